From an optimization exercise on the open Yosys and OpenROAD flow, aimed at small area, a short achievable clock period and few clock cycles; shortcuts taken in it are not production practice. At most, simulation tests tie the RTL to the original design; equivalence was not proved. Order is by start time. A run may have started before the one above it ended, and the first run may already hold edits. Not every run is shown, and edits may drop behaviour that the tests do not exercise. No functional check of the RTL was part of runs 1, 6 and 7. Power and IR drop assume default switching activity.

==> design/flow/design.v <==
`timescale 1ns / 1ps
module sub_4set #
(
    parameter DW      = 24,     
    parameter NUM_SET = 4       
)(
    input  wire clk,
    input  wire rst_n,
    input  wire [(NUM_SET*DW)-1:0] a_vec,  
    input  wire [(NUM_SET*DW)-1:0] b_vec,  
    output reg  [(NUM_SET*DW)-1:0] res_vec  
);
    wire signed [DW-1:0] a [0:NUM_SET-1];
    wire signed [DW-1:0] b [0:NUM_SET-1];
    genvar i;
    generate
        for (i = 0; i < NUM_SET; i = i + 1) begin : unpack_vecs
            assign a[i] = a_vec[i*DW +: DW];
            assign b[i] = b_vec[i*DW +: DW];
        end
    endgenerate
    integer j;
    always @(posedge clk or negedge rst_n) begin
        if (!rst_n) begin
            res_vec <= 0;
        end else begin
            for (j = 0; j < NUM_SET; j = j + 1) begin
                res_vec[j*DW +: DW] <= a[j] - b[j];
            end
        end
    end
endmodule
`timescale 1ns / 1ps
module mul_scalar_4set #
(
    parameter DW      = 24,     
    parameter SW      = 24,     
    parameter NUM_SET = 4       
)(
    input  wire clk,
    input  wire rst_n,
    input  wire [(NUM_SET*DW)-1:0] v_in,      
    input  wire signed [SW-1:0]    scalar,
    input  wire [5:0]              shift, 
    output reg  [(NUM_SET*DW)-1:0] v_out      
);
    wire signed [DW-1:0] v [0:NUM_SET-1];
    genvar i;
    generate
        for (i = 0; i < NUM_SET; i = i + 1) begin : unpack_v
            assign v[i] = v_in[i*DW +: DW];
        end
    endgenerate
    reg signed [DW+SW-1:0] m [0:NUM_SET-1];
    localparam signed [DW-1:0] MAX_POS = {1'b0, {(DW-1){1'b1}}};  
    localparam signed [DW-1:0] MAX_NEG = {1'b1, {(DW-1){1'b0}}};  
    integer j;
    always @(posedge clk) begin
        for (j = 0; j < NUM_SET; j = j + 1) begin
            m[j] <= v[j] * scalar;
        end
        for (j = 0; j < NUM_SET; j = j + 1) begin
            v_out[j*DW +: DW] <= saturate(m[j] >>> shift);
        end
    end
    function [DW-1:0] saturate(input signed [DW+SW-1:0] val);
        if (val > $signed({ {(SW){1'b0}}, MAX_POS })) 
            saturate = MAX_POS;
        else if (val < $signed({ {(SW){1'b1}}, MAX_NEG })) 
            saturate = MAX_NEG;
        else 
            saturate = val[DW-1:0];
    endfunction
endmodule
`timescale 1ns / 1ps
module fast_isr #
(
    parameter IN_W   = 56,     
    parameter OUT_W  = 24,     
    parameter FW_IN  = 26,     
    parameter FW_OUT = 22,     
    parameter LUT_ADDR_W = 8   
)
(
    input  wire clk,
    input  wire rst_n,
    input  wire start,
    input  wire [IN_W-1:0] u_in,
    output reg [OUT_W-1:0] y_out,
    output reg             done
);
    localparam SHIFT_U_Y2 = (FW_IN + 2*FW_OUT) - FW_OUT;  
    localparam SHIFT_FINAL = (2*FW_OUT) - FW_OUT + 1;     
    localparam IDLE    = 3'd0,
               CALC_1  = 3'd1,  
               CALC_2  = 3'd2,  
               CALC_3  = 3'd3,  
               CALC_4  = 3'd4,  
               FINISH  = 3'd5;
    reg [2:0] state;
    reg [IN_W-1:0] u_reg;
    reg [OUT_W-1:0] y_initial;  
    reg signed [(2*OUT_W)-1:0]      y0_sq_q44;       
    reg signed [(IN_W+2*OUT_W)-1:0] u_y2_q70;       
    reg signed [OUT_W+7:0]          diff_q22;        
    reg signed [(OUT_W + 40) - 1 : 0] prod_final_q44;
    localparam signed [OUT_W+7:0] CONST_3_Q = (3 << FW_OUT); 
    wire [LUT_ADDR_W-1:0] lut_addr = (u_in[IN_W-1 : FW_IN+4] != 0) ? {LUT_ADDR_W{1'b1}} : 
                                      u_in[FW_IN+4-1 : FW_IN+4-LUT_ADDR_W];
    always @(*) begin
        case(lut_addr)
            8'h00: y_initial = 24'hFFFFFF;
            8'h01: y_initial = 24'hFFFFFF;
            8'h02: y_initial = 24'hB504F3;
            8'h03: y_initial = 24'h93CD3A;
            8'h04: y_initial = 24'h800000;
            8'h05: y_initial = 24'h727C97;
            8'h06: y_initial = 24'h6882F6;
            8'h07: y_initial = 24'h60C248;
            8'h08: y_initial = 24'h5A827A;
            8'h09: y_initial = 24'h555555;
            8'h0A: y_initial = 24'h50F44E;
            8'h0B: y_initial = 24'h4D2FD9;
            8'h0C: y_initial = 24'h49E69D;
            8'h0D: y_initial = 24'h47006B;
            8'h0E: y_initial = 24'h446B3C;
            8'h0F: y_initial = 24'h421953;
            8'h10: y_initial = 24'h400000;
            8'h11: y_initial = 24'h3E16D1;
            8'h12: y_initial = 24'h3C56FC;
            8'h13: y_initial = 24'h3ABAFD;
            8'h14: y_initial = 24'h393E4C;
            8'h15: y_initial = 24'h37DD21;
            8'h16: y_initial = 24'h369452;
            8'h17: y_initial = 24'h356133;
            8'h18: y_initial = 24'h34417B;
            8'h19: y_initial = 24'h333333;
            8'h1A: y_initial = 24'h3234AB;
            8'h1B: y_initial = 24'h314469;
            8'h1C: y_initial = 24'h306124;
            8'h1D: y_initial = 24'h2F89BB;
            8'h1E: y_initial = 24'h2EBD2F;
            8'h1F: y_initial = 24'h2DFA9D;
            8'h20: y_initial = 24'h2D413D;
            8'h21: y_initial = 24'h2C905A;
            8'h22: y_initial = 24'h2BE755;
            8'h23: y_initial = 24'h2B459B;
            8'h24: y_initial = 24'h2AAAAB;
            8'h25: y_initial = 24'h2A160D;
            8'h26: y_initial = 24'h298758;
            8'h27: y_initial = 24'h28FE29;
            8'h28: y_initial = 24'h287A27;
            8'h29: y_initial = 24'h27FB01;
            8'h2A: y_initial = 24'h27806D;
            8'h2B: y_initial = 24'h270A25;
            8'h2C: y_initial = 24'h2697EC;
            8'h2D: y_initial = 24'h262988;
            8'h2E: y_initial = 24'h25BEC2;
            8'h2F: y_initial = 24'h255768;
            8'h30: y_initial = 24'h24F34F;
            8'h31: y_initial = 24'h249249;
            8'h32: y_initial = 24'h243431;
            8'h33: y_initial = 24'h23D8E0;
            8'h34: y_initial = 24'h238035;
            8'h35: y_initial = 24'h232A10;
            8'h36: y_initial = 24'h22D652;
            8'h37: y_initial = 24'h2284DF;
            8'h38: y_initial = 24'h22359E;
            8'h39: y_initial = 24'h21E875;
            8'h3A: y_initial = 24'h219D4C;
            8'h3B: y_initial = 24'h21540F;
            8'h3C: y_initial = 24'h210CA9;
            8'h3D: y_initial = 24'h20C706;
            8'h3E: y_initial = 24'h208315;
            8'h3F: y_initial = 24'h2040C3;
            8'h40: y_initial = 24'h200000;
            8'h41: y_initial = 24'h1FC0BE;
            8'h42: y_initial = 24'h1F82ED;
            8'h43: y_initial = 24'h1F467F;
            8'h44: y_initial = 24'h1F0B68;
            8'h45: y_initial = 24'h1ED19B;
            8'h46: y_initial = 24'h1E990D;
            8'h47: y_initial = 24'h1E61B1;
            8'h48: y_initial = 24'h1E2B7E;
            8'h49: y_initial = 24'h1DF669;
            8'h4A: y_initial = 24'h1DC268;
            8'h4B: y_initial = 24'h1D8F72;
            8'h4C: y_initial = 24'h1D5D7F;
            8'h4D: y_initial = 24'h1D2C85;
            8'h4E: y_initial = 24'h1CFC7E;
            8'h4F: y_initial = 24'h1CCD60;
            8'h50: y_initial = 24'h1C9F26;
            8'h51: y_initial = 24'h1C71C7;
            8'h52: y_initial = 24'h1C453E;
            8'h53: y_initial = 24'h1C1983;
            8'h54: y_initial = 24'h1BEE90;
            8'h55: y_initial = 24'h1BC461;
            8'h56: y_initial = 24'h1B9AEE;
            8'h57: y_initial = 24'h1B7232;
            8'h58: y_initial = 24'h1B4A29;
            8'h59: y_initial = 24'h1B22CD;
            8'h5A: y_initial = 24'h1AFC1A;
            8'h5B: y_initial = 24'h1AD60A;
            8'h5C: y_initial = 24'h1AB09A;
            8'h5D: y_initial = 24'h1A8BC4;
            8'h5E: y_initial = 24'h1A6786;
            8'h5F: y_initial = 24'h1A43DA;
            8'h60: y_initial = 24'h1A20BD;
            8'h61: y_initial = 24'h19FE2C;
            8'h62: y_initial = 24'h19DC23;
            8'h63: y_initial = 24'h19BA9E;
            8'h64: y_initial = 24'h19999A;
            8'h65: y_initial = 24'h197913;
            8'h66: y_initial = 24'h195908;
            8'h67: y_initial = 24'h193974;
            8'h68: y_initial = 24'h191A55;
            8'h69: y_initial = 24'h18FBA9;
            8'h6A: y_initial = 24'h18DD6B;
            8'h6B: y_initial = 24'h18BF9B;
            8'h6C: y_initial = 24'h18A234;
            8'h6D: y_initial = 24'h188536;
            8'h6E: y_initial = 24'h18689D;
            8'h6F: y_initial = 24'h184C67;
            8'h70: y_initial = 24'h183092;
            8'h71: y_initial = 24'h18151C;
            8'h72: y_initial = 24'h17FA02;
            8'h73: y_initial = 24'h17DF43;
            8'h74: y_initial = 24'h17C4DD;
            8'h75: y_initial = 24'h17AACE;
            8'h76: y_initial = 24'h179114;
            8'h77: y_initial = 24'h1777AD;
            8'h78: y_initial = 24'h175E97;
            8'h79: y_initial = 24'h1745D1;
            8'h7A: y_initial = 24'h172D5A;
            8'h7B: y_initial = 24'h17152F;
            8'h7C: y_initial = 24'h16FD4E;
            8'h7D: y_initial = 24'h16E5B8;
            8'h7E: y_initial = 24'h16CE69;
            8'h7F: y_initial = 24'h16B761;
            8'h80: y_initial = 24'h16A09E;
            8'h81: y_initial = 24'h168A20;
            8'h82: y_initial = 24'h1673E3;
            8'h83: y_initial = 24'h165DE8;
            8'h84: y_initial = 24'h16482D;
            8'h85: y_initial = 24'h1632B1;
            8'h86: y_initial = 24'h161D73;
            8'h87: y_initial = 24'h160871;
            8'h88: y_initial = 24'h15F3AA;
            8'h89: y_initial = 24'h15DF1E;
            8'h8A: y_initial = 24'h15CACB;
            8'h8B: y_initial = 24'h15B6B1;
            8'h8C: y_initial = 24'h15A2CE;
            8'h8D: y_initial = 24'h158F20;
            8'h8E: y_initial = 24'h157BA9;
            8'h8F: y_initial = 24'h156865;
            8'h90: y_initial = 24'h155555;
            8'h91: y_initial = 24'h154278;
            8'h92: y_initial = 24'h152FCC;
            8'h93: y_initial = 24'h151D51;
            8'h94: y_initial = 24'h150B07;
            8'h95: y_initial = 24'h14F8EB;
            8'h96: y_initial = 24'h14E6FE;
            8'h97: y_initial = 24'h14D53E;
            8'h98: y_initial = 24'h14C3AC;
            8'h99: y_initial = 24'h14B246;
            8'h9A: y_initial = 24'h14A10B;
            8'h9B: y_initial = 24'h148FFA;
            8'h9C: y_initial = 24'h147F14;
            8'h9D: y_initial = 24'h146E58;
            8'h9E: y_initial = 24'h145DC4;
            8'h9F: y_initial = 24'h144D58;
            8'hA0: y_initial = 24'h143D13;
            8'hA1: y_initial = 24'h142CF6;
            8'hA2: y_initial = 24'h141CFF;
            8'hA3: y_initial = 24'h140D2D;
            8'hA4: y_initial = 24'h13FD80;
            8'hA5: y_initial = 24'h13EDF8;
            8'hA6: y_initial = 24'h13DE95;
            8'hA7: y_initial = 24'h13CF54;
            8'hA8: y_initial = 24'h13C036;
            8'hA9: y_initial = 24'h13B13B;
            8'hAA: y_initial = 24'h13A262;
            8'hAB: y_initial = 24'h1393AA;
            8'hAC: y_initial = 24'h138513;
            8'hAD: y_initial = 24'h13769C;
            8'hAE: y_initial = 24'h136845;
            8'hAF: y_initial = 24'h135A0E;
            8'hB0: y_initial = 24'h134BF6;
            8'hB1: y_initial = 24'h133DFD;
            8'hB2: y_initial = 24'h133022;
            8'hB3: y_initial = 24'h132264;
            8'hB4: y_initial = 24'h1314C4;
            8'hB5: y_initial = 24'h130741;
            8'hB6: y_initial = 24'h12F9DA;
            8'hB7: y_initial = 24'h12EC8F;
            8'hB8: y_initial = 24'h12DF61;
            8'hB9: y_initial = 24'h12D24D;
            8'hBA: y_initial = 24'h12C555;
            8'hBB: y_initial = 24'h12B878;
            8'hBC: y_initial = 24'h12ABB4;
            8'hBD: y_initial = 24'h129F0B;
            8'hBE: y_initial = 24'h12927B;
            8'hBF: y_initial = 24'h128605;
            8'hC0: y_initial = 24'h1279A7;
            8'hC1: y_initial = 24'h126D62;
            8'hC2: y_initial = 24'h126136;
            8'hC3: y_initial = 24'h125521;
            8'hC4: y_initial = 24'h124925;
            8'hC5: y_initial = 24'h123D3F;
            8'hC6: y_initial = 24'h123171;
            8'hC7: y_initial = 24'h1225B9;
            8'hC8: y_initial = 24'h121A18;
            8'hC9: y_initial = 24'h120E8E;
            8'hCA: y_initial = 24'h120319;
            8'hCB: y_initial = 24'h11F7BA;
            8'hCC: y_initial = 24'h11EC70;
            8'hCD: y_initial = 24'h11E13C;
            8'hCE: y_initial = 24'h11D61C;
            8'hCF: y_initial = 24'h11CB11;
            8'hD0: y_initial = 24'h11C01B;
            8'hD1: y_initial = 24'h11B538;
            8'hD2: y_initial = 24'h11AA6A;
            8'hD3: y_initial = 24'h119FAF;
            8'hD4: y_initial = 24'h119508;
            8'hD5: y_initial = 24'h118A74;
            8'hD6: y_initial = 24'h117FF3;
            8'hD7: y_initial = 24'h117585;
            8'hD8: y_initial = 24'h116B29;
            8'hD9: y_initial = 24'h1160E0;
            8'hDA: y_initial = 24'h1156A8;
            8'hDB: y_initial = 24'h114C83;
            8'hDC: y_initial = 24'h114270;
            8'hDD: y_initial = 24'h11386E;
            8'hDE: y_initial = 24'h112E7D;
            8'hDF: y_initial = 24'h11249D;
            8'hE0: y_initial = 24'h111ACF;
            8'hE1: y_initial = 24'h111111;
            8'hE2: y_initial = 24'h110764;
            8'hE3: y_initial = 24'h10FDC7;
            8'hE4: y_initial = 24'h10F43A;
            8'hE5: y_initial = 24'h10EABE;
            8'hE6: y_initial = 24'h10E151;
            8'hE7: y_initial = 24'h10D7F4;
            8'hE8: y_initial = 24'h10CEA6;
            8'hE9: y_initial = 24'h10C568;
            8'hEA: y_initial = 24'h10BC39;
            8'hEB: y_initial = 24'h10B319;
            8'hEC: y_initial = 24'h10AA08;
            8'hED: y_initial = 24'h10A105;
            8'hEE: y_initial = 24'h109811;
            8'hEF: y_initial = 24'h108F2C;
            8'hF0: y_initial = 24'h108655;
            8'hF1: y_initial = 24'h107D8B;
            8'hF2: y_initial = 24'h1074D0;
            8'hF3: y_initial = 24'h106C23;
            8'hF4: y_initial = 24'h106383;
            8'hF5: y_initial = 24'h105AF1;
            8'hF6: y_initial = 24'h10526C;
            8'hF7: y_initial = 24'h1049F5;
            8'hF8: y_initial = 24'h10418A;
            8'hF9: y_initial = 24'h10392D;
            8'hFA: y_initial = 24'h1030DC;
            8'hFB: y_initial = 24'h102898;
            8'hFC: y_initial = 24'h102061;
            8'hFD: y_initial = 24'h101837;
            8'hFE: y_initial = 24'h101018;
            8'hFF: y_initial = 24'h100806;
            default: y_initial = 24'h400000;
        endcase
    end
    always @(posedge clk or negedge rst_n) begin
        if (!rst_n) begin
            state <= IDLE; done <= 0; y_out <= 0;
            u_reg <= 0; y0_sq_q44 <= 0; u_y2_q70 <= 0; diff_q22 <= 0; prod_final_q44 <= 0;
        end else begin
            case (state)
                IDLE: begin
                    done <= 0;
                    if (start) begin
                        u_reg <= u_in;
                        state <= CALC_1;
                    end
                end
                CALC_1: begin
                    y0_sq_q44 <= $signed({1'b0, y_initial}) * $signed({1'b0, y_initial});
                    state <= CALC_2;
                end
                CALC_2: begin
                    u_y2_q70 <= $signed({1'b0, u_reg}) * y0_sq_q44;
                    state <= CALC_3;
                end
                CALC_3: begin
                    diff_q22 <= CONST_3_Q - $signed(u_y2_q70[(IN_W+2*OUT_W)-1 : SHIFT_U_Y2]);
                    state <= CALC_4;
                end
                CALC_4: begin
                    if (diff_q22[OUT_W+7])  
                        prod_final_q44 <= {1'b0, y_initial, {(FW_OUT+1){1'b0}}};
                    else
                        prod_final_q44 <= $signed({1'b0, y_initial}) * diff_q22;
                    state <= FINISH;
                end
                FINISH: begin
                    if (prod_final_q44[(OUT_W + 40) - 1 : FW_OUT+FW_IN-1] != 0) 
                        y_out <= {OUT_W{1'b1}};
                    else
                        y_out <= prod_final_q44[SHIFT_FINAL + OUT_W - 1 : SHIFT_FINAL]; 
                    done  <= 1'b1;
                    state <= IDLE;
                end
                default: state <= IDLE;
            endcase
        end
    end
endmodule
`timescale 1ns / 1ps
module dot_product_4mac #
(
    parameter NUM_MAC = 4,     
    parameter ADDR_W = 12,     
    parameter COL_W  = 8,      
    parameter ROW_W  = 6,      
    parameter ROW_N  = 4,      
    parameter DW     = 24,     
    parameter ACC_W  = 56,     
    parameter OUT_W  = 56      
)
(
    input  wire clk,
    input  wire rst_n,
    input  wire start_a,      
    input  wire [COL_W-1:0] N_cols,  
    input  wire [ROW_W-1:0] M_rows,  
    output reg  [ADDR_W-1:0] phi_addr, 
    input  wire [(NUM_MAC*DW)-1:0]   phi_data,  
    output reg  [ROW_W-1:0]  r_addr, 
    input  wire [(NUM_MAC*DW)-1:0]   r_data,    
    output reg  [OUT_W-1:0]  dot_result, 
    output reg  [COL_W-1:0]  current_col_idx,
    output wire [ROW_W-1:0]  row_cnt_out,
    output reg               col_done, 
    output reg               all_done  
);
    localparam IDLE      = 2'd0,
               RUN_COL   = 2'd1,  
               HOLD_RES  = 2'd2,  
               FINISH    = 2'd3;
    reg [1:0] state;
    reg [ROW_W-1:0] row_ptr;     
    reg [COL_W-1:0] col_ptr;     
    reg signed [ACC_W-1:0] acc;  
    reg pipe_vld;                
    wire signed [DW-1:0] p[0:NUM_MAC-1];  
    wire signed [DW-1:0] r[0:NUM_MAC-1];  
    genvar g;  
    generate
        for (g = 0; g < NUM_MAC; g = g + 1) begin : unpack_loop
            assign p[g] = phi_data[g*DW +: DW];
            assign r[g] = r_data[g*DW +: DW];
        end
    endgenerate
    assign row_cnt_out = row_ptr;
    always @(posedge clk or negedge rst_n) begin
        if (!rst_n) begin
            state <= IDLE;
            phi_addr <= 0; r_addr <= 0;
            acc <= 0; pipe_vld <= 0;
            col_done <= 0; all_done <= 0;
            row_ptr <= 0; col_ptr <= 0;
            current_col_idx <= 0; dot_result <= 0;
        end else begin
            col_done <= 0;  
            case (state)
                IDLE: begin
                    all_done <= 0;
                    if (start_a) begin
                        state    <= RUN_COL;
                        col_ptr  <= 0;
                        row_ptr  <= 0;
                        acc      <= 0;
                        pipe_vld <= 0;
                        phi_addr <= (0 << ROW_N); 
                        r_addr   <= 0;
                    end
                end
                RUN_COL: begin
                    if (row_ptr < M_rows) begin
                        row_ptr  <= row_ptr + 1'b1;
                        phi_addr <= (col_ptr << ROW_N) + (row_ptr + 1'b1);
                        r_addr   <= row_ptr + 1'b1;
                        pipe_vld <= 1'b1;
                    end else begin
                        pipe_vld <= 1'b0;  
                    end
                    if (pipe_vld || (row_ptr > 0 && row_ptr <= M_rows)) begin
                        acc <= acc + 
                               ($signed(p[0]) * $signed(r[0])) +
                               ($signed(p[1]) * $signed(r[1])) +
                               ($signed(p[2]) * $signed(r[2])) +
                               ($signed(p[3]) * $signed(r[3]));
                    end
                    if (!pipe_vld && row_ptr == M_rows) begin
                        state <= HOLD_RES;
                    end
                end
                HOLD_RES: begin
                    dot_result      <= acc;
                    current_col_idx <= col_ptr;
                    col_done        <= 1'b1;  
                    if (col_ptr == N_cols) begin
                        state <= FINISH;
                    end else begin
                        col_ptr  <= col_ptr + 1'b1;
                        row_ptr  <= 0;
                        acc      <= 0;
                        pipe_vld <= 0;
                        phi_addr <= ((col_ptr + 1'b1) << ROW_N);
                        r_addr   <= 0;
                        state    <= RUN_COL;
                    end
                end
                FINISH: begin
                    all_done <= 1'b1;
                    state    <= IDLE;
                end
                default: state <= IDLE;
            endcase
        end
    end
endmodule
`timescale 1ns / 1ps
module qr_mgs_core #
(
    parameter NUM_MAC    = 4,      
    parameter DW         = 24,     
    parameter DOT_W      = 56,     
    parameter COL_W      = 8,      
    parameter I_W        = 4,      
    parameter M_W        = 6,      
    parameter ROW_N      = 4,      
    parameter ADDR_W_PHI = 12,     
    parameter ADDR_W_Q   = 12,     
    parameter ADDR_W_R   = 12,    
    parameter FW_DATA    = 13,     
    parameter FW_ISR     = 22      
)
(
    input  wire                  clk, 
    input  wire                  rst_n, 
    input  wire                  start_core,      
    input  wire [COL_W-1:0]      lambda_i,    
    input  wire [I_W-1:0]        current_i,   
    input  wire [M_W-1:0]        M_rows_in,   
    output wire [ADDR_W_PHI-1:0] phi_addr,
    input  wire [(NUM_MAC*DW)-1:0] phi_data,  
    output reg  [ADDR_W_R-1:0]   r_addr_a,    
    output reg                   r_we_a,
    output reg  [DW-1:0]         r_din_a,
    output wire [ADDR_W_Q-1:0]   q_addr_a,    
    output wire                  q_we_a,
    output wire [(NUM_MAC*DW)-1:0] q_din_a,
    output wire [ADDR_W_Q-1:0]   q_addr_b,
    input  wire [(NUM_MAC*DW)-1:0] q_dout_b,
    output wire [M_W-1:0]        res_addr_a,  
    output wire                  res_we_a,
    output wire [(NUM_MAC*DW)-1:0] res_din_a,
    output wire [M_W-1:0]        res_addr_b, 
    input  wire [(NUM_MAC*DW)-1:0] res_dout_b,
    output reg                   core_done
);
    localparam W_DEPTH = 1 << ROW_N; 
    localparam IDLE       = 4'd0, LOAD_W = 4'd1, J_INIT = 4'd2, TRG_MAC = 4'd3, 
               WAIT_MAC   = 4'd4, RJI_SUB = 4'd5, TRG_U = 4'd6, WAIT_U = 4'd7, 
               TRG_ISR    = 4'd8, WAIT_ISR = 4'd9, NORM_Q = 4'd10, TRG_ALPHA = 4'd11, 
               WAIT_ALPHA = 4'd12, UPD_RESID = 4'd13;
    reg [3:0] state;
    reg [I_W-1:0] j_cnt;       
    reg [M_W-1:0] r_ptr;       
    reg signed [DW-1:0] r_ji_reg, isr_reg, alpha_reg;
    reg mac_start, isr_start, mac_done_latch;
    wire        w_we_a; 
    wire [M_W-1:0]  w_addr_a; 
    wire [(NUM_MAC*DW)-1:0] w_din_a; 
    wire [M_W-1:0]  w_addr_b;
    wire [(NUM_MAC*DW)-1:0] w_dout_b;
    reg [(NUM_MAC*DW)-1:0] w_ram [0:W_DEPTH-1];
    reg [(NUM_MAC*DW)-1:0] w_dout_reg;
    always @(posedge clk) begin
        if(w_we_a) w_ram[w_addr_a] <= w_din_a;
        w_dout_reg <= w_ram[w_addr_b]; 
    end
    assign w_dout_b = w_dout_reg;
    wire [DOT_W-1:0] mac_res; 
    wire mac_done_p; 
    wire [M_W-1:0] mac_r_addr; 
    wire [ADDR_W_PHI-1:0] mac_phi_addr_p;
    wire is_mac_j = (state == TRG_MAC   || state == WAIT_MAC);
    wire is_mac_u = (state == TRG_U     || state == WAIT_U);
    wire is_mac_i = (state == TRG_ALPHA || state == WAIT_ALPHA);
    wire [(NUM_MAC*DW)-1:0] mac_in_phi = is_mac_u ? w_dout_b   : q_dout_b; 
    wire [(NUM_MAC*DW)-1:0] mac_in_r   = is_mac_i ? res_dout_b : w_dout_b; 
    assign phi_addr = (state == LOAD_W) ? (lambda_i << ROW_N) + r_ptr : mac_phi_addr_p;
    assign q_addr_b = is_mac_j ? ((j_cnt << ROW_N) + mac_phi_addr_p) : 
                      is_mac_i ? ((current_i << ROW_N) + mac_phi_addr_p) : 
                      (state == RJI_SUB) ? ((j_cnt << ROW_N) + r_ptr) :          
                      (state == UPD_RESID) ? ((current_i << ROW_N) + r_ptr) : {ADDR_W_Q{1'b0}};
    assign w_addr_b = (is_mac_j || is_mac_u) ? mac_r_addr :
                      (state == RJI_SUB || state == NORM_Q)  ? r_ptr : {M_W{1'b0}};
    assign res_addr_b = is_mac_i ? mac_r_addr :
                        (state == UPD_RESID)  ? r_ptr : {M_W{1'b0}};
    dot_product_4mac #(.NUM_MAC(NUM_MAC), .ROW_W(M_W), .ROW_N(ROW_N), .DW(DW), .ACC_W(DOT_W), .OUT_W(DOT_W)) u_mac (
        .clk(clk), .rst_n(rst_n), .start_a(mac_start), 
        .N_cols({COL_W{1'b0}}), .M_rows(M_rows_in),
        .phi_addr(mac_phi_addr_p), .phi_data(mac_in_phi), 
        .r_data(mac_in_r), .dot_result(mac_res), 
        .all_done(mac_done_p), .r_addr(mac_r_addr)
    );
    wire isr_done_p; wire [DW-1:0] isr_val;
    fast_isr #(.IN_W(DOT_W), .OUT_W(DW), .FW_IN(26), .FW_OUT(FW_ISR)) u_isr (
        .clk(clk), .rst_n(rst_n), .start(isr_start),
        .u_in(mac_res), .y_out(isr_val), .done(isr_done_p)
    );
    reg [DW-1:0] mul_scalar; reg [5:0] mul_shift; wire [(NUM_MAC*DW)-1:0] mul_res, sub_res;
    wire [(NUM_MAC*DW)-1:0] mul_vector_in = (state == NORM_Q) ? w_dout_b : q_dout_b; 
    reg [(NUM_MAC*DW)-1:0] vec_from_ram, vec_delay_1;
    mul_scalar_4set #(.DW(DW), .SW(DW), .NUM_SET(NUM_MAC)) u_mul (
        .clk(clk), .rst_n(rst_n), 
        .v_in(mul_vector_in), .scalar(mul_scalar), .shift(mul_shift), .v_out(mul_res)
    );
    sub_4set #(.DW(DW), .NUM_SET(NUM_MAC)) u_sub (
        .clk(clk), .rst_n(rst_n), 
        .a_vec(vec_delay_1), 
        .b_vec(mul_res), .res_vec(sub_res)
    );
    reg [M_W-1:0] addr_p1, addr_p2, addr_p3, addr_p4;
    reg we_load_p1, we_nrm_p1, we_nrm_p2, we_nrm_p3;
    reg we_sub_p1, we_sub_p2, we_sub_p3, we_sub_p4, is_rji_p1, is_rji_p2, is_rji_p3, is_rji_p4;
    always @(posedge clk or negedge rst_n) begin
        if(!rst_n) begin
            addr_p1 <= 0; addr_p2 <= 0; addr_p3 <= 0; addr_p4 <= 0;
            we_load_p1 <= 0; we_nrm_p1 <= 0; we_nrm_p2 <= 0; we_nrm_p3 <= 0; 
            we_sub_p1 <= 0; we_sub_p2 <= 0; we_sub_p3 <= 0; we_sub_p4 <= 0; 
            is_rji_p1 <= 0; is_rji_p2 <= 0; is_rji_p3 <= 0; is_rji_p4 <= 0; 
            vec_from_ram <= 0; vec_delay_1 <= 0;
        end else begin
            addr_p1   <= r_ptr;
            we_load_p1<= (state == LOAD_W)    && (r_ptr <= M_rows_in);
            we_nrm_p1 <= (state == NORM_Q)    && (r_ptr <= M_rows_in);
            we_sub_p1 <= (state == RJI_SUB || state == UPD_RESID) && (r_ptr <= M_rows_in);
            is_rji_p1 <= (state == RJI_SUB);
            addr_p2   <= addr_p1; we_nrm_p2 <= we_nrm_p1; we_sub_p2 <= we_sub_p1; is_rji_p2 <= is_rji_p1;
            vec_from_ram <= (we_sub_p1) ? (is_rji_p1 ? w_dout_b : res_dout_b) : {(NUM_MAC*DW){1'b0}};
            addr_p3   <= addr_p2; we_nrm_p3 <= we_nrm_p2; we_sub_p3 <= we_sub_p2; is_rji_p3 <= is_rji_p2;
            vec_delay_1 <= vec_from_ram; 
            addr_p4   <= addr_p3; we_sub_p4 <= we_sub_p3; is_rji_p4 <= is_rji_p3;
        end
    end
    assign w_we_a   = we_load_p1 | (we_sub_p4 & is_rji_p4);
    assign w_addr_a = we_load_p1 ? addr_p1 : addr_p4;
    assign w_din_a  = we_load_p1 ? phi_data : sub_res;
    assign q_we_a   = we_nrm_p3;
    assign q_addr_a = (current_i << ROW_N) + addr_p3;  
    assign q_din_a  = mul_res;
    assign res_we_a   = (we_sub_p4 & ~is_rji_p4);
    assign res_addr_a = addr_p4;
    assign res_din_a  = sub_res;
    always @(posedge clk or negedge rst_n) begin
        if(!rst_n) begin 
            state <= IDLE; core_done <= 0; mac_start <= 0; isr_start <= 0; mac_done_latch <= 0; 
            r_ptr <= 0; j_cnt <= 0; r_we_a <= 0; r_addr_a <= 0; r_din_a <= 0;
        end else begin
            core_done <= 0; mac_start <= 0; isr_start <= 0; r_we_a <= 0;
            if (mac_done_p) mac_done_latch <= 1;
            case(state)
                IDLE: begin r_ptr <= 0; if(start_core) state <= LOAD_W; end
                LOAD_W: begin
                    if(r_ptr >= M_rows_in + 1) begin state <= J_INIT; r_ptr <= 0; end 
                    else r_ptr <= r_ptr + 1'b1;
                end
                J_INIT: begin 
                    j_cnt <= 0; mac_done_latch <= 0; 
                    if(current_i == 0) state <= TRG_U; 
                    else state <= TRG_MAC; 
                end
                TRG_MAC: begin mac_start <= 1; state <= WAIT_MAC; end
                WAIT_MAC: begin
                    if(mac_done_latch) begin 
                        r_ji_reg <= mac_res[FW_DATA +: DW];  
                        state <= RJI_SUB; r_ptr <= 0; mac_done_latch <= 0; 
                    end
                end
                RJI_SUB: begin
                    mul_scalar <= r_ji_reg; mul_shift <= FW_DATA;  
                    if (r_ptr == 0) begin
                        r_we_a   <= 1'b1; 
                        r_addr_a <= (j_cnt << ROW_N) + current_i;  
                        r_din_a  <= r_ji_reg;
                    end
                    if(r_ptr >= M_rows_in + 4) begin 
                        r_ptr <= 0; 
                        if(j_cnt >= current_i - 1'b1) state <= TRG_U; 
                        else begin j_cnt <= j_cnt + 1'b1; state <= TRG_MAC; end
                    end else r_ptr <= r_ptr + 1'b1;
                end
                TRG_U: begin mac_start <= 1; state <= WAIT_U; end
                WAIT_U: begin
                    if(mac_done_latch) begin state <= TRG_ISR; mac_done_latch <= 0; end
                end
                TRG_ISR: begin isr_start <= 1; state <= WAIT_ISR; end
                WAIT_ISR: begin
                    if(isr_done_p) begin isr_reg <= isr_val; state <= NORM_Q; r_ptr <= 0; end
                end
                NORM_Q: begin
                    mul_scalar <= isr_reg; mul_shift <= FW_ISR;  
                    if (r_ptr == 0) begin
                        r_we_a   <= 1'b1; 
                        r_addr_a <= (current_i << ROW_N) + current_i;  
                        r_din_a  <= isr_reg;
                    end
                    if(r_ptr >= M_rows_in + 3) begin state <= TRG_ALPHA; r_ptr <= 0; end 
                    else r_ptr <= r_ptr + 1'b1;
                end
                TRG_ALPHA: begin mac_start <= 1; state <= WAIT_ALPHA; end
                WAIT_ALPHA: begin
                    if(mac_done_latch) begin 
                        alpha_reg <= mac_res[FW_DATA +: DW];  
                        state <= UPD_RESID; r_ptr <= 0; mac_done_latch <= 0; 
                    end
                end
                UPD_RESID: begin
                    mul_scalar <= alpha_reg; mul_shift <= FW_DATA;  
                    if(r_ptr >= M_rows_in + 4) begin core_done <= 1; state <= IDLE; end 
                    else r_ptr <= r_ptr + 1'b1;
                end
                default: state <= IDLE;
            endcase
        end
    end
endmodule
==> design/flow/run.sh <==
#!/bin/bash
# synth_recipe.tcl (not shown) runs the flow's synth.tcl, then flattens the netlist and writes it again
# the make line also repeats each setting of config.mk as NAME=value (left out here)
make -C /OpenROAD-flow-scripts/flow DESIGN_CONFIG=/design/flow/config.mk WORK_HOME=/design/flow/orfs CLKGATE_MAP_FILE= SYNTH_SCRIPT=/design/flow/synth_recipe.tcl finish
==> design/flow/config.mk <==
export PLATFORM = sky130hd
export DESIGN_NAME = qr_mgs_core
export DESIGN_NICKNAME = qr_mgs_core
export VERILOG_FILES = /design/flow/design.v
export SDC_FILE = /design/flow/constraint.sdc
export NUM_CORES = 8
export LEC_CHECK = 0
export CAP_MARGIN = 20
export CORE_MARGIN = 2
export CORE_UTILIZATION = 40
export PLACE_DENSITY = 0.6
export SLEW_MARGIN = 20
export SYNTH_MEMORY_MAX_BITS = 8192
==> design/flow/constraint.sdc <==
create_clock -name core_clock -period 25.0 [get_ports {clk}]
set_input_delay 5.0000 -clock core_clock [delete_from_list [all_inputs] [get_ports {clk}]]
set_output_delay 5.0000 -clock core_clock [all_outputs]
set_load 0.01 [all_outputs]
==> summary.md, run 1 <==
| Metric | Value |
|---|---|
| Status | finished clean |
| Sequential-to-total area share from yosys stat | 0.187 |
| Drt total wl | 1460000 microns |
| Critical path peak fanout | 24 |
| Initial antenna violation count | 227 |
| DRT iter0 DRCs | 27600 |
| Worst clock skew | 0.172 ns |
| Cell taking the most area after synthesis | fa_1 |
| Cts repair resizes | 0 |
| CTS H-tree lvls | 5 |
| DR pass1 iterations | 8 |
| Clock sink count | 2748 |
| Via-to-Cell Ratio | 5.43 |
| Hold buffers post-CTS | 0 |
| Pre-CTS setup slack | 5.57 ns |
| Vias in the first global route | 317000 |
| Main synth FF type | edfxtp_1 |
| Syn Inst Count | 41200 |
| Buffers on Ports | 581 |
| Post-synth ARST share | 0.271 |
| I/O Pins | 589 |
| Max reg flops | 1536 |
| DIE WIDTH | 1010 microns |
| Placer Congestion | 0.973 |
| Worst Hold Class | reg2reg |
| Core ar. | 999000 sq um |
| Post-route ant nets | 0 |
| Slew @ Worst Pin | 1.42 ns |
| Largest net degree at the start of global routing | 154 |
| MaxCap Viol Count | 0 |
| Yosys top cell area share | 0.419 |
| Slowest cell delay on critical path | 0.98 ns |
| Area of the mapped netlist | 401000 sq um |
| Num CTS Buffers | 311 |
| Setup bufs post-CTS | 0 |
| Setup repair after global routing missed its margin | no |
| Latest clock arrival within the worst-skew pair | 1.07 ns |
| Initial Util | 0.401 |
| Final WS setup | 6.45 ns |
| Required time of the critical path | 25.80 ns |
| Die H | 1010 microns |
| Final Setup Violations | 0 |
| CP max-delay cell | mux2i_4 |
| Fin crit share | 0.742 |
| Die ar. | 1010000 sq um |
| Biggest regs | w_ram (1536), u_mul.m (176) |
| DP Wirelength | 1120000 microns |
| CTS root buffer | clkbuf_16 |
| GRT Total Usage | 0.291 |
| F_max | 53.9 MHz |
| Final hold violations | 0 |
| Via Count | 296000 |
| Register bit count reported by yosys | 2748 |
| YS warnings | 6 |
| Post-synth EDFFs | 1634 |
| Total Negative Setup Slacks | 0 ns |
| Post-Syn Area per Cell | 9.73 sq um |
| Final Net Count | 51500 |
| Max-slew headroom | 0.0556 |
| Global-route wire length before repair | 2160000 microns |
| Crit Path Class | in2reg |
| CTS tree | done |
| Layout cell share with drive strength beyond 1 | 0.0559 |
| Gr ovfl total | 0 |
| DRC errors left | 0 |
| Max clock buf depth | 4 |
| R2R setup slack | 7.31 ns |
| Reg clk slew, reported paths | 0.06 ns |
| DR WL/cell | 26.8 microns |
| Synth cell types | 106 |
| Area growth syn-to-layout | 8.33% |
| Worst Setup End Kind | register |
| Final Util | 0.435 |
| Crit path launch type | input pin |
| Largest reg by FF count | w_ram |
| Fin crit period | 18.55 ns |
| Top area cells in the synthesized netlist | fa_1 42%, edfxtp_1 12%, inv_1 8.1%, nand2_1 7.2%, ha_1 6.3% |
| FP Rows | 367 |
| Pins Over Slew Limit | 0 |
| Crit-path most repeated cell | fa_1 |
| CP arrival | 19.35 ns |
-- worst paths after layout --
path,end,from,cells after the start
min in group asynchronous,u_isr.prod_final_q44[49],rst_n,1
hold reg to reg,vec_delay_1[21],vec_from_ram[21],0
hold / removal,vec_delay_1[21],vec_from_ram[21],0
max in group asynchronous,u_isr.u_reg[33],rst_n,5
setup reg to reg,u_mac.acc[54],state[0],46
setup / recovery,u_mac.acc[54],res_dout_b[1],39
-- worst max-delay path: cells and delay by family --
kind | cells | cell delay, ns
buffers and inverters | 6 | 1.21
AO/OA/AOI/OAI | 16 | 5.97
multiplexers | 1 | 0.98
AND/OR/NAND/NOR | 3 | 0.57
XOR/XNOR | 2 | 0.33
adder cells (fa/ha/maj) | 11 | 5.23
-- synth_stat cells, types with 58 or more instances --
cell type	number
mux4_2	101
nand3_1	563
and3_1	279
clkbuf_1	2034
a211oi_1	71
nand2b_1	149
dfrtp_1	746
and2_1	1716
a21boi_0	58
a21oi_1	699
nor2b_1	192
o21a_1	125
or2_2	160
buf_1	108
edfxtp_1	1634
mux2i_1	324
o211ai_1	81
inv_1	8604
a21o_1	269
nor3_1	208
nor2_1	1554
fa_1	8382
a22o_1	73
a31oi_1	168
nand2_1	7690
xor2_1	187
o21bai_1	71
nand4_1	58
ha_1	2020
o21ai_0	596
mux2_2	397
a311oi_1	311
dfxtp_1	368
xnor2_1	565
-- logic make-up (layout without fill, tap and decap cells) --
family | after synthesis | count (layout) | share of synthesized area
xor+xnor | 752 | 752 | 0.0164
other cells | 2 | 311 | 0.0000187
simple gates | 12700 | 12700 | 0.139
buf+inv | 10800 | 10600 | 0.101
flops | 2748 | 2748 | 0.187
fa+ha+maj | 10400 | 10400 | 0.482
mux | 822 | 822 | 0.0249
compound gates | 2968 | 2968 | 0.0496
-- final cells by class --
type                            count  area (sq um)
Antenna cell                      303           758
Clock inverter                    169          2070
Tap cell                        13300         16600
Multi-Input combinational cell  27700        287000
Inverter                         8611         32300
Sequential cell                  2748         75300
Fill cell                       95800        564000
Clock buffer                      406          8550
Timing Repair Buffer             1382         12100
-- placed cells by master (no fill, tap or decap), types with 123 or more instances in the layout --
| cell type | Yosys | layout |
|---|---|---|
| inv_1 | 8604 | 8602 |
| fa_1 | 8382 | 8382 |
| nand2_1 | 7690 | 7679 |
| ha_1 | 2020 | 2016 |
| and2_1 | 1716 | 1715 |
| edfxtp_1 | 1634 | 1634 |
| nor2_1 | 1554 | 1526 |
| buf_4 | 15 | 777 |
| a21oi_1 | 699 | 690 |
| dfrtp_1 | 746 | 659 |
| o21ai_0 | 596 | 589 |
| clkdlybuf4s50_1 | 0 | 580 |
| nand3_1 | 563 | 562 |
| xnor2_1 | 565 | 534 |
| mux2_2 | 397 | 397 |
| dfxtp_1 | 368 | 368 |
| clkbuf_16 | 0 | 316 |
| a311oi_1 | 311 | 311 |
| diode_2 | 0 | 303 |
| and3_1 | 279 | 276 |
| a21o_1 | 269 | 269 |
| mux2i_1 | 324 | 267 |
| nor3_1 | 208 | 207 |
| nor2b_1 | 192 | 191 |
| xor2_1 | 187 | 176 |
| a31oi_1 | 168 | 163 |
| or2_2 | 160 | 159 |
| nand2b_1 | 149 | 148 |
| o21a_1 | 125 | 123 |
-- metal layers --
layer  global-route usage  up-vias  routed length [microns]  share of wire
met3               0.0641     3255                   138000          0.094
met4                0.173       78                   105000          0.072
met2                0.447    14000                   648000           0.44
met1                0.380   155000                   573000           0.39
met5                    0        -                      504        0.00034
li1                     -   124000                        -              -
-- stage by stage --
stage | area (sq um) | hold slack [ns] | instances
final | 434000 | 0.286 | 54600
after global routing | 434000 | 0.296 | 54500
after CTS | 433000 | 0.297 | 54300
after detailed placement | 423000 | 0.335 | 53700
after global placement | 423000 | 0.333 | 53700
after floorplan | 401000 | 0.331 | 41200
Power of run 1 is left out: the tool's default activity adds up to more than one toggle a clock period on the data nets, which glitch-free logic cannot reach.
--- run 2: outline of the changes from run 1 ---
design/flow/design.v: 739 -> 1969 lines; modules unchanged: 0
  qr_scale_lane: new, 15 lines
  qr_mul_cs: new, 594 lines, not shown
  qr_isr_lut: new, 263 lines
  qr_add9: new, 785 lines, shown in part
  qr_mgs_core: edited, 208 -> 311 lines
  removed: sub_4set, mul_scalar_4set, fast_isr, dot_product_4mac
  code outside the modules changed too, not shown
==> module qr_scale_lane as of run 2 <==
module qr_scale_lane (
    input  wire [47:0] ps,
    input  wire [47:0] pc,
    input  wire        sh22,
    input  wire        sub,
    input  wire [23:0] base,
    output wire [23:0] o
);
    wire [47:0] p = ps + pc;
    wire fit13 = (&p[47:36]) | ~(|p[47:36]);
    wire fit22 = (&p[47:45]) | ~(|p[47:45]);
    wire [23:0] sat = p[47] ? 24'h800000 : 24'h7FFFFF;
    wire [23:0] y = sh22 ? (fit22 ? p[45:22] : sat) : (fit13 ? p[36:13] : sat);
    assign o = sub ? base - y : y;
endmodule
==> module qr_isr_lut as of run 2 <==
module qr_isr_lut(input [7:0] a, output reg [23:0] y);
  always @(*) begin
    case (a)
      8'h00: y = 24'hFFFFFF;
      8'h01: y = 24'hFFFFFF;
      8'h02: y = 24'hB504F3;
      8'h03: y = 24'h93CD3A;
      8'h04: y = 24'h800000;
      8'h05: y = 24'h727C97;
      8'h06: y = 24'h6882F6;
      8'h07: y = 24'h60C248;
      8'h08: y = 24'h5A827A;
      8'h09: y = 24'h555555;
      8'h0A: y = 24'h50F44E;
      8'h0B: y = 24'h4D2FD9;
      8'h0C: y = 24'h49E69D;
      8'h0D: y = 24'h47006B;
      8'h0E: y = 24'h446B3C;
      8'h0F: y = 24'h421953;
      8'h10: y = 24'h400000;
      8'h11: y = 24'h3E16D1;
      8'h12: y = 24'h3C56FC;
      8'h13: y = 24'h3ABAFD;
      8'h14: y = 24'h393E4C;
      8'h15: y = 24'h37DD21;
      8'h16: y = 24'h369452;
      8'h17: y = 24'h356133;
      8'h18: y = 24'h34417B;
      8'h19: y = 24'h333333;
      8'h1A: y = 24'h3234AB;
      8'h1B: y = 24'h314469;
      8'h1C: y = 24'h306124;
      8'h1D: y = 24'h2F89BB;
      8'h1E: y = 24'h2EBD2F;
      8'h1F: y = 24'h2DFA9D;
      8'h20: y = 24'h2D413D;
      8'h21: y = 24'h2C905A;
      8'h22: y = 24'h2BE755;
      8'h23: y = 24'h2B459B;
      8'h24: y = 24'h2AAAAB;
      8'h25: y = 24'h2A160D;
      8'h26: y = 24'h298758;
      8'h27: y = 24'h28FE29;
      8'h28: y = 24'h287A27;
      8'h29: y = 24'h27FB01;
      8'h2A: y = 24'h27806D;
      8'h2B: y = 24'h270A25;
      8'h2C: y = 24'h2697EC;
      8'h2D: y = 24'h262988;
      8'h2E: y = 24'h25BEC2;
      8'h2F: y = 24'h255768;
      8'h30: y = 24'h24F34F;
      8'h31: y = 24'h249249;
      8'h32: y = 24'h243431;
      8'h33: y = 24'h23D8E0;
      8'h34: y = 24'h238035;
      8'h35: y = 24'h232A10;
      8'h36: y = 24'h22D652;
      8'h37: y = 24'h2284DF;
      8'h38: y = 24'h22359E;
      8'h39: y = 24'h21E875;
      8'h3A: y = 24'h219D4C;
      8'h3B: y = 24'h21540F;
      8'h3C: y = 24'h210CA9;
      8'h3D: y = 24'h20C706;
      8'h3E: y = 24'h208315;
      8'h3F: y = 24'h2040C3;
      8'h40: y = 24'h200000;
      8'h41: y = 24'h1FC0BE;
      8'h42: y = 24'h1F82ED;
      8'h43: y = 24'h1F467F;
      8'h44: y = 24'h1F0B68;
      8'h45: y = 24'h1ED19B;
      8'h46: y = 24'h1E990D;
      8'h47: y = 24'h1E61B1;
      8'h48: y = 24'h1E2B7E;
      8'h49: y = 24'h1DF669;
      8'h4A: y = 24'h1DC268;
      8'h4B: y = 24'h1D8F72;
      8'h4C: y = 24'h1D5D7F;
      8'h4D: y = 24'h1D2C85;
      8'h4E: y = 24'h1CFC7E;
      8'h4F: y = 24'h1CCD60;
      8'h50: y = 24'h1C9F26;
      8'h51: y = 24'h1C71C7;
      8'h52: y = 24'h1C453E;
      8'h53: y = 24'h1C1983;
      8'h54: y = 24'h1BEE90;
      8'h55: y = 24'h1BC461;
      8'h56: y = 24'h1B9AEE;
      8'h57: y = 24'h1B7232;
      8'h58: y = 24'h1B4A29;
      8'h59: y = 24'h1B22CD;
      8'h5A: y = 24'h1AFC1A;
      8'h5B: y = 24'h1AD60A;
      8'h5C: y = 24'h1AB09A;
      8'h5D: y = 24'h1A8BC4;
      8'h5E: y = 24'h1A6786;
      8'h5F: y = 24'h1A43DA;
      8'h60: y = 24'h1A20BD;
      8'h61: y = 24'h19FE2C;
      8'h62: y = 24'h19DC23;
      8'h63: y = 24'h19BA9E;
      8'h64: y = 24'h19999A;
      8'h65: y = 24'h197913;
      8'h66: y = 24'h195908;
      8'h67: y = 24'h193974;
      8'h68: y = 24'h191A55;
      8'h69: y = 24'h18FBA9;
      8'h6A: y = 24'h18DD6B;
      8'h6B: y = 24'h18BF9B;
      8'h6C: y = 24'h18A234;
      8'h6D: y = 24'h188536;
      8'h6E: y = 24'h18689D;
      8'h6F: y = 24'h184C67;
      8'h70: y = 24'h183092;
      8'h71: y = 24'h18151C;
      8'h72: y = 24'h17FA02;
      8'h73: y = 24'h17DF43;
      8'h74: y = 24'h17C4DD;
      8'h75: y = 24'h17AACE;
      8'h76: y = 24'h179114;
      8'h77: y = 24'h1777AD;
      8'h78: y = 24'h175E97;
      8'h79: y = 24'h1745D1;
      8'h7A: y = 24'h172D5A;
      8'h7B: y = 24'h17152F;
      8'h7C: y = 24'h16FD4E;
      8'h7D: y = 24'h16E5B8;
      8'h7E: y = 24'h16CE69;
      8'h7F: y = 24'h16B761;
      8'h80: y = 24'h16A09E;
      8'h81: y = 24'h168A20;
      8'h82: y = 24'h1673E3;
      8'h83: y = 24'h165DE8;
      8'h84: y = 24'h16482D;
      8'h85: y = 24'h1632B1;
      8'h86: y = 24'h161D73;
      8'h87: y = 24'h160871;
      8'h88: y = 24'h15F3AA;
      8'h89: y = 24'h15DF1E;
      8'h8A: y = 24'h15CACB;
      8'h8B: y = 24'h15B6B1;
      8'h8C: y = 24'h15A2CE;
      8'h8D: y = 24'h158F20;
      8'h8E: y = 24'h157BA9;
      8'h8F: y = 24'h156865;
      8'h90: y = 24'h155555;
      8'h91: y = 24'h154278;
      8'h92: y = 24'h152FCC;
      8'h93: y = 24'h151D51;
      8'h94: y = 24'h150B07;
      8'h95: y = 24'h14F8EB;
      8'h96: y = 24'h14E6FE;
      8'h97: y = 24'h14D53E;
      8'h98: y = 24'h14C3AC;
      8'h99: y = 24'h14B246;
      8'h9A: y = 24'h14A10B;
      8'h9B: y = 24'h148FFA;
      8'h9C: y = 24'h147F14;
      8'h9D: y = 24'h146E58;
      8'h9E: y = 24'h145DC4;
      8'h9F: y = 24'h144D58;
      8'hA0: y = 24'h143D13;
      8'hA1: y = 24'h142CF6;
      8'hA2: y = 24'h141CFF;
      8'hA3: y = 24'h140D2D;
      8'hA4: y = 24'h13FD80;
      8'hA5: y = 24'h13EDF8;
      8'hA6: y = 24'h13DE95;
      8'hA7: y = 24'h13CF54;
      8'hA8: y = 24'h13C036;
      8'hA9: y = 24'h13B13B;
      8'hAA: y = 24'h13A262;
      8'hAB: y = 24'h1393AA;
      8'hAC: y = 24'h138513;
      8'hAD: y = 24'h13769C;
      8'hAE: y = 24'h136845;
      8'hAF: y = 24'h135A0E;
      8'hB0: y = 24'h134BF6;
      8'hB1: y = 24'h133DFD;
      8'hB2: y = 24'h133022;
      8'hB3: y = 24'h132264;
      8'hB4: y = 24'h1314C4;
      8'hB5: y = 24'h130741;
      8'hB6: y = 24'h12F9DA;
      8'hB7: y = 24'h12EC8F;
      8'hB8: y = 24'h12DF61;
      8'hB9: y = 24'h12D24D;
      8'hBA: y = 24'h12C555;
      8'hBB: y = 24'h12B878;
      8'hBC: y = 24'h12ABB4;
      8'hBD: y = 24'h129F0B;
      8'hBE: y = 24'h12927B;
      8'hBF: y = 24'h128605;
      8'hC0: y = 24'h1279A7;
      8'hC1: y = 24'h126D62;
      8'hC2: y = 24'h126136;
      8'hC3: y = 24'h125521;
      8'hC4: y = 24'h124925;
      8'hC5: y = 24'h123D3F;
      8'hC6: y = 24'h123171;
      8'hC7: y = 24'h1225B9;
      8'hC8: y = 24'h121A18;
      8'hC9: y = 24'h120E8E;
      8'hCA: y = 24'h120319;
      8'hCB: y = 24'h11F7BA;
      8'hCC: y = 24'h11EC70;
      8'hCD: y = 24'h11E13C;
      8'hCE: y = 24'h11D61C;
      8'hCF: y = 24'h11CB11;
      8'hD0: y = 24'h11C01B;
      8'hD1: y = 24'h11B538;
      8'hD2: y = 24'h11AA6A;
      8'hD3: y = 24'h119FAF;
      8'hD4: y = 24'h119508;
      8'hD5: y = 24'h118A74;
      8'hD6: y = 24'h117FF3;
      8'hD7: y = 24'h117585;
      8'hD8: y = 24'h116B29;
      8'hD9: y = 24'h1160E0;
      8'hDA: y = 24'h1156A8;
      8'hDB: y = 24'h114C83;
      8'hDC: y = 24'h114270;
      8'hDD: y = 24'h11386E;
      8'hDE: y = 24'h112E7D;
      8'hDF: y = 24'h11249D;
      8'hE0: y = 24'h111ACF;
      8'hE1: y = 24'h111111;
      8'hE2: y = 24'h110764;
      8'hE3: y = 24'h10FDC7;
      8'hE4: y = 24'h10F43A;
      8'hE5: y = 24'h10EABE;
      8'hE6: y = 24'h10E151;
      8'hE7: y = 24'h10D7F4;
      8'hE8: y = 24'h10CEA6;
      8'hE9: y = 24'h10C568;
      8'hEA: y = 24'h10BC39;
      8'hEB: y = 24'h10B319;
      8'hEC: y = 24'h10AA08;
      8'hED: y = 24'h10A105;
      8'hEE: y = 24'h109811;
      8'hEF: y = 24'h108F2C;
      8'hF0: y = 24'h108655;
      8'hF1: y = 24'h107D8B;
      8'hF2: y = 24'h1074D0;
      8'hF3: y = 24'h106C23;
      8'hF4: y = 24'h106383;
      8'hF5: y = 24'h105AF1;
      8'hF6: y = 24'h10526C;
      8'hF7: y = 24'h1049F5;
      8'hF8: y = 24'h10418A;
      8'hF9: y = 24'h10392D;
      8'hFA: y = 24'h1030DC;
      8'hFB: y = 24'h102898;
      8'hFC: y = 24'h102061;
      8'hFD: y = 24'h101837;
      8'hFE: y = 24'h101018;
      8'hFF: y = 24'h100806;
      default: y = 24'h400000;
    endcase
  end
endmodule
==> module qr_add9 as of run 2, first 34 of 785 lines <==
module qr_add9(input [55:0] i0, input [55:0] i1, input [55:0] i2, input [55:0] i3, input [55:0] i4, input [55:0] i5, input [55:0] i6, input [55:0] i7, input [55:0] i8, output [55:0] o);
  wire t_1 = i0[0] ^ i1[0] ^ i2[0];
  wire t_2 = (i0[0] & i1[0]) | (i0[0] & i2[0]) | (i1[0] & i2[0]);
  wire t_3 = i3[0] ^ i4[0];
  wire t_4 = i3[0] & i4[0];
  wire t_5 = i0[1] ^ i1[1] ^ i2[1];
  wire t_6 = (i0[1] & i1[1]) | (i0[1] & i2[1]) | (i1[1] & i2[1]);
  wire t_7 = i3[1] ^ i4[1] ^ i5[1];
  wire t_8 = (i3[1] & i4[1]) | (i3[1] & i5[1]) | (i4[1] & i5[1]);
  wire t_9 = i6[1] ^ i7[1];
  wire t_10 = i6[1] & i7[1];
  wire t_11 = i0[2] ^ i1[2] ^ i2[2];
  wire t_12 = (i0[2] & i1[2]) | (i0[2] & i2[2]) | (i1[2] & i2[2]);
  wire t_13 = i3[2] ^ i4[2] ^ i5[2];
  wire t_14 = (i3[2] & i4[2]) | (i3[2] & i5[2]) | (i4[2] & i5[2]);
  wire t_15 = i6[2] ^ i7[2] ^ i8[2];
  wire t_16 = (i6[2] & i7[2]) | (i6[2] & i8[2]) | (i7[2] & i8[2]);
  wire t_17 = i0[3] ^ i1[3] ^ i2[3];
  wire t_18 = (i0[3] & i1[3]) | (i0[3] & i2[3]) | (i1[3] & i2[3]);
  wire t_19 = i3[3] ^ i4[3] ^ i5[3];
  wire t_20 = (i3[3] & i4[3]) | (i3[3] & i5[3]) | (i4[3] & i5[3]);
  wire t_21 = i6[3] ^ i7[3] ^ i8[3];
  wire t_22 = (i6[3] & i7[3]) | (i6[3] & i8[3]) | (i7[3] & i8[3]);
  wire t_23 = i0[4] ^ i1[4] ^ i2[4];
  wire t_24 = (i0[4] & i1[4]) | (i0[4] & i2[4]) | (i1[4] & i2[4]);
  wire t_25 = i3[4] ^ i4[4] ^ i5[4];
  wire t_26 = (i3[4] & i4[4]) | (i3[4] & i5[4]) | (i4[4] & i5[4]);
  wire t_27 = i6[4] ^ i7[4] ^ i8[4];
  wire t_28 = (i6[4] & i7[4]) | (i6[4] & i8[4]) | (i7[4] & i8[4]);
  wire t_29 = i0[5] ^ i1[5] ^ i2[5];
  wire t_30 = (i0[5] & i1[5]) | (i0[5] & i2[5]) | (i1[5] & i2[5]);
  wire t_31 = i3[5] ^ i4[5] ^ i5[5];
  wire t_32 = (i3[5] & i4[5]) | (i3[5] & i5[5]) | (i4[5] & i5[5]);
  wire t_33 = i6[5] ^ i7[5] ^ i8[5];
==> module qr_mgs_core as of run 2 <==
module qr_mgs_core #
(
    parameter NUM_MAC    = 4,
    parameter DW         = 24,
    parameter DOT_W      = 56,
    parameter COL_W      = 8,
    parameter I_W        = 4,
    parameter M_W        = 6,
    parameter ROW_N      = 4,
    parameter ADDR_W_PHI = 12,
    parameter ADDR_W_Q   = 12,
    parameter ADDR_W_R   = 12,
    parameter FW_DATA    = 13,
    parameter FW_ISR     = 22
)
(
    input  wire                    clk,
    input  wire                    rst_n,
    input  wire                    start_core,
    input  wire [COL_W-1:0]        lambda_i,
    input  wire [I_W-1:0]          current_i,
    input  wire [M_W-1:0]          M_rows_in,
    output reg  [ADDR_W_PHI-1:0]   phi_addr,
    input  wire [(NUM_MAC*DW)-1:0] phi_data,
    output reg  [ADDR_W_R-1:0]     r_addr_a,
    output reg                     r_we_a,
    output reg  [DW-1:0]           r_din_a,
    output reg  [ADDR_W_Q-1:0]     q_addr_a,
    output reg                     q_we_a,
    output wire [(NUM_MAC*DW)-1:0] q_din_a,
    output reg  [ADDR_W_Q-1:0]     q_addr_b,
    input  wire [(NUM_MAC*DW)-1:0] q_dout_b,
    output reg  [M_W-1:0]          res_addr_a,
    output reg                     res_we_a,
    output wire [(NUM_MAC*DW)-1:0] res_din_a,
    output reg  [M_W-1:0]          res_addr_b,
    input  wire [(NUM_MAC*DW)-1:0] res_dout_b,
    output reg                     core_done
);
    localparam P_LD0 = 3'd0,   
               P_LU  = 3'd1,   
               P_D   = 3'd2,   
               P_U   = 3'd3,   
               P_UQ  = 3'd4,   
               P_N1  = 3'd5,   
               P_N2  = 3'd6,   
               P_RR  = 3'd7;   
    localparam S_IDLE = 2'd0, S_PASS = 2'd1, S_GAP = 2'd2, S_WISR = 2'd3;
    reg [1:0] st;
    reg [2:0] ptype;
    reg [3:0] pcnt;           
    reg [3:0] jc;
    reg       gcnt;
    reg [3:0] cur_i;
    reg [5:0] mrow;
    reg [7:0] lam;
    wire isr_go;
    wire       start_now = (st == S_IDLE) && start_core;
    wire       issue     = (st == S_PASS) || start_now;
    wire [2:0] iss_type  = start_now ? ((current_i == 4'd0) ? P_LU : P_LD0) : ptype;
    wire [3:0] rr        = start_now ? 4'd0 : pcnt;
    wire [5:0] mm        = start_now ? M_rows_in : mrow;
    wire       iss_val   = ({2'b00, rr} <= mm);
    wire       iss_first = start_now || (pcnt == 4'd0);
    wire       iss_last  = (st == S_PASS) && (pcnt == 4'd15);
    wire [3:0] jq        = start_now ? 4'd0 : (ptype == P_N2 || ptype == P_RR) ? cur_i : jc;
    always @(posedge clk or negedge rst_n) begin
        if (!rst_n) begin
            st <= S_IDLE; ptype <= P_LD0; pcnt <= 4'd0; jc <= 4'd0; gcnt <= 1'b0;
            cur_i <= 4'd0; mrow <= 6'd0; lam <= 8'd0;
        end else begin
            case (st)
                S_IDLE: if (start_core) begin
                    cur_i <= current_i; mrow <= M_rows_in; lam <= lambda_i;
                    ptype <= (current_i == 4'd0) ? P_LU : P_LD0;
                    jc <= 4'd0; pcnt <= 4'd1; st <= S_PASS;
                end
                S_PASS: begin
                    pcnt <= pcnt + 4'd1;
                    if (pcnt == 4'd15) begin
                        case (ptype)
                            P_LD0, P_D: begin ptype <= P_U; st <= S_GAP; gcnt <= 1'b1; end
                            P_U: begin
                                if (jc == cur_i - 4'd1) ptype <= P_UQ;
                                else begin jc <= jc + 4'd1; ptype <= P_D; end
                            end
                            P_LU, P_UQ: begin ptype <= P_N1; st <= S_WISR; end
                            P_N1: ptype <= P_N2;
                            P_N2: begin ptype <= P_RR; st <= S_GAP; gcnt <= 1'b1; end
                            default: st <= S_IDLE;    
                        endcase
                    end
                end
                S_GAP: begin
                    if (!gcnt) st <= S_PASS;
                    gcnt <= 1'b0;
                end
                default: if (isr_go) st <= S_PASS;    
            endcase
        end
    end
    always @(posedge clk) begin
        phi_addr   <= {start_now ? lambda_i : lam, rr};
        q_addr_b   <= {4'd0, jq, rr};
        res_addr_b <= {2'b00, rr};
    end
    reg       a_v, a_val, a_first, a_last;
    reg [2:0] a_type;
    reg [3:0] a_row;
    always @(posedge clk or negedge rst_n) begin
        if (!rst_n) begin
            a_v <= 1'b0; a_val <= 1'b0; a_first <= 1'b0; a_last <= 1'b0; a_type <= 3'd0; a_row <= 4'd0;
        end else begin
            a_v <= issue; a_val <= issue && iss_val; a_first <= iss_first; a_last <= iss_last;
            a_type <= iss_type; a_row <= rr;
        end
    end
    reg d_v, d_val, d_first, d_last, d_load;
    reg [2:0] d_type;
    reg [3:0] d_row;
    reg d_xphi, d_xres, d_xscal, d_yq, d_yphi, d_yres, d_bq;
    always @(posedge clk or negedge rst_n) begin
        if (!rst_n) begin
            d_v <= 1'b0; d_val <= 1'b0; d_first <= 1'b0; d_last <= 1'b0; d_load <= 1'b0;
            d_type <= 3'd0; d_row <= 4'd0;
            d_xphi <= 1'b0; d_xres <= 1'b0; d_xscal <= 1'b0;
            d_yq <= 1'b0; d_yphi <= 1'b0; d_yres <= 1'b0; d_bq <= 1'b0;
        end else begin
            d_v <= a_v; d_val <= a_val; d_first <= a_first; d_last <= a_last; d_type <= a_type; d_row <= a_row;
            d_load  <= a_val && (a_type == P_LD0 || a_type == P_LU);
            d_xphi  <= a_val && (a_type == P_LD0 || a_type == P_LU);
            d_xres  <= a_val && (a_type == P_D || a_type == P_UQ || a_type == P_N2);
            d_xscal <= a_v && (a_type == P_U || a_type == P_RR || a_type == P_N1);
            d_yq    <= a_type == P_LD0 || a_type == P_D || a_type == P_U || a_type == P_N2;
            d_yphi  <= a_type == P_LU;
            d_yres  <= a_type == P_UQ || a_type == P_N1 || a_type == P_RR;
            d_bq    <= a_type == P_RR;
        end
    end
    reg        isr_act;
    reg [3:0]  ic;
    reg [23:0] y0reg;
    reg [52:0] ureg;          
    reg [22:0] sreg0, sreg1;  
    reg [1:0]  sreg2;
    reg [55:0] acc;
    wire       s2_lastu;
    wire [7:0]  lut_a = (|acc[55:30]) ? 8'hFF : acc[29:22];
    wire [23:0] lut_y;
    qr_isr_lut u_lut (.a(lut_a), .y(lut_y));
    wire [22:0] yc0 = y0reg[22:0];
    wire        yc1 = y0reg[23];
    wire [22:0] u0 = ureg[22:0];
    wire [22:0] u1 = ureg[45:23];
    wire [6:0]  u2 = ureg[52:46];
    wire [31:0] dreg = ureg[31:0];
    wire [31:0] diff = 32'h00C00000 - {acc[10:0], sreg0[22:2]} + (sreg2[1] ? ureg[31:0] : 32'd0);
    always @(posedge clk or negedge rst_n) begin
        if (!rst_n) begin
            isr_act <= 1'b0; ic <= 4'd0;
        end else if (s2_lastu) begin
            isr_act <= 1'b1; ic <= 4'd0;
        end else if (isr_act) begin
            ic <= ic + 4'd1;
            if (ic == 4'd14) isr_act <= 1'b0;
        end
    end
    assign isr_go = isr_act && (ic == 4'd11);
    always @(posedge clk) begin
        if (isr_act) begin
            if (ic == 4'd0) begin y0reg <= lut_y; ureg <= acc[52:0]; end
            if (ic == 4'd4) sreg0 <= acc[22:0];
            if (ic == 4'd5) begin sreg1 <= acc[22:0]; sreg2 <= acc[24:23]; end
            if (ic == 4'd9) sreg0 <= acc[22:0];
            if (ic == 4'd10) ureg[31:0] <= diff;
        end
    end
    wire [23:0] isr_y = dreg[31] ? y0reg : ((|acc[40:24]) ? 24'hFFFFFF : acc[23:0]);
    reg [23:0] ix0, iy0, ix1, iy1, ix2, iy2;
    reg        i_ld, i_clr;
    always @(*) begin
        ix0 = 24'd0; iy0 = 24'd0; ix1 = 24'd0; iy1 = 24'd0; ix2 = 24'd0; iy2 = 24'd0;
        i_ld = 1'b0; i_clr = 1'b0;
        if (isr_act) begin
            case (ic)
                4'd1: begin i_ld = 1'b1; i_clr = 1'b1; ix0 = {1'b0, yc0}; iy0 = {1'b0, yc0}; end
                4'd2: begin i_ld = 1'b1; ix0 = {1'b0, yc0}; iy0 = {22'd0, yc1, 1'b0};
                            ix1 = {1'b0, yc1, 22'd0}; iy1 = 24'd2; end
                4'd4: begin i_ld = 1'b1; i_clr = 1'b1; ix0 = {1'b0, u0}; iy0 = {1'b0, acc[22:0]}; end
                4'd5: begin i_ld = 1'b1; ix0 = {1'b0, u0}; iy0 = {1'b0, acc[22:0]};
                            ix1 = {1'b0, u1}; iy1 = {1'b0, sreg0}; end
                4'd6: begin i_ld = 1'b1; ix0 = {1'b0, u0}; iy0 = {22'd0, sreg2};
                            ix1 = {1'b0, u1}; iy1 = {1'b0, sreg1};
                            ix2 = {17'd0, u2}; iy2 = {1'b0, sreg0}; end
                4'd7: begin i_ld = 1'b1; ix0 = {1'b0, u1}; iy0 = {22'd0, sreg2};
                            ix1 = {17'd0, u2}; iy1 = {1'b0, sreg1}; end
                4'd10: begin i_ld = 1'b1; i_clr = 1'b1; ix0 = {1'b0, yc0}; iy0 = {1'b0, diff[22:0]}; end
                4'd11: begin i_ld = 1'b1; ix0 = {1'b0, yc0}; iy0 = {16'd0, dreg[30:23]};
                             ix1 = {23'd0, yc1}; iy1 = {1'b0, dreg[22:0]};
                             ix2 = {1'b0, (yc1 ? dreg[30:23] : 8'd0), 15'd0}; iy2 = 24'd256; end
                default: ;
            endcase
        end
    end
    wire [23:0] scal = (d_type == P_N1) ? isr_y : acc[36:13];
    reg [95:0] xr, yr;        
    reg [95:0] br1, br2;      
    reg [95:0] qd;            
    reg [95:0] rd;            
    wire [95:0] sc_out;
    integer l;
    always @(posedge clk) begin
        for (l = 0; l < 4; l = l + 1) begin
            xr[l*24 +: 24] <= ({24{d_xphi}}  & phi_data[l*24 +: 24]) |
                              ({24{d_xres}}  & res_dout_b[l*24 +: 24]) |
                              ({24{d_xscal}} & scal);
            yr[l*24 +: 24] <= ({24{d_yq}}    & q_dout_b[l*24 +: 24]) |
                              ({24{d_yphi}}  & phi_data[l*24 +: 24]) |
                              ({24{d_yres}}  & res_dout_b[l*24 +: 24]);
        end
        if (i_ld) begin
            xr[23:0]  <= ix0; yr[23:0]  <= iy0;
            xr[47:24] <= ix1; yr[47:24] <= iy1;
            xr[71:48] <= ix2; yr[71:48] <= iy2;
            xr[95:72] <= 24'd0; yr[95:72] <= 24'd0;
        end
        br1 <= d_bq ? q_dout_b : res_dout_b;
        br2 <= br1;
        qd  <= res_dout_b;
        rd  <= d_load ? phi_data : sc_out;
    end
    assign q_din_a   = qd;
    assign res_din_a = rd;
    reg s1_acc, s1_clr, s1_shift, s1_wres, s1_sh22, s1_sub, s1_lastu, s1_done;
    reg [3:0] s1_row;
    always @(posedge clk or negedge rst_n) begin
        if (!rst_n) begin
            s1_acc <= 1'b0; s1_clr <= 1'b0; s1_shift <= 1'b0; s1_wres <= 1'b0;
            s1_sh22 <= 1'b0; s1_sub <= 1'b0; s1_lastu <= 1'b0; s1_done <= 1'b0; s1_row <= 4'd0;
        end else begin
            s1_acc   <= (d_v && (d_type == P_LD0 || d_type == P_LU || d_type == P_D ||
                                 d_type == P_UQ || d_type == P_N2)) || i_ld;
            s1_clr   <= (d_v && d_first) || i_clr;
            s1_shift <= i_ld && !i_clr;
            s1_wres  <= d_val && (d_type == P_U || d_type == P_N1 || d_type == P_RR);
            s1_sh22  <= d_type == P_N1;
            s1_sub   <= d_type != P_N1;
            s1_lastu <= d_v && d_last && (d_type == P_LU || d_type == P_UQ);
            s1_done  <= d_v && d_last && (d_type == P_RR);
            s1_row   <= d_row;
        end
    end
    reg  [223:0] cs_s, cs_c;                   
    wire [223:0] ms, mc;
    genvar g;
    generate
        for (g = 0; g < 4; g = g + 1) begin : lane
            qr_mul_cs u_mul (.a(xr[g*24 +: 24]), .b(yr[g*24 +: 24]), .s(ms[g*56 +: 56]), .c(mc[g*56 +: 56]));
        end
    endgenerate
    always @(posedge clk) begin
        cs_s <= ms;
        cs_c <= mc;
    end
    reg s2_acc, s2_clr, s2_shift, s2_wres, s2_sh22, s2_sub, s2_lastu_r, s2_done;
    reg [3:0] s2_row;
    always @(posedge clk or negedge rst_n) begin
        if (!rst_n) begin
            s2_acc <= 1'b0; s2_clr <= 1'b0; s2_shift <= 1'b0; s2_wres <= 1'b0; s2_sh22 <= 1'b0;
            s2_sub <= 1'b0; s2_lastu_r <= 1'b0; s2_done <= 1'b0; s2_row <= 4'd0;
        end else begin
            s2_acc <= s1_acc; s2_clr <= s1_clr; s2_shift <= s1_shift; s2_wres <= s1_wres;
            s2_sh22 <= s1_sh22; s2_sub <= s1_sub; s2_lastu_r <= s1_lastu; s2_done <= s1_done;
            s2_row <= s1_row;
        end
    end
    assign s2_lastu = s2_lastu_r;
    wire [55:0] acc_src = s2_clr ? 56'd0 : (s2_shift ? {23'd0, acc[55:23]} : acc);
    wire [55:0] acc_next;
    qr_add9 u_add (.i0(cs_s[0 +: 56]), .i1(cs_c[0 +: 56]), .i2(cs_s[56 +: 56]), .i3(cs_c[56 +: 56]),
                   .i4(cs_s[112 +: 56]), .i5(cs_c[112 +: 56]), .i6(cs_s[168 +: 56]), .i7(cs_c[168 +: 56]),
                   .i8(acc_src), .o(acc_next));
    always @(posedge clk) begin
        if (s2_acc) acc <= acc_next;
    end
    generate
        for (g = 0; g < 4; g = g + 1) begin : slane
            qr_scale_lane u_sc (.ps(cs_s[g*56 +: 48]), .pc(cs_c[g*56 +: 48]), .sh22(s2_sh22), .sub(s2_sub),
                                .base(br2[g*24 +: 24]), .o(sc_out[g*24 +: 24]));
        end
    endgenerate
    always @(posedge clk or negedge rst_n) begin
        if (!rst_n) begin
            q_we_a <= 1'b0; q_addr_a <= 12'd0; res_we_a <= 1'b0; res_addr_a <= 6'd0;
            r_we_a <= 1'b0; r_addr_a <= 12'd0; r_din_a <= 24'd0; core_done <= 1'b0;
        end else begin
            q_we_a     <= d_val && (d_type == P_LD0 || d_type == P_LU || d_type == P_RR);
            q_addr_a   <= {4'd0, cur_i, d_row};
            res_we_a   <= d_load || s2_wres;
            res_addr_a <= {2'b00, d_load ? d_row : s2_row};
            core_done  <= s2_done;
            r_we_a     <= 1'b0;
            if (d_v && d_first && d_type == P_U) begin
                r_we_a <= 1'b1; r_addr_a <= {4'd0, jc, cur_i}; r_din_a <= acc[36:13];
            end
            if (isr_act && ic == 4'd14) begin
                r_we_a <= 1'b1; r_addr_a <= {4'd0, cur_i, cur_i}; r_din_a <= isr_y;
            end
        end
    end
endmodule
--- a/design/flow/config.mk
+++ b/design/flow/config.mk
@@ -8,5 +8,6 @@
 export CAP_MARGIN = 20
+export CELL_PAD_IN_SITES_DETAIL_PLACEMENT = 1
 export CORE_MARGIN = 2
 export CORE_UTILIZATION = 40
-export PLACE_DENSITY = 0.6
+export PLACE_DENSITY = 0.45
 export SLEW_MARGIN = 20
==> run 2 against run 1 <==
  * Still clean on timing, DRC and antenna
  * Wire length shrank 53%
  * Hold slack gained 0.033 ns
  * Flip-flop and latch count shrank 1469
  * Global-route usage grew 15 points
  * Area after synthesis shrank 70%
  * Critical path type is now reg2reg
==> summary.md, run 2 <==
| Metric | Value |
|---|---|
| Status | finished clean |
| F_max | 104 MHz |
| GRT Total Usage | 0.436 |
| CP arrival | 10.35 ns |
| DIE WIDTH | 553 microns |
| Main synth FF type | dfxtp_1 |
| Max clock buf depth | 4 |
| Cell taking the most area after synthesis | fa_1 |
| Final Util | 0.455 |
| Area of the mapped netlist | 121000 sq um |
| Worst Hold Class | reg2reg |
| FP Rows | 201 |
| Slowest cell delay on critical path | 0.85 ns |
| Buffers on Ports | 572 |
| Worst clock skew | 0.0647 ns |
| Slew @ Worst Pin | 1.37 ns |
| Via Count | 114000 |
| Vias in the first global route | 116000 |
| Latest clock arrival within the worst-skew pair | 0.90 ns |
| Top area cells in the synthesized netlist | fa_1 20%, dfxtp_1 16%, xnor2_1 8.7%, ha_1 7.0%, a22oi_1 6.7% |
| DR WL/cell | 39.2 microns |
| Core ar. | 300000 sq um |
| Crit path launch type | register |
| CTS H-tree lvls | 4 |
| Sequential-to-total area share from yosys stat | 0.233 |
| Setup bufs post-CTS | 0 |
| Num CTS Buffers | 167 |
| DR pass1 iterations | 11 |
| MaxCap Viol Count | 0 |
| Pre-CTS setup slack | 15.71 ns |
| Max-slew headroom | 0.0835 |
| Pins Over Slew Limit | 0 |
| Final WS setup | 15.37 ns |
| CTS root buffer | clkbuf_16 |
| Largest net degree at the start of global routing | 94 |
| Register bit count reported by yosys | 1279 |
| Post-Syn Area per Cell | 9.11 sq um |
| Largest reg by FF count | cs_s |
| Initial Util | 0.402 |
| DRT iter0 DRCs | 16500 |
| Gr ovfl total | 0 |
| Post-route ant nets | 0 |
| Fin crit period | 9.63 ns |
| Most common cell in the netlist | inv_1 |
| I/O Pins | 589 |
| Final Net Count | 15500 |
| Die H | 553 microns |
| Most frequent cells after synthesis | 1545 x inv_1, 1204 x xnor2_1, 1188 x fa_1 |
| Setup repair after global routing missed its margin | no |
| DP Wirelength | 531000 microns |
| Critical path peak fanout | 28 |
| Required time of the critical path | 25.72 ns |
| Via-to-Cell Ratio | 6.51 |
| Clock sink count | 1279 |
| Area growth syn-to-layout | 13.0% |
| Cts repair resizes | 0 |
| Yosys top cell area share | 0.197 |
| Syn Inst Count | 13200 |
| Final Setup Violations | 0 |
| Synth cell types | 106 |
| Final hold violations | 0 |
| Post-synth EDFFs | 181 |
| CP max-delay cell | a2111oi_0 |
| Worst Setup End Kind | register |
| Crit Path Class | reg2reg |
| Placer Congestion | 1.08 |
| Max reg flops | 188 |
| Final Hold Slack | 0.319 ns |
| Crit-path most repeated cell | o21ai_0 |
| Initial antenna violation count | 119 |
| Layout cell share with drive strength beyond 1 | 0.0765 |
| Biggest regs | cs_s (188), cs_c (184) |
| Reg clk slew, reported paths | 0.06 ns |
| CTS tree | done |
| Post-synth ARST share | 0.105 |
| DRC errors left | 0 |
| Most frequent cells in the layout | 1545 x inv_1, 1204 x xnor2_1, 1188 x fa_1, 1076 x a22oi_1, 958 x dfxtp_1 |
| Total Negative Setup Slacks | 0 ns |
| Global-route wire length before repair | 946000 microns |
| Hold buffers post-CTS | 0 |
| Drt total wl | 686000 microns |
| Fin crit share | 0.385 |
| Most common cell after layout, fill and taps aside | inv_1 |
| YS warnings | 2 |
| Die ar. | 306000 sq um |
run 2: cell type report:
class / count / area [sq um]
antenna: 64 / 160
inverter: 1589 / 5960
sequential: 1279 / 28100
tap: 3958 / 4950
clock inverter: 83 / 937
clock buffer: 217 / 4680
fill: 33900 / 164000
multi-input combinational: 9340 / 82800
timing repair buffer: 976 / 8790
run 2: logic make-up after synthesis:
group,count (synthesis),share of synthesized area
AO/OA/AOI/OAI,3664,0.208
XOR/XNOR,1463,0.106
adder cells (fa/ha/maj),1866,0.267
buffers and inverters,2638,0.0831
flip-flops,1279,0.233
multiplexers,248,0.0226
other,1,0.0000311
AND/OR/NAND/NOR,2083,0.0801
run 2: per-layer routing:
layer	wire length (microns)	up-vias	GRT usage
met5	514	-	0
met4	55200	74	0.290
met3	74800	1907	0.119
met2	292000	7524	0.646
met1	263000	58500	0.555
li1	-	45900	-
run 2: final timing paths:
kind                            cells after the start             to  slack, ns  startpoint
worst max-delay path                               30         rd[46]      15.37    cs_c[84]
worst min-delay path                                0        br2[21]       0.32     br1[21]
worst max register to register                     30         rd[46]      15.37    cs_c[84]
worst min register to register                      0        br2[21]       0.32     br1[21]
max in group asynchronous                           2         s2_sub      19.47       rst_n
min in group asynchronous                           1  res_addr_a[0]       4.17       rst_n
run 2: worst max-delay path: cells and delay by family (launching register included):
family,cells,cell delay (ns)
xor gates and xnor gates,2,0.28
adders and majority gates,3,1.03
AOI/OAI and AO/OA,15,4.92
DFF,1,0.33
and+or+nand+nor,9,2.85
buffers and inverters,1,0.06
run 2: through the flow:
| step | instance area (sq um) | instances |
|---|---|---|
| after floorplan | 121000 | 13300 |
| after global placement | 131000 | 17100 |
| after detailed placement | 131000 | 17100 |
| after CTS | 136000 | 17400 |
| after global routing | 136000 | 17500 |
| final | 136000 | 17500 |
Testbench counts for the RTL of run 2, summed over its fixed seeds: cycles 98,226.
Power of run 2 is left out for the same reason.
==> run 3: too many edits to list; what changed since run 2 <==
design/flow/design.v: 1969 -> 2213 lines; modules unchanged: 1
  qr_scale_lane: edited, 15 -> 22 lines
  qr_mul_cs: edited, 594 -> 825 lines, shown in part
  qr_csa6: new, 782 lines, not shown
  qr_mgs_core: edited, 311 -> 320 lines
  removed: qr_add9
==> module qr_scale_lane as of run 3 <==
module qr_scale_lane (
    input  wire [47:0] ps,
    input  wire [47:0] pc,
    input  wire        sh22,
    input  wire [23:0] base,
    output wire [47:0] p,
    output wire [23:0] o
);
    assign p = ps + pc;
    wire fit13 = (&p[47:36]) | ~(|p[47:36]);
    wire fit22 = (&p[47:45]) | ~(|p[47:45]);
    wire [23:0] sat = p[47] ? 24'h800000 : 24'h7FFFFF;
    wire [13:0] lo = {1'b0, ps[12:0]} + {1'b0, pc[12:0]};
    wire c13 = lo[13];
    wire [23:0] na = ~ps[36:13];
    wire [23:0] nb = ~pc[36:13];
    wire [23:0] t_s = base ^ na ^ nb;
    wire [23:0] t_c = (base & na) | (base & nb) | (na & nb);
    wire [23:0] dif = t_s + {t_c[22:0], 1'b1} + {23'd0, ~c13};
    wire [23:0] bsat = p[47] ? (base ^ 24'h800000) : ((base + 24'd1) ^ 24'h800000);
    assign o = sh22 ? (fit22 ? p[45:22] : sat) : (fit13 ? dif : bsat);
endmodule
==> module qr_mul_cs as of run 3, first 42 of 825 lines <==
module qr_mul_cs(input [23:0] a, input [23:0] b, output [47:0] s, output [47:0] c);
  wire [24:0] ae = {a[23], a};
  wire [25:0] bb = {b, 1'b0};
  wire [2:0] g0 = bb[2:0];
  wire one0 = g0[0] ^ g0[1];
  wire two0 = (g0==3'b011) | (g0==3'b100);
  wire neg0 = g0[2];
  wire [24:0] y0 = (({25{one0}} & ae) | ({25{two0}} & {ae[23:0],1'b0})) ^ {25{neg0}};
  wire [2:0] g1 = bb[4:2];
  wire one1 = g1[0] ^ g1[1];
  wire two1 = (g1==3'b011) | (g1==3'b100);
  wire neg1 = g1[2];
  wire [24:0] y1 = (({25{one1}} & ae) | ({25{two1}} & {ae[23:0],1'b0})) ^ {25{neg1}};
  wire [2:0] g2 = bb[6:4];
  wire one2 = g2[0] ^ g2[1];
  wire two2 = (g2==3'b011) | (g2==3'b100);
  wire neg2 = g2[2];
  wire [24:0] y2 = (({25{one2}} & ae) | ({25{two2}} & {ae[23:0],1'b0})) ^ {25{neg2}};
  wire [2:0] g3 = bb[8:6];
  wire one3 = g3[0] ^ g3[1];
  wire two3 = (g3==3'b011) | (g3==3'b100);
  wire neg3 = g3[2];
  wire [24:0] y3 = (({25{one3}} & ae) | ({25{two3}} & {ae[23:0],1'b0})) ^ {25{neg3}};
  wire [2:0] g4 = bb[10:8];
  wire one4 = g4[0] ^ g4[1];
  wire two4 = (g4==3'b011) | (g4==3'b100);
  wire neg4 = g4[2];
  wire [24:0] y4 = (({25{one4}} & ae) | ({25{two4}} & {ae[23:0],1'b0})) ^ {25{neg4}};
  wire [2:0] g5 = bb[12:10];
  wire one5 = g5[0] ^ g5[1];
  wire two5 = (g5==3'b011) | (g5==3'b100);
  wire neg5 = g5[2];
  wire [24:0] y5 = (({25{one5}} & ae) | ({25{two5}} & {ae[23:0],1'b0})) ^ {25{neg5}};
  wire [2:0] g6 = bb[14:12];
  wire one6 = g6[0] ^ g6[1];
  wire two6 = (g6==3'b011) | (g6==3'b100);
  wire neg6 = g6[2];
  wire [24:0] y6 = (({25{one6}} & ae) | ({25{two6}} & {ae[23:0],1'b0})) ^ {25{neg6}};
  wire [2:0] g7 = bb[16:14];
  wire one7 = g7[0] ^ g7[1];
  wire two7 = (g7==3'b011) | (g7==3'b100);
  wire neg7 = g7[2];
==> module qr_mgs_core, changes in run 3 <==
@@ -145,5 +145,5 @@
     reg [1:0]  sreg2;
-    reg [55:0] acc;
+    wire [55:0] accv;         
     wire       s2_lastu;
-    wire [7:0]  lut_a = (|acc[55:30]) ? 8'hFF : acc[29:22];
+    wire [7:0]  lut_a = (|ureg[52:30]) ? 8'hFF : ureg[29:22];
     wire [23:0] lut_y;
@@ -156,3 +156,3 @@
     wire [31:0] dreg = ureg[31:0];
-    wire [31:0] diff = 32'h00C00000 - {acc[10:0], sreg0[22:2]} + (sreg2[1] ? ureg[31:0] : 32'd0);
+    wire [31:0] diff = 32'h00C00000 - {accv[10:0], sreg0[22:2]} + (sreg2[1] ? ureg[31:0] : 32'd0);
     always @(posedge clk or negedge rst_n) begin
@@ -164,16 +164,17 @@
             ic <= ic + 4'd1;
-            if (ic == 4'd14) isr_act <= 1'b0;
+            if (ic == 4'd15) isr_act <= 1'b0;
         end
     end
-    assign isr_go = isr_act && (ic == 4'd11);
+    assign isr_go = isr_act && (ic == 4'd12);
     always @(posedge clk) begin
         if (isr_act) begin
-            if (ic == 4'd0) begin y0reg <= lut_y; ureg <= acc[52:0]; end
-            if (ic == 4'd4) sreg0 <= acc[22:0];
-            if (ic == 4'd5) begin sreg1 <= acc[22:0]; sreg2 <= acc[24:23]; end
-            if (ic == 4'd9) sreg0 <= acc[22:0];
-            if (ic == 4'd10) ureg[31:0] <= diff;
+            if (ic == 4'd0) ureg <= accv[52:0];
+            if (ic == 4'd1) y0reg <= lut_y;
+            if (ic == 4'd5) sreg0 <= accv[22:0];
+            if (ic == 4'd6) begin sreg1 <= accv[22:0]; sreg2 <= accv[24:23]; end
+            if (ic == 4'd10) sreg0 <= accv[22:0];
+            if (ic == 4'd11) ureg[31:0] <= diff;
         end
     end
-    wire [23:0] isr_y = dreg[31] ? y0reg : ((|acc[40:24]) ? 24'hFFFFFF : acc[23:0]);
+    wire [23:0] isr_y = dreg[31] ? y0reg : ((|accv[40:24]) ? 24'hFFFFFF : accv[23:0]);
     reg [23:0] ix0, iy0, ix1, iy1, ix2, iy2;
@@ -185,15 +186,15 @@
             case (ic)
-                4'd1: begin i_ld = 1'b1; i_clr = 1'b1; ix0 = {1'b0, yc0}; iy0 = {1'b0, yc0}; end
-                4'd2: begin i_ld = 1'b1; ix0 = {1'b0, yc0}; iy0 = {22'd0, yc1, 1'b0};
+                4'd2: begin i_ld = 1'b1; i_clr = 1'b1; ix0 = {1'b0, yc0}; iy0 = {1'b0, yc0}; end
+                4'd3: begin i_ld = 1'b1; ix0 = {1'b0, yc0}; iy0 = {22'd0, yc1, 1'b0};
                             ix1 = {1'b0, yc1, 22'd0}; iy1 = 24'd2; end
-                4'd4: begin i_ld = 1'b1; i_clr = 1'b1; ix0 = {1'b0, u0}; iy0 = {1'b0, acc[22:0]}; end
-                4'd5: begin i_ld = 1'b1; ix0 = {1'b0, u0}; iy0 = {1'b0, acc[22:0]};
+                4'd5: begin i_ld = 1'b1; i_clr = 1'b1; ix0 = {1'b0, u0}; iy0 = {1'b0, accv[22:0]}; end
+                4'd6: begin i_ld = 1'b1; ix0 = {1'b0, u0}; iy0 = {1'b0, accv[22:0]};
                             ix1 = {1'b0, u1}; iy1 = {1'b0, sreg0}; end
-                4'd6: begin i_ld = 1'b1; ix0 = {1'b0, u0}; iy0 = {22'd0, sreg2};
+                4'd7: begin i_ld = 1'b1; ix0 = {1'b0, u0}; iy0 = {22'd0, sreg2};
                             ix1 = {1'b0, u1}; iy1 = {1'b0, sreg1};
                             ix2 = {17'd0, u2}; iy2 = {1'b0, sreg0}; end
-                4'd7: begin i_ld = 1'b1; ix0 = {1'b0, u1}; iy0 = {22'd0, sreg2};
+                4'd8: begin i_ld = 1'b1; ix0 = {1'b0, u1}; iy0 = {22'd0, sreg2};
                             ix1 = {17'd0, u2}; iy1 = {1'b0, sreg1}; end
-                4'd10: begin i_ld = 1'b1; i_clr = 1'b1; ix0 = {1'b0, yc0}; iy0 = {1'b0, diff[22:0]}; end
-                4'd11: begin i_ld = 1'b1; ix0 = {1'b0, yc0}; iy0 = {16'd0, dreg[30:23]};
+                4'd11: begin i_ld = 1'b1; i_clr = 1'b1; ix0 = {1'b0, yc0}; iy0 = {1'b0, diff[22:0]}; end
+                4'd12: begin i_ld = 1'b1; ix0 = {1'b0, yc0}; iy0 = {16'd0, dreg[30:23]};
                              ix1 = {23'd0, yc1}; iy1 = {1'b0, dreg[22:0]};
@@ -204,3 +205,3 @@
     end
-    wire [23:0] scal = (d_type == P_N1) ? isr_y : acc[36:13];
+    wire [23:0] scal = (d_type == P_N1) ? isr_y : accv[36:13];
     reg [95:0] xr, yr;        
@@ -233,3 +234,3 @@
     assign res_din_a = rd;
-    reg s1_acc, s1_clr, s1_shift, s1_wres, s1_sh22, s1_sub, s1_lastu, s1_done;
+    reg s1_acc, s1_clr, s1_shift, s1_wres, s1_sh22, s1_lastu, s1_done;
     reg [3:0] s1_row;
@@ -238,3 +239,3 @@
             s1_acc <= 1'b0; s1_clr <= 1'b0; s1_shift <= 1'b0; s1_wres <= 1'b0;
-            s1_sh22 <= 1'b0; s1_sub <= 1'b0; s1_lastu <= 1'b0; s1_done <= 1'b0; s1_row <= 4'd0;
+            s1_sh22 <= 1'b0; s1_lastu <= 1'b0; s1_done <= 1'b0; s1_row <= 4'd0;
         end else begin
@@ -246,3 +247,2 @@
             s1_sh22  <= d_type == P_N1;
-            s1_sub   <= d_type != P_N1;
             s1_lastu <= d_v && d_last && (d_type == P_LU || d_type == P_UQ);
@@ -252,4 +252,4 @@
     end
-    reg  [223:0] cs_s, cs_c;                   
-    wire [223:0] ms, mc;
+    reg  [191:0] cs_s, cs_c;                   
+    wire [191:0] ms, mc;
     genvar g;
@@ -257,3 +257,3 @@
         for (g = 0; g < 4; g = g + 1) begin : lane
-            qr_mul_cs u_mul (.a(xr[g*24 +: 24]), .b(yr[g*24 +: 24]), .s(ms[g*56 +: 56]), .c(mc[g*56 +: 56]));
+            qr_mul_cs u_mul (.a(xr[g*24 +: 24]), .b(yr[g*24 +: 24]), .s(ms[g*48 +: 48]), .c(mc[g*48 +: 48]));
         end
@@ -264,3 +264,3 @@
     end
-    reg s2_acc, s2_clr, s2_shift, s2_wres, s2_sh22, s2_sub, s2_lastu_r, s2_done;
+    reg s2_acc, s2_clr, s2_shift, s2_wres, s2_sh22, s2_lastu_r, s2_done;
     reg [3:0] s2_row;
@@ -269,6 +269,6 @@
             s2_acc <= 1'b0; s2_clr <= 1'b0; s2_shift <= 1'b0; s2_wres <= 1'b0; s2_sh22 <= 1'b0;
-            s2_sub <= 1'b0; s2_lastu_r <= 1'b0; s2_done <= 1'b0; s2_row <= 4'd0;
+            s2_lastu_r <= 1'b0; s2_done <= 1'b0; s2_row <= 4'd0;
         end else begin
             s2_acc <= s1_acc; s2_clr <= s1_clr; s2_shift <= s1_shift; s2_wres <= s1_wres;
-            s2_sh22 <= s1_sh22; s2_sub <= s1_sub; s2_lastu_r <= s1_lastu; s2_done <= s1_done;
+            s2_sh22 <= s1_sh22; s2_lastu_r <= s1_lastu; s2_done <= s1_done;
             s2_row <= s1_row;
@@ -277,16 +277,25 @@
     assign s2_lastu = s2_lastu_r;
-    wire [55:0] acc_src = s2_clr ? 56'd0 : (s2_shift ? {23'd0, acc[55:23]} : acc);
-    wire [55:0] acc_next;
-    qr_add9 u_add (.i0(cs_s[0 +: 56]), .i1(cs_c[0 +: 56]), .i2(cs_s[56 +: 56]), .i3(cs_c[56 +: 56]),
-                   .i4(cs_s[112 +: 56]), .i5(cs_c[112 +: 56]), .i6(cs_s[168 +: 56]), .i7(cs_c[168 +: 56]),
-                   .i8(acc_src), .o(acc_next));
-    always @(posedge clk) begin
-        if (s2_acc) acc <= acc_next;
-    end
+    wire [191:0] pl;          
     generate
         for (g = 0; g < 4; g = g + 1) begin : slane
-            qr_scale_lane u_sc (.ps(cs_s[g*56 +: 48]), .pc(cs_c[g*56 +: 48]), .sh22(s2_sh22), .sub(s2_sub),
-                                .base(br2[g*24 +: 24]), .o(sc_out[g*24 +: 24]));
+            qr_scale_lane u_sc (.ps(cs_s[g*48 +: 48]), .pc(cs_c[g*48 +: 48]), .sh22(s2_sh22),
+                                .base(br2[g*24 +: 24]), .p(pl[g*48 +: 48]), .o(sc_out[g*24 +: 24]));
         end
     endgenerate
+    reg  [55:0] acc_s, acc_c;
+    wire [23:0] lo23 = {1'b0, acc_s[22:0]} + {1'b0, acc_c[22:0]};
+    wire [55:0] src_s = s2_clr ? 56'd0 : (s2_shift ? {23'd0, acc_s[55:23]} : acc_s);
+    wire [55:0] src_c = s2_clr ? 56'd0 : (s2_shift ? {23'd0, acc_c[55:23]} : acc_c);
+    wire        src_i = s2_shift && !s2_clr && lo23[23];
+    wire [55:0] nx_s, nx_c;
+    qr_csa6 u_csa (.i0({{8{pl[47]}}, pl[47:0]}), .i1({{8{pl[95]}}, pl[95:48]}),
+                   .i2({{8{pl[143]}}, pl[143:96]}), .i3({{8{pl[191]}}, pl[191:144]}),
+                   .i4(src_s), .i5(src_c), .ci(src_i), .s(nx_s), .c(nx_c));
+    always @(posedge clk) begin
+        if (s2_acc) begin
+            acc_s <= nx_s;
+            acc_c <= nx_c;
+        end
+    end
+    assign accv = acc_s + acc_c;
     always @(posedge clk or negedge rst_n) begin
@@ -303,5 +312,5 @@
             if (d_v && d_first && d_type == P_U) begin
-                r_we_a <= 1'b1; r_addr_a <= {4'd0, jc, cur_i}; r_din_a <= acc[36:13];
+                r_we_a <= 1'b1; r_addr_a <= {4'd0, jc, cur_i}; r_din_a <= accv[36:13];
             end
-            if (isr_act && ic == 4'd14) begin
+            if (isr_act && ic == 4'd15) begin
                 r_we_a <= 1'b1; r_addr_a <= {4'd0, cur_i, cur_i}; r_din_a <= isr_y;
==> run 3 against run 2 <==
  * Still clean
  * Synthesized cell count grew 4.8%
  * Non-clock buffer count up 23
  * Utilization increased by 0.074 points
  * Global-route usage fell by 0.30 points
  * Final area is 5.3% higher
  * Highest routed layer unchanged
==> summary.md, run 3 <==
| Metric | Value |
|---|---|
| Critical path endpoint | q_din_a[9] |
| Num CTS Buffers | 174 |
| Fin crit share | 0.296 |
| Critical path peak fanout | 1 |
| Most frequent cells after synthesis | 1570 x inv_1, 1304 x xnor2_1, 1174 x fa_1 |
| CP cell instances | clkdlybuf4s50_1 |
| Die ar. | 322000 sq um |
| Setup repair after global routing missed its margin | no |
| Setup bufs post-CTS | 0 |
| Syn Inst Count | 13900 |
| Hold buffers post-CTS | 0 |
| Layout fillers | 35700 |
| Post-Syn Area per Cell | 9.15 sq um |
| Largest reg by FF count | cs_s |
| CP delay by family, top | flip-flops |
| Largest net degree at the start of global routing | 80 |
| DR WL/cell | 39.1 microns |
| Reg2reg path depth | 14 |
| MaxCap Viol Count | 0 |
| Final Util | 0.455 |
| Final Setup Violations | 0 |
| Sequential-to-total area share from yosys stat | 0.234 |
| Post-route ant nets | 0 |
| Crit Path Class | reg2out |
| Final WS setup | 17.60 ns |
| Setup crit start | qd[9] |
| F_max | 135 MHz |
| Fin crit period | 7.40 ns |
| Worst Hold Class | reg2reg |
| Die H | 567 microns |
| Pre-CTS setup slack | 17.36 ns |
| Register bit count reported by yosys | 1333 |
| Core ar. | 315000 sq um |
| Worst R2R End | y0reg[15] |
| Dpl cells | 18000 |
| Fin cells | 18300 |
| R2R setup slack | 17.94 ns |
| Slowest cell delay on critical path | 0.79 ns |
| Area growth syn-to-layout | 13.2% |
| Worst Setup End Kind | output port |
| Worst path depth | 1 |
| Gr ovfl total | 0 |
| Max-slew headroom | 0.129 |
| Main synth FF type | dfxtp_1 |
| Slew @ Worst Pin | 1.30 ns |
| GRT Total Usage | 0.433 |
| DR pass1 iterations | 13 |
| Hold Path Depth | 0 |
| Buffers on Ports | 572 |
| Initial Util | 0.402 |
| CP arrival | 2.40 ns |
| Top area cells in the synthesized netlist | fa_1 19%, dfxtp_1 15%, xnor2_1 9.0%, ha_1 8.1%, a22oi_1 6.4% |
| Clock sink count | 1333 |
| Most common cell after layout, fill and taps aside | inv_1 |
| CTS root buffer | clkbuf_16 |
| Worst clock skew | 0.0770 ns |
| Area of the mapped netlist | 127000 sq um |
| Via-to-Cell Ratio | 6.50 |
| Biggest regs | cs_s (188), cs_c (184) |
| Worst R2R Start | ureg[34] |
| Synth cell types | 102 |
| Final hold violations | 0 |
| Post-synth EDFFs | 237 |
| Max reg flops | 188 |
| Reg clk slew, reported paths | 0.06 ns |
| Drt total wl | 717000 microns |
| Placer Congestion | 1.06 |
| Cell taking the most area after synthesis | fa_1 |
| Layout cell share with drive strength beyond 1 | 0.0785 |
| CTS H-tree lvls | 4 |
| Via Count | 119000 |
| Crit path launch type | register |
| DP Wirelength | 550000 microns |
| Latest clock arrival within the worst-skew pair | 0.95 ns |
| Required time of the critical path | 20.00 ns |
| Most common cell in the netlist | inv_1 |
| Initial antenna violation count | 96 |
| Total Negative Setup Slacks | 0 ns |
| FP Rows | 206 |
| I/O Pins | 589 |
| Pins Over Slew Limit | 0 |
| Vias in the first global route | 122000 |
| Status | finished clean |
| Most frequent cells in the layout | 1568 x inv_1, 1281 x xnor2_1, 1174 x fa_1, 1083 x a22oi_1, 940 x dfxtp_1 |
| Buf+Inv Stages, Crit Path | 1 |
| Post-synth ARST share | 0.0990 |
| Yosys top cell area share | 0.185 |
| DIE WIDTH | 567 microns |
| Max clock buf depth | 4 |
| CP max-delay cell | dfxtp_1 |
| DRC errors left | 0 |
| YS warnings | 2 |
| DRT iter0 DRCs | 15900 |
| CTS tree | done |
| Cts repair resizes | 0 |
| Global-route wire length before repair | 985000 microns |
| Final Net Count | 16300 |
-- run 3: changes by cell type in the layout (fill, tap and decap cells not counted), moves of 68 or more --
cell | before | now
ha_1 | 675 | 816
mux2i_1 | 61 | 168
nand3_1 | 139 | 243
nor2_1 | 428 | 518
xnor2_1 | 1204 | 1281
a21oi_1 | 684 | 609
o22ai_1 | 101 | 33
-- run 3: how the worst min path moves through the flow --
| stage | from | endpoint |
|---|---|---|
| 5_1_grt | br1[9] | br2[9] |
| 4_1_cts | br1[9] | br2[9] |
| 3_5_place_dp | br1[8] | br2[8] |
| 2_1_floorplan | br1[0] | br2[0] |
| 3_3_place_gp | br1[56] | br2[56] |
| 6_report | br1[9] | br2[9] |
-- run 3: per-stage QoR --
step	hold WS [ns]	instance area [sq um]
after floorplan	0.310	127000
after global placement	0.313	138000
after detailed placement	0.313	138000
after CTS	0.320	143000
after global routing	0.328	144000
final	0.317	144000
-- run 3: cells by family after synthesis --
kind of cell	count (synthesis)	synth area share
adders and majority gates	1995	0.266
and+or+nand+nor	2402	0.0904
DFF	1333	0.234
muxes	339	0.0284
other	1	0.0000295
AOI/OAI and AO/OA	3596	0.195
xor gates and xnor gates	1534	0.106
buffers and inverters	2681	0.0804
-- run 3: final cells by class --
| cell class | instances | area [sq um] | share of cell area |
|---|---|---|---|
| antenna | 55 | 138 | 0.000958 |
| tap | 4160 | 5200 | 0.0362 |
| timing repair buffer | 999 | 8980 | 0.0625 |
| clock inverter | 95 | 921 | 0.00641 |
| multi-input combinational | 9882 | 87700 | 0.611 |
| sequential | 1333 | 29800 | 0.207 |
| inverter | 1601 | 6010 | 0.0418 |
| clock buffer | 223 | 4910 | 0.0342 |
-- run 3: worst register-to-register path, stage by stage (launching register included) --
cell and delay (ns):
edfxtp_1 0.54, nor3_1 0.79, nand4_1 0.57, or2_2 0.59, nor2_1 0.13, buf_4 0.37, inv_1 0.44, ha_2 0.55
nand2_1 0.48, o21ai_0 0.48, nor3_1 0.46, a21oi_1 0.07, o21ai_0 0.21, o31ai_1 0.20, o21ai_0 0.78
-- run 3: per-layer routing --
layer / up-vias / global-route usage / part of all wire
met3: 1884 / 0.120 / 0.11
met1: 61900 / 0.548 / 0.39
met5: - / 0 / 0.00048
li1: 47900 / - / -
met2: 7510 / 0.642 / 0.43
met4: 50 / 0.294 / 0.080
Testbench counts for the RTL of run 3, summed over its fixed seeds: cycles 98,514.
Power of run 3 is not shown: the default activity estimate is doubtful for this run.
==> run 4: changes to the inputs <==
==> design/flow/flow/run.sh (new file) <==
#!/bin/bash
# Standard layout, except that the port buffers are sky130_fd_sc_hd__buf_2 instead of the
# weakest buffer the resizer would pick. Each step's output goes to a log file of its own.
set -euo pipefail
bash standard.sh synth > synth.log 2>&1
BUFFER_PORTS_ARGS="-buffer_cell sky130_fd_sc_hd__buf_2" bash standard.sh > layout.log 2>&1
==> design/flow/standard.sh (new file) <==
#!/bin/bash
# synth_recipe.tcl (not shown) runs the flow's synth.tcl, then flattens the netlist and writes it again
# the make line also repeats each setting of config.mk as NAME=value (left out here)
make -C /OpenROAD-flow-scripts/flow DESIGN_CONFIG=/design/flow/config.mk WORK_HOME=/design/flow/orfs CLKGATE_MAP_FILE= SYNTH_SCRIPT=/design/flow/synth_recipe.tcl "${@:-finish}"
removed: design/flow/run.sh
==> run 4 against run 3 <==
  * Synthesized cell count stayed put
  * Final area is 1.8% lower
  * Global-route usage is 1.1 points lower
  * Utilization is 0.83 points lower
  * Fmax is 8.1% higher
  * Non-clock buffer count is 5 lower
  * Wire length is 2.6% lower
  * Critical path type unchanged
  * Highest routed layer unchanged
==> summary.md, run 4 <==
| Metric | Value |
|---|---|
| Hold Path Depth | 0 |
| R2R setup slack | 18.20 ns |
| Vias in the first global route | 122000 |
| Most frequent cells after synthesis | 1570 x inv_1, 1304 x xnor2_1, 1174 x fa_1 |
| CP max-delay cell | dfxtp_1 |
| Fin crit share | 0.274 |
| CP delay by family, top | flip-flops |
| Setup repair after global routing missed its margin | no |
| CTS H-tree lvls | 4 |
| CTS root buffer | clkbuf_16 |
| Clock sink count | 1333 |
| Initial Util | 0.402 |
| WHS Endpoint | br2[66] |
| Layout cell share with drive strength beyond 1 | 0.118 |
| Die ar. | 322000 sq um |
| Setup bufs post-CTS | 0 |
| Area growth syn-to-layout | 11.1% |
| Most frequent cells in the layout | 1568 x inv_1, 1283 x xnor2_1, 1174 x fa_1, 1083 x a22oi_1, 933 x dfxtp_1 |
| Crit path launch type | register |
| Most common cell after layout, fill and taps aside | inv_1 |
| DR WL/cell | 38.0 microns |
| Final Setup Violations | 0 |
| Met2 global-route usage | 0.629 |
| GRT Total Usage | 0.422 |
| DRT iter0 DRCs | 14700 |
| Max-slew headroom | 0.0659 |
| Compound-cell area share of the yosys netlist | 0.195 |
| Die H | 567 microns |
| Cts repair resizes | 0 |
| Post-synth EDFFs | 237 |
| Layout fillers | 35900 |
| Slowest cell delay on critical path | 0.71 ns |
| Drt total wl | 698000 microns |
| Main synth FF type | dfxtp_1 |
| Num CTS Buffers | 177 |
| CP cell instances | buf_2 |
| Met1 usage | 0.530 |
| Hold Startpoint | br1[66] |
| Slew @ Worst Pin | 1.40 ns |
| Top area cells in the synthesized netlist | fa_1 19%, dfxtp_1 15%, xnor2_1 9.0%, ha_1 8.1%, a22oi_1 6.4% |
| Total Negative Setup Slacks | 0 ns |
| Cell taking the most area after synthesis | fa_1 |
| F_max | 146 MHz |
| Mux cell area share after synthesis | 0.0284 |
| YS warnings | 2 |
| Main combinational cell family by area after synthesis | adder cells |
| Core ar. | 315000 sq um |
| Most common cell in the netlist | inv_1 |
| CTS tree | done |
| Max reg flops | 188 |
| Biggest regs | cs_s (188), cs_c (184) |
| Gr busiest metal | met2 |
| Buf+Inv Stages, Crit Path | 1 |
| Required time of the critical path | 20.00 ns |
| Fin crit period | 6.84 ns |
| Final Net Count | 16300 |
| DP Wirelength | 535000 microns |
| Synth Area in Simple Gates | 0.0904 |
| Post-synth ARST share | 0.0990 |
| Synth Area in XOR/XNOR | 0.106 |
| Area of the mapped netlist | 127000 sq um |
| Buffers on Ports | 572 |
| Latest clock arrival within the worst-skew pair | 0.94 ns |
| Placed inst area | 135000 sq um |
| Global-route wire length before repair | 965000 microns |
| Hold buffers post-CTS | 0 |
| Final hold violations | 0 |
| Reg clk slew, reported paths | 0.06 ns |
| Initial antenna violation count | 117 |
| Worst R2R Start | cs_s[0] |
| MaxCap Viol Count | 0 |
| Via Count | 118000 |
| Sequential-to-total area share from yosys stat | 0.234 |
| Post-Syn Area per Cell | 9.15 sq um |
| DR pass1 iterations | 10 |
| Placer Congestion | 1.04 |
| CP arrival | 1.84 ns |
| Syn Inst Count | 13900 |
| I/O Pins | 589 |
| Worst R2R End | acc_s[47] |
| Via-to-Cell Ratio | 6.43 |
| FP Rows | 206 |
| Worst Hold Class | reg2reg |
| Reg2reg path depth | 17 |
| Post-route ant nets | 0 |
| Largest reg by FF count | cs_s |
| Gr ovfl total | 0 |
| Final Util | 0.447 |
| Register bit count reported by yosys | 1333 |
| Crit Path Class | reg2out |
| Met3 Use GR | 0.103 |
| Post-synthesis adder-cell area fraction | 0.266 |
| DRC errors left | 0 |
| Largest net degree at the start of global routing | 119 |
| DIE WIDTH | 567 microns |
| Synth cell types | 102 |
| Max clock buf depth | 4 |
| Worst clock skew | 0.0767 ns |
| Critical path peak fanout | 1 |
| Pins Over Slew Limit | 0 |
| Worst Setup End Kind | output port |
| Status | finished clean |
| Post-route cell area | 141000 sq um |
| Yosys top cell area share | 0.185 |
| Final Hold Slack | 0.302 ns |
[run 4: cell count changes in the layout (fill, tap and decap cells not counted), sizes merged]
cell / before / now
buf: 427 / 994
bufinv: 10 / 20
clkbuf: 224 / 236
clkdlybuf4s50: 571 / 0
clkinv: 65 / 44
clkinvlp: 12 / 10
diode: 55 / 82
inv: 1609 / 1615
[run 4: metal layers]
layer  part of all wire  vias to the layer above
met5            0.00041                        -
met4              0.088                       46
met3               0.10                     1905
met2               0.43                     7267
met1               0.38                    60900
li1                   -                    48000
[run 4: how the worst max path moves through the flow]
stage | slack, ns | to | depth (start not counted) | from
after detailed placement | 17.63 | a_val | 9 | start_core
after global routing | 18.15 | acc_s[46] | 17 | cs_s[0]
final | 18.16 | q_din_a[9] | 1 | qd[9]
after floorplan | 18.22 | a_val | 10 | start_core
after global placement | 17.51 | a_val | 9 | start_core
after CTS | 18.10 | q_din_a[9] | 1 | qd[9]
[run 4: area by class of cell]
type / instances / area [sq um] / share of cell area
multi-input combinational: 9882 / 87600 / 0.621
sequential: 1333 / 29800 / 0.211
timing repair buffer: 994 / 6050 / 0.0429
inverter: 1601 / 6010 / 0.0426
tap: 4160 / 5200 / 0.0369
clock buffer: 236 / 5050 / 0.0358
clock inverter: 88 / 1170 / 0.00829
antenna: 82 / 205 / 0.00145
[run 4: logic make-up (layout without fill, tap and decap cells)]
| family | Yosys count | count (layout) |
|---|---|---|
| AND/OR/NAND/NOR | 2402 | 2402 |
| AO/OA/AOI/OAI | 3596 | 3596 |
| multiplexers | 339 | 339 |
| XOR/XNOR | 1534 | 1534 |
| other | 1 | 98 |
| adder cells (fa/ha/maj) | 1995 | 1995 |
| buffers and inverters | 2681 | 2919 |
| flip-flops | 1333 | 1333 |
[run 4: through the flow]
| step | setup WS, ns | instances |
|---|---|---|
| floorplan | 18.22 | 13900 |
| global placement | 17.51 | 18000 |
| detailed placement | 17.63 | 18000 |
| CTS | 18.10 | 18300 |
| global route | 18.15 | 18300 |
| finish | 18.16 | 18400 |
Power of run 4 is not shown: the default activity estimate is doubtful for this run.
==> run 5: changes to the inputs <==
--- a/design/flow/design.v
+++ b/design/flow/design.v
@@ -18,3 +18,4 @@
     wire [23:0] t_c = (base & na) | (base & nb) | (na & nb);
-    wire [23:0] dif = t_s + {t_c[22:0], 1'b1} + {23'd0, ~c13};
+    wire [24:0] sum25 = {t_s, 1'b1} + {t_c[22:0], 1'b1, ~c13};
+    wire [23:0] dif = sum25[24:1];
     wire [23:0] bsat = p[47] ? (base ^ 24'h800000) : ((base + 24'd1) ^ 24'h800000);
@@ -22,65 +23,17 @@
 endmodule
-module qr_mul_cs(input [23:0] a, input [23:0] b, output [47:0] s, output [47:0] c);
+module qr_mul_cs(input [23:0] a, input [11:0] one, input [11:0] two, input [11:0] neg,
+                 output [47:0] s, output [47:0] c);
   wire [24:0] ae = {a[23], a};
-  wire [25:0] bb = {b, 1'b0};
-  wire [2:0] g0 = bb[2:0];
-  wire one0 = g0[0] ^ g0[1];
-  wire two0 = (g0==3'b011) | (g0==3'b100);
-  wire neg0 = g0[2];
-  wire [24:0] y0 = (({25{one0}} & ae) | ({25{two0}} & {ae[23:0],1'b0})) ^ {25{neg0}};
-  wire [2:0] g1 = bb[4:2];
-  wire one1 = g1[0] ^ g1[1];
-  wire two1 = (g1==3'b011) | (g1==3'b100);
-  wire neg1 = g1[2];
-  wire [24:0] y1 = (({25{one1}} & ae) | ({25{two1}} & {ae[23:0],1'b0})) ^ {25{neg1}};
-  wire [2:0] g2 = bb[6:4];
-  wire one2 = g2[0] ^ g2[1];
-  wire two2 = (g2==3'b011) | (g2==3'b100);
-  wire neg2 = g2[2];
-  wire [24:0] y2 = (({25{one2}} & ae) | ({25{two2}} & {ae[23:0],1'b0})) ^ {25{neg2}};
-  wire [2:0] g3 = bb[8:6];
-  wire one3 = g3[0] ^ g3[1];
-  wire two3 = (g3==3'b011) | (g3==3'b100);
-  wire neg3 = g3[2];
-  wire [24:0] y3 = (({25{one3}} & ae) | ({25{two3}} & {ae[23:0],1'b0})) ^ {25{neg3}};
-  wire [2:0] g4 = bb[10:8];
-  wire one4 = g4[0] ^ g4[1];
-  wire two4 = (g4==3'b011) | (g4==3'b100);
-  wire neg4 = g4[2];
-  wire [24:0] y4 = (({25{one4}} & ae) | ({25{two4}} & {ae[23:0],1'b0})) ^ {25{neg4}};
-  wire [2:0] g5 = bb[12:10];
-  wire one5 = g5[0] ^ g5[1];
-  wire two5 = (g5==3'b011) | (g5==3'b100);
-  wire neg5 = g5[2];
-  wire [24:0] y5 = (({25{one5}} & ae) | ({25{two5}} & {ae[23:0],1'b0})) ^ {25{neg5}};
-  wire [2:0] g6 = bb[14:12];
-  wire one6 = g6[0] ^ g6[1];
-  wire two6 = (g6==3'b011) | (g6==3'b100);
-  wire neg6 = g6[2];
-  wire [24:0] y6 = (({25{one6}} & ae) | ({25{two6}} & {ae[23:0],1'b0})) ^ {25{neg6}};
-  wire [2:0] g7 = bb[16:14];
-  wire one7 = g7[0] ^ g7[1];
-  wire two7 = (g7==3'b011) | (g7==3'b100);
-  wire neg7 = g7[2];
-  wire [24:0] y7 = (({25{one7}} & ae) | ({25{two7}} & {ae[23:0],1'b0})) ^ {25{neg7}};
-  wire [2:0] g8 = bb[18:16];
-  wire one8 = g8[0] ^ g8[1];
-  wire two8 = (g8==3'b011) | (g8==3'b100);
-  wire neg8 = g8[2];
-  wire [24:0] y8 = (({25{one8}} & ae) | ({25{two8}} & {ae[23:0],1'b0})) ^ {25{neg8}};
-  wire [2:0] g9 = bb[20:18];
-  wire one9 = g9[0] ^ g9[1];
-  wire two9 = (g9==3'b011) | (g9==3'b100);
-  wire neg9 = g9[2];
-  wire [24:0] y9 = (({25{one9}} & ae) | ({25{two9}} & {ae[23:0],1'b0})) ^ {25{neg9}};
-  wire [2:0] g10 = bb[22:20];
-  wire one10 = g10[0] ^ g10[1];
-  wire two10 = (g10==3'b011) | (g10==3'b100);
-  wire neg10 = g10[2];
-  wire [24:0] y10 = (({25{one10}} & ae) | ({25{two10}} & {ae[23:0],1'b0})) ^ {25{neg10}};
-  wire [2:0] g11 = bb[24:22];
-  wire one11 = g11[0] ^ g11[1];
-  wire two11 = (g11==3'b011) | (g11==3'b100);
-  wire neg11 = g11[2];
-  wire [24:0] y11 = (({25{one11}} & ae) | ({25{two11}} & {ae[23:0],1'b0})) ^ {25{neg11}};
+  wire [24:0] y0 = (({25{one[0]}} & ae) | ({25{two[0]}} & {ae[23:0],1'b0})) ^ {25{neg[0]}};
+  wire [24:0] y1 = (({25{one[1]}} & ae) | ({25{two[1]}} & {ae[23:0],1'b0})) ^ {25{neg[1]}};
+  wire [24:0] y2 = (({25{one[2]}} & ae) | ({25{two[2]}} & {ae[23:0],1'b0})) ^ {25{neg[2]}};
+  wire [24:0] y3 = (({25{one[3]}} & ae) | ({25{two[3]}} & {ae[23:0],1'b0})) ^ {25{neg[3]}};
+  wire [24:0] y4 = (({25{one[4]}} & ae) | ({25{two[4]}} & {ae[23:0],1'b0})) ^ {25{neg[4]}};
+  wire [24:0] y5 = (({25{one[5]}} & ae) | ({25{two[5]}} & {ae[23:0],1'b0})) ^ {25{neg[5]}};
+  wire [24:0] y6 = (({25{one[6]}} & ae) | ({25{two[6]}} & {ae[23:0],1'b0})) ^ {25{neg[6]}};
+  wire [24:0] y7 = (({25{one[7]}} & ae) | ({25{two[7]}} & {ae[23:0],1'b0})) ^ {25{neg[7]}};
+  wire [24:0] y8 = (({25{one[8]}} & ae) | ({25{two[8]}} & {ae[23:0],1'b0})) ^ {25{neg[8]}};
+  wire [24:0] y9 = (({25{one[9]}} & ae) | ({25{two[9]}} & {ae[23:0],1'b0})) ^ {25{neg[9]}};
+  wire [24:0] y10 = (({25{one[10]}} & ae) | ({25{two[10]}} & {ae[23:0],1'b0})) ^ {25{neg[10]}};
+  wire [24:0] y11 = (({25{one[11]}} & ae) | ({25{two[11]}} & {ae[23:0],1'b0})) ^ {25{neg[11]}};
   wire t_1 = y0[16] ^ y1[14];
@@ -229,5 +182,5 @@
   wire t_143 = (y5[6] & y6[4]) | (t_144 & y7[2]);
-  wire t_147 = y8[0] ^ neg8;
+  wire t_147 = y8[0] ^ neg[8];
   wire t_145 = t_147 ^ t_1;
-  wire t_146 = (y8[0] & neg8) | (t_147 & t_1);
+  wire t_146 = (y8[0] & neg[8]) | (t_147 & t_1);
   wire t_150 = y2[13] ^ y3[11];
@@ -245,4 +198,4 @@
   wire t_162 = y8[2] ^ y9[0];
-  wire t_160 = t_162 ^ neg9;
-  wire t_161 = (y8[2] & y9[0]) | (t_162 & neg9);
+  wire t_160 = t_162 ^ neg[9];
+  wire t_161 = (y8[2] & y9[0]) | (t_162 & neg[9]);
   wire t_165 = t_5 ^ t_8;
@@ -262,5 +215,5 @@
   wire t_176 = (y8[4] & y9[2]) | (t_177 & y10[0]);
-  wire t_180 = neg10 ^ t_15;
+  wire t_180 = neg[10] ^ t_15;
   wire t_178 = t_180 ^ t_18;
-  wire t_179 = (neg10 & t_15) | (t_180 & t_18);
+  wire t_179 = (neg[10] & t_15) | (t_180 & t_18);
   wire t_183 = t_21 ^ t_11;
@@ -277,5 +230,5 @@
   wire t_191 = (t_16 & t_19) | (t_192 & t_22);
-  wire t_195 = y11[0] ^ neg11;
+  wire t_195 = y11[0] ^ neg[11];
   wire t_193 = t_195 ^ t_31;
-  wire t_194 = (y11[0] & neg11) | (t_195 & t_31);
+  wire t_194 = (y11[0] & neg[11]) | (t_195 & t_31);
   wire t_198 = t_34 ^ t_37;
@@ -417,5 +370,5 @@
   wire t_331 = (y2[6] & y3[4]) | (t_332 & y4[2]);
-  wire t_335 = y5[0] ^ neg5;
+  wire t_335 = y5[0] ^ neg[5];
   wire t_333 = t_335 ^ t_109;
-  wire t_334 = (y5[0] & neg5) | (t_335 & t_109);
+  wire t_334 = (y5[0] & neg[5]) | (t_335 & t_109);
   wire t_338 = y2[7] ^ y3[5];
@@ -427,4 +380,4 @@
   wire t_344 = y5[2] ^ y6[0];
-  wire t_342 = t_344 ^ neg6;
-  wire t_343 = (y5[2] & y6[0]) | (t_344 & neg6);
+  wire t_342 = t_344 ^ neg[6];
+  wire t_343 = (y5[2] & y6[0]) | (t_344 & neg[6]);
   wire t_347 = t_113 ^ t_116;
@@ -438,5 +391,5 @@
   wire t_352 = (t_121 & t_114) | (t_353 & t_117);
-  wire t_356 = neg7 ^ t_123;
+  wire t_356 = neg[7] ^ t_123;
   wire t_354 = t_356 ^ t_126;
-  wire t_355 = (neg7 & t_123) | (t_356 & t_126);
+  wire t_355 = (neg[7] & t_123) | (t_356 & t_126);
   wire t_359 = t_129 ^ t_119;
@@ -603,4 +556,4 @@
   wire t_520 = y2[2] ^ y3[0];
-  wire t_518 = t_520 ^ neg3;
-  wire t_519 = (y2[2] & y3[0]) | (t_520 & neg3);
+  wire t_518 = t_520 ^ neg[3];
+  wire t_519 = (y2[2] & y3[0]) | (t_520 & neg[3]);
   wire t_523 = y2[3] ^ y3[1];
@@ -608,5 +561,5 @@
   wire t_522 = (y2[3] & y3[1]) | (t_523 & t_318);
-  wire t_526 = neg4 ^ t_320;
+  wire t_526 = neg[4] ^ t_320;
   wire t_524 = t_526 ^ t_323;
-  wire t_525 = (neg4 & t_320) | (t_526 & t_323);
+  wire t_525 = (neg[4] & t_320) | (t_526 & t_323);
   wire t_529 = t_325 ^ t_328;
@@ -719,5 +672,5 @@
   wire t_634 = y0[3] & y1[1];
-  wire t_637 = y2[0] ^ neg2;
+  wire t_637 = y2[0] ^ neg[2];
   wire t_635 = t_637 ^ t_514;
-  wire t_636 = (y2[0] & neg2) | (t_637 & t_514);
+  wire t_636 = (y2[0] & neg[2]) | (t_637 & t_514);
   wire t_640 = y2[1] ^ t_516;
@@ -844,4 +797,16 @@
   wire t_759 = y11[23] & 1'b1;
-  assign s = {1'b1, ~y11[24], t_758, t_755, t_752, t_749, t_746, t_743, t_740, t_737, t_734, t_731, t_728, t_725, t_722, t_719, t_716, t_713, t_710, t_707, t_704, t_701, t_698, t_695, t_692, t_689, t_686, t_683, t_680, t_677, t_674, t_671, t_668, t_665, t_662, t_659, t_656, t_653, t_650, t_647, t_644, t_641, t_638, t_635, t_633, neg1, y0[1], y0[0]};
-  assign c = {1'b0, t_759, t_756, t_753, t_750, t_747, t_744, t_741, t_738, t_735, t_732, t_729, t_726, t_723, t_720, t_717, t_714, t_711, t_708, t_705, t_702, t_699, t_696, t_693, t_690, t_687, t_684, t_681, t_678, t_675, t_672, t_669, t_666, t_663, t_660, t_657, t_654, t_651, t_648, t_645, t_642, t_639, t_636, t_634, t_632, t_631, 1'b0, neg0};
+  assign s = {1'b1, ~y11[24], t_758, t_755, t_752, t_749, t_746, t_743, t_740, t_737, t_734, t_731, t_728, t_725, t_722, t_719, t_716, t_713, t_710, t_707, t_704, t_701, t_698, t_695, t_692, t_689, t_686, t_683, t_680, t_677, t_674, t_671, t_668, t_665, t_662, t_659, t_656, t_653, t_650, t_647, t_644, t_641, t_638, t_635, t_633, neg[1], y0[1], y0[0]};
+  assign c = {1'b0, t_759, t_756, t_753, t_750, t_747, t_744, t_741, t_738, t_735, t_732, t_729, t_726, t_723, t_720, t_717, t_714, t_711, t_708, t_705, t_702, t_699, t_696, t_693, t_690, t_687, t_684, t_681, t_678, t_675, t_672, t_669, t_666, t_663, t_660, t_657, t_654, t_651, t_648, t_645, t_642, t_639, t_636, t_634, t_632, t_631, 1'b0, neg[0]};
+endmodule
+module qr_booth_enc(input [23:0] b, output [11:0] one, output [11:0] two, output [11:0] neg);
+  wire [24:0] bb = {b, 1'b0};
+  genvar k;
+  generate
+    for (k = 0; k < 12; k = k + 1) begin : dg
+      wire [2:0] g3 = bb[2*k+2 : 2*k];
+      assign one[k] = g3[0] ^ g3[1];
+      assign two[k] = (g3 == 3'b011) | (g3 == 3'b100);
+      assign neg[k] = g3[2];
+    end
+  endgenerate
 endmodule
@@ -1110,783 +1075,707 @@
 endmodule
-module qr_csa6(input [55:0] i0, input [55:0] i1, input [55:0] i2, input [55:0] i3, input [55:0] i4, input [55:0] i5, input ci, output [55:0] s, output [55:0] c);
-  wire t_1 = i0[0] ^ i1[0];
-  wire t_2 = i0[0] & i1[0];
-  wire t_3 = i0[1] ^ i1[1];
-  wire t_4 = i0[1] & i1[1];
-  wire t_5 = i0[2] ^ i1[2];
-  wire t_6 = i0[2] & i1[2];
-  wire t_7 = i0[3] ^ i1[3];
-  wire t_8 = i0[3] & i1[3];
-  wire t_9 = i0[4] ^ i1[4];
-  wire t_10 = i0[4] & i1[4];
-  wire t_11 = i0[5] ^ i1[5];
-  wire t_12 = i0[5] & i1[5];
-  wire t_13 = i0[6] ^ i1[6];
-  wire t_14 = i0[6] & i1[6];
-  wire t_15 = i0[7] ^ i1[7];
-  wire t_16 = i0[7] & i1[7];
-  wire t_17 = i0[8] ^ i1[8];
-  wire t_18 = i0[8] & i1[8];
-  wire t_19 = i0[9] ^ i1[9];
-  wire t_20 = i0[9] & i1[9];
-  wire t_21 = i0[10] ^ i1[10];
-  wire t_22 = i0[10] & i1[10];
-  wire t_23 = i0[11] ^ i1[11];
-  wire t_24 = i0[11] & i1[11];
-  wire t_25 = i0[12] ^ i1[12];
-  wire t_26 = i0[12] & i1[12];
-  wire t_27 = i0[13] ^ i1[13];
-  wire t_28 = i0[13] & i1[13];
-  wire t_29 = i0[14] ^ i1[14];
-  wire t_30 = i0[14] & i1[14];
-  wire t_31 = i0[15] ^ i1[15];
-  wire t_32 = i0[15] & i1[15];
-  wire t_33 = i0[16] ^ i1[16];
-  wire t_34 = i0[16] & i1[16];
-  wire t_35 = i0[17] ^ i1[17];
-  wire t_36 = i0[17] & i1[17];
-  wire t_37 = i0[18] ^ i1[18];
-  wire t_38 = i0[18] & i1[18];
-  wire t_39 = i0[19] ^ i1[19];
-  wire t_40 = i0[19] & i1[19];
-  wire t_41 = i0[20] ^ i1[20];
-  wire t_42 = i0[20] & i1[20];
-  wire t_43 = i0[21] ^ i1[21];
-  wire t_44 = i0[21] & i1[21];
-  wire t_45 = i0[22] ^ i1[22];
-  wire t_46 = i0[22] & i1[22];
-  wire t_47 = i0[23] ^ i1[23];
-  wire t_48 = i0[23] & i1[23];
-  wire t_49 = i0[24] ^ i1[24];
-  wire t_50 = i0[24] & i1[24];
-  wire t_51 = i0[25] ^ i1[25];
-  wire t_52 = i0[25] & i1[25];
-  wire t_53 = i0[26] ^ i1[26];
-  wire t_54 = i0[26] & i1[26];
-  wire t_55 = i0[27] ^ i1[27];
-  wire t_56 = i0[27] & i1[27];
-  wire t_57 = i0[28] ^ i1[28];
-  wire t_58 = i0[28] & i1[28];
-  wire t_59 = i0[29] ^ i1[29];
-  wire t_60 = i0[29] & i1[29];
-  wire t_61 = i0[30] ^ i1[30];
-  wire t_62 = i0[30] & i1[30];
-  wire t_63 = i0[31] ^ i1[31];
-  wire t_64 = i0[31] & i1[31];
-  wire t_65 = i0[32] ^ i1[32];
-  wire t_66 = i0[32] & i1[32];
-  wire t_67 = i0[33] ^ i1[33];
-  wire t_68 = i0[33] & i1[33];
-  wire t_69 = i0[34] ^ i1[34];
-  wire t_70 = i0[34] & i1[34];
-  wire t_71 = i0[35] ^ i1[35];
-  wire t_72 = i0[35] & i1[35];
-  wire t_73 = i0[36] ^ i1[36];
-  wire t_74 = i0[36] & i1[36];
-  wire t_75 = i0[37] ^ i1[37];
-  wire t_76 = i0[37] & i1[37];
-  wire t_77 = i0[38] ^ i1[38];
-  wire t_78 = i0[38] & i1[38];
-  wire t_79 = i0[39] ^ i1[39];
-  wire t_80 = i0[39] & i1[39];
-  wire t_81 = i0[40] ^ i1[40];
-  wire t_82 = i0[40] & i1[40];
-  wire t_83 = i0[41] ^ i1[41];
-  wire t_84 = i0[41] & i1[41];
-  wire t_85 = i0[42] ^ i1[42];
-  wire t_86 = i0[42] & i1[42];
-  wire t_87 = i0[43] ^ i1[43];
-  wire t_88 = i0[43] & i1[43];
-  wire t_89 = i0[44] ^ i1[44];
-  wire t_90 = i0[44] & i1[44];
-  wire t_91 = i0[45] ^ i1[45];
-  wire t_92 = i0[45] & i1[45];
-  wire t_93 = i0[46] ^ i1[46];
-  wire t_94 = i0[46] & i1[46];
-  wire t_95 = i0[47] ^ i1[47];
-  wire t_96 = i0[47] & i1[47];
-  wire t_97 = i0[48] ^ i1[48];
-  wire t_98 = i0[48] & i1[48];
-  wire t_99 = i0[49] ^ i1[49];
-  wire t_100 = i0[49] & i1[49];
-  wire t_101 = i0[50] ^ i1[50];
-  wire t_102 = i0[50] & i1[50];
-  wire t_103 = i0[51] ^ i1[51];
-  wire t_104 = i0[51] & i1[51];
-  wire t_105 = i0[52] ^ i1[52];
-  wire t_106 = i0[52] & i1[52];
-  wire t_107 = i0[53] ^ i1[53];
-  wire t_108 = i0[53] & i1[53];
-  wire t_109 = i0[54] ^ i1[54];
-  wire t_110 = i0[54] & i1[54];
-  wire t_111 = i0[55] ^ i1[55];
-  wire t_112 = i0[55] & i1[55];
-  wire t_115 = i2[0] ^ i3[0];
-  wire t_113 = t_115 ^ i4[0];
-  wire t_114 = (i2[0] & i3[0]) | (t_115 & i4[0]);
-  wire t_118 = i2[1] ^ i3[1];
-  wire t_116 = t_118 ^ i4[1];
-  wire t_117 = (i2[1] & i3[1]) | (t_118 & i4[1]);
-  wire t_119 = i5[1] ^ t_3;
-  wire t_120 = i5[1] & t_3;
-  wire t_123 = i2[2] ^ i3[2];
-  wire t_121 = t_123 ^ i4[2];
-  wire t_122 = (i2[2] & i3[2]) | (t_123 & i4[2]);
-  wire t_126 = i5[2] ^ t_5;
-  wire t_124 = t_126 ^ t_4;
-  wire t_125 = (i5[2] & t_5) | (t_126 & t_4);
-  wire t_129 = i2[3] ^ i3[3];
-  wire t_127 = t_129 ^ i4[3];
-  wire t_128 = (i2[3] & i3[3]) | (t_129 & i4[3]);
-  wire t_132 = i5[3] ^ t_7;
-  wire t_130 = t_132 ^ t_6;
-  wire t_131 = (i5[3] & t_7) | (t_132 & t_6);
-  wire t_135 = i2[4] ^ i3[4];
-  wire t_133 = t_135 ^ i4[4];
-  wire t_134 = (i2[4] & i3[4]) | (t_135 & i4[4]);
-  wire t_138 = i5[4] ^ t_9;
-  wire t_136 = t_138 ^ t_8;
-  wire t_137 = (i5[4] & t_9) | (t_138 & t_8);
-  wire t_141 = i2[5] ^ i3[5];
-  wire t_139 = t_141 ^ i4[5];
-  wire t_140 = (i2[5] & i3[5]) | (t_141 & i4[5]);
-  wire t_144 = i5[5] ^ t_11;
-  wire t_142 = t_144 ^ t_10;
-  wire t_143 = (i5[5] & t_11) | (t_144 & t_10);
-  wire t_147 = i2[6] ^ i3[6];
-  wire t_145 = t_147 ^ i4[6];
-  wire t_146 = (i2[6] & i3[6]) | (t_147 & i4[6]);
-  wire t_150 = i5[6] ^ t_13;
-  wire t_148 = t_150 ^ t_12;
-  wire t_149 = (i5[6] & t_13) | (t_150 & t_12);
-  wire t_153 = i2[7] ^ i3[7];
-  wire t_151 = t_153 ^ i4[7];
-  wire t_152 = (i2[7] & i3[7]) | (t_153 & i4[7]);
-  wire t_156 = i5[7] ^ t_15;
-  wire t_154 = t_156 ^ t_14;
-  wire t_155 = (i5[7] & t_15) | (t_156 & t_14);
-  wire t_159 = i2[8] ^ i3[8];
-  wire t_157 = t_159 ^ i4[8];
-  wire t_158 = (i2[8] & i3[8]) | (t_159 & i4[8]);
-  wire t_162 = i5[8] ^ t_17;
-  wire t_160 = t_162 ^ t_16;
-  wire t_161 = (i5[8] & t_17) | (t_162 & t_16);
-  wire t_165 = i2[9] ^ i3[9];
-  wire t_163 = t_165 ^ i4[9];
-  wire t_164 = (i2[9] & i3[9]) | (t_165 & i4[9]);
-  wire t_168 = i5[9] ^ t_19;
-  wire t_166 = t_168 ^ t_18;
-  wire t_167 = (i5[9] & t_19) | (t_168 & t_18);
-  wire t_171 = i2[10] ^ i3[10];
-  wire t_169 = t_171 ^ i4[10];
-  wire t_170 = (i2[10] & i3[10]) | (t_171 & i4[10]);
-  wire t_174 = i5[10] ^ t_21;
-  wire t_172 = t_174 ^ t_20;
-  wire t_173 = (i5[10] & t_21) | (t_174 & t_20);
-  wire t_177 = i2[11] ^ i3[11];
-  wire t_175 = t_177 ^ i4[11];
-  wire t_176 = (i2[11] & i3[11]) | (t_177 & i4[11]);
-  wire t_180 = i5[11] ^ t_23;
-  wire t_178 = t_180 ^ t_22;
-  wire t_179 = (i5[11] & t_23) | (t_180 & t_22);
-  wire t_183 = i2[12] ^ i3[12];
-  wire t_181 = t_183 ^ i4[12];
-  wire t_182 = (i2[12] & i3[12]) | (t_183 & i4[12]);
-  wire t_186 = i5[12] ^ t_25;
-  wire t_184 = t_186 ^ t_24;
-  wire t_185 = (i5[12] & t_25) | (t_186 & t_24);
-  wire t_189 = i2[13] ^ i3[13];
-  wire t_187 = t_189 ^ i4[13];
-  wire t_188 = (i2[13] & i3[13]) | (t_189 & i4[13]);
-  wire t_192 = i5[13] ^ t_27;
-  wire t_190 = t_192 ^ t_26;
-  wire t_191 = (i5[13] & t_27) | (t_192 & t_26);
-  wire t_195 = i2[14] ^ i3[14];
-  wire t_193 = t_195 ^ i4[14];
-  wire t_194 = (i2[14] & i3[14]) | (t_195 & i4[14]);
-  wire t_198 = i5[14] ^ t_29;
-  wire t_196 = t_198 ^ t_28;
-  wire t_197 = (i5[14] & t_29) | (t_198 & t_28);
-  wire t_201 = i2[15] ^ i3[15];
-  wire t_199 = t_201 ^ i4[15];
-  wire t_200 = (i2[15] & i3[15]) | (t_201 & i4[15]);
-  wire t_204 = i5[15] ^ t_31;
-  wire t_202 = t_204 ^ t_30;
-  wire t_203 = (i5[15] & t_31) | (t_204 & t_30);
-  wire t_207 = i2[16] ^ i3[16];
-  wire t_205 = t_207 ^ i4[16];
-  wire t_206 = (i2[16] & i3[16]) | (t_207 & i4[16]);
-  wire t_210 = i5[16] ^ t_33;
-  wire t_208 = t_210 ^ t_32;
-  wire t_209 = (i5[16] & t_33) | (t_210 & t_32);
-  wire t_213 = i2[17] ^ i3[17];
-  wire t_211 = t_213 ^ i4[17];
-  wire t_212 = (i2[17] & i3[17]) | (t_213 & i4[17]);
-  wire t_216 = i5[17] ^ t_35;
-  wire t_214 = t_216 ^ t_34;
-  wire t_215 = (i5[17] & t_35) | (t_216 & t_34);
-  wire t_219 = i2[18] ^ i3[18];
-  wire t_217 = t_219 ^ i4[18];
-  wire t_218 = (i2[18] & i3[18]) | (t_219 & i4[18]);
-  wire t_222 = i5[18] ^ t_37;
-  wire t_220 = t_222 ^ t_36;
-  wire t_221 = (i5[18] & t_37) | (t_222 & t_36);
-  wire t_225 = i2[19] ^ i3[19];
-  wire t_223 = t_225 ^ i4[19];
-  wire t_224 = (i2[19] & i3[19]) | (t_225 & i4[19]);
-  wire t_228 = i5[19] ^ t_39;
-  wire t_226 = t_228 ^ t_38;
-  wire t_227 = (i5[19] & t_39) | (t_228 & t_38);
-  wire t_231 = i2[20] ^ i3[20];
-  wire t_229 = t_231 ^ i4[20];
-  wire t_230 = (i2[20] & i3[20]) | (t_231 & i4[20]);
-  wire t_234 = i5[20] ^ t_41;
-  wire t_232 = t_234 ^ t_40;
-  wire t_233 = (i5[20] & t_41) | (t_234 & t_40);
-  wire t_237 = i2[21] ^ i3[21];
-  wire t_235 = t_237 ^ i4[21];
-  wire t_236 = (i2[21] & i3[21]) | (t_237 & i4[21]);
-  wire t_240 = i5[21] ^ t_43;
-  wire t_238 = t_240 ^ t_42;
-  wire t_239 = (i5[21] & t_43) | (t_240 & t_42);
-  wire t_243 = i2[22] ^ i3[22];
-  wire t_241 = t_243 ^ i4[22];
-  wire t_242 = (i2[22] & i3[22]) | (t_243 & i4[22]);
-  wire t_246 = i5[22] ^ t_45;
-  wire t_244 = t_246 ^ t_44;
-  wire t_245 = (i5[22] & t_45) | (t_246 & t_44);
-  wire t_249 = i2[23] ^ i3[23];
-  wire t_247 = t_249 ^ i4[23];
-  wire t_248 = (i2[23] & i3[23]) | (t_249 & i4[23]);
-  wire t_252 = i5[23] ^ t_47;
-  wire t_250 = t_252 ^ t_46;
-  wire t_251 = (i5[23] & t_47) | (t_252 & t_46);
-  wire t_255 = i2[24] ^ i3[24];
-  wire t_253 = t_255 ^ i4[24];
-  wire t_254 = (i2[24] & i3[24]) | (t_255 & i4[24]);
-  wire t_258 = i5[24] ^ t_49;
-  wire t_256 = t_258 ^ t_48;
-  wire t_257 = (i5[24] & t_49) | (t_258 & t_48);
-  wire t_261 = i2[25] ^ i3[25];
-  wire t_259 = t_261 ^ i4[25];
-  wire t_260 = (i2[25] & i3[25]) | (t_261 & i4[25]);
-  wire t_264 = i5[25] ^ t_51;
-  wire t_262 = t_264 ^ t_50;
-  wire t_263 = (i5[25] & t_51) | (t_264 & t_50);
-  wire t_267 = i2[26] ^ i3[26];
-  wire t_265 = t_267 ^ i4[26];
-  wire t_266 = (i2[26] & i3[26]) | (t_267 & i4[26]);
-  wire t_270 = i5[26] ^ t_53;
-  wire t_268 = t_270 ^ t_52;
-  wire t_269 = (i5[26] & t_53) | (t_270 & t_52);
-  wire t_273 = i2[27] ^ i3[27];
-  wire t_271 = t_273 ^ i4[27];
-  wire t_272 = (i2[27] & i3[27]) | (t_273 & i4[27]);
-  wire t_276 = i5[27] ^ t_55;
-  wire t_274 = t_276 ^ t_54;
-  wire t_275 = (i5[27] & t_55) | (t_276 & t_54);
-  wire t_279 = i2[28] ^ i3[28];
-  wire t_277 = t_279 ^ i4[28];
-  wire t_278 = (i2[28] & i3[28]) | (t_279 & i4[28]);
-  wire t_282 = i5[28] ^ t_57;
-  wire t_280 = t_282 ^ t_56;
-  wire t_281 = (i5[28] & t_57) | (t_282 & t_56);
-  wire t_285 = i2[29] ^ i3[29];
-  wire t_283 = t_285 ^ i4[29];
-  wire t_284 = (i2[29] & i3[29]) | (t_285 & i4[29]);
-  wire t_288 = i5[29] ^ t_59;
-  wire t_286 = t_288 ^ t_58;
-  wire t_287 = (i5[29] & t_59) | (t_288 & t_58);
-  wire t_291 = i2[30] ^ i3[30];
-  wire t_289 = t_291 ^ i4[30];
-  wire t_290 = (i2[30] & i3[30]) | (t_291 & i4[30]);
-  wire t_294 = i5[30] ^ t_61;
-  wire t_292 = t_294 ^ t_60;
-  wire t_293 = (i5[30] & t_61) | (t_294 & t_60);
-  wire t_297 = i2[31] ^ i3[31];
-  wire t_295 = t_297 ^ i4[31];
-  wire t_296 = (i2[31] & i3[31]) | (t_297 & i4[31]);
-  wire t_300 = i5[31] ^ t_63;
-  wire t_298 = t_300 ^ t_62;
-  wire t_299 = (i5[31] & t_63) | (t_300 & t_62);
-  wire t_303 = i2[32] ^ i3[32];
-  wire t_301 = t_303 ^ i4[32];
-  wire t_302 = (i2[32] & i3[32]) | (t_303 & i4[32]);
-  wire t_306 = i5[32] ^ t_65;
-  wire t_304 = t_306 ^ t_64;
-  wire t_305 = (i5[32] & t_65) | (t_306 & t_64);
-  wire t_309 = i2[33] ^ i3[33];
-  wire t_307 = t_309 ^ i4[33];
-  wire t_308 = (i2[33] & i3[33]) | (t_309 & i4[33]);
-  wire t_312 = i5[33] ^ t_67;
-  wire t_310 = t_312 ^ t_66;
-  wire t_311 = (i5[33] & t_67) | (t_312 & t_66);
-  wire t_315 = i2[34] ^ i3[34];
-  wire t_313 = t_315 ^ i4[34];
-  wire t_314 = (i2[34] & i3[34]) | (t_315 & i4[34]);
-  wire t_318 = i5[34] ^ t_69;
-  wire t_316 = t_318 ^ t_68;
-  wire t_317 = (i5[34] & t_69) | (t_318 & t_68);
-  wire t_321 = i2[35] ^ i3[35];
-  wire t_319 = t_321 ^ i4[35];
-  wire t_320 = (i2[35] & i3[35]) | (t_321 & i4[35]);
-  wire t_324 = i5[35] ^ t_71;
-  wire t_322 = t_324 ^ t_70;
-  wire t_323 = (i5[35] & t_71) | (t_324 & t_70);
-  wire t_327 = i2[36] ^ i3[36];
-  wire t_325 = t_327 ^ i4[36];
-  wire t_326 = (i2[36] & i3[36]) | (t_327 & i4[36]);
-  wire t_330 = i5[36] ^ t_73;
-  wire t_328 = t_330 ^ t_72;
-  wire t_329 = (i5[36] & t_73) | (t_330 & t_72);
-  wire t_333 = i2[37] ^ i3[37];
-  wire t_331 = t_333 ^ i4[37];
-  wire t_332 = (i2[37] & i3[37]) | (t_333 & i4[37]);
-  wire t_336 = i5[37] ^ t_75;
-  wire t_334 = t_336 ^ t_74;
-  wire t_335 = (i5[37] & t_75) | (t_336 & t_74);
-  wire t_339 = i2[38] ^ i3[38];
-  wire t_337 = t_339 ^ i4[38];
-  wire t_338 = (i2[38] & i3[38]) | (t_339 & i4[38]);
-  wire t_342 = i5[38] ^ t_77;
-  wire t_340 = t_342 ^ t_76;
-  wire t_341 = (i5[38] & t_77) | (t_342 & t_76);
-  wire t_345 = i2[39] ^ i3[39];
-  wire t_343 = t_345 ^ i4[39];
-  wire t_344 = (i2[39] & i3[39]) | (t_345 & i4[39]);
-  wire t_348 = i5[39] ^ t_79;
-  wire t_346 = t_348 ^ t_78;
-  wire t_347 = (i5[39] & t_79) | (t_348 & t_78);
-  wire t_351 = i2[40] ^ i3[40];
-  wire t_349 = t_351 ^ i4[40];
-  wire t_350 = (i2[40] & i3[40]) | (t_351 & i4[40]);
-  wire t_354 = i5[40] ^ t_81;
-  wire t_352 = t_354 ^ t_80;
-  wire t_353 = (i5[40] & t_81) | (t_354 & t_80);
-  wire t_357 = i2[41] ^ i3[41];
-  wire t_355 = t_357 ^ i4[41];
-  wire t_356 = (i2[41] & i3[41]) | (t_357 & i4[41]);
-  wire t_360 = i5[41] ^ t_83;
-  wire t_358 = t_360 ^ t_82;
-  wire t_359 = (i5[41] & t_83) | (t_360 & t_82);
-  wire t_363 = i2[42] ^ i3[42];
-  wire t_361 = t_363 ^ i4[42];
-  wire t_362 = (i2[42] & i3[42]) | (t_363 & i4[42]);
-  wire t_366 = i5[42] ^ t_85;
-  wire t_364 = t_366 ^ t_84;
-  wire t_365 = (i5[42] & t_85) | (t_366 & t_84);
-  wire t_369 = i2[43] ^ i3[43];
-  wire t_367 = t_369 ^ i4[43];
-  wire t_368 = (i2[43] & i3[43]) | (t_369 & i4[43]);
-  wire t_372 = i5[43] ^ t_87;
-  wire t_370 = t_372 ^ t_86;
-  wire t_371 = (i5[43] & t_87) | (t_372 & t_86);
-  wire t_375 = i2[44] ^ i3[44];
-  wire t_373 = t_375 ^ i4[44];
-  wire t_374 = (i2[44] & i3[44]) | (t_375 & i4[44]);
-  wire t_378 = i5[44] ^ t_89;
-  wire t_376 = t_378 ^ t_88;
-  wire t_377 = (i5[44] & t_89) | (t_378 & t_88);
-  wire t_381 = i2[45] ^ i3[45];
-  wire t_379 = t_381 ^ i4[45];
-  wire t_380 = (i2[45] & i3[45]) | (t_381 & i4[45]);
-  wire t_384 = i5[45] ^ t_91;
-  wire t_382 = t_384 ^ t_90;
-  wire t_383 = (i5[45] & t_91) | (t_384 & t_90);
-  wire t_387 = i2[46] ^ i3[46];
-  wire t_385 = t_387 ^ i4[46];
-  wire t_386 = (i2[46] & i3[46]) | (t_387 & i4[46]);
-  wire t_390 = i5[46] ^ t_93;
-  wire t_388 = t_390 ^ t_92;
-  wire t_389 = (i5[46] & t_93) | (t_390 & t_92);
-  wire t_393 = i2[47] ^ i3[47];
-  wire t_391 = t_393 ^ i4[47];
-  wire t_392 = (i2[47] & i3[47]) | (t_393 & i4[47]);
-  wire t_396 = i5[47] ^ t_95;
-  wire t_394 = t_396 ^ t_94;
-  wire t_395 = (i5[47] & t_95) | (t_396 & t_94);
-  wire t_399 = i2[48] ^ i3[48];
-  wire t_397 = t_399 ^ i4[48];
-  wire t_398 = (i2[48] & i3[48]) | (t_399 & i4[48]);
-  wire t_402 = i5[48] ^ t_97;
-  wire t_400 = t_402 ^ t_96;
-  wire t_401 = (i5[48] & t_97) | (t_402 & t_96);
-  wire t_405 = i2[49] ^ i3[49];
-  wire t_403 = t_405 ^ i4[49];
-  wire t_404 = (i2[49] & i3[49]) | (t_405 & i4[49]);
-  wire t_408 = i5[49] ^ t_99;
-  wire t_406 = t_408 ^ t_98;
-  wire t_407 = (i5[49] & t_99) | (t_408 & t_98);
-  wire t_411 = i2[50] ^ i3[50];
-  wire t_409 = t_411 ^ i4[50];
-  wire t_410 = (i2[50] & i3[50]) | (t_411 & i4[50]);
-  wire t_414 = i5[50] ^ t_101;
-  wire t_412 = t_414 ^ t_100;
-  wire t_413 = (i5[50] & t_101) | (t_414 & t_100);
-  wire t_417 = i2[51] ^ i3[51];
-  wire t_415 = t_417 ^ i4[51];
-  wire t_416 = (i2[51] & i3[51]) | (t_417 & i4[51]);
-  wire t_420 = i5[51] ^ t_103;
-  wire t_418 = t_420 ^ t_102;
-  wire t_419 = (i5[51] & t_103) | (t_420 & t_102);
-  wire t_423 = i2[52] ^ i3[52];
-  wire t_421 = t_423 ^ i4[52];
-  wire t_422 = (i2[52] & i3[52]) | (t_423 & i4[52]);
-  wire t_426 = i5[52] ^ t_105;
-  wire t_424 = t_426 ^ t_104;
-  wire t_425 = (i5[52] & t_105) | (t_426 & t_104);
-  wire t_429 = i2[53] ^ i3[53];
-  wire t_427 = t_429 ^ i4[53];
-  wire t_428 = (i2[53] & i3[53]) | (t_429 & i4[53]);
-  wire t_432 = i5[53] ^ t_107;
-  wire t_430 = t_432 ^ t_106;
-  wire t_431 = (i5[53] & t_107) | (t_432 & t_106);
-  wire t_435 = i2[54] ^ i3[54];
-  wire t_433 = t_435 ^ i4[54];
-  wire t_434 = (i2[54] & i3[54]) | (t_435 & i4[54]);
-  wire t_438 = i5[54] ^ t_109;
-  wire t_436 = t_438 ^ t_108;
-  wire t_437 = (i5[54] & t_109) | (t_438 & t_108);
-  wire t_441 = i2[55] ^ i3[55];
-  wire t_439 = t_441 ^ i4[55];
-  wire t_440 = (i2[55] & i3[55]) | (t_441 & i4[55]);
-  wire t_444 = i5[55] ^ t_111;
-  wire t_442 = t_444 ^ t_110;
-  wire t_443 = (i5[55] & t_111) | (t_444 & t_110);
-  wire t_445 = i5[0] ^ ci;
-  wire t_446 = i5[0] & ci;
-  wire t_449 = t_2 ^ t_116;
-  wire t_447 = t_449 ^ t_119;
-  wire t_448 = (t_2 & t_116) | (t_449 & t_119);
-  wire t_452 = t_121 ^ t_124;
-  wire t_450 = t_452 ^ t_117;
-  wire t_451 = (t_121 & t_124) | (t_452 & t_117);
-  wire t_455 = t_127 ^ t_130;
-  wire t_453 = t_455 ^ t_122;
-  wire t_454 = (t_127 & t_130) | (t_455 & t_122);
-  wire t_458 = t_133 ^ t_136;
-  wire t_456 = t_458 ^ t_128;
-  wire t_457 = (t_133 & t_136) | (t_458 & t_128);
-  wire t_461 = t_139 ^ t_142;
-  wire t_459 = t_461 ^ t_134;
-  wire t_460 = (t_139 & t_142) | (t_461 & t_134);
-  wire t_464 = t_145 ^ t_148;
-  wire t_462 = t_464 ^ t_140;
-  wire t_463 = (t_145 & t_148) | (t_464 & t_140);
-  wire t_467 = t_151 ^ t_154;
-  wire t_465 = t_467 ^ t_146;
-  wire t_466 = (t_151 & t_154) | (t_467 & t_146);
-  wire t_470 = t_157 ^ t_160;
-  wire t_468 = t_470 ^ t_152;
-  wire t_469 = (t_157 & t_160) | (t_470 & t_152);
-  wire t_473 = t_163 ^ t_166;
-  wire t_471 = t_473 ^ t_158;
-  wire t_472 = (t_163 & t_166) | (t_473 & t_158);
-  wire t_476 = t_169 ^ t_172;
-  wire t_474 = t_476 ^ t_164;
-  wire t_475 = (t_169 & t_172) | (t_476 & t_164);
-  wire t_479 = t_175 ^ t_178;
-  wire t_477 = t_479 ^ t_170;
-  wire t_478 = (t_175 & t_178) | (t_479 & t_170);
-  wire t_482 = t_181 ^ t_184;
-  wire t_480 = t_482 ^ t_176;
-  wire t_481 = (t_181 & t_184) | (t_482 & t_176);
-  wire t_485 = t_187 ^ t_190;
-  wire t_483 = t_485 ^ t_182;
-  wire t_484 = (t_187 & t_190) | (t_485 & t_182);
-  wire t_488 = t_193 ^ t_196;
-  wire t_486 = t_488 ^ t_188;
-  wire t_487 = (t_193 & t_196) | (t_488 & t_188);
-  wire t_491 = t_199 ^ t_202;
-  wire t_489 = t_491 ^ t_194;
-  wire t_490 = (t_199 & t_202) | (t_491 & t_194);
-  wire t_494 = t_205 ^ t_208;
-  wire t_492 = t_494 ^ t_200;
-  wire t_493 = (t_205 & t_208) | (t_494 & t_200);
-  wire t_497 = t_211 ^ t_214;
-  wire t_495 = t_497 ^ t_206;
-  wire t_496 = (t_211 & t_214) | (t_497 & t_206);
-  wire t_500 = t_217 ^ t_220;
-  wire t_498 = t_500 ^ t_212;
-  wire t_499 = (t_217 & t_220) | (t_500 & t_212);
-  wire t_503 = t_223 ^ t_226;
-  wire t_501 = t_503 ^ t_218;
-  wire t_502 = (t_223 & t_226) | (t_503 & t_218);
-  wire t_506 = t_229 ^ t_232;
-  wire t_504 = t_506 ^ t_224;
-  wire t_505 = (t_229 & t_232) | (t_506 & t_224);
-  wire t_509 = t_235 ^ t_238;
-  wire t_507 = t_509 ^ t_230;
-  wire t_508 = (t_235 & t_238) | (t_509 & t_230);
-  wire t_512 = t_241 ^ t_244;
-  wire t_510 = t_512 ^ t_236;
-  wire t_511 = (t_241 & t_244) | (t_512 & t_236);
-  wire t_515 = t_247 ^ t_250;
-  wire t_513 = t_515 ^ t_242;
-  wire t_514 = (t_247 & t_250) | (t_515 & t_242);
-  wire t_518 = t_253 ^ t_256;
-  wire t_516 = t_518 ^ t_248;
-  wire t_517 = (t_253 & t_256) | (t_518 & t_248);
-  wire t_521 = t_259 ^ t_262;
-  wire t_519 = t_521 ^ t_254;
-  wire t_520 = (t_259 & t_262) | (t_521 & t_254);
-  wire t_524 = t_265 ^ t_268;
-  wire t_522 = t_524 ^ t_260;
-  wire t_523 = (t_265 & t_268) | (t_524 & t_260);
-  wire t_527 = t_271 ^ t_274;
-  wire t_525 = t_527 ^ t_266;
-  wire t_526 = (t_271 & t_274) | (t_527 & t_266);
-  wire t_530 = t_277 ^ t_280;
-  wire t_528 = t_530 ^ t_272;
-  wire t_529 = (t_277 & t_280) | (t_530 & t_272);
-  wire t_533 = t_283 ^ t_286;
-  wire t_531 = t_533 ^ t_278;
-  wire t_532 = (t_283 & t_286) | (t_533 & t_278);
-  wire t_536 = t_289 ^ t_292;
-  wire t_534 = t_536 ^ t_284;
-  wire t_535 = (t_289 & t_292) | (t_536 & t_284);
-  wire t_539 = t_295 ^ t_298;
-  wire t_537 = t_539 ^ t_290;
-  wire t_538 = (t_295 & t_298) | (t_539 & t_290);
-  wire t_542 = t_301 ^ t_304;
-  wire t_540 = t_542 ^ t_296;
-  wire t_541 = (t_301 & t_304) | (t_542 & t_296);
-  wire t_545 = t_307 ^ t_310;
-  wire t_543 = t_545 ^ t_302;
-  wire t_544 = (t_307 & t_310) | (t_545 & t_302);
-  wire t_548 = t_313 ^ t_316;
-  wire t_546 = t_548 ^ t_308;
-  wire t_547 = (t_313 & t_316) | (t_548 & t_308);
-  wire t_551 = t_319 ^ t_322;
-  wire t_549 = t_551 ^ t_314;
-  wire t_550 = (t_319 & t_322) | (t_551 & t_314);
-  wire t_554 = t_325 ^ t_328;
-  wire t_552 = t_554 ^ t_320;
-  wire t_553 = (t_325 & t_328) | (t_554 & t_320);
-  wire t_557 = t_331 ^ t_334;
-  wire t_555 = t_557 ^ t_326;
-  wire t_556 = (t_331 & t_334) | (t_557 & t_326);
-  wire t_560 = t_337 ^ t_340;
-  wire t_558 = t_560 ^ t_332;
-  wire t_559 = (t_337 & t_340) | (t_560 & t_332);
-  wire t_563 = t_343 ^ t_346;
-  wire t_561 = t_563 ^ t_338;
-  wire t_562 = (t_343 & t_346) | (t_563 & t_338);
-  wire t_566 = t_349 ^ t_352;
-  wire t_564 = t_566 ^ t_344;
-  wire t_565 = (t_349 & t_352) | (t_566 & t_344);
-  wire t_569 = t_355 ^ t_358;
-  wire t_567 = t_569 ^ t_350;
-  wire t_568 = (t_355 & t_358) | (t_569 & t_350);
-  wire t_572 = t_361 ^ t_364;
-  wire t_570 = t_572 ^ t_356;
-  wire t_571 = (t_361 & t_364) | (t_572 & t_356);
-  wire t_575 = t_367 ^ t_370;
-  wire t_573 = t_575 ^ t_362;
-  wire t_574 = (t_367 & t_370) | (t_575 & t_362);
-  wire t_578 = t_373 ^ t_376;
-  wire t_576 = t_578 ^ t_368;
-  wire t_577 = (t_373 & t_376) | (t_578 & t_368);
-  wire t_581 = t_379 ^ t_382;
-  wire t_579 = t_581 ^ t_374;
-  wire t_580 = (t_379 & t_382) | (t_581 & t_374);
-  wire t_584 = t_385 ^ t_388;
-  wire t_582 = t_584 ^ t_380;
-  wire t_583 = (t_385 & t_388) | (t_584 & t_380);
-  wire t_587 = t_391 ^ t_394;
-  wire t_585 = t_587 ^ t_386;
-  wire t_586 = (t_391 & t_394) | (t_587 & t_386);
-  wire t_590 = t_397 ^ t_400;
-  wire t_588 = t_590 ^ t_392;
-  wire t_589 = (t_397 & t_400) | (t_590 & t_392);
-  wire t_593 = t_403 ^ t_406;
-  wire t_591 = t_593 ^ t_398;
-  wire t_592 = (t_403 & t_406) | (t_593 & t_398);
-  wire t_596 = t_409 ^ t_412;
-  wire t_594 = t_596 ^ t_404;
-  wire t_595 = (t_409 & t_412) | (t_596 & t_404);
-  wire t_599 = t_415 ^ t_418;
-  wire t_597 = t_599 ^ t_410;
-  wire t_598 = (t_415 & t_418) | (t_599 & t_410);
-  wire t_602 = t_421 ^ t_424;
-  wire t_600 = t_602 ^ t_416;
-  wire t_601 = (t_421 & t_424) | (t_602 & t_416);
-  wire t_605 = t_427 ^ t_430;
-  wire t_603 = t_605 ^ t_422;
-  wire t_604 = (t_427 & t_430) | (t_605 & t_422);
-  wire t_608 = t_433 ^ t_436;
-  wire t_606 = t_608 ^ t_428;
-  wire t_607 = (t_433 & t_436) | (t_608 & t_428);
-  wire t_611 = t_439 ^ t_442;
-  wire t_609 = t_611 ^ t_434;
-  wire t_610 = (t_439 & t_442) | (t_611 & t_434);
-  wire t_612 = t_1 ^ t_113;
-  wire t_613 = t_1 & t_113;
-  wire t_616 = t_114 ^ t_447;
-  wire t_614 = t_616 ^ t_446;
-  wire t_615 = (t_114 & t_447) | (t_616 & t_446);
-  wire t_619 = t_120 ^ t_450;
-  wire t_617 = t_619 ^ t_448;
-  wire t_618 = (t_120 & t_450) | (t_619 & t_448);
-  wire t_622 = t_125 ^ t_453;
-  wire t_620 = t_622 ^ t_451;
-  wire t_621 = (t_125 & t_453) | (t_622 & t_451);
-  wire t_625 = t_131 ^ t_456;
-  wire t_623 = t_625 ^ t_454;
-  wire t_624 = (t_131 & t_456) | (t_625 & t_454);
-  wire t_628 = t_137 ^ t_459;
-  wire t_626 = t_628 ^ t_457;
-  wire t_627 = (t_137 & t_459) | (t_628 & t_457);
-  wire t_631 = t_143 ^ t_462;
-  wire t_629 = t_631 ^ t_460;
-  wire t_630 = (t_143 & t_462) | (t_631 & t_460);
-  wire t_634 = t_149 ^ t_465;
-  wire t_632 = t_634 ^ t_463;
-  wire t_633 = (t_149 & t_465) | (t_634 & t_463);
-  wire t_637 = t_155 ^ t_468;
-  wire t_635 = t_637 ^ t_466;
-  wire t_636 = (t_155 & t_468) | (t_637 & t_466);
-  wire t_640 = t_161 ^ t_471;
-  wire t_638 = t_640 ^ t_469;
-  wire t_639 = (t_161 & t_471) | (t_640 & t_469);
-  wire t_643 = t_167 ^ t_474;
-  wire t_641 = t_643 ^ t_472;
-  wire t_642 = (t_167 & t_474) | (t_643 & t_472);
-  wire t_646 = t_173 ^ t_477;
-  wire t_644 = t_646 ^ t_475;
-  wire t_645 = (t_173 & t_477) | (t_646 & t_475);
-  wire t_649 = t_179 ^ t_480;
-  wire t_647 = t_649 ^ t_478;
-  wire t_648 = (t_179 & t_480) | (t_649 & t_478);
-  wire t_652 = t_185 ^ t_483;
-  wire t_650 = t_652 ^ t_481;
-  wire t_651 = (t_185 & t_483) | (t_652 & t_481);
-  wire t_655 = t_191 ^ t_486;
-  wire t_653 = t_655 ^ t_484;
-  wire t_654 = (t_191 & t_486) | (t_655 & t_484);
-  wire t_658 = t_197 ^ t_489;
-  wire t_656 = t_658 ^ t_487;
-  wire t_657 = (t_197 & t_489) | (t_658 & t_487);
-  wire t_661 = t_203 ^ t_492;
-  wire t_659 = t_661 ^ t_490;
-  wire t_660 = (t_203 & t_492) | (t_661 & t_490);
-  wire t_664 = t_209 ^ t_495;
-  wire t_662 = t_664 ^ t_493;
-  wire t_663 = (t_209 & t_495) | (t_664 & t_493);
-  wire t_667 = t_215 ^ t_498;
-  wire t_665 = t_667 ^ t_496;
-  wire t_666 = (t_215 & t_498) | (t_667 & t_496);
-  wire t_670 = t_221 ^ t_501;
-  wire t_668 = t_670 ^ t_499;
-  wire t_669 = (t_221 & t_501) | (t_670 & t_499);
-  wire t_673 = t_227 ^ t_504;
-  wire t_671 = t_673 ^ t_502;
-  wire t_672 = (t_227 & t_504) | (t_673 & t_502);
-  wire t_676 = t_233 ^ t_507;
-  wire t_674 = t_676 ^ t_505;
-  wire t_675 = (t_233 & t_507) | (t_676 & t_505);
-  wire t_679 = t_239 ^ t_510;
-  wire t_677 = t_679 ^ t_508;
-  wire t_678 = (t_239 & t_510) | (t_679 & t_508);
-  wire t_682 = t_245 ^ t_513;
-  wire t_680 = t_682 ^ t_511;
-  wire t_681 = (t_245 & t_513) | (t_682 & t_511);
-  wire t_685 = t_251 ^ t_516;
-  wire t_683 = t_685 ^ t_514;
-  wire t_684 = (t_251 & t_516) | (t_685 & t_514);
-  wire t_688 = t_257 ^ t_519;
-  wire t_686 = t_688 ^ t_517;
-  wire t_687 = (t_257 & t_519) | (t_688 & t_517);
-  wire t_691 = t_263 ^ t_522;
-  wire t_689 = t_691 ^ t_520;
-  wire t_690 = (t_263 & t_522) | (t_691 & t_520);
-  wire t_694 = t_269 ^ t_525;
-  wire t_692 = t_694 ^ t_523;
-  wire t_693 = (t_269 & t_525) | (t_694 & t_523);
-  wire t_697 = t_275 ^ t_528;
-  wire t_695 = t_697 ^ t_526;
-  wire t_696 = (t_275 & t_528) | (t_697 & t_526);
-  wire t_700 = t_281 ^ t_531;
-  wire t_698 = t_700 ^ t_529;
-  wire t_699 = (t_281 & t_531) | (t_700 & t_529);
-  wire t_703 = t_287 ^ t_534;
-  wire t_701 = t_703 ^ t_532;
-  wire t_702 = (t_287 & t_534) | (t_703 & t_532);
-  wire t_706 = t_293 ^ t_537;
-  wire t_704 = t_706 ^ t_535;
-  wire t_705 = (t_293 & t_537) | (t_706 & t_535);
-  wire t_709 = t_299 ^ t_540;
-  wire t_707 = t_709 ^ t_538;
-  wire t_708 = (t_299 & t_540) | (t_709 & t_538);
-  wire t_712 = t_305 ^ t_543;
-  wire t_710 = t_712 ^ t_541;
-  wire t_711 = (t_305 & t_543) | (t_712 & t_541);
-  wire t_715 = t_311 ^ t_546;
-  wire t_713 = t_715 ^ t_544;
-  wire t_714 = (t_311 & t_546) | (t_715 & t_544);
-  wire t_718 = t_317 ^ t_549;
-  wire t_716 = t_718 ^ t_547;
-  wire t_717 = (t_317 & t_549) | (t_718 & t_547);
-  wire t_721 = t_323 ^ t_552;
-  wire t_719 = t_721 ^ t_550;
-  wire t_720 = (t_323 & t_552) | (t_721 & t_550);
-  wire t_724 = t_329 ^ t_555;
-  wire t_722 = t_724 ^ t_553;
-  wire t_723 = (t_329 & t_555) | (t_724 & t_553);
-  wire t_727 = t_335 ^ t_558;
-  wire t_725 = t_727 ^ t_556;
-  wire t_726 = (t_335 & t_558) | (t_727 & t_556);
-  wire t_730 = t_341 ^ t_561;
-  wire t_728 = t_730 ^ t_559;
-  wire t_729 = (t_341 & t_561) | (t_730 & t_559);
-  wire t_733 = t_347 ^ t_564;
-  wire t_731 = t_733 ^ t_562;
-  wire t_732 = (t_347 & t_564) | (t_733 & t_562);
-  wire t_736 = t_353 ^ t_567;
-  wire t_734 = t_736 ^ t_565;
-  wire t_735 = (t_353 & t_567) | (t_736 & t_565);
-  wire t_739 = t_359 ^ t_570;
-  wire t_737 = t_739 ^ t_568;
-  wire t_738 = (t_359 & t_570) | (t_739 & t_568);
-  wire t_742 = t_365 ^ t_573;
-  wire t_740 = t_742 ^ t_571;
-  wire t_741 = (t_365 & t_573) | (t_742 & t_571);
-  wire t_745 = t_371 ^ t_576;
-  wire t_743 = t_745 ^ t_574;
-  wire t_744 = (t_371 & t_576) | (t_745 & t_574);
-  wire t_748 = t_377 ^ t_579;
-  wire t_746 = t_748 ^ t_577;
-  wire t_747 = (t_377 & t_579) | (t_748 & t_577);
-  wire t_751 = t_383 ^ t_582;
-  wire t_749 = t_751 ^ t_580;
-  wire t_750 = (t_383 & t_582) | (t_751 & t_580);
-  wire t_754 = t_389 ^ t_585;
-  wire t_752 = t_754 ^ t_583;
-  wire t_753 = (t_389 & t_585) | (t_754 & t_583);
-  wire t_757 = t_395 ^ t_588;
-  wire t_755 = t_757 ^ t_586;
-  wire t_756 = (t_395 & t_588) | (t_757 & t_586);
-  wire t_760 = t_401 ^ t_591;
-  wire t_758 = t_760 ^ t_589;
-  wire t_759 = (t_401 & t_591) | (t_760 & t_589);
-  wire t_763 = t_407 ^ t_594;
-  wire t_761 = t_763 ^ t_592;
-  wire t_762 = (t_407 & t_594) | (t_763 & t_592);
-  wire t_766 = t_413 ^ t_597;
-  wire t_764 = t_766 ^ t_595;
-  wire t_765 = (t_413 & t_597) | (t_766 & t_595);
-  wire t_769 = t_419 ^ t_600;
-  wire t_767 = t_769 ^ t_598;
-  wire t_768 = (t_419 & t_600) | (t_769 & t_598);
-  wire t_772 = t_425 ^ t_603;
-  wire t_770 = t_772 ^ t_601;
-  wire t_771 = (t_425 & t_603) | (t_772 & t_601);
-  wire t_775 = t_431 ^ t_606;
-  wire t_773 = t_775 ^ t_604;
-  wire t_774 = (t_431 & t_606) | (t_775 & t_604);
-  wire t_778 = t_437 ^ t_609;
-  wire t_776 = t_778 ^ t_607;
-  wire t_777 = (t_437 & t_609) | (t_778 & t_607);
-  assign s = {t_776, t_773, t_770, t_767, t_764, t_761, t_758, t_755, t_752, t_749, t_746, t_743, t_740, t_737, t_734, t_731, t_728, t_725, t_722, t_719, t_716, t_713, t_710, t_707, t_704, t_701, t_698, t_695, t_692, t_689, t_686, t_683, t_680, t_677, t_674, t_671, t_668, t_665, t_662, t_659, t_656, t_653, t_650, t_647, t_644, t_641, t_638, t_635, t_632, t_629, t_626, t_623, t_620, t_617, t_614, t_445};
-  assign c = {t_774, t_771, t_768, t_765, t_762, t_759, t_756, t_753, t_750, t_747, t_744, t_741, t_738, t_735, t_732, t_729, t_726, t_723, t_720, t_717, t_714, t_711, t_708, t_705, t_702, t_699, t_696, t_693, t_690, t_687, t_684, t_681, t_678, t_675, t_672, t_669, t_666, t_663, t_660, t_657, t_654, t_651, t_648, t_645, t_642, t_639, t_636, t_633, t_630, t_627, t_624, t_621, t_618, t_615, t_613, t_612};
+module qr_csa_acc(input [46:0] p0, input [46:0] p1, input [46:0] p2, input [46:0] p3, input [8:0] sg, input [55:0] a0, input [55:0] a1, input ci, output [55:0] s, output [55:0] c);
+  wire t_1 = p0[0] ^ p1[0];
+  wire t_2 = p0[0] & p1[0];
+  wire t_3 = p0[1] ^ p1[1];
+  wire t_4 = p0[1] & p1[1];
+  wire t_5 = p0[2] ^ p1[2];
+  wire t_6 = p0[2] & p1[2];
+  wire t_7 = p0[3] ^ p1[3];
+  wire t_8 = p0[3] & p1[3];
+  wire t_9 = p0[4] ^ p1[4];
+  wire t_10 = p0[4] & p1[4];
+  wire t_11 = p0[5] ^ p1[5];
+  wire t_12 = p0[5] & p1[5];
+  wire t_13 = p0[6] ^ p1[6];
+  wire t_14 = p0[6] & p1[6];
+  wire t_15 = p0[7] ^ p1[7];
+  wire t_16 = p0[7] & p1[7];
+  wire t_17 = p0[8] ^ p1[8];
+  wire t_18 = p0[8] & p1[8];
+  wire t_19 = p0[9] ^ p1[9];
+  wire t_20 = p0[9] & p1[9];
+  wire t_21 = p0[10] ^ p1[10];
+  wire t_22 = p0[10] & p1[10];
+  wire t_23 = p0[11] ^ p1[11];
+  wire t_24 = p0[11] & p1[11];
+  wire t_25 = p0[12] ^ p1[12];
+  wire t_26 = p0[12] & p1[12];
+  wire t_27 = p0[13] ^ p1[13];
+  wire t_28 = p0[13] & p1[13];
+  wire t_29 = p0[14] ^ p1[14];
+  wire t_30 = p0[14] & p1[14];
+  wire t_31 = p0[15] ^ p1[15];
+  wire t_32 = p0[15] & p1[15];
+  wire t_33 = p0[16] ^ p1[16];
+  wire t_34 = p0[16] & p1[16];
+  wire t_35 = p0[17] ^ p1[17];
+  wire t_36 = p0[17] & p1[17];
+  wire t_37 = p0[18] ^ p1[18];
+  wire t_38 = p0[18] & p1[18];
+  wire t_39 = p0[19] ^ p1[19];
+  wire t_40 = p0[19] & p1[19];
+  wire t_41 = p0[20] ^ p1[20];
+  wire t_42 = p0[20] & p1[20];
+  wire t_43 = p0[21] ^ p1[21];
+  wire t_44 = p0[21] & p1[21];
+  wire t_45 = p0[22] ^ p1[22];
+  wire t_46 = p0[22] & p1[22];
+  wire t_47 = p0[23] ^ p1[23];
+  wire t_48 = p0[23] & p1[23];
+  wire t_49 = p0[24] ^ p1[24];
+  wire t_50 = p0[24] & p1[24];
+  wire t_51 = p0[25] ^ p1[25];
+  wire t_52 = p0[25] & p1[25];
+  wire t_53 = p0[26] ^ p1[26];
+  wire t_54 = p0[26] & p1[26];
+  wire t_55 = p0[27] ^ p1[27];
+  wire t_56 = p0[27] & p1[27];
+  wire t_57 = p0[28] ^ p1[28];
+  wire t_58 = p0[28] & p1[28];
+  wire t_59 = p0[29] ^ p1[29];
+  wire t_60 = p0[29] & p1[29];
+  wire t_61 = p0[30] ^ p1[30];
+  wire t_62 = p0[30] & p1[30];
+  wire t_63 = p0[31] ^ p1[31];
+  wire t_64 = p0[31] & p1[31];
+  wire t_65 = p0[32] ^ p1[32];
+  wire t_66 = p0[32] & p1[32];
+  wire t_67 = p0[33] ^ p1[33];
+  wire t_68 = p0[33] & p1[33];
+  wire t_69 = p0[34] ^ p1[34];
+  wire t_70 = p0[34] & p1[34];
+  wire t_71 = p0[35] ^ p1[35];
+  wire t_72 = p0[35] & p1[35];
+  wire t_73 = p0[36] ^ p1[36];
+  wire t_74 = p0[36] & p1[36];
+  wire t_75 = p0[37] ^ p1[37];
+  wire t_76 = p0[37] & p1[37];
+  wire t_77 = p0[38] ^ p1[38];
+  wire t_78 = p0[38] & p1[38];
+  wire t_79 = p0[39] ^ p1[39];
+  wire t_80 = p0[39] & p1[39];
+  wire t_81 = p0[40] ^ p1[40];
+  wire t_82 = p0[40] & p1[40];
+  wire t_83 = p0[41] ^ p1[41];
+  wire t_84 = p0[41] & p1[41];
+  wire t_85 = p0[42] ^ p1[42];
+  wire t_86 = p0[42] & p1[42];
+  wire t_87 = p0[43] ^ p1[43];
+  wire t_88 = p0[43] & p1[43];
+  wire t_89 = p0[44] ^ p1[44];
+  wire t_90 = p0[44] & p1[44];
+  wire t_91 = p0[45] ^ p1[45];
+  wire t_92 = p0[45] & p1[45];
+  wire t_93 = p0[46] ^ p1[46];
+  wire t_94 = p0[46] & p1[46];
+  wire t_97 = p2[0] ^ p3[0];
+  wire t_95 = t_97 ^ a0[0];
+  wire t_96 = (p2[0] & p3[0]) | (t_97 & a0[0]);
+  wire t_100 = p2[1] ^ p3[1];
+  wire t_98 = t_100 ^ a0[1];
+  wire t_99 = (p2[1] & p3[1]) | (t_100 & a0[1]);
+  wire t_101 = a1[1] ^ t_3;
+  wire t_102 = a1[1] & t_3;
+  wire t_105 = p2[2] ^ p3[2];
+  wire t_103 = t_105 ^ a0[2];
+  wire t_104 = (p2[2] & p3[2]) | (t_105 & a0[2]);
+  wire t_108 = a1[2] ^ t_5;
+  wire t_106 = t_108 ^ t_4;
+  wire t_107 = (a1[2] & t_5) | (t_108 & t_4);
+  wire t_111 = p2[3] ^ p3[3];
+  wire t_109 = t_111 ^ a0[3];
+  wire t_110 = (p2[3] & p3[3]) | (t_111 & a0[3]);
+  wire t_114 = a1[3] ^ t_7;
+  wire t_112 = t_114 ^ t_6;
+  wire t_113 = (a1[3] & t_7) | (t_114 & t_6);
+  wire t_117 = p2[4] ^ p3[4];
+  wire t_115 = t_117 ^ a0[4];
+  wire t_116 = (p2[4] & p3[4]) | (t_117 & a0[4]);
+  wire t_120 = a1[4] ^ t_9;
+  wire t_118 = t_120 ^ t_8;
+  wire t_119 = (a1[4] & t_9) | (t_120 & t_8);
+  wire t_123 = p2[5] ^ p3[5];
+  wire t_121 = t_123 ^ a0[5];
+  wire t_122 = (p2[5] & p3[5]) | (t_123 & a0[5]);
+  wire t_126 = a1[5] ^ t_11;
+  wire t_124 = t_126 ^ t_10;
+  wire t_125 = (a1[5] & t_11) | (t_126 & t_10);
+  wire t_129 = p2[6] ^ p3[6];
+  wire t_127 = t_129 ^ a0[6];
+  wire t_128 = (p2[6] & p3[6]) | (t_129 & a0[6]);
+  wire t_132 = a1[6] ^ t_13;
+  wire t_130 = t_132 ^ t_12;
+  wire t_131 = (a1[6] & t_13) | (t_132 & t_12);
+  wire t_135 = p2[7] ^ p3[7];
+  wire t_133 = t_135 ^ a0[7];
+  wire t_134 = (p2[7] & p3[7]) | (t_135 & a0[7]);
+  wire t_138 = a1[7] ^ t_15;
+  wire t_136 = t_138 ^ t_14;
+  wire t_137 = (a1[7] & t_15) | (t_138 & t_14);
+  wire t_141 = p2[8] ^ p3[8];
+  wire t_139 = t_141 ^ a0[8];
+  wire t_140 = (p2[8] & p3[8]) | (t_141 & a0[8]);
+  wire t_144 = a1[8] ^ t_17;
+  wire t_142 = t_144 ^ t_16;
+  wire t_143 = (a1[8] & t_17) | (t_144 & t_16);
+  wire t_147 = p2[9] ^ p3[9];
+  wire t_145 = t_147 ^ a0[9];
+  wire t_146 = (p2[9] & p3[9]) | (t_147 & a0[9]);
+  wire t_150 = a1[9] ^ t_19;
+  wire t_148 = t_150 ^ t_18;
+  wire t_149 = (a1[9] & t_19) | (t_150 & t_18);
+  wire t_153 = p2[10] ^ p3[10];
+  wire t_151 = t_153 ^ a0[10];
+  wire t_152 = (p2[10] & p3[10]) | (t_153 & a0[10]);
+  wire t_156 = a1[10] ^ t_21;
+  wire t_154 = t_156 ^ t_20;
+  wire t_155 = (a1[10] & t_21) | (t_156 & t_20);
+  wire t_159 = p2[11] ^ p3[11];
+  wire t_157 = t_159 ^ a0[11];
+  wire t_158 = (p2[11] & p3[11]) | (t_159 & a0[11]);
+  wire t_162 = a1[11] ^ t_23;
+  wire t_160 = t_162 ^ t_22;
+  wire t_161 = (a1[11] & t_23) | (t_162 & t_22);
+  wire t_165 = p2[12] ^ p3[12];
+  wire t_163 = t_165 ^ a0[12];
+  wire t_164 = (p2[12] & p3[12]) | (t_165 & a0[12]);
+  wire t_168 = a1[12] ^ t_25;
+  wire t_166 = t_168 ^ t_24;
+  wire t_167 = (a1[12] & t_25) | (t_168 & t_24);
+  wire t_171 = p2[13] ^ p3[13];
+  wire t_169 = t_171 ^ a0[13];
+  wire t_170 = (p2[13] & p3[13]) | (t_171 & a0[13]);
+  wire t_174 = a1[13] ^ t_27;
+  wire t_172 = t_174 ^ t_26;
+  wire t_173 = (a1[13] & t_27) | (t_174 & t_26);
+  wire t_177 = p2[14] ^ p3[14];
+  wire t_175 = t_177 ^ a0[14];
+  wire t_176 = (p2[14] & p3[14]) | (t_177 & a0[14]);
+  wire t_180 = a1[14] ^ t_29;
+  wire t_178 = t_180 ^ t_28;
+  wire t_179 = (a1[14] & t_29) | (t_180 & t_28);
+  wire t_183 = p2[15] ^ p3[15];
+  wire t_181 = t_183 ^ a0[15];
+  wire t_182 = (p2[15] & p3[15]) | (t_183 & a0[15]);
+  wire t_186 = a1[15] ^ t_31;
+  wire t_184 = t_186 ^ t_30;
+  wire t_185 = (a1[15] & t_31) | (t_186 & t_30);
+  wire t_189 = p2[16] ^ p3[16];
+  wire t_187 = t_189 ^ a0[16];
+  wire t_188 = (p2[16] & p3[16]) | (t_189 & a0[16]);
+  wire t_192 = a1[16] ^ t_33;
+  wire t_190 = t_192 ^ t_32;
+  wire t_191 = (a1[16] & t_33) | (t_192 & t_32);
+  wire t_195 = p2[17] ^ p3[17];
+  wire t_193 = t_195 ^ a0[17];
+  wire t_194 = (p2[17] & p3[17]) | (t_195 & a0[17]);
+  wire t_198 = a1[17] ^ t_35;
+  wire t_196 = t_198 ^ t_34;
+  wire t_197 = (a1[17] & t_35) | (t_198 & t_34);
+  wire t_201 = p2[18] ^ p3[18];
+  wire t_199 = t_201 ^ a0[18];
+  wire t_200 = (p2[18] & p3[18]) | (t_201 & a0[18]);
+  wire t_204 = a1[18] ^ t_37;
+  wire t_202 = t_204 ^ t_36;
+  wire t_203 = (a1[18] & t_37) | (t_204 & t_36);
+  wire t_207 = p2[19] ^ p3[19];
+  wire t_205 = t_207 ^ a0[19];
+  wire t_206 = (p2[19] & p3[19]) | (t_207 & a0[19]);
+  wire t_210 = a1[19] ^ t_39;
+  wire t_208 = t_210 ^ t_38;
+  wire t_209 = (a1[19] & t_39) | (t_210 & t_38);
+  wire t_213 = p2[20] ^ p3[20];
+  wire t_211 = t_213 ^ a0[20];
+  wire t_212 = (p2[20] & p3[20]) | (t_213 & a0[20]);
+  wire t_216 = a1[20] ^ t_41;
+  wire t_214 = t_216 ^ t_40;
+  wire t_215 = (a1[20] & t_41) | (t_216 & t_40);
+  wire t_219 = p2[21] ^ p3[21];
+  wire t_217 = t_219 ^ a0[21];
+  wire t_218 = (p2[21] & p3[21]) | (t_219 & a0[21]);
+  wire t_222 = a1[21] ^ t_43;
+  wire t_220 = t_222 ^ t_42;
+  wire t_221 = (a1[21] & t_43) | (t_222 & t_42);
+  wire t_225 = p2[22] ^ p3[22];
+  wire t_223 = t_225 ^ a0[22];
+  wire t_224 = (p2[22] & p3[22]) | (t_225 & a0[22]);
+  wire t_228 = a1[22] ^ t_45;
+  wire t_226 = t_228 ^ t_44;
+  wire t_227 = (a1[22] & t_45) | (t_228 & t_44);
+  wire t_231 = p2[23] ^ p3[23];
+  wire t_229 = t_231 ^ a0[23];
+  wire t_230 = (p2[23] & p3[23]) | (t_231 & a0[23]);
+  wire t_234 = a1[23] ^ t_47;
+  wire t_232 = t_234 ^ t_46;
+  wire t_233 = (a1[23] & t_47) | (t_234 & t_46);
+  wire t_237 = p2[24] ^ p3[24];
+  wire t_235 = t_237 ^ a0[24];
+  wire t_236 = (p2[24] & p3[24]) | (t_237 & a0[24]);
+  wire t_240 = a1[24] ^ t_49;
+  wire t_238 = t_240 ^ t_48;
+  wire t_239 = (a1[24] & t_49) | (t_240 & t_48);
+  wire t_243 = p2[25] ^ p3[25];
+  wire t_241 = t_243 ^ a0[25];
+  wire t_242 = (p2[25] & p3[25]) | (t_243 & a0[25]);
+  wire t_246 = a1[25] ^ t_51;
+  wire t_244 = t_246 ^ t_50;
+  wire t_245 = (a1[25] & t_51) | (t_246 & t_50);
+  wire t_249 = p2[26] ^ p3[26];
+  wire t_247 = t_249 ^ a0[26];
+  wire t_248 = (p2[26] & p3[26]) | (t_249 & a0[26]);
+  wire t_252 = a1[26] ^ t_53;
+  wire t_250 = t_252 ^ t_52;
+  wire t_251 = (a1[26] & t_53) | (t_252 & t_52);
+  wire t_255 = p2[27] ^ p3[27];
+  wire t_253 = t_255 ^ a0[27];
+  wire t_254 = (p2[27] & p3[27]) | (t_255 & a0[27]);
+  wire t_258 = a1[27] ^ t_55;
+  wire t_256 = t_258 ^ t_54;
+  wire t_257 = (a1[27] & t_55) | (t_258 & t_54);
+  wire t_261 = p2[28] ^ p3[28];
+  wire t_259 = t_261 ^ a0[28];
+  wire t_260 = (p2[28] & p3[28]) | (t_261 & a0[28]);
+  wire t_264 = a1[28] ^ t_57;
+  wire t_262 = t_264 ^ t_56;
+  wire t_263 = (a1[28] & t_57) | (t_264 & t_56);
+  wire t_267 = p2[29] ^ p3[29];
+  wire t_265 = t_267 ^ a0[29];
+  wire t_266 = (p2[29] & p3[29]) | (t_267 & a0[29]);
+  wire t_270 = a1[29] ^ t_59;
+  wire t_268 = t_270 ^ t_58;
+  wire t_269 = (a1[29] & t_59) | (t_270 & t_58);
+  wire t_273 = p2[30] ^ p3[30];
+  wire t_271 = t_273 ^ a0[30];
+  wire t_272 = (p2[30] & p3[30]) | (t_273 & a0[30]);
+  wire t_276 = a1[30] ^ t_61;
+  wire t_274 = t_276 ^ t_60;
+  wire t_275 = (a1[30] & t_61) | (t_276 & t_60);
+  wire t_279 = p2[31] ^ p3[31];
+  wire t_277 = t_279 ^ a0[31];
+  wire t_278 = (p2[31] & p3[31]) | (t_279 & a0[31]);
+  wire t_282 = a1[31] ^ t_63;
+  wire t_280 = t_282 ^ t_62;
+  wire t_281 = (a1[31] & t_63) | (t_282 & t_62);
+  wire t_285 = p2[32] ^ p3[32];
+  wire t_283 = t_285 ^ a0[32];
+  wire t_284 = (p2[32] & p3[32]) | (t_285 & a0[32]);
+  wire t_288 = a1[32] ^ t_65;
+  wire t_286 = t_288 ^ t_64;
+  wire t_287 = (a1[32] & t_65) | (t_288 & t_64);
+  wire t_291 = p2[33] ^ p3[33];
+  wire t_289 = t_291 ^ a0[33];
+  wire t_290 = (p2[33] & p3[33]) | (t_291 & a0[33]);
+  wire t_294 = a1[33] ^ t_67;
+  wire t_292 = t_294 ^ t_66;
+  wire t_293 = (a1[33] & t_67) | (t_294 & t_66);
+  wire t_297 = p2[34] ^ p3[34];
+  wire t_295 = t_297 ^ a0[34];
+  wire t_296 = (p2[34] & p3[34]) | (t_297 & a0[34]);
+  wire t_300 = a1[34] ^ t_69;
+  wire t_298 = t_300 ^ t_68;
+  wire t_299 = (a1[34] & t_69) | (t_300 & t_68);
+  wire t_303 = p2[35] ^ p3[35];
+  wire t_301 = t_303 ^ a0[35];
+  wire t_302 = (p2[35] & p3[35]) | (t_303 & a0[35]);
+  wire t_306 = a1[35] ^ t_71;
+  wire t_304 = t_306 ^ t_70;
+  wire t_305 = (a1[35] & t_71) | (t_306 & t_70);
+  wire t_309 = p2[36] ^ p3[36];
+  wire t_307 = t_309 ^ a0[36];
+  wire t_308 = (p2[36] & p3[36]) | (t_309 & a0[36]);
+  wire t_312 = a1[36] ^ t_73;
+  wire t_310 = t_312 ^ t_72;
+  wire t_311 = (a1[36] & t_73) | (t_312 & t_72);
+  wire t_315 = p2[37] ^ p3[37];
+  wire t_313 = t_315 ^ a0[37];
+  wire t_314 = (p2[37] & p3[37]) | (t_315 & a0[37]);
+  wire t_318 = a1[37] ^ t_75;
+  wire t_316 = t_318 ^ t_74;
+  wire t_317 = (a1[37] & t_75) | (t_318 & t_74);
+  wire t_321 = p2[38] ^ p3[38];
+  wire t_319 = t_321 ^ a0[38];
+  wire t_320 = (p2[38] & p3[38]) | (t_321 & a0[38]);
+  wire t_324 = a1[38] ^ t_77;
+  wire t_322 = t_324 ^ t_76;
+  wire t_323 = (a1[38] & t_77) | (t_324 & t_76);
+  wire t_327 = p2[39] ^ p3[39];
+  wire t_325 = t_327 ^ a0[39];
+  wire t_326 = (p2[39] & p3[39]) | (t_327 & a0[39]);
+  wire t_330 = a1[39] ^ t_79;
+  wire t_328 = t_330 ^ t_78;
+  wire t_329 = (a1[39] & t_79) | (t_330 & t_78);
+  wire t_333 = p2[40] ^ p3[40];
+  wire t_331 = t_333 ^ a0[40];
+  wire t_332 = (p2[40] & p3[40]) | (t_333 & a0[40]);
+  wire t_336 = a1[40] ^ t_81;
+  wire t_334 = t_336 ^ t_80;
+  wire t_335 = (a1[40] & t_81) | (t_336 & t_80);
+  wire t_339 = p2[41] ^ p3[41];
+  wire t_337 = t_339 ^ a0[41];
+  wire t_338 = (p2[41] & p3[41]) | (t_339 & a0[41]);
+  wire t_342 = a1[41] ^ t_83;
+  wire t_340 = t_342 ^ t_82;
+  wire t_341 = (a1[41] & t_83) | (t_342 & t_82);
+  wire t_345 = p2[42] ^ p3[42];
+  wire t_343 = t_345 ^ a0[42];
+  wire t_344 = (p2[42] & p3[42]) | (t_345 & a0[42]);
+  wire t_348 = a1[42] ^ t_85;
+  wire t_346 = t_348 ^ t_84;
+  wire t_347 = (a1[42] & t_85) | (t_348 & t_84);
+  wire t_351 = p2[43] ^ p3[43];
+  wire t_349 = t_351 ^ a0[43];
+  wire t_350 = (p2[43] & p3[43]) | (t_351 & a0[43]);
+  wire t_354 = a1[43] ^ t_87;
+  wire t_352 = t_354 ^ t_86;
+  wire t_353 = (a1[43] & t_87) | (t_354 & t_86);
+  wire t_357 = p2[44] ^ p3[44];
+  wire t_355 = t_357 ^ a0[44];
+  wire t_356 = (p2[44] & p3[44]) | (t_357 & a0[44]);
+  wire t_360 = a1[44] ^ t_89;
+  wire t_358 = t_360 ^ t_88;
+  wire t_359 = (a1[44] & t_89) | (t_360 & t_88);
+  wire t_363 = p2[45] ^ p3[45];
+  wire t_361 = t_363 ^ a0[45];
+  wire t_362 = (p2[45] & p3[45]) | (t_363 & a0[45]);
+  wire t_366 = a1[45] ^ t_91;
+  wire t_364 = t_366 ^ t_90;
+  wire t_365 = (a1[45] & t_91) | (t_366 & t_90);
+  wire t_369 = p2[46] ^ p3[46];
+  wire t_367 = t_369 ^ a0[46];
+  wire t_368 = (p2[46] & p3[46]) | (t_369 & a0[46]);
+  wire t_372 = a1[46] ^ t_93;
+  wire t_370 = t_372 ^ t_92;
+  wire t_371 = (a1[46] & t_93) | (t_372 & t_92);
+  wire t_375 = sg[0] ^ a0[47];
+  wire t_373 = t_375 ^ a1[47];
+  wire t_374 = (sg[0] & a0[47]) | (t_375 & a1[47]);
+  wire t_376 = a1[0] ^ ci;
+  wire t_377 = a1[0] & ci;
+  wire t_380 = t_2 ^ t_98;
+  wire t_378 = t_380 ^ t_101;
+  wire t_379 = (t_2 & t_98) | (t_380 & t_101);
+  wire t_383 = t_103 ^ t_106;
+  wire t_381 = t_383 ^ t_99;
+  wire t_382 = (t_103 & t_106) | (t_383 & t_99);
+  wire t_386 = t_109 ^ t_112;
+  wire t_384 = t_386 ^ t_104;
+  wire t_385 = (t_109 & t_112) | (t_386 & t_104);
+  wire t_389 = t_115 ^ t_118;
+  wire t_387 = t_389 ^ t_110;
+  wire t_388 = (t_115 & t_118) | (t_389 & t_110);
+  wire t_392 = t_121 ^ t_124;
+  wire t_390 = t_392 ^ t_116;
+  wire t_391 = (t_121 & t_124) | (t_392 & t_116);
+  wire t_395 = t_127 ^ t_130;
+  wire t_393 = t_395 ^ t_122;
+  wire t_394 = (t_127 & t_130) | (t_395 & t_122);
+  wire t_398 = t_133 ^ t_136;
+  wire t_396 = t_398 ^ t_128;
+  wire t_397 = (t_133 & t_136) | (t_398 & t_128);
+  wire t_401 = t_139 ^ t_142;
+  wire t_399 = t_401 ^ t_134;
+  wire t_400 = (t_139 & t_142) | (t_401 & t_134);
+  wire t_404 = t_145 ^ t_148;
+  wire t_402 = t_404 ^ t_140;
+  wire t_403 = (t_145 & t_148) | (t_404 & t_140);
+  wire t_407 = t_151 ^ t_154;
+  wire t_405 = t_407 ^ t_146;
+  wire t_406 = (t_151 & t_154) | (t_407 & t_146);
+  wire t_410 = t_157 ^ t_160;
+  wire t_408 = t_410 ^ t_152;
+  wire t_409 = (t_157 & t_160) | (t_410 & t_152);
+  wire t_413 = t_163 ^ t_166;
+  wire t_411 = t_413 ^ t_158;
+  wire t_412 = (t_163 & t_166) | (t_413 & t_158);
+  wire t_416 = t_169 ^ t_172;
+  wire t_414 = t_416 ^ t_164;
+  wire t_415 = (t_169 & t_172) | (t_416 & t_164);
+  wire t_419 = t_175 ^ t_178;
+  wire t_417 = t_419 ^ t_170;
+  wire t_418 = (t_175 & t_178) | (t_419 & t_170);
+  wire t_422 = t_181 ^ t_184;
+  wire t_420 = t_422 ^ t_176;
+  wire t_421 = (t_181 & t_184) | (t_422 & t_176);
+  wire t_425 = t_187 ^ t_190;
+  wire t_423 = t_425 ^ t_182;
+  wire t_424 = (t_187 & t_190) | (t_425 & t_182);
+  wire t_428 = t_193 ^ t_196;
+  wire t_426 = t_428 ^ t_188;
+  wire t_427 = (t_193 & t_196) | (t_428 & t_188);
+  wire t_431 = t_199 ^ t_202;
+  wire t_429 = t_431 ^ t_194;
+  wire t_430 = (t_199 & t_202) | (t_431 & t_194);
+  wire t_434 = t_205 ^ t_208;
+  wire t_432 = t_434 ^ t_200;
+  wire t_433 = (t_205 & t_208) | (t_434 & t_200);
+  wire t_437 = t_211 ^ t_214;
+  wire t_435 = t_437 ^ t_206;
+  wire t_436 = (t_211 & t_214) | (t_437 & t_206);
+  wire t_440 = t_217 ^ t_220;
+  wire t_438 = t_440 ^ t_212;
+  wire t_439 = (t_217 & t_220) | (t_440 & t_212);
+  wire t_443 = t_223 ^ t_226;
+  wire t_441 = t_443 ^ t_218;
+  wire t_442 = (t_223 & t_226) | (t_443 & t_218);
+  wire t_446 = t_229 ^ t_232;
+  wire t_444 = t_446 ^ t_224;
+  wire t_445 = (t_229 & t_232) | (t_446 & t_224);
+  wire t_449 = t_235 ^ t_238;
+  wire t_447 = t_449 ^ t_230;
+  wire t_448 = (t_235 & t_238) | (t_449 & t_230);
+  wire t_452 = t_241 ^ t_244;
+  wire t_450 = t_452 ^ t_236;
+  wire t_451 = (t_241 & t_244) | (t_452 & t_236);
+  wire t_455 = t_247 ^ t_250;
+  wire t_453 = t_455 ^ t_242;
+  wire t_454 = (t_247 & t_250) | (t_455 & t_242);
+  wire t_458 = t_253 ^ t_256;
+  wire t_456 = t_458 ^ t_248;
+  wire t_457 = (t_253 & t_256) | (t_458 & t_248);
+  wire t_461 = t_259 ^ t_262;
+  wire t_459 = t_461 ^ t_254;
+  wire t_460 = (t_259 & t_262) | (t_461 & t_254);
+  wire t_464 = t_265 ^ t_268;
+  wire t_462 = t_464 ^ t_260;
+  wire t_463 = (t_265 & t_268) | (t_464 & t_260);
+  wire t_467 = t_271 ^ t_274;
+  wire t_465 = t_467 ^ t_266;
+  wire t_466 = (t_271 & t_274) | (t_467 & t_266);
+  wire t_470 = t_277 ^ t_280;
+  wire t_468 = t_470 ^ t_272;
+  wire t_469 = (t_277 & t_280) | (t_470 & t_272);
+  wire t_473 = t_283 ^ t_286;
+  wire t_471 = t_473 ^ t_278;
+  wire t_472 = (t_283 & t_286) | (t_473 & t_278);
+  wire t_476 = t_289 ^ t_292;
+  wire t_474 = t_476 ^ t_284;
+  wire t_475 = (t_289 & t_292) | (t_476 & t_284);
+  wire t_479 = t_295 ^ t_298;
+  wire t_477 = t_479 ^ t_290;
+  wire t_478 = (t_295 & t_298) | (t_479 & t_290);
+  wire t_482 = t_301 ^ t_304;
+  wire t_480 = t_482 ^ t_296;
+  wire t_481 = (t_301 & t_304) | (t_482 & t_296);
+  wire t_485 = t_307 ^ t_310;
+  wire t_483 = t_485 ^ t_302;
+  wire t_484 = (t_307 & t_310) | (t_485 & t_302);
+  wire t_488 = t_313 ^ t_316;
+  wire t_486 = t_488 ^ t_308;
+  wire t_487 = (t_313 & t_316) | (t_488 & t_308);
+  wire t_491 = t_319 ^ t_322;
+  wire t_489 = t_491 ^ t_314;
+  wire t_490 = (t_319 & t_322) | (t_491 & t_314);
+  wire t_494 = t_325 ^ t_328;
+  wire t_492 = t_494 ^ t_320;
+  wire t_493 = (t_325 & t_328) | (t_494 & t_320);
+  wire t_497 = t_331 ^ t_334;
+  wire t_495 = t_497 ^ t_326;
+  wire t_496 = (t_331 & t_334) | (t_497 & t_326);
+  wire t_500 = t_337 ^ t_340;
+  wire t_498 = t_500 ^ t_332;
+  wire t_499 = (t_337 & t_340) | (t_500 & t_332);
+  wire t_503 = t_343 ^ t_346;
+  wire t_501 = t_503 ^ t_338;
+  wire t_502 = (t_343 & t_346) | (t_503 & t_338);
+  wire t_506 = t_349 ^ t_352;
+  wire t_504 = t_506 ^ t_344;
+  wire t_505 = (t_349 & t_352) | (t_506 & t_344);
+  wire t_509 = t_355 ^ t_358;
+  wire t_507 = t_509 ^ t_350;
+  wire t_508 = (t_355 & t_358) | (t_509 & t_350);
+  wire t_512 = t_361 ^ t_364;
+  wire t_510 = t_512 ^ t_356;
+  wire t_511 = (t_361 & t_364) | (t_512 & t_356);
+  wire t_515 = t_367 ^ t_370;
+  wire t_513 = t_515 ^ t_362;
+  wire t_514 = (t_367 & t_370) | (t_515 & t_362);
+  wire t_518 = t_94 ^ t_373;
+  wire t_516 = t_518 ^ t_368;
+  wire t_517 = (t_94 & t_373) | (t_518 & t_368);
+  wire t_521 = sg[1] ^ a0[48];
+  wire t_519 = t_521 ^ a1[48];
+  wire t_520 = (sg[1] & a0[48]) | (t_521 & a1[48]);
+  wire t_522 = sg[2] ^ a0[49];
+  wire t_523 = sg[2] & a0[49];
+  wire t_524 = sg[3] ^ a0[50];
+  wire t_525 = sg[3] & a0[50];
+  wire t_526 = sg[4] ^ a0[51];
+  wire t_527 = sg[4] & a0[51];
+  wire t_528 = sg[5] ^ a0[52];
+  wire t_529 = sg[5] & a0[52];
+  wire t_530 = sg[6] ^ a0[53];
+  wire t_531 = sg[6] & a0[53];
+  wire t_532 = sg[7] ^ a0[54];
+  wire t_533 = sg[7] & a0[54];
+  wire t_534 = sg[8] ^ a0[55];
+  wire t_535 = sg[8] & a0[55];
+  wire t_536 = t_1 ^ t_95;
+  wire t_537 = t_1 & t_95;
+  wire t_540 = t_96 ^ t_378;
+  wire t_538 = t_540 ^ t_377;
+  wire t_539 = (t_96 & t_378) | (t_540 & t_377);
+  wire t_543 = t_102 ^ t_381;
+  wire t_541 = t_543 ^ t_379;
+  wire t_542 = (t_102 & t_381) | (t_543 & t_379);
+  wire t_546 = t_107 ^ t_384;
+  wire t_544 = t_546 ^ t_382;
+  wire t_545 = (t_107 & t_384) | (t_546 & t_382);
+  wire t_549 = t_113 ^ t_387;
+  wire t_547 = t_549 ^ t_385;
+  wire t_548 = (t_113 & t_387) | (t_549 & t_385);
+  wire t_552 = t_119 ^ t_390;
+  wire t_550 = t_552 ^ t_388;
+  wire t_551 = (t_119 & t_390) | (t_552 & t_388);
+  wire t_555 = t_125 ^ t_393;
+  wire t_553 = t_555 ^ t_391;
+  wire t_554 = (t_125 & t_393) | (t_555 & t_391);
+  wire t_558 = t_131 ^ t_396;
+  wire t_556 = t_558 ^ t_394;
+  wire t_557 = (t_131 & t_396) | (t_558 & t_394);
+  wire t_561 = t_137 ^ t_399;
+  wire t_559 = t_561 ^ t_397;
+  wire t_560 = (t_137 & t_399) | (t_561 & t_397);
+  wire t_564 = t_143 ^ t_402;
+  wire t_562 = t_564 ^ t_400;
+  wire t_563 = (t_143 & t_402) | (t_564 & t_400);
+  wire t_567 = t_149 ^ t_405;
+  wire t_565 = t_567 ^ t_403;
+  wire t_566 = (t_149 & t_405) | (t_567 & t_403);
+  wire t_570 = t_155 ^ t_408;
+  wire t_568 = t_570 ^ t_406;
+  wire t_569 = (t_155 & t_408) | (t_570 & t_406);
+  wire t_573 = t_161 ^ t_411;
+  wire t_571 = t_573 ^ t_409;
+  wire t_572 = (t_161 & t_411) | (t_573 & t_409);
+  wire t_576 = t_167 ^ t_414;
+  wire t_574 = t_576 ^ t_412;
+  wire t_575 = (t_167 & t_414) | (t_576 & t_412);
+  wire t_579 = t_173 ^ t_417;
+  wire t_577 = t_579 ^ t_415;
+  wire t_578 = (t_173 & t_417) | (t_579 & t_415);
+  wire t_582 = t_179 ^ t_420;
+  wire t_580 = t_582 ^ t_418;
+  wire t_581 = (t_179 & t_420) | (t_582 & t_418);
+  wire t_585 = t_185 ^ t_423;
+  wire t_583 = t_585 ^ t_421;
+  wire t_584 = (t_185 & t_423) | (t_585 & t_421);
+  wire t_588 = t_191 ^ t_426;
+  wire t_586 = t_588 ^ t_424;
+  wire t_587 = (t_191 & t_426) | (t_588 & t_424);
+  wire t_591 = t_197 ^ t_429;
+  wire t_589 = t_591 ^ t_427;
+  wire t_590 = (t_197 & t_429) | (t_591 & t_427);
+  wire t_594 = t_203 ^ t_432;
+  wire t_592 = t_594 ^ t_430;
+  wire t_593 = (t_203 & t_432) | (t_594 & t_430);
+  wire t_597 = t_209 ^ t_435;
+  wire t_595 = t_597 ^ t_433;
+  wire t_596 = (t_209 & t_435) | (t_597 & t_433);
+  wire t_600 = t_215 ^ t_438;
+  wire t_598 = t_600 ^ t_436;
+  wire t_599 = (t_215 & t_438) | (t_600 & t_436);
+  wire t_603 = t_221 ^ t_441;
+  wire t_601 = t_603 ^ t_439;
+  wire t_602 = (t_221 & t_441) | (t_603 & t_439);
+  wire t_606 = t_227 ^ t_444;
+  wire t_604 = t_606 ^ t_442;
+  wire t_605 = (t_227 & t_444) | (t_606 & t_442);
+  wire t_609 = t_233 ^ t_447;
+  wire t_607 = t_609 ^ t_445;
+  wire t_608 = (t_233 & t_447) | (t_609 & t_445);
+  wire t_612 = t_239 ^ t_450;
+  wire t_610 = t_612 ^ t_448;
+  wire t_611 = (t_239 & t_450) | (t_612 & t_448);
+  wire t_615 = t_245 ^ t_453;
+  wire t_613 = t_615 ^ t_451;
+  wire t_614 = (t_245 & t_453) | (t_615 & t_451);
+  wire t_618 = t_251 ^ t_456;
+  wire t_616 = t_618 ^ t_454;
+  wire t_617 = (t_251 & t_456) | (t_618 & t_454);
+  wire t_621 = t_257 ^ t_459;
+  wire t_619 = t_621 ^ t_457;
+  wire t_620 = (t_257 & t_459) | (t_621 & t_457);
+  wire t_624 = t_263 ^ t_462;
+  wire t_622 = t_624 ^ t_460;
+  wire t_623 = (t_263 & t_462) | (t_624 & t_460);
+  wire t_627 = t_269 ^ t_465;
+  wire t_625 = t_627 ^ t_463;
+  wire t_626 = (t_269 & t_465) | (t_627 & t_463);
+  wire t_630 = t_275 ^ t_468;
+  wire t_628 = t_630 ^ t_466;
+  wire t_629 = (t_275 & t_468) | (t_630 & t_466);
+  wire t_633 = t_281 ^ t_471;
+  wire t_631 = t_633 ^ t_469;
+  wire t_632 = (t_281 & t_471) | (t_633 & t_469);
+  wire t_636 = t_287 ^ t_474;
+  wire t_634 = t_636 ^ t_472;
+  wire t_635 = (t_287 & t_474) | (t_636 & t_472);
+  wire t_639 = t_293 ^ t_477;
+  wire t_637 = t_639 ^ t_475;
+  wire t_638 = (t_293 & t_477) | (t_639 & t_475);
+  wire t_642 = t_299 ^ t_480;
+  wire t_640 = t_642 ^ t_478;
+  wire t_641 = (t_299 & t_480) | (t_642 & t_478);
+  wire t_645 = t_305 ^ t_483;
+  wire t_643 = t_645 ^ t_481;
+  wire t_644 = (t_305 & t_483) | (t_645 & t_481);
+  wire t_648 = t_311 ^ t_486;
+  wire t_646 = t_648 ^ t_484;
+  wire t_647 = (t_311 & t_486) | (t_648 & t_484);
+  wire t_651 = t_317 ^ t_489;
+  wire t_649 = t_651 ^ t_487;
+  wire t_650 = (t_317 & t_489) | (t_651 & t_487);
+  wire t_654 = t_323 ^ t_492;
+  wire t_652 = t_654 ^ t_490;
+  wire t_653 = (t_323 & t_492) | (t_654 & t_490);
+  wire t_657 = t_329 ^ t_495;
+  wire t_655 = t_657 ^ t_493;
+  wire t_656 = (t_329 & t_495) | (t_657 & t_493);
+  wire t_660 = t_335 ^ t_498;
+  wire t_658 = t_660 ^ t_496;
+  wire t_659 = (t_335 & t_498) | (t_660 & t_496);
+  wire t_663 = t_341 ^ t_501;
+  wire t_661 = t_663 ^ t_499;
+  wire t_662 = (t_341 & t_501) | (t_663 & t_499);
+  wire t_666 = t_347 ^ t_504;
+  wire t_664 = t_666 ^ t_502;
+  wire t_665 = (t_347 & t_504) | (t_666 & t_502);
+  wire t_669 = t_353 ^ t_507;
+  wire t_667 = t_669 ^ t_505;
+  wire t_668 = (t_353 & t_507) | (t_669 & t_505);
+  wire t_672 = t_359 ^ t_510;
+  wire t_670 = t_672 ^ t_508;
+  wire t_671 = (t_359 & t_510) | (t_672 & t_508);
+  wire t_675 = t_365 ^ t_513;
+  wire t_673 = t_675 ^ t_511;
+  wire t_674 = (t_365 & t_513) | (t_675 & t_511);
+  wire t_678 = t_371 ^ t_516;
+  wire t_676 = t_678 ^ t_514;
+  wire t_677 = (t_371 & t_516) | (t_678 & t_514);
+  wire t_681 = t_374 ^ t_519;
+  wire t_679 = t_681 ^ t_517;
+  wire t_680 = (t_374 & t_519) | (t_681 & t_517);
+  wire t_684 = a1[49] ^ t_522;
+  wire t_682 = t_684 ^ t_520;
+  wire t_683 = (a1[49] & t_522) | (t_684 & t_520);
+  wire t_687 = a1[50] ^ t_524;
+  wire t_685 = t_687 ^ t_523;
+  wire t_686 = (a1[50] & t_524) | (t_687 & t_523);
+  wire t_690 = a1[51] ^ t_526;
+  wire t_688 = t_690 ^ t_525;
+  wire t_689 = (a1[51] & t_526) | (t_690 & t_525);
+  wire t_693 = a1[52] ^ t_528;
+  wire t_691 = t_693 ^ t_527;
+  wire t_692 = (a1[52] & t_528) | (t_693 & t_527);
+  wire t_696 = a1[53] ^ t_530;
+  wire t_694 = t_696 ^ t_529;
+  wire t_695 = (a1[53] & t_530) | (t_696 & t_529);
+  wire t_699 = a1[54] ^ t_532;
+  wire t_697 = t_699 ^ t_531;
+  wire t_698 = (a1[54] & t_532) | (t_699 & t_531);
+  wire t_702 = a1[55] ^ t_534;
+  wire t_700 = t_702 ^ t_533;
+  wire t_701 = (a1[55] & t_534) | (t_702 & t_533);
+  assign s = {t_700, t_697, t_694, t_691, t_688, t_685, t_682, t_679, t_676, t_673, t_670, t_667, t_664, t_661, t_658, t_655, t_652, t_649, t_646, t_643, t_640, t_637, t_634, t_631, t_628, t_625, t_622, t_619, t_616, t_613, t_610, t_607, t_604, t_601, t_598, t_595, t_592, t_589, t_586, t_583, t_580, t_577, t_574, t_571, t_568, t_565, t_562, t_559, t_556, t_553, t_550, t_547, t_544, t_541, t_538, t_376};
+  assign c = {t_698, t_695, t_692, t_689, t_686, t_683, t_680, t_677, t_674, t_671, t_668, t_665, t_662, t_659, t_656, t_653, t_650, t_647, t_644, t_641, t_638, t_635, t_632, t_629, t_626, t_623, t_620, t_617, t_614, t_611, t_608, t_605, t_602, t_599, t_596, t_593, t_590, t_587, t_584, t_581, t_578, t_575, t_572, t_569, t_566, t_563, t_560, t_557, t_554, t_551, t_548, t_545, t_542, t_539, t_537, t_536};
 endmodule
@@ -2099,3 +1988,6 @@
     wire [23:0] scal = (d_type == P_N1) ? isr_y : accv[36:13];
-    reg [95:0] xr, yr;        
+    reg  [95:0]  xr;          
+    reg  [143:0] yenc;        
+    wire [95:0]  yv;          
+    wire [143:0] yenc_d;
     reg [95:0] br1, br2;      
@@ -2104,2 +1996,13 @@
     wire [95:0] sc_out;
+    genvar g;
+    generate
+        for (g = 0; g < 4; g = g + 1) begin : ysel
+            wire [23:0] ym = ({24{d_yq}}   & q_dout_b[g*24 +: 24]) |
+                             ({24{d_yphi}} & phi_data[g*24 +: 24]) |
+                             ({24{d_yres}} & res_dout_b[g*24 +: 24]);
+            assign yv[g*24 +: 24] = i_ld ? (g == 0 ? iy0 : g == 1 ? iy1 : g == 2 ? iy2 : 24'd0) : ym;
+            qr_booth_enc u_enc (.b(yv[g*24 +: 24]), .one(yenc_d[g*36 + 24 +: 12]),
+                                .two(yenc_d[g*36 + 12 +: 12]), .neg(yenc_d[g*36 +: 12]));
+        end
+    endgenerate
     integer l;
@@ -2110,12 +2013,10 @@
                               ({24{d_xscal}} & scal);
-            yr[l*24 +: 24] <= ({24{d_yq}}    & q_dout_b[l*24 +: 24]) |
-                              ({24{d_yphi}}  & phi_data[l*24 +: 24]) |
-                              ({24{d_yres}}  & res_dout_b[l*24 +: 24]);
         end
         if (i_ld) begin
-            xr[23:0]  <= ix0; yr[23:0]  <= iy0;
-            xr[47:24] <= ix1; yr[47:24] <= iy1;
-            xr[71:48] <= ix2; yr[71:48] <= iy2;
-            xr[95:72] <= 24'd0; yr[95:72] <= 24'd0;
+            xr[23:0]  <= ix0;
+            xr[47:24] <= ix1;
+            xr[71:48] <= ix2;
+            xr[95:72] <= 24'd0;
         end
+        yenc <= yenc_d;
         br1 <= d_bq ? q_dout_b : res_dout_b;
@@ -2147,8 +2048,9 @@
     wire [191:0] ms, mc;
-    genvar g;
     generate
         for (g = 0; g < 4; g = g + 1) begin : lane
-            qr_mul_cs u_mul (.a(xr[g*24 +: 24]), .b(yr[g*24 +: 24]), .s(ms[g*48 +: 48]), .c(mc[g*48 +: 48]));
+            qr_mul_cs u_mul (.a(xr[g*24 +: 24]), .one(yenc[g*36 + 24 +: 12]), .two(yenc[g*36 + 12 +: 12]),
+                             .neg(yenc[g*36 +: 12]), .s(ms[g*48 +: 48]), .c(mc[g*48 +: 48]));
         end
     endgenerate
+    reg [3:0] psg;            
     always @(posedge clk) begin
@@ -2156,2 +2058,4 @@
         cs_c <= mc;
+        for (l = 0; l < 4; l = l + 1)
+            psg[l] <= (xr[l*24 + 23] ^ yenc[l*36 + 11]) & (|xr[l*24 +: 24]) & (|yenc[l*36 + 12 +: 24]);
     end
@@ -2183,5 +2087,6 @@
     wire [55:0] nx_s, nx_c;
-    qr_csa6 u_csa (.i0({{8{pl[47]}}, pl[47:0]}), .i1({{8{pl[95]}}, pl[95:48]}),
-                   .i2({{8{pl[143]}}, pl[143:96]}), .i3({{8{pl[191]}}, pl[191:144]}),
-                   .i4(src_s), .i5(src_c), .ci(src_i), .s(nx_s), .c(nx_c));
+    wire [2:0] nneg = {2'b00, psg[0]} + {2'b00, psg[1]} + {2'b00, psg[2]} + {2'b00, psg[3]};
+    wire [8:0] sgrow = 9'd0 - {6'd0, nneg};
+    qr_csa_acc u_csa (.p0(pl[46:0]), .p1(pl[94:48]), .p2(pl[142:96]), .p3(pl[190:144]), .sg(sgrow),
+                      .a0(src_s), .a1(src_c), .ci(src_i), .s(nx_s), .c(nx_c));
     always @(posedge clk) begin
==> design/flow/flow/run.sh (replaced) <==
#!/bin/bash
# Standard layout with two changes: the port buffers are sky130_fd_sc_hd__buf_2 instead of the
# weakest buffer the resizer would pick, and after placement the flip-flops that drive output
# ports get the 4x drive strength of their cell. Each step's output goes to a log file of its own.
set -euo pipefail
export BUFFER_PORTS_ARGS="-buffer_cell sky130_fd_sc_hd__buf_2"
bash standard.sh synth > synth.log 2>&1
bash standard.sh place > place.log 2>&1
RESULTS=orfs/results/sky130hd/qr_mgs_core/base openroad -no_init -exit flow/upsize.tcl > upsize.log 2>&1
bash standard.sh > layout.log 2>&1
==> design/flow/flow/upsize.tcl (new file) <==
# Upsize the flip-flops that drive output ports (through their port buffers) to the 4x drive
# strength of the same cell, then legalize the placement again.
read_liberty $::env(FLOW_HOME)/platforms/sky130hd/lib/sky130_fd_sc_hd__tt_025C_1v80.lib
set res $::env(RESULTS)
read_db $res/3_place.odb
set block [ord::get_db_block]
set n 0
foreach bterm [$block getBTerms] {
  if {[$bterm getIoType] != "OUTPUT"} continue
  set net [$bterm getNet]
  if {$net == "NULL"} continue
  set buf ""
  foreach it [$net getITerms] { if {[$it isOutputSignal]} { set buf [$it getInst] } }
  if {$buf == ""} continue
  set in_net ""
  foreach it [$buf getITerms] { if {[$it isInputSignal] && [$it getNet] != "NULL"} { set in_net [$it getNet] } }
  if {$in_net == "" || [$in_net getSigType] != "SIGNAL"} continue
  foreach it [$in_net getITerms] {
    if {![$it isOutputSignal]} continue
    set drv [$it getInst]
    set m [[$drv getMaster] getName]
    if {[regexp {^(sky130_fd_sc_hd__(dfxtp|dfrtp))_[12]$} $m -> base]} {
      replace_cell [$drv getName] ${base}_4
      incr n
    }
  }
}
puts "upsized $n flip-flops that drive outputs"
detailed_placement
check_placement -verbose
write_db $res/3_place.odb
==> run 5 against run 4 <==
  * Still clean on timing, DRC and antenna
  * Wire length up 0.51%
  * Setup slack improved by 0.16 ns
  * Non-clock buffer count rose by 33
  * Critical endpoint is now xr[95]
==> summary.md, run 5 <==
| Metric | Value |
|---|---|
| Layout cell share with drive strength beyond 1 | 0.138 |
| Setup repair after global routing missed its margin | no |
| Status | finished clean |
| YS warnings | 2 |
| DRT iter0 DRCs | 14700 |
| Yosys top cell area share | 0.178 |
| Setup bufs post-CTS | 0 |
| Gr ovfl total | 0 |
| Most common cell after layout, fill and taps aside | inv_1 |
| Die ar. | 327000 sq um |
| Sequential-to-total area share from yosys stat | 0.238 |
| Most frequent cells in the layout | 1570 x inv_1, 1160 x a22oi_1, 1150 x fa_1, 962 x xor2_1, 891 x nand2_1 |
| Buffers on Ports | 572 |
| Drt total wl | 702000 microns |
| Final Net Count | 16500 |
| CTS root buffer | clkbuf_16 |
| Max-slew headroom | 0.118 |
| Worst Hold Class | reg2reg |
| Synth cell types | 118 |
| Via Count | 119000 |
| Max clock buf depth | 4 |
| F_max | 150 MHz |
| Global-route wire length before repair | 971000 microns |
| Area growth syn-to-layout | 11.6% |
| Worst Setup End Kind | register |
| Fin crit share | 0.267 |
| Final hold violations | 0 |
| Hold buffers post-CTS | 0 |
| Cts repair resizes | 0 |
| Post-route ant nets | 0 |
| Post-synth EDFFs | 237 |
| Crit Path Class | reg2reg |
| Largest reg by FF count | cs_s |
| Cell taking the most area after synthesis | fa_1 |
| Via-to-Cell Ratio | 6.36 |
| DP Wirelength | 530000 microns |
| Post-Syn Area per Cell | 9.10 sq um |
| Top area cells in the synthesized netlist | fa_1 18%, dfxtp_1 16%, ha_1 8.0%, a22oi_1 6.8%, xor2_1 6.6% |
| CTS tree | done |
| Final Hold Slack | 0.312 ns |
| Critical path peak fanout | 25 |
| I/O Pins | 589 |
| Vias in the first global route | 122000 |
| Area taken by multi-input logic gates | 88100 sq um |
| Area of the mapped netlist | 129000 sq um |
| Crit path launch type | register |
| CP arrival | 7.33 ns |
| Reg area | 31800 sq um |
| Initial antenna violation count | 86 |
| Core ar. | 321000 sq um |
| Main synth FF type | dfxtp_1 |
| Register bit count reported by yosys | 1385 |
| MaxCap Viol Count | 0 |
| Initial Util | 0.402 |
| Num CTS Buffers | 180 |
| Max reg flops | 188 |
| Most common cell in the netlist | inv_1 |
| Clock sink count | 1385 |
| Die H | 572 microns |
| Worst clock skew | 0.0713 ns |
| Slew @ Worst Pin | 1.31 ns |
| CTS H-tree lvls | 4 |
| Placer Congestion | 1.05 |
| Latest clock arrival within the worst-skew pair | 0.96 ns |
| Post-synth ARST share | 0.0953 |
| Reg clk slew, reported paths | 0.07 ns |
| DIE WIDTH | 572 microns |
| Fin crit period | 6.68 ns |
| Syn Inst Count | 14200 |
| Most frequent cells after synthesis | 1571 x inv_1, 1160 x a22oi_1, 1150 x fa_1 |
| Layout fillers | 36500 |
| DRC errors left | 0 |
| DR pass1 iterations | 10 |
| Largest net degree at the start of global routing | 129 |
| GRT Total Usage | 0.419 |
| Biggest regs | cs_s (188), cs_c (184), yenc (144) |
| Pins Over Slew Limit | 0 |
| Final Setup Violations | 0 |
| DR WL/cell | 37.5 microns |
| Required time of the critical path | 25.65 ns |
| Total Negative Setup Slacks | 0 ns |
| FP Rows | 208 |
-- run 5: cell types whose count changed in the layout (fill, tap and decap cells not counted), sizes merged, moves of 37 or more --
cell,delta
a21oi,+77
a22oi,+78
a31oi,-44
and3,-37
dfxtp,+52
mux2i,-59
nand2,+133
nor2,+53
nor4,+42
o21ai,-42
o31ai,+40
xnor2,-663
xor2,+742
-- run 5: cell families after synthesis --
group	Yosys count	share of synthesized area
AOI/OAI and AO/OA	3651	0.197
buffers and inverters	2790	0.0827
other	1	0.0000291
adders and majority gates	1977	0.259
and+or+nand+nor	2502	0.0912
muxes	263	0.0220
DFF	1385	0.238
xor gates and xnor gates	1613	0.110
-- run 5: stage by stage --
stage / util / instances / instance area [sq um] / setup WS [ns]
after CTS: 0.448 / 18600 / 144000 / 18.28
final: 0.448 / 18700 / 144000 / 18.32
after detailed placement: 0.425 / 18300 / 136000 / 17.66
after global placement: 0.425 / 18300 / 136000 / 17.71
after global routing: 0.448 / 18700 / 144000 / 17.92
after floorplan: - / 14200 / 129000 / 18.24
-- run 5: critical path: stages (launching register included) --
cell and delay, ns:
edfxtp_1 0.37, ha_1 0.20, inv_1 0.06, fa_1 0.40
nor2b_1 0.14, o21ai_0 0.14, a21boi_1 0.37, o211ai_1 0.30
a21oi_1 0.44, a21oi_1 0.32, or3_1 0.45, a21oi_1 0.52
xnor2_1 0.23, nand3_1 0.10, nor3_1 0.23, and4_1 0.22
buf_4 0.32, nand3_1 0.17, a31oi_2 0.68, buf_4 0.34
o21ai_0 0.35
-- run 5: final timing paths --
check | from | to | slack [ns] | cells after the start
worst max-delay path | acc_c[0] | xr[95] | 18.32 | 20
min in group asynchronous | rst_n | lam[1] | 4.08 | 1
worst min-delay path | br1[94] | br2[94] | 0.31 | 0
worst min register to register | br1[94] | br2[94] | 0.31 | 0
worst max register to register | acc_c[0] | xr[95] | 18.32 | 20
max in group asynchronous | rst_n | s2_shift | 19.40 | 2
-- run 5: layer usage --
layer / part of all wire / vias to the layer above / global-route usage
met5: 0.00050 / - / 0
met4: 0.074 / 48 / 0.263
met3: 0.099 / 1792 / 0.102
met2: 0.43 / 7131 / 0.636
met1: 0.39 / 61500 / 0.535
li1: - / 48500 / -
-- run 5: final cells by class --
type                            instances  share of cell area
Multi-Input combinational cell      10000               0.612
Sequential cell                      1385               0.221
Timing Repair Buffer                 1027              0.0439
Inverter                             1574              0.0411
Tap cell                             4305              0.0374
Clock buffer                          252              0.0366
Clock inverter                         81             0.00653
Antenna cell                           63             0.00110
Testbench counts for the RTL of run 5, summed over its fixed seeds: cycles 98,514.
Power of run 5 is not shown: the default activity estimate is doubtful for this run.
==> run 6: changes to the inputs <==
--- a/design/flow/design.v
+++ b/design/flow/design.v
@@ -1946,6 +1946,6 @@
             ic <= ic + 4'd1;
-            if (ic == 4'd15) isr_act <= 1'b0;
+            if (ic == 4'd14) isr_act <= 1'b0;
         end
     end
-    assign isr_go = isr_act && (ic == 4'd12);
+    assign isr_go = isr_act && (ic == 4'd11);
     always @(posedge clk) begin
@@ -1954,6 +1954,6 @@
             if (ic == 4'd1) y0reg <= lut_y;
-            if (ic == 4'd5) sreg0 <= accv[22:0];
-            if (ic == 4'd6) begin sreg1 <= accv[22:0]; sreg2 <= accv[24:23]; end
-            if (ic == 4'd10) sreg0 <= accv[22:0];
-            if (ic == 4'd11) ureg[31:0] <= diff;
+            if (ic == 4'd4) sreg0 <= accv[22:0];
+            if (ic == 4'd5) begin sreg1 <= accv[22:0]; sreg2 <= accv[24:23]; end
+            if (ic == 4'd9) sreg0 <= accv[22:0];
+            if (ic == 4'd10) ureg[31:0] <= diff;
         end
@@ -1968,15 +1968,15 @@
             case (ic)
-                4'd2: begin i_ld = 1'b1; i_clr = 1'b1; ix0 = {1'b0, yc0}; iy0 = {1'b0, yc0}; end
-                4'd3: begin i_ld = 1'b1; ix0 = {1'b0, yc0}; iy0 = {22'd0, yc1, 1'b0};
+                4'd1: begin i_ld = 1'b1; i_clr = 1'b1; ix0 = {1'b0, lut_y[22:0]}; iy0 = {1'b0, lut_y[22:0]}; end
+                4'd2: begin i_ld = 1'b1; ix0 = {1'b0, yc0}; iy0 = {22'd0, yc1, 1'b0};
                             ix1 = {1'b0, yc1, 22'd0}; iy1 = 24'd2; end
-                4'd5: begin i_ld = 1'b1; i_clr = 1'b1; ix0 = {1'b0, u0}; iy0 = {1'b0, accv[22:0]}; end
-                4'd6: begin i_ld = 1'b1; ix0 = {1'b0, u0}; iy0 = {1'b0, accv[22:0]};
+                4'd4: begin i_ld = 1'b1; i_clr = 1'b1; ix0 = {1'b0, u0}; iy0 = {1'b0, accv[22:0]}; end
+                4'd5: begin i_ld = 1'b1; ix0 = {1'b0, u0}; iy0 = {1'b0, accv[22:0]};
                             ix1 = {1'b0, u1}; iy1 = {1'b0, sreg0}; end
-                4'd7: begin i_ld = 1'b1; ix0 = {1'b0, u0}; iy0 = {22'd0, sreg2};
+                4'd6: begin i_ld = 1'b1; ix0 = {1'b0, u0}; iy0 = {22'd0, sreg2};
                             ix1 = {1'b0, u1}; iy1 = {1'b0, sreg1};
                             ix2 = {17'd0, u2}; iy2 = {1'b0, sreg0}; end
-                4'd8: begin i_ld = 1'b1; ix0 = {1'b0, u1}; iy0 = {22'd0, sreg2};
+                4'd7: begin i_ld = 1'b1; ix0 = {1'b0, u1}; iy0 = {22'd0, sreg2};
                             ix1 = {17'd0, u2}; iy1 = {1'b0, sreg1}; end
-                4'd11: begin i_ld = 1'b1; i_clr = 1'b1; ix0 = {1'b0, yc0}; iy0 = {1'b0, diff[22:0]}; end
-                4'd12: begin i_ld = 1'b1; ix0 = {1'b0, yc0}; iy0 = {16'd0, dreg[30:23]};
+                4'd10: begin i_ld = 1'b1; i_clr = 1'b1; ix0 = {1'b0, yc0}; iy0 = {1'b0, diff[22:0]}; end
+                4'd11: begin i_ld = 1'b1; ix0 = {1'b0, yc0}; iy0 = {16'd0, dreg[30:23]};
                              ix1 = {23'd0, yc1}; iy1 = {1'b0, dreg[22:0]};
@@ -2112,3 +2112,3 @@
             end
-            if (isr_act && ic == 4'd15) begin
+            if (isr_act && ic == 4'd14) begin
                 r_we_a <= 1'b1; r_addr_a <= {4'd0, cur_i, cur_i}; r_din_a <= isr_y;
--- a/design/flow/config.mk
+++ b/design/flow/config.mk
@@ -11,2 +11,4 @@
 export CORE_UTILIZATION = 40
+export CTS_CLUSTER_DIAMETER = 100
+export CTS_CLUSTER_SIZE = 20
 export PLACE_DENSITY = 0.45
==> run 6 against run 5 <==
  * Cell count shrank 2.1%
  * Clock skew grew 0.0079 ns
  * Final area shrank 2.8%
  * Die area shrank 1.1%
  * Via count shrank 1.3%
  * Global-route usage grew 0.64 points
  * Highest routed layer unchanged
  * Sequential share of layout area grew 0.63 points
  * Utilization shrank 0.84 points
  * Critical endpoint is now yenc[14]
  * Register-to-register slack lost 0.99 ns
  * Non-clock buffer count shrank 5
==> summary.md, run 6 <==
| Metric | Value |
|---|---|
| Initial antenna violation count | 148 |
| Post-Syn Area per Cell | 9.12 sq um |
| Crit path launch type | register |
| Worst R2R End | yenc[14] |
| Syn Inst Count | 14000 |
| Reg2reg path depth | 21 |
| Hold Path Depth | 0 |
| Via-to-Cell Ratio | 6.42 |
| Num CTS Buffers | 109 |
| FP Rows | 207 |
| Final WS setup | 17.34 ns |
| Most common cell after layout, fill and taps aside | inv_1 |
| CTS tree | done |
| CP arrival | 8.44 ns |
| Sequential-to-total area share from yosys stat | 0.241 |
| Initial Util | 0.401 |
| GRT Total Usage | 0.426 |
| Biggest regs | cs_s (188), cs_c (184), yenc (144) |
| Area growth syn-to-layout | 9.60% |
| Hold Startpoint | br1[80] |
| Layout fillers | 36200 |
| Pre-CTS setup slack | 17.67 ns |
| Vias in the first global route | 121000 |
| Max reg flops | 188 |
| DRT iter0 DRCs | 15200 |
| Pins Over Slew Limit | 0 |
| CP cell instances | nor4_1 > nand4_1 > or2_2 > buf_4 > nor2_1 > buf_4 > inv_1 > ha_2 > buf_4 > nor2b_1 > nor2_1 > a221oi_1 > o21ai_0 > o311a_1 > a211oi_1 > a21oi_1 > nand2_1 > a41oi_1 > inv_1 > ha_1 > mux2_2 |
| Largest reg by FF count | cs_s |
| F_max | 130 MHz |
| Global-route wire length before repair | 975000 microns |
| Die H | 569 microns |
| I/O Pins | 589 |
| Post-synth EDFFs | 237 |
| DR WL/cell | 38.4 microns |
| Buffers on Ports | 572 |
| DRC errors left | 0 |
| Final Setup Violations | 0 |
| Final Net Count | 16200 |
| Worst clock skew | 0.0791 ns |
| Reg clk slew, reported paths | 0.09 ns |
| MaxCap Viol Count | 0 |
| Final Hold Slack | 0.327 ns |
| Setup crit start | ureg[49] |
| WHS Endpoint | br2[80] |
| Final hold violations | 0 |
| Latest clock arrival within the worst-skew pair | 0.93 ns |
| Yosys top cell area share | 0.180 |
| Status | finished clean |
| DIE WIDTH | 569 microns |
| Area of the mapped netlist | 128000 sq um |
| Setup repair after global routing missed its margin | no |
| DP Wirelength | 534000 microns |
| Hold buffers post-CTS | 0 |
| Largest net degree at the start of global routing | 92 |
| Crit-path most repeated cell | buf_4 |
| Worst R2R Start | ureg[49] |
| YS warnings | 2 |
| Register bit count reported by yosys | 1385 |
| Top area cells in the synthesized netlist | fa_1 18%, dfxtp_1 16%, ha_1 8.1%, xor2_1 6.9%, a22oi_1 6.9% |
| Most frequent cells after synthesis | 1568 x inv_1, 1165 x a22oi_1, 1150 x fa_1 |
| Clock sink count | 1385 |
| CTS root buffer | clkbuf_16 |
| Fin crit period | 7.66 ns |
| DR pass1 iterations | 10 |
| Crit Path Class | reg2reg |
| Slew @ Worst Pin | 1.31 ns |
| CP delay by family, top | simple AND/OR/NAND/NOR gates |
| Total Negative Setup Slacks | 0 ns |
| Gr ovfl total | 0 |
| Post-route ant nets | 0 |
| Required time of the critical path | 25.77 ns |
| Placer Congestion | 1.05 |
| Via Count | 117000 |
| Worst Hold Class | reg2reg |
| CTS H-tree lvls | 3 |
| Critical path peak fanout | 23 |
| Cts repair resizes | 0 |
| R2R setup slack | 17.34 ns |
| Die ar. | 324000 sq um |
| Max clock buf depth | 4 |
| Most frequent cells in the layout | 1567 x inv_1, 1165 x a22oi_1, 1150 x fa_1, 986 x xor2_1, 824 x ha_1 |
| Fin crit share | 0.307 |
| Setup bufs post-CTS | 0 |
| Slowest cell delay on critical path | 0.82 ns |
| Core ar. | 318000 sq um |
| Synth cell types | 106 |
| Buf+Inv Stages, Crit Path | 5 |
| Post-synth ARST share | 0.0953 |
| Cell taking the most area after synthesis | fa_1 |
| Most common cell in the netlist | inv_1 |
| Main synth FF type | dfxtp_1 |
| Worst Setup End Kind | register |
| Drt total wl | 703000 microns |
| Layout cell share with drive strength beyond 1 | 0.129 |
| Max-slew headroom | 0.126 |
| CP max-delay cell | nor2_1 |
## run 6: changes by cell type after synthesis, moves of 17 or more
cell      previous run  this run
nor2_1             585       614
nor3_1             120       101
and2_1             118        92
nand2_1            894       810
a211oi_1            96       113
nand3_1            217       191
a31oi_1             93       117
a21o_1             238       182
nand2b_1            93        63
xor2_1             970       999
a21oi_1            686       717
## run 6: final cells by class
type,count,area (sq um),share of cell area
inverter,1569,5890,0.0421
multi-input combinational,9849,86800,0.621
clock buffer,146,2990,0.0213
tap,4180,5230,0.0374
clock inverter,51,636,0.00455
antenna,106,265,0.00190
timing repair buffer,1022,6260,0.0448
sequential,1385,31800,0.227
## run 6: how the worst max path moves through the flow
| stage | end | cells after the start |
|---|---|---|
| final | yenc[14] | 21 |
| after global routing | yenc[14] | 21 |
| after CTS | yenc[13] | 20 |
| after detailed placement | a_val | 9 |
| after global placement | a_val | 9 |
| after floorplan | a_val | 10 |
## run 6: routing by layer
metal | vias up | global-route usage | part of all wire
met5 | - | 0 | 0.00050
met4 | 56 | 0.276 | 0.080
met3 | 1705 | 0.0896 | 0.097
met2 | 6996 | 0.634 | 0.42
met1 | 61000 | 0.557 | 0.40
li1 | 47700 | - | -
## run 6: cell families (layout without fill, tap and decap cells)
logic type,count (synthesis),in the layout,share of synthesized area
simple gates,2312,2312,0.0839
xor+xnor,1633,1633,0.112
mux,281,281,0.0238
flops,1385,1385,0.241
fa+ha+maj,1975,1975,0.261
other cells,1,122,0.0000294
compound gates,3632,3632,0.195
buf+inv,2770,2788,0.0827
## run 6: through the flow
stage,utilization,std cells,area [sq um]
6_report,0.440,18300,140000
5_1_grt,0.440,18200,140000
4_1_cts,0.439,18200,140000
3_3_place_gp,0.424,18000,135000
3_5_place_dp,0.425,18000,135000
2_1_floorplan,-,14000,128000
Power of run 6 is not shown: the default activity estimate is doubtful for this run.
==> run 7: changes to the inputs <==
--- a/design/flow/config.mk
+++ b/design/flow/config.mk
@@ -10,6 +10,4 @@
 export CORE_MARGIN = 2
-export CORE_UTILIZATION = 40
-export CTS_CLUSTER_DIAMETER = 100
-export CTS_CLUSTER_SIZE = 20
-export PLACE_DENSITY = 0.45
+export CORE_UTILIZATION = 55
+export PLACE_DENSITY = 0.62
 export SLEW_MARGIN = 20
==> run 7 against run 6 <==
  * The run now fails in global routing (5_1_grt)
  * Area after synthesis stayed put
  * Synthesized cell count stayed put
==> summary.md, run 7 <==
| Metric | Value |
|---|---|
| Syn Inst Count | 14000 |
| Fail Step | global routing (5_1_grt) |
| Dpl cells | 16800 |
| Max clock buf depth | 3 |
| Sequential-to-total area share from yosys stat | 0.241 |
| Yosys top cell area share | 0.180 |
| Area of the mapped netlist | 128000 sq um |
| Cell taking the most area after synthesis | fa_1 |
| Most frequent cells after synthesis | 1568 x inv_1, 1165 x a22oi_1, 1150 x fa_1 |
| Placer Congestion | 1.07 |
| GRT Total Usage | 0.748 |
| Clock sink count | 1385 |
| Most common cell in the netlist | inv_1 |
| Initial Util | 0.554 |
| Post-synth EDFFs | 237 |
| Hold buffers post-CTS | 0 |
| Post-synth ARST share | 0.0953 |
| I/O Pins | 589 |
| Synth cell types | 106 |
| Setup bufs post-CTS | 0 |
| Cts repair resizes | 0 |
| Tool error | [ERROR GRT-0232] Routing congestion too high. Check the congestion heatmap in the GUI. |
| Gr ovfl total | 29 |
| Main synth FF type | dfxtp_1 |
| Largest net degree at the start of global routing | 132 |
| Status | stopped before the end |
| CTS root buffer | clkbuf_16 |
| DP Wirelength | 541000 microns |
| YS warnings | 2 |
| DIE WIDTH | 486 microns |
| Num CTS Buffers | 167 |
| Register bit count reported by yosys | 1385 |
| Top area cells in the synthesized netlist | fa_1 18%, dfxtp_1 16%, ha_1 8.1%, xor2_1 6.9%, a22oi_1 6.9% |
| FP Rows | 176 |
| Buffers on Ports | 572 |
| CTS H-tree lvls | 4 |
| Die H | 486 microns |
| Post-Syn Area per Cell | 9.12 sq um |
-- run 7: cell counts after synthesis --
Identical to the previous run, type by type.
-- run 7: worst max path at each step --
stage	endpoint	slack, ns
floorplan	a_val	18.26
global placement	a_val	17.67
detailed placement	a_val	17.49
CTS	rd[70]	17.67
-- run 7: stage by stage --
| step | instance area [sq um] | setup slack [ns] | hold WS (ns) |
|---|---|---|---|
| CTS | 140000 | 17.67 | 0.306 |
| global placement | 133000 | 17.67 | 0.310 |
| detailed placement | 133000 | 17.49 | 0.313 |
| floorplan | 128000 | 18.26 | 0.310 |
-- run 7: kinds of logic after synthesis --
family,count (synthesis),synth area share
mux,281,0.0238
xor+xnor,1633,0.112
compound gates,3632,0.195
flops,1385,0.241
buf+inv,2770,0.0827
fa+ha+maj,1975,0.261
other cells,1,0.0000294
simple gates,2312,0.0839
-- run 7: per-layer routing --
layer,GRT usage,overflow
met5,0.306,0
met4,0.722,11
met3,0.605,7
met2,0.901,11
met1,0.760,0
==> run 8: changes to the inputs <==
--- a/design/flow/design.v
+++ b/design/flow/design.v
@@ -1946,6 +1946,6 @@
             ic <= ic + 4'd1;
-            if (ic == 4'd14) isr_act <= 1'b0;
+            if (ic == 4'd15) isr_act <= 1'b0;
         end
     end
-    assign isr_go = isr_act && (ic == 4'd11);
+    assign isr_go = isr_act && (ic == 4'd12);
     always @(posedge clk) begin
@@ -1954,6 +1954,6 @@
             if (ic == 4'd1) y0reg <= lut_y;
-            if (ic == 4'd4) sreg0 <= accv[22:0];
-            if (ic == 4'd5) begin sreg1 <= accv[22:0]; sreg2 <= accv[24:23]; end
-            if (ic == 4'd9) sreg0 <= accv[22:0];
-            if (ic == 4'd10) ureg[31:0] <= diff;
+            if (ic == 4'd5) sreg0 <= accv[22:0];
+            if (ic == 4'd6) begin sreg1 <= accv[22:0]; sreg2 <= accv[24:23]; end
+            if (ic == 4'd10) sreg0 <= accv[22:0];
+            if (ic == 4'd11) ureg[31:0] <= diff;
         end
@@ -1968,15 +1968,15 @@
             case (ic)
-                4'd1: begin i_ld = 1'b1; i_clr = 1'b1; ix0 = {1'b0, lut_y[22:0]}; iy0 = {1'b0, lut_y[22:0]}; end
-                4'd2: begin i_ld = 1'b1; ix0 = {1'b0, yc0}; iy0 = {22'd0, yc1, 1'b0};
+                4'd2: begin i_ld = 1'b1; i_clr = 1'b1; ix0 = {1'b0, yc0}; iy0 = {1'b0, yc0}; end
+                4'd3: begin i_ld = 1'b1; ix0 = {1'b0, yc0}; iy0 = {22'd0, yc1, 1'b0};
                             ix1 = {1'b0, yc1, 22'd0}; iy1 = 24'd2; end
-                4'd4: begin i_ld = 1'b1; i_clr = 1'b1; ix0 = {1'b0, u0}; iy0 = {1'b0, accv[22:0]}; end
-                4'd5: begin i_ld = 1'b1; ix0 = {1'b0, u0}; iy0 = {1'b0, accv[22:0]};
+                4'd5: begin i_ld = 1'b1; i_clr = 1'b1; ix0 = {1'b0, u0}; iy0 = {1'b0, accv[22:0]}; end
+                4'd6: begin i_ld = 1'b1; ix0 = {1'b0, u0}; iy0 = {1'b0, accv[22:0]};
                             ix1 = {1'b0, u1}; iy1 = {1'b0, sreg0}; end
-                4'd6: begin i_ld = 1'b1; ix0 = {1'b0, u0}; iy0 = {22'd0, sreg2};
+                4'd7: begin i_ld = 1'b1; ix0 = {1'b0, u0}; iy0 = {22'd0, sreg2};
                             ix1 = {1'b0, u1}; iy1 = {1'b0, sreg1};
                             ix2 = {17'd0, u2}; iy2 = {1'b0, sreg0}; end
-                4'd7: begin i_ld = 1'b1; ix0 = {1'b0, u1}; iy0 = {22'd0, sreg2};
+                4'd8: begin i_ld = 1'b1; ix0 = {1'b0, u1}; iy0 = {22'd0, sreg2};
                             ix1 = {17'd0, u2}; iy1 = {1'b0, sreg1}; end
-                4'd10: begin i_ld = 1'b1; i_clr = 1'b1; ix0 = {1'b0, yc0}; iy0 = {1'b0, diff[22:0]}; end
-                4'd11: begin i_ld = 1'b1; ix0 = {1'b0, yc0}; iy0 = {16'd0, dreg[30:23]};
+                4'd11: begin i_ld = 1'b1; i_clr = 1'b1; ix0 = {1'b0, yc0}; iy0 = {1'b0, diff[22:0]}; end
+                4'd12: begin i_ld = 1'b1; ix0 = {1'b0, yc0}; iy0 = {16'd0, dreg[30:23]};
                              ix1 = {23'd0, yc1}; iy1 = {1'b0, dreg[22:0]};
@@ -1988,6 +1988,4 @@
     wire [23:0] scal = (d_type == P_N1) ? isr_y : accv[36:13];
-    reg  [95:0]  xr;          
-    reg  [143:0] yenc;        
-    wire [95:0]  yv;          
-    wire [143:0] yenc_d;
+    reg  [95:0]  xr, yr;      
+    wire [95:0]  yv;
     reg [95:0] br1, br2;      
@@ -2003,4 +2001,2 @@
             assign yv[g*24 +: 24] = i_ld ? (g == 0 ? iy0 : g == 1 ? iy1 : g == 2 ? iy2 : 24'd0) : ym;
-            qr_booth_enc u_enc (.b(yv[g*24 +: 24]), .one(yenc_d[g*36 + 24 +: 12]),
-                                .two(yenc_d[g*36 + 12 +: 12]), .neg(yenc_d[g*36 +: 12]));
         end
@@ -2020,3 +2016,3 @@
         end
-        yenc <= yenc_d;
+        yr <= yv;
         br1 <= d_bq ? q_dout_b : res_dout_b;
@@ -2050,4 +2046,6 @@
         for (g = 0; g < 4; g = g + 1) begin : lane
-            qr_mul_cs u_mul (.a(xr[g*24 +: 24]), .one(yenc[g*36 + 24 +: 12]), .two(yenc[g*36 + 12 +: 12]),
-                             .neg(yenc[g*36 +: 12]), .s(ms[g*48 +: 48]), .c(mc[g*48 +: 48]));
+            wire [11:0] one, two, neg;
+            qr_booth_enc u_enc (.b(yr[g*24 +: 24]), .one(one), .two(two), .neg(neg));
+            qr_mul_cs u_mul (.a(xr[g*24 +: 24]), .one(one), .two(two), .neg(neg),
+                             .s(ms[g*48 +: 48]), .c(mc[g*48 +: 48]));
         end
@@ -2059,3 +2057,3 @@
         for (l = 0; l < 4; l = l + 1)
-            psg[l] <= (xr[l*24 + 23] ^ yenc[l*36 + 11]) & (|xr[l*24 +: 24]) & (|yenc[l*36 + 12 +: 24]);
+            psg[l] <= (xr[l*24 + 23] ^ yr[l*24 + 23]) & (|xr[l*24 +: 24]) & (|yr[l*24 +: 24]);
     end
@@ -2112,3 +2110,3 @@
             end
-            if (isr_act && ic == 4'd14) begin
+            if (isr_act && ic == 4'd15) begin
                 r_we_a <= 1'b1; r_addr_a <= {4'd0, cur_i, cur_i}; r_din_a <= isr_y;
--- a/design/flow/config.mk
+++ b/design/flow/config.mk
@@ -10,4 +10,6 @@
 export CORE_MARGIN = 2
-export CORE_UTILIZATION = 55
-export PLACE_DENSITY = 0.62
+export CORE_UTILIZATION = 40
+export CTS_CLUSTER_DIAMETER = 100
+export CTS_CLUSTER_SIZE = 20
+export PLACE_DENSITY = 0.45
 export SLEW_MARGIN = 20
==> run 8 against run 7 <==
  * The run now finishes clean
  * Area after synthesis rose by 0.80%
  * Synthesized cell count rose by 1.7%
==> summary.md, run 8 <==
| Metric | Value |
|---|---|
| Via-to-Cell Ratio | 6.44 |
| Vias in the first global route | 122000 |
| Most frequent cells in the layout | 1548 x inv_1, 1246 x xnor2_1, 1150 x fa_1, 1076 x a22oi_1, 866 x a21oi_1 |
| Final hold violations | 0 |
| Critical path endpoint | xr[51] |
| Post-route ant nets | 0 |
| Post-synth EDFFs | 237 |
| Initial antenna violation count | 95 |
| Max clock buf depth | 4 |
| Placer Congestion | 1.04 |
| Main synth FF type | dfxtp_1 |
| Crit-path most repeated cell | o2111a_1 |
| Setup repair after global routing missed its margin | no |
| Yosys top cell area share | 0.179 |
| Required time of the critical path | 25.71 ns |
| CP delay by family, top | compound AO/OA/AOI/OAI gates |
| DIE WIDTH | 571 microns |
| F_max | 148 MHz |
| Area growth syn-to-layout | 9.51% |
| Sequential-to-total area share from yosys stat | 0.232 |
| Pins Over Slew Limit | 0 |
| CTS H-tree lvls | 3 |
| Initial Util | 0.401 |
| Cts repair resizes | 0 |
| Worst clock skew | 0.102 ns |
| DRT iter0 DRCs | 15200 |
| Biggest regs | cs_s (188), cs_c (184) |
| R2R setup slack | 18.24 ns |
| Area of the mapped netlist | 129000 sq um |
| Total Negative Setup Slacks | 0 ns |
| CTS root buffer | clkbuf_16 |
| Synth cell types | 105 |
| Die ar. | 326000 sq um |
| Fin crit period | 6.76 ns |
| Final Net Count | 16500 |
| CP cell instances | ha_1 > inv_1 > fa_1 > nor2b_1 > o31ai_2 > a21oi_1 > o2111a_1 > a2111oi_2 > nor2_1 > xnor2_1 > o2111a_1 > nand4_1 > nor4_4 > nand3_2 > o22ai_2 > o221ai_1 |
| Max reg flops | 188 |
| Setup bufs post-CTS | 0 |
| Layout cell share with drive strength beyond 1 | 0.127 |
| Largest reg by FF count | cs_s |
| Via Count | 120000 |
| Critical path peak fanout | 37 |
| DR WL/cell | 37.6 microns |
| Most frequent cells after synthesis | 1551 x inv_1, 1276 x xnor2_1, 1150 x fa_1 |
| Buf+Inv Stages, Crit Path | 1 |
| Final Setup Violations | 0 |
| FP Rows | 208 |
| Slowest cell delay on critical path | 1.25 ns |
| Status | finished clean |
| Num CTS Buffers | 107 |
| CTS tree | done |
| Most common cell in the netlist | inv_1 |
| Drt total wl | 699000 microns |
| Max-slew headroom | 0.0718 |
| Cell taking the most area after synthesis | fa_1 |
| I/O Pins | 589 |
| Clock sink count | 1337 |
| Global-route wire length before repair | 967000 microns |
| Setup crit start | acc_s[0] |
| Post-Syn Area per Cell | 9.04 sq um |
| Post-synth ARST share | 0.0987 |
| Fin crit share | 0.270 |
| YS warnings | 2 |
| Worst Hold Class | reg2reg |
| DR pass1 iterations | 10 |
| Worst path depth | 16 |
| Layout fillers | 36800 |
| Reg clk slew, reported paths | 0.08 ns |
| CP arrival | 7.46 ns |
| Core ar. | 321000 sq um |
| Crit path launch type | register |
| Slew @ Worst Pin | 1.39 ns |
| GRT Total Usage | 0.418 |
| Latest clock arrival within the worst-skew pair | 0.96 ns |
| Gr ovfl total | 0 |
| DRC errors left | 0 |
| Die H | 571 microns |
| Worst R2R End | xr[51] |
| CP max-delay cell | o22ai_2 |
| Largest net degree at the start of global routing | 128 |
| Hold buffers post-CTS | 0 |
| MaxCap Viol Count | 0 |
| Most common cell after layout, fill and taps aside | inv_1 |
| Crit Path Class | reg2reg |
| DP Wirelength | 530000 microns |
| Worst R2R Start | acc_s[0] |
| Register bit count reported by yosys | 1337 |
| Worst Setup End Kind | register |
| Syn Inst Count | 14200 |
| Reg2reg path depth | 16 |
| Buffers on Ports | 572 |
| Top area cells in the synthesized netlist | fa_1 18%, dfxtp_1 15%, xnor2_1 8.7%, ha_1 8.0%, a22oi_1 6.3% |
run 8: cell count changes after synthesis, sizes merged, moves of 35 or more:
cell and change:
a21oi +151, a22oi -88, and3 +37, clkbuf -57, dfxtp -48, mux2i +58
nand2b +57, nand3 +40, nor2 -78, nor3 +42, o21a +35, o31ai -47
xnor2 +642, xor2 -758
run 8: layer usage:
layer,vias to the layer above,GRT usage,share of wire
met1,61800,0.535,0.39
met3,1619,0.112,0.11
li1,49000,-,-
met2,7341,0.630,0.43
met5,-,0,0.00059
met4,60,0.251,0.070
run 8: cells by family after synthesis:
family / Yosys count / share of synthesized area
AND/OR/NAND/NOR: 2458 / 0.0916
adder cells (fa/ha/maj): 1977 / 0.259
multiplexers: 353 / 0.0292
buffers and inverters: 2734 / 0.0813
AO/OA/AOI/OAI: 3854 / 0.203
flip-flops: 1337 / 0.232
other: 1 / 0.0000292
XOR/XNOR: 1517 / 0.103
run 8: final cells by class:
class                           instances  area (sq um)  share of cell area
Antenna cell                           38          95.1            0.000675
Clock buffer                          139          2870              0.0204
Clock inverter                         56           756             0.00537
Inverter                             1582          5940              0.0422
Multi-Input combinational cell      10200         88900               0.631
Sequential cell                      1337         30800               0.219
Tap cell                             4305          5390              0.0382
Timing Repair Buffer                  988          6020              0.0428
run 8: how the worst min path moves through the flow:
stage	slack [ns]	from	endpoint	depth (start not counted)
floorplan	0.31	br1[0]	br2[0]	0
CTS	0.33	br1[51]	br2[51]	0
detailed placement	0.31	br1[11]	br2[11]	0
finish	0.33	br1[51]	br2[51]	0
global placement	0.31	br1[60]	br2[60]	0
global route	0.33	br1[32]	br2[32]	0
run 8: per-stage QoR:
| step | area, sq um | hold WS, ns | util | setup WS, ns | std cells |
|---|---|---|---|---|---|
| after global routing | 141000 | 0.330 | 0.439 | 18.11 | 18600 |
| after detailed placement | 136000 | 0.313 | 0.424 | 17.61 | 18400 |
| after CTS | 141000 | 0.329 | 0.439 | 18.33 | 18600 |
| final | 141000 | 0.329 | 0.439 | 18.24 | 18600 |
| after floorplan | 129000 | 0.310 | - | 18.21 | 14200 |
| after global placement | 136000 | 0.310 | 0.424 | 17.57 | 18400 |
Testbench counts for the RTL of run 8, summed over its fixed seeds: cycles 98,514.
Power of run 8 is not shown: the default activity estimate is doubtful for this run.
==> run 9: changes to the inputs <==
--- a/design/flow/design.v
+++ b/design/flow/design.v
@@ -1988,4 +1988,6 @@
     wire [23:0] scal = (d_type == P_N1) ? isr_y : accv[36:13];
-    reg  [95:0]  xr, yr;      
-    wire [95:0]  yv;
+    reg  [95:0]  xr;          
+    reg  [143:0] yenc;        
+    wire [95:0]  yv;          
+    wire [143:0] yenc_d;
     reg [95:0] br1, br2;      
@@ -2001,2 +2003,4 @@
             assign yv[g*24 +: 24] = i_ld ? (g == 0 ? iy0 : g == 1 ? iy1 : g == 2 ? iy2 : 24'd0) : ym;
+            qr_booth_enc u_enc (.b(yv[g*24 +: 24]), .one(yenc_d[g*36 + 24 +: 12]),
+                                .two(yenc_d[g*36 + 12 +: 12]), .neg(yenc_d[g*36 +: 12]));
         end
@@ -2016,3 +2020,3 @@
         end
-        yr <= yv;
+        yenc <= yenc_d;
         br1 <= d_bq ? q_dout_b : res_dout_b;
@@ -2046,6 +2050,4 @@
         for (g = 0; g < 4; g = g + 1) begin : lane
-            wire [11:0] one, two, neg;
-            qr_booth_enc u_enc (.b(yr[g*24 +: 24]), .one(one), .two(two), .neg(neg));
-            qr_mul_cs u_mul (.a(xr[g*24 +: 24]), .one(one), .two(two), .neg(neg),
-                             .s(ms[g*48 +: 48]), .c(mc[g*48 +: 48]));
+            qr_mul_cs u_mul (.a(xr[g*24 +: 24]), .one(yenc[g*36 + 24 +: 12]), .two(yenc[g*36 + 12 +: 12]),
+                             .neg(yenc[g*36 +: 12]), .s(ms[g*48 +: 48]), .c(mc[g*48 +: 48]));
         end
@@ -2057,3 +2059,3 @@
         for (l = 0; l < 4; l = l + 1)
-            psg[l] <= (xr[l*24 + 23] ^ yr[l*24 + 23]) & (|xr[l*24 +: 24]) & (|yr[l*24 +: 24]);
+            psg[l] <= (xr[l*24 + 23] ^ yenc[l*36 + 11]) & (|xr[l*24 +: 24]) & (|yenc[l*36 + 12 +: 24]);
     end
==> run 9 against run 8 <==
  * Flip-flop and latch count increased by 48
  * Hold slack got worse by 0.013 ns
  * Final area increased by 0.50%
  * Global-route usage decreased by 0.13 points
  * Die area increased by 0.29%
  * Synthesized cell count decreased by 0.34%
  * Register-to-register slack got worse by 0.06 ns
  * Highest routed layer unchanged
==> summary.md, run 9 <==
| Metric | Value |
|---|---|
| DP Wirelength | 530000 microns |
| Max clock buf depth | 4 |
| Status | finished clean |
| I/O Pins | 589 |
| Num CTS Buffers | 114 |
| CTS tree | done |
| Drt total wl | 697000 microns |
| Most frequent cells after synthesis | 1571 x inv_1, 1160 x a22oi_1, 1150 x fa_1 |
| Post-route ant nets | 0 |
| Synth cell types | 118 |
| Largest reg by FF count | cs_s |
| Vias in the first global route | 121000 |
| Via-to-Cell Ratio | 6.38 |
| Required time of the critical path | 25.63 ns |
| Worst R2R Start | acc_c[0] |
| Core ar. | 321000 sq um |
| DRC errors left | 0 |
| Post-synth EDFFs | 237 |
| Worst path depth | 20 |
| Area of the mapped netlist | 129000 sq um |
| Pins Over Slew Limit | 0 |
| Die H | 572 microns |
| Reg2reg path depth | 20 |
| Critical path endpoint | xr[95] |
| Crit Path Class | reg2reg |
| Final hold violations | 0 |
| Die ar. | 327000 sq um |
| DIE WIDTH | 572 microns |
| R2R setup slack | 18.18 ns |
| CP cell instances | ha_1 > inv_1 > fa_1 > nor2b_1 > o21ai_0 > a21boi_1 > o211ai_1 > a21oi_1 > a21oi_1 > o31a_1 > o21ai_0 > xnor2_1 > nand2_1 > a2111oi_2 > and4_1 > buf_4 > nand3_1 > a31oi_2 > buf_4 > o21ai_0 |
| Hold buffers post-CTS | 0 |
| CTS root buffer | clkbuf_16 |
| Placed inst area | 136000 sq um |
| DR WL/cell | 37.5 microns |
| Layout fillers | 36700 |
| Final Setup Violations | 0 |
| Most common cell after layout, fill and taps aside | inv_1 |
| Critical path peak fanout | 25 |
| FP Rows | 208 |
| Worst Hold Class | reg2reg |
| Post-route cell area | 142000 sq um |
| Initial Util | 0.402 |
| Slowest cell delay on critical path | 0.70 ns |
| Clock sink count | 1385 |
| Largest net degree at the start of global routing | 129 |
| Cell taking the most area after synthesis | fa_1 |
| Sequential-to-total area share from yosys stat | 0.238 |
| Main synth FF type | dfxtp_1 |
| DR pass1 iterations | 10 |
| Cts repair resizes | 0 |
| Buffers on Ports | 572 |
| Mux cell area share after synthesis | 0.0220 |
| MaxCap Viol Count | 0 |
| CP max-delay cell | a31oi_2 |
| Latest clock arrival within the worst-skew pair | 0.96 ns |
| Crit-path most repeated cell | o21ai_0 |
| Slew @ Worst Pin | 1.38 ns |
| Crit path launch type | register |
| Global-route wire length before repair | 966000 microns |
| Gr ovfl total | 0 |
| Post-Syn Area per Cell | 9.10 sq um |
| Total Negative Setup Slacks | 0 ns |
| Fin crit period | 6.82 ns |
| Placer Congestion | 1.05 |
| Main combinational cell family by area after synthesis | adder cells |
| Most common cell in the netlist | inv_1 |
| Initial antenna violation count | 92 |
| Worst R2R End | xr[95] |
| Max-slew headroom | 0.0831 |
| Biggest regs | cs_s (188), cs_c (184), yenc (144) |
| Area taken by multi-input logic gates | 88100 sq um |
| Most frequent cells in the layout | 1570 x inv_1, 1160 x a22oi_1, 1150 x fa_1, 962 x xor2_1, 891 x nand2_1 |
| Yosys top cell area share | 0.178 |
| Syn Inst Count | 14200 |
| Setup repair after global routing missed its margin | no |
| Register bit count reported by yosys | 1385 |
| Reg clk slew, reported paths | 0.09 ns |
| Reg area | 31800 sq um |
| Final Net Count | 16400 |
| Post-synth ARST share | 0.0953 |
| CP delay by family, top | compound AO/OA/AOI/OAI gates |
| Setup bufs post-CTS | 0 |
| Setup crit start | acc_c[0] |
| Post-synthesis adder-cell area fraction | 0.259 |
| Via Count | 119000 |
| Area growth syn-to-layout | 9.73% |
| Synth Area in Simple Gates | 0.0912 |
| Synth Area in XOR/XNOR | 0.110 |
| F_max | 147 MHz |
| Max reg flops | 188 |
| YS warnings | 2 |
| DRT iter0 DRCs | 14500 |
| GRT Total Usage | 0.417 |
| Buf+Inv Stages, Crit Path | 3 |
| CP arrival | 7.45 ns |
| Layout cell share with drive strength beyond 1 | 0.132 |
| Fin crit share | 0.273 |
| Worst Setup End Kind | register |
| Compound-cell area share of the yosys netlist | 0.197 |
| CTS H-tree lvls | 3 |
| Top area cells in the synthesized netlist | fa_1 18%, dfxtp_1 16%, ha_1 8.0%, a22oi_1 6.8%, xor2_1 6.6% |
| Worst clock skew | 0.0774 ns |
[run 9: changes by cell type after synthesis, moves of 42 or more]
cell      change
xor2_1      +729
a21oi_1     -180
mux2i_1      -68
a21o_1       +42
nor2_1       +49
o21ai_0      -52
nand2_1     +103
dfxtp_1      +48
a31oi_1      -60
a22oi_1      +83
clkbuf_1     +81
xnor2_1     -635
o31ai_1      +62
[run 9: layer usage]
layer,GRT usage,routed length [microns],vias up
met1,0.531,275000,61300
li1,-,-,48300
met4,0.266,51700,50
met3,0.102,68500,1781
met2,0.630,302000,7092
met5,0,330,-
[run 9: logic make-up after synthesis]
| kind of cell | after synthesis |
|---|---|
| AO/OA/AOI/OAI | 3651 |
| buffers and inverters | 2790 |
| AND/OR/NAND/NOR | 2502 |
| adder cells (fa/ha/maj) | 1977 |
| XOR/XNOR | 1613 |
| flip-flops | 1385 |
| multiplexers | 263 |
| other | 1 |
[run 9: metrics by stage]
stage	utilization	hold slack, ns	cells	worst slack (ns)
after CTS	0.440	0.317	18500	18.25
after global placement	0.425	0.312	18300	17.71
after floorplan	-	0.310	14200	18.24
final	0.441	0.317	18600	18.18
after detailed placement	0.425	0.313	18300	17.66
after global routing	0.441	0.315	18500	17.91
[run 9: worst min-delay path by stage]
stage	startpoint	to	slack [ns]	cells after the start
6_report	br1[29]	br2[29]	0.32	0
5_1_grt	br1[29]	br2[29]	0.31	0
4_1_cts	br1[29]	br2[29]	0.32	0
3_5_place_dp	br1[32]	br2[32]	0.31	0
3_3_place_gp	br1[95]	br2[95]	0.31	0
2_1_floorplan	br1[0]	br2[0]	0.31	0
[run 9: area by class of cell]
type / count / area share
multi-input cells: 10000 / 0.622
flip-flops and latches: 1385 / 0.225
repair buffers: 1027 / 0.0447
inverters: 1574 / 0.0417
well taps: 4305 / 0.0381
clock buffers: 146 / 0.0218
clock inverters: 63 / 0.00552
diodes: 58 / 0.00103
[run 9: worst register-to-register path: stages (launching register included)]
cell and delay [ns]:
edfxtp_1 0.42, ha_1 0.23, inv_1 0.07, fa_1 0.20
nor2b_1 0.06, o21ai_0 0.26, a21boi_1 0.20, o211ai_1 0.49
a21oi_1 0.26, a21oi_1 0.63, o31a_1 0.35, o21ai_0 0.14
xnor2_1 0.57, nand2_1 0.16, a2111oi_2 0.35, and4_1 0.23
buf_4 0.32, nand3_1 0.18, a31oi_2 0.70, buf_4 0.35
o21ai_0 0.36
Testbench counts for the RTL of run 9, summed over its fixed seeds: cycles 98,514.
Power of run 9 is not shown: the default activity estimate is doubtful for this run.
==> run 10: changes to the inputs <==
--- a/design/flow/design.v
+++ b/design/flow/design.v
@@ -1922,3 +1922,3 @@
     reg        isr_act;
-    reg [3:0]  ic;
+    reg [4:0]  ic;
     reg [23:0] y0reg;
@@ -1945,7 +1945,7 @@
         end else if (isr_act) begin
-            ic <= ic + 4'd1;
-            if (ic == 4'd15) isr_act <= 1'b0;
+            ic <= ic + 5'd1;
+            if (ic == 5'd16) isr_act <= 1'b0;
         end
     end
-    assign isr_go = isr_act && (ic == 4'd12);
+    assign isr_go = isr_act && (ic == 5'd13);
     always @(posedge clk) begin
@@ -1961,2 +1961,4 @@
     wire [23:0] isr_y = dreg[31] ? y0reg : ((|accv[40:24]) ? 24'hFFFFFF : accv[23:0]);
+    reg  [23:0] yreg;         
+    always @(posedge clk) if (isr_act && ic == 5'd15) yreg <= isr_y;
     reg [23:0] ix0, iy0, ix1, iy1, ix2, iy2;
@@ -1987,7 +1989,5 @@
     end
-    wire [23:0] scal = (d_type == P_N1) ? isr_y : accv[36:13];
-    reg  [95:0]  xr;          
-    reg  [143:0] yenc;        
-    wire [95:0]  yv;          
-    wire [143:0] yenc_d;
+    wire [23:0] scal = (d_type == P_N1) ? yreg : accv[36:13];
+    reg  [95:0]  xr, yr;      
+    wire [95:0]  yv;
     reg [95:0] br1, br2;      
@@ -2003,4 +2003,2 @@
             assign yv[g*24 +: 24] = i_ld ? (g == 0 ? iy0 : g == 1 ? iy1 : g == 2 ? iy2 : 24'd0) : ym;
-            qr_booth_enc u_enc (.b(yv[g*24 +: 24]), .one(yenc_d[g*36 + 24 +: 12]),
-                                .two(yenc_d[g*36 + 12 +: 12]), .neg(yenc_d[g*36 +: 12]));
         end
@@ -2020,3 +2018,3 @@
         end
-        yenc <= yenc_d;
+        yr <= yv;
         br1 <= d_bq ? q_dout_b : res_dout_b;
@@ -2050,4 +2048,6 @@
         for (g = 0; g < 4; g = g + 1) begin : lane
-            qr_mul_cs u_mul (.a(xr[g*24 +: 24]), .one(yenc[g*36 + 24 +: 12]), .two(yenc[g*36 + 12 +: 12]),
-                             .neg(yenc[g*36 +: 12]), .s(ms[g*48 +: 48]), .c(mc[g*48 +: 48]));
+            wire [11:0] one, two, neg;
+            qr_booth_enc u_enc (.b(yr[g*24 +: 24]), .one(one), .two(two), .neg(neg));
+            qr_mul_cs u_mul (.a(xr[g*24 +: 24]), .one(one), .two(two), .neg(neg),
+                             .s(ms[g*48 +: 48]), .c(mc[g*48 +: 48]));
         end
@@ -2059,3 +2059,3 @@
         for (l = 0; l < 4; l = l + 1)
-            psg[l] <= (xr[l*24 + 23] ^ yenc[l*36 + 11]) & (|xr[l*24 +: 24]) & (|yenc[l*36 + 12 +: 24]);
+            psg[l] <= (xr[l*24 + 23] ^ yr[l*24 + 23]) & (|xr[l*24 +: 24]) & (|yr[l*24 +: 24]);
     end
@@ -2112,4 +2112,4 @@
             end
-            if (isr_act && ic == 4'd15) begin
-                r_we_a <= 1'b1; r_addr_a <= {4'd0, cur_i, cur_i}; r_din_a <= isr_y;
+            if (isr_act && ic == 5'd16) begin
+                r_we_a <= 1'b1; r_addr_a <= {4'd0, cur_i, cur_i}; r_din_a <= yreg;
             end
==> run 10 against run 9 <==
  * Register-to-register slack improved by 0.03 ns
  * Count of clock-buffer cells in the layout decreased by 7
  * Flip-flop and latch count decreased by 23
  * Non-clock buffer count decreased by 31
  * Via count decreased by 2.8%
  * Hold slack got worse by 0.034 ns
  * Sequential share of layout area increased by 0.28 points
  * First-iteration DRC count decreased by 1.3%
  * Synthesized cell count decreased by 2.3%
  * Global-route usage decreased by 1.7 points
  * Clock skew about the same
  * Critical path type unchanged
  * Critical endpoint is now acc_s[46]
  * Largest cell class unchanged
==> summary.md, run 10 <==
| Metric | Value |
|---|---|
| Status | finished clean |
| DIE WIDTH | 567 microns |
| Setup bufs post-CTS | 0 |
| Die H | 567 microns |
| Clock sink count | 1362 |
| Total Negative Setup Slacks | 0 ns |
| FP Rows | 206 |
| Most frequent cells after synthesis | 1512 x inv_1, 1296 x xnor2_1, 1150 x fa_1 |
| Critical path peak fanout | 4 |
| CTS root buffer | clkbuf_16 |
| Syn Inst Count | 13900 |
| Num CTS Buffers | 102 |
| Setup repair after global routing missed its margin | no |
| Cts repair resizes | 0 |
| I/O Pins | 589 |
| DRC errors left | 0 |
| MaxCap Viol Count | 0 |
| Area taken by multi-input logic gates | 86600 sq um |
| Via-to-Cell Ratio | 6.34 |
| CP arrival | 7.45 ns |
| Buffers on Ports | 572 |
| Placer Congestion | 1.02 |
| Layout fillers | 35800 |
| Vias in the first global route | 118000 |
| Placed inst area | 134000 sq um |
| Final hold violations | 0 |
| Worst Setup End Kind | register |
| Post-route ant nets | 0 |
| Slew @ Worst Pin | 1.35 ns |
| Final Setup Violations | 0 |
| Top area cells in the synthesized netlist | fa_1 18%, dfxtp_1 15%, xnor2_1 9.0%, ha_1 8.1%, a22oi_1 6.4% |
| Core ar. | 315000 sq um |
| Largest reg by FF count | cs_s |
| Max reg flops | 188 |
| Reg clk slew, reported paths | 0.09 ns |
| Largest net degree at the start of global routing | 148 |
| Post-route cell area | 139000 sq um |
| Layout cell share with drive strength beyond 1 | 0.130 |
| Worst clock skew | 0.0771 ns |
| Post-synth EDFFs | 261 |
| Worst Hold Class | reg2reg |
| F_max | 147 MHz |
| Pins Over Slew Limit | 0 |
| DR WL/cell | 36.4 microns |
| Latest clock arrival within the worst-skew pair | 0.95 ns |
| Most frequent cells in the layout | 1511 x inv_1, 1277 x xnor2_1, 1150 x fa_1, 1077 x a22oi_1, 830 x nand2_1 |
| Reg area | 31600 sq um |
| Initial Util | 0.402 |
| YS warnings | 2 |
| Post-Syn Area per Cell | 9.15 sq um |
| Final Net Count | 16100 |
| CTS H-tree lvls | 3 |
| Initial antenna violation count | 83 |
| Biggest regs | cs_s (188), cs_c (184) |
| GRT Total Usage | 0.400 |
| Final WS setup | 18.22 ns |
| Main synth FF type | dfxtp_1 |
| Required time of the critical path | 25.67 ns |
| Yosys top cell area share | 0.182 |
| Crit Path Class | reg2reg |
| Post-synth ARST share | 0.0977 |
| Max clock buf depth | 4 |
| Fin crit period | 6.78 ns |
| Cell taking the most area after synthesis | fa_1 |
| Pre-CTS setup slack | 17.56 ns |
| Drt total wl | 660000 microns |
| Hold buffers post-CTS | 0 |
| Gr ovfl total | 0 |
| Most common cell in the netlist | inv_1 |
| Area growth syn-to-layout | 9.48% |
| Fin crit share | 0.271 |
| Final Hold Slack | 0.283 ns |
| Sequential-to-total area share from yosys stat | 0.241 |
| DRT iter0 DRCs | 14300 |
| Global-route wire length before repair | 924000 microns |
| Register bit count reported by yosys | 1362 |
| Area of the mapped netlist | 127000 sq um |
| DP Wirelength | 501000 microns |
| Via Count | 115000 |
| Max-slew headroom | 0.0979 |
| DR pass1 iterations | 10 |
| Most common cell after layout, fill and taps aside | inv_1 |
| CTS tree | done |
| Crit path launch type | register |
| Die ar. | 321000 sq um |
| Synth cell types | 101 |
run 10: cell families (layout without fill, tap and decap cells):
logic type / after synthesis / count (layout) / share of synthesized area
compound gates: 3559 / 3559 / 0.191
buf+inv: 2638 / 2724 / 0.0797
simple gates: 2450 / 2450 / 0.0914
fa+ha+maj: 1967 / 1967 / 0.262
xor+xnor: 1559 / 1559 / 0.108
flops: 1362 / 1362 / 0.241
mux: 318 / 318 / 0.0269
other cells: 1 / 63 / 0.0000296
run 10: worst paths after layout:
kind	start	endpoint	slack [ns]	cells after the start
max in group asynchronous	rst_n	d_xphi	19.50	2
min	br1[71]	br2[71]	0.28	0
min reg2reg	br1[71]	br2[71]	0.28	0
max	cs_s[96]	acc_s[46]	18.22	16
max reg2reg	cs_s[96]	acc_s[46]	18.22	16
min in group asynchronous	rst_n	d_row[0]	4.08	1
run 10: through the flow:
step            util  std cells
2_1_floorplan      -      13900
3_3_place_gp   0.426      17900
3_5_place_dp   0.426      17900
4_1_cts        0.440      18100
5_1_grt        0.440      18100
6_report       0.440      18200
run 10: area by class of cell:
class                           count  area share
Clock inverter                     48     0.00433
Sequential cell                  1362       0.228
Clock buffer                      139      0.0200
Multi-Input combinational cell   9869       0.624
Tap cell                         4160      0.0375
Antenna cell                       47    0.000848
Timing Repair Buffer              996      0.0438
Inverter                         1541      0.0417
run 10: layer usage:
metal / part of all wire / vias to the layer above / track usage
li1: - / 47400 / -
met1: 0.41 / 59600 / 0.532
met2: 0.43 / 6696 / 0.606
met3: 0.093 / 1454 / 0.0787
met4: 0.068 / 34 / 0.230
met5: 0.00033 / - / 0
run 10: critical path: stages (launching register included):
cell and delay [ns]:
dfxtp_1 0.32, ha_1 0.36, ha_1 0.29, a211oi_1 0.11, o21ai_0 0.45, nand4b_1 0.24, a31o_2 0.32, a211oi_1 0.63
o21ai_0 0.39, and2_1 0.29, o31ai_1 0.50, a211oi_1 0.21, xnor2_1 0.80, fa_1 0.57, fa_1 0.50, inv_1 0.06
fa_1 0.44
Testbench counts for the RTL of run 10, summed over its fixed seeds: cycles 98,802.
Power of run 10 is not shown: the default activity estimate is doubtful for this run.
==> run 11: changes to the inputs <==
--- a/design/flow/flow/run.sh
+++ b/design/flow/flow/run.sh
@@ -3,3 +3,3 @@
 # weakest buffer the resizer would pick, and after placement the flip-flops that drive output
-# ports get the 4x drive strength of their cell. Each step's output goes to a log file of its own.
+# ports get the 4x drive strength of their cell and move next to their port buffers. Each step's output goes to a log file of its own.
 set -euo pipefail
--- a/design/flow/flow/upsize.tcl
+++ b/design/flow/flow/upsize.tcl
@@ -1,3 +1,3 @@
 # Upsize the flip-flops that drive output ports (through their port buffers) to the 4x drive
-# strength of the same cell, then legalize the placement again.
+# strength of the same cell and move each next to its port buffer, then legalize the placement.
 read_liberty $::env(FLOW_HOME)/platforms/sky130hd/lib/sky130_fd_sc_hd__tt_025C_1v80.lib
@@ -23,2 +23,4 @@
       replace_cell [$drv getName] ${base}_4
+      set bb [$buf getBBox]
+      $drv setLocation [$bb xMin] [$bb yMin]
       incr n
==> run 11 against run 10 <==
  * Sequential share of layout area about the same
  * Still clean
  * First-iteration DRC count up 5.2%
  * Non-clock buffer count unchanged
  * Area after synthesis unchanged
  * Count of clock-buffer cells in the layout unchanged
  * Die area unchanged
  * Clock skew up 0.051 ns
  * Register-to-register slack worse by 0.47 ns
  * Global-route usage up 0.51 points
  * Flip-flop and latch count unchanged
  * Setup slack worse by 0.47 ns
==> summary.md, run 11 <==
| Metric | Value |
|---|---|
| Status | finished clean |
| Initial antenna violation count | 100 |
| DRC errors left | 0 |
| Register bit count reported by yosys | 1362 |
| Max reg flops | 188 |
| Synth Area in Simple Gates | 0.0914 |
| MaxCap Viol Count | 0 |
| Most frequent cells after synthesis | 1512 x inv_1, 1296 x xnor2_1, 1150 x fa_1 |
| Main combinational cell family by area after synthesis | adder cells |
| Most common cell in the netlist | inv_1 |
| Crit-path most repeated cell | a211oi_1 |
| Worst Setup End Kind | register |
| Most frequent cells in the layout | 1511 x inv_1, 1279 x xnor2_1, 1150 x fa_1, 1077 x a22oi_1, 830 x nand2_1 |
| CTS tree | done |
| Placed inst area | 134000 sq um |
| Max-slew headroom | 0.0915 |
| Placer Congestion | 1.02 |
| Drt total wl | 669000 microns |
| Sequential-to-total area share from yosys stat | 0.241 |
| DR WL/cell | 36.8 microns |
| F_max | 138 MHz |
| Cell taking the most area after synthesis | fa_1 |
| YS warnings | 2 |
| Slowest cell delay on critical path | 0.96 ns |
| Via Count | 115000 |
| Vias in the first global route | 119000 |
| Initial Util | 0.402 |
| Fin crit period | 7.25 ns |
| Area growth syn-to-layout | 9.65% |
| Pins Over Slew Limit | 0 |
| Most common cell after layout, fill and taps aside | inv_1 |
| GRT Total Usage | 0.405 |
| R2R setup slack | 17.75 ns |
| Buffers on Ports | 572 |
| Compound-cell area share of the yosys netlist | 0.191 |
| Met1 usage | 0.536 |
| Syn Inst Count | 13900 |
| Via-to-Cell Ratio | 6.34 |
| Largest reg by FF count | cs_s |
| Global-route wire length before repair | 934000 microns |
| CTS root buffer | clkbuf_16 |
| Main synth FF type | dfxtp_1 |
| Fin crit share | 0.290 |
| Largest net degree at the start of global routing | 148 |
| Worst clock skew | 0.128 ns |
| Post-route cell area | 139000 sq um |
| Latest clock arrival within the worst-skew pair | 0.98 ns |
| Gr ovfl total | 0 |
| Max clock buf depth | 4 |
| Post-synth EDFFs | 261 |
| Area of the mapped netlist | 127000 sq um |
| Clock sink count | 1362 |
| Yosys top cell area share | 0.182 |
| Biggest regs | cs_s (188), cs_c (184) |
| FP Rows | 206 |
| Setup bufs post-CTS | 0 |
| Final hold violations | 0 |
| Post-route ant nets | 0 |
| Required time of the critical path | 25.73 ns |
| Synth cell types | 101 |
| Setup repair after global routing missed its margin | no |
| CP arrival | 7.98 ns |
| Post-synth ARST share | 0.0977 |
| Met2 global-route usage | 0.613 |
| Met3 Use GR | 0.0792 |
| DIE WIDTH | 567 microns |
| Top area cells in the synthesized netlist | fa_1 18%, dfxtp_1 15%, xnor2_1 9.0%, ha_1 8.1%, a22oi_1 6.4% |
| CTS H-tree lvls | 3 |
| Post-Syn Area per Cell | 9.15 sq um |
| CP cell instances | ha_1 > ha_1 > a211oi_1 > o21ai_0 > nand4b_1 > a31o_2 > a211oi_1 > o21ai_0 > and2_1 > o31ai_1 > a211oi_1 > xnor2_1 > nor2_1 > a41o_1 > nor2_1 > a211oi_1 > o31ai_1 |
| Critical path peak fanout | 17 |
| I/O Pins | 589 |
| Layout cell share with drive strength beyond 1 | 0.131 |
| CP max-delay cell | o31ai_1 |
| Synth Area in XOR/XNOR | 0.108 |
| DR pass1 iterations | 11 |
| Mux cell area share after synthesis | 0.0269 |
| Crit Path Class | reg2reg |
| Gr busiest metal | met2 |
| Slew @ Worst Pin | 1.35 ns |
| Reg clk slew, reported paths | 0.09 ns |
| Post-synthesis adder-cell area fraction | 0.262 |
| Final Net Count | 16200 |
| Num CTS Buffers | 104 |
| Worst Hold Class | reg2reg |
| Buf+Inv Stages, Crit Path | 0 |
| CP delay by family, top | compound AO/OA/AOI/OAI gates |
| Core ar. | 315000 sq um |
| Final Util | 0.441 |
| Cts repair resizes | 0 |
| Total Negative Setup Slacks | 0 ns |
| DRT iter0 DRCs | 15100 |
| Die H | 567 microns |
| Die ar. | 321000 sq um |
| Hold buffers post-CTS | 0 |
| Final Setup Violations | 0 |
| Crit path launch type | register |
| DP Wirelength | 501000 microns |
[run 11: cell counts after synthesis]
No cell type changed its count.
[run 11: final timing paths]
check | start | to | cells after the start
worst max-delay path | cs_s[96] | rd[68] | 17
worst min-delay path | br1[94] | br2[94] | 0
worst max register to register | cs_s[96] | rd[68] | 17
worst min register to register | br1[94] | br2[94] | 0
max in group asynchronous | rst_n | d_xphi | 2
min in group asynchronous | rst_n | s2_shift | 1
[run 11: metal layers]
layer / share of wire / wire length, microns / up-vias
met2: 0.43 / 290000 / 6645
met5: 0.00038 / 255 / -
met4: 0.070 / 46600 / 40
li1: - / - / 47400
met1: 0.41 / 271000 / 59700
met3: 0.092 / 61400 / 1446
[run 11: cell families (layout without fill, tap and decap cells)]
group,after synthesis,in the layout
AOI/OAI and AO/OA,3559,3559
buffers and inverters,2638,2728
and+or+nand+nor,2450,2450
adders and majority gates,1967,1967
xor gates and xnor gates,1559,1559
DFF,1362,1362
muxes,318,318
other,1,68
[run 11: metrics by stage]
step	hold slack [ns]	std cells	setup slack (ns)
floorplan	0.310	13900	18.22
global placement	0.311	17900	17.58
detailed placement	0.313	17900	17.56
CTS	0.323	18100	18.06
global route	0.324	18100	17.61
finish	0.323	18200	17.75
[run 11: worst register-to-register path, cell delays in order (launching register included)]
cell	delay, ns
dfxtp_1	0.32
ha_1	0.32
ha_1	0.28
a211oi_1	0.12
o21ai_0	0.44
nand4b_1	0.24
a31o_2	0.32
a211oi_1	0.67
o21ai_0	0.42
and2_1	0.29
o31ai_1	0.51
a211oi_1	0.22
xnor2_1	0.78
nor2_1	0.20
a41o_1	0.62
nor2_1	0.24
a211oi_1	0.08
o31ai_1	0.96
[run 11: area by class of cell]
| class | instances | area [sq um] |
|---|---|---|
| Antenna cell | 52 | 130 |
| Clock buffer | 139 | 2890 |
| Clock inverter | 52 | 676 |
| Fill cell | 35700 | 176000 |
| Inverter | 1541 | 5780 |
| Multi-Input combinational cell | 9869 | 86600 |
| Sequential cell | 1362 | 31600 |
| Tap cell | 4160 | 5200 |
| Timing Repair Buffer | 996 | 6080 |
Power of run 11 is not shown: the default activity estimate is doubtful for this run.
==> run 12: changes to the inputs <==
--- a/design/flow/flow/run.sh
+++ b/design/flow/flow/run.sh
@@ -3,3 +3,3 @@
 # weakest buffer the resizer would pick, and after placement the flip-flops that drive output
-# ports get the 4x drive strength of their cell and move next to their port buffers. Each step's output goes to a log file of its own.
+# ports get the 4x drive strength of their cell. Each step's output goes to a log file of its own.
 set -euo pipefail
--- a/design/flow/flow/upsize.tcl
+++ b/design/flow/flow/upsize.tcl
@@ -1,3 +1,3 @@
 # Upsize the flip-flops that drive output ports (through their port buffers) to the 4x drive
-# strength of the same cell and move each next to its port buffer, then legalize the placement.
+# strength of the same cell, then legalize the placement again.
 read_liberty $::env(FLOW_HOME)/platforms/sky130hd/lib/sky130_fd_sc_hd__tt_025C_1v80.lib
@@ -23,4 +23,2 @@
       replace_cell [$drv getName] ${base}_4
-      set bb [$buf getBBox]
-      $drv setLocation [$bb xMin] [$bb yMin]
       incr n
--- a/design/flow/config.mk
+++ b/design/flow/config.mk
@@ -13,3 +13,3 @@
 export CTS_CLUSTER_SIZE = 20
-export PLACE_DENSITY = 0.45
+export PLACE_DENSITY = 0.52
 export SLEW_MARGIN = 20
==> run 12 against run 11 <==
  * Final area shrank 0.24%
  * Die area is the same
  * Fmax grew 10%
  * Critical path type is now reg2out
  * Synthesized cell count is the same
  * Global-route usage shrank 3.1 points
  * Count of clock-buffer cells in the layout grew 9
  * Non-clock buffer count shrank 8
  * Critical endpoint is now r_din_a[8]
  * Setup slack gained 0.67 ns
==> summary.md, run 12 <==
| Metric | Value |
|---|---|
| Status | finished clean |
| Pins Over Slew Limit | 0 |
| FP Rows | 206 |
| DR pass1 iterations | 12 |
| Most common cell in the netlist | inv_1 |
| Final Util | 0.440 |
| Via Count | 114000 |
| Area growth syn-to-layout | 9.39% |
| Gr ovfl total | 0 |
| Crit path launch type | register |
| Cts repair resizes | 0 |
| Top area cells in the synthesized netlist | fa_1 18%, dfxtp_1 15%, xnor2_1 9.0%, ha_1 8.1%, a22oi_1 6.4% |
| Placer Congestion | 1.04 |
| Cell taking the most area after synthesis | fa_1 |
| Final Setup Violations | 0 |
| Die H | 567 microns |
| DIE WIDTH | 567 microns |
| DRC errors left | 0 |
| Slowest cell delay on critical path | 0.49 ns |
| Setup repair after global routing missed its margin | no |
| CTS root buffer | clkbuf_16 |
| Via-to-Cell Ratio | 6.30 |
| Fin crit share | 0.263 |
| Worst clock skew | 0.0969 ns |
| Global-route wire length before repair | 869000 microns |
| Post-synth EDFFs | 261 |
| Max clock buf depth | 4 |
| Num CTS Buffers | 105 |
| Reg2reg path depth | 15 |
| CP max-delay cell | dfrtp_4 |
| Core ar. | 315000 sq um |
| Latest clock arrival within the worst-skew pair | 0.93 ns |
| Most frequent cells after synthesis | 1512 x inv_1, 1296 x xnor2_1, 1150 x fa_1 |
| Syn Inst Count | 13900 |
| Setup crit start | r_din_a[8] |
| Pre-CTS setup slack | 17.68 ns |
| CTS tree | done |
| Synth cell types | 101 |
| Initial Util | 0.402 |
| Yosys top cell area share | 0.182 |
| Worst R2R Start | ureg[44] |
| Largest net degree at the start of global routing | 70 |
| PnR Total Power | 21300 uW |
| Final WS setup | 18.42 ns |
| Worst Setup End Kind | output port |
| Layout fillers | 36200 |
| Reg clk slew, reported paths | 0.10 ns |
| Critical path peak fanout | 2 |
| PwrDens | 154 nW/um^2 |
| Switching power | 11300 uW |
| Post-route ant nets | 0 |
| Final Net Count | 16100 |
| Int Pwr | 9940 uW |
| MaxCap Viol Count | 0 |
| DR WL/cell | 34.0 microns |
| Crit Path Class | reg2out |
| Hold buffers post-CTS | 0 |
| Buf+Inv Stages, Crit Path | 1 |
| Worst Hold Class | reg2reg |
| Placed inst area | 134000 sq um |
| Main synth FF type | dfxtp_1 |
| Sw frac | 0.533 |
| Setup bufs post-CTS | 0 |
| Max-slew headroom | 0.107 |
| Clock sink count | 1362 |
| DRT iter0 DRCs | 15100 |
| CP cell instances | buf_2 |
| F_max | 152 MHz |
| Critical path endpoint | r_din_a[8] |
| Sequential-to-total area share from yosys stat | 0.241 |
| Drt total wl | 617000 microns |
| Most frequent cells in the layout | 1512 x inv_1, 1292 x xnor2_1, 1150 x fa_1, 1077 x a22oi_1, 831 x nand2_1 |
| CP delay by family, top | flip-flops |
| Die ar. | 321000 sq um |
| Post-route cell area | 139000 sq um |
| Total Negative Setup Slacks | 0 ns |
| Worst R2R End | y0reg[9] |
| Max reg flops | 188 |
| Most common cell after layout, fill and taps aside | inv_1 |
| Initial antenna violation count | 90 |
| CTS H-tree lvls | 3 |
| GRT Total Usage | 0.374 |
| Slew @ Worst Pin | 1.33 ns |
| Sequential power share | 0.185 |
| R2R setup slack | 18.59 ns |
| Layout cell share with drive strength beyond 1 | 0.128 |
| Register bit count reported by yosys | 1362 |
| Gate power share | 0.727 |
| Vias in the first global route | 115000 |
| Area of the mapped netlist | 127000 sq um |
| DP Wirelength | 463000 microns |
| Biggest regs | cs_s (188), cs_c (184) |
| Clock power frac | 0.088 |
| Worst VDD drop | 0.000166 V |
| LEAKAGE | 0.0575 uW |
| Post-synth ARST share | 0.0977 |
| CP arrival | 1.58 ns |
| Fin crit period | 6.58 ns |
| Largest reg by FF count | cs_s |
| Final hold violations | 0 |
| YS warnings | 2 |
| Buffers on Ports | 572 |
| Required time of the critical path | 20.00 ns |
| Post-Syn Area per Cell | 9.15 sq um |
| I/O Pins | 589 |
| Worst path depth | 1 |
run 12: worst min-delay path by stage:
| stage | start | end | slack, ns | cells past startpoint |
|---|---|---|---|---|
| 3_3_place_gp | br1[70] | br2[70] | 0.31 | 0 |
| 6_report | s1_done | s2_done | 0.28 | 0 |
| 3_5_place_dp | br1[8] | br2[8] | 0.31 | 0 |
| 4_1_cts | br1[84] | br2[84] | 0.29 | 0 |
| 2_1_floorplan | br1[0] | br2[0] | 0.31 | 0 |
| 5_1_grt | br1[84] | br2[84] | 0.30 | 0 |
run 12: cell type report:
class,count,area (sq um),area share
clock inverters,45,636,0.00459
clock buffers,148,2920,0.0210
repair buffers,988,6010,0.0433
well taps,4160,5200,0.0375
diodes,51,128,0.000921
flip-flops and latches,1362,31600,0.228
inverters,1541,5780,0.0417
multi-input cells,9869,86400,0.623
run 12: per-stage QoR:
step / hold WS, ns / cells
after detailed placement: 0.313 / 17900
after CTS: 0.293 / 18100
final: 0.283 / 18200
after global placement: 0.310 / 17900
after global routing: 0.296 / 18100
after floorplan: 0.310 / 13900
run 12: routing by layer:
layer,track usage,vias up,share of wire
met1,0.486,58400,0.39
met3,0.111,1518,0.12
li1,-,47400,-
met2,0.545,7024,0.42
met5,0,-,0.00066
met4,0.229,62,0.070
run 12: cells by family after synthesis:
group                      synth area share
xor gates and xnor gates              0.108
other                             0.0000296
AOI/OAI and AO/OA                     0.191
and+or+nand+nor                      0.0914
muxes                                0.0269
buffers and inverters                0.0797
adders and majority gates             0.262
DFF                                   0.241
run 12: power groups by stage:
stage / Clock (uW) / Combinational (uW) / Sequential, uW
after floorplan: 0 / 9350 / 3740
final: 1880 / 15500 / 3930
after detailed placement: 0 / 14900 / 3950
after CTS: 1910 / 15100 / 3920
after global placement: 0 / 14400 / 3940
after global routing: 1970 / 16900 / 3960
==> run 13: changes to the inputs <==
--- a/design/flow/config.mk
+++ b/design/flow/config.mk
@@ -13,3 +13,3 @@
 export CTS_CLUSTER_SIZE = 20
-export PLACE_DENSITY = 0.52
+export PLACE_DENSITY = 0.6
 export SLEW_MARGIN = 20
==> run 13 against run 12 <==
  * Still clean
  * Wire length decreased by 1.2%
  * Fmax decreased by 0.53%
  * Synthesized cell count unchanged
  * Register-to-register slack improved by 0.05 ns
==> summary.md, run 13 <==
| Metric | Value |
|---|---|
| Initial antenna violation count | 93 |
| F_max | 151 MHz |
| Global-route wire length before repair | 864000 microns |
| Most frequent cells in the layout | 1511 x inv_1, 1295 x xnor2_1, 1150 x fa_1, 1077 x a22oi_1, 831 x nand2_1 |
| Setup bufs post-CTS | 0 |
| Setup repair after global routing missed its margin | no |
| Core ar. | 315000 sq um |
| Syn Inst Count | 13900 |
| Final Setup Violations | 0 |
| Crit path launch type | register |
| DR WL/cell | 33.6 microns |
| Sequential-to-total area share from yosys stat | 0.241 |
| Via-to-Cell Ratio | 6.41 |
| CP arrival | 1.62 ns |
| Post-synth EDFFs | 261 |
| Slowest cell delay on critical path | 0.51 ns |
| Worst Hold Class | reg2reg |
| Critical path peak fanout | 2 |
| CTS root buffer | clkbuf_16 |
| Worst clock skew | 0.0909 ns |
| Cts repair resizes | 0 |
| Pins Over Slew Limit | 0 |
| Largest net degree at the start of global routing | 147 |
| DRT iter0 DRCs | 16300 |
| DP Wirelength | 455000 microns |
| Die ar. | 321000 sq um |
| Register bit count reported by yosys | 1362 |
| YS warnings | 2 |
| Clock sink count | 1362 |
| Cell taking the most area after synthesis | fa_1 |
| Fin crit share | 0.265 |
| Final hold violations | 0 |
| FP Rows | 206 |
| CTS H-tree lvls | 3 |
| Max reg flops | 188 |
| Placer Congestion | 1.05 |
| DR pass1 iterations | 10 |
| Num CTS Buffers | 100 |
| Initial Util | 0.402 |
| Most common cell after layout, fill and taps aside | inv_1 |
| Reg2reg path depth | 19 |
| MaxCap Viol Count | 0 |
| Die H | 567 microns |
| Buffers on Ports | 572 |
| Post-route ant nets | 0 |
| Most common cell in the netlist | inv_1 |
| Crit Path Class | reg2out |
| Most frequent cells after synthesis | 1512 x inv_1, 1296 x xnor2_1, 1150 x fa_1 |
| Max-slew headroom | 0.131 |
| Hold buffers post-CTS | 0 |
| DRC errors left | 0 |
| Vias in the first global route | 118000 |
| GRT Total Usage | 0.368 |
| Fin crit period | 6.62 ns |
| Area of the mapped netlist | 127000 sq um |
| Synth cell types | 101 |
| Worst path depth | 1 |
| Required time of the critical path | 20.00 ns |
| Hold Path Depth | 0 |
| DIE WIDTH | 567 microns |
| Top area cells in the synthesized netlist | fa_1 18%, dfxtp_1 15%, xnor2_1 9.0%, ha_1 8.1%, a22oi_1 6.4% |
| Latest clock arrival within the worst-skew pair | 0.93 ns |
| CP max-delay cell | dfrtp_4 |
| CP delay by family, top | flip-flops |
| Max clock buf depth | 4 |
| Biggest regs | cs_s (188), cs_c (184) |
| Post-synth ARST share | 0.0977 |
| Post-Syn Area per Cell | 9.15 sq um |
| Layout cell share with drive strength beyond 1 | 0.125 |
| Area growth syn-to-layout | 9.08% |
| Final Net Count | 16100 |
| Reg clk slew, reported paths | 0.10 ns |
| CP cell instances | buf_2 |
| Main synth FF type | dfxtp_1 |
| Drt total wl | 609000 microns |
| Worst Setup End Kind | output port |
| CTS tree | done |
| Buf+Inv Stages, Crit Path | 1 |
| Slew @ Worst Pin | 1.30 ns |
| I/O Pins | 589 |
| Total Negative Setup Slacks | 0 ns |
| Status | finished clean |
| Largest reg by FF count | cs_s |
| Gr ovfl total | 0 |
| Yosys top cell area share | 0.182 |
| Via Count | 116000 |
[run 13: cell types whose count changed in the layout (fill, tap and decap cells not counted), moves of 4 or more]
| cell | before | now |
|---|---|---|
| nor2_1 | 538 | 542 |
| buf_4 | 410 | 392 |
| nor2_2 | 9 | 5 |
| inv_16 | 8 | 3 |
| dfxtp_2 | 37 | 25 |
| clkbuf_16 | 110 | 102 |
| dfxtp_1 | 723 | 734 |
| clkinv_8 | 6 | 13 |
[run 13: cells by family (layout without fill, tap and decap cells)]
kind of cell             Yosys count  after routing  synth area share
other                              1             65         0.0000296
buffers and inverters           2638           2691            0.0797
AND/OR/NAND/NOR                 2450           2450            0.0914
AO/OA/AOI/OAI                   3559           3559             0.191
adder cells (fa/ha/maj)         1967           1967             0.262
multiplexers                     318            318            0.0269
XOR/XNOR                        1559           1559             0.108
flip-flops                      1362           1362             0.241
[run 13: area by class of cell]
class	instances	area (sq um)
fillers	36200	177000
clock buffers	139	2700
clock inverters	42	548
multi-input cells	9869	86400
flip-flops and latches	1362	31600
inverters	1541	5780
diodes	49	123
well taps	4160	5200
repair buffers	969	5900
[run 13: layer usage]
metal,routed length (microns),global-route usage,vias up
met1,224000,0.457,58500
met2,253000,0.533,8279
li1,-,-,47400
met5,398,0,-
met3,85800,0.138,1972
met4,46500,0.241,58
[run 13: per-stage QoR]
| stage | cells | hold WS, ns | instance area [sq um] | utilization | setup slack, ns |
|---|---|---|---|---|---|
| finish | 18100 | 0.312 | 138000 | 0.439 | 18.38 |
| global placement | 17900 | 0.310 | 134000 | 0.425 | 17.62 |
| CTS | 18100 | 0.297 | 138000 | 0.438 | 18.36 |
| detailed placement | 17900 | 0.313 | 134000 | 0.425 | 17.69 |
| global route | 18100 | 0.310 | 138000 | 0.439 | 18.35 |
| floorplan | 13900 | 0.310 | 127000 | - | 18.22 |
[run 13: worst paths after layout]
| path | start | endpoint | slack [ns] |
|---|---|---|---|
| max | r_din_a[0] | r_din_a[0] | 18.38 |
| min | br1[57] | br2[57] | 0.31 |
| max reg2reg | cs_s[48] | rd[26] | 18.64 |
| min reg2reg | br1[57] | br2[57] | 0.31 |
| max in group asynchronous | rst_n | r_din_a[11] | 19.41 |
| min in group asynchronous | rst_n | lam[4] | 4.10 |
Power of run 13 is not shown: the default activity estimate is doubtful for this run.
==> run 14: changes to the inputs <==
--- a/design/flow/config.mk
+++ b/design/flow/config.mk
@@ -13,3 +13,3 @@
 export CTS_CLUSTER_SIZE = 20
-export PLACE_DENSITY = 0.6
+export PLACE_DENSITY = 0.72
 export SLEW_MARGIN = 20
==> run 14 against run 13 <==
  * Still clean
  * Critical endpoint is now rd[95]
  * Final area hardly changed
  * Clock skew up 0.026 ns
  * Synthesized cell count did not move
  * Hold slack improved by 0.018 ns
==> summary.md, run 14 <==
| Metric | Value |
|---|---|
| Worst Hold Class | reg2reg |
| Fin crit share | 0.268 |
| Initial antenna violation count | 122 |
| Via-to-Cell Ratio | 6.65 |
| Post-synth EDFFs | 261 |
| Cell taking the most area after synthesis | fa_1 |
| MaxCap Viol Count | 0 |
| Largest reg by FF count | cs_s |
| Num CTS Buffers | 104 |
| Required time of the critical path | 25.79 ns |
| Area taken by multi-input logic gates | 86400 sq um |
| Biggest regs | cs_s (188), cs_c (184) |
| Reg area | 31600 sq um |
| Most common cell after layout, fill and taps aside | inv_1 |
| Largest net degree at the start of global routing | 79 |
| DRT iter0 DRCs | 18300 |
| Area growth syn-to-layout | 9.18% |
| Most frequent cells after synthesis | 1512 x inv_1, 1296 x xnor2_1, 1150 x fa_1 |
| Worst Setup End Kind | register |
| Met1 usage | 0.440 |
| Most common cell in the netlist | inv_1 |
| DR WL/cell | 34.9 microns |
| Max clock buf depth | 4 |
| Most frequent cells in the layout | 1512 x inv_1, 1289 x xnor2_1, 1150 x fa_1, 1077 x a22oi_1, 829 x nand2_1 |
| Die ar. | 321000 sq um |
| Met3 Use GR | 0.170 |
| Slowest cell delay on critical path | 0.92 ns |
| Max reg flops | 188 |
| DRC errors left | 0 |
| Layout cell share with drive strength beyond 1 | 0.125 |
| Critical path peak fanout | 5 |
| CTS tree | done |
| Worst clock skew | 0.117 ns |
| Final hold violations | 0 |
| Post-synth ARST share | 0.0977 |
| CTS H-tree lvls | 3 |
| Final Setup Violations | 0 |
| Crit-path most repeated cell | a21oi_1 |
| Slew @ Worst Pin | 1.40 ns |
| CP delay by family, top | compound AO/OA/AOI/OAI gates |
| DP Wirelength | 469000 microns |
| Fin crit period | 6.70 ns |
| CTS root buffer | clkbuf_16 |
| Area of the mapped netlist | 127000 sq um |
| Vias in the first global route | 124000 |
| Cts repair resizes | 0 |
| YS warnings | 2 |
| Post-route ant nets | 0 |
| Latest clock arrival within the worst-skew pair | 0.94 ns |
| Buffers on Ports | 572 |
| Setup bufs post-CTS | 0 |
| Gr busiest metal | met2 |
| Top area cells in the synthesized netlist | fa_1 18%, dfxtp_1 15%, xnor2_1 9.0%, ha_1 8.1%, a22oi_1 6.4% |
| Synth cell types | 101 |
| Syn Inst Count | 13900 |
| Die H | 567 microns |
| Status | finished clean |
| GRT Total Usage | 0.380 |
| Post-Syn Area per Cell | 9.15 sq um |
| Final Net Count | 16100 |
| Final WS setup | 18.30 ns |
| Hold buffers post-CTS | 0 |
| Pins Over Slew Limit | 0 |
| Gr ovfl total | 0 |
| DR pass1 iterations | 14 |
| FP Rows | 206 |
| Reg clk slew, reported paths | 0.09 ns |
| CP cell instances | ha_1 > a31o_2 > a21oi_1 > o21ai_2 > o21a_1 > ha_1 > inv_1 > a21oi_1 > o21ai_0 > a21oi_1 > o21bai_1 > a21boi_0 > o21ai_0 > a221oi_1 > a211oi_1 > o311ai_0 > nand2b_1 > a21oi_1 > xnor2_1 > mux2i_1 > xor2_1 > o221ai_1 |
| Drt total wl | 633000 microns |
| Layout fillers | 36200 |
| Main synth FF type | dfxtp_1 |
| F_max | 149 MHz |
| Met2 global-route usage | 0.547 |
| Placer Congestion | 1.05 |
| I/O Pins | 589 |
| Total Negative Setup Slacks | 0 ns |
| Global-route wire length before repair | 894000 microns |
| DIE WIDTH | 567 microns |
| Clock sink count | 1362 |
| Crit Path Class | reg2reg |
| CP arrival | 7.49 ns |
| Pre-CTS setup slack | 17.71 ns |
| Register bit count reported by yosys | 1362 |
| Buf+Inv Stages, Crit Path | 1 |
| Sequential-to-total area share from yosys stat | 0.241 |
| CP max-delay cell | a221oi_1 |
| Core ar. | 315000 sq um |
| Crit path launch type | register |
| Setup repair after global routing missed its margin | no |
| Yosys top cell area share | 0.182 |
| Max-slew headroom | 0.0666 |
| Initial Util | 0.402 |
| Via Count | 121000 |
run 14: cell types whose count changed in the layout (fill, tap and decap cells not counted), sizes merged:
cell / previous run / this run
clkinv: 27 / 18
buf: 968 / 953
inv: 1554 / 1564
diode: 49 / 81
clkinvlp: 1 / 2
clkbuf: 140 / 144
run 14: per-stage QoR:
| step | instances | instance area (sq um) | hold WS (ns) | utilization |
|---|---|---|---|---|
| after floorplan | 13900 | 127000 | 0.310 | - |
| after global placement | 17900 | 134000 | 0.310 | 0.424 |
| after detailed placement | 17900 | 134000 | 0.313 | 0.424 |
| after CTS | 18100 | 138000 | 0.330 | 0.438 |
| after global routing | 18100 | 138000 | 0.337 | 0.439 |
| final | 18200 | 138000 | 0.330 | 0.439 |
run 14: final timing paths:
check / cells past startpoint / from / end / slack (ns)
setup / recovery: 22 / cs_s[146] / rd[95] / 18.30
min in group asynchronous: 1 / rst_n / cur_i[2] / 4.17
hold / removal: 0 / br1[73] / br2[73] / 0.33
hold reg to reg: 0 / br1[73] / br2[73] / 0.33
max in group asynchronous: 2 / rst_n / r_din_a[1] / 19.35
setup reg to reg: 22 / cs_s[146] / rd[95] / 18.30
run 14: cell type report:
type | count | area share
inverter | 1541 | 0.0418
timing repair buffer | 953 | 0.0414
multi-input combinational | 9869 | 0.625
antenna | 81 | 0.00146
clock inverter | 44 | 0.00435
sequential | 1362 | 0.228
clock buffer | 144 | 0.0204
tap | 4160 | 0.0376
run 14: logic make-up after synthesis:
group / count (synthesis) / synth area share
adder cells (fa/ha/maj): 1967 / 0.262
AND/OR/NAND/NOR: 2450 / 0.0914
flip-flops: 1362 / 0.241
XOR/XNOR: 1559 / 0.108
multiplexers: 318 / 0.0269
AO/OA/AOI/OAI: 3559 / 0.191
other: 1 / 0.0000296
buffers and inverters: 2638 / 0.0797
run 14: routing by layer:
| metal | share of wire | wire (microns) |
|---|---|---|
| met2 | 0.41 | 260000 |
| met4 | 0.093 | 58900 |
| met5 | 0.00092 | 584 |
| met3 | 0.15 | 97400 |
| met1 | 0.34 | 216000 |
Power of run 14 is not shown: the default activity estimate is doubtful for this run.
==> run 15: changes to the inputs <==
--- a/design/flow/design.v
+++ b/design/flow/design.v
@@ -2100,19 +2100,16 @@
         if (!rst_n) begin
-            q_we_a <= 1'b0; q_addr_a <= 12'd0; res_we_a <= 1'b0; res_addr_a <= 6'd0;
-            r_we_a <= 1'b0; r_addr_a <= 12'd0; r_din_a <= 24'd0; core_done <= 1'b0;
+            q_we_a <= 1'b0; res_we_a <= 1'b0; r_we_a <= 1'b0; core_done <= 1'b0;
         end else begin
-            q_we_a     <= d_val && (d_type == P_LD0 || d_type == P_LU || d_type == P_RR);
-            q_addr_a   <= {4'd0, cur_i, d_row};
-            res_we_a   <= d_load || s2_wres;
-            res_addr_a <= {2'b00, d_load ? d_row : s2_row};
-            core_done  <= s2_done;
-            r_we_a     <= 1'b0;
-            if (d_v && d_first && d_type == P_U) begin
-                r_we_a <= 1'b1; r_addr_a <= {4'd0, jc, cur_i}; r_din_a <= accv[36:13];
-            end
-            if (isr_act && ic == 5'd16) begin
-                r_we_a <= 1'b1; r_addr_a <= {4'd0, cur_i, cur_i}; r_din_a <= yreg;
-            end
+            q_we_a    <= d_val && (d_type == P_LD0 || d_type == P_LU || d_type == P_RR);
+            res_we_a  <= d_load || s2_wres;
+            core_done <= s2_done;
+            r_we_a    <= (d_v && d_first && d_type == P_U) || (isr_act && ic == 5'd16);
         end
     end
+    always @(posedge clk) begin
+        q_addr_a   <= {4'd0, cur_i, d_row};
+        res_addr_a <= {2'b00, d_load ? d_row : s2_row};
+        r_addr_a   <= {4'd0, isr_act ? cur_i : jc, cur_i};
+        r_din_a    <= isr_act ? yreg : accv[36:13];
+    end
 endmodule
--- a/design/flow/config.mk
+++ b/design/flow/config.mk
@@ -13,3 +13,3 @@
 export CTS_CLUSTER_SIZE = 20
-export PLACE_DENSITY = 0.72
+export PLACE_DENSITY = 0.6
 export SLEW_MARGIN = 20
==> run 15 against run 14 <==
  * First-iteration DRC count is 13% lower
  * Cell count is 0.96% higher
  * Final area is 0.66% higher
  * Register-to-register slack better by 0.31 ns
  * Flip-flop and latch count stayed put
  * Area after synthesis is 1.0% higher
  * Critical path depth is 13 lower
  * Via count is 2.6% lower
  * Count of clock-buffer cells in the layout is 7 lower
  * Synthesized cell count is 1.6% higher
  * Hold slack worse by 0.023 ns
  * Fmax is 2.9% higher
  * Largest cell class unchanged
==> summary.md, run 15 <==
| Metric | Value |
|---|---|
| Hold buffers post-CTS | 0 |
| Setup repair after global routing missed its margin | no |
| Core ar. | 318000 sq um |
| Cts repair resizes | 0 |
| Final Hold Slack | 0.307 ns |
| Status | finished clean |
| Max reg flops | 188 |
| Layout cell share with drive strength beyond 1 | 0.126 |
| Biggest regs | cs_s (188), cs_c (184) |
| DP Wirelength | 474000 microns |
| DRC errors left | 0 |
| Layout fillers | 36500 |
| Slew @ Worst Pin | 1.35 ns |
| Final Net Count | 16300 |
| MaxCap Viol Count | 0 |
| Fin crit share | 0.261 |
| Crit Path Class | in2reg |
| Latest clock arrival within the worst-skew pair | 0.86 ns |
| CP cell instances | buf_2 > and2_1 > mux2i_1 > ha_1 > nor2b_1 > o21ai_0 > nand2b_1 > a21oi_1 > o41a_1 |
| DR WL/cell | 34.6 microns |
| Yosys top cell area share | 0.180 |
| Post-route ant nets | 0 |
| CTS root buffer | clkbuf_16 |
| Worst Hold Class | reg2reg |
| Crit path launch type | input pin |
| Vias in the first global route | 119000 |
| Die ar. | 325000 sq um |
| Register bit count reported by yosys | 1362 |
| CTS tree | done |
| YS warnings | 2 |
| Critical path peak fanout | 26 |
| DIE WIDTH | 570 microns |
| Initial Util | 0.402 |
| CP delay by family, top | simple AND/OR/NAND/NOR gates |
| Clock sink count | 1362 |
| Drt total wl | 634000 microns |
| Most frequent cells after synthesis | 1507 x inv_1, 1275 x xnor2_1, 1150 x fa_1 |
| Reg clk slew, reported paths | 0.09 ns |
| Hold Startpoint | br1[88] |
| Global-route wire length before repair | 892000 microns |
| Setup crit start | start_core |
| Main synth FF type | dfxtp_1 |
| Slowest cell delay on critical path | 0.80 ns |
| Max-slew headroom | 0.0886 |
| Buf+Inv Stages, Crit Path | 1 |
| Initial antenna violation count | 91 |
| FP Rows | 207 |
| Post-synth EDFFs | 261 |
| Max clock buf depth | 3 |
| Sequential-to-total area share from yosys stat | 0.237 |
| I/O Pins | 589 |
| Die H | 570 microns |
| Fin crit period | 6.51 ns |
| Worst Setup End Kind | register |
| Setup bufs post-CTS | 0 |
| Cell taking the most area after synthesis | fa_1 |
| Buffers on Ports | 572 |
| Most common cell in the netlist | inv_1 |
| Largest net degree at the start of global routing | 139 |
| GRT Total Usage | 0.381 |
| CTS H-tree lvls | 3 |
| Via Count | 118000 |
| Gr ovfl total | 0 |
| Syn Inst Count | 14100 |
| DR pass1 iterations | 10 |
| Post-Syn Area per Cell | 9.10 sq um |
| Area growth syn-to-layout | 8.77% |
| Via-to-Cell Ratio | 6.41 |
| CP arrival | 7.20 ns |
| Total Negative Setup Slacks | 0 ns |
| Placer Congestion | 1.06 |
| F_max | 154 MHz |
| Required time of the critical path | 25.68 ns |
| Worst R2R Start | ureg[40] |
| Num CTS Buffers | 95 |
| Final Setup Violations | 0 |
| Most frequent cells in the layout | 1506 x inv_1, 1265 x xnor2_1, 1150 x fa_1, 1070 x a22oi_1, 848 x nand2_1 |
| Top area cells in the synthesized netlist | fa_1 18%, dfxtp_1 16%, xnor2_1 8.7%, ha_1 8.0%, a22oi_1 6.3% |
| Post-synth ARST share | 0.0683 |
| Largest reg by FF count | cs_s |
| CP max-delay cell | and2_1 |
| DRT iter0 DRCs | 16000 |
| Most common cell after layout, fill and taps aside | inv_1 |
| Final hold violations | 0 |
| Synth cell types | 119 |
| Area of the mapped netlist | 128000 sq um |
| Pins Over Slew Limit | 0 |
| Worst clock skew | 0.139 ns |
[run 15: layout make-up]
| type | count | area, sq um | share of cell area |
|---|---|---|---|
| diodes | 76 | 190 | 0.00137 |
| inverters | 1538 | 5770 | 0.0415 |
| multi-input cells | 10000 | 87700 | 0.630 |
| clock inverters | 39 | 541 | 0.00388 |
| clock buffers | 137 | 2650 | 0.0190 |
| well taps | 4180 | 5230 | 0.0376 |
| repair buffers | 960 | 5810 | 0.0417 |
| flip-flops and latches | 1362 | 31400 | 0.225 |
[run 15: cells by family after synthesis]
group	after synthesis	synth area share
AOI/OAI and AO/OA	3683	0.198
xor gates and xnor gates	1534	0.105
adders and majority gates	1967	0.260
buffers and inverters	2689	0.0808
DFF	1362	0.237
muxes	279	0.0235
other	1	0.0000293
and+or+nand+nor	2557	0.0959
[run 15: worst reg2reg max path: cells and delay by family (launching register included)]
kind	cells	cell delay, ns
compound gates	3	1.24
fa+ha+maj	1	0.37
buf+inv	4	1.16
flops	1	0.59
simple gates	7	2.65
[run 15: path summary, 6_finish.rpt]
kind	to	slack, ns	cells past startpoint
setup / recovery	a_val	18.49	9
min in group asynchronous	lam[6]	4.14	1
hold / removal	br2[88]	0.31	0
hold reg to reg	br2[88]	0.31	0
max in group asynchronous	s2_sh22	19.54	2
setup reg to reg	y0reg[11]	18.61	15
[run 15: layer usage]
metal  share of wire  vias up  GRT usage
met4           0.087       52      0.277
met2            0.42     7707      0.559
met3            0.12     1999      0.119
li1                -    48300          -
met1            0.37    59500      0.470
met5         0.00095        -    0.00521
[run 15: per-stage QoR]
step	worst slack, ns	util	instances	cell area, sq um
after floorplan	18.24	-	14100	128000
after global placement	17.66	0.423	18100	135000
after detailed placement	17.74	0.424	18100	135000
after CTS	18.51	0.437	18200	139000
after global routing	18.30	0.437	18300	139000
final	18.49	0.438	18300	139000
Testbench counts for the RTL of run 15, summed over its fixed seeds: cycles 98,802.
Power of run 15 is not shown: the default activity estimate is doubtful for this run.
==> run 16: changes to the inputs <==
--- a/design/flow/design.v
+++ b/design/flow/design.v
@@ -1843,4 +1843,3 @@
     wire [3:0] rr        = start_now ? 4'd0 : pcnt;
-    wire [5:0] mm        = start_now ? M_rows_in : mrow;
-    wire       iss_val   = ({2'b00, rr} <= mm);
+    wire       iss_val   = start_now || ({2'b00, pcnt} <= mrow);
     wire       iss_first = start_now || (pcnt == 4'd0);
==> design/flow/flow/run.sh (replaced) <==
#!/bin/bash
# Standard layout with three changes: the port buffers are sky130_fd_sc_hd__buf_2 instead of the
# weakest buffer the resizer would pick; after placement the flip-flops that drive output ports
# get the 4x drive strength of their cell (flow/upsize.tcl); and clock tree synthesis places its
# buffers at most 300 um apart (CTS_BUF_DISTANCE), which gives a shallower tree.
# Each step's output goes to a log file of its own.
set -euo pipefail
export BUFFER_PORTS_ARGS="-buffer_cell sky130_fd_sc_hd__buf_2"
export CTS_BUF_DISTANCE=300
bash standard.sh synth > synth.log 2>&1
bash standard.sh place > place.log 2>&1
RESULTS=orfs/results/sky130hd/qr_mgs_core/base openroad -no_init -exit flow/upsize.tcl > upsize.log 2>&1
bash standard.sh > layout.log 2>&1
==> run 16 against run 15 <==
  * Highest routed layer unchanged
  * Utilization is essentially flat
  * Global-route usage down 1.1 points
  * Still clean on timing, DRC and antenna
  * Via count decreased by 0.74%
  * Hold slack got worse by 0.0033 ns
==> summary.md, run 16 <==
| Metric | Value |
|---|---|
| Syn Inst Count | 13900 |
| Setup bufs post-CTS | 0 |
| CP delay by family, top | flip-flops |
| Worst clock skew | 0.0832 ns |
| Core ar. | 315000 sq um |
| Most frequent cells in the layout | 1535 x inv_1, 1284 x xnor2_1, 1150 x fa_1, 1061 x a22oi_1, 893 x nand2_1 |
| Post-route cell area | 138000 sq um |
| Biggest regs | cs_s (188), cs_c (184) |
| Top area cells in the synthesized netlist | fa_1 18%, dfxtp_1 16%, xnor2_1 8.9%, ha_1 8.1%, a22oi_1 6.3% |
| Via-to-Cell Ratio | 6.43 |
| DP Wirelength | 454000 microns |
| DRT iter0 DRCs | 15400 |
| F_max | 154 MHz |
| Synth cell types | 103 |
| Post-synth EDFFs | 261 |
| Slowest cell delay on critical path | 0.41 ns |
| Placer Congestion | 1.04 |
| Max reg flops | 188 |
| Final hold violations | 0 |
| Max clock buf depth | 3 |
| Initial antenna violation count | 81 |
| Largest net degree at the start of global routing | 116 |
| CP cell instances | buf_2 |
| Pins Over Slew Limit | 0 |
| Area growth syn-to-layout | 8.76% |
| Status | finished clean |
| Max-slew headroom | 0.112 |
| Die ar. | 322000 sq um |
| Post-route ant nets | 0 |
| Yosys top cell area share | 0.181 |
| Gr ovfl total | 0 |
| Drt total wl | 611000 microns |
| Required time of the critical path | 20.00 ns |
| Area of the mapped netlist | 127000 sq um |
| Layout cell share with drive strength beyond 1 | 0.124 |
| Most frequent cells after synthesis | 1536 x inv_1, 1287 x xnor2_1, 1150 x fa_1 |
| Sequential-to-total area share from yosys stat | 0.239 |
| Post-synth ARST share | 0.0683 |
| Placed inst area | 134000 sq um |
| Initial Util | 0.403 |
| DIE WIDTH | 567 microns |
| R2R setup slack | 18.56 ns |
| CP max-delay cell | dfxtp_4 |
| Worst Setup End Kind | output port |
| GRT Total Usage | 0.369 |
| CTS tree | done |
| Final WS setup | 18.52 ns |
| Vias in the first global route | 118000 |
| Global-route wire length before repair | 867000 microns |
| Final Util | 0.438 |
| Num CTS Buffers | 94 |
| Setup repair after global routing missed its margin | no |
| Crit path launch type | register |
| Worst Hold Class | reg2reg |
| Critical path peak fanout | 1 |
| Crit Path Class | reg2out |
| DRC errors left | 0 |
| Via Count | 117000 |
| Reg clk slew, reported paths | 0.09 ns |
| Total Negative Setup Slacks | 0 ns |
| DR pass1 iterations | 9 |
| Buf+Inv Stages, Crit Path | 1 |
| DR WL/cell | 33.7 microns |
| Clock sink count | 1362 |
| I/O Pins | 589 |
| Cts repair resizes | 0 |
| Cell taking the most area after synthesis | fa_1 |
| Final Setup Violations | 0 |
| YS warnings | 2 |
| Main synth FF type | dfxtp_1 |
| CTS H-tree lvls | 3 |
| Fin crit share | 0.259 |
| Latest clock arrival within the worst-skew pair | 0.84 ns |
| MaxCap Viol Count | 0 |
| CTS root buffer | clkbuf_16 |
| Final Net Count | 16100 |
| Slew @ Worst Pin | 1.32 ns |
| Die H | 567 microns |
| Most common cell in the netlist | inv_1 |
| Most common cell after layout, fill and taps aside | inv_1 |
| CP arrival | 1.48 ns |
| Pre-CTS setup slack | 18.18 ns |
| Post-Syn Area per Cell | 9.11 sq um |
| Buffers on Ports | 572 |
| Fin crit period | 6.48 ns |
| FP Rows | 206 |
| Register bit count reported by yosys | 1362 |
| Largest reg by FF count | cs_s |
| Hold buffers post-CTS | 0 |
-- run 16: cell count changes after synthesis, sizes merged, moves of 14 or more --
cell	change
o21ai	-17
nand2	+46
xnor2	+14
a211oi	-27
nor2	-43
a41oi	+20
inv	+28
clkbuf	-20
nand3	-29
and2	-14
o31ai	-15
mux2i	+18
a22o	-18
-- run 16: layout make-up --
cell class              count  area [sq um]
diodes                     44           110
clock buffers             138          2610
clock inverters            37           498
fillers                 36200        177000
inverters                1567          5880
multi-input cells        9879         86500
flip-flops and latches   1362         31400
well taps                4160          5200
repair buffers            968          5850
-- run 16: path summary, 6_finish.rpt --
kind | start | endpoint | cells past startpoint
max in group asynchronous | rst_n | d_xphi | 2
min in group asynchronous | rst_n | cur_i[1] | 1
setup reg to reg | ureg[50] | y0reg[3] | 13
hold reg to reg | br1[81] | br2[81] | 0
setup / recovery | rd[23] | res_din_a[23] | 1
hold / removal | br1[81] | br2[81] | 0
-- run 16: cells by family after synthesis --
family / after synthesis / share of synthesized area
multiplexers: 302 / 0.0255
AO/OA/AOI/OAI: 3566 / 0.192
XOR/XNOR: 1549 / 0.107
other: 1 / 0.0000296
AND/OR/NAND/NOR: 2479 / 0.0923
adder cells (fa/ha/maj): 1967 / 0.262
flip-flops: 1362 / 0.239
buffers and inverters: 2709 / 0.0818
-- run 16: routing by layer --
layer,vias up,part of all wire,track usage
li1,47600,-,-
met3,1939,0.12,0.113
met5,-,0.00058,0
met1,59100,0.37,0.459
met2,7967,0.42,0.538
met4,56,0.088,0.276
-- run 16: stage by stage --
stage,instances,hold WS (ns)
after floorplan,14000,0.310
after global placement,17900,0.310
after detailed placement,17900,0.313
after CTS,18100,0.305
after global routing,18100,0.309
final,18200,0.304
Testbench counts for the RTL of run 16, summed over its fixed seeds: cycles 98,802.
Power of run 16 is not shown: the default activity estimate is doubtful for this run.
==> run 17: changes to the inputs <==
==> design/flow/flow/run.sh (replaced) <==
#!/bin/bash
# Standard layout with two changes: the port buffers are sky130_fd_sc_hd__buf_2 instead of the
# weakest buffer the resizer would pick, and after placement the flip-flops that drive output
# ports get the 4x drive strength of their cell. Each step's output goes to a log file of its own.
set -euo pipefail
export BUFFER_PORTS_ARGS="-buffer_cell sky130_fd_sc_hd__buf_2"
bash standard.sh synth > synth.log 2>&1
bash standard.sh place > place.log 2>&1
RESULTS=orfs/results/sky130hd/qr_mgs_core/base openroad -no_init -exit flow/upsize.tcl > upsize.log 2>&1
bash standard.sh > layout.log 2>&1
==> run 17 against run 16 <==
  * Sequential share of layout area barely moved
  * Still clean
  * Hold slack got worse by 0.022 ns
  * Fmax decreased by 1.4%
  * Clock skew increased by 0.027 ns
  * Critical path depth unchanged
  * Area after synthesis stayed put
  * First-iteration DRC count increased by 0.23%
  * Final area hardly changed
  * Non-clock buffer count is the same
  * Critical path type unchanged
  * Utilization barely moved
  * Count of clock-buffer cells in the layout is 5 higher
  * Register-to-register slack lost 0.04 ns
==> summary.md, run 17 <==
| Metric | Value |
|---|---|
| Slowest cell delay on critical path | 0.42 ns |
| Max-slew headroom | 0.122 |
| Synth Area in Simple Gates | 0.0923 |
| CP arrival | 1.57 ns |
| Placer Congestion | 1.04 |
| Sequential-to-total area share from yosys stat | 0.239 |
| DRC errors left | 0 |
| DR pass1 iterations | 14 |
| Area growth syn-to-layout | 8.79% |
| Synth cell types | 103 |
| MaxCap Viol Count | 0 |
| Status | finished clean |
| Register bit count reported by yosys | 1362 |
| DP Wirelength | 454000 microns |
| DIE WIDTH | 567 microns |
| Slew @ Worst Pin | 1.32 ns |
| Area taken by multi-input logic gates | 86500 sq um |
| GRT Total Usage | 0.369 |
| Required time of the critical path | 20.00 ns |
| CTS root buffer | clkbuf_16 |
| DRT iter0 DRCs | 15400 |
| Crit path launch type | register |
| Final Util | 0.438 |
| Cell taking the most area after synthesis | fa_1 |
| Post-route ant nets | 0 |
| Pre-CTS setup slack | 18.18 ns |
| Crit Path Class | reg2out |
| Via-to-Cell Ratio | 6.41 |
| Worst path depth | 1 |
| Post-synth EDFFs | 261 |
| Vias in the first global route | 118000 |
| Compound-cell area share of the yosys netlist | 0.192 |
| Most common cell after layout, fill and taps aside | inv_1 |
| Final Net Count | 16200 |
| Critical path peak fanout | 1 |
| Worst Setup End Kind | output port |
| Most common cell in the netlist | inv_1 |
| Most frequent cells in the layout | 1535 x inv_1, 1285 x xnor2_1, 1150 x fa_1, 1061 x a22oi_1, 893 x nand2_1 |
| Hold buffers post-CTS | 0 |
| Reg area | 31400 sq um |
| Die H | 567 microns |
| CP delay by family, top | flip-flops |
| Post-Syn Area per Cell | 9.11 sq um |
| Worst R2R Start | ureg[50] |
| CTS tree | done |
| Setup bufs post-CTS | 0 |
| Die ar. | 322000 sq um |
| Hold Startpoint | br1[81] |
| CP cell instances | buf_2 |
| Synth Area in XOR/XNOR | 0.107 |
| Max clock buf depth | 4 |
| Setup crit start | rd[23] |
| Worst clock skew | 0.110 ns |
| F_max | 152 MHz |
| Most frequent cells after synthesis | 1536 x inv_1, 1287 x xnor2_1, 1150 x fa_1 |
| Via Count | 116000 |
| Mux cell area share after synthesis | 0.0255 |
| Fin crit period | 6.57 ns |
| Buf+Inv Stages, Crit Path | 1 |
| Cts repair resizes | 0 |
| Largest net degree at the start of global routing | 116 |
| Biggest regs | cs_s (188), cs_c (184) |
| Setup repair after global routing missed its margin | no |
| Hold Path Depth | 0 |
| Buffers on Ports | 572 |
| Layout cell share with drive strength beyond 1 | 0.124 |
| FP Rows | 206 |
| Post-route cell area | 138000 sq um |
| Post-synth ARST share | 0.0683 |
| CP max-delay cell | dfxtp_4 |
| Pins Over Slew Limit | 0 |
| Final Setup Violations | 0 |
| YS warnings | 2 |
| Top area cells in the synthesized netlist | fa_1 18%, dfxtp_1 16%, xnor2_1 8.9%, ha_1 8.1%, a22oi_1 6.3% |
| Yosys top cell area share | 0.181 |
| Main synth FF type | dfxtp_1 |
| Post-synthesis adder-cell area fraction | 0.262 |
| Largest reg by FF count | cs_s |
| DR WL/cell | 33.6 microns |
| Core ar. | 315000 sq um |
| Initial antenna violation count | 76 |
| CTS H-tree lvls | 3 |
| Clock sink count | 1362 |
| Area of the mapped netlist | 127000 sq um |
| Placed inst area | 134000 sq um |
| Syn Inst Count | 13900 |
| Drt total wl | 611000 microns |
| Fin crit share | 0.263 |
| Total Negative Setup Slacks | 0 ns |
| Reg clk slew, reported paths | 0.09 ns |
| Final hold violations | 0 |
| Gr ovfl total | 0 |
| Max reg flops | 188 |
| Num CTS Buffers | 98 |
| Global-route wire length before repair | 867000 microns |
| Main combinational cell family by area after synthesis | adder cells |
| Worst Hold Class | reg2reg |
| Layout fillers | 36200 |
| Initial Util | 0.403 |
| I/O Pins | 589 |
| Latest clock arrival within the worst-skew pair | 0.94 ns |
| Reg2reg path depth | 13 |
| Final WS setup | 18.43 ns |
-- run 17: area by class of cell --
cell class              instances  area share
clock inverters                34     0.00313
multi-input cells            9879       0.626
well taps                    4160      0.0377
diodes                         40    0.000725
flip-flops and latches       1362       0.227
inverters                    1567      0.0426
repair buffers                968      0.0424
clock buffers                 143      0.0198
-- run 17: kinds of logic after synthesis --
kind of cell,count (synthesis)
AOI/OAI and AO/OA,3566
buffers and inverters,2709
and+or+nand+nor,2479
adders and majority gates,1967
xor gates and xnor gates,1549
DFF,1362
muxes,302
other,1
-- run 17: final timing paths --
path	to	slack [ns]
min reg2reg	br2[81]	0.28
min	br2[81]	0.28
max reg2reg	y0reg[3]	18.52
max	res_din_a[23]	18.43
min in group asynchronous	cur_i[1]	4.07
max in group asynchronous	r_we_a	19.67
-- run 17: metal layers --
layer / vias to the layer above / routed length [microns] / GRT usage
li1: 47600 / - / -
met1: 58800 / 226000 / 0.459
met2: 7944 / 253000 / 0.538
met3: 1946 / 76500 / 0.113
met4: 58 / 54700 / 0.273
met5: - / 379 / 0
-- run 17: through the flow --
stage               hold slack, ns  instances
finish                       0.282      18200
global route                 0.288      18100
CTS                          0.280      18100
detailed placement           0.313      17900
global placement             0.310      17900
floorplan                    0.310      14000
Power of run 17 is not shown: the default activity estimate is doubtful for this run.
==> run 18: changes to the inputs <==
==> design/flow/flow/run.sh (replaced) <==
#!/bin/bash
# Standard layout with three changes: the port buffers are sky130_fd_sc_hd__buf_2 instead of the
# weakest buffer the resizer would pick; after placement the flip-flops that drive output ports
# get the 4x drive strength of their cell (flow/upsize.tcl); and clock tree synthesis places its
# buffers at most 300 um apart (CTS_BUF_DISTANCE), which gives a shallower tree.
# Each step's output goes to a log file of its own.
set -euo pipefail
export BUFFER_PORTS_ARGS="-buffer_cell sky130_fd_sc_hd__buf_2"
export CTS_BUF_DISTANCE=300
bash standard.sh synth > synth.log 2>&1
bash standard.sh place > place.log 2>&1
RESULTS=orfs/results/sky130hd/qr_mgs_core/base openroad -no_init -exit flow/upsize.tcl > upsize.log 2>&1
bash standard.sh > layout.log 2>&1
--- a/design/flow/config.mk
+++ b/design/flow/config.mk
@@ -8,3 +8,2 @@
 export CAP_MARGIN = 20
-export CELL_PAD_IN_SITES_DETAIL_PLACEMENT = 1
 export CORE_MARGIN = 2
==> run 18 against run 17 <==
  * Setup slack better by 0.085 ns
  * Non-clock buffer count up 1
  * Cell count about the same
  * Count of clock-buffer cells in the layout down 2
  * Clock skew down 0.015 ns
  * Flip-flop and latch count unchanged
  * Hold slack better by 0.032 ns
  * Largest cell class unchanged
==> summary.md, run 18 <==
| Metric | Value |
|---|---|
| Pins Over Slew Limit | 0 |
| DP Wirelength | 429000 microns |
| Via-to-Cell Ratio | 6.23 |
| Cts repair resizes | 0 |
| DRC errors left | 0 |
| Num CTS Buffers | 95 |
| Max clock buf depth | 3 |
| DIE WIDTH | 567 microns |
| Sequential-to-total area share from yosys stat | 0.239 |
| Main synth FF type | dfxtp_1 |
| I/O Pins | 589 |
| Largest net degree at the start of global routing | 116 |
| Worst clock skew | 0.0957 ns |
| Reg2reg path depth | 14 |
| MaxCap Viol Count | 0 |
| Yosys top cell area share | 0.181 |
| Final Net Count | 16200 |
| Vias in the first global route | 109000 |
| Final Setup Violations | 0 |
| Clock sink count | 1362 |
| Initial Util | 0.403 |
| R2R setup slack | 18.51 ns |
| Worst Setup End Kind | register |
| Register bit count reported by yosys | 1362 |
| Slew @ Worst Pin | 1.29 ns |
| Final hold violations | 0 |
| Placer Congestion | 1.04 |
| Largest reg by FF count | cs_s |
| Required time of the critical path | 25.46 ns |
| DR pass1 iterations | 10 |
| Global-route wire length before repair | 817000 microns |
| FP Rows | 206 |
| Layout cell share with drive strength beyond 1 | 0.124 |
| Setup bufs post-CTS | 0 |
| Most common cell after layout, fill and taps aside | inv_1 |
| Post-synth EDFFs | 261 |
| Top area cells in the synthesized netlist | fa_1 18%, dfxtp_1 16%, xnor2_1 8.9%, ha_1 8.1%, a22oi_1 6.3% |
| Setup repair after global routing missed its margin | no |
| Worst Hold Class | reg2reg |
| Total Negative Setup Slacks | 0 ns |
| Hold Path Depth | 0 |
| CP arrival | 6.95 ns |
| F_max | 154 MHz |
| Fin crit share | 0.260 |
| Die H | 567 microns |
| Synth cell types | 103 |
| Critical path peak fanout | 31 |
| DRT iter0 DRCs | 16200 |
| Core ar. | 315000 sq um |
| Post-route ant nets | 0 |
| CTS root buffer | clkbuf_16 |
| Crit path launch type | register |
| Reg clk slew, reported paths | 0.09 ns |
| Most frequent cells in the layout | 1535 x inv_1, 1285 x xnor2_1, 1150 x fa_1, 1061 x a22oi_1, 893 x nand2_1 |
| Status | finished clean |
| Cell taking the most area after synthesis | fa_1 |
| DR WL/cell | 31.9 microns |
| Most common cell in the netlist | inv_1 |
| Max-slew headroom | 0.142 |
| Drt total wl | 580000 microns |
| GRT Total Usage | 0.350 |
| Area of the mapped netlist | 127000 sq um |
| Gr ovfl total | 0 |
| Die ar. | 322000 sq um |
| Buffers on Ports | 572 |
| Crit Path Class | reg2reg |
| Post-Syn Area per Cell | 9.11 sq um |
| Post-synth ARST share | 0.0683 |
| Syn Inst Count | 13900 |
| Latest clock arrival within the worst-skew pair | 0.84 ns |
| CTS tree | done |
| Hold buffers post-CTS | 0 |
| Area growth syn-to-layout | 8.78% |
| Most frequent cells after synthesis | 1536 x inv_1, 1287 x xnor2_1, 1150 x fa_1 |
| CTS H-tree lvls | 3 |
| Initial antenna violation count | 79 |
| Fin crit period | 6.49 ns |
| Via Count | 113000 |
| YS warnings | 2 |
| Biggest regs | cs_s (188), cs_c (184) |
| Max reg flops | 188 |
[run 18: changes by cell type in the layout (fill, tap and decap cells not counted), moves of 2 or more]
cell       before  now
clkinv_8        7    9
inv_16          2    4
clkinv_4        3    1
clkbuf_16     102  100
clkbuf_1       37   41
clkbuf_8        3    0
diode_2        40   38
[run 18: cell families after synthesis]
kind of cell | after synthesis | synth area share
buf+inv | 2709 | 0.0818
simple gates | 2479 | 0.0923
compound gates | 3566 | 0.192
flops | 1362 | 0.239
other cells | 1 | 0.0000296
fa+ha+maj | 1967 | 0.262
xor+xnor | 1549 | 0.107
mux | 302 | 0.0255
[run 18: layout make-up]
type | count | area (sq um)
well taps | 4160 | 5200
diodes | 38 | 95.1
repair buffers | 969 | 5860
clock inverters | 36 | 509
fillers | 31100 | 177000
multi-input cells | 9879 | 86500
inverters | 1567 | 5880
clock buffers | 141 | 2660
flip-flops and latches | 1362 | 31400
[run 18: worst paths after layout]
check,from,to
max in group asynchronous,rst_n,r_we_a
min reg2reg,br1[81],br2[81]
min in group asynchronous,rst_n,cur_i[1]
max reg2reg,ureg[50],y0reg[12]
min,br1[81],br2[81]
max,ureg[50],y0reg[12]
[run 18: worst max-delay path: stages (launching register included)]
cell	delay [ns]
edfxtp_1	0.50
nor4_1	0.65
nand4_1	0.69
or2_2	0.51
buf_4	0.27
nor2_4	0.13
buf_4	0.35
clkinv_1	0.11
buf_4	0.23
nand2_1	0.61
nor2_1	0.31
a211oi_1	0.33
o22ai_1	0.11
a2111oi_0	0.90
o31ai_1	0.38
[run 18: per-layer routing]
layer | global-route usage | vias up | part of all wire
li1 | - | 47600 | -
met1 | 0.446 | 56100 | 0.37
met2 | 0.503 | 7736 | 0.41
met3 | 0.114 | 1604 | 0.13
met4 | 0.232 | 66 | 0.079
met5 | 0 | - | 0.00069
[run 18: per-stage QoR]
stage                     cell area, sq um  hold slack [ns]  utilization  std cells  setup WS, ns
after global placement              134000            0.310        0.424      17900         18.24
final                               138000            0.314        0.438      18200         18.51
after floorplan                     127000            0.310            -      14000         18.57
after global routing                138000            0.334        0.438      18100         18.48
after detailed placement            134000            0.312        0.424      17900         18.24
after CTS                           138000            0.319        0.438      18100         18.48
Power of run 18 is not shown: the default activity estimate is doubtful for this run.
==> run 19: changes to the inputs <==
--- a/design/flow/config.mk
+++ b/design/flow/config.mk
@@ -8,2 +8,3 @@
 export CAP_MARGIN = 20
+export CELL_PAD_IN_SITES_DETAIL_PLACEMENT = 1
 export CORE_MARGIN = 2
@@ -12,2 +13,3 @@
 export CTS_CLUSTER_SIZE = 20
+export GPL_ROUTABILITY_DRIVEN = 0
 export PLACE_DENSITY = 0.6
==> run 19 against run 18 <==
  * Still clean on timing, DRC and antenna
  * Cell count about the same
  * Area after synthesis unchanged
  * Critical path depth down 2
  * Wire length up 3.2%
  * Die area unchanged
  * Final area about the same
  * Flip-flop and latch count unchanged
  * Critical path type unchanged
  * Highest routed layer unchanged
==> summary.md, run 19 <==
| Metric | Value |
|---|---|
| Max-slew headroom | 0.0613 |
| Worst Hold Class | reg2reg |
| Most common cell in the netlist | inv_1 |
| Latest clock arrival within the worst-skew pair | 0.85 ns |
| CP arrival | 7.43 ns |
| Most frequent cells after synthesis | 1536 x inv_1, 1287 x xnor2_1, 1150 x fa_1 |
| Crit Path Class | reg2reg |
| Worst Setup End Kind | register |
| DRC errors left | 0 |
| Yosys top cell area share | 0.181 |
| Post-route ant nets | 0 |
| CP max-delay cell | ha_1 |
| Initial antenna violation count | 83 |
| Syn Inst Count | 13900 |
| Final hold violations | 0 |
| DP Wirelength | 437000 microns |
| Num CTS Buffers | 96 |
| MaxCap Viol Count | 0 |
| Most common cell after layout, fill and taps aside | inv_1 |
| Register bit count reported by yosys | 1362 |
| Cts repair resizes | 0 |
| CP cell instances | nor4_1 > nand4_1 > or3_1 > inv_1 > ha_1 > nand2_1 > o21ai_0 > nand2_1 > and3_1 > or4_1 > a2111oi_0 > o41ai_1 |
| Buffers on Ports | 572 |
| Buf+Inv Stages, Crit Path | 1 |
| Via-to-Cell Ratio | 6.50 |
| Reg clk slew, reported paths | 0.09 ns |
| DIE WIDTH | 567 microns |
| DRT iter0 DRCs | 16400 |
| Crit path launch type | register |
| Area growth syn-to-layout | 8.74% |
| Biggest regs | cs_s (188), cs_c (184) |
| Main synth FF type | dfxtp_1 |
| DR WL/cell | 33.0 microns |
| Synth cell types | 103 |
| Core ar. | 315000 sq um |
| Post-Syn Area per Cell | 9.11 sq um |
| Hold buffers post-CTS | 0 |
| Max reg flops | 188 |
| DR pass1 iterations | 14 |
| GRT Total Usage | 0.360 |
| Global-route wire length before repair | 848000 microns |
| Largest net degree at the start of global routing | 79 |
| Worst clock skew | 0.109 ns |
| Gr ovfl total | 0 |
| Layout cell share with drive strength beyond 1 | 0.122 |
| Setup repair after global routing missed its margin | no |
| F_max | 145 MHz |
| Most frequent cells in the layout | 1535 x inv_1, 1286 x xnor2_1, 1150 x fa_1, 1061 x a22oi_1, 895 x nand2_1 |
| Final Net Count | 16100 |
| Clock sink count | 1362 |
| Vias in the first global route | 120000 |
| YS warnings | 2 |
| Crit-path most repeated cell | nand2_1 |
| Fin crit period | 6.91 ns |
| Drt total wl | 598000 microns |
| Slew @ Worst Pin | 1.41 ns |
| Fin crit share | 0.276 |
| I/O Pins | 589 |
| Post-synth EDFFs | 261 |
| Die ar. | 322000 sq um |
| CTS tree | done |
| Sequential-to-total area share from yosys stat | 0.239 |
| Post-synth ARST share | 0.0683 |
| Critical path peak fanout | 19 |
| Pins Over Slew Limit | 0 |
| Area of the mapped netlist | 127000 sq um |
| Cell taking the most area after synthesis | fa_1 |
| Initial Util | 0.403 |
| Top area cells in the synthesized netlist | fa_1 18%, dfxtp_1 16%, xnor2_1 8.9%, ha_1 8.1%, a22oi_1 6.3% |
| Final Setup Violations | 0 |
| CTS root buffer | clkbuf_16 |
| Total Negative Setup Slacks | 0 ns |
| Die H | 567 microns |
| Required time of the critical path | 25.52 ns |
| CP delay by family, top | simple AND/OR/NAND/NOR gates |
| Status | finished clean |
| Slowest cell delay on critical path | 1.01 ns |
| Via Count | 118000 |
| FP Rows | 206 |
| Largest reg by FF count | cs_s |
| Max clock buf depth | 3 |
| CTS H-tree lvls | 3 |
| Setup bufs post-CTS | 0 |
## run 19: cell counts after synthesis
No cell type changed its count.
## run 19: path summary, 6_finish.rpt
check                            end  slack [ns]  cells past startpoint  startpoint
min in group asynchronous     lam[7]        4.14                      1       rst_n
max in group asynchronous     s2_acc       19.59                      2       rst_n
max                        y0reg[13]       18.09                     12    ureg[49]
min                          br2[43]        0.30                      0     br1[43]
min reg2reg                  br2[43]        0.30                      0     br1[43]
max reg2reg                y0reg[13]       18.09                     12    ureg[49]
## run 19: metal layers
layer  wire length [microns]  part of all wire  GRT usage  up-vias
met5                     688            0.0012    0.00193        -
met4                   55200             0.092      0.274       78
met3                   87400              0.15      0.147     2544
met2                  246000              0.41      0.521     8640
met1                  209000              0.35      0.425    59000
li1                        -                 -          -    47600
## run 19: layout make-up
class,count,area (sq um)
Fill cell,36400,177000
Multi-Input combinational cell,9879,86500
Antenna cell,46,115
Tap cell,4160,5200
Clock buffer,130,2600
Inverter,1567,5880
Clock inverter,44,647
Timing Repair Buffer,948,5710
Sequential cell,1362,31400
## run 19: metrics by stage
stage / hold WS [ns] / cells / area [sq um] / util / setup slack (ns)
floorplan: 0.310 / 14000 / 127000 / - / 18.57
global placement: 0.310 / 17900 / 134000 / 0.424 / 18.18
detailed placement: 0.313 / 17900 / 134000 / 0.424 / 18.25
CTS: 0.305 / 18100 / 138000 / 0.437 / 18.47
global route: 0.311 / 18100 / 138000 / 0.437 / 18.32
finish: 0.302 / 18100 / 138000 / 0.438 / 18.09
## run 19: cell families (layout without fill, tap and decap cells)
group | after synthesis | in the layout | share of synthesized area
AO/OA/AOI/OAI | 3566 | 3566 | 0.192
buffers and inverters | 2709 | 2689 | 0.0818
XOR/XNOR | 1549 | 1549 | 0.107
adder cells (fa/ha/maj) | 1967 | 1967 | 0.262
other | 1 | 62 | 0.0000296
multiplexers | 302 | 302 | 0.0255
flip-flops | 1362 | 1362 | 0.239
AND/OR/NAND/NOR | 2479 | 2479 | 0.0923
Power of run 19 is not shown: the default activity estimate is doubtful for this run.

==> what the ideal ports hide <==
Ports are ideal in the flow. The routed layouts listed here were re-timed in OpenROAD. Step 1 sets driving cells, clkbuf_16 on the clock port and buf_2 on the other inputs (assumed; they add their load-dependent delay and slew). Step 2, shift: input delay + t, output delay - t, t = (earliest + latest rising clock arrival at the registers) / 2. This alone moves slack from input paths to output paths. Slacks: no drivers / after step 1 / after step 2; pairs: no drivers / after step 1.
run | shift t [ns] | slack for setup (ns) | hold WS [ns]
run 1 | 1.123 | 6.450 / 6.571 / 5.448 | 0.286 / 0.286 / 0.286
run 2 | 0.972 | 15.374 / 15.374 / 15.374 | 0.319 / 0.319 / 0.319
run 3 | 1.024 | 17.602 / 17.484 / 17.202 | 0.317 / 0.317 / 0.317
run 4 | 1.014 | 18.157 / 18.042 / 17.561 | 0.302 / 0.302 / 0.302
run 5 | 1.043 | 18.320 / 18.201 / 17.637 | 0.312 / 0.312 / 0.312
run 6 | 1.016 | 17.335 / 17.335 / 17.335 | 0.327 / 0.327 / 0.327
run 8 | 1.028 | 18.242 / 18.229 / 17.648 | 0.329 / 0.329 / 0.329
run 9 | 1.042 | 18.184 / 18.159 / 17.638 | 0.317 / 0.317 / 0.317
run 10 | 1.003 | 18.217 / 18.217 / 17.631 | 0.283 / 0.283 / 0.283
run 11 | 1.002 | 17.751 / 17.751 / 17.591 | 0.323 / 0.323 / 0.323
run 12 | 0.982 | 18.417 / 18.319 / 17.685 | 0.283 / 0.283 / 0.283
run 13 | 0.999 | 18.382 / 18.265 / 17.737 | 0.312 / 0.312 / 0.312
run 14 | 1.004 | 18.296 / 18.270 / 17.616 | 0.330 / 0.330 / 0.330
run 15 | 0.895 | 18.486 / 18.442 / 17.657 | 0.307 / 0.307 / 0.307
run 16 | 0.897 | 18.518 / 18.421 / 18.125 | 0.304 / 0.304 / 0.304
run 17 | 0.978 | 18.425 / 18.329 / 18.105 | 0.282 / 0.282 / 0.282
run 18 | 0.896 | 18.511 / 18.419 / 18.140 | 0.314 / 0.314 / 0.314
run 19 | 0.894 | 18.089 / 18.089 / 18.089 | 0.302 / 0.302 / 0.302
After both steps setup and hold are still met in every run listed. The setup slack of run 1, which loses most, moves by +0.121 ns with the drivers and by -1.002 ns with both steps.
